Context: an optimization exercise on an open-source flow, tuned for small area, a short achievable clock period and few clock cycles. The choices shown serve that exercise and are no tape-out recipe.
Where RTL was checked, it was by simulation tests only, not by an equivalence proof against the original.
Order is by start time. A run may have started before the one above it ended, and the first run may already hold edits.
Not every run is shown, and edits may drop behaviour that the tests do not exercise.
No functional check of the RTL was part of runs 10, 15, 17, 29, 30 and 35.

===== flow/config.mk =====
export PLATFORM = sky130hd
export DESIGN_NAME = day02_core
export DESIGN_NICKNAME = day02_core
export VERILOG_FILES = /design/flow/design.v
export SDC_FILE = /design/flow/constraint.sdc
export NUM_CORES = 8
export LEC_CHECK = 0
export CAP_MARGIN = 20
export CORE_MARGIN = 2
export CORE_UTILIZATION = 40
export SLEW_MARGIN = 20

===== flow/constraint.sdc =====
create_clock -name core_clock -period 60.0 [get_ports {clk}]
set_input_delay 12.0000 -clock core_clock [delete_from_list [all_inputs] [get_ports {clk}]]
set_output_delay 12.0000 -clock core_clock [all_outputs]
set_load 0.01 [all_outputs]

===== flow/design.v =====
module period_summer (
    input wire clk,
    input wire rst,
    input wire start,
    input wire [63:0] limit_lower,
    input wire [63:0] limit_upper,
    input wire [71:0] parsed_lower_bcd,
    input wire [71:0] parsed_upper_bcd,
    input wire [4:0] D,
    input wire [4:0] L,
    output reg done,
    output reg [63:0] sum
);
    parameter S_IDLE = 0;
    parameter S_CALC_M = 1;
    parameter S_CALC_MIN = 2;
    parameter S_CALC_MAX = 3;
    parameter S_CALC_SUM = 4;
    reg [2:0] state;
    reg [63:0] M;
    reg [63:0] s_min;
    reg [63:0] s_max;
    reg [63:0] count;
    reg [63:0] sum_ab;
    reg [63:0] temp_M;
    reg [63:0] seed;
    integer k;
    function [63:0] extract_seed;  
        input [71:0] bcd;
        input [4:0] D_in;
        input [4:0] L_in;
        integer i;
        begin
            extract_seed = 0;
            for (i = 0; i < 9; i = i+1) begin
                if (i < L_in) begin
                    extract_seed = extract_seed * 10 + bcd[(D_in - 1 - i)*4 +: 4];
                end
            end
        end
    endfunction
    function [63:0] pow10;  
        input [5:0] p;
        begin
            case (p)
                0: pow10 = 64'd1;
                1: pow10 = 64'd10;
                2: pow10 = 64'd100;
                3: pow10 = 64'd1000;
                4: pow10 = 64'd10000;
                5: pow10 = 64'd100000;
                6: pow10 = 64'd1000000;
                7: pow10 = 64'd10000000;
                8: pow10 = 64'd100000000;
                9: pow10 = 64'd1000000000;
                10: pow10 = 64'd10000000000;
                11: pow10 = 64'd100000000000;
                12: pow10 = 64'd1000000000000;
                13: pow10 = 64'd10000000000000;
                14: pow10 = 64'd100000000000000;
                15: pow10 = 64'd1000000000000000;
                16: pow10 = 64'd10000000000000000;
                17: pow10 = 64'd100000000000000000;
                18: pow10 = 64'd1000000000000000000;
                default: pow10 = 0;
            endcase
        end
    endfunction
    always @(posedge clk) begin
        if (rst) begin
            state <= S_IDLE;
            done <= 0;
        end 
        else begin
            case (state)
                S_IDLE: begin
                    done <= 0;
                    if (start) begin
                        M <= 0;
                        state <= S_CALC_M;
                    end
                end
                S_CALC_M: begin
                    temp_M = 0;
                    for (k = 0; k < 18; k = k + 1) begin
                        if ((k+1)*L <= D) begin
                            temp_M = temp_M + pow10(k*L);
                        end
                    end
                    M <= temp_M;
                    state <= S_CALC_MIN;
                end
                S_CALC_MIN: begin
                    if (limit_lower == 0) begin
                        s_min <= pow10(L-1);
                    end else begin
                        seed = extract_seed(parsed_lower_bcd, D, L);
                        if (seed < pow10(L-1)) begin
                            seed = pow10(L-1);
                        end
                        if (seed * M < limit_lower) begin
                            s_min <= seed+1;
                        end else begin
                            s_min <= seed;
                        end
                    end
                    state <= S_CALC_MAX;
                end
                S_CALC_MAX: begin
                    if (limit_upper > 64'hF000000000000000) begin
                        s_max <= pow10(L)-1;
                    end else begin
                        seed = extract_seed(parsed_upper_bcd, D, L);
                        if (seed * M > limit_upper) begin
                            s_max <= seed-1;
                        end else begin
                            s_max <= seed;
                        end
                    end
                    state <= S_CALC_SUM;
                end
                S_CALC_SUM: begin
                    if (s_max < s_min) begin
                        sum <= 0;
                    end else begin
                        count = s_max - s_min + 1;
                        sum_ab = s_max + s_min;
                        if (count[0] == 0) begin
                            count = count >> 1;
                        end else begin
                            sum_ab = sum_ab >> 1;
                        end
                        sum <= M * sum_ab * count;
                    end
                    state <= S_IDLE;
                    done <= 1;
                end
            endcase
        end
    end
endmodule
module range_summer (
    input wire clk,
    input wire rst,
    input wire start,
    input wire [4:0] D,
    input wire [63:0] range_start,
    input wire [63:0] range_end,
    input wire [71:0] parsed_lower_bcd,
    input wire [71:0] parsed_upper_bcd,
    output reg [63:0] sum_out,
    output reg [63:0] part1_sum_out,
    output reg done
);
    reg [3:0] state;
    localparam S_IDLE = 0;
    localparam S_PROCESS_PERIODS = 1;
    localparam S_WAIT_SUMMER_START = 2;
    localparam S_WAIT_RESULT = 3;
    reg [4:0] period_L;
    reg [1:0] period_idx;
    reg [4:0] p1, p2, p3;
    reg [1:0] op1, op2, op3;  
    reg [63:0] term_sum;
    wire [63:0] period_result;
    reg [4:0] next_L;
    reg [1:0] next_op;
    reg [1:0] cur_op;
    reg period_go;
    wire period_done;
    period_summer u_summer_0 (
        .clk(clk),
        .rst(rst),
        .start(period_go),
        .limit_lower(range_start),
        .limit_upper(range_end),
        .parsed_lower_bcd(parsed_lower_bcd),
        .parsed_upper_bcd(parsed_upper_bcd),
        .D(D),
        .L(period_L),
        .done(period_done),
        .sum(period_result)
    );
    always @(posedge clk) begin
        if (rst) begin
            state <= S_IDLE;
            done <= 0;
            period_go <= 0;
            part1_sum_out <= 0;
            sum_out <= 0;
        end else begin
            case (state)
                S_IDLE: begin
                    done <= 0;
                    if (start) begin
                        part1_sum_out <= 0;
                        sum_out <= 0;
                        p1 = 0;
                        p2 = 0;
                        p3 = 0;
                        op1 = 2;
                        op2 = 2;
                        op3 = 2;
                        case (D)
                            4: begin
                                p1 = 2;
                                p2 = 1;
                                op1 = 0;
                                op2 = 2;
                            end
                            6: begin
                                p1 = 3;
                                p2 = 2;
                                p3 = 1;
                                op1 = 0;
                                op2 = 0;
                                op3 = 1;
                            end
                            8: begin
                                p1 = 4;
                                p2 = 0;
                                op1 = 0;
                                op2 = 2;
                            end
                            9: begin
                                p1 = 3;
                                p2 = 0;
                                op1 = 0;
                                op2 = 2;
                            end
                            10: begin
                                p1 = 5;
                                p2 = 2;
                                p3 = 1;
                                op1 = 0;
                                op2 = 0;
                                op3 = 1;
                            end
                            12: begin
                                p1 = 6;
                                p2 = 4;
                                p3 = 2;
                                op1 = 0;
                                op2 = 0;
                                op3 = 1;
                            end
                            14: begin
                                p1 = 7;
                                p2 = 2;
                                p3 = 1;
                                op1 = 0;
                                op2 = 0;
                                op3 = 1;
                            end
                            15: begin
                                p1 = 5;
                                p2 = 3;
                                p3 = 1;
                                op1 = 0;
                                op2 = 0;
                                op3 = 1;
                            end
                            16: begin
                                p1 = 8;
                                p2 = 0;
                                op1 = 0;
                                op2 = 2;
                            end
                            18: begin
                                p1 = 9;
                                p2 = 6;
                                p3 = 3;
                                op1 = 0;
                                op2 = 0;
                                op3 = 1;
                            end
                            default: begin
                                if (D > 1) begin
                                    p1 = 1;
                                    p2 = 0;
                                    op1 = 0;
                                    op2 = 2;
                                end else begin
                                    p1 = 0;
                                    op1 = 2;
                                end
                            end
                        endcase
                        period_idx <= 0;
                        state <= S_PROCESS_PERIODS;
                    end
                end
                S_PROCESS_PERIODS: begin
                    if (period_idx == 0) begin
                        next_L = p1;
                        next_op = op1;
                    end else if (period_idx == 1) begin
                        next_L = p2;
                        next_op = op2;
                    end else if (period_idx == 2) begin
                        next_L = p3;
                        next_op = op3;
                    end else begin
                        next_L = 0;
                        next_op = 2;
                    end
                    if (next_op == 2 || next_L == 0) begin
                        done <= 1;
                        state <= S_IDLE;
                    end 
                    else begin
                        period_L <= next_L;
                        period_go <= 1;
                        state <= S_WAIT_SUMMER_START;
                    end
                end
                S_WAIT_SUMMER_START: begin
                    period_go <= 0;
                    if (!period_done) begin
                        state <= S_WAIT_RESULT;
                    end
                end
                S_WAIT_RESULT: begin
                    if (period_done) begin
                        if (period_idx == 0) begin
                            cur_op = op1;
                        end else if (period_idx == 1) begin
                            cur_op = op2;
                        end else begin
                            cur_op = op3;
                        end
                        if (period_idx == 0 && D[0] == 0) begin
                            part1_sum_out <= period_result;
                        end
                        if (cur_op == 0) begin
                            sum_out <= sum_out + period_result;
                        end else begin
                            sum_out <= sum_out - period_result;
                        end
                        period_idx <= period_idx + 2'd1;
                        state <= S_PROCESS_PERIODS;
                    end
                end
            endcase
        end
    end
endmodule
module day02_core # (
    parameter N_ADDR_BITS = 16
) (
    input wire clk,
    input wire rst,
    input wire [7:0] rom_data,
    input wire rom_valid,
    output reg [N_ADDR_BITS:0] rom_addr,
    output reg [63:0] part1_result,
    output reg [63:0] part2_result,
    output reg done
);
    reg [2:0] state;
    localparam S_WAIT_ROM = 0;
    localparam S_PARSE_LOWER = 1;
    localparam S_PARSE_UPPER = 2;
    localparam S_SETUP_CALC = 3;
    localparam S_CALC_LOOP = 4;
    localparam S_WAIT_SUMMERS = 5;
    localparam S_DONE = 6;
    wire [3:0] digit_val;
    assign digit_val = rom_data - "0";
    wire is_digit;
    assign is_digit = (rom_data >= "0" && rom_data <= "9");
    reg [2:0] next_state_after_wait;  
    reg [63:0] parsed_lower_bin, parsed_upper_bin;
    reg [71:0] parsed_lower_bcd, parsed_upper_bcd;
    reg [5:0] lower_digits, upper_digits; 
    reg [63:0] current_range_start, current_range_end;
    reg [5:0] current_D;
    reg calc_start;  
    wire done_summer;
    wire [63:0] chunk_sum_part1, chunk_sum_part2;
    reg [4:0] calc_D;
    reg [63:0] calc_range_start, calc_range_end;
    reg [71:0] calc_lower_bcd, calc_upper_bcd;
    range_summer u_range_summer_0 (
        .clk(clk),
        .rst(rst),
        .start(calc_start),
        .D(calc_D),
        .range_start(calc_range_start),
        .range_end(calc_range_end),
        .parsed_lower_bcd(calc_lower_bcd),
        .parsed_upper_bcd(calc_upper_bcd),
        .done(done_summer),
        .part1_sum_out(chunk_sum_part1),
        .sum_out(chunk_sum_part2)
    );
    function [63:0] pow10;  
        input [5:0] p;
        begin
            case (p)
                0: pow10 = 64'd1;
                1: pow10 = 64'd10;
                2: pow10 = 64'd100;
                3: pow10 = 64'd1000;
                4: pow10 = 64'd10000;
                5: pow10 = 64'd100000;
                6: pow10 = 64'd1000000;
                7: pow10 = 64'd10000000;
                8: pow10 = 64'd100000000;
                9: pow10 = 64'd1000000000;
                10: pow10 = 64'd10000000000;
                11: pow10 = 64'd100000000000;
                12: pow10 = 64'd1000000000000;
                13: pow10 = 64'd10000000000000;
                14: pow10 = 64'd100000000000000;
                15: pow10 = 64'd1000000000000000;
                16: pow10 = 64'd10000000000000000;
                17: pow10 = 64'd100000000000000000;
                18: pow10 = 64'd1000000000000000000;
                default: pow10 = 0;
            endcase
        end
    endfunction
    reg done_r;
    always @(posedge clk) begin
        if (rst) begin
            state <= S_WAIT_ROM;
            next_state_after_wait <= S_PARSE_LOWER;
            rom_addr <= 0;
            part1_result <= 0;
            part2_result <= 0;
            parsed_lower_bin <= 0;
            parsed_lower_bcd <= 0;
            parsed_upper_bin <= 0;
            parsed_upper_bcd <= 0;
            lower_digits <= 0;
            upper_digits <= 0;
            done <= 0;
            calc_start <= 0;
            done_r <= 0;
        end else begin
            case (state)
                S_WAIT_ROM: begin
                    state <= next_state_after_wait;
                end
                S_PARSE_LOWER: begin
                    if (is_digit) begin
                        if (parsed_lower_bin == 0 && digit_val == 0 && lower_digits == 0) begin
                        end else begin
                            parsed_lower_bin <= (parsed_lower_bin<<3) + (parsed_lower_bin<<1) + digit_val;
                            parsed_lower_bcd <= {parsed_lower_bcd[67:0], digit_val};
                            lower_digits <= lower_digits + 6'd1;
                        end
                        next_state_after_wait <= S_PARSE_LOWER;
                    end else if (rom_data == "-") begin
                        parsed_upper_bcd <= 0;
                        parsed_upper_bin <= 0;
                        upper_digits <= 0;
                        next_state_after_wait <= S_PARSE_UPPER;
                    end
                    state <= S_WAIT_ROM;
                    rom_addr <= rom_addr + 1'b1;
                end
                S_PARSE_UPPER: begin
                    if (is_digit) begin
                        parsed_upper_bin <= (parsed_upper_bin<<3) + (parsed_upper_bin<<1) + digit_val;
                        parsed_upper_bcd <= {parsed_upper_bcd[67:0], digit_val};
                        upper_digits <= upper_digits + 6'd1;
                        rom_addr <= rom_addr + 1'b1;
                        state <= S_WAIT_ROM;
                        next_state_after_wait <= S_PARSE_UPPER;
                    end else begin
                        state <= S_SETUP_CALC;
                        current_range_start <= parsed_lower_bin;
                        current_range_end <= parsed_upper_bin;
                        current_D <= lower_digits;
                        if (rom_data == ",") begin
                            rom_addr <= rom_addr + 1'b1;
                            next_state_after_wait <= S_PARSE_LOWER;
                        end 
                        else begin
                            next_state_after_wait <= S_DONE;
                        end
                    end
                end
                S_SETUP_CALC: begin
                    if (current_range_start > current_range_end) begin
                        parsed_lower_bin <= 0; 
                        parsed_lower_bcd <= 0; 
                        parsed_upper_bin <= 0; 
                        parsed_upper_bcd <= 0; 
                        lower_digits <= 0;
                        upper_digits <= 0;
                        if (next_state_after_wait == S_DONE) begin
                            state <= S_DONE;
                        end else begin
                            state <= S_WAIT_ROM;
                        end
                    end else begin
                        calc_D <= current_D;
                        calc_range_start <= current_range_start;
                        if (upper_digits > current_D) begin
                            calc_range_end <= 64'hFFFFFFFFFFFFFFFF;
                        end else begin
                            calc_range_end <= current_range_end;
                        end
                        if (current_D > lower_digits) begin
                            calc_lower_bcd <= 0;
                        end else begin
                            calc_lower_bcd <= parsed_lower_bcd;
                        end
                        calc_upper_bcd <= parsed_upper_bcd;
                        calc_start <= 1;
                        done_r <= 0;
                        state <= S_WAIT_SUMMERS;
                    end
                end
                S_CALC_LOOP: begin
                    current_D <= current_D + 6'd1;
                    state <= S_SETUP_CALC;
                    if (current_D < 19) begin
                        current_range_start <= pow10(current_D);
                    end else begin
                        current_range_start <= 64'hFFFFFFFFFFFFFFFF;  
                    end
                end
                S_WAIT_SUMMERS: begin
                    calc_start <= 0;
                    if (done_summer) begin
                        part1_result <= part1_result + chunk_sum_part1;
                        part2_result <= part2_result + chunk_sum_part2;
                        state <= S_CALC_LOOP;
                    end
                end
                S_DONE: begin
                    done <= 1;
                end
            endcase
        end
    end
endmodule

===== flow/run.sh =====
#!/bin/bash
# synth_recipe.tcl (not shown) runs the flow's synth.tcl, then flattens the netlist and writes it again
# the make line also repeats each setting of config.mk as NAME=value (left out here)
make -C /OpenROAD-flow-scripts/flow DESIGN_CONFIG=/design/flow/config.mk WORK_HOME=/design/flow/orfs CLKGATE_MAP_FILE= SYNTH_SCRIPT=/design/flow/synth_recipe.tcl finish

==> flow_summary_export.csv, run 1 <==
group,metric,value,unit
worst_setup_path,critPathMaxFanout,30,
placement,dp_hpwl,1260000,µm
min_path,holdPathStages,2,
synth,yosys.area_share.simple,19.1,%
sta,maxSlewViolCount,0,
synth,syn_avg_cell_area,8.32,µm²
routing,drtIter0Drc,33000,
synth,netlist_top_cells_area,"fa_1 34%, ha_1 11%, inv_1 7.5%",
synth,syn-cell-area,423000,µm²
worst_setup_path,worstSetupEndpointType,"flip-flop",
run,drv_cap,0,
synth,synth.top_cell.area_share,34.1,%
floorplanning,coreArea,1050000,µm²
synth,syn_inst,50800,
synth,yosysUniqueCellTypes,136,
synth,synth_mux_area_share,1.45,%
sta,rsz0062_at_grt,"no",
sta,setup_viol,0,
routing,routed_wirelength,1560000,µm
clock_tree,clkTransAtPathRegs,0.06,ns
routing,avgRoutedWirePerCell,24.4,µm
sta,setup_ws,17.83,ns
routing,first_pass_iters,6,
worst_setup_path,path_class,"reg -> reg",
worst_setup_path,max_stage_delay,0.98,ns
clock_tree,htreeDepth,4,
clock_tree,postCtsSetupBuffers,0,
layout,fillerInstances,106000,
synth,synth_top_family_by_area,"adder cells",
clock_tree,clock_sinks,1393,
synth,ys_seq_area_share,8.20,%
worst_setup_path,slowest_stage,"nor3b_1",
grt,grt_pass1_wl,2330000,µm
placement,place_congestion,1.03,
min_path,hp-class,"reg -> reg",
sta,max_freq,23.7,MHz
grt,grt_pass1_vias,354000,
grt,overflow,0,
synth,yosysWarnings,3,
clock_tree,clock_latency,1.00,ns
floorplanning,num_rows,377,
layout,fin_nets,60600,
sta,finClkSkew,0.117,ns
clock_tree,tritoncts,"done",
worst_setup_path,cp_data_arrival_time,43.01,ns
synth,synth-xor-area-share,5.42,%
floorplanning,initial_core_util,40.1,%
clock_tree,ctsResizeCount,0,
worst_setup_path,ff2ff_path_depth,149,
clock_tree,holdBufCountCts,0,
floorplanning,ios,157,
synth,ys_ff_latch,1393,
worst_setup_path,startpoint,"calc_D[1]",
sta,period_share,70.3,%
routing,vias,355000,
sta,tightestPinTransition,1.33,ns
worst_setup_path,r2r_slack,17.83,ns
layout,post-route-util,42.6,%
synth,yosys-top-cells-count,"8,403 x inv_1, 7,192 x fa_1, 7,022 x nand2_1",
synth,synthArstFlopShare,0,%
synth,yosys.area_share.adder,45.3,%
worst_setup_path,timing.rr.start,"calc_D[1]",
layout,drive_gt1_share,4.56,%
sta,period_needed,42.17,ns
layout,syn_to_final_growth,6.30,%
grt,globalRouteTotalUtil,29.0,%
worst_setup_path,endpoint,"u_range_summer_0.u_summer_0.s_max[49]",
floorplanning,die-width,1030,µm
sta,hold_viol,0,
sta,relSlewSlack,11.1,%
worst_setup_path,critPathLaunchType,"flip-flop",
worst_setup_path,required,60.84,ns
synth,synth_edf_count,675,
grt,antenna_found_initial,134,
clock_tree,clockBufferDepth,4,
worst_setup_path,crit_top_cell,"xnor2_1",
floorplanning,die_h,1030,µm
synth,synth_top_area_cell,"fa_1",
floorplanning,die_area,1060000,µm²
run_status,status,"no timing/DRC/antenna violations",
clock_tree,cts-root-buf,"clkbuf_16",
clock_tree,numCtsBuffers,172,
synth,synth_compound_area_share,10.8,%
sta,setup_tns,0,ns
routing,drcViolationCount,0,
synth,ys.flop_type,"dfxtp_1",
worst_setup_path,r2r_end,"u_range_summer_0.u_summer_0.s_max[49]",
placement,io_buffers,155,
grt,grt_max_degree,148,
placement,preCtsSetupSlack,18.51,ns
routing,ant_nets,0,
routing,via_per_inst,5.56,
synth,post-synth-top-count-cell,"inv_1",
layout by cell type (no fill, tap or decap), types with 431 or more instances in the layout:
master    instances
edfxtp_1        675
and2_1         3420
a21oi_1        2430
buf_4          1005
nand3_1         729
nor3_1          608
a21o_1          561
nand2_1        7015
nor2b_1         431
xor2_1          767
nor2_1         3040
dfxtp_1         718
inv_1          8399
xnor2_1        1692
o21ai_0        1474
fa_1           7190
ha_1           3771
kinds of logic after synthesis:
group | Yosys count
other | 2
XOR/XNOR | 2567
AND/OR/NAND/NOR | 17100
flip-flops | 1393
adder cells (fa/ha/maj) | 11000
multiplexers | 526
buffers and inverters | 11000
AO/OA/AOI/OAI | 7240
worst max-delay path: cells and delay by family (launching register included):
kind / cells / cell delay, ns
adders and majority gates: 30 / 11.08
AOI/OAI and AO/OA: 33 / 9.15
and+or+nand+nor: 37 / 10.38
xor gates and xnor gates: 38 / 8.22
DFF: 1 / 0.53
buffers and inverters: 11 / 2.53
through the flow:
stage | instance area (µm²) | hold WS, ns | cells
2_1_floorplan | 423000 | 0.408 | 50800
4_1_cts | 449000 | 0.404 | 63800
5_1_grt | 449000 | 0.424 | 63800
3_5_place_dp | 443000 | 0.418 | 63400
3_3_place_gp | 443000 | 0.416 | 63400
6_report | 449000 | 0.415 | 63900
how the worst min path moves through the flow:
stage,startpoint,end,slack [ns]
detailed placement,parsed_upper_bcd[69],calc_upper_bcd[69],0.42
global placement,parsed_upper_bcd[71],calc_upper_bcd[71],0.42
finish,parsed_lower_bcd[25],parsed_lower_bcd[29],0.41
global route,parsed_lower_bcd[25],parsed_lower_bcd[29],0.42
floorplan,parsed_upper_bcd[68],calc_upper_bcd[68],0.41
CTS,parsed_lower_bcd[25],parsed_lower_bcd[29],0.40
area by class of cell:
class	count	area (µm²)	area share [%]
Clock buffer	211	4600	1.02
Antenna cell	99	248	0.0551
Timing Repair Buffer	1188	9620	2.14
Inverter	8419	31600	7.04
Multi-Input combinational cell	38400	349000	77.8
Sequential cell	1393	34600	7.71
Tap cell	14000	17500	3.91
Clock inverter	107	1470	0.326
per-layer routing:
metal | share of wire, % | up-vias | GRT usage (%)
li1 | - | 158000 | -
met3 | 10 | 3647 | 7.42
met2 | 43 | 15900 | 44.5
met4 | 6.7 | 74 | 15.6
met1 | 40 | 178000 | 37.6
met5 | 0.037 | - | 0
Testbench counts, summed over its fixed seeds: cycles 150,387.
Power of run 1 is not shown: default switching activity piles up to over one toggle a cycle in this logic, so the estimate is an artifact.
==> run 2: changes to the inputs <==
==> flow/design.v (replaced) <==
module period_summer (
    input  wire [4:0]  d,
    input  wire [1:0]  t,
    output reg  [64:0] k1,
    output reg  [64:0] k21,
    output reg  [56:0] m
);
    always @(*) begin
        case (d)
            5'd1: begin k1 = 65'h0; k21 = 65'h0; end
            5'd2: begin k1 = 65'h0; k21 = 65'h0; end
            5'd3: begin k1 = 65'h3de; k21 = 65'h0; end
            5'd4: begin k1 = 65'h1ffffffffffffe05c; k21 = 65'h2706; end
            5'd5: begin k1 = 65'hf2238; k21 = 65'h2706; end
            5'd6: begin k1 = 65'h1ffffffffff77ebac; k21 = 65'h18a1a; end
            5'd7: begin k1 = 65'h3b12b1c4; k21 = 65'h55ed440; end
            5'd8: begin k1 = 65'h1fffffffde79025ec; k21 = 65'hb54b536; end
            5'd9: begin k1 = 65'he6bc350edc; k21 = 65'h1fffffffdbca77baa; end
            5'd10: begin k1 = 65'h1fffff7cea3677eec; k21 = 65'he473704420; end
            5'd11: begin k1 = 65'h3854d482c784c; k21 = 65'h1b5ff9e6bc6; end
            5'd12: begin k1 = 65'h1ffdffe6fccd802ec; k21 = 65'h1ffffa89462c80386; end
            5'd13: begin k1 = 65'hdc0b523742cc0ac; k21 = 65'h22d493c20e9cda; end
            5'd14: begin k1 = 65'h182f99a4e642192ec; k21 = 65'h22dcd86676d12e; end
            5'd15: begin k1 = 65'h1b8c348144228fc6c; k21 = 65'h1f23f3c70cdca4f58; end
            5'd16: begin k1 = 65'h19ee5b0e524cdd2ec; k21 = 65'h16bc3ca5f687bc4da; end
            5'd17: begin k1 = 65'h1bab47dd2bfd7f1ec; k21 = 65'h16bc3ca5f687bc4da; end
            5'd18: begin k1 = 65'ha5e03b106996d2ec; k21 = 65'h1ea8a8882202300fc; end
            default: begin k1 = 65'd0; k21 = 65'd0; end
        endcase
        case ({d, t})
            {5'd2, 2'd0}: m = 57'd11;
            {5'd3, 2'd0}: m = 57'd111;
            {5'd4, 2'd0}: m = 57'd101;
            {5'd5, 2'd0}: m = 57'd11111;
            {5'd6, 2'd0}: m = 57'd1001;
            {5'd6, 2'd1}: m = 57'd10101;
            {5'd6, 2'd2}: m = 57'd111111;
            {5'd7, 2'd0}: m = 57'd1111111;
            {5'd8, 2'd0}: m = 57'd10001;
            {5'd9, 2'd0}: m = 57'd1001001;
            {5'd10, 2'd0}: m = 57'd100001;
            {5'd10, 2'd1}: m = 57'd101010101;
            {5'd10, 2'd2}: m = 57'd1111111111;
            {5'd11, 2'd0}: m = 57'd11111111111;
            {5'd12, 2'd0}: m = 57'd1000001;
            {5'd12, 2'd1}: m = 57'd100010001;
            {5'd12, 2'd2}: m = 57'd10101010101;
            {5'd13, 2'd0}: m = 57'd1111111111111;
            {5'd14, 2'd0}: m = 57'd10000001;
            {5'd14, 2'd1}: m = 57'd1010101010101;
            {5'd14, 2'd2}: m = 57'd11111111111111;
            {5'd15, 2'd0}: m = 57'd10000100001;
            {5'd15, 2'd1}: m = 57'd1001001001001;
            {5'd15, 2'd2}: m = 57'd111111111111111;
            {5'd16, 2'd0}: m = 57'd100000001;
            {5'd17, 2'd0}: m = 57'd11111111111111111;
            {5'd18, 2'd0}: m = 57'd1000000001;
            {5'd18, 2'd1}: m = 57'd1000001000001;
            {5'd18, 2'd2}: m = 57'd1001001001001001;
            default: m = 57'd0;
        endcase
    end
endmodule
module day02_core #(
    parameter N_ADDR_BITS = 16
) (
    input  wire                 clk,
    input  wire                 rst,
    input  wire [7:0]           rom_data,
    input  wire                 rom_valid,
    output reg  [N_ADDR_BITS:0] rom_addr,
    output wire [63:0]          part1_result,
    output wire [63:0]          part2_result,
    output reg                  done
);
    reg rst_q;
    reg  [5:0]  rq;         
    reg         vq;         
    reg         hold;       
    reg         in_b;       
    reg         eot;        
    reg  [4:0]  dc;         
    reg  [35:0] pdig;       
    reg  [35:0] hist;       
    reg  [9:1]  dec;        
    reg  [9:1]  gt;         
    wire        is_dig = rq[4];
    wire [3:0]  dig    = rq[3:0];
    wire        more   = rq[5];    
    reg         busy;
    reg  [4:0]  cd;         
    reg  [35:0] cp;         
    reg  [9:1]  cf;         
    reg         cb;         
    reg  [1:0]  t;          
    reg         ps;         
    reg  [3:0]  j;          
    reg         kx;         
    reg  [64:0] r;
    reg  [64:0] acc1;       
    reg  [64:0] accx;       
    assign part1_result = acc1[64:1];
    assign part2_result = accx[64:1];
    reg [3:0] tl;
    reg [1:0] nt;
    always @(*) begin
        nt = 2'd1;
        tl = 4'd1;
        case (cd)
            5'd1:  nt = 2'd0;
            5'd4:  tl = 4'd2;
            5'd6:  begin nt = 2'd3; tl = (t == 2'd0) ? 4'd3 : (t == 2'd1) ? 4'd2 : 4'd1; end
            5'd8:  tl = 4'd4;
            5'd9:  tl = 4'd3;
            5'd10: begin nt = 2'd3; tl = (t == 2'd0) ? 4'd5 : (t == 2'd1) ? 4'd2 : 4'd1; end
            5'd12: begin nt = 2'd3; tl = (t == 2'd0) ? 4'd6 : (t == 2'd1) ? 4'd4 : 4'd2; end
            5'd14: begin nt = 2'd3; tl = (t == 2'd0) ? 4'd7 : (t == 2'd1) ? 4'd2 : 4'd1; end
            5'd15: begin nt = 2'd3; tl = (t == 2'd0) ? 4'd5 : (t == 2'd1) ? 4'd3 : 4'd1; end
            5'd16: tl = 4'd8;
            5'd18: begin nt = 2'd3; tl = (t == 2'd0) ? 4'd9 : (t == 2'd1) ? 4'd6 : 4'd3; end
            default: ;
        endcase
    end
    wire [64:0] k1, k21;
    wire [56:0] mval;
    period_summer u_tab (.d(cd), .t(t), .k1(k1), .k21(k21), .m(mval));
    wire last_t  = (t == nt - 2'd1);
    wire half_t  = (t == 2'd0) && !cd[0];
    wire neg_t   = (t == 2'd2);
    wire f_t     = cf[tl];
    wire jl      = (j == tl - 4'd1);
    wire need_kx = (cd == 5'd5) || (cd == 5'd7) || (cd == 5'd11) || (cd == 5'd13) || (cd == 5'd17);
    wire last_cyc   = busy && !kx && ps && jl && last_t;
    wire second_cyc = busy && !kx && last_t &&
                      ((ps && (j == tl - 4'd2) && (tl != 4'd1)) || (!ps && jl && (tl == 4'd1)));
    wire cready      = !busy || last_cyc;
    wire cready_next = !busy || last_cyc || second_cyc;
    wire sep  = vq && !is_dig && !eot;
    wire take = !hold && sep && cready;
    wire stall = !hold && sep && !cready;
    wire [3:0] pidx = ps ? (tl - 4'd1 - j) : j;
    reg  [3:0] pd;
    always @(*) begin
        case (pidx)
            4'd0: pd = cp[3:0];
            4'd1: pd = cp[7:4];
            4'd2: pd = cp[11:8];
            4'd3: pd = cp[15:12];
            4'd4: pd = cp[19:16];
            4'd5: pd = cp[23:20];
            4'd6: pd = cp[27:24];
            4'd7: pd = cp[31:28];
            default: pd = cp[35:32];
        endcase
    end
    wire [4:0] e = {1'b0, pd} + ((ps && j == 4'd0) ? (f_t ? 5'd1 : 5'd31) : 5'd0);
    reg       a_on, a_neg, b_on, b_neg;
    reg [1:0] a_sh;
    reg       b_sh;
    always @(*) begin
        a_on = 1'b1; a_neg = 1'b0; a_sh = 2'd0;
        b_on = 1'b0; b_neg = 1'b0; b_sh = 1'b0;
        case (e)
            5'd31:  a_neg = 1'b1;
            5'd0:  a_on = 1'b0;
            5'd1:  ;
            5'd2:  a_sh = 2'd1;
            5'd3:  begin a_sh = 2'd2; b_on = 1'b1; b_neg = 1'b1; end
            5'd4:  a_sh = 2'd2;
            5'd5:  begin a_sh = 2'd2; b_on = 1'b1; end
            5'd6:  begin a_sh = 2'd2; b_on = 1'b1; b_sh = 1'b1; end
            5'd7:  begin a_sh = 2'd3; b_on = 1'b1; b_neg = 1'b1; end
            5'd8:  a_sh = 2'd3;
            5'd9:  begin a_sh = 2'd3; b_on = 1'b1; end
            5'd10: begin a_sh = 2'd3; b_on = 1'b1; b_sh = 1'b1; end
            default: a_on = 1'b0;
        endcase
    end
    wire [64:0] mx   = {8'd0, mval};
    wire [64:0] ma   = a_on ? (mx << a_sh) : 65'd0;
    wire [64:0] mb   = b_on ? (mx << b_sh) : 65'd0;
    wire        mbn  = b_on && b_neg;
    wire        r0   = !ps && (j == 4'd0);
    wire [64:0] r10  = r0 ? 65'd0 : ((r << 3) + (r << 1));
    wire [64:0] rnext = ps ? r10 : (r10 + ma + (mbn ? ~mb : mb) + {64'd0, mbn});
    wire cyc_p2   = busy && !kx && ps;
    wire cyc_k1   = busy && !kx && !ps && (t == 2'd0) && (j == 4'd0);
    wire cyc_k21  = busy && ((kx) || (!need_kx && !ps && (t == 2'd0) && (j == 4'd1)));
    wire cyc_mrg  = eot && !busy && !done;
    wire sg       = cb ^ neg_t;      
    wire to1      = cyc_k1 || (cyc_p2 && half_t);
    wire [64:0] ra  = a_on ? (r << a_sh) : 65'd0;
    wire [64:0] rb  = b_on ? (r << b_sh) : 65'd0;
    wire        ran = a_on && (a_neg ^ !sg);
    wire        rbn = b_on && (b_neg ^ !sg);
    wire [64:0] kv  = cyc_k1 ? k1 : k21;
    wire        kn  = !cb;
    reg  [64:0] op1, op2;
    reg         c1, c2;
    always @(*) begin
        op1 = 65'd0; op2 = 65'd0; c1 = 1'b0; c2 = 1'b0;
        if (cyc_p2) begin
            op1 = ran ? ~ra : ra; c1 = ran;
            op2 = rbn ? ~rb : rb; c2 = rbn;
        end else if (cyc_mrg) begin
            op1 = acc1;
        end else begin
            op1 = kn ? ~kv : kv; c1 = kn;
        end
    end
    wire [64:0] ain  = to1 ? acc1 : accx;
    wire [64:0] asum = ain + op1 + op2 + {64'd0, c1} + {64'd0, c2};
    wire        acc_we = cyc_p2 || cyc_k1 || cyc_k21 || cyc_mrg;
    integer li;
    always @(posedge clk) begin
        rst_q <= rst;
        if (rst) begin
            rom_addr <= 0;
        end else if (rst_q) begin
            rom_addr <= 1;
        end else if (hold) begin
            if (cready_next) rom_addr <= rom_addr + 1'b1;
        end else if (stall) begin
            rom_addr <= rom_addr - 1'b1;
        end else if (!eot) begin
            rom_addr <= rom_addr + 1'b1;
        end
        if (rst_q) begin
            vq   <= 1'b0;
            hold <= 1'b0;
            in_b <= 1'b0;
            eot  <= 1'b0;
            dc   <= 5'd0;
            dec  <= 9'd0;
        end else begin
            if (hold) begin
                if (cready_next) hold <= 1'b0;
            end else if (stall) begin
                hold <= 1'b1;
            end else begin
                if (!vq || (!eot && (is_dig || take))) begin
                    rq <= rom_data[5:0];
                    vq <= 1'b1;
                end
                if (vq && !eot && is_dig) begin
                    dc   <= dc + 5'd1;
                    hist <= {hist[31:0], dig};
                    if (dc < 5'd9) pdig[dc*4 +: 4] <= dig;
                    for (li = 1; li <= 9; li = li + 1) begin
                        if (!dec[li] && dc >= li && dig != hist[(li-1)*4 +: 4]) begin
                            dec[li] <= 1'b1;
                            gt[li]  <= dig > hist[(li-1)*4 +: 4];
                        end
                    end
                end
                if (take) begin
                    dc   <= 5'd0;
                    dec  <= 9'd0;
                    in_b <= !in_b;
                    if (in_b && !more) eot <= 1'b1;
                end
            end
        end
        if (rst_q) begin
            busy <= 1'b0;
            acc1 <= 65'd0;
            accx <= 65'd0;
        end else begin
            if (acc_we) begin
                if (to1) acc1 <= asum;
                else     accx <= asum;
            end
            if (busy && !kx && !(ps && jl && last_t)) r <= rnext;
            if (busy) begin
                if (kx) begin
                    kx <= 1'b0;
                end else if (!ps) begin
                    if (jl) begin ps <= 1'b1; j <= 4'd0; end
                    else j <= j + 4'd1;
                end else begin
                    if (jl) begin
                        ps <= 1'b0;
                        j  <= 4'd0;
                        t  <= t + 2'd1;
                        if (last_t) busy <= 1'b0;
                    end else begin
                        j <= j + 4'd1;
                    end
                end
            end
            if (take) begin
                busy <= (dc != 5'd1);
                cd   <= dc;
                cp   <= pdig;
                for (li = 1; li <= 9; li = li + 1)
                    cf[li] <= dec[li] ? gt[li] : in_b;
                cb   <= in_b;
                t    <= 2'd0;
                ps   <= 1'b0;
                j    <= 4'd0;
                kx   <= (dc == 5'd5) || (dc == 5'd7) || (dc == 5'd11) || (dc == 5'd13) || (dc == 5'd17);
            end
        end
        if (rst || rst_q) done <= 1'b0;
        else if (cyc_mrg) done <= 1'b1;
    end
endmodule
==> run 2 against run 1 <==
  * The run now fails in synthesis
==> flow_summary_export.csv, run 2 <==
group,metric,value,unit
run_status,tool.error,"ERROR: TCL interpreter returned an error: Source files actually used in the design:",
synth,yosysWarnings,2,
run_status,status,"aborted with a tool error",
run_status,stop_stage,"synthesis",
Testbench counts for the RTL of run 2, summed over its fixed seeds: cycles 44,913.
==> run 3: changes to the inputs <==
--- a/flow/design.v
+++ b/flow/design.v
@@ -2,63 +2,71 @@
     input  wire [4:0]  d,
     input  wire [1:0]  t,
-    output reg  [64:0] k1,
-    output reg  [64:0] k21,
-    output reg  [56:0] m
+    output wire [64:0] k1,
+    output wire [64:0] k21,
+    output wire [56:0] m
 );
-    always @(*) begin
-        case (d)
-            5'd1: begin k1 = 65'h0; k21 = 65'h0; end
-            5'd2: begin k1 = 65'h0; k21 = 65'h0; end
-            5'd3: begin k1 = 65'h3de; k21 = 65'h0; end
-            5'd4: begin k1 = 65'h1ffffffffffffe05c; k21 = 65'h2706; end
-            5'd5: begin k1 = 65'hf2238; k21 = 65'h2706; end
-            5'd6: begin k1 = 65'h1ffffffffff77ebac; k21 = 65'h18a1a; end
-            5'd7: begin k1 = 65'h3b12b1c4; k21 = 65'h55ed440; end
-            5'd8: begin k1 = 65'h1fffffffde79025ec; k21 = 65'hb54b536; end
-            5'd9: begin k1 = 65'he6bc350edc; k21 = 65'h1fffffffdbca77baa; end
-            5'd10: begin k1 = 65'h1fffff7cea3677eec; k21 = 65'he473704420; end
-            5'd11: begin k1 = 65'h3854d482c784c; k21 = 65'h1b5ff9e6bc6; end
-            5'd12: begin k1 = 65'h1ffdffe6fccd802ec; k21 = 65'h1ffffa89462c80386; end
-            5'd13: begin k1 = 65'hdc0b523742cc0ac; k21 = 65'h22d493c20e9cda; end
-            5'd14: begin k1 = 65'h182f99a4e642192ec; k21 = 65'h22dcd86676d12e; end
-            5'd15: begin k1 = 65'h1b8c348144228fc6c; k21 = 65'h1f23f3c70cdca4f58; end
-            5'd16: begin k1 = 65'h19ee5b0e524cdd2ec; k21 = 65'h16bc3ca5f687bc4da; end
-            5'd17: begin k1 = 65'h1bab47dd2bfd7f1ec; k21 = 65'h16bc3ca5f687bc4da; end
-            5'd18: begin k1 = 65'ha5e03b106996d2ec; k21 = 65'h1ea8a8882202300fc; end
-            default: begin k1 = 65'd0; k21 = 65'd0; end
-        endcase
-        case ({d, t})
-            {5'd2, 2'd0}: m = 57'd11;
-            {5'd3, 2'd0}: m = 57'd111;
-            {5'd4, 2'd0}: m = 57'd101;
-            {5'd5, 2'd0}: m = 57'd11111;
-            {5'd6, 2'd0}: m = 57'd1001;
-            {5'd6, 2'd1}: m = 57'd10101;
-            {5'd6, 2'd2}: m = 57'd111111;
-            {5'd7, 2'd0}: m = 57'd1111111;
-            {5'd8, 2'd0}: m = 57'd10001;
-            {5'd9, 2'd0}: m = 57'd1001001;
-            {5'd10, 2'd0}: m = 57'd100001;
-            {5'd10, 2'd1}: m = 57'd101010101;
-            {5'd10, 2'd2}: m = 57'd1111111111;
-            {5'd11, 2'd0}: m = 57'd11111111111;
-            {5'd12, 2'd0}: m = 57'd1000001;
-            {5'd12, 2'd1}: m = 57'd100010001;
-            {5'd12, 2'd2}: m = 57'd10101010101;
-            {5'd13, 2'd0}: m = 57'd1111111111111;
-            {5'd14, 2'd0}: m = 57'd10000001;
-            {5'd14, 2'd1}: m = 57'd1010101010101;
-            {5'd14, 2'd2}: m = 57'd11111111111111;
-            {5'd15, 2'd0}: m = 57'd10000100001;
-            {5'd15, 2'd1}: m = 57'd1001001001001;
-            {5'd15, 2'd2}: m = 57'd111111111111111;
-            {5'd16, 2'd0}: m = 57'd100000001;
-            {5'd17, 2'd0}: m = 57'd11111111111111111;
-            {5'd18, 2'd0}: m = 57'd1000000001;
-            {5'd18, 2'd1}: m = 57'd1000001000001;
-            {5'd18, 2'd2}: m = 57'd1001001001001001;
-            default: m = 57'd0;
-        endcase
-    end
+    assign k1 =
+        ({65{d == 5'd3}} & 65'h3de) |
+        ({65{d == 5'd4}} & 65'h1ffffffffffffe05c) |
+        ({65{d == 5'd5}} & 65'hf2238) |
+        ({65{d == 5'd6}} & 65'h1ffffffffff77ebac) |
+        ({65{d == 5'd7}} & 65'h3b12b1c4) |
+        ({65{d == 5'd8}} & 65'h1fffffffde79025ec) |
+        ({65{d == 5'd9}} & 65'he6bc350edc) |
+        ({65{d == 5'd10}} & 65'h1fffff7cea3677eec) |
+        ({65{d == 5'd11}} & 65'h3854d482c784c) |
+        ({65{d == 5'd12}} & 65'h1ffdffe6fccd802ec) |
+        ({65{d == 5'd13}} & 65'hdc0b523742cc0ac) |
+        ({65{d == 5'd14}} & 65'h182f99a4e642192ec) |
+        ({65{d == 5'd15}} & 65'h1b8c348144228fc6c) |
+        ({65{d == 5'd16}} & 65'h19ee5b0e524cdd2ec) |
+        ({65{d == 5'd17}} & 65'h1bab47dd2bfd7f1ec) |
+        ({65{d == 5'd18}} & 65'ha5e03b106996d2ec);
+    assign k21 =
+        ({65{d == 5'd4}} & 65'h2706) |
+        ({65{d == 5'd5}} & 65'h2706) |
+        ({65{d == 5'd6}} & 65'h18a1a) |
+        ({65{d == 5'd7}} & 65'h55ed440) |
+        ({65{d == 5'd8}} & 65'hb54b536) |
+        ({65{d == 5'd9}} & 65'h1fffffffdbca77baa) |
+        ({65{d == 5'd10}} & 65'he473704420) |
+        ({65{d == 5'd11}} & 65'h1b5ff9e6bc6) |
+        ({65{d == 5'd12}} & 65'h1ffffa89462c80386) |
+        ({65{d == 5'd13}} & 65'h22d493c20e9cda) |
+        ({65{d == 5'd14}} & 65'h22dcd86676d12e) |
+        ({65{d == 5'd15}} & 65'h1f23f3c70cdca4f58) |
+        ({65{d == 5'd16}} & 65'h16bc3ca5f687bc4da) |
+        ({65{d == 5'd17}} & 65'h16bc3ca5f687bc4da) |
+        ({65{d == 5'd18}} & 65'h1ea8a8882202300fc);
+    assign m =
+        ({57{d == 5'd2 && t == 2'd0}} & 57'hb) |
+        ({57{d == 5'd3 && t == 2'd0}} & 57'h6f) |
+        ({57{d == 5'd4 && t == 2'd0}} & 57'h65) |
+        ({57{d == 5'd5 && t == 2'd0}} & 57'h2b67) |
+        ({57{d == 5'd6 && t == 2'd0}} & 57'h3e9) |
+        ({57{d == 5'd6 && t == 2'd1}} & 57'h2775) |
+        ({57{d == 5'd6 && t == 2'd2}} & 57'h1b207) |
+        ({57{d == 5'd7 && t == 2'd0}} & 57'h10f447) |
+        ({57{d == 5'd8 && t == 2'd0}} & 57'h2711) |
+        ({57{d == 5'd9 && t == 2'd0}} & 57'hf4629) |
+        ({57{d == 5'd10 && t == 2'd0}} & 57'h186a1) |
+        ({57{d == 5'd10 && t == 2'd1}} & 57'h6054ab5) |
+        ({57{d == 5'd10 && t == 2'd2}} & 57'h423a35c7) |
+        ({57{d == 5'd11 && t == 2'd0}} & 57'h2964619c7) |
+        ({57{d == 5'd12 && t == 2'd0}} & 57'hf4241) |
+        ({57{d == 5'd12 && t == 2'd1}} & 57'h5f60811) |
+        ({57{d == 5'd12 && t == 2'd2}} & 57'h25a112eb5) |
+        ({57{d == 5'd13 && t == 2'd0}} & 57'h102b36211c7) |
+        ({57{d == 5'd14 && t == 2'd0}} & 57'h989681) |
+        ({57{d == 5'd14 && t == 2'd1}} & 57'heb2eb63eb5) |
+        ({57{d == 5'd14 && t == 2'd2}} & 57'ha1b01d4b1c7) |
+        ({57{d == 5'd15 && t == 2'd0}} & 57'h2540d6aa1) |
+        ({57{d == 5'd15 && t == 2'd1}} & 57'he9104f2029) |
+        ({57{d == 5'd15 && t == 2'd2}} & 57'h650e124ef1c7) |
+        ({57{d == 5'd16 && t == 2'd0}} & 57'h5f5e101) |
+        ({57{d == 5'd17 && t == 2'd0}} & 57'h27797f26d671c7) |
+        ({57{d == 5'd18 && t == 2'd0}} & 57'h3b9aca01) |
+        ({57{d == 5'd18 && t == 2'd1}} & 57'he8d4b45241) |
+        ({57{d == 5'd18 && t == 2'd2}} & 57'h38e67b515a029);
 endmodule
 module day02_core #(
@@ -102,23 +110,17 @@
     assign part1_result = acc1[64:1];
     assign part2_result = accx[64:1];
-    reg [3:0] tl;
-    reg [1:0] nt;
+    wire three = (cd == 5'd6) || (cd == 5'd10) || (cd == 5'd12) || (cd == 5'd14) ||
+                 (cd == 5'd15) || (cd == 5'd18);
+    wire [1:0] nt = (cd == 5'd1) ? 2'd0 : three ? 2'd3 : 2'd1;
+    reg  [3:0] tl;
     always @(*) begin
-        nt = 2'd1;
-        tl = 4'd1;
-        case (cd)
-            5'd1:  nt = 2'd0;
-            5'd4:  tl = 4'd2;
-            5'd6:  begin nt = 2'd3; tl = (t == 2'd0) ? 4'd3 : (t == 2'd1) ? 4'd2 : 4'd1; end
-            5'd8:  tl = 4'd4;
-            5'd9:  tl = 4'd3;
-            5'd10: begin nt = 2'd3; tl = (t == 2'd0) ? 4'd5 : (t == 2'd1) ? 4'd2 : 4'd1; end
-            5'd12: begin nt = 2'd3; tl = (t == 2'd0) ? 4'd6 : (t == 2'd1) ? 4'd4 : 4'd2; end
-            5'd14: begin nt = 2'd3; tl = (t == 2'd0) ? 4'd7 : (t == 2'd1) ? 4'd2 : 4'd1; end
-            5'd15: begin nt = 2'd3; tl = (t == 2'd0) ? 4'd5 : (t == 2'd1) ? 4'd3 : 4'd1; end
-            5'd16: tl = 4'd8;
-            5'd18: begin nt = 2'd3; tl = (t == 2'd0) ? 4'd9 : (t == 2'd1) ? 4'd6 : 4'd3; end
-            default: ;
-        endcase
+        if (t == 2'd0)
+            tl = (cd == 5'd4) ? 4'd2 : (cd == 5'd6 || cd == 5'd9) ? 4'd3 : (cd == 5'd8) ? 4'd4 :
+                 (cd == 5'd10 || cd == 5'd15) ? 4'd5 : (cd == 5'd12) ? 4'd6 : (cd == 5'd14) ? 4'd7 :
+                 (cd == 5'd16) ? 4'd8 : (cd == 5'd18) ? 4'd9 : 4'd1;
+        else if (t == 2'd1)
+            tl = (cd == 5'd15) ? 4'd3 : (cd == 5'd12) ? 4'd4 : (cd == 5'd18) ? 4'd6 : 4'd2;
+        else
+            tl = (cd == 5'd12) ? 4'd2 : (cd == 5'd18) ? 4'd3 : 4'd1;
     end
     wire [64:0] k1, k21;
==> run 3 against run 2 <==
  * The run now finishes clean
==> flow_summary_export.csv, run 3 <==
group,metric,value,unit
worst_setup_path,crit_top_cell,"buf_4",
worst_setup_path,timing.rr.start,"cd[2]",
run,drv_cap,0,
synth,synth_top_area_cell,"edfxtp_1",
run_status,status,"no timing/DRC/antenna violations",
synth,syn-cell-area,43700,µm²
synth,synth_compound_area_share,24.2,%
clock_tree,clock_latency,0.67,ns
grt,grt_busiest_layer,"met2",
sta,setup_viol,0,
synth,post-synth-top-count-cell,"nand2_1",
sta,period_share,25.0,%
clock_tree,postCtsSetupBuffers,0,
min_path,min_to,"cp[23]",
clock_tree,holdBufCountCts,0,
synth,synth_mux_area_share,5.11,%
clock_tree,htreeDepth,2,
clock_tree,clkTransAtPathRegs,0.06,ns
worst_setup_path,startpoint,"cd[2]",
grt,grtUsageMet2,44.0,%
placement,place_congestion,1.02,
floorplanning,ios,157,
routing,via_per_inst,5.93,
clock_tree,cts-root-buf,"clkbuf_16",
worst_setup_path,cp_top_family,"compound AO/OA/AOI/OAI gates",
sta,max_freq,66.7,MHz
synth,ys_seq_area_share,22.2,%
grt,antenna_found_initial,0,
synth,netlist_top_cells_area,"edfxtp_1 14%, dfxtp_1 7.7%, ha_1 7.5%",
layout,mostFrequentLayoutCell,"nand2_1",
worst_setup_path,slowest_stage,"a311oi_1",
synth,yosys-top-cells-count,"657 x nand2_1, 625 x a21oi_1, 551 x nor2_1",
worst_setup_path,ff2ff_path_depth,46,
synth,syn_avg_cell_area,7.65,µm²
floorplanning,num_rows,121,
floorplanning,die-width,335,µm
worst_setup_path,cp_data_arrival_time,15.60,ns
grt,grt_use_met3,4.27,%
routing,vias,41100,
sta,tightestPinTransition,1.06,ns
min_path,holdPathStages,0,
placement,dp_hpwl,116000,µm
synth,yosys.area_share.simple,18.1,%
sta,relSlewSlack,28.3,%
layout,drive_gt1_share,5.01,%
floorplanning,coreArea,109000,µm²
synth,synth.top_cell.area_share,14.5,%
worst_setup_path,worstSetupEndpointType,"flip-flop",
sta,rsz0062_at_grt,"no",
worst_setup_path,required,60.61,ns
worst_setup_path,max_stage_delay,0.87,ns
worst_setup_path,critPathBufInv,8,
routing,first_pass_iters,6,
synth,yosys.area_share.adder,13.3,%
layout,final_cell_mix,"655 x nand2_1, 624 x a21oi_1, 548 x nor2_1",
synth,synth-xor-area-share,8.65,%
grt,globalRouteTotalUtil,27.3,%
routing,avgRoutedWirePerCell,22.6,µm
grt,grt_pass1_wl,240000,µm
routing,routed_wirelength,157000,µm
floorplanning,initial_core_util,40.2,%
floorplanning,die_h,335,µm
min_path,hp-class,"reg -> reg",
clock_tree,clockBufferDepth,3,
routing,drtIter0Drc,3922,
sta,maxSlewViolCount,0,
synth,ys_ff_latch,379,
sta,setup_tns,0,ns
clock_tree,clock_sinks,379,
worst_setup_path,r2r_end,"acc1[59]",
sta,hold_viol,0,
worst_setup_path,critPathMaxFanout,72,
grt,use_met1,36.8,%
clock_tree,numCtsBuffers,50,
worst_setup_path,r2r_slack,45.01,ns
synth,syn_inst,5716,
sta,period_needed,14.99,ns
grt,overflow,0,
sta,finClkSkew,0.0452,ns
floorplanning,die_area,112000,µm²
layout,fin_nets,5884,
worst_setup_path,critPathLaunchType,"flip-flop",
worst_setup_path,path_class,"reg -> reg",
grt,grt_pass1_vias,39200,
placement,io_buffers,153,
synth,synth_top_family_by_area,"compound AO/OA/AOI/OAI gates",
routing,drcViolationCount,0,
synth,synthArstFlopShare,0,%
layout,top_regs,"acc1 (65), accx (65), r (65)",
synth,yosysWarnings,1,
synth,yosysUniqueCellTypes,97,
routing,ant_nets,0,
min_path,min_from,"pdig[23]",
grt,grt_max_degree,73,
synth,ys.flop_type,"edfxtp_1",
synth,synth_edf_count,211,
clock_tree,tritoncts,"done",
layout,syn_to_final_growth,7.55,%
clock_tree,ctsResizeCount,0,
layout,antenna-diode-count,0,
==> run 3: worst max-delay path by stage <==
stage | cells past startpoint | slack, ns | endpoint
floorplan | 4 | 47.21 | rom_addr[10]
global placement | 46 | 45.49 | acc1[59]
detailed placement | 46 | 45.45 | acc1[59]
CTS | 46 | 45.36 | acc1[59]
global route | 46 | 44.41 | acc1[59]
finish | 46 | 45.01 | acc1[59]
==> run 3: worst reg2reg max path: cells and delay by family, from the launching register on <==
family / cells / cell delay, ns
muxes: 4 / 1.11
adders and majority gates: 5 / 1.97
DFF: 1 / 0.32
and+or+nand+nor: 8 / 2.22
buffers and inverters: 8 / 3.17
AOI/OAI and AO/OA: 20 / 6.02
xor gates and xnor gates: 1 / 0.16
==> run 3: logic make-up (layout without fill, tap and decap cells) <==
| group | after synthesis | in the layout |
|---|---|---|
| AO/OA/AOI/OAI | 1695 | 1695 |
| XOR/XNOR | 430 | 430 |
| adder cells (fa/ha/maj) | 388 | 388 |
| buffers and inverters | 853 | 665 |
| flip-flops | 379 | 379 |
| multiplexers | 205 | 205 |
| AND/OR/NAND/NOR | 1766 | 1766 |
==> run 3: final cells by class <==
class                      instances  area (µm²)
clock inverter                    30         300
fill                           11000       61700
tap                             1414        1770
timing repair buffer             232        2120
sequential                       379        9700
multi-input combinational       4484       30400
clock buffer                      64        1430
inverter                         339        1270
==> run 3: per-layer routing <==
metal | vias to the layer above | share of wire, %
met5 | - | 0
met4 | 0 | 4.1
met3 | 309 | 7.8
met2 | 1692 | 45
met1 | 19500 | 43
li1 | 19600 | -
==> run 3: through the flow <==
stage	instances	util (%)	hold slack (ns)	area (µm²)	setup slack (ns)
global placement	6848	41.7	0.428	45300	45.49
detailed placement	6848	41.7	0.433	45300	45.45
CTS	6942	43.3	0.448	47000	45.36
global route	6942	43.3	0.453	47000	44.41
finish	6942	43.3	0.445	47000	45.01
floorplan	5716	-	0.406	43700	47.21
Testbench counts for the RTL of run 3, summed over its fixed seeds: cycles 44,913.
Power of run 3 is not shown: the default activity estimate is doubtful for this run.
==> run 4: changes to the inputs <==
==> flow/design.v (replaced) <==
module period_summer (
    input  wire [4:0]  d,
    input  wire [1:0]  t,
    output wire [64:0] k1,
    output wire [64:0] k21,
    output wire [56:0] m
);
    assign k1 =
        ({65{d == 5'd3}} & 65'h3de) |
        ({65{d == 5'd4}} & 65'h1ffffffffffffe05c) |
        ({65{d == 5'd5}} & 65'hf2238) |
        ({65{d == 5'd6}} & 65'h1ffffffffff77ebac) |
        ({65{d == 5'd7}} & 65'h3b12b1c4) |
        ({65{d == 5'd8}} & 65'h1fffffffde79025ec) |
        ({65{d == 5'd9}} & 65'he6bc350edc) |
        ({65{d == 5'd10}} & 65'h1fffff7cea3677eec) |
        ({65{d == 5'd11}} & 65'h3854d482c784c) |
        ({65{d == 5'd12}} & 65'h1ffdffe6fccd802ec) |
        ({65{d == 5'd13}} & 65'hdc0b523742cc0ac) |
        ({65{d == 5'd14}} & 65'h182f99a4e642192ec) |
        ({65{d == 5'd15}} & 65'h1b8c348144228fc6c) |
        ({65{d == 5'd16}} & 65'h19ee5b0e524cdd2ec) |
        ({65{d == 5'd17}} & 65'h1bab47dd2bfd7f1ec) |
        ({65{d == 5'd18}} & 65'ha5e03b106996d2ec);
    assign k21 =
        ({65{d == 5'd4}} & 65'h2706) |
        ({65{d == 5'd5}} & 65'h2706) |
        ({65{d == 5'd6}} & 65'h18a1a) |
        ({65{d == 5'd7}} & 65'h55ed440) |
        ({65{d == 5'd8}} & 65'hb54b536) |
        ({65{d == 5'd9}} & 65'h1fffffffdbca77baa) |
        ({65{d == 5'd10}} & 65'he473704420) |
        ({65{d == 5'd11}} & 65'h1b5ff9e6bc6) |
        ({65{d == 5'd12}} & 65'h1ffffa89462c80386) |
        ({65{d == 5'd13}} & 65'h22d493c20e9cda) |
        ({65{d == 5'd14}} & 65'h22dcd86676d12e) |
        ({65{d == 5'd15}} & 65'h1f23f3c70cdca4f58) |
        ({65{d == 5'd16}} & 65'h16bc3ca5f687bc4da) |
        ({65{d == 5'd17}} & 65'h16bc3ca5f687bc4da) |
        ({65{d == 5'd18}} & 65'h1ea8a8882202300fc);
    assign m =
        ({57{d == 5'd2 && t == 2'd0}} & 57'hb) |
        ({57{d == 5'd3 && t == 2'd0}} & 57'h6f) |
        ({57{d == 5'd4 && t == 2'd0}} & 57'h65) |
        ({57{d == 5'd5 && t == 2'd0}} & 57'h2b67) |
        ({57{d == 5'd6 && t == 2'd0}} & 57'h3e9) |
        ({57{d == 5'd6 && t == 2'd1}} & 57'h2775) |
        ({57{d == 5'd6 && t == 2'd2}} & 57'h1b207) |
        ({57{d == 5'd7 && t == 2'd0}} & 57'h10f447) |
        ({57{d == 5'd8 && t == 2'd0}} & 57'h2711) |
        ({57{d == 5'd9 && t == 2'd0}} & 57'hf4629) |
        ({57{d == 5'd10 && t == 2'd0}} & 57'h186a1) |
        ({57{d == 5'd10 && t == 2'd1}} & 57'h6054ab5) |
        ({57{d == 5'd10 && t == 2'd2}} & 57'h423a35c7) |
        ({57{d == 5'd11 && t == 2'd0}} & 57'h2964619c7) |
        ({57{d == 5'd12 && t == 2'd0}} & 57'hf4241) |
        ({57{d == 5'd12 && t == 2'd1}} & 57'h5f60811) |
        ({57{d == 5'd12 && t == 2'd2}} & 57'h25a112eb5) |
        ({57{d == 5'd13 && t == 2'd0}} & 57'h102b36211c7) |
        ({57{d == 5'd14 && t == 2'd0}} & 57'h989681) |
        ({57{d == 5'd14 && t == 2'd1}} & 57'heb2eb63eb5) |
        ({57{d == 5'd14 && t == 2'd2}} & 57'ha1b01d4b1c7) |
        ({57{d == 5'd15 && t == 2'd0}} & 57'h2540d6aa1) |
        ({57{d == 5'd15 && t == 2'd1}} & 57'he9104f2029) |
        ({57{d == 5'd15 && t == 2'd2}} & 57'h650e124ef1c7) |
        ({57{d == 5'd16 && t == 2'd0}} & 57'h5f5e101) |
        ({57{d == 5'd17 && t == 2'd0}} & 57'h27797f26d671c7) |
        ({57{d == 5'd18 && t == 2'd0}} & 57'h3b9aca01) |
        ({57{d == 5'd18 && t == 2'd1}} & 57'he8d4b45241) |
        ({57{d == 5'd18 && t == 2'd2}} & 57'h38e67b515a029);
endmodule
module range_summer #(
    parameter W = 65
) (
    input  wire [W-1:0] a,
    input  wire [W-1:0] b,
    input  wire [W-1:0] c,
    input  wire [W-1:0] d,
    input  wire         ci0,
    input  wire         ci1,
    input  wire         ci2,
    output wire [W-1:0] s
);
    wire [W-1:0] s1 = a ^ b ^ c;
    wire [W-1:0] c1 = {(a[W-2:0] & b[W-2:0]) | (a[W-2:0] & c[W-2:0]) | (b[W-2:0] & c[W-2:0]), ci0};
    wire [W-1:0] s2 = s1 ^ c1 ^ d;
    wire [W-1:0] c2 = {(s1[W-2:0] & c1[W-2:0]) | (s1[W-2:0] & d[W-2:0]) | (c1[W-2:0] & d[W-2:0]), ci1};
    bk_add #(.W(W)) u_cpa (.a(s2), .b(c2), .ci(ci2), .s(s));
endmodule
module bk_add #(
    parameter W = 65
) (
    input  wire [W-1:0] a,
    input  wire [W-1:0] b,
    input  wire         ci,
    output wire [W-1:0] s
);
    reg [W-1:0] p, g;
    integer i, j;
    always @(*) begin
        p = a ^ b;
        g = a & b;
        g[0] = g[0] | (p[0] & ci);
        for (i = 1; (1 << i) <= W; i = i + 1)
            for (j = (1 << i) - 1; j < W; j = j + (1 << i)) begin
                g[j] = g[j] | (p[j] & g[j - (1 << (i - 1))]);
                p[j] = p[j] & p[j - (1 << (i - 1))];
            end
        for (i = 6; i > 0; i = i - 1)
            for (j = (1 << i) + (1 << (i - 1)) - 1; j < W; j = j + (1 << i)) begin
                g[j] = g[j] | (p[j] & g[j - (1 << (i - 1))]);
                p[j] = p[j] & p[j - (1 << (i - 1))];
            end
    end
    assign s = a ^ b ^ {g[W-2:0], ci};
endmodule
module day02_core #(
    parameter N_ADDR_BITS = 16
) (
    input  wire                 clk,
    input  wire                 rst,
    input  wire [7:0]           rom_data,
    input  wire                 rom_valid,
    output reg  [N_ADDR_BITS:0] rom_addr,
    output wire [63:0]          part1_result,
    output wire [63:0]          part2_result,
    output reg                  done
);
    reg rst_q;
    reg  [5:0]  rq;         
    reg         vq;         
    reg         hold;       
    reg  [5:0]  skid;
    reg         in_b;       
    reg         eot;        
    reg  [4:0]  dc;         
    reg  [35:0] pdig;       
    reg  [35:0] hist;       
    reg  [9:1]  dec;        
    reg  [9:1]  gt;         
    wire        is_dig = rq[4];
    wire [3:0]  dig    = rq[3:0];
    wire        more   = rq[5];    
    reg         busy;
    reg  [4:0]  cd;         
    reg  [35:0] cp;         
    reg  [2:0]  cf;         
    reg         cb;         
    reg  [1:0]  t;          
    reg         ph;         
    reg  [3:0]  i;          
    reg  [3:0]  jr;         
    reg  [3:0]  pdq;        
    reg         kp1;        
    reg         kp21;       
    reg  [64:0] r;
    reg  [30:0] pb;         
    reg         bprev;      
    reg  [64:0] acc1;       
    reg  [64:0] accx;       
    assign part1_result = acc1[64:1];
    assign part2_result = accx[64:1];
    function [3:0] tlf;
        input [4:0] d;
        input [1:0] tt;
        begin
            if (tt == 2'd0)
                tlf = (d == 5'd4) ? 4'd2 : (d == 5'd6 || d == 5'd9) ? 4'd3 : (d == 5'd8) ? 4'd4 :
                      (d == 5'd10 || d == 5'd15) ? 4'd5 : (d == 5'd12) ? 4'd6 : (d == 5'd14) ? 4'd7 :
                      (d == 5'd16) ? 4'd8 : (d == 5'd18) ? 4'd9 : 4'd1;
            else if (tt == 2'd1)
                tlf = (d == 5'd15) ? 4'd3 : (d == 5'd12) ? 4'd4 : (d == 5'd18) ? 4'd6 : 4'd2;
            else
                tlf = (d == 5'd12) ? 4'd2 : (d == 5'd18) ? 4'd3 : 4'd1;
        end
    endfunction
    function [3:0] nib;
        input [35:0] v;
        input [3:0]  k;
        begin
            case (k)
                4'd0: nib = v[3:0];
                4'd1: nib = v[7:4];
                4'd2: nib = v[11:8];
                4'd3: nib = v[15:12];
                4'd4: nib = v[19:16];
                4'd5: nib = v[23:20];
                4'd6: nib = v[27:24];
                4'd7: nib = v[31:28];
                default: nib = v[35:32];
            endcase
        end
    endfunction
    wire three  = (cd == 5'd6) || (cd == 5'd10) || (cd == 5'd12) || (cd == 5'd14) ||
                  (cd == 5'd15) || (cd == 5'd18);
    wire last_t = three ? (t == 2'd2) : (t == 2'd0);
    wire half_t = (t == 2'd0) && !cd[0];
    wire f_t    = (t == 2'd0) ? cf[0] : (t == 2'd1) ? cf[1] : cf[2];
    wire jl     = (jr == 4'd0);
    wire sg     = cb ^ (t == 2'd2);           
    wire [64:0] k1, k21;
    wire [56:0] mval;
    period_summer u_tab (.d(cd), .t(t), .k1(k1), .k21(k21), .m(mval));
    reg       c_on, c_sh, d_on, d_sh, d_neg;
    always @(*) begin
        c_on = 1'b0; c_sh = 1'b0; d_on = 1'b1; d_sh = 1'b0; d_neg = 1'b0;
        if (jl && !f_t) begin                  
            case (pdq)
                4'd0: d_neg = 1'b1;
                4'd1: d_on = 1'b0;
                4'd2: ;
                4'd3: d_sh = 1'b1;
                4'd4: begin c_on = 1'b1; d_neg = 1'b1; end
                4'd5: begin c_on = 1'b1; d_on = 1'b0; end
                4'd6: c_on = 1'b1;
                4'd7: begin c_on = 1'b1; d_sh = 1'b1; end
                4'd8: begin c_on = 1'b1; c_sh = 1'b1; d_neg = 1'b1; end
                default: begin c_on = 1'b1; c_sh = 1'b1; d_on = 1'b0; end
            endcase
        end else if (jl) begin                 
            case (pdq)
                4'd0: ;
                4'd1: d_sh = 1'b1;
                4'd2: begin c_on = 1'b1; d_neg = 1'b1; end
                4'd3: begin c_on = 1'b1; d_on = 1'b0; end
                4'd4: c_on = 1'b1;
                4'd5: begin c_on = 1'b1; d_sh = 1'b1; end
                4'd6: begin c_on = 1'b1; c_sh = 1'b1; d_neg = 1'b1; end
                4'd7: begin c_on = 1'b1; c_sh = 1'b1; d_on = 1'b0; end
                4'd8: begin c_on = 1'b1; c_sh = 1'b1; end
                default: begin c_on = 1'b1; c_sh = 1'b1; d_sh = 1'b1; end
            endcase
        end else begin                         
            case (pdq)
                4'd0: d_on = 1'b0;
                4'd1: ;
                4'd2: d_sh = 1'b1;
                4'd3: begin c_on = 1'b1; d_neg = 1'b1; end
                4'd4: begin c_on = 1'b1; d_on = 1'b0; end
                4'd5: c_on = 1'b1;
                4'd6: begin c_on = 1'b1; d_sh = 1'b1; end
                4'd7: begin c_on = 1'b1; c_sh = 1'b1; d_neg = 1'b1; end
                4'd8: begin c_on = 1'b1; c_sh = 1'b1; d_on = 1'b0; end
                default: begin c_on = 1'b1; c_sh = 1'b1; end
            endcase
        end
    end
    wire [2:0] bw0 = {pb[1:0], bprev};
    wire [2:0] bw1 = pb[3:1];
    wire b0_on  = (bw0 != 3'b000) && (bw0 != 3'b111);
    wire b0_two = (bw0 == 3'b011) || (bw0 == 3'b100);
    wire b0_neg = bw0[2];
    wire b1_on  = (bw1 != 3'b000) && (bw1 != 3'b111);
    wire b1_two = (bw1 == 3'b011) || (bw1 == 3'b100);
    wire b1_neg = bw1[2];
    wire blast  = (pb[30:3] == 28'd0);         
    wire p0     = busy && !ph && (t != 2'd3);
    wire p1     = busy && ph;
    wire kc     = busy && !ph && (t == 2'd3);  
    wire mrg    = eot && !busy && !done;
    wire fold1  = p1 && half_t && kp1;
    wire fold21 = p1 && !half_t && kp21;
    wire kc1    = kc && kp1;
    wire kc21   = kc && !kp1;
    wire kp1_n  = kp1 && !fold1 && !kc1;
    wire kp21_n = kp21 && !fold21 && !kc21;
    wire to1    = (p1 && half_t) || kc1;
    wire last_cyc = (p1 && blast && last_t && !kp1_n && !kp21_n) || (kc && !(kp1_n || kp21_n));
    wire cready   = !busy || last_cyc;
    wire sep   = vq && !is_dig && !eot;
    wire take  = sep && cready;
    wire stall = !hold && sep && !cready;
    wire [64:0] xv   = ph ? r : {8'd0, mval};
    wire        first = (i == 4'd0);
    wire        kon  = fold1 || fold21 || kc;
    wire        uc   = p0 ? c_on  : (p1 && b1_on);
    wire        ucs  = p0 ? c_sh  : b1_two;
    wire        ucn  = p1 && (b1_neg ^ !sg);
    wire        ud   = p0 ? d_on  : (p1 && b0_on);
    wire        uds  = p0 ? d_sh  : b0_two;
    wire        udn  = p0 ? d_neg : (b0_neg ^ !sg);
    wire [64:0] oa   = p0 ? (first ? 65'd0 : r << 3) : (to1 ? acc1 : accx);
    wire [64:0] kv   = (fold1 || kc1) ? k1 : k21;
    wire        ubn  = kon && !cb;
    wire [64:0] ob   = p0 ? (first ? 65'd0 : r << 1) : kon ? kv : mrg ? acc1 : 65'd0;
    wire [64:0] oc   = uc ? (ucs ? xv << 3 : xv << 2) : 65'd0;
    wire [64:0] od   = ud ? (uds ? xv << 1 : xv) : 65'd0;
    wire        ncn  = uc && ucn;
    wire        ndn  = ud && udn;
    wire [64:0] sum;
    range_summer #(.W(65)) u_add (
        .a(oa), .b(ubn ? ~ob : ob), .c(ncn ? ~oc : oc), .d(ndn ? ~od : od),
        .ci0(ubn), .ci1(ncn), .ci2(ndn), .s(sum));
    wire [30:0] pbm = first ? 31'd0 : pb;
    wire [30:0] pbn;
    range_summer #(.W(31)) u_pb (
        .a(pbm << 3), .b(pbm << 1), .c({27'd0, pdq}), .d(31'd0),
        .ci0(1'b0), .ci1(1'b0), .ci2(1'b0), .s(pbn));
    integer li;
    always @(posedge clk) begin
        rst_q <= rst;
        if (rst) begin
            rom_addr <= 0;
        end else if (rst_q) begin
            rom_addr <= 1;
        end else if (!vq || (!eot && (is_dig || take) && !(sep && !cready))) begin
            rom_addr <= rom_addr + 1'b1;
        end
        if (rst_q) begin
            vq   <= 1'b0;
            hold <= 1'b0;
            in_b <= 1'b0;
            eot  <= 1'b0;
            dc   <= 5'd0;
            dec  <= 9'd0;
        end else begin
            if (stall) begin
                hold <= 1'b1;
                skid <= rom_data[5:0];
            end
            if (!vq || (!eot && (is_dig || take))) begin
                rq   <= hold ? skid : rom_data[5:0];
                vq   <= 1'b1;
                hold <= 1'b0;
            end
            if (vq && !eot && is_dig) begin
                dc   <= dc + 5'd1;
                hist <= {hist[31:0], dig};
                if (dc < 5'd9) pdig[dc*4 +: 4] <= dig;
                for (li = 1; li <= 9; li = li + 1) begin
                    if (!dec[li] && dc >= li && dig != hist[(li-1)*4 +: 4]) begin
                        dec[li] <= 1'b1;
                        gt[li]  <= dig > hist[(li-1)*4 +: 4];
                    end
                end
            end
            if (take) begin
                dc   <= 5'd0;
                dec  <= 9'd0;
                in_b <= !in_b;
                if (in_b && !more) eot <= 1'b1;
            end
        end
        if (rst_q) begin
            busy <= 1'b0;
            acc1 <= 65'd0;
            accx <= 65'd0;
        end else begin
            if (p1 || kc || mrg) begin
                if (to1) acc1 <= sum;
                else     accx <= sum;
            end
            kp1  <= kp1_n;
            kp21 <= kp21_n;
            if (p0) begin
                r   <= sum;
                pb  <= pbn;
                i   <= i + 4'd1;
                jr  <= jr - 4'd1;
                pdq <= nib(cp, i + 4'd1);
                if (jl) begin
                    ph    <= 1'b1;
                    bprev <= 1'b0;
                end
            end
            if (p1) begin
                r     <= r << 4;
                pb    <= pb >> 4;
                bprev <= pb[3];
                if (blast) begin
                    ph  <= 1'b0;
                    i   <= 4'd0;
                    jr  <= tlf(cd, t + 2'd1) - 4'd1;
                    pdq <= cp[3:0];
                    t   <= last_t ? 2'd3 : t + 2'd1;
                end
            end
            if (last_cyc) busy <= 1'b0;
            if (take) begin
                busy <= (dc != 5'd1);
                cd   <= dc;
                cp   <= pdig;
                for (li = 0; li < 3; li = li + 1)
                    cf[li] <= dec[tlf(dc, li)] ? gt[tlf(dc, li)] : in_b;
                cb   <= in_b;
                t    <= 2'd0;
                ph   <= 1'b0;
                i    <= 4'd0;
                jr   <= tlf(dc, 2'd0) - 4'd1;
                pdq  <= pdig[3:0];
                kp1  <= (dc >= 5'd3);
                kp21 <= (dc >= 5'd4);
            end
        end
        if (rst || rst_q) done <= 1'b0;
        else if (mrg) done <= 1'b1;
    end
endmodule
==> run 4 against run 3 <==
  * Still clean
  * Clock-buffer cell count is 2 lower
  * Cell area decreased by 13%
  * Global-route usage shrank 1.1 points
  * Core utilization up 0.88 points
  * Synthesized cell count decreased by 20%
  * Critical path depth decreased by 45
  * Via count fell by 20%
  * Critical path type is now reg -> out
==> flow_summary_export.csv, run 4 <==
group,metric,value,unit
placement,place_congestion,1.00,
routing,vias,32800,
run,drv_cap,0,
synth,syn_avg_cell_area,8.21,µm²
floorplanning,die_area,96300,µm²
sta,setup_tns,0,ns
worst_setup_path,max_stage_delay,0.62,ns
synth,yosys.area_share.simple,16.7,%
run_status,status,"no timing/DRC/antenna violations",
synth,synthArstFlopShare,0,%
routing,drtIter0Drc,3347,
grt,globalRouteTotalUtil,26.2,%
layout,multi_input_area,23000,µm²
synth,yosysWarnings,3,
synth,syn-cell-area,37500,µm²
synth,netlist_top_cells_area,"edfxtp_1 20%, dfxtp_1 9.7%, fa_1 9.3%",
worst_setup_path,worstSetupEndpointType,"primary output",
placement,io_buffers,153,
synth,ys_ff_latch,433,
worst_setup_path,critPathLaunchType,"flip-flop",
clock_tree,clockBufferDepth,3,
floorplanning,die_h,310,µm
placement,dp_hpwl,91200,µm
sta,finClkSkew,0.0361,ns
worst_setup_path,crit_cells,1,
sta,maxSlewViolCount,0,
grt,antenna_found_initial,3,
synth,synth_mux_area_share,2.27,%
grt,grtUsageMet2,43.6,%
grt,grt_pass1_vias,32300,
floorplanning,num_rows,112,
placement,post_dp_cell_area,39300,µm²
grt,grt_use_met3,4.22,%
grt,grt_busiest_layer,"met2",
layout,fillerInstances,9236,
routing,drcViolationCount,0,
routing,ant_nets,0,
layout,final_cell_mix,"689 x nand2_1, 455 x a21oi_1, 421 x nor2_1",
worst_setup_path,cp_top_family,"buffers and inverters",
sta,rsz0062_at_grt,"no",
sta,setup_ws,46.23,ns
clock_tree,cts-root-buf,"clkbuf_16",
sta,relSlewSlack,30.7,%
sta,hold_viol,0,
grt,grt_pass1_wl,195000,µm
clock_tree,numCtsBuffers,51,
synth,yosys.area_share.adder,16.1,%
floorplanning,die-width,310,µm
worst_setup_path,worstPathCellList,"clkdlybuf4s50_1",
layout,antenna-diode-count,0,
clock_tree,clock_sinks,433,
worst_setup_path,cp_data_arrival_time,1.77,ns
placement,preCtsSetupSlack,46.81,ns
sta,whs,0.444,ns
synth,post-synth-top-count-cell,"nand2_1",
sta,period_share,22.9,%
clock_tree,tritoncts,"done",
routing,routed_wirelength,127000,µm
grt,use_met1,33.4,%
routing,avgRoutedWirePerCell,22.1,µm
min_path,hp-class,"reg -> reg",
synth,ys_seq_area_share,29.8,%
worst_setup_path,critPathMaxFanout,3,
clock_tree,postCtsSetupBuffers,0,
clock_tree,holdBufCountCts,0,
sta,setup_viol,0,
synth,ys.flop_type,"edfxtp_1",
synth,synth_top_area_cell,"edfxtp_1",
floorplanning,ios,157,
layout,syn_to_final_growth,9.64,%
worst_setup_path,path_class,"reg -> out",
grt,overflow,0,
synth,synth.top_cell.area_share,20.2,%
clock_tree,clock_latency,0.66,ns
worst_setup_path,required,48.00,ns
clock_tree,htreeDepth,2,
synth,synth_top_family_by_area,"compound AO/OA/AOI/OAI gates",
synth,syn_inst,4572,
layout,drive_gt1_share,5.63,%
synth,synth_edf_count,252,
routing,first_pass_iters,6,
layout,top_regs,"acc1 (65), accx (65), r (65)",
worst_setup_path,slowest_stage,"clkdlybuf4s50_1",
sta,period_needed,13.77,ns
grt,grt_max_degree,93,
synth,synth_compound_area_share,19.4,%
routing,via_per_inst,5.72,
clock_tree,clkTransAtPathRegs,0.06,ns
synth,yosys-top-cells-count,"693 x nand2_1, 457 x a21oi_1, 425 x nor2_1",
layout,fin_nets,4828,
synth,synth-xor-area-share,6.44,%
sta,max_freq,72.6,MHz
worst_setup_path,critPathBufInv,1,
synth,yosysUniqueCellTypes,95,
floorplanning,initial_core_util,40.3,%
clock_tree,ctsResizeCount,0,
floorplanning,coreArea,93200,µm²
layout,fin_area,41100,µm²
min_path,holdPathStages,0,
worst_setup_path,ff2ff_path_depth,29,
layout,regArea,11200,µm²
sta,tightestPinTransition,1.03,ns
layout,mostFrequentLayoutCell,"nand2_1",
==> run 4: changes by cell type after synthesis, moves of 62 or more <==
cell,delta
a21oi_1,-168
nor2_1,-126
a21o_1,-117
mux2i_1,-109
xor2_1,-101
o21ai_0,-82
o22ai_1,-82
clkbuf_1,-73
nand3_1,-64
xnor2_1,-62
==> run 4: kinds of logic (layout without fill, tap and decap cells) <==
group / after synthesis / count (layout)
AND/OR/NAND/NOR: 1455 / 1455
AO/OA/AOI/OAI: 1169 / 1169
buffers and inverters: 789 / 697
flip-flops: 433 / 433
adder cells (fa/ha/maj): 379 / 379
XOR/XNOR: 270 / 270
multiplexers: 77 / 77
==> run 4: per-layer routing <==
layer	vias to the layer above	share of wire, %
li1	15300	-
met1	15800	41
met2	1326	47
met3	306	7.4
met4	4	4.9
met5	-	0.021
==> run 4: final timing paths <==
check,from,slack [ns],end
hold / removal,pdig[18],0.44,cp[18]
setup reg to reg,t[0],50.21,r[59]
hold reg to reg,pdig[18],0.44,cp[18]
setup / recovery,accx[4],46.23,part2_result[3]
==> run 4: worst register-to-register path, delay by kind of cell (launching register included) <==
family / cells / cell delay [ns]
AOI/OAI and AO/OA: 12 / 3.38
adders and majority gates: 5 / 2.48
and+or+nand+nor: 5 / 1.56
buffers and inverters: 5 / 1.18
xor gates and xnor gates: 2 / 0.51
DFF: 1 / 0.42
==> run 4: layout make-up <==
| type | instances | area share (%) |
|---|---|---|
| inverter | 367 | 3.35 |
| multi-input combinational | 3350 | 56.0 |
| timing repair buffer | 235 | 5.22 |
| clock inverter | 33 | 1.10 |
| tap | 1254 | 3.81 |
| clock buffer | 62 | 3.35 |
| sequential | 433 | 27.2 |
==> run 4: stage by stage <==
| stage | util (%) | instances |
|---|---|---|
| after floorplan | - | 4572 |
| after global placement | 42.2 | 5638 |
| after detailed placement | 42.2 | 5638 |
| after CTS | 44.1 | 5733 |
| after global routing | 44.2 | 5734 |
| final | 44.2 | 5734 |
Testbench counts for the RTL of run 4, summed over its fixed seeds: cycles 44,660.
Power of run 4 is not shown: the default activity estimate is doubtful for this run.
==> run 5: changes to the inputs <==
--- a/flow/design.v
+++ b/flow/design.v
@@ -142,4 +142,9 @@
     wire [3:0]  dig    = rq[3:0];
     wire        more   = rq[5];    
+    reg         qv;         
+    reg  [4:0]  qd;
+    reg  [35:0] qp;
+    reg  [2:0]  qf;
+    reg         qb;
     reg         busy;
     reg  [4:0]  cd;         
@@ -258,5 +263,5 @@
     wire p1     = busy && ph;
     wire kc     = busy && !ph && (t == 2'd3);  
-    wire mrg    = eot && !busy && !done;
+    wire mrg    = eot && !busy && !qv && !done;
     wire fold1  = p1 && half_t && kp1;
     wire fold21 = p1 && !half_t && kp21;
@@ -269,6 +274,8 @@
     wire cready   = !busy || last_cyc;
     wire sep   = vq && !is_dig && !eot;
-    wire take  = sep && cready;
-    wire stall = !hold && sep && !cready;
+    wire cload = qv && cready;                
+    wire qfree = !qv || cload;
+    wire take  = sep && qfree;
+    wire stall = !hold && sep && !qfree;
     wire [64:0] xv   = ph ? r : {8'd0, mval};
     wire        first = (i == 4'd0);
@@ -300,9 +307,13 @@
     always @(posedge clk) begin
         rst_q <= rst;
+        hist  <= {hist[31:0], dig};
+        r     <= p1 ? (r << 4) : sum;
+        pb    <= p1 ? (pb >> 4) : pbn;
+        bprev <= p1 && pb[3];
         if (rst) begin
             rom_addr <= 0;
         end else if (rst_q) begin
             rom_addr <= 1;
-        end else if (!vq || (!eot && (is_dig || take) && !(sep && !cready))) begin
+        end else if (!vq || (!eot && (is_dig || take))) begin
             rom_addr <= rom_addr + 1'b1;
         end
@@ -326,5 +337,4 @@
             if (vq && !eot && is_dig) begin
                 dc   <= dc + 5'd1;
-                hist <= {hist[31:0], dig};
                 if (dc < 5'd9) pdig[dc*4 +: 4] <= dig;
                 for (li = 1; li <= 9; li = li + 1) begin
@@ -343,4 +353,17 @@
         end
         if (rst_q) begin
+            qv <= 1'b0;
+        end else begin
+            if (cload) qv <= 1'b0;
+            if (take && dc != 5'd1) begin
+                qv <= 1'b1;
+                qd <= dc;
+                qp <= pdig;
+                for (li = 0; li < 3; li = li + 1)
+                    qf[li] <= dec[tlf(dc, li)] ? gt[tlf(dc, li)] : in_b;
+                qb <= in_b;
+            end
+        end
+        if (rst_q) begin
             busy <= 1'b0;
             acc1 <= 65'd0;
@@ -354,18 +377,10 @@
             kp21 <= kp21_n;
             if (p0) begin
-                r   <= sum;
-                pb  <= pbn;
                 i   <= i + 4'd1;
                 jr  <= jr - 4'd1;
                 pdq <= nib(cp, i + 4'd1);
-                if (jl) begin
-                    ph    <= 1'b1;
-                    bprev <= 1'b0;
-                end
+                if (jl) ph <= 1'b1;
             end
             if (p1) begin
-                r     <= r << 4;
-                pb    <= pb >> 4;
-                bprev <= pb[3];
                 if (blast) begin
                     ph  <= 1'b0;
@@ -377,18 +392,17 @@
             end
             if (last_cyc) busy <= 1'b0;
-            if (take) begin
-                busy <= (dc != 5'd1);
-                cd   <= dc;
-                cp   <= pdig;
-                for (li = 0; li < 3; li = li + 1)
-                    cf[li] <= dec[tlf(dc, li)] ? gt[tlf(dc, li)] : in_b;
-                cb   <= in_b;
+            if (cload) begin
+                busy <= 1'b1;
+                cd   <= qd;
+                cp   <= qp;
+                cf   <= qf;
+                cb   <= qb;
                 t    <= 2'd0;
                 ph   <= 1'b0;
                 i    <= 4'd0;
-                jr   <= tlf(dc, 2'd0) - 4'd1;
-                pdq  <= pdig[3:0];
-                kp1  <= (dc >= 5'd3);
-                kp21 <= (dc >= 5'd4);
+                jr   <= tlf(qd, 2'd0) - 4'd1;
+                pdq  <= qp[3:0];
+                kp1  <= (qd >= 5'd3);
+                kp21 <= (qd >= 5'd4);
             end
         end
==> run 5 against run 4 <==
  * Via count down 0.18%
  * Clock-buffer cell count up 5
  * Core utilization up 0.15 points
  * Area after synthesis up 0.43%
  * Critical path depth unchanged
  * Fmax down 0.39%
  * Non-clock buffer count down 6
  * Die area up 0.43%
  * Synthesized cell count up 0.87%
  * Worst hold slack worse by 0.099 ns
  * Register-to-register slack better by 0.03 ns
  * Largest cell class unchanged
==> flow_summary_export.csv, run 5 <==
group,metric,value,unit
run_status,status,"no timing/DRC/antenna violations",
placement,io_buffers,153,
routing,ant_nets,0,
layout,fin_nets,4873,
synth,synth_top_area_cell,"dfxtp_1",
routing,vias,32700,
sta,setup_tns,0,ns
sta,tightestPinTransition,1.14,ns
synth,ys_seq_area_share,29.8,%
layout,final_cell_mix,"642 x nand2_1, 426 x nor2_1, 425 x a21oi_1",
sta,whs,0.345,ns
clock_tree,ctsResizeCount,0,
floorplanning,num_rows,112,
layout,syn_to_final_growth,9.70,%
synth,yosys.area_share.adder,16.1,%
routing,via_per_inst,5.66,
worst_setup_path,worstPathCellList,"clkdlybuf4s50_1",
synth,yosysUniqueCellTypes,85,
worst_setup_path,critPathLaunchType,"flip-flop",
synth,yosys.area_share.simple,16.4,%
synth,synth.top_cell.area_share,16.7,%
synth,synth_edf_count,164,
routing,first_pass_iters,7,
worst_setup_path,slowest_stage,"clkdlybuf4s50_1",
synth,ys.flop_type,"dfxtp_1",
floorplanning,die_h,311,µm
synth,synth_top_family_by_area,"compound AO/OA/AOI/OAI gates",
clock_tree,htreeDepth,2,
worst_setup_path,path_class,"reg -> out",
floorplanning,die_area,96700,µm²
floorplanning,die-width,311,µm
clock_tree,clock_latency,0.66,ns
placement,post_dp_cell_area,39500,µm²
routing,avgRoutedWirePerCell,21.8,µm
worst_setup_path,critPathBufInv,1,
floorplanning,coreArea,93300,µm²
clock_tree,tritoncts,"done",
clock_tree,holdBufCountCts,0,
layout,drive_gt1_share,5.79,%
synth,syn_avg_cell_area,8.17,µm²
layout,top_regs,"acc1 (65), accx (65), r (65)",
grt,overflow,0,
placement,place_congestion,1.02,
synth,synth_compound_area_share,18.5,%
synth,post-synth-top-count-cell,"nand2_1",
sta,relSlewSlack,22.9,%
routing,routed_wirelength,126000,µm
worst_setup_path,worstSetupEndpointType,"primary output",
min_path,hp-class,"reg -> reg",
synth,synthArstFlopShare,0,%
sta,maxSlewViolCount,0,
layout,antenna-diode-count,0,
layout,mostFrequentLayoutCell,"nand2_1",
synth,syn-cell-area,37700,µm²
grt,antenna_found_initial,0,
routing,drtIter0Drc,3033,
synth,syn_inst,4612,
worst_setup_path,required,48.00,ns
layout,fin_area,41300,µm²
worst_setup_path,cp_top_family,"buffers and inverters",
sta,period_share,23.0,%
grt,grt_pass1_wl,194000,µm
worst_setup_path,cp_data_arrival_time,1.82,ns
routing,drcViolationCount,0,
clock_tree,cts-root-buf,"clkbuf_16",
synth,yosys-top-cells-count,"646 x nand2_1, 430 x nor2_1, 427 x a21oi_1",
placement,dp_hpwl,89700,µm
clock_tree,clock_sinks,479,
sta,rsz0062_at_grt,"no",
sta,hold_viol,0,
synth,yosysWarnings,3,
clock_tree,clkTransAtPathRegs,0.06,ns
clock_tree,clockBufferDepth,3,
worst_setup_path,critPathMaxFanout,4,
grt,grt_pass1_vias,31900,
sta,period_needed,13.82,ns
clock_tree,postCtsSetupBuffers,0,
synth,netlist_top_cells_area,"dfxtp_1 17%, edfxtp_1 13%, fa_1 9.3%",
run,drv_cap,0,
sta,max_freq,72.3,MHz
floorplanning,ios,157,
grt,grt_max_degree,84,
synth,synth_mux_area_share,4.18,%
grt,globalRouteTotalUtil,25.5,%
floorplanning,initial_core_util,40.4,%
clock_tree,numCtsBuffers,55,
sta,setup_viol,0,
synth,synth-xor-area-share,5.83,%
worst_setup_path,max_stage_delay,0.62,ns
synth,ys_ff_latch,479,
sta,finClkSkew,0.0255,ns
-- run 5: cell count changes after synthesis, moves of 29 or more --
| cell | before | now |
|---|---|---|
| xnor2_1 | 215 | 178 |
| mux2i_1 | 52 | 103 |
| nand2_1 | 693 | 646 |
| edfxtp_1 | 252 | 164 |
| and2_1 | 47 | 18 |
| a21oi_1 | 457 | 427 |
| dfxtp_1 | 181 | 315 |
-- run 5: per-layer routing --
layer / global-route usage [%] / part of all wire (%) / up-vias
li1: - / - / 15400
met1: 33.2 / 42 / 15700
met2: 41.9 / 46 / 1323
met3: 4.09 / 7.4 / 307
met4: 11.3 / 4.8 / 0
met5: 0 / 0 / -
-- run 5: final cells by class --
cell class / instances / area (µm²)
clock buffers: 67 / 1450
clock inverters: 35 / 415
fillers: 9417 / 52000
inverters: 378 / 1420
multi-input cells: 3339 / 23200
flip-flops and latches: 479 / 11200
well taps: 1254 / 1570
repair buffers: 229 / 2100
-- run 5: final timing paths --
check        slack [ns]          endpoint      from  cells past startpoint
max               46.18  part1_result[59]  acc1[60]                      1
min                0.35          hist[35]  hist[31]                      0
max reg2reg       50.24          acc1[63]     cd[4]                     29
min reg2reg        0.35          hist[35]  hist[31]                      0
-- run 5: logic make-up after synthesis --
group / after synthesis
xor+xnor: 249
compound gates: 1136
flops: 479
buf+inv: 794
mux: 147
simple gates: 1427
fa+ha+maj: 380
-- run 5: per-stage QoR --
stage / instances / setup slack (ns) / utilization (%)
after global placement: 5679 / 46.79 / 42.3
after global routing: 5781 / 46.13 / 44.3
after detailed placement: 5679 / 46.78 / 42.3
after CTS: 5781 / 46.15 / 44.3
final: 5781 / 46.18 / 44.3
after floorplan: 4612 / 47.21 / -
Testbench counts for the RTL of run 5, summed over its fixed seeds: cycles 40,788.
Power of run 5 is not shown: the default activity estimate is doubtful for this run.
==> run 6: changes to the inputs <==
--- a/flow/config.mk
+++ b/flow/config.mk
@@ -6,6 +6,8 @@
 export NUM_CORES = 8
 export LEC_CHECK = 0
+export ABC_AREA = 1
 export CAP_MARGIN = 20
 export CORE_MARGIN = 2
 export CORE_UTILIZATION = 40
+export GPL_TIMING_DRIVEN = 1
 export SLEW_MARGIN = 20
==> run 6 against run 5 <==
  * Die area shrank 3.9%
  * Via count shrank 3.7%
  * Still clean
  * Critical path type unchanged
  * Wire length shrank 7.1%
  * Core utilization shrank 0.23 points
  * Highest routed layer unchanged
==> flow_summary_export.csv, run 6 <==
group,metric,value,unit
placement,preCtsSetupSlack,46.60,ns
synth,synthArstFlopShare,0,%
floorplanning,die_area,92900,µm²
grt,grt_max_degree,155,
worst_setup_path,critPathLaunchType,"flip-flop",
routing,via_per_inst,5.37,
synth,syn_avg_cell_area,7.65,µm²
synth,post-synth-top-count-cell,"nand2_1",
sta,whs,0.344,ns
clock_tree,clockBufferDepth,3,
clock_tree,numCtsBuffers,54,
sta,max_freq,72.7,MHz
sta,period_share,22.9,%
min_path,hp-class,"reg -> reg",
synth,yosysUniqueCellTypes,58,
routing,wl_met2,54500,µm
run,drv_cap,0,
clock_tree,clock_sinks,479,
synth,synth_top_area_cell,"dfxtp_1",
run_status,status,"no timing/DRC/antenna violations",
synth,synth_edf_count,164,
worst_setup_path,path_class,"reg -> out",
clock_tree,cts-root-buf,"clkbuf_16",
clock_tree,clock_latency,0.64,ns
floorplanning,die_h,305,µm
worst_setup_path,slowest_stage,"clkdlybuf4s50_1",
layout,antenna-diode-count,0,
layout,drive_gt1_share,4.37,%
clock_tree,holdBufCountCts,0,
worst_setup_path,cp_data_arrival_time,1.76,ns
layout,syn_to_final_growth,9.40,%
worst_setup_path,max_stage_delay,0.61,ns
routing,drtIter0Drc,2547,
sta,maxSlewViolCount,0,
synth,synth.top_cell.area_share,17.4,%
layout,fin_nets,5039,
routing,ant_nets,0,
sta,hold_viol,0,
worst_setup_path,critPathBufInv,1,
clock_tree,ctsResizeCount,0,
routing,wl_met3,7280,µm
sta,rsz0062_at_grt,"no",
sta,relSlewSlack,23.0,%
grt,overflow,0,
sta,setup_ws,46.24,ns
clock_tree,clkTransAtPathRegs,0.06,ns
synth,yosys-top-cells-count,"830 x nand2_1, 643 x inv_1, 453 x nor2_1",
placement,dp_hpwl,88200,µm
worst_setup_path,cp_top_family,"buffers and inverters",
synth,ys.flop_type,"dfxtp_1",
synth,ys_ff_latch,479,
synth,netlist_top_cells_area,"dfxtp_1 17%, edfxtp_1 14%, fa_1 9.7%",
floorplanning,initial_core_util,40.3,%
grt,grt_pass1_wl,182000,µm
grt,globalRouteTotalUtil,24.8,%
synth,syn_inst,4732,
layout,top_regs,"acc1 (65), accx (65), r (65)",
worst_setup_path,worstSetupEndpointType,"primary output",
routing,routed_wirelength,117000,µm
worst_setup_path,critPathMaxFanout,4,
sta,finClkSkew,0.0327,ns
synth,yosysWarnings,3,
routing,maxUsedRoutingLayer,"met4",
worst_setup_path,required,48.00,ns
layout,final_cell_mix,"825 x nand2_1, 641 x inv_1, 450 x nor2_1",
floorplanning,die-width,305,µm
sta,setup_tns,0,ns
clock_tree,tritoncts,"done",
routing,drcViolationCount,0,
sta,period_needed,13.76,ns
placement,place_congestion,0.984,
routing,vias,31500,
layout,fillerInstances,9160,
grt,antenna_found_initial,1,
clock_tree,postCtsSetupBuffers,0,
synth,syn-cell-area,36200,µm²
floorplanning,ios,157,
routing,avgRoutedWirePerCell,19.9,µm
routing,first_pass_iters,6,
floorplanning,num_rows,110,
worst_setup_path,r2r_slack,50.21,ns
layout,mostFrequentLayoutCell,"nand2_1",
sta,setup_viol,0,
clock_tree,htreeDepth,2,
routing,drt-met1-wl,51500,µm
floorplanning,coreArea,89900,µm²
grt,grt_pass1_vias,30600,
placement,io_buffers,153,
worst_setup_path,worstPathCellList,"clkdlybuf4s50_1",
sta,tightestPinTransition,1.14,ns
synth,ys_seq_area_share,31.0,%
-- run 6: changes by cell type after synthesis, sizes merged, moves of 87 or more --
| cell | change |
|---|---|
| a21oi | -168 |
| o21ai | +135 |
| nand3 | +105 |
| inv | +293 |
| xor2 | +177 |
| clkbuf | -87 |
| o22ai | +104 |
| xnor2 | -165 |
| nand2 | +193 |
| mux2i | -102 |
-- run 6: path summary, 6_finish.rpt --
kind	cells after the start	endpoint	from
worst max register to register	35	acc1[55]	busy
worst min-delay path	0	hist[30]	hist[26]
worst max-delay path	1	part1_result[59]	acc1[60]
worst min register to register	0	hist[30]	hist[26]
-- run 6: metal layers --
layer / track usage, % / up-vias
met3: 3.09 / 200
met2: 41.2 / 1013
li1: - / 15300
met5: 0 / -
met4: 7.54 / 0
met1: 33.7 / 15000
-- run 6: cells by family (layout without fill, tap and decap cells) --
logic type / Yosys count / in the layout / share of synthesized area [%]
compound gates: 985 / 985 / 15.4
xor+xnor: 260 / 260 / 6.29
fa+ha+maj: 380 / 380 / 16.8
buf+inv: 1005 / 967 / 11.9
flops: 479 / 479 / 31.0
mux: 1 / 1 / 0.0276
simple gates: 1622 / 1622 / 18.6
-- run 6: area by class of cell --
cell class / count / area, µm² / share of cell area, %
multi-input combinational: 3248 / 20700 / 52.4
timing repair buffer: 193 / 1840 / 4.66
clock inverter: 31 / 325 / 0.821
inverter: 672 / 2530 / 6.39
clock buffer: 71 / 1460 / 3.67
sequential: 479 / 11200 / 28.4
tap: 1176 / 1470 / 3.71
-- run 6: stage by stage --
step                cells  instance area (µm²)  util (%)
detailed placement   5768                37800      42.1
global route         5870                39600      44.1
global placement     5768                37800      42.1
floorplan            4732                36200         -
CTS                  5870                39600      44.1
finish               5870                39600      44.1
Power of run 6 is not shown: the default activity estimate is doubtful for this run.
==> run 7: changes to the inputs <==
--- a/flow/config.mk
+++ b/flow/config.mk
@@ -10,4 +10,3 @@
 export CORE_MARGIN = 2
 export CORE_UTILIZATION = 40
-export GPL_TIMING_DRIVEN = 1
 export SLEW_MARGIN = 20
==> run 7 against run 6 <==
  * Worst hold slack unchanged
  * Critical path depth unchanged
  * Global-route usage unchanged
  * Wire length unchanged
  * Synthesized cell count unchanged
  * Sequential cell count unchanged
  * Sequential share of layout area unchanged
  * Clock-buffer cell count unchanged
  * Area after synthesis unchanged
  * Die area unchanged
==> flow_summary_export.csv, run 7 <==
group,metric,value,unit
run_status,status,"no timing/DRC/antenna violations",
clock_tree,tritoncts,"done",
clock_tree,cts-root-buf,"clkbuf_16",
routing,avgRoutedWirePerCell,19.9,µm
sta,setup_viol,0,
synth,post-synth-top-count-cell,"nand2_1",
run,drv_cap,0,
clock_tree,postCtsSetupBuffers,0,
clock_tree,holdBufCountCts,0,
routing,vias,31500,
synth,syn_inst,4732,
clock_tree,clkTransAtPathRegs,0.06,ns
floorplanning,die_area,92900,µm²
synth,netlist_top_cells_area,"dfxtp_1 17%, edfxtp_1 14%, fa_1 9.7%",
layout,final_cell_mix,"825 x nand2_1, 641 x inv_1, 450 x nor2_1",
worst_setup_path,critPathBufInv,1,
worst_setup_path,worstPathCellList,"clkdlybuf4s50_1",
worst_setup_path,timing.rr.start,"busy",
synth,ys_ff_latch,479,
sta,rsz0062_at_grt,"no",
routing,drcViolationCount,0,
min_path,hp-class,"reg -> reg",
worst_setup_path,worstSetupEndpointType,"primary output",
layout,antenna-diode-count,0,
clock_tree,numCtsBuffers,54,
sta,maxSlewViolCount,0,
floorplanning,num_rows,110,
floorplanning,ios,157,
worst_setup_path,slowest_stage,"clkdlybuf4s50_1",
clock_tree,clock_sinks,479,
floorplanning,die_h,305,µm
sta,relSlewSlack,23.0,%
synth,synth_top_area_cell,"dfxtp_1",
min_path,min_to,"hist[30]",
layout,mostFrequentLayoutCell,"nand2_1",
grt,grt_pass1_vias,30600,
synth,ys.flop_type,"dfxtp_1",
routing,ant_nets,0,
placement,place_congestion,0.984,
synth,syn_avg_cell_area,7.65,µm²
synth,syn-cell-area,36200,µm²
min_path,min_from,"hist[26]",
placement,io_buffers,153,
worst_setup_path,ff2ff_path_depth,35,
clock_tree,clockBufferDepth,3,
routing,routed_wirelength,117000,µm
synth,synthArstFlopShare,0,%
grt,globalRouteTotalUtil,24.8,%
synth,ys_seq_area_share,31.0,%
min_path,holdPathStages,0,
grt,antenna_found_initial,1,
synth,synth.top_cell.area_share,17.4,%
sta,finClkSkew,0.0327,ns
worst_setup_path,required,48.00,ns
grt,grt_pass1_wl,182000,µm
layout,fin_nets,5039,
sta,max_freq,72.7,MHz
placement,placed_cells,5768,
clock_tree,clock_latency,0.64,ns
routing,via_per_inst,5.37,
routing,drtIter0Drc,2547,
sta,period_share,22.9,%
worst_setup_path,critPathMaxFanout,4,
sta,period_needed,13.76,ns
grt,overflow,0,
worst_setup_path,critPathLaunchType,"flip-flop",
floorplanning,coreArea,89900,µm²
worst_setup_path,cp_data_arrival_time,1.76,ns
worst_setup_path,r2r_slack,50.21,ns
clock_tree,htreeDepth,2,
worst_setup_path,r2r_end,"acc1[55]",
placement,dp_hpwl,88200,µm
worst_setup_path,max_stage_delay,0.61,ns
layout,final_cells,5870,
clock_tree,ctsResizeCount,0,
worst_setup_path,startpoint,"acc1[60]",
worst_setup_path,path_class,"reg -> out",
synth,yosysUniqueCellTypes,58,
grt,grt_max_degree,155,
sta,setup_tns,0,ns
sta,hold_viol,0,
worst_setup_path,cp_top_family,"buffers and inverters",
synth,synth_edf_count,164,
floorplanning,die-width,305,µm
sta,tightestPinTransition,1.14,ns
layout,syn_to_final_growth,9.40,%
floorplanning,initial_core_util,40.3,%
synth,yosys-top-cells-count,"830 x nand2_1, 643 x inv_1, 453 x nor2_1",
layout,drive_gt1_share,4.37,%
routing,first_pass_iters,6,
layout,top_regs,"acc1 (65), accx (65), r (65)",
synth,yosysWarnings,3,
-- run 7: cell counts after synthesis --
Identical to the previous run, type by type.
-- run 7: logic make-up after synthesis --
group           Yosys count  share of synthesized area, %
mux                       1                        0.0276
fa+ha+maj               380                          16.8
compound gates          985                          15.4
buf+inv                1005                          11.9
simple gates           1622                          18.6
xor+xnor                260                          6.29
flops                   479                          31.0
-- run 7: worst max-delay path by stage --
| stage | to | slack [ns] | cells past startpoint |
|---|---|---|---|
| 2_1_floorplan | rom_addr[11] | 47.35 | 4 |
| 3_3_place_gp | rom_addr[6] | 46.61 | 4 |
| 3_5_place_dp | rom_addr[6] | 46.60 | 4 |
| 4_1_cts | part1_result[48] | 46.19 | 1 |
| 5_1_grt | done | 46.16 | 1 |
| 6_report | part1_result[59] | 46.24 | 1 |
-- run 7: cell type report --
class | instances | area (µm²)
inverters | 672 | 2530
flip-flops and latches | 479 | 11200
clock buffers | 71 | 1460
repair buffers | 193 | 1840
fillers | 9160 | 50300
clock inverters | 31 | 325
well taps | 1176 | 1470
multi-input cells | 3248 | 20700
-- run 7: layer usage --
metal	GRT usage, %	vias up	share of wire, %
li1	-	15300	-
met1	33.7	15000	44
met2	41.2	1013	47
met3	3.09	200	6.2
met4	7.54	0	3.1
met5	0	-	0
-- run 7: per-stage QoR --
stage | hold slack (ns) | util [%] | cell area, µm² | setup WS, ns
global route | 0.353 | 44.1 | 39600 | 46.16
finish | 0.344 | 44.1 | 39600 | 46.24
global placement | 0.338 | 42.1 | 37800 | 46.61
detailed placement | 0.338 | 42.1 | 37800 | 46.60
floorplan | 0.331 | - | 36200 | 47.35
CTS | 0.345 | 44.1 | 39600 | 46.19
Power of run 7 is not shown: the default activity estimate is doubtful for this run.
==> run 8: changes to the inputs <==
==> flow/flow/run.sh (new file) <==
#!/bin/bash
# The standard layout, with buf_2 cells as the port buffers.
set -o pipefail
export BUFFER_PORTS_ARGS="-buffer_cell sky130_fd_sc_hd__buf_2"
bash standard.sh > standard.log 2>&1
==> flow/standard.sh (new file) <==
#!/bin/bash
# synth_recipe.tcl (not shown) runs the flow's synth.tcl, then flattens the netlist and writes it again
# the make line also repeats each setting of config.mk as NAME=value (left out here)
make -C /OpenROAD-flow-scripts/flow DESIGN_CONFIG=/design/flow/config.mk WORK_HOME=/design/flow/orfs CLKGATE_MAP_FILE= SYNTH_SCRIPT=/design/flow/synth_recipe.tcl "${@:-finish}"
--- a/flow/config.mk
+++ b/flow/config.mk
@@ -10,3 +10,4 @@
 export CORE_MARGIN = 2
 export CORE_UTILIZATION = 40
+export GPL_TIMING_DRIVEN = 1
 export SLEW_MARGIN = 20
removed: flow/run.sh
==> run 8 against run 7 <==
  * Still clean on timing, DRC and antenna
  * Cell area shrank 1.5%
  * Final cell count is essentially flat
  * Fmax grew 2.9%
  * Synthesized cell count is the same
  * Worst setup slack gained 0.39 ns
  * Die area is the same
  * Clock-buffer cell count shrank 3
  * Critical path depth is the same
  * Sequential cell count is the same
  * Area after synthesis is the same
  * Core utilization shrank 0.68 points
  * Clock skew shrank 0.011 ns
  * Critical endpoint is now part1_result[48]
==> flow_summary_export.csv, run 8 <==
group,metric,value,unit
clock_tree,ctsResizeCount,0,
routing,first_pass_iters,5,
sta,max_freq,74.8,MHz
layout,mostFrequentLayoutCell,"nand2_1",
routing,drtIter0Drc,2557,
layout,regArea,11200,µm²
worst_setup_path,worstSetupEndpointType,"primary output",
layout,fillerInstances,9277,
sta,relSlewSlack,23.2,%
synth,syn-cell-area,36200,µm²
clock_tree,clock_latency,0.66,ns
floorplanning,coreArea,89900,µm²
worst_setup_path,path_class,"reg -> out",
synth,synth_edf_count,164,
floorplanning,ios,157,
worst_setup_path,max_stage_delay,0.52,ns
worst_setup_path,critPathBufInv,1,
sta,setup_ws,46.63,ns
sta,finClkSkew,0.0213,ns
clock_tree,postCtsSetupBuffers,0,
grt,grt_pass1_wl,181000,µm
clock_tree,holdBufCountCts,0,
worst_setup_path,required,48.00,ns
min_path,hp-class,"reg -> reg",
clock_tree,clockBufferDepth,3,
placement,preCtsSetupSlack,47.00,ns
synth,yosysUniqueCellTypes,58,
worst_setup_path,cp_top_family,"flip-flops",
floorplanning,num_rows,110,
sta,setup_viol,0,
routing,ant_nets,0,
clock_tree,clock_sinks,479,
synth,ys_ff_latch,479,
grt,globalRouteTotalUtil,24.6,%
layout,syn_to_final_growth,7.72,%
layout,antenna-diode-count,0,
sta,maxSlewViolCount,0,
worst_setup_path,slowest_stage,"dfxtp_1",
placement,io_buffers,153,
sta,period_share,22.3,%
worst_setup_path,critPathLaunchType,"flip-flop",
clock_tree,clkTransAtPathRegs,0.06,ns
placement,dp_hpwl,87200,µm
layout,final_cell_mix,"825 x nand2_1, 641 x inv_1, 450 x nor2_1",
sta,hold_viol,0,
layout,multi_input_area,20700,µm²
clock_tree,tritoncts,"done",
synth,syn_avg_cell_area,7.65,µm²
layout,fin_nets,5038,
synth,syn_inst,4732,
worst_setup_path,critPathMaxFanout,4,
synth,synthArstFlopShare,0,%
clock_tree,numCtsBuffers,57,
run_status,status,"no timing/DRC/antenna violations",
grt,grt_pass1_vias,31000,
routing,drcViolationCount,0,
sta,tightestPinTransition,1.14,ns
synth,synth.top_cell.area_share,17.4,%
floorplanning,die_h,305,µm
synth,yosysWarnings,3,
grt,overflow,0,
synth,synth_top_area_cell,"dfxtp_1",
routing,avgRoutedWirePerCell,19.8,µm
placement,place_congestion,1.03,
floorplanning,die_area,92900,µm²
routing,routed_wirelength,116000,µm
synth,ys.flop_type,"dfxtp_1",
grt,antenna_found_initial,0,
floorplanning,die-width,305,µm
sta,rsz0062_at_grt,"no",
synth,post-synth-top-count-cell,"nand2_1",
sta,period_needed,13.37,ns
routing,via_per_inst,5.40,
grt,grt_max_degree,92,
synth,yosys-top-cells-count,"830 x nand2_1, 643 x inv_1, 453 x nor2_1",
routing,vias,31700,
sta,setup_tns,0,ns
worst_setup_path,worstPathCellList,"buf_2",
synth,ys_seq_area_share,31.0,%
run,drv_cap,0,
floorplanning,initial_core_util,40.3,%
worst_setup_path,cp_data_arrival_time,1.37,ns
layout,top_regs,"acc1 (65), accx (65), r (65)",
clock_tree,cts-root-buf,"clkbuf_16",
synth,netlist_top_cells_area,"dfxtp_1 17%, edfxtp_1 14%, fa_1 9.7%",
layout,drive_gt1_share,7.84,%
clock_tree,htreeDepth,2,
[run 8: cells by family after synthesis]
| kind of cell | Yosys count | synth area share (%) |
|---|---|---|
| AND/OR/NAND/NOR | 1622 | 18.6 |
| buffers and inverters | 1005 | 11.9 |
| AO/OA/AOI/OAI | 985 | 15.4 |
| flip-flops | 479 | 31.0 |
| XOR/XNOR | 260 | 6.29 |
| adder cells (fa/ha/maj) | 380 | 16.8 |
| multiplexers | 1 | 0.0276 |
[run 8: worst paths after layout]
path                            startpoint               end  slack, ns  cells past startpoint
worst max register to register          ph             r[55]      50.77                     33
worst min-delay path              hist[18]          hist[22]       0.35                      0
worst min register to register    hist[18]          hist[22]       0.35                      0
worst max-delay path              acc1[49]  part1_result[48]      46.63                      1
[run 8: metal layers]
layer	wire [µm]	vias to the layer above	global-route usage, %
met5	0	-	0
met4	3680	0	8.24
met3	8190	199	4.28
met2	53600	1053	40.4
met1	50700	15100	32.8
li1	-	15300	-
[run 8: cell type report]
cell class	count	share of cell area, %
Inverter	672	6.49
Tap cell	1176	3.77
Sequential cell	479	28.8
Multi-Input combinational cell	3248	53.2
Timing Repair Buffer	189	2.66
Clock inverter	37	1.23
Clock buffer	68	3.87
[run 8: metrics by stage]
step / hold slack, ns / cell area [µm²] / std cells / util, %
after floorplan: 0.331 / 36200 / 4732 / -
after global placement: 0.338 / 37000 / 5764 / 41.2
after detailed placement: 0.338 / 37000 / 5764 / 41.2
after CTS: 0.348 / 39000 / 5869 / 43.4
after global routing: 0.354 / 39000 / 5869 / 43.4
final: 0.347 / 39000 / 5869 / 43.4
Power of run 8 is not shown: the default activity estimate is doubtful for this run.
==> run 9: changes to the inputs <==
==> flow/flow/run.sh (replaced) <==
#!/bin/bash
set -o pipefail
export BUFFER_PORTS_ARGS="-buffer_cell sky130_fd_sc_hd__buf_2"
bash standard.sh > standard.log 2>&1
--- a/flow/config.mk
+++ b/flow/config.mk
@@ -10,4 +10,3 @@
 export CORE_MARGIN = 2
 export CORE_UTILIZATION = 40
-export GPL_TIMING_DRIVEN = 1
 export SLEW_MARGIN = 20
==> run 9 against run 8 <==
  * Area after synthesis unchanged
  * Non-clock buffer count unchanged
  * First-iteration DRC count unchanged
  * Synthesized cell count unchanged
  * Fmax unchanged
  * Clock-buffer cell count unchanged
  * Global-route usage unchanged
  * Critical path depth unchanged
  * Die area unchanged
  * Clock skew unchanged
  * Sequential share of layout area unchanged
  * Largest cell class unchanged
==> flow_summary_export.csv, run 9 <==
group,metric,value,unit
run_status,status,"no timing/DRC/antenna violations",
routing,maxUsedRoutingLayer,"met4",
routing,vias,31700,
layout,syn_to_final_growth,7.72,%
layout,antenna-diode-count,0,
sta,period_needed,13.37,ns
layout,final_cells,5869,
run,drv_cap,0,
clock_tree,clock_sinks,479,
worst_setup_path,critPathMaxFanout,4,
sta,setup_ws,46.63,ns
sta,relSlewSlack,23.2,%
clock_tree,holdBufCountCts,0,
routing,first_pass_iters,5,
grt,grt_pass1_wl,181000,µm
layout,final_cell_mix,"825 x nand2_1, 641 x inv_1, 450 x nor2_1",
layout,fillerInstances,9277,
synth,post-synth-top-count-cell,"nand2_1",
clock_tree,postCtsSetupBuffers,0,
routing,drcViolationCount,0,
synth,synth_top_area_cell,"dfxtp_1",
clock_tree,cts-root-buf,"clkbuf_16",
sta,setup_viol,0,
routing,wl_met2,53600,µm
worst_setup_path,path_class,"reg -> out",
worst_setup_path,cp_top_family,"flip-flops",
sta,period_share,22.3,%
floorplanning,num_rows,110,
routing,wl_met3,8190,µm
worst_setup_path,critPathLaunchType,"flip-flop",
sta,tightestPinTransition,1.14,ns
grt,antenna_found_initial,0,
layout,mostFrequentLayoutCell,"nand2_1",
routing,routed_wirelength,116000,µm
grt,grt_pass1_vias,31000,
placement,io_buffers,153,
placement,place_congestion,1.03,
floorplanning,ios,157,
synth,synthArstFlopShare,0,%
worst_setup_path,worstSetupEndpointType,"primary output",
sta,rsz0062_at_grt,"no",
clock_tree,tritoncts,"done",
floorplanning,die_h,305,µm
clock_tree,clock_latency,0.66,ns
synth,synth.top_cell.area_share,17.4,%
synth,syn_inst,4732,
worst_setup_path,required,48.00,ns
routing,avgRoutedWirePerCell,19.8,µm
synth,syn-cell-area,36200,µm²
sta,maxSlewViolCount,0,
worst_setup_path,cp_data_arrival_time,1.37,ns
min_path,hp-class,"reg -> reg",
grt,overflow,0,
layout,top_regs,"acc1 (65), accx (65), r (65)",
worst_setup_path,critPathBufInv,1,
worst_setup_path,max_stage_delay,0.52,ns
clock_tree,ctsResizeCount,0,
clock_tree,clockBufferDepth,3,
placement,dp_hpwl,87200,µm
synth,yosysUniqueCellTypes,58,
synth,synth_edf_count,164,
clock_tree,numCtsBuffers,57,
synth,syn_avg_cell_area,7.65,µm²
worst_setup_path,worstPathCellList,"buf_2",
layout,drive_gt1_share,7.84,%
sta,max_freq,74.8,MHz
synth,ys.flop_type,"dfxtp_1",
synth,ys_seq_area_share,31.0,%
floorplanning,coreArea,89900,µm²
sta,whs,0.347,ns
grt,globalRouteTotalUtil,24.6,%
placement,preCtsSetupSlack,47.00,ns
floorplanning,die_area,92900,µm²
synth,yosys-top-cells-count,"830 x nand2_1, 643 x inv_1, 453 x nor2_1",
layout,fin_nets,5038,
worst_setup_path,slowest_stage,"dfxtp_1",
grt,grt_max_degree,92,
routing,drtIter0Drc,2557,
floorplanning,die-width,305,µm
sta,finClkSkew,0.0213,ns
synth,ys_ff_latch,479,
synth,yosysWarnings,3,
clock_tree,clkTransAtPathRegs,0.06,ns
routing,via_per_inst,5.40,
clock_tree,htreeDepth,2,
routing,ant_nets,0,
synth,netlist_top_cells_area,"dfxtp_1 17%, edfxtp_1 14%, fa_1 9.7%",
floorplanning,initial_core_util,40.3,%
routing,drt-met1-wl,50700,µm
placement,placed_cells,5764,
sta,hold_viol,0,
sta,setup_tns,0,ns
## run 9: cell counts after synthesis
No cell type changed its count.
## run 9: path summary, 6_finish.rpt
kind | startpoint | to | slack (ns) | depth (start not counted)
hold reg to reg | hist[18] | hist[22] | 0.35 | 0
setup reg to reg | ph | r[55] | 50.77 | 33
setup / recovery | acc1[49] | part1_result[48] | 46.63 | 1
hold / removal | hist[18] | hist[22] | 0.35 | 0
## run 9: cell families after synthesis
| family | synth area share [%] |
|---|---|
| AO/OA/AOI/OAI | 15.4 |
| XOR/XNOR | 6.29 |
| adder cells (fa/ha/maj) | 16.8 |
| buffers and inverters | 11.9 |
| flip-flops | 31.0 |
| multiplexers | 0.0276 |
| AND/OR/NAND/NOR | 18.6 |
## run 9: layout make-up
class	instances	area, µm²	share of cell area, %
timing repair buffer	189	1040	2.66
inverter	672	2530	6.49
clock inverter	37	479	1.23
multi-input combinational	3248	20700	53.2
clock buffer	68	1510	3.87
sequential	479	11200	28.8
tap	1176	1470	3.77
## run 9: per-stage QoR
step | utilization [%] | cell area [µm²]
after global routing | 43.4 | 39000
after CTS | 43.4 | 39000
final | 43.4 | 39000
after floorplan | - | 36200
after global placement | 41.2 | 37000
after detailed placement | 41.2 | 37000
## run 9: routing by layer
metal  GRT usage (%)  vias to the layer above
li1                -                    15300
met1            32.8                    15100
met2            40.4                     1053
met3            4.28                      199
met4            8.24                        0
met5               0                        -
Power of run 9 is not shown: the default activity estimate is doubtful for this run.
==> run 10: changes to the inputs <==
--- a/flow/design.v
+++ b/flow/design.v
@@ -259,11 +259,15 @@
     wire b1_two = (bw1 == 3'b011) || (bw1 == 3'b100);
     wire b1_neg = bw1[2];
-    wire blast  = (pb[30:3] == 28'd0);         
+    wire [2:0] bw2 = pb[5:3];
+    wire b2_on  = (bw2 != 3'b000) && (bw2 != 3'b111);
+    wire b2_two = (bw2 == 3'b011) || (bw2 == 3'b100);
+    wire b2_neg = bw2[2];
+    wire blast  = (pb[30:5] == 26'd0);         
     wire p0     = busy && !ph && (t != 2'd3);
     wire p1     = busy && ph;
     wire kc     = busy && !ph && (t == 2'd3);  
     wire mrg    = eot && !busy && !qv && !done;
-    wire fold1  = p1 && half_t && kp1;
-    wire fold21 = p1 && !half_t && kp21;
+    wire fold1  = p1 && !b2_on && half_t && kp1;
+    wire fold21 = p1 && !b2_on && !half_t && kp21;
     wire kc1    = kc && kp1;
     wire kc21   = kc && !kp1;
@@ -289,6 +293,8 @@
     wire [64:0] oa   = p0 ? (first ? 65'd0 : r << 3) : (to1 ? acc1 : accx);
     wire [64:0] kv   = (fold1 || kc1) ? k1 : k21;
-    wire        ubn  = kon && !cb;
-    wire [64:0] ob   = p0 ? (first ? 65'd0 : r << 1) : kon ? kv : mrg ? acc1 : 65'd0;
+    wire        ub2  = p1 && b2_on;
+    wire        ubn  = kon ? !cb : (ub2 && (b2_neg ^ !sg));
+    wire [64:0] ob   = p0 ? (first ? 65'd0 : r << 1) : ub2 ? (b2_two ? r << 5 : r << 4) :
+                       kon ? kv : mrg ? acc1 : 65'd0;
     wire [64:0] oc   = uc ? (ucs ? xv << 3 : xv << 2) : 65'd0;
     wire [64:0] od   = ud ? (uds ? xv << 1 : xv) : 65'd0;
@@ -308,7 +314,7 @@
         rst_q <= rst;
         hist  <= {hist[31:0], dig};
-        r     <= p1 ? (r << 4) : sum;
-        pb    <= p1 ? (pb >> 4) : pbn;
-        bprev <= p1 && pb[3];
+        r     <= p1 ? (r << 6) : sum;
+        pb    <= p1 ? (pb >> 6) : pbn;
+        bprev <= p1 && pb[5];
         if (rst) begin
             rom_addr <= 0;
==> run 10 against run 9 <==
  * First-iteration DRC count is 14% higher
  * Clock-buffer cell count is 6 lower
  * Die area is 3.6% higher
  * Worst setup slack worse by 0.10 ns
  * Area after synthesis is 3.6% higher
  * Clock skew is 0.012 ns higher
  * Register-to-register slack worse by 0.62 ns
  * Non-clock buffer count is 8 higher
  * Critical endpoint is now part1_result[3]
==> flow_summary_export.csv, run 10 <==
group,metric,value,unit
synth,synthArstFlopShare,0,%
sta,finClkSkew,0.0329,ns
placement,io_buffers,153,
clock_tree,clock_sinks,479,
run,drv_cap,0,
routing,drcViolationCount,0,
layout,antenna-diode-count,0,
synth,syn_inst,4977,
clock_tree,postCtsSetupBuffers,0,
routing,avgRoutedWirePerCell,20.4,µm
sta,whs,0.347,ns
sta,period_share,22.5,%
floorplanning,ios,157,
worst_setup_path,required,48.00,ns
clock_tree,ctsResizeCount,0,
clock_tree,clock_latency,0.68,ns
run_status,status,"no timing/DRC/antenna violations",
grt,grt_pass1_vias,33100,
routing,routed_wirelength,126000,µm
floorplanning,initial_core_util,40.3,%
synth,synth_edf_count,164,
sta,maxSlewViolCount,0,
routing,first_pass_iters,6,
layout,final_cells,6181,
layout,fin_nets,5268,
sta,period_needed,13.47,ns
placement,post_dp_cell_area,38400,µm²
grt,grt_max_degree,94,
floorplanning,die_area,96200,µm²
clock_tree,clockBufferDepth,3,
synth,ys_seq_area_share,29.9,%
routing,vias,33700,
synth,yosysUniqueCellTypes,62,
grt,antenna_found_initial,1,
min_path,hp-class,"reg -> reg",
floorplanning,num_rows,112,
synth,yosysWarnings,3,
clock_tree,holdBufCountCts,0,
synth,synth.top_cell.area_share,16.8,%
sta,tightestPinTransition,1.16,ns
worst_setup_path,critPathMaxFanout,4,
grt,overflow,0,
worst_setup_path,slowest_stage,"dfxtp_1",
placement,placed_cells,6071,
grt,globalRouteTotalUtil,25.9,%
worst_setup_path,r2r_slack,50.15,ns
worst_setup_path,max_stage_delay,0.52,ns
routing,via_per_inst,5.45,
layout,syn_to_final_growth,7.91,%
clock_tree,clkTransAtPathRegs,0.06,ns
clock_tree,cts-root-buf,"clkbuf_16",
sta,setup_viol,0,
synth,synth_top_area_cell,"dfxtp_1",
synth,ys_ff_latch,479,
floorplanning,die_h,310,µm
floorplanning,die-width,310,µm
sta,rsz0062_at_grt,"no",
worst_setup_path,worstPathCellList,"buf_2",
placement,place_congestion,0.999,
worst_setup_path,critPathBufInv,1,
sta,max_freq,74.2,MHz
worst_setup_path,critPathLaunchType,"flip-flop",
synth,syn-cell-area,37500,µm²
layout,fin_area,40500,µm²
synth,post-synth-top-count-cell,"nand2_1",
worst_setup_path,worstSetupEndpointType,"primary output",
floorplanning,coreArea,93200,µm²
sta,setup_tns,0,ns
layout,top_regs,"acc1 (65), accx (65), r (65)",
layout,final_cell_mix,"789 x nand2_1, 684 x inv_1, 437 x o21ai_0",
synth,syn_avg_cell_area,7.54,µm²
worst_setup_path,cp_top_family,"flip-flops",
worst_setup_path,path_class,"reg -> out",
synth,ys.flop_type,"dfxtp_1",
synth,yosys-top-cells-count,"796 x nand2_1, 689 x inv_1, 437 x o21ai_0",
layout,mostFrequentLayoutCell,"nand2_1",
routing,ant_nets,0,
synth,netlist_top_cells_area,"dfxtp_1 17%, edfxtp_1 13%, fa_1 9.3%",
grt,grt_pass1_wl,194000,µm
layout,drive_gt1_share,7.83,%
worst_setup_path,cp_data_arrival_time,1.47,ns
clock_tree,numCtsBuffers,58,
clock_tree,tritoncts,"done",
routing,drtIter0Drc,2917,
sta,relSlewSlack,21.8,%
sta,hold_viol,0,
placement,dp_hpwl,93300,µm
clock_tree,htreeDepth,2,
==> run 10: cell count changes in the layout (fill, tap and decap cells not counted), moves of 24 or more <==
cell / delta
a21oi_1: +178
nor2_1: -24
inv_1: +43
a31oi_1: -87
o21ai_0: +79
nand2_1: -36
==> run 10: kinds of logic (layout without fill, tap and decap cells) <==
group	after synthesis	after routing	synth area share, %
buffers and inverters	1065	1015	12.1
muxes	1	1	0.0267
DFF	479	479	29.9
and+or+nand+nor	1613	1613	18.3
adders and majority gates	380	380	16.2
xor gates and xnor gates	255	255	5.95
AOI/OAI and AO/OA	1184	1184	17.5
==> run 10: path summary, 6_finish.rpt <==
kind,start,endpoint,cells past startpoint
max,acc1[4],part1_result[3],1
min reg2reg,hist[5],hist[9],0
max reg2reg,busy,acc1[63],34
min,hist[5],hist[9],0
==> run 10: layout make-up <==
cell class | count | area [µm²]
clock buffer | 62 | 1510
clock inverter | 48 | 598
fill | 9528 | 52700
inverter | 708 | 2670
multi-input combinational | 3433 | 21800
sequential | 479 | 11200
tap | 1254 | 1570
timing repair buffer | 197 | 1100
==> run 10: routing by layer <==
layer / up-vias / routed length [µm] / share of wire, % / track usage (%)
li1: 16200 / - / - / -
met1: 16000 / 52300 / 42 / 32.8
met2: 1295 / 60700 / 48 / 44.6
met3: 293 / 7480 / 5.9 / 3.24
met4: 2 / 5260 / 4.2 / 10.4
met5: - / 20 / 0.016 / 0
==> run 10: metrics by stage <==
step                      setup WS (ns)  util [%]
final                             46.53      43.4
after global routing              46.52      43.4
after CTS                         46.51      43.4
after detailed placement          47.09      41.2
after global placement            47.09      41.2
after floorplan                   47.37         -
Power of run 10 is not shown: the default activity estimate is doubtful for this run.
==> run 11: changes to the inputs <==
--- a/flow/design.v
+++ b/flow/design.v
@@ -139,4 +139,6 @@
     reg  [9:1]  dec;        
     reg  [9:1]  gt;         
+    reg         qa;         
+    reg         pm;         
     wire        is_dig = rq[4];
     wire [3:0]  dig    = rq[3:0];
@@ -147,4 +149,6 @@
     reg  [2:0]  qf;
     reg         qb;
+    reg         qpair;      
+    reg  [2:0]  qskip;
     reg         busy;
     reg  [4:0]  cd;         
@@ -152,4 +156,6 @@
     reg  [2:0]  cf;         
     reg         cb;         
+    reg         cpair;      
+    reg  [2:0]  cskip;      
     reg  [1:0]  t;          
     reg         ph;         
@@ -197,11 +203,31 @@
         end
     endfunction
-    wire three  = (cd == 5'd6) || (cd == 5'd10) || (cd == 5'd12) || (cd == 5'd14) ||
-                  (cd == 5'd15) || (cd == 5'd18);
-    wire last_t = three ? (t == 2'd2) : (t == 2'd0);
-    wire half_t = (t == 2'd0) && !cd[0];
-    wire f_t    = (t == 2'd0) ? cf[0] : (t == 2'd1) ? cf[1] : cf[2];
-    wire jl     = (jr == 4'd0);
-    wire sg     = cb ^ (t == 2'd2);           
+    function three;
+        input [4:0] d;
+        three = (d == 5'd6) || (d == 5'd10) || (d == 5'd12) || (d == 5'd14) ||
+                (d == 5'd15) || (d == 5'd18);
+    endfunction
+    function [1:0] nxt;
+        input [2:0] sk;
+        input [1:0] fr;
+        input       th;
+        begin
+            if (fr == 2'd0 && !sk[0])
+                nxt = 2'd0;
+            else if (fr <= 2'd1 && th && !sk[1])
+                nxt = 2'd1;
+            else if (fr <= 2'd2 && th && !sk[2])
+                nxt = 2'd2;
+            else
+                nxt = 2'd3;
+        end
+    endfunction
+    wire [1:0] tn     = nxt(cskip, t + 2'd1, three(cd));
+    wire       last_t = (tn == 2'd3);
+    wire       half_t = (t == 2'd0) && !cd[0];
+    wire       f_t    = (t == 2'd0) ? cf[0] : (t == 2'd1) ? cf[1] : cf[2];
+    wire       jl     = (jr == 4'd0);
+    wire       adj    = jl && !cpair;         
+    wire       sg     = (cpair ? f_t : cb) ^ (t == 2'd2);    
     wire [64:0] k1, k21;
     wire [56:0] mval;
@@ -210,5 +236,5 @@
     always @(*) begin
         c_on = 1'b0; c_sh = 1'b0; d_on = 1'b1; d_sh = 1'b0; d_neg = 1'b0;
-        if (jl && !f_t) begin                  
+        if (adj && !f_t) begin                 
             case (pdq)
                 4'd0: d_neg = 1'b1;
@@ -223,5 +249,5 @@
                 default: begin c_on = 1'b1; c_sh = 1'b1; d_on = 1'b0; end
             endcase
-        end else if (jl) begin                 
+        end else if (adj) begin                
             case (pdq)
                 4'd0: ;
@@ -277,9 +303,12 @@
     wire last_cyc = (p1 && blast && last_t && !kp1_n && !kp21_n) || (kc && !(kp1_n || kp21_n));
     wire cready   = !busy || last_cyc;
-    wire sep   = vq && !is_dig && !eot;
-    wire cload = qv && cready;                
-    wire qfree = !qv || cload;
-    wire take  = sep && qfree;
-    wire stall = !hold && sep && !qfree;
+    wire sep     = vq && !is_dig && !eot;
+    wire pairok  = qa && in_b && pm && (dc == qd);
+    wire hold_a  = qa && in_b && pm && (!sep || dc == qd);
+    wire cload   = qv && cready && !hold_a;   
+    wire qfree   = !qv || cload;
+    wire pair_tk = sep && pairok;
+    wire take    = sep && (pairok || qfree);
+    wire stall   = !hold && sep && !(pairok || qfree);
     wire [64:0] xv   = ph ? r : {8'd0, mval};
     wire        first = (i == 4'd0);
@@ -315,5 +344,5 @@
         hist  <= {hist[31:0], dig};
         r     <= p1 ? (r << 6) : sum;
-        pb    <= p1 ? (pb >> 6) : pbn;
+        pb    <= p1 ? (pb >> 6) : (p0 && jl && cpair) ? 31'd2 : pbn;
         bprev <= p1 && pb[5];
         if (rst) begin
@@ -325,4 +354,5 @@
         end
         if (rst_q) begin
+            qa   <= 1'b0;
             vq   <= 1'b0;
             hold <= 1'b0;
@@ -341,6 +371,9 @@
                 hold <= 1'b0;
             end
+            if (cload) qa <= 1'b0;
             if (vq && !eot && is_dig) begin
                 dc   <= dc + 5'd1;
+                if ((dc < {1'b0, tlf(qd, 2'd0)} && dig != nib(qp, dc[3:0])) || dc == qd)
+                    pm <= 1'b0;
                 if (dc < 5'd9) pdig[dc*4 +: 4] <= dig;
                 for (li = 1; li <= 9; li = li + 1) begin
@@ -356,4 +389,6 @@
                 in_b <= !in_b;
                 if (in_b && !more) eot <= 1'b1;
+                qa   <= !in_b && (dc != 5'd1);
+                pm   <= 1'b1;
             end
         end
@@ -362,11 +397,19 @@
         end else begin
             if (cload) qv <= 1'b0;
-            if (take && dc != 5'd1) begin
-                qv <= 1'b1;
-                qd <= dc;
-                qp <= pdig;
+            if (pair_tk) begin
+                qpair <= 1'b1;
+                for (li = 0; li < 3; li = li + 1) begin
+                    qf[li]    <= dec[tlf(dc, li)] ? gt[tlf(dc, li)] : 1'b1;
+                    qskip[li] <= (dec[tlf(dc, li)] ? gt[tlf(dc, li)] : 1'b1) == qf[li];
+                end
+            end else if (take && dc != 5'd1) begin
+                qv    <= 1'b1;
+                qd    <= dc;
+                qp    <= pdig;
                 for (li = 0; li < 3; li = li + 1)
                     qf[li] <= dec[tlf(dc, li)] ? gt[tlf(dc, li)] : in_b;
-                qb <= in_b;
+                qb    <= in_b;
+                qpair <= 1'b0;
+                qskip <= 3'd0;
             end
         end
@@ -392,23 +435,25 @@
                     ph  <= 1'b0;
                     i   <= 4'd0;
-                    jr  <= tlf(cd, t + 2'd1) - 4'd1;
+                    jr  <= tlf(cd, tn) - 4'd1;
                     pdq <= cp[3:0];
-                    t   <= last_t ? 2'd3 : t + 2'd1;
+                    t   <= tn;
                 end
             end
             if (last_cyc) busy <= 1'b0;
             if (cload) begin
-                busy <= 1'b1;
-                cd   <= qd;
-                cp   <= qp;
-                cf   <= qf;
-                cb   <= qb;
-                t    <= 2'd0;
-                ph   <= 1'b0;
-                i    <= 4'd0;
-                jr   <= tlf(qd, 2'd0) - 4'd1;
-                pdq  <= qp[3:0];
-                kp1  <= (qd >= 5'd3);
-                kp21 <= (qd >= 5'd4);
+                busy  <= (nxt(qskip, 2'd0, three(qd)) != 2'd3);
+                cd    <= qd;
+                cp    <= qp;
+                cf    <= qf;
+                cb    <= qb;
+                cpair <= qpair;
+                cskip <= qskip;
+                t     <= nxt(qskip, 2'd0, three(qd));
+                ph    <= 1'b0;
+                i     <= 4'd0;
+                jr    <= tlf(qd, nxt(qskip, 2'd0, three(qd))) - 4'd1;
+                pdq   <= qp[3:0];
+                kp1   <= !qpair && (qd >= 5'd3);
+                kp21  <= !qpair && (qd >= 5'd4);
             end
         end
==> run 11 against run 10 <==
  * Still clean
  * Area after synthesis up 1.7%
  * Fmax increased by 0.75%
  * Via count up 2.8%
  * Cell area rose by 1.3%
  * First-iteration DRC count up 15%
  * Clock-buffer cell count rose by 11
  * Worst setup slack gained 0.10 ns
  * Highest routed layer unchanged
==> flow_summary_export.csv, run 11 <==
group,metric,value,unit
min_path,holdPathStages,0,
floorplanning,die-width,313,µm
grt,use_met1,32.5,%
worst_setup_path,max_stage_delay,0.52,ns
sta,tightestPinTransition,1.08,ns
floorplanning,coreArea,94700,µm²
worst_setup_path,critPathMaxFanout,4,
synth,post-synth-top-count-cell,"nand2_1",
layout,final_cell_mix,"825 x nand2_1, 674 x inv_1, 454 x nor2_1",
layout,drive_gt1_share,7.46,%
synth,syn-cell-area,38100,µm²
run,drv_cap,0,
run_status,status,"no timing/DRC/antenna violations",
clock_tree,clockBufferDepth,3,
synth,ys_ff_latch,489,
routing,drtIter0Drc,3356,
worst_setup_path,slowest_stage,"dfxtp_1",
placement,io_buffers,153,
min_path,hp-class,"reg -> reg",
clock_tree,postCtsSetupBuffers,0,
placement,dp_hpwl,96100,µm
synth,yosysUniqueCellTypes,63,
floorplanning,num_rows,113,
floorplanning,die_area,97800,µm²
worst_setup_path,r2r_end,"acc1[55]",
routing,via_per_inst,5.53,
sta,period_share,22.3,%
grt,grt_use_met3,4.09,%
clock_tree,holdBufCountCts,0,
worst_setup_path,critPathBufInv,1,
layout,top_regs,"acc1 (65), accx (65), r (65)",
sta,period_needed,13.37,ns
worst_setup_path,timing.rr.start,"busy",
routing,ant_nets,0,
routing,vias,34600,
worst_setup_path,cp_data_arrival_time,1.37,ns
synth,yosysWarnings,3,
grt,overflow,0,
clock_tree,cts-root-buf,"clkbuf_16",
synth,ys.flop_type,"dfxtp_1",
sta,max_freq,74.8,MHz
routing,routed_wirelength,128000,µm
layout,mostFrequentLayoutCell,"nand2_1",
sta,relSlewSlack,27.3,%
worst_setup_path,crit_cells,1,
grt,antenna_found_initial,1,
worst_setup_path,worstSetupEndpointType,"primary output",
layout,antenna-diode-count,0,
synth,synth_edf_count,173,
clock_tree,clkTransAtPathRegs,0.06,ns
grt,grt_pass1_wl,199000,µm
clock_tree,numCtsBuffers,56,
clock_tree,tritoncts,"done",
layout,fillerInstances,9767,
clock_tree,ctsResizeCount,0,
routing,drcViolationCount,0,
min_path,min_from,"hist[27]",
grt,grtUsageMet2,43.5,%
clock_tree,clock_sinks,489,
worst_setup_path,ff2ff_path_depth,37,
layout,fin_nets,5345,
routing,avgRoutedWirePerCell,20.4,µm
worst_setup_path,critPathLaunchType,"flip-flop",
sta,finClkSkew,0.0230,ns
sta,hold_viol,0,
worst_setup_path,required,48.00,ns
synth,netlist_top_cells_area,"dfxtp_1 17%, edfxtp_1 14%, fa_1 9.2%",
sta,rsz0062_at_grt,"no",
sta,maxSlewViolCount,0,
clock_tree,htreeDepth,2,
synth,syn_inst,5047,
min_path,min_to,"hist[31]",
clock_tree,clock_latency,0.66,ns
routing,first_pass_iters,6,
synth,synth_top_area_cell,"dfxtp_1",
worst_setup_path,cp_top_family,"flip-flops",
sta,setup_viol,0,
grt,globalRouteTotalUtil,25.7,%
sta,setup_tns,0,ns
synth,ys_seq_area_share,30.2,%
placement,place_congestion,1.08,
grt,grt_busiest_layer,"met2",
synth,synth.top_cell.area_share,16.6,%
floorplanning,die_h,313,µm
worst_setup_path,worstPathCellList,"buf_2",
worst_setup_path,path_class,"reg -> out",
grt,grt_pass1_vias,33500,
floorplanning,initial_core_util,40.3,%
worst_setup_path,startpoint,"acc1[56]",
synth,yosys-top-cells-count,"834 x nand2_1, 675 x inv_1, 457 x nor2_1",
synth,synthArstFlopShare,0,%
worst_setup_path,r2r_slack,49.74,ns
grt,grt_max_degree,87,
synth,syn_avg_cell_area,7.56,µm²
floorplanning,ios,157,
layout,syn_to_final_growth,7.58,%
-- run 11: cell count changes after synthesis, moves of 27 or more --
| cell | previous run | this run |
|---|---|---|
| nand2_1 | 796 | 834 |
| nor2_1 | 430 | 457 |
| a21oi_1 | 436 | 344 |
| a31oi_1 | 13 | 61 |
-- run 11: cell type report --
type                    count  area, µm²  area share (%)
clock buffers              73       1550            3.77
clock inverters            33        440            1.07
inverters                 708       2660            6.49
multi-input cells        3499      22200            54.1
flip-flops and latches    489      11500            28.1
well taps                1265       1580            3.86
repair buffers            196       1090            2.65
-- run 11: logic make-up (layout without fill, tap and decap cells) --
family | count (synthesis) | after routing | synth area share (%)
AOI/OAI and AO/OA | 1163 | 1163 | 17.4
and+or+nand+nor | 1690 | 1690 | 18.5
adders and majority gates | 384 | 384 | 16.0
xor gates and xnor gates | 262 | 262 | 6.02
DFF | 489 | 489 | 30.2
buffers and inverters | 1059 | 1010 | 11.9
-- run 11: per-layer routing --
| layer | up-vias | share of wire (%) | wire [µm] |
|---|---|---|---|
| li1 | 16500 | - | - |
| met1 | 16500 | 42 | 53100 |
| met2 | 1288 | 47 | 60700 |
| met3 | 309 | 6.6 | 8400 |
| met4 | 2 | 4.5 | 5740 |
| met5 | - | 0.010 | 13 |
-- run 11: through the flow --
stage | cell area (µm²) | hold slack [ns] | utilization, % | setup WS (ns) | cells
after floorplan | 38100 | 0.331 | - | 47.22 | 5047
after global placement | 39000 | 0.338 | 41.2 | 46.66 | 6157
after detailed placement | 39000 | 0.337 | 41.2 | 46.58 | 6157
after CTS | 41000 | 0.347 | 43.3 | 46.58 | 6263
after global routing | 41000 | 0.355 | 43.3 | 46.59 | 6263
final | 41000 | 0.347 | 43.3 | 46.63 | 6263
-- run 11: worst max-delay path by stage --
stage	to	slack, ns
5_1_grt	part1_result[55]	46.59
3_3_place_gp	rom_addr[15]	46.66
6_report	part1_result[55]	46.63
3_5_place_dp	rom_addr[16]	46.58
4_1_cts	part1_result[55]	46.58
2_1_floorplan	rom_addr[11]	47.22
-- run 11: worst register-to-register path: cells and delay by family (launching register included) --
kind	cells	cell delay (ns)
xor+xnor	2	0.53
buf+inv	5	1.93
simple gates	22	4.07
flops	1	0.65
compound gates	4	1.54
fa+ha+maj	4	1.49
Testbench counts for the RTL of run 11, summed over its fixed seeds: cycles 35,727.
Power of run 11 is not shown: the default activity estimate is doubtful for this run.
==> run 12: changes to the inputs <==
==> flow/flow/run.sh (replaced) <==
#!/bin/bash
set -o pipefail
export BUFFER_PORTS_ARGS="-buffer_cell sky130_fd_sc_hd__buf_2"
export SETUP_SLACK_MARGIN=46.9
bash standard.sh > standard.log 2>&1
==> run 12 against run 11 <==
  * Sequential cell count unchanged
  * Worst hold slack is essentially flat
  * Fmax is 1.5% higher
  * Core utilization up 2.4 points
  * Clock-buffer cell count is the same
  * Clock skew is 0.00080 ns higher
  * Area after synthesis unchanged
  * Worst setup slack gained 0.20 ns
  * Highest routed layer unchanged
  * Critical path type unchanged
==> flow_summary_export.csv, run 12 <==
group,metric,value,unit
run_status,status,"no timing/DRC/antenna violations",
layout,syn_to_final_growth,13.7,%
sta,maxSlewViolCount,0,
grt,grt_max_degree,87,
worst_setup_path,cp_top_family,"flip-flops",
layout,multi_input_area,22200,µm²
sta,setup_viol,0,
worst_setup_path,timing.rr.start,"busy",
min_path,min_from,"hist[27]",
clock_tree,clock_latency,0.66,ns
clock_tree,clockBufferDepth,3,
synth,ys_ff_latch,489,
layout,fin_nets,5491,
routing,avgRoutedWirePerCell,20.3,µm
routing,drcViolationCount,0,
synth,ys.flop_type,"dfxtp_1",
clock_tree,tritoncts,"done",
worst_setup_path,worstSetupEndpointType,"primary output",
run,drv_cap,0,
routing,drtIter0Drc,3520,
synth,syn_avg_cell_area,7.56,µm²
synth,synth.top_cell.area_share,16.6,%
floorplanning,num_rows,113,
grt,antenna_found_initial,1,
floorplanning,ios,157,
worst_setup_path,slowest_stage,"dfxtp_4",
synth,yosysWarnings,3,
sta,rsz0062_at_grt,"yes",
sta,relSlewSlack,30.0,%
synth,synth_edf_count,173,
sta,setup_tns,0,ns
synth,netlist_top_cells_area,"dfxtp_1 17%, edfxtp_1 14%, fa_1 9.2%",
sta,tightestPinTransition,1.04,ns
routing,first_pass_iters,6,
floorplanning,coreArea,94700,µm²
worst_setup_path,worstPathCellList,"buf_6",
sta,setup_ws,46.82,ns
floorplanning,die_area,97800,µm²
placement,dp_hpwl,96100,µm
placement,place_congestion,1.08,
routing,via_per_inst,5.50,
sta,period_needed,13.18,ns
sta,period_share,22.0,%
routing,vias,35200,
grt,grt_pass1_wl,202000,µm
worst_setup_path,max_stage_delay,0.40,ns
floorplanning,initial_core_util,40.3,%
synth,synth_top_area_cell,"dfxtp_1",
worst_setup_path,ff2ff_path_depth,37,
layout,final_cell_mix,"825 x nand2_1, 674 x inv_1, 454 x nor2_1",
worst_setup_path,path_class,"reg -> out",
layout,drive_gt1_share,12.9,%
min_path,holdPathStages,0,
worst_setup_path,cp_data_arrival_time,1.18,ns
layout,antenna-diode-count,0,
synth,ys_seq_area_share,30.2,%
sta,finClkSkew,0.0238,ns
clock_tree,numCtsBuffers,56,
grt,globalRouteTotalUtil,26.1,%
worst_setup_path,required,48.00,ns
placement,io_buffers,153,
synth,synthArstFlopShare,0,%
layout,regArea,11800,µm²
clock_tree,clkTransAtPathRegs,0.07,ns
sta,hold_viol,0,
clock_tree,holdBufCountCts,0,
routing,routed_wirelength,130000,µm
synth,syn-cell-area,38100,µm²
floorplanning,die-width,313,µm
layout,fillerInstances,9526,
routing,ant_nets,0,
layout,top_regs,"acc1 (65), accx (65), r (65)",
synth,yosys-top-cells-count,"834 x nand2_1, 675 x inv_1, 457 x nor2_1",
grt,grt_pass1_vias,34500,
worst_setup_path,critPathLaunchType,"flip-flop",
synth,yosysUniqueCellTypes,63,
min_path,hp-class,"reg -> reg",
worst_setup_path,startpoint,"acc1[64]",
floorplanning,die_h,313,µm
worst_setup_path,crit_cells,1,
clock_tree,cts-root-buf,"clkbuf_16",
synth,syn_inst,5047,
clock_tree,htreeDepth,2,
grt,overflow,0,
synth,post-synth-top-count-cell,"nand2_1",
worst_setup_path,r2r_slack,49.79,ns
layout,mostFrequentLayoutCell,"nand2_1",
worst_setup_path,critPathBufInv,1,
placement,preCtsSetupSlack,46.58,ns
sta,max_freq,75.9,MHz
clock_tree,clock_sinks,489,
worst_setup_path,critPathMaxFanout,2,
[run 12: changes by cell type in the layout (fill, tap and decap cells not counted), sizes merged]
cell	change
buf	+146
[run 12: final cells by class]
cell class	instances	share of cell area [%]
clock buffer	73	3.57
clock inverter	33	1.02
inverter	708	6.15
multi-input combinational	3499	51.2
sequential	489	27.3
tap	1265	3.65
timing repair buffer	342	7.15
[run 12: cell families after synthesis]
kind of cell / Yosys count / synth area share, %
DFF: 489 / 30.2
adders and majority gates: 384 / 16.0
AOI/OAI and AO/OA: 1163 / 17.4
and+or+nand+nor: 1690 / 18.5
xor gates and xnor gates: 262 / 6.02
buffers and inverters: 1059 / 11.9
[run 12: path summary, 6_finish.rpt]
path	endpoint
setup / recovery	part1_result[63]
hold / removal	hist[31]
setup reg to reg	acc1[55]
hold reg to reg	hist[31]
[run 12: routing by layer]
metal  part of all wire, %  vias to the layer above  global-route usage (%)
li1                      -                    16800                       -
met1                    41                    16800                    33.0
met2                    48                     1336                    44.3
met3                   6.6                      314                    3.96
met4                   4.4                        2                    10.9
met5                 0.010                        -                       0
[run 12: per-stage QoR]
step	instance area [µm²]	util [%]	std cells	hold slack (ns)
final	43300	45.7	6409	0.346
after global routing	43300	45.7	6409	0.355
after CTS	43300	45.7	6404	0.347
after detailed placement	39000	41.2	6157	0.337
after global placement	39000	41.2	6157	0.338
after floorplan	38100	-	5047	0.331
[run 12: timing repair]
action	CTS	global route
setup endpoints to repair	146	144
buffers inserted	141	5
gates resized for setup	386	1
hold endpoints to repair	0	0
Power of run 12 is not shown: the default activity estimate is doubtful for this run.
==> run 13: changes to the inputs <==
==> flow/flow/run.sh (replaced) <==
#!/bin/bash
# The standard layout (standard.sh), with two changes:
#  - after the standard synthesis, OpenROAD's restructure re-maps the logic
#    between the registers for area (flow/restructure.tcl), with a copy of the
#    platform library that leaves out its don't-use cells (flow/filter_lib.py);
#  - buf_2 cells as the port buffers.
# Each tool's output goes to its own log in this folder.
set -eo pipefail
export BUFFER_PORTS_ARGS="-buffer_cell sky130_fd_sc_hd__buf_2"
bash standard.sh synth > standard_synth.log 2>&1
export RESULTS=$PWD/orfs/results/sky130hd/day02_core/base
export LIB=$FLOW_HOME/platforms/sky130hd/lib/sky130_fd_sc_hd__tt_025C_1v80.lib
export LIB_RS=$PWD/restructure_lib.lib
python3 flow/filter_lib.py "$LIB" "$LIB_RS" '*__lpflow_*' '*__probe*' '*__fill_*' \
    '*__dlygate*' '*__dlymetal*' '*__clkdly*' > filter_lib.log 2>&1
mkdir -p restructure_work
export WORK=$PWD/restructure_work
openroad -no_init -exit flow/restructure.tcl > restructure.log 2>&1
bash standard.sh > standard.log 2>&1
==> flow/flow/filter_lib.py (new file) <==
#!/usr/bin/env python3
# Writes a copy of a liberty file without the cells whose names match the given
# glob patterns (the platform's don't-use cells), for restructure/ABC.
import sys, fnmatch
src, dst, pats = sys.argv[1], sys.argv[2], sys.argv[3:]
text = open(src).read()
out = []
pos = 0
while True:
    i = text.find('cell (', pos)
    if i < 0:
        out.append(text[pos:])
        break
    # start of the line holding the cell group
    ls = text.rfind('\n', 0, i) + 1
    name = text[i + 6:text.find(')', i)].strip().strip('"')
    j = text.find('{', i)
    depth, k = 1, j + 1
    while depth:
        c = text[k]
        if c == '{':
            depth += 1
        elif c == '}':
            depth -= 1
        k += 1
    out.append(text[pos:ls])
    if not any(fnmatch.fnmatch(name, p) for p in pats):
        out.append(text[ls:k])
    pos = k
open(dst, 'w').write(''.join(out))
==> flow/flow/restructure.tcl (new file) <==
# Area recovery on the synthesized netlist: OpenROAD's restructure re-maps the
# combinational logic between registers with ABC (the registers are untouched).
# ABC maps to $::env(LIB_RS), the platform library less its don't-use cells.
set results $::env(RESULTS)
read_db $results/1_synth.odb
read_liberty $::env(LIB)
read_sdc $results/1_synth.sdc
report_design_area
restructure -liberty_file $::env(LIB_RS) -target area \
    -tielo_port sky130_fd_sc_hd__conb_1/LO -tiehi_port sky130_fd_sc_hd__conb_1/HI \
    -work_dir $::env(WORK)
report_design_area
write_db $results/1_synth.odb
==> run 13 against run 12 <==
  * Global-route usage rose by 3.4 points
  * Area after synthesis fell by 11%
  * Core utilization fell by 0.11 points
  * Cell area fell by 12%
  * Worst hold slack improved by 0.017 ns
  * Die area fell by 11%
  * Sequential cell count did not move
  * Fmax fell by 1.4%
  * Via count fell by 0.28%
==> flow_summary_export.csv, run 13 <==
group,metric,value,unit
worst_setup_path,path_class,"reg -> out",
grt,grt_max_degree,85,
sta,tightestPinTransition,1.19,ns
run,drv_cap,0,
routing,avgRoutedWirePerCell,23.7,µm
routing,drcViolationCount,0,
grt,overflow,0,
layout,top_regs,"acc1 (65), accx (65), r (65)",
routing,ant_nets,0,
floorplanning,die_h,295,µm
sta,whs,0.363,ns
sta,relSlewSlack,20.0,%
run_status,status,"no timing/DRC/antenna violations",
grt,antenna_found_initial,2,
min_path,holdPathStages,0,
worst_setup_path,critPathLaunchType,"flip-flop",
layout,antenna-diode-count,0,
layout,fin_nets,4428,
sta,setup_ws,46.64,ns
placement,preCtsSetupSlack,47.14,ns
sta,period_needed,13.36,ns
layout,syn_to_final_growth,12.8,%
placement,io_buffers,153,
clock_tree,clockBufferDepth,3,
worst_setup_path,critPathMaxFanout,3,
synth,yosysWarnings,3,
routing,vias,35100,
min_path,min_to,"hist[8]",
synth,syn_inst,4269,
worst_setup_path,max_stage_delay,0.46,ns
worst_setup_path,ff2ff_path_depth,33,
clock_tree,clock_sinks,489,
worst_setup_path,timing.rr.start,"cd[4]",
grt,grt_pass1_vias,32800,
floorplanning,initial_core_util,40.5,%
layout,mostFrequentLayoutCell,"nor2_1",
sta,max_freq,74.8,MHz
sta,period_share,22.3,%
sta,maxSlewViolCount,0,
routing,first_pass_iters,6,
worst_setup_path,critPathBufInv,1,
worst_setup_path,worstSetupEndpointType,"primary output",
clock_tree,holdBufCountCts,0,
sta,setup_viol,0,
clock_tree,tritoncts,"done",
sta,rsz0062_at_grt,"no",
synth,syn-cell-area,33900,µm²
floorplanning,num_rows,106,
clock_tree,numCtsBuffers,56,
synth,syn_avg_cell_area,7.95,µm²
routing,via_per_inst,6.28,
sta,setup_tns,0,ns
floorplanning,die-width,295,µm
min_path,min_from,"hist[4]",
clock_tree,ctsResizeCount,0,
worst_setup_path,required,48.00,ns
clock_tree,cts-root-buf,"clkbuf_16",
clock_tree,htreeDepth,2,
worst_setup_path,worstPathCellList,"buf_2",
clock_tree,clock_latency,0.67,ns
worst_setup_path,cp_data_arrival_time,1.36,ns
worst_setup_path,cp_top_family,"flip-flops",
floorplanning,coreArea,83800,µm²
min_path,hp-class,"reg -> reg",
placement,dp_hpwl,96100,µm
floorplanning,ios,157,
floorplanning,die_area,87100,µm²
layout,drive_gt1_share,7.51,%
worst_setup_path,r2r_end,"r[64]",
layout,final_cell_mix,"583 x nor2_1, 509 x o21ai_0, 343 x nand2_1",
sta,hold_viol,0,
grt,globalRouteTotalUtil,29.5,%
routing,routed_wirelength,132000,µm
worst_setup_path,r2r_slack,48.80,ns
clock_tree,clkTransAtPathRegs,0.07,ns
placement,place_congestion,1.03,
worst_setup_path,slowest_stage,"dfxtp_1",
grt,grt_pass1_wl,200000,µm
sta,finClkSkew,0.0474,ns
clock_tree,postCtsSetupBuffers,0,
routing,drtIter0Drc,3590,
[run 13: layout make-up]
type,count,area [µm²]
Sequential cell,489,11500
Clock buffer,72,1500
Inverter,302,1140
Tap cell,1134,1420
Timing Repair Buffer,219,1260
Clock inverter,31,479
Fill cell,8484,45600
Multi-Input combinational cell,3349,20900
[run 13: how the worst max path moves through the flow]
stage,slack (ns),cells past startpoint,startpoint,end
2_1_floorplan,38.44,31,ph,acc1[64]
3_3_place_gp,47.12,4,rst,rom_addr[16]
3_5_place_dp,47.14,4,rst,rom_addr[16]
4_1_cts,46.61,1,accx[25],part2_result[24]
5_1_grt,46.62,1,acc1[39],part1_result[38]
6_report,46.64,1,accx[25],part2_result[24]
[run 13: worst reg2reg max path, delay by kind of cell (launching register included)]
kind / cells / cell delay, ns
buffers and inverters: 6 / 1.68
AND/OR/NAND/NOR: 11 / 4.54
AO/OA/AOI/OAI: 16 / 4.37
flip-flops: 1 / 0.44
[run 13: routing by layer]
| layer | wire length [µm] | part of all wire, % | track usage, % | up-vias |
|---|---|---|---|---|
| li1 | - | - | - | 16700 |
| met1 | 55600 | 42 | 37.4 | 16500 |
| met2 | 60700 | 46 | 48.9 | 1458 |
| met3 | 9130 | 6.9 | 4.59 | 387 |
| met4 | 6940 | 5.2 | 14.2 | 2 |
| met5 | 13 | 0.0098 | 0 | - |
[run 13: through the flow]
stage | utilization (%) | area (µm²) | cells
after floorplan | - | 33900 | 4269
after global placement | 43.3 | 36300 | 5493
after detailed placement | 43.3 | 36300 | 5493
after CTS | 45.6 | 38200 | 5596
after global routing | 45.6 | 38300 | 5596
final | 45.6 | 38300 | 5596
Power of run 13 is not shown: the default activity estimate is doubtful for this run.
==> run 14: changes to the inputs <==
==> flow/flow/run.sh (replaced) <==
#!/bin/bash
# The standard layout (standard.sh), with two changes:
#  - after the standard synthesis, the logic between the registers is mapped
#    again for area with Yosys/ABC (flow/remap.tcl, flow/remap.abc), to a copy
#    of the platform library without its don't-use cells (flow/filter_lib.py);
#    the registers are left as the standard synthesis made them;
#  - buf_2 cells as the port buffers.
# Each tool's output goes to its own log in this folder.
set -eo pipefail
export BUFFER_PORTS_ARGS="-buffer_cell sky130_fd_sc_hd__buf_2"
R=$PWD/orfs/results/sky130hd/day02_core/base
bash standard.sh synth > standard_synth.log 2>&1
LIB=$FLOW_HOME/platforms/sky130hd/lib/sky130_fd_sc_hd__tt_025C_1v80.lib
export LIB_RS=$PWD/remap_lib.lib
python3 flow/filter_lib.py "$LIB" "$LIB_RS" '*__lpflow_*' '*__probe*' '*__fill_*' \
    '*__dlygate*' '*__dlymetal*' '*__clkdly*' > filter_lib.log 2>&1
export SEQ_CELLS="$(python3 flow/seq_cells.py "$LIB_RS")"
cp "$R/1_2_yosys.v" "$PWD/standard_netlist.v"
export NETLIST_IN=$PWD/standard_netlist.v
export NETLIST_OUT=$R/1_2_yosys.v
export FLOW_TOP
yosys -c flow/remap.tcl > remap.log 2>&1
rm -f "$R/1_synth.odb" "$R/1_synth.sdc"
bash standard.sh synth > standard_synth2.log 2>&1
bash standard.sh > standard.log 2>&1
==> flow/flow/remap.abc (new file) <==
strash
&get -n
&deepsyn -T 150
&put
dch -f
amap
topo
==> flow/flow/remap.tcl (new file) <==
# Re-maps the combinational logic of the standard synthesis netlist with ABC for
# area.  The cells' functions come from the library; the registers (sequential
# cells) stay black boxes, so they keep their instances, names and cell types.
set lib $::env(LIB_RS)
yosys read_liberty -ignore_miss_func $lib
yosys blackbox {*}$::env(SEQ_CELLS)
yosys read_verilog $::env(NETLIST_IN)
yosys hierarchy -check -top $::env(FLOW_TOP)
yosys flatten
yosys opt_clean -purge
yosys tee -o remap_before.txt stat -liberty $lib
yosys abc -liberty $lib -script flow/remap.abc
yosys opt_clean -purge
yosys hilomap -singleton -hicell sky130_fd_sc_hd__conb_1 HI -locell sky130_fd_sc_hd__conb_1 LO
yosys splitnets
yosys opt_clean -purge
yosys insbuf -buf sky130_fd_sc_hd__buf_4 A X
yosys tee -o remap_after.txt stat -liberty $lib
yosys write_verilog -noattr -noexpr -nohex -nodec $::env(NETLIST_OUT)
==> flow/flow/seq_cells.py (new file) <==
#!/usr/bin/env python3
# Prints the names of the sequential cells (flip-flops, latches) of a liberty file.
import re, sys
lib = open(sys.argv[1]).read()
names = []
for m in re.finditer(r'cell \("?(\w+)"?\)', lib):
    body = lib[m.end():m.end() + 6000]
    nxt = body.find('cell (')
    if nxt >= 0:
        body = body[:nxt]
    if re.search(r'\b(ff|latch|statetable)\s*\(', body):
        names.append(m.group(1))
print(' '.join(names))
removed: flow/flow/restructure.tcl
==> run 14 against run 13 <==
  * Area after synthesis down 5.6%
  * Non-clock buffer count is 30 higher
  * Worst setup slack worse by 10 ns
  * Die area decreased by 5.6%
==> flow_summary_export.csv, run 14 <==
group,metric,value,unit
run_status,status,"no timing/DRC/antenna violations",
sta,finClkSkew,0.0508,ns
clock_tree,holdBufCountCts,0,
routing,drtIter0Drc,4053,
floorplanning,initial_core_util,40.5,%
placement,io_buffers,153,
layout,drive_gt1_share,7.95,%
worst_setup_path,timing.rr.start,"ph",
placement,preCtsSetupSlack,37.22,ns
routing,vias,35500,
clock_tree,clock_latency,0.68,ns
worst_setup_path,r2r_end,"accx[64]",
clock_tree,htreeDepth,2,
worst_setup_path,cp_data_arrival_time,23.89,ns
sta,max_freq,42.8,MHz
grt,globalRouteTotalUtil,35.3,%
floorplanning,num_rows,103,
run,drv_cap,0,
layout,post-route-util,45.3,%
layout,fillerInstances,8155,
grt,grt_max_degree,72,
worst_setup_path,crit_top_cell,"nor2_1",
sta,tightestPinTransition,1.24,ns
placement,place_congestion,1.07,
sta,relSlewSlack,16.9,%
min_path,min_from,"hist[3]",
floorplanning,die_h,287,µm
worst_setup_path,endpoint,"accx[64]",
worst_setup_path,slowest_stage,"edfxtp_1",
worst_setup_path,required,60.53,ns
clock_tree,postCtsSetupBuffers,0,
sta,period_share,38.9,%
worst_setup_path,ff2ff_path_depth,141,
min_path,hp-class,"reg -> reg",
clock_tree,clkTransAtPathRegs,0.06,ns
clock_tree,cts-root-buf,"clkbuf_16",
floorplanning,ios,157,
floorplanning,coreArea,79100,µm²
sta,rsz0062_at_grt,"no",
worst_setup_path,critPathMaxFanout,47,
layout,mostFrequentLayoutCell,"nor2_1",
floorplanning,die_area,82300,µm²
layout,syn_to_final_growth,12.0,%
sta,setup_viol,0,
clock_tree,clock_sinks,489,
grt,grt_pass1_vias,33500,
clock_tree,clockBufferDepth,3,
worst_setup_path,r2r_slack,36.63,ns
synth,syn_inst,4468,
routing,ant_nets,0,
grt,antenna_found_initial,2,
clock_tree,numCtsBuffers,58,
routing,drcViolationCount,0,
layout,fin_area,35900,µm²
grt,grt_pass1_wl,218000,µm
synth,syn_avg_cell_area,7.16,µm²
clock_tree,ctsResizeCount,0,
worst_setup_path,critPathLaunchType,"flip-flop",
routing,first_pass_iters,7,
grt,overflow,0,
sta,maxSlewViolCount,0,
sta,setup_tns,0,ns
routing,avgRoutedWirePerCell,26.0,µm
floorplanning,die-width,287,µm
layout,top_regs,"acc1 (65), accx (65), r (65)",
placement,dp_hpwl,108000,µm
routing,via_per_inst,6.19,
sta,hold_viol,0,
sta,setup_ws,36.63,ns
synth,syn-cell-area,32000,µm²
layout,fin_nets,4642,
worst_setup_path,worstSetupEndpointType,"flip-flop",
worst_setup_path,path_class,"reg -> reg",
sta,period_needed,23.37,ns
routing,routed_wirelength,149000,µm
clock_tree,tritoncts,"done",
placement,post_dp_cell_area,33900,µm²
worst_setup_path,max_stage_delay,0.89,ns
synth,yosysWarnings,3,
layout,final_cell_mix,"912 x nor2_1, 457 x o21ai_0, 457 x a21oi_1",
worst_setup_path,startpoint,"ph",
## run 14: per-layer routing
layer	global-route usage, %	wire [µm]	up-vias
li1	-	-	16800
met1	43.8	58700	16200
met2	56.3	65900	1876
met3	6.90	13400	533
met4	22.5	10900	2
met5	0	13	-
## run 14: how the worst min path moves through the flow
| stage | to | depth (start not counted) |
|---|---|---|
| global placement | hist[35] | 0 |
| floorplan | hist[11] | 0 |
| detailed placement | hist[23] | 0 |
| finish | hist[7] | 0 |
| CTS | hist[23] | 0 |
| global route | hist[23] | 0 |
## run 14: critical path, delay by kind of cell (launching register included)
family | cells | cell delay (ns)
compound gates | 38 | 7.49
simple gates | 89 | 10.31
flops | 1 | 0.89
buf+inv | 14 | 4.31
## run 14: area by class of cell
class	count	area, µm²	share of cell area (%)
diodes	2	5.00	0.0140
clock buffers	81	1660	4.63
clock inverters	27	299	0.834
inverters	387	1450	4.05
multi-input cells	3446	18100	50.5
flip-flops and latches	489	11500	32.1
well taps	1050	1310	3.66
repair buffers	249	1490	4.15
## run 14: metrics by stage
step           std cells  hold WS, ns
2_1_floorplan       4468        0.338
5_1_grt             5729        0.362
3_5_place_dp        5621        0.348
4_1_cts             5729        0.357
3_3_place_gp        5621        0.344
6_report            5731        0.355
Power of run 14 is not shown: the default activity estimate is doubtful for this run.
==> run 15: changes to the inputs <==
--- a/flow/design.v
+++ b/flow/design.v
@@ -86,5 +86,5 @@
     wire [W-1:0] s2 = s1 ^ c1 ^ d;
     wire [W-1:0] c2 = {(s1[W-2:0] & c1[W-2:0]) | (s1[W-2:0] & d[W-2:0]) | (c1[W-2:0] & d[W-2:0]), ci1};
-    bk_add #(.W(W)) u_cpa (.a(s2), .b(c2), .ci(ci2), .s(s));
+    assign s = s2 + c2 + {{(W-1){1'b0}}, ci2};
 endmodule
 module bk_add #(
==> flow/flow/run.sh (replaced) <==
#!/bin/bash
# The standard layout (standard.sh), with two changes:
#  - after the standard synthesis, OpenROAD's restructure re-maps the logic
#    between the registers for area (flow/restructure.tcl), with a copy of the
#    platform library that leaves out its don't-use cells (flow/filter_lib.py);
#  - buf_2 cells as the port buffers.
# Each tool's output goes to its own log in this folder.
set -eo pipefail
export BUFFER_PORTS_ARGS="-buffer_cell sky130_fd_sc_hd__buf_2"
bash standard.sh synth > standard_synth.log 2>&1
export RESULTS=$PWD/orfs/results/sky130hd/day02_core/base
export LIB=$FLOW_HOME/platforms/sky130hd/lib/sky130_fd_sc_hd__tt_025C_1v80.lib
export LIB_RS=$PWD/restructure_lib.lib
python3 flow/filter_lib.py "$LIB" "$LIB_RS" '*__lpflow_*' '*__probe*' '*__fill_*' \
    '*__dlygate*' '*__dlymetal*' '*__clkdly*' > filter_lib.log 2>&1
mkdir -p restructure_work
export WORK=$PWD/restructure_work
openroad -no_init -exit flow/restructure.tcl > restructure.log 2>&1
bash standard.sh > standard.log 2>&1
==> flow/flow/restructure.tcl (new file) <==
# Area recovery on the synthesized netlist: OpenROAD's restructure re-maps the
# combinational logic between registers with ABC (the registers are untouched).
# ABC maps to $::env(LIB_RS), the platform library less its don't-use cells.
set results $::env(RESULTS)
read_db $results/1_synth.odb
read_liberty $::env(LIB)
read_sdc $results/1_synth.sdc
report_design_area
restructure -liberty_file $::env(LIB_RS) -target area \
    -tielo_port sky130_fd_sc_hd__conb_1/LO -tiehi_port sky130_fd_sc_hd__conb_1/HI \
    -work_dir $::env(WORK)
report_design_area
write_db $results/1_synth.odb
removed: flow/flow/remap.abc
removed: flow/flow/remap.tcl
removed: flow/flow/seq_cells.py
==> run 15 against run 14 <==
  * Die area is 8.7% higher
  * Clock skew is 0.0023 ns higher
  * Critical endpoint is now part1_result[51]
  * Register-to-register slack better by 10 ns
  * Worst setup slack better by 10 ns
  * Fmax is 75% higher
  * Clock-buffer cell count is 6 lower
  * Sequential cell count stayed put
  * Critical path depth is 140 lower
  * First-iteration DRC count is 6.3% higher
  * Cell area is 8.9% higher
  * Final cell count is 2.9% higher
  * Core utilization is 0.16 points lower
  * Critical path type is now reg -> out
==> flow_summary_export.csv, run 15 <==
group,metric,value,unit
grt,antenna_found_initial,2,
clock_tree,postCtsSetupBuffers,0,
sta,period_needed,13.39,ns
floorplanning,die-width,299,µm
floorplanning,num_rows,108,
routing,drcViolationCount,0,
placement,post_dp_cell_area,37200,µm²
sta,max_freq,74.7,MHz
worst_setup_path,path_class,"reg -> out",
clock_tree,tritoncts,"done",
sta,setup_tns,0,ns
placement,place_congestion,0.992,
floorplanning,initial_core_util,40.3,%
layout,top_regs,"acc1 (65), accx (65), r (65)",
placement,placed_cells,5790,
sta,whs,0.367,ns
layout,syn_to_final_growth,12.2,%
clock_tree,ctsResizeCount,0,
synth,syn_avg_cell_area,7.65,µm²
layout,final_cell_mix,"624 x nor2_1, 404 x o21ai_0, 377 x clkinv_1",
worst_setup_path,r2r_slack,46.97,ns
layout,fin_nets,4704,
clock_tree,clkTransAtPathRegs,0.06,ns
sta,tightestPinTransition,1.23,ns
placement,dp_hpwl,102000,µm
worst_setup_path,worstPathCellList,"buf_2",
worst_setup_path,critPathLaunchType,"flip-flop",
placement,io_buffers,153,
floorplanning,ios,157,
sta,period_share,22.3,%
worst_setup_path,critPathBufInv,1,
floorplanning,die_h,299,µm
layout,fin_area,39100,µm²
clock_tree,cts-root-buf,"clkbuf_16",
clock_tree,htreeDepth,2,
grt,grt_pass1_vias,34100,
routing,first_pass_iters,8,
min_path,hp-class,"reg -> reg",
worst_setup_path,slowest_stage,"dfxtp_1",
grt,grt_max_degree,127,
routing,ant_nets,0,
layout,fillerInstances,8882,
grt,grt_pass1_wl,208000,µm
routing,drtIter0Drc,4309,
routing,avgRoutedWirePerCell,23.4,µm
clock_tree,clockBufferDepth,3,
clock_tree,numCtsBuffers,56,
clock_tree,clock_sinks,489,
run_status,status,"no timing/DRC/antenna violations",
floorplanning,coreArea,86500,µm²
grt,overflow,0,
layout,final_cells,5897,
worst_setup_path,required,48.00,ns
sta,hold_viol,0,
worst_setup_path,cp_data_arrival_time,1.39,ns
sta,rsz0062_at_grt,"no",
layout,drive_gt1_share,7.00,%
layout,mostFrequentLayoutCell,"nor2_1",
clock_tree,clock_latency,0.69,ns
worst_setup_path,worstSetupEndpointType,"primary output",
synth,syn_inst,4551,
routing,routed_wirelength,138000,µm
sta,relSlewSlack,16.8,%
sta,setup_viol,0,
run,drv_cap,0,
sta,finClkSkew,0.0531,ns
sta,maxSlewViolCount,0,
grt,globalRouteTotalUtil,29.7,%
synth,yosysWarnings,1,
synth,syn-cell-area,34800,µm²
routing,via_per_inst,6.36,
worst_setup_path,max_stage_delay,0.53,ns
clock_tree,holdBufCountCts,0,
routing,vias,37500,
worst_setup_path,cp_top_family,"flip-flops",
worst_setup_path,critPathMaxFanout,4,
floorplanning,die_area,89400,µm²
==> run 15: final timing paths <==
path | from | endpoint | depth (start not counted)
worst max register to register | t[0] | r[61] | 48
worst max-delay path | acc1[52] | part1_result[51] | 1
worst min-delay path | hist[5] | hist[9] | 0
worst min register to register | hist[5] | hist[9] | 0
==> run 15: area by class of cell <==
class,instances,area [µm²],area share (%)
sequential,489,11500,29.5
clock inverter,31,314,0.804
antenna,1,2.50,0.00641
multi-input combinational,3556,21500,55.2
tap,1155,1450,3.70
clock buffer,75,1570,4.01
inverter,377,1420,3.64
timing repair buffer,213,1230,3.16
==> run 15: routing by layer <==
layer  track usage, %  part of all wire (%)  vias up
li1                 -                     -    17900
met1             43.0                    45    17400
met2             43.6                    41     1835
met3             5.60                   9.5      283
met4             10.9                   3.6        4
met5             1.06                  0.11        -
==> run 15: metrics by stage <==
step,utilization (%),worst slack [ns]
global route,45.2,46.22
detailed placement,43.0,47.29
global placement,43.0,47.29
floorplan,-,38.67
CTS,45.2,46.60
finish,45.2,46.61
Power of run 15 is not shown: the default activity estimate is doubtful for this run.
==> run 16: changes to the inputs <==
--- a/flow/design.v
+++ b/flow/design.v
@@ -86,5 +86,5 @@
     wire [W-1:0] s2 = s1 ^ c1 ^ d;
     wire [W-1:0] c2 = {(s1[W-2:0] & c1[W-2:0]) | (s1[W-2:0] & d[W-2:0]) | (c1[W-2:0] & d[W-2:0]), ci1};
-    assign s = s2 + c2 + {{(W-1){1'b0}}, ci2};
+    bk_add #(.W(W)) u_cpa (.a(s2), .b(c2), .ci(ci2), .s(s));
 endmodule
 module bk_add #(
--- a/flow/config.mk
+++ b/flow/config.mk
@@ -6,5 +6,4 @@
 export NUM_CORES = 8
 export LEC_CHECK = 0
-export ABC_AREA = 1
 export CAP_MARGIN = 20
 export CORE_MARGIN = 2
==> run 16 against run 15 <==
  * Still clean
  * Non-clock buffer count increased by 31
  * Clock skew decreased by 0.0016 ns
  * Sequential share of layout area hardly changed
  * Sequential cell count stayed put
  * Synthesized cell count decreased by 2.8%
  * Final cell count down 1.7%
  * Die area shrank 1.1%
  * Register-to-register slack improved by 0.06 ns
  * Critical path type unchanged
  * Critical endpoint is now part1_result[2]
==> flow_summary_export.csv, run 16 <==
group,metric,value,unit
synth,syn_inst,4425,
worst_setup_path,cp_data_arrival_time,1.42,ns
clock_tree,clockBufferDepth,3,
placement,dp_hpwl,104000,µm
placement,io_buffers,153,
min_path,hp-class,"reg -> reg",
min_path,min_from,"hist[24]",
clock_tree,postCtsSetupBuffers,0,
worst_setup_path,max_stage_delay,0.52,ns
synth,syn-cell-area,34400,µm²
grt,overflow,0,
routing,vias,37500,
synth,syn_avg_cell_area,7.78,µm²
worst_setup_path,critPathMaxFanout,4,
sta,rsz0062_at_grt,"no",
routing,drtIter0Drc,3982,
sta,setup_viol,0,
clock_tree,htreeDepth,2,
routing,ant_nets,0,
routing,first_pass_iters,9,
routing,routed_wirelength,147000,µm
placement,place_congestion,1.03,
grt,antenna_found_initial,3,
layout,mostFrequentLayoutCell,"nor2_1",
routing,via_per_inst,6.47,
floorplanning,initial_core_util,40.4,%
clock_tree,clkTransAtPathRegs,0.07,ns
grt,globalRouteTotalUtil,31.7,%
sta,max_freq,74.5,MHz
floorplanning,die-width,297,µm
worst_setup_path,path_class,"reg -> out",
grt,grt_max_degree,95,
worst_setup_path,required,48.00,ns
floorplanning,coreArea,85300,µm²
sta,period_needed,13.42,ns
sta,tightestPinTransition,1.10,ns
sta,relSlewSlack,26.5,%
sta,maxSlewViolCount,0,
layout,syn_to_final_growth,13.3,%
grt,grt_pass1_wl,217000,µm
layout,final_cell_mix,"695 x nor2_1, 546 x o21ai_0, 368 x nand2_1",
clock_tree,cts-root-buf,"clkbuf_16",
worst_setup_path,worstPathCellList,"buf_2",
layout,fillerInstances,8599,
layout,regArea,11500,µm²
clock_tree,holdBufCountCts,0,
worst_setup_path,worstSetupEndpointType,"primary output",
run_status,status,"no timing/DRC/antenna violations",
sta,setup_tns,0,ns
worst_setup_path,timing.rr.start,"ph",
layout,fin_nets,4611,
floorplanning,die_h,297,µm
worst_setup_path,cp_top_family,"flip-flops",
floorplanning,num_rows,107,
clock_tree,tritoncts,"done",
clock_tree,numCtsBuffers,58,
clock_tree,clock_sinks,489,
sta,hold_viol,0,
routing,drcViolationCount,0,
run,drv_cap,0,
layout,drive_gt1_share,7.83,%
sta,finClkSkew,0.0516,ns
worst_setup_path,startpoint,"acc1[3]",
worst_setup_path,critPathLaunchType,"flip-flop",
clock_tree,clock_latency,0.70,ns
floorplanning,die_area,88400,µm²
worst_setup_path,critPathBufInv,1,
sta,period_share,22.4,%
floorplanning,ios,157,
grt,grt_pass1_vias,34400,
layout,antenna-diode-count,0,
clock_tree,ctsResizeCount,0,
layout,top_regs,"acc1 (65), accx (65), r (65)",
routing,avgRoutedWirePerCell,25.3,µm
worst_setup_path,slowest_stage,"dfxtp_1",
synth,yosysWarnings,3,
layout,multi_input_area,21400,µm²
==> run 16: layout make-up <==
class	count	area share [%]
clock buffers	72	3.96
clock inverters	38	1.15
inverters	325	3.16
multi-input cells	3482	54.8
flip-flops and latches	489	29.5
well taps	1144	3.67
repair buffers	244	3.71
==> run 16: per-stage QoR <==
stage / setup slack (ns) / util [%] / hold slack, ns / area, µm² / cells
2_1_floorplan: 38.08 / - / 0.345 / 34400 / 4425
3_3_place_gp: 46.92 / 43.4 / 0.355 / 37000 / 5684
3_5_place_dp: 46.92 / 43.4 / 0.357 / 37000 / 5684
4_1_cts: 46.55 / 45.7 / 0.364 / 39000 / 5794
5_1_grt: 46.49 / 45.7 / 0.378 / 39000 / 5794
6_report: 46.58 / 45.7 / 0.364 / 39000 / 5794
==> run 16: routing by layer <==
layer | share of wire (%) | GRT usage [%] | up-vias | routed length [µm]
li1 | - | - | 17500 | -
met1 | 41 | 40.0 | 17800 | 60500
met2 | 45 | 51.4 | 1794 | 66000
met3 | 8.2 | 6.19 | 435 | 12000
met4 | 5.5 | 16.0 | 6 | 8070
met5 | 0.029 | 0 | - | 42
==> run 16: path summary, 6_finish.rpt <==
| check | end | slack [ns] | depth (start not counted) |
|---|---|---|---|
| worst max-delay path | part1_result[2] | 46.58 | 1 |
| worst min-delay path | hist[28] | 0.36 | 0 |
| worst max register to register | r[62] | 47.03 | 43 |
| worst min register to register | hist[28] | 0.36 | 0 |
Testbench counts for the RTL of run 16, summed over its fixed seeds: cycles 35,727.
Power of run 16 is not shown: the default activity estimate is doubtful for this run.
==> run 17: changes to the inputs <==
--- a/flow/design.v
+++ b/flow/design.v
@@ -289,11 +289,11 @@
     wire b2_two = (bw2 == 3'b011) || (bw2 == 3'b100);
     wire b2_neg = bw2[2];
-    wire blast  = (pb[30:5] == 26'd0);         
+    wire blast  = (pb[30:3] == 28'd0);         
     wire p0     = busy && !ph && (t != 2'd3);
     wire p1     = busy && ph;
     wire kc     = busy && !ph && (t == 2'd3);  
     wire mrg    = eot && !busy && !qv && !done;
-    wire fold1  = p1 && !b2_on && half_t && kp1;
-    wire fold21 = p1 && !b2_on && !half_t && kp21;
+    wire fold1  = p1 && half_t && kp1;
+    wire fold21 = p1 && !half_t && kp21;
     wire kc1    = kc && kp1;
     wire kc21   = kc && !kp1;
@@ -322,5 +322,5 @@
     wire [64:0] oa   = p0 ? (first ? 65'd0 : r << 3) : (to1 ? acc1 : accx);
     wire [64:0] kv   = (fold1 || kc1) ? k1 : k21;
-    wire        ub2  = p1 && b2_on;
+    wire        ub2  = 1'b0;
     wire        ubn  = kon ? !cb : (ub2 && (b2_neg ^ !sg));
     wire [64:0] ob   = p0 ? (first ? 65'd0 : r << 1) : ub2 ? (b2_two ? r << 5 : r << 4) :
@@ -343,7 +343,7 @@
         rst_q <= rst;
         hist  <= {hist[31:0], dig};
-        r     <= p1 ? (r << 6) : sum;
-        pb    <= p1 ? (pb >> 6) : (p0 && jl && cpair) ? 31'd2 : pbn;
-        bprev <= p1 && pb[5];
+        r     <= p1 ? (r << 4) : sum;
+        pb    <= p1 ? (pb >> 4) : (p0 && jl && cpair) ? 31'd2 : pbn;
+        bprev <= p1 && pb[3];
         if (rst) begin
             rom_addr <= 0;
--- a/flow/config.mk
+++ b/flow/config.mk
@@ -6,4 +6,5 @@
 export NUM_CORES = 8
 export LEC_CHECK = 0
+export ABC_AREA = 1
 export CAP_MARGIN = 20
 export CORE_MARGIN = 2
==> run 17 against run 16 <==
  * First-iteration DRC count shrank 23%
  * Clock-buffer cell count down 3
  * Worst setup slack better by 0.13 ns
  * Die area is 3.8% lower
  * Wire length shrank 12%
  * Clock skew shrank 0.020 ns
  * Via count fell by 9.0%
  * Area after synthesis is 3.8% lower
  * Highest routed layer is now met4
==> flow_summary_export.csv, run 17 <==
group,metric,value,unit
clock_tree,tritoncts,"done",
worst_setup_path,path_class,"reg -> out",
worst_setup_path,critPathLaunchType,"flip-flop",
sta,relSlewSlack,19.7,%
synth,syn-cell-area,33100,µm²
layout,drive_gt1_share,7.47,%
worst_setup_path,r2r_slack,47.23,ns
placement,io_buffers,153,
synth,yosysWarnings,3,
clock_tree,holdBufCountCts,0,
grt,overflow,0,
clock_tree,clockBufferDepth,3,
worst_setup_path,r2r_end,"accx[64]",
layout,syn_to_final_growth,12.7,%
grt,grt_max_degree,118,
worst_setup_path,timing.rr.start,"t[1]",
clock_tree,postCtsSetupBuffers,0,
floorplanning,die-width,292,µm
clock_tree,clkTransAtPathRegs,0.06,ns
sta,finClkSkew,0.0318,ns
layout,fin_nets,4351,
floorplanning,die_h,292,µm
synth,syn_inst,4200,
sta,maxSlewViolCount,0,
clock_tree,clock_sinks,489,
min_path,min_to,"hist[31]",
sta,setup_tns,0,ns
routing,routed_wirelength,129000,µm
routing,first_pass_iters,9,
worst_setup_path,cp_data_arrival_time,1.29,ns
sta,setup_viol,0,
min_path,holdPathStages,0,
sta,rsz0062_at_grt,"no",
worst_setup_path,worstPathCellList,"buf_2",
floorplanning,ios,157,
worst_setup_path,startpoint,"acc1[30]",
worst_setup_path,max_stage_delay,0.46,ns
placement,place_congestion,1.05,
routing,avgRoutedWirePerCell,23.6,µm
worst_setup_path,required,48.00,ns
grt,grt_pass1_wl,193000,µm
sta,max_freq,75.2,MHz
clock_tree,numCtsBuffers,57,
worst_setup_path,ff2ff_path_depth,41,
clock_tree,cts-root-buf,"clkbuf_16",
worst_setup_path,worstSetupEndpointType,"primary output",
layout,fillerInstances,8289,
worst_setup_path,critPathMaxFanout,4,
routing,drcViolationCount,0,
layout,mostFrequentLayoutCell,"nor2_1",
floorplanning,initial_core_util,40.4,%
floorplanning,die_area,85100,µm²
routing,drtIter0Drc,3076,
floorplanning,coreArea,82000,µm²
synth,syn_avg_cell_area,7.89,µm²
sta,period_needed,13.29,ns
routing,vias,34100,
floorplanning,num_rows,105,
run_status,status,"no timing/DRC/antenna violations",
clock_tree,ctsResizeCount,0,
sta,tightestPinTransition,1.20,ns
worst_setup_path,slowest_stage,"dfxtp_1",
placement,post_dp_cell_area,35300,µm²
min_path,hp-class,"reg -> reg",
routing,ant_nets,0,
sta,period_share,22.2,%
routing,via_per_inst,6.25,
grt,globalRouteTotalUtil,29.0,%
sta,hold_viol,0,
worst_setup_path,critPathBufInv,1,
layout,top_regs,"acc1 (65), accx (65), r (65)",
run,drv_cap,0,
min_path,min_from,"hist[27]",
worst_setup_path,cp_top_family,"flip-flops",
placement,dp_hpwl,92200,µm
layout,antenna-diode-count,0,
grt,antenna_found_initial,0,
grt,grt_pass1_vias,31500,
layout,final_cell_mix,"666 x nor2_1, 454 x o22ai_1, 327 x clkinv_1",
clock_tree,clock_latency,0.67,ns
layout,fin_area,37300,µm²
clock_tree,htreeDepth,2,
-- run 17: layout make-up --
cell class	count	area (µm²)	area share [%]
tap	1070	1340	3.59
clock inverter	39	492	1.32
timing repair buffer	210	1240	3.32
sequential	489	11500	30.9
clock buffer	69	1500	4.02
multi-input combinational	3252	20000	53.5
inverter	330	1250	3.35
-- run 17: layer usage --
layer / global-route usage [%] / wire length (µm) / share of wire (%)
met5: 0 / 0 / 0
met4: 12.1 / 5580 / 4.3
met3: 5.17 / 9290 / 7.2
met2: 47.4 / 58600 / 46
met1: 37.7 / 55100 / 43
-- run 17: worst max-delay path by stage --
stage,to,slack (ns),cells past startpoint
after floorplan,accx[64],38.15,35
after global placement,rom_addr[16],47.20,4
after detailed placement,rom_addr[16],47.20,4
after CTS,part1_result[29],46.66,1
after global routing,part1_result[29],46.68,1
final,part1_result[29],46.71,1
-- run 17: stage by stage --
stage / utilization (%) / setup WS, ns / instances / hold WS [ns]
6_report: 45.5 / 46.71 / 5459 / 0.355
4_1_cts: 45.5 / 46.66 / 5458 / 0.352
3_3_place_gp: 43.0 / 47.20 / 5350 / 0.358
5_1_grt: 45.5 / 46.68 / 5459 / 0.366
3_5_place_dp: 43.0 / 47.20 / 5350 / 0.360
2_1_floorplan: - / 38.15 / 4200 / 0.351
Power of run 17 is not shown: the default activity estimate is doubtful for this run.
==> run 18: changes to the inputs <==
--- a/flow/design.v
+++ b/flow/design.v
@@ -289,11 +289,11 @@
     wire b2_two = (bw2 == 3'b011) || (bw2 == 3'b100);
     wire b2_neg = bw2[2];
-    wire blast  = (pb[30:3] == 28'd0);         
+    wire blast  = (pb[30:5] == 26'd0);         
     wire p0     = busy && !ph && (t != 2'd3);
     wire p1     = busy && ph;
     wire kc     = busy && !ph && (t == 2'd3);  
     wire mrg    = eot && !busy && !qv && !done;
-    wire fold1  = p1 && half_t && kp1;
-    wire fold21 = p1 && !half_t && kp21;
+    wire fold1  = p1 && !b2_on && half_t && kp1;
+    wire fold21 = p1 && !b2_on && !half_t && kp21;
     wire kc1    = kc && kp1;
     wire kc21   = kc && !kp1;
@@ -322,5 +322,5 @@
     wire [64:0] oa   = p0 ? (first ? 65'd0 : r << 3) : (to1 ? acc1 : accx);
     wire [64:0] kv   = (fold1 || kc1) ? k1 : k21;
-    wire        ub2  = 1'b0;
+    wire        ub2  = p1 && b2_on;
     wire        ubn  = kon ? !cb : (ub2 && (b2_neg ^ !sg));
     wire [64:0] ob   = p0 ? (first ? 65'd0 : r << 1) : ub2 ? (b2_two ? r << 5 : r << 4) :
@@ -343,7 +343,7 @@
         rst_q <= rst;
         hist  <= {hist[31:0], dig};
-        r     <= p1 ? (r << 4) : sum;
-        pb    <= p1 ? (pb >> 4) : (p0 && jl && cpair) ? 31'd2 : pbn;
-        bprev <= p1 && pb[3];
+        r     <= p1 ? (r << 6) : sum;
+        pb    <= p1 ? (pb >> 6) : (p0 && jl && cpair) ? 31'd2 : pbn;
+        bprev <= p1 && pb[5];
         if (rst) begin
             rom_addr <= 0;
--- a/flow/config.mk
+++ b/flow/config.mk
@@ -9,4 +9,5 @@
 export CAP_MARGIN = 20
 export CORE_MARGIN = 2
-export CORE_UTILIZATION = 40
+export CORE_UTILIZATION = 65
+export PLACE_DENSITY = 0.75
 export SLEW_MARGIN = 20
==> run 18 against run 17 <==
  * Sequential cell count unchanged
  * Register-to-register slack improved by 0.73 ns
  * Non-clock buffer count increased by 7
  * Synthesized cell count increased by 1.6%
  * Sequential share of layout area decreased by 0.19 points
  * Still clean
  * Area after synthesis increased by 2.4%
  * Fmax decreased by 0.32%
  * Die area decreased by 37%
  * Clock-buffer cell count decreased by 5
  * Critical endpoint is now done
  * Highest routed layer is now met5
  * Core utilization increased by 27 points
  * Critical path depth unchanged
==> flow_summary_export.csv, run 18 <==
group,metric,value,unit
run_status,status,"no timing/DRC/antenna violations",
clock_tree,clockBufferDepth,3,
floorplanning,coreArea,51400,µm²
routing,drcViolationCount,0,
worst_setup_path,worstSetupEndpointType,"primary output",
routing,routed_wirelength,126000,µm
routing,via_per_inst,7.27,
worst_setup_path,critPathMaxFanout,3,
sta,rsz0062_at_grt,"no",
grt,globalRouteTotalUtil,44.8,%
run,drv_cap,0,
sta,period_share,22.2,%
placement,preCtsSetupSlack,47.17,ns
sta,maxSlewViolCount,0,
clock_tree,htreeDepth,2,
floorplanning,die_h,232,µm
worst_setup_path,slowest_stage,"dfxtp_1",
floorplanning,num_rows,83,
layout,final_cell_mix,"583 x nor2_1, 510 x o21ai_0, 343 x nand2_1",
worst_setup_path,crit_cells,1,
sta,setup_tns,0,ns
worst_setup_path,max_stage_delay,0.53,ns
grt,grt_pass1_vias,33700,
worst_setup_path,cp_data_arrival_time,1.33,ns
worst_setup_path,r2r_end,"r[64]",
clock_tree,tritoncts,"done",
worst_setup_path,endpoint,"done",
floorplanning,initial_core_util,66.0,%
synth,syn_avg_cell_area,7.95,µm²
sta,setup_viol,0,
worst_setup_path,ff2ff_path_depth,36,
placement,dp_hpwl,87200,µm
worst_setup_path,required,48.00,ns
min_path,hp-class,"reg -> reg",
layout,syn_to_final_growth,10.6,%
layout,fin_area,37500,µm²
routing,ant_nets,0,
routing,avgRoutedWirePerCell,24.6,µm
routing,first_pass_iters,7,
grt,grt_max_degree,111,
routing,vias,37300,
worst_setup_path,cp_top_family,"flip-flops",
sta,relSlewSlack,16.6,%
layout,drive_gt1_share,7.39,%
synth,syn-cell-area,33900,µm²
clock_tree,cts-root-buf,"clkbuf_16",
clock_tree,holdBufCountCts,0,
worst_setup_path,startpoint,"done",
clock_tree,ctsResizeCount,0,
worst_setup_path,path_class,"reg -> out",
sta,finClkSkew,0.0528,ns
grt,overflow,0,
layout,top_regs,"acc1 (65), accx (65), r (65)",
layout,final_cells,5132,
clock_tree,numCtsBuffers,52,
worst_setup_path,timing.rr.start,"t[0]",
worst_setup_path,r2r_slack,47.96,ns
sta,period_needed,13.33,ns
placement,post_dp_cell_area,35700,µm²
layout,mostFrequentLayoutCell,"nor2_1",
layout,antenna-diode-count,0,
floorplanning,ios,157,
grt,antenna_found_initial,1,
layout,fin_nets,4422,
synth,syn_inst,4269,
placement,io_buffers,153,
clock_tree,clock_sinks,489,
sta,tightestPinTransition,1.24,ns
placement,placed_cells,5036,
layout,fillerInstances,4011,
sta,setup_ws,46.67,ns
placement,place_congestion,1.10,
worst_setup_path,critPathBufInv,1,
worst_setup_path,worstPathCellList,"buf_2",
grt,grt_pass1_wl,190000,µm
clock_tree,clkTransAtPathRegs,0.06,ns
sta,max_freq,75.0,MHz
synth,yosysWarnings,3,
routing,drtIter0Drc,5278,
floorplanning,die-width,232,µm
worst_setup_path,critPathLaunchType,"flip-flop",
floorplanning,die_area,54000,µm²
clock_tree,clock_latency,0.65,ns
sta,hold_viol,0,
clock_tree,postCtsSetupBuffers,0,
run 18: metal layers:
metal  vias up  wire, µm  GRT usage, %
met5         -        18             0
met4         2      6580          21.2
met3       596     16500          11.3
met2      2807     53800          67.9
met1     17200     49200          59.7
li1      16700         -             -
run 18: final cells by class:
cell class / instances / area [µm²] / share of cell area [%]
Clock inverter: 31 / 450 / 1.20
Tap cell: 680 / 851 / 2.27
Sequential cell: 489 / 11500 / 30.7
Timing Repair Buffer: 217 / 1260 / 3.36
Inverter: 302 / 1140 / 3.04
Clock buffer: 64 / 1380 / 3.67
Multi-Input combinational cell: 3349 / 20900 / 55.8
run 18: worst reg2reg max path: cells and delay by family (launching register included):
kind | cells | cell delay (ns)
AND/OR/NAND/NOR | 10 | 2.77
buffers and inverters | 8 | 3.05
AO/OA/AOI/OAI | 18 | 5.68
flip-flops | 1 | 0.38
run 18: how the worst min path moves through the flow:
stage	startpoint	endpoint	slack (ns)	cells past startpoint
floorplan	hist[12]	hist[16]	0.35	0
global placement	hist[28]	hist[32]	0.36	0
detailed placement	hist[28]	hist[32]	0.36	0
CTS	hist[28]	hist[32]	0.37	0
global route	hist[28]	hist[32]	0.37	0
finish	hist[28]	hist[32]	0.37	0
run 18: through the flow:
stage | utilization, % | hold WS [ns]
2_1_floorplan | - | 0.347
3_3_place_gp | 69.4 | 0.357
3_5_place_dp | 69.4 | 0.357
4_1_cts | 72.9 | 0.365
5_1_grt | 73.0 | 0.373
6_report | 73.0 | 0.367
Testbench counts for the RTL of run 18, summed over its fixed seeds: cycles 35,727.
Power of run 18 is not shown: the default activity estimate is doubtful for this run.
==> run 19: changes to the inputs <==
--- a/flow/config.mk
+++ b/flow/config.mk
@@ -9,5 +9,5 @@
 export CAP_MARGIN = 20
 export CORE_MARGIN = 2
-export CORE_UTILIZATION = 65
-export PLACE_DENSITY = 0.75
+export CORE_UTILIZATION = 40
+export CTS_BUF_LIST = sky130_fd_sc_hd__clkbuf_16
 export SLEW_MARGIN = 20
==> run 19 against run 18 <==
  * Clock-buffer cell count decreased by 8
  * Global-route usage decreased by 15 points
  * Core utilization decreased by 27 points
  * Die area increased by 61%
  * Still clean on timing, DRC and antenna
  * Worst setup slack got worse by 0.023 ns
  * Clock skew decreased by 0.0088 ns
  * Register-to-register slack improved by 0.90 ns
==> flow_summary_export.csv, run 19 <==
group,metric,value,unit
run_status,status,"no timing/DRC/antenna violations",
placement,place_congestion,1.03,
sta,max_freq,74.9,MHz
grt,grt_pass1_vias,32800,
worst_setup_path,max_stage_delay,0.45,ns
sta,finClkSkew,0.0439,ns
routing,routed_wirelength,133000,µm
run,drv_cap,0,
worst_setup_path,worstPathCellList,"buf_2",
floorplanning,coreArea,83800,µm²
worst_setup_path,worstSetupEndpointType,"primary output",
layout,syn_to_final_growth,12.7,%
worst_setup_path,required,48.00,ns
sta,relSlewSlack,20.4,%
floorplanning,initial_core_util,40.5,%
synth,syn_avg_cell_area,7.95,µm²
sta,rsz0062_at_grt,"no",
routing,maxUsedRoutingLayer,"met5",
worst_setup_path,r2r_end,"accx[55]",
sta,hold_viol,0,
floorplanning,die_h,295,µm
clock_tree,cts-root-buf,"clkbuf_16",
clock_tree,clock_latency,0.67,ns
sta,setup_tns,0,ns
clock_tree,postCtsSetupBuffers,0,
grt,grt_pass1_wl,200000,µm
worst_setup_path,ff2ff_path_depth,34,
worst_setup_path,cp_top_family,"flip-flops",
floorplanning,die_area,87100,µm²
worst_setup_path,startpoint,"accx[25]",
routing,drtIter0Drc,3664,
sta,period_needed,13.36,ns
sta,period_share,22.3,%
grt,antenna_found_initial,2,
worst_setup_path,endpoint,"part2_result[24]",
synth,syn-cell-area,33900,µm²
worst_setup_path,critPathLaunchType,"flip-flop",
synth,yosysWarnings,3,
worst_setup_path,r2r_slack,48.86,ns
routing,via_per_inst,6.27,
sta,tightestPinTransition,1.19,ns
placement,placed_cells,5493,
clock_tree,htreeDepth,2,
worst_setup_path,critPathBufInv,1,
layout,drive_gt1_share,7.42,%
layout,mostFrequentLayoutCell,"nor2_1",
worst_setup_path,critPathMaxFanout,3,
sta,setup_viol,0,
routing,wl_met3,9170,µm
sta,whs,0.363,ns
grt,grt_max_degree,85,
min_path,min_from,"hist[4]",
layout,fin_area,38200,µm²
routing,wl_met2,61000,µm
floorplanning,die-width,295,µm
worst_setup_path,cp_data_arrival_time,1.36,ns
clock_tree,holdBufCountCts,0,
routing,first_pass_iters,6,
routing,drt-met1-wl,55600,µm
sta,maxSlewViolCount,0,
layout,fin_nets,4428,
placement,post_dp_cell_area,36300,µm²
worst_setup_path,path_class,"reg -> out",
clock_tree,tritoncts,"done",
routing,avgRoutedWirePerCell,23.7,µm
clock_tree,clock_sinks,489,
floorplanning,ios,157,
clock_tree,clkTransAtPathRegs,0.07,ns
layout,final_cell_mix,"583 x nor2_1, 509 x o21ai_0, 343 x nand2_1",
routing,vias,35100,
routing,drcViolationCount,0,
routing,ant_nets,0,
placement,io_buffers,153,
grt,globalRouteTotalUtil,29.5,%
layout,top_regs,"acc1 (65), accx (65), r (65)",
clock_tree,clockBufferDepth,3,
worst_setup_path,timing.rr.start,"t[0]",
layout,fillerInstances,8491,
clock_tree,ctsResizeCount,0,
worst_setup_path,slowest_stage,"dfxtp_1",
min_path,hp-class,"reg -> reg",
floorplanning,num_rows,106,
synth,syn_inst,4269,
layout,final_cells,5596,
placement,dp_hpwl,96100,µm
clock_tree,numCtsBuffers,56,
layout,antenna-diode-count,0,
grt,overflow,0,
worst_setup_path,crit_cells,1,
[run 19: layout make-up]
type,instances,area [µm²],area share (%)
multi-input combinational,3349,20900,54.8
sequential,489,11500,30.2
tap,1134,1420,3.71
clock buffer,56,1400,3.67
timing repair buffer,219,1260,3.30
inverter,302,1140,3.00
clock inverter,47,539,1.41
[run 19: worst min-delay path by stage]
stage,slack (ns),depth (start not counted),end
6_report,0.36,0,hist[8]
5_1_grt,0.38,0,hist[15]
4_1_cts,0.36,0,hist[8]
3_5_place_dp,0.36,0,hist[12]
3_3_place_gp,0.36,0,hist[11]
2_1_floorplan,0.35,0,hist[16]
[run 19: per-layer routing]
metal	vias to the layer above	track usage [%]
met1	16500	37.4
met2	1430	48.9
met5	-	0
li1	16800	-
met3	346	4.59
met4	2	14.2
[run 19: stage by stage]
step / setup WS (ns) / utilization (%)
3_3_place_gp: 47.12 / 43.3
2_1_floorplan: 38.44 / -
5_1_grt: 46.62 / 45.6
6_report: 46.64 / 45.6
4_1_cts: 46.61 / 45.6
3_5_place_dp: 47.14 / 43.3
Power of run 19 is not shown: the default activity estimate is doubtful for this run.
==> run 20: changes to the inputs <==
--- a/flow/config.mk
+++ b/flow/config.mk
@@ -10,4 +10,5 @@
 export CORE_MARGIN = 2
 export CORE_UTILIZATION = 40
-export CTS_BUF_LIST = sky130_fd_sc_hd__clkbuf_16
+export CTS_CLUSTER_DIAMETER = 80
+export CTS_CLUSTER_SIZE = 30
 export SLEW_MARGIN = 20
==> run 20 against run 19 <==
  * Still clean
  * Worst hold slack is essentially flat
  * Worst setup slack gained 0.056 ns
  * Area after synthesis is the same
  * Non-clock buffer count is the same
  * Wire length shrank 0.46%
  * Sequential cell count is the same
  * Sequential share of layout area grew 0.58 points
  * Synthesized cell count is the same
  * Cell area shrank 1.9%
  * Fmax grew 0.42%
  * Highest routed layer is now met4
==> flow_summary_export.csv, run 20 <==
group,metric,value,unit
routing,drtIter0Drc,3756,
worst_setup_path,worstSetupEndpointType,"primary output",
clock_tree,cts-root-buf,"clkbuf_16",
layout,multi_input_area,20900,µm²
floorplanning,die_h,295,µm
clock_tree,postCtsSetupBuffers,0,
grt,grt_pass1_wl,199000,µm
clock_tree,ctsResizeCount,0,
sta,setup_viol,0,
layout,regArea,11500,µm²
clock_tree,numCtsBuffers,34,
worst_setup_path,critPathLaunchType,"flip-flop",
worst_setup_path,worstPathCellList,"buf_2",
grt,antenna_found_initial,1,
layout,antenna-diode-count,0,
layout,final_cell_mix,"583 x nor2_1, 509 x o21ai_0, 343 x nand2_1",
layout,drive_gt1_share,6.97,%
routing,via_per_inst,6.28,
synth,syn_avg_cell_area,7.95,µm²
worst_setup_path,path_class,"reg -> out",
floorplanning,initial_core_util,40.5,%
synth,syn_inst,4269,
sta,max_freq,75.2,MHz
layout,mostFrequentLayoutCell,"nor2_1",
layout,post-route-util,44.7,%
sta,rsz0062_at_grt,"no",
placement,preCtsSetupSlack,47.14,ns
sta,relSlewSlack,22.3,%
worst_setup_path,cp_top_family,"flip-flops",
worst_setup_path,cp_data_arrival_time,1.30,ns
worst_setup_path,critPathMaxFanout,3,
run_status,status,"no timing/DRC/antenna violations",
floorplanning,ios,157,
sta,period_needed,13.30,ns
routing,vias,34900,
clock_tree,tritoncts,"done",
placement,place_congestion,1.03,
floorplanning,die_area,87100,µm²
floorplanning,die-width,295,µm
clock_tree,clockBufferDepth,3,
routing,ant_nets,0,
worst_setup_path,required,48.00,ns
routing,avgRoutedWirePerCell,23.8,µm
worst_setup_path,slowest_stage,"dfxtp_1",
placement,dp_hpwl,96100,µm
routing,drcViolationCount,0,
floorplanning,coreArea,83800,µm²
min_path,hp-class,"reg -> reg",
clock_tree,htreeDepth,2,
grt,grt_pass1_vias,32500,
placement,io_buffers,153,
worst_setup_path,max_stage_delay,0.48,ns
routing,first_pass_iters,6,
sta,tightestPinTransition,1.16,ns
sta,setup_ws,46.70,ns
run,drv_cap,0,
clock_tree,holdBufCountCts,0,
layout,fillerInstances,8553,
layout,syn_to_final_growth,10.5,%
clock_tree,clkTransAtPathRegs,0.11,ns
sta,period_share,22.2,%
sta,finClkSkew,0.0474,ns
clock_tree,clock_latency,0.61,ns
worst_setup_path,critPathBufInv,1,
grt,grt_max_degree,85,
clock_tree,clock_sinks,489,
layout,fin_nets,4406,
grt,globalRouteTotalUtil,29.3,%
sta,hold_viol,0,
sta,setup_tns,0,ns
layout,top_regs,"acc1 (65), accx (65), r (65)",
sta,maxSlewViolCount,0,
floorplanning,num_rows,106,
synth,syn-cell-area,33900,µm²
synth,yosysWarnings,3,
routing,routed_wirelength,132000,µm
grt,overflow,0,
-- run 20: worst paths after layout --
path	start	to	slack, ns	cells after the start
min reg2reg	hist[2]	hist[6]	0.36	0
max reg2reg	cd[2]	r[64]	48.85	32
min	hist[2]	hist[6]	0.36	0
max	accx[25]	part2_result[24]	46.70	1
-- run 20: worst register-to-register path, delay by kind of cell, from the launching register on --
| kind | cells | cell delay (ns) |
|---|---|---|
| buf+inv | 6 | 1.78 |
| compound gates | 16 | 4.40 |
| simple gates | 10 | 4.34 |
| flops | 1 | 0.47 |
-- run 20: area by class of cell --
type | instances | share of cell area [%]
tap | 1134 | 3.78
multi-input combinational | 3349 | 55.8
sequential | 489 | 30.7
inverter | 302 | 3.05
clock buffer | 36 | 2.35
clock inverter | 24 | 0.904
timing repair buffer | 219 | 3.36
-- run 20: per-stage QoR --
stage	hold WS (ns)	cell area, µm²	cells
after detailed placement	0.360	36300	5493
after global routing	0.362	37500	5553
final	0.363	37500	5553
after floorplan	0.347	33900	4269
after CTS	0.367	37500	5553
after global placement	0.360	36300	5493
-- run 20: layer usage --
layer | track usage (%) | vias up | wire, µm
li1 | - | 16700 | -
met3 | 4.04 | 313 | 9050
met5 | 0 | - | 0
met1 | 37.6 | 16500 | 55600
met2 | 48.7 | 1382 | 60900
met4 | 13.7 | 0 | 6360
Power of run 20 is not shown: the default activity estimate is doubtful for this run.
==> run 21: changes to the inputs <==
--- a/flow/config.mk
+++ b/flow/config.mk
@@ -10,5 +10,4 @@
 export CORE_MARGIN = 2
 export CORE_UTILIZATION = 40
-export CTS_CLUSTER_DIAMETER = 80
-export CTS_CLUSTER_SIZE = 30
+export CTS_BUF_LIST = sky130_fd_sc_hd__clkbuf_4 sky130_fd_sc_hd__clkbuf_8
 export SLEW_MARGIN = 20
==> run 21 against run 20 <==
  * Wire length rose by 0.90%
  * Cell area increased by 2.0%
  * Worst setup slack worse by 0.11 ns
  * Area after synthesis is the same
  * Core utilization increased by 0.90 points
  * Global-route usage up 0.38 points
  * Worst hold slack got worse by 0.0013 ns
  * Register-to-register slack better by 0.11 ns
  * Critical path type unchanged
==> flow_summary_export.csv, run 21 <==
group,metric,value,unit
layout,fillerInstances,8528,
worst_setup_path,worstSetupEndpointType,"primary output",
sta,rsz0062_at_grt,"no",
routing,drtIter0Drc,3600,
placement,placed_cells,5493,
worst_setup_path,cp_top_family,"flip-flops",
clock_tree,clockBufferDepth,3,
synth,syn_avg_cell_area,7.95,µm²
synth,syn-cell-area,33900,µm²
worst_setup_path,critPathLaunchType,"flip-flop",
run,drv_cap,0,
clock_tree,tritoncts,"done",
placement,io_buffers,153,
sta,period_share,22.4,%
sta,setup_viol,0,
worst_setup_path,ff2ff_path_depth,31,
worst_setup_path,slowest_stage,"dfxtp_1",
layout,fin_nets,4462,
sta,setup_tns,0,ns
routing,vias,35400,
worst_setup_path,worstPathCellList,"buf_2",
grt,antenna_found_initial,2,
floorplanning,num_rows,106,
clock_tree,numCtsBuffers,90,
layout,mostFrequentLayoutCell,"nor2_1",
routing,first_pass_iters,9,
layout,final_cell_mix,"583 x nor2_1, 509 x o21ai_0, 343 x nand2_1",
floorplanning,coreArea,83800,µm²
routing,avgRoutedWirePerCell,23.5,µm
floorplanning,die_area,87100,µm²
clock_tree,cts-root-buf,"clkbuf_8",
min_path,hp-class,"reg -> reg",
sta,tightestPinTransition,1.13,ns
grt,overflow,0,
clock_tree,clock_sinks,489,
placement,dp_hpwl,96100,µm
sta,max_freq,74.5,MHz
layout,drive_gt1_share,8.91,%
routing,drcViolationCount,0,
sta,maxSlewViolCount,0,
clock_tree,holdBufCountCts,0,
grt,grt_max_degree,85,
layout,syn_to_final_growth,12.7,%
grt,grt_pass1_vias,33100,
worst_setup_path,crit_cells,1,
worst_setup_path,path_class,"reg -> out",
clock_tree,htreeDepth,3,
worst_setup_path,required,48.00,ns
clock_tree,clkTransAtPathRegs,0.05,ns
min_path,holdPathStages,0,
sta,period_needed,13.41,ns
routing,routed_wirelength,133000,µm
clock_tree,ctsResizeCount,0,
synth,yosysWarnings,3,
floorplanning,die_h,295,µm
worst_setup_path,max_stage_delay,0.46,ns
synth,syn_inst,4269,
sta,whs,0.362,ns
run_status,status,"no timing/DRC/antenna violations",
sta,finClkSkew,0.0519,ns
routing,via_per_inst,6.26,
worst_setup_path,cp_data_arrival_time,1.41,ns
floorplanning,initial_core_util,40.5,%
worst_setup_path,critPathMaxFanout,3,
placement,place_congestion,1.03,
layout,final_cells,5657,
clock_tree,postCtsSetupBuffers,0,
worst_setup_path,critPathBufInv,1,
floorplanning,ios,157,
sta,hold_viol,0,
grt,grt_pass1_wl,201000,µm
floorplanning,die-width,295,µm
layout,antenna-diode-count,0,
routing,ant_nets,0,
grt,globalRouteTotalUtil,29.7,%
clock_tree,clock_latency,0.76,ns
layout,top_regs,"acc1 (65), accx (65), r (65)",
sta,relSlewSlack,24.0,%
run 21: cell type report:
cell class / instances / area [µm²] / area share [%]
multi-input cells: 3349 / 20900 / 54.7
flip-flops and latches: 489 / 11500 / 30.1
clock buffers: 131 / 1620 / 4.24
well taps: 1134 / 1420 / 3.71
repair buffers: 219 / 1260 / 3.30
inverters: 302 / 1140 / 2.99
clock inverters: 33 / 350 / 0.916
run 21: metal layers:
layer | vias up | GRT usage, % | part of all wire (%)
met5 | - | 0 | 0.0098
met4 | 2 | 14.9 | 5.0
met3 | 367 | 4.89 | 7.0
met2 | 1520 | 49.1 | 46
met1 | 16700 | 37.4 | 42
li1 | 16800 | - | -
run 21: path summary, 6_finish.rpt:
kind | start | end | slack, ns
worst min register to register | hist[28] | hist[32] | 0.36
worst max-delay path | accx[25] | part2_result[24] | 46.59
worst max register to register | cd[2] | accx[55] | 48.96
worst min-delay path | hist[28] | hist[32] | 0.36
run 21: metrics by stage:
| stage | utilization (%) | setup WS [ns] | cell area (µm²) |
|---|---|---|---|
| final | 45.6 | 46.59 | 38200 |
| after global routing | 45.6 | 46.56 | 38200 |
| after CTS | 45.6 | 46.55 | 38200 |
| after detailed placement | 43.3 | 47.14 | 36300 |
| after global placement | 43.3 | 47.12 | 36300 |
| after floorplan | - | 38.44 | 33900 |
Power of run 21 is not shown: the default activity estimate is doubtful for this run.
==> run 22: changes to the inputs <==
--- a/flow/config.mk
+++ b/flow/config.mk
@@ -10,4 +10,4 @@
 export CORE_MARGIN = 2
 export CORE_UTILIZATION = 40
-export CTS_BUF_LIST = sky130_fd_sc_hd__clkbuf_4 sky130_fd_sc_hd__clkbuf_8
+export CTS_BUF_LIST = sky130_fd_sc_hd__clkbuf_8
 export SLEW_MARGIN = 20
==> run 22 against run 21 <==
  * Sequential share of layout area increased by 0.084 points
  * Worst setup slack got worse by 0.0053 ns
  * Non-clock buffer count unchanged
  * Critical endpoint is now part1_result[18]
==> flow_summary_export.csv, run 22 <==
group,metric,value,unit
clock_tree,clkTransAtPathRegs,0.06,ns
sta,maxSlewViolCount,0,
layout,drive_gt1_share,8.27,%
grt,grt_pass1_wl,201000,µm
clock_tree,ctsResizeCount,0,
floorplanning,die_area,87100,µm²
min_path,min_to,"hist[32]",
worst_setup_path,critPathMaxFanout,4,
layout,final_cell_mix,"583 x nor2_1, 509 x o21ai_0, 343 x nand2_1",
layout,mostFrequentLayoutCell,"nor2_1",
synth,yosysWarnings,3,
sta,max_freq,74.5,MHz
clock_tree,cts-root-buf,"clkbuf_8",
clock_tree,postCtsSetupBuffers,0,
sta,hold_viol,0,
floorplanning,die_h,295,µm
worst_setup_path,worstSetupEndpointType,"primary output",
sta,tightestPinTransition,1.16,ns
grt,globalRouteTotalUtil,29.7,%
grt,grt_max_degree,85,
synth,syn-cell-area,33900,µm²
sta,finClkSkew,0.0486,ns
floorplanning,die-width,295,µm
routing,drtIter0Drc,3660,
clock_tree,clock_sinks,489,
layout,fillerInstances,8551,
worst_setup_path,worstPathCellList,"buf_2",
worst_setup_path,cp_data_arrival_time,1.42,ns
worst_setup_path,r2r_end,"r[64]",
worst_setup_path,slowest_stage,"dfxtp_1",
clock_tree,htreeDepth,3,
layout,regArea,11500,µm²
routing,routed_wirelength,133000,µm
grt,antenna_found_initial,3,
layout,multi_input_area,20900,µm²
worst_setup_path,critPathBufInv,1,
placement,io_buffers,153,
layout,syn_to_final_growth,12.4,%
clock_tree,numCtsBuffers,90,
worst_setup_path,required,48.00,ns
placement,place_congestion,1.03,
floorplanning,coreArea,83800,µm²
placement,dp_hpwl,96100,µm
floorplanning,num_rows,106,
worst_setup_path,timing.rr.start,"cd[2]",
run_status,status,"no timing/DRC/antenna violations",
sta,setup_tns,0,ns
synth,syn_avg_cell_area,7.95,µm²
routing,via_per_inst,6.26,
routing,vias,35400,
clock_tree,clockBufferDepth,3,
routing,avgRoutedWirePerCell,23.6,µm
routing,ant_nets,0,
worst_setup_path,ff2ff_path_depth,37,
floorplanning,initial_core_util,40.5,%
layout,top_regs,"acc1 (65), accx (65), r (65)",
routing,drcViolationCount,0,
worst_setup_path,r2r_slack,48.80,ns
min_path,holdPathStages,0,
worst_setup_path,cp_top_family,"flip-flops",
sta,period_needed,13.42,ns
clock_tree,holdBufCountCts,0,
floorplanning,ios,157,
clock_tree,tritoncts,"done",
sta,relSlewSlack,22.0,%
worst_setup_path,critPathLaunchType,"flip-flop",
worst_setup_path,max_stage_delay,0.47,ns
min_path,hp-class,"reg -> reg",
layout,fin_nets,4462,
min_path,min_from,"hist[28]",
sta,period_share,22.4,%
run,drv_cap,0,
clock_tree,clock_latency,0.76,ns
sta,setup_viol,0,
grt,grt_pass1_vias,33100,
sta,rsz0062_at_grt,"no",
routing,first_pass_iters,8,
grt,overflow,0,
synth,syn_inst,4269,
worst_setup_path,path_class,"reg -> out",
[run 22: cell count changes in the layout (fill, tap and decap cells not counted)]
cell / delta
diode_2: +1
inv_1: +29
clkbuf_4: -29
[run 22: worst register-to-register path: cells and delay by family (launching register included)]
family                 cells  cell delay (ns)
AO/OA/AOI/OAI             17             4.53
buffers and inverters      5             1.43
flip-flops                 1             0.45
AND/OR/NAND/NOR           15             4.67
[run 22: routing by layer]
layer	vias up	part of all wire [%]	track usage, %
met5	-	0.012	0
li1	16800	-	-
met4	2	4.9	14.7
met3	359	7.3	4.90
met1	16700	42	37.5
met2	1521	46	49.2
[run 22: worst max-delay path by stage]
stage / to / cells after the start / startpoint
floorplan: acc1[64] / 31 / ph
global placement: rom_addr[16] / 4 / rst
detailed placement: rom_addr[16] / 4 / rst
CTS: part2_result[24] / 1 / accx[25]
global route: part2_result[24] / 1 / accx[25]
finish: part1_result[18] / 1 / acc1[19]
[run 22: per-stage QoR]
stage / setup WS [ns] / cells / util [%] / instance area, µm² / hold WS (ns)
floorplan: 38.44 / 4269 / - / 33900 / 0.347
global placement: 47.12 / 5493 / 43.3 / 36300 / 0.360
detailed placement: 47.14 / 5493 / 43.3 / 36300 / 0.360
CTS: 46.54 / 5657 / 45.5 / 38100 / 0.369
global route: 46.56 / 5657 / 45.5 / 38100 / 0.371
finish: 46.58 / 5658 / 45.5 / 38100 / 0.361
[run 22: cell type report]
cell class	instances	share of cell area [%]
clock buffers	102	3.68
well taps	1134	3.72
flip-flops and latches	489	30.2
clock inverters	62	1.20
diodes	1	0.00656
repair buffers	219	3.31
multi-input cells	3349	54.9
inverters	302	3.00
Power of run 22 is not shown: the default activity estimate is doubtful for this run.
==> run 23: changes to the inputs <==
--- a/flow/config.mk
+++ b/flow/config.mk
@@ -10,4 +10,5 @@
 export CORE_MARGIN = 2
 export CORE_UTILIZATION = 40
-export CTS_BUF_LIST = sky130_fd_sc_hd__clkbuf_8
+export CTS_CLUSTER_DIAMETER = 100
+export CTS_CLUSTER_SIZE = 20
 export SLEW_MARGIN = 20
==> run 23 against run 22 <==
  * Still clean
  * Via count is 1.4% lower
  * Final cell count is 1.8% lower
  * Core utilization is 0.88 points lower
  * Register-to-register slack hardly changed
  * Sequential cell count stayed put
  * Clock-buffer cell count is 54 lower
  * Critical endpoint is now part2_result[24]
  * Largest cell class unchanged
==> flow_summary_export.csv, run 23 <==
group,metric,value,unit
clock_tree,clock_sinks,489,
routing,via_per_inst,6.29,
worst_setup_path,required,48.00,ns
routing,avgRoutedWirePerCell,23.7,µm
placement,dp_hpwl,96100,µm
synth,syn_avg_cell_area,7.95,µm²
grt,antenna_found_initial,2,
layout,final_cell_mix,"583 x nor2_1, 509 x o21ai_0, 343 x nand2_1",
routing,drtIter0Drc,3579,
layout,fin_nets,4407,
synth,syn-cell-area,33900,µm²
sta,finClkSkew,0.0365,ns
clock_tree,cts-root-buf,"clkbuf_16",
layout,fillerInstances,8567,
sta,relSlewSlack,19.1,%
routing,drcViolationCount,0,
worst_setup_path,worstSetupEndpointType,"primary output",
run_status,status,"no timing/DRC/antenna violations",
layout,syn_to_final_growth,10.3,%
layout,regArea,11500,µm²
clock_tree,ctsResizeCount,0,
layout,multi_input_area,20900,µm²
floorplanning,ios,157,
clock_tree,clockBufferDepth,3,
placement,io_buffers,153,
clock_tree,clkTransAtPathRegs,0.08,ns
worst_setup_path,r2r_slack,48.80,ns
layout,mostFrequentLayoutCell,"nor2_1",
sta,rsz0062_at_grt,"no",
floorplanning,initial_core_util,40.5,%
worst_setup_path,cp_data_arrival_time,1.28,ns
floorplanning,coreArea,83800,µm²
worst_setup_path,slowest_stage,"dfxtp_1",
sta,setup_viol,0,
clock_tree,clock_latency,0.61,ns
synth,syn_inst,4269,
layout,drive_gt1_share,6.76,%
grt,overflow,0,
layout,top_regs,"acc1 (65), accx (65), r (65)",
routing,first_pass_iters,7,
clock_tree,holdBufCountCts,0,
worst_setup_path,critPathLaunchType,"flip-flop",
sta,period_needed,13.28,ns
sta,tightestPinTransition,1.21,ns
grt,grt_pass1_wl,198000,µm
sta,hold_viol,0,
floorplanning,num_rows,106,
sta,setup_tns,0,ns
floorplanning,die_area,87100,µm²
min_path,hp-class,"reg -> reg",
worst_setup_path,cp_top_family,"flip-flops",
clock_tree,htreeDepth,2,
clock_tree,tritoncts,"done",
sta,period_share,22.1,%
grt,globalRouteTotalUtil,29.3,%
placement,place_congestion,1.03,
floorplanning,die_h,295,µm
layout,antenna-diode-count,0,
grt,grt_pass1_vias,32500,
routing,ant_nets,0,
worst_setup_path,critPathMaxFanout,3,
worst_setup_path,path_class,"reg -> out",
routing,routed_wirelength,132000,µm
floorplanning,die-width,295,µm
synth,yosysWarnings,3,
sta,maxSlewViolCount,0,
grt,grt_max_degree,85,
run,drv_cap,0,
clock_tree,numCtsBuffers,35,
routing,vias,34900,
clock_tree,postCtsSetupBuffers,0,
sta,max_freq,75.3,MHz
worst_setup_path,worstPathCellList,"buf_2",
worst_setup_path,critPathBufInv,1,
worst_setup_path,max_stage_delay,0.46,ns
[run 23: layout make-up]
cell class | instances | share of cell area [%]
multi-input combinational | 3349 | 56.0
inverter | 302 | 3.06
tap | 1134 | 3.79
clock inverter | 14 | 0.512
sequential | 489 | 30.8
clock buffer | 48 | 2.50
timing repair buffer | 219 | 3.37
[run 23: worst paths after layout]
check,from,to,depth (start not counted)
min reg2reg,hist[8],hist[12],0
max,accx[25],part2_result[24],1
max reg2reg,cd[2],r[64],32
min,hist[8],hist[12],0
[run 23: metrics by stage]
step | setup slack [ns] | hold slack (ns) | instances | area, µm² | utilization (%)
after floorplan | 38.44 | 0.347 | 4269 | 33900 | -
after global placement | 47.12 | 0.360 | 5493 | 36300 | 43.3
after detailed placement | 47.14 | 0.360 | 5493 | 36300 | 43.3
after CTS | 46.70 | 0.374 | 5555 | 37400 | 44.6
after global routing | 46.69 | 0.384 | 5555 | 37400 | 44.6
final | 46.72 | 0.373 | 5555 | 37400 | 44.6
[run 23: metal layers]
layer,track usage [%],part of all wire [%],vias to the layer above
met5,0,0,-
li1,-,-,16700
met1,37.3,42,16400
met2,48.9,46,1474
met3,4.12,7.1,329
met4,13.7,4.9,0
Power of run 23 is not shown: the default activity estimate is doubtful for this run.
==> run 24: changes to the inputs <==
--- a/flow/config.mk
+++ b/flow/config.mk
@@ -11,4 +11,4 @@
 export CORE_UTILIZATION = 40
 export CTS_CLUSTER_DIAMETER = 100
-export CTS_CLUSTER_SIZE = 20
+export CTS_CLUSTER_SIZE = 25
 export SLEW_MARGIN = 20
==> run 24 against run 23 <==
  * Highest routed layer unchanged
  * Critical path type unchanged
  * Via count is 0.37% lower
  * Sequential share of layout area is 0.099 points higher
  * Largest cell class unchanged
  * Worst hold slack better by 0.0028 ns
  * Worst setup slack got worse by 0.054 ns
  * Clock skew fell by 0.0077 ns
==> flow_summary_export.csv, run 24 <==
group,metric,value,unit
grt,globalRouteTotalUtil,29.2,%
layout,final_cell_mix,"583 x nor2_1, 509 x o21ai_0, 343 x nand2_1",
worst_setup_path,cp_top_family,"flip-flops",
floorplanning,die_h,295,µm
routing,ant_nets,0,
floorplanning,coreArea,83800,µm²
routing,routed_wirelength,132000,µm
floorplanning,die-width,295,µm
sta,period_share,22.2,%
clock_tree,clock_latency,0.66,ns
min_path,hp-class,"reg -> reg",
worst_setup_path,critPathLaunchType,"flip-flop",
worst_setup_path,max_stage_delay,0.46,ns
floorplanning,num_rows,106,
synth,syn_inst,4269,
sta,tightestPinTransition,1.15,ns
routing,drcViolationCount,0,
worst_setup_path,cp_data_arrival_time,1.33,ns
synth,syn-cell-area,33900,µm²
layout,fin_nets,4402,
sta,rsz0062_at_grt,"no",
grt,grt_pass1_wl,198000,µm
routing,via_per_inst,6.27,
placement,io_buffers,153,
worst_setup_path,critPathBufInv,1,
sta,relSlewSlack,23.0,%
floorplanning,ios,157,
worst_setup_path,required,48.00,ns
clock_tree,htreeDepth,1,
layout,mostFrequentLayoutCell,"nor2_1",
layout,syn_to_final_growth,9.90,%
floorplanning,die_area,87100,µm²
sta,setup_viol,0,
floorplanning,initial_core_util,40.5,%
grt,grt_pass1_vias,32400,
worst_setup_path,critPathMaxFanout,3,
clock_tree,postCtsSetupBuffers,0,
layout,antenna-diode-count,0,
routing,drtIter0Drc,3783,
grt,overflow,0,
worst_setup_path,worstSetupEndpointType,"primary output",
grt,antenna_found_initial,2,
clock_tree,clkTransAtPathRegs,0.09,ns
synth,syn_avg_cell_area,7.95,µm²
placement,place_congestion,1.03,
layout,top_regs,"acc1 (65), accx (65), r (65)",
run,drv_cap,0,
synth,yosysWarnings,3,
clock_tree,cts-root-buf,"clkbuf_16",
clock_tree,holdBufCountCts,0,
sta,finClkSkew,0.0287,ns
routing,avgRoutedWirePerCell,23.7,µm
run_status,status,"no timing/DRC/antenna violations",
worst_setup_path,path_class,"reg -> out",
clock_tree,numCtsBuffers,30,
worst_setup_path,slowest_stage,"dfxtp_1",
sta,hold_viol,0,
clock_tree,tritoncts,"done",
sta,setup_tns,0,ns
worst_setup_path,worstPathCellList,"buf_2",
clock_tree,ctsResizeCount,0,
layout,drive_gt1_share,6.66,%
sta,maxSlewViolCount,0,
sta,max_freq,75.0,MHz
sta,period_needed,13.33,ns
grt,grt_max_degree,85,
placement,dp_hpwl,96100,µm
clock_tree,clock_sinks,489,
clock_tree,clockBufferDepth,3,
routing,vias,34800,
routing,first_pass_iters,6,
-- run 24: stage by stage --
| stage | util (%) | setup WS, ns | cell area [µm²] | hold slack (ns) | cells |
|---|---|---|---|---|---|
| 2_1_floorplan | - | 38.44 | 33900 | 0.347 | 4269 |
| 3_3_place_gp | 43.3 | 47.12 | 36300 | 0.360 | 5493 |
| 3_5_place_dp | 43.3 | 47.14 | 36300 | 0.360 | 5493 |
| 4_1_cts | 44.5 | 46.63 | 37300 | 0.377 | 5549 |
| 5_1_grt | 44.5 | 46.63 | 37300 | 0.386 | 5549 |
| 6_report | 44.5 | 46.67 | 37300 | 0.375 | 5549 |
-- run 24: path summary, 6_finish.rpt --
check        depth (start not counted)     start  slack (ns)          endpoint
max reg2reg                         32     cd[2]       48.88             r[64]
min                                  0   hist[8]        0.38          hist[12]
min reg2reg                          0   hist[8]        0.38          hist[12]
max                                  1  accx[25]       46.67  part2_result[24]
-- run 24: cell type report --
cell class / count / area (µm²)
Timing Repair Buffer: 219 / 1260
Clock buffer: 41 / 792
Fill cell: 8585 / 46500
Tap cell: 1134 / 1420
Clock inverter: 15 / 214
Inverter: 302 / 1140
Multi-Input combinational cell: 3349 / 20900
Sequential cell: 489 / 11500
-- run 24: layer usage --
metal / GRT usage, % / vias to the layer above / part of all wire [%]
met1: 37.5 / 16400 / 42
met3: 3.64 / 316 / 6.6
met4: 13.0 / 0 / 5.0
li1: - / 16700 / -
met5: 0 / - / 0
met2: 48.9 / 1374 / 46
Power of run 24 is not shown: the default activity estimate is doubtful for this run.
==> run 25: changes to the inputs <==
--- a/flow/config.mk
+++ b/flow/config.mk
@@ -9,6 +9,7 @@
 export CAP_MARGIN = 20
 export CORE_MARGIN = 2
-export CORE_UTILIZATION = 40
+export CORE_UTILIZATION = 65
 export CTS_CLUSTER_DIAMETER = 100
-export CTS_CLUSTER_SIZE = 25
+export CTS_CLUSTER_SIZE = 20
+export PLACE_DENSITY = 0.75
 export SLEW_MARGIN = 20
==> run 25 against run 24 <==
  * Still clean on timing, DRC and antenna
  * Clock-buffer cell count unchanged
  * First-iteration DRC count up 37%
  * Via count up 5.4%
  * Cell area down 2.0%
  * Worst hold slack worse by 0.019 ns
  * Critical endpoint is now done
  * Largest cell class unchanged
==> flow_summary_export.csv, run 25 <==
group,metric,value,unit
routing,vias,36700,
worst_setup_path,cp_data_arrival_time,1.40,ns
sta,hold_viol,0,
worst_setup_path,r2r_end,"r[64]",
floorplanning,die_h,232,µm
sta,setup_tns,0,ns
worst_setup_path,path_class,"reg -> out",
routing,drcViolationCount,0,
layout,mostFrequentLayoutCell,"nor2_1",
worst_setup_path,critPathBufInv,1,
layout,regArea,11500,µm²
synth,syn-cell-area,33900,µm²
grt,grt_pass1_vias,33100,
placement,place_congestion,1.10,
sta,finClkSkew,0.0288,ns
worst_setup_path,required,48.00,ns
worst_setup_path,critPathLaunchType,"flip-flop",
min_path,hp-class,"reg -> reg",
clock_tree,clockBufferDepth,3,
grt,antenna_found_initial,4,
layout,post-route-util,71.1,%
min_path,holdPathStages,0,
placement,post_dp_cell_area,35700,µm²
min_path,min_to,"hist[24]",
sta,setup_viol,0,
clock_tree,cts-root-buf,"clkbuf_16",
floorplanning,initial_core_util,66.0,%
placement,io_buffers,153,
clock_tree,htreeDepth,1,
layout,drive_gt1_share,6.38,%
routing,via_per_inst,7.21,
floorplanning,die-width,232,µm
min_path,min_from,"hist[20]",
sta,tightestPinTransition,1.12,ns
grt,grt_max_degree,111,
routing,ant_nets,0,
routing,drtIter0Drc,5197,
layout,top_regs,"acc1 (65), accx (65), r (65)",
worst_setup_path,ff2ff_path_depth,36,
sta,period_needed,13.40,ns
worst_setup_path,slowest_stage,"dfxtp_1",
routing,first_pass_iters,10,
grt,overflow,0,
floorplanning,die_area,54000,µm²
floorplanning,num_rows,83,
layout,fin_area,36500,µm²
floorplanning,ios,157,
layout,final_cells,5085,
grt,globalRouteTotalUtil,43.6,%
clock_tree,postCtsSetupBuffers,0,
clock_tree,clock_sinks,489,
routing,avgRoutedWirePerCell,24.2,µm
layout,fin_nets,4399,
layout,syn_to_final_growth,7.72,%
synth,syn_inst,4269,
placement,placed_cells,5036,
worst_setup_path,critPathMaxFanout,3,
clock_tree,tritoncts,"done",
sta,period_share,22.3,%
layout,multi_input_area,20900,µm²
clock_tree,holdBufCountCts,0,
sta,relSlewSlack,24.3,%
layout,fillerInstances,4179,
run_status,status,"no timing/DRC/antenna violations",
synth,yosysWarnings,3,
synth,syn_avg_cell_area,7.95,µm²
run,drv_cap,0,
floorplanning,coreArea,51400,µm²
placement,dp_hpwl,87200,µm
clock_tree,clkTransAtPathRegs,0.09,ns
worst_setup_path,timing.rr.start,"t[0]",
sta,rsz0062_at_grt,"no",
routing,routed_wirelength,123000,µm
grt,grt_pass1_wl,186000,µm
clock_tree,clock_latency,0.65,ns
layout,final_cell_mix,"583 x nor2_1, 510 x o21ai_0, 343 x nand2_1",
worst_setup_path,cp_top_family,"flip-flops",
sta,max_freq,74.6,MHz
worst_setup_path,worstSetupEndpointType,"primary output",
clock_tree,numCtsBuffers,29,
sta,maxSlewViolCount,0,
worst_setup_path,r2r_slack,48.13,ns
clock_tree,ctsResizeCount,0,
worst_setup_path,worstPathCellList,"buf_2",
worst_setup_path,max_stage_delay,0.54,ns
==> run 25: per-layer routing <==
metal	global-route usage, %	vias to the layer above	wire length, µm
met3	10.9	548	15800
met2	66.5	2648	52300
li1	-	16600	-
met1	58.4	16800	48600
met5	0	-	29
met4	19.4	4	6480
==> run 25: layout make-up <==
| class | count | share of cell area, % |
|---|---|---|
| well taps | 680 | 2.33 |
| flip-flops and latches | 489 | 31.5 |
| diodes | 1 | 0.00685 |
| repair buffers | 217 | 3.46 |
| clock inverters | 6 | 0.175 |
| clock buffers | 41 | 2.11 |
| inverters | 302 | 3.13 |
| multi-input cells | 3349 | 57.3 |
==> run 25: worst max path at each step <==
stage	end	startpoint	cells after the start
after floorplan	acc1[64]	ph	31
after global placement	rom_addr[16]	rst	4
after detailed placement	rom_addr[16]	rst	4
after CTS	done	done	1
after global routing	done	done	1
final	done	done	1
==> run 25: stage by stage <==
| stage | hold slack, ns | worst slack (ns) |
|---|---|---|
| finish | 0.356 | 46.60 |
| global route | 0.369 | 46.62 |
| CTS | 0.359 | 46.60 |
| detailed placement | 0.357 | 47.17 |
| global placement | 0.357 | 47.21 |
| floorplan | 0.347 | 38.44 |
Power of run 25 is not shown: the default activity estimate is doubtful for this run.
==> run 26: changes to the inputs <==
--- a/flow/design.v
+++ b/flow/design.v
@@ -166,5 +166,5 @@
     reg         kp21;       
     reg  [64:0] r;
-    reg  [30:0] pb;         
+    reg  [29:0] pb;         
     reg         bprev;      
     reg  [64:0] acc1;       
@@ -289,5 +289,5 @@
     wire b2_two = (bw2 == 3'b011) || (bw2 == 3'b100);
     wire b2_neg = bw2[2];
-    wire blast  = (pb[30:5] == 26'd0);         
+    wire blast  = (pb[29:5] == 25'd0);         
     wire p0     = busy && !ph && (t != 2'd3);
     wire p1     = busy && ph;
@@ -312,5 +312,4 @@
     wire stall   = !hold && sep && !(pairok || qfree);
     wire [64:0] xv   = ph ? r : {8'd0, mval};
-    wire        first = (i == 4'd0);
     wire        kon  = fold1 || fold21 || kc;
     wire        uc   = p0 ? c_on  : (p1 && b1_on);
@@ -320,9 +319,9 @@
     wire        uds  = p0 ? d_sh  : b0_two;
     wire        udn  = p0 ? d_neg : (b0_neg ^ !sg);
-    wire [64:0] oa   = p0 ? (first ? 65'd0 : r << 3) : (to1 ? acc1 : accx);
+    wire [64:0] oa   = p0 ? r << 3 : (to1 ? acc1 : accx);
     wire [64:0] kv   = (fold1 || kc1) ? k1 : k21;
     wire        ub2  = p1 && b2_on;
     wire        ubn  = kon ? !cb : (ub2 && (b2_neg ^ !sg));
-    wire [64:0] ob   = p0 ? (first ? 65'd0 : r << 1) : ub2 ? (b2_two ? r << 5 : r << 4) :
+    wire [64:0] ob   = p0 ? r << 1 : ub2 ? (b2_two ? r << 5 : r << 4) :
                        kon ? kv : mrg ? acc1 : 65'd0;
     wire [64:0] oc   = uc ? (ucs ? xv << 3 : xv << 2) : 65'd0;
@@ -334,8 +333,7 @@
         .a(oa), .b(ubn ? ~ob : ob), .c(ncn ? ~oc : oc), .d(ndn ? ~od : od),
         .ci0(ubn), .ci1(ncn), .ci2(ndn), .s(sum));
-    wire [30:0] pbm = first ? 31'd0 : pb;
-    wire [30:0] pbn;
-    range_summer #(.W(31)) u_pb (
-        .a(pbm << 3), .b(pbm << 1), .c({27'd0, pdq}), .d(31'd0),
+    wire [29:0] pbn;
+    range_summer #(.W(30)) u_pb (
+        .a(pb << 3), .b(pb << 1), .c({26'd0, pdq}), .d(30'd0),
         .ci0(1'b0), .ci1(1'b0), .ci2(1'b0), .s(pbn));
     integer li;
@@ -343,6 +341,6 @@
         rst_q <= rst;
         hist  <= {hist[31:0], dig};
-        r     <= p1 ? (r << 6) : sum;
-        pb    <= p1 ? (pb >> 6) : (p0 && jl && cpair) ? 31'd2 : pbn;
+        r     <= p0 ? sum : (p1 && !blast) ? (r << 6) : 65'd0;
+        pb    <= p0 ? ((jl && cpair) ? 30'd2 : pbn) : (p1 && !blast) ? (pb >> 6) : 30'd0;
         bprev <= p1 && pb[5];
         if (rst) begin
==> run 26 against run 25 <==
  * Still clean
  * Global-route usage decreased by 1.4 points
  * Wire length decreased by 5.2%
  * Worst setup slack improved by 0.023 ns
  * Critical path depth unchanged
  * First-iteration DRC count increased by 0.48%
  * Via count decreased by 2.1%
  * Final cell count decreased by 2.3%
  * Area after synthesis decreased by 1.7%
  * Sequential cell count decreased by 1
  * Die area decreased by 1.6%
  * Largest cell class unchanged
==> flow_summary_export.csv, run 26 <==
group,metric,value,unit
placement,post_dp_cell_area,35000,µm²
clock_tree,htreeDepth,1,
layout,top_regs,"acc1 (65), accx (65), r (65)",
layout,fin_nets,4281,
worst_setup_path,critPathMaxFanout,3,
routing,ant_nets,0,
worst_setup_path,worstSetupEndpointType,"primary output",
clock_tree,holdBufCountCts,0,
grt,grt_pass1_vias,32300,
worst_setup_path,cp_data_arrival_time,1.37,ns
floorplanning,die_h,231,µm
sta,rsz0062_at_grt,"no",
sta,max_freq,74.8,MHz
worst_setup_path,startpoint,"done",
sta,period_needed,13.37,ns
worst_setup_path,worstPathCellList,"buf_2",
floorplanning,coreArea,51000,µm²
min_path,holdPathStages,0,
sta,maxSlewViolCount,0,
layout,fin_area,35900,µm²
clock_tree,tritoncts,"done",
routing,avgRoutedWirePerCell,23.5,µm
synth,syn_avg_cell_area,8.02,µm²
clock_tree,clock_sinks,488,
run,drv_cap,0,
grt,grt_max_degree,80,
run_status,status,"no timing/DRC/antenna violations",
clock_tree,clock_latency,0.65,ns
sta,hold_viol,0,
worst_setup_path,ff2ff_path_depth,42,
floorplanning,initial_core_util,65.4,%
clock_tree,clockBufferDepth,3,
clock_tree,clkTransAtPathRegs,0.09,ns
placement,io_buffers,153,
sta,setup_tns,0,ns
routing,first_pass_iters,8,
layout,regArea,11500,µm²
grt,grt_pass1_wl,181000,µm
layout,fillerInstances,4248,
routing,drcViolationCount,0,
routing,drtIter0Drc,5222,
worst_setup_path,crit_cells,1,
worst_setup_path,critPathLaunchType,"flip-flop",
worst_setup_path,cp_top_family,"flip-flops",
placement,place_congestion,1.04,
clock_tree,cts-root-buf,"clkbuf_16",
worst_setup_path,path_class,"reg -> out",
layout,mostFrequentLayoutCell,"nor2_1",
routing,routed_wirelength,117000,µm
layout,drive_gt1_share,6.27,%
worst_setup_path,slowest_stage,"dfxtp_1",
placement,placed_cells,4919,
layout,syn_to_final_growth,7.69,%
grt,globalRouteTotalUtil,42.3,%
sta,period_share,22.3,%
routing,via_per_inst,7.22,
synth,syn_inst,4160,
layout,post-route-util,70.4,%
min_path,hp-class,"reg -> reg",
layout,final_cells,4970,
floorplanning,die-width,231,µm
clock_tree,ctsResizeCount,0,
layout,multi_input_area,20300,µm²
routing,vias,35900,
worst_setup_path,required,48.00,ns
floorplanning,ios,157,
synth,syn-cell-area,33400,µm²
min_path,min_from,"hist[28]",
worst_setup_path,timing.rr.start,"t[1]",
layout,final_cell_mix,"587 x nor2_1, 413 x o22ai_1, 314 x dfxtp_1",
sta,tightestPinTransition,1.20,ns
grt,antenna_found_initial,2,
grt,overflow,0,
clock_tree,postCtsSetupBuffers,0,
placement,dp_hpwl,82200,µm
floorplanning,num_rows,83,
synth,yosysWarnings,3,
clock_tree,numCtsBuffers,29,
worst_setup_path,critPathBufInv,1,
sta,relSlewSlack,18.9,%
worst_setup_path,max_stage_delay,0.53,ns
sta,setup_viol,0,
floorplanning,die_area,53100,µm²
sta,finClkSkew,0.0257,ns
-- run 26: cell type report --
cell class | count | area share [%]
Multi-Input combinational cell | 3225 | 56.5
Sequential cell | 488 | 32.0
Inverter | 318 | 3.35
Timing Repair Buffer | 208 | 3.28
Tap cell | 680 | 2.37
Clock buffer | 44 | 2.18
Clock inverter | 5 | 0.240
Antenna cell | 2 | 0.0139
-- run 26: worst paths after layout --
path | to | slack [ns]
worst max-delay path | done | 46.63
worst min register to register | hist[32] | 0.37
worst min-delay path | hist[32] | 0.37
worst max register to register | r[63] | 47.28
-- run 26: through the flow --
step	hold WS (ns)	worst slack, ns
floorplan	0.351	36.37
global placement	0.356	47.26
detailed placement	0.363	47.24
CTS	0.374	46.61
global route	0.381	46.63
finish	0.370	46.63
-- run 26: metal layers --
metal	vias to the layer above	wire [µm]	track usage, %	part of all wire, %
met4	2	4860	17.5	4.2
met2	2450	49800	63.8	43
li1	16600	-	-	-
met3	429	14800	10.1	13
met1	16500	47300	58.1	41
met5	-	11	0	0.0094
Testbench counts for the RTL of run 26, summed over its fixed seeds: cycles 35,727.
Power of run 26 is not shown: the default activity estimate is doubtful for this run.
==> run 27: changes to the inputs <==
--- a/flow/config.mk
+++ b/flow/config.mk
@@ -7,5 +7,5 @@
 export LEC_CHECK = 0
 export ABC_AREA = 1
-export CAP_MARGIN = 20
+export CAP_MARGIN = 0
 export CORE_MARGIN = 2
 export CORE_UTILIZATION = 65
@@ -13,3 +13,3 @@
 export CTS_CLUSTER_SIZE = 20
 export PLACE_DENSITY = 0.75
-export SLEW_MARGIN = 20
+export SLEW_MARGIN = 0
==> run 27 against run 26 <==
  * Wire length about the same
  * Area after synthesis unchanged
  * Critical path depth unchanged
  * First-iteration DRC count about the same
  * Die area unchanged
  * Cell area about the same
  * Critical endpoint unchanged
==> flow_summary_export.csv, run 27 <==
group,metric,value,unit
run_status,status,"no timing/DRC/antenna violations",
sta,hold_viol,0,
clock_tree,holdBufCountCts,0,
grt,grt_pass1_wl,181000,µm
grt,grt_pass1_vias,32300,
sta,max_freq,74.8,MHz
floorplanning,initial_core_util,65.4,%
worst_setup_path,worstSetupEndpointType,"primary output",
layout,syn_to_final_growth,7.68,%
worst_setup_path,critPathLaunchType,"flip-flop",
synth,yosysWarnings,3,
routing,ant_nets,0,
sta,tightestPinTransition,1.19,ns
clock_tree,cts-root-buf,"clkbuf_16",
sta,rsz0062_at_grt,"no",
grt,globalRouteTotalUtil,42.3,%
clock_tree,postCtsSetupBuffers,0,
min_path,hp-class,"reg -> reg",
floorplanning,die_h,231,µm
routing,avgRoutedWirePerCell,23.5,µm
routing,via_per_inst,7.22,
sta,setup_ws,46.63,ns
synth,syn_inst,4160,
placement,dp_hpwl,82200,µm
worst_setup_path,critPathMaxFanout,3,
worst_setup_path,startpoint,"done",
grt,overflow,0,
layout,top_regs,"acc1 (65), accx (65), r (65)",
grt,grt_max_degree,80,
routing,routed_wirelength,117000,µm
routing,drtIter0Drc,5223,
sta,period_share,22.3,%
floorplanning,num_rows,83,
worst_setup_path,cp_data_arrival_time,1.37,ns
layout,fin_nets,4281,
worst_setup_path,path_class,"reg -> out",
worst_setup_path,r2r_slack,47.26,ns
worst_setup_path,cp_top_family,"flip-flops",
clock_tree,clockBufferDepth,3,
placement,preCtsSetupSlack,47.24,ns
worst_setup_path,r2r_end,"r[63]",
placement,io_buffers,153,
floorplanning,die_area,53100,µm²
clock_tree,clock_latency,0.64,ns
min_path,min_to,"hist[32]",
sta,finClkSkew,0.0249,ns
run,drv_cap,0,
floorplanning,coreArea,51000,µm²
synth,syn-cell-area,33400,µm²
floorplanning,ios,157,
routing,vias,35900,
worst_setup_path,required,48.00,ns
layout,post-route-util,70.4,%
routing,first_pass_iters,8,
worst_setup_path,max_stage_delay,0.53,ns
min_path,min_from,"hist[28]",
grt,antenna_found_initial,2,
placement,place_congestion,1.04,
clock_tree,clock_sinks,488,
sta,maxSlewViolCount,0,
clock_tree,numCtsBuffers,29,
worst_setup_path,ff2ff_path_depth,42,
synth,syn_avg_cell_area,8.02,µm²
min_path,holdPathStages,0,
worst_setup_path,timing.rr.start,"t[1]",
sta,setup_viol,0,
clock_tree,tritoncts,"done",
routing,drcViolationCount,0,
layout,mostFrequentLayoutCell,"nor2_1",
worst_setup_path,critPathBufInv,1,
sta,relSlewSlack,18.4,%
clock_tree,clkTransAtPathRegs,0.09,ns
sta,setup_tns,0,ns
layout,drive_gt1_share,6.27,%
clock_tree,htreeDepth,1,
worst_setup_path,slowest_stage,"dfxtp_1",
worst_setup_path,worstPathCellList,"buf_2",
floorplanning,die-width,231,µm
sta,period_needed,13.37,ns
clock_tree,ctsResizeCount,0,
layout,final_cell_mix,"587 x nor2_1, 413 x o22ai_1, 314 x dfxtp_1",
-- run 27: final cells by class --
class / instances / area (µm²)
clock inverter: 5 / 86.3
sequential: 488 / 11500
tap: 680 / 851
inverter: 318 / 1200
fill: 4249 / 15100
multi-input combinational: 3225 / 20300
antenna: 2 / 5.00
timing repair buffer: 208 / 1180
clock buffer: 44 / 782
-- run 27: through the flow --
step,instances,hold slack [ns],area (µm²)
CTS,4968,0.374,35900
global route,4968,0.381,35900
finish,4970,0.370,35900
floorplan,4160,0.351,33400
global placement,4919,0.356,35000
detailed placement,4919,0.363,35000
-- run 27: worst reg2reg max path, delay by kind of cell, from the launching register on --
family | cells | cell delay, ns
AO/OA/AOI/OAI | 20 | 6.29
buffers and inverters | 11 | 3.31
AND/OR/NAND/NOR | 9 | 2.03
flip-flops | 1 | 0.50
XOR/XNOR | 2 | 0.47
-- run 27: per-layer routing --
metal,up-vias,routed length [µm],global-route usage [%]
met5,-,11,0
met4,2,4910,17.5
met3,437,14700,10.1
met2,2450,49800,63.8
met1,16500,47400,58.1
li1,16500,-,-
-- run 27: worst max-delay path by stage --
stage	slack (ns)	to	cells past startpoint
4_1_cts	46.61	done	1
3_5_place_dp	47.24	rom_addr[16]	4
3_3_place_gp	47.26	rom_addr[16]	4
6_report	46.63	done	1
2_1_floorplan	36.37	acc1[63]	29
5_1_grt	46.63	done	1
Power of run 27 is not shown: the default activity estimate is doubtful for this run.
==> run 28: changes to the inputs <==
--- a/flow/config.mk
+++ b/flow/config.mk
@@ -7,9 +7,9 @@
 export LEC_CHECK = 0
 export ABC_AREA = 1
-export CAP_MARGIN = 0
+export CAP_MARGIN = 20
 export CORE_MARGIN = 2
-export CORE_UTILIZATION = 65
+export CORE_UTILIZATION = 75
 export CTS_CLUSTER_DIAMETER = 100
 export CTS_CLUSTER_SIZE = 20
-export PLACE_DENSITY = 0.75
-export SLEW_MARGIN = 0
+export PLACE_DENSITY = 0.85
+export SLEW_MARGIN = 20
==> run 28 against run 27 <==
  * Still clean on timing, DRC and antenna
  * Clock-buffer cell count stayed put
  * Worst setup slack hardly changed
  * Core utilization is 11 points higher
  * Wire length is 9.2% higher
  * Sequential share of layout area is 0.13 points higher
  * Highest routed layer unchanged
==> flow_summary_export.csv, run 28 <==
group,metric,value,unit
run_status,status,"no timing/DRC/antenna violations",
placement,post_dp_cell_area,34900,µm²
layout,drive_gt1_share,6.14,%
layout,regArea,11500,µm²
sta,relSlewSlack,15.3,%
min_path,hp-class,"reg -> reg",
routing,ant_nets,0,
sta,hold_viol,0,
worst_setup_path,worstSetupEndpointType,"primary output",
sta,maxSlewViolCount,0,
layout,syn_to_final_growth,7.24,%
layout,fin_nets,4278,
clock_tree,clkTransAtPathRegs,0.10,ns
layout,final_cell_mix,"587 x nor2_1, 413 x o22ai_1, 314 x dfxtp_1",
floorplanning,die-width,215,µm
worst_setup_path,critPathBufInv,1,
routing,drtIter0Drc,8261,
worst_setup_path,path_class,"reg -> out",
sta,max_freq,74.8,MHz
clock_tree,numCtsBuffers,28,
sta,rsz0062_at_grt,"no",
placement,place_congestion,1.06,
worst_setup_path,required,48.00,ns
floorplanning,ios,157,
layout,post-route-util,81.2,%
synth,yosysWarnings,3,
clock_tree,htreeDepth,1,
grt,antenna_found_initial,2,
clock_tree,ctsResizeCount,0,
routing,first_pass_iters,13,
grt,grt_pass1_vias,35700,
floorplanning,die_area,46200,µm²
clock_tree,holdBufCountCts,0,
routing,via_per_inst,8.04,
run,drv_cap,0,
clock_tree,clock_latency,0.66,ns
clock_tree,clock_sinks,488,
sta,period_needed,13.37,ns
worst_setup_path,cp_data_arrival_time,1.37,ns
floorplanning,coreArea,44000,µm²
layout,fin_area,35800,µm²
placement,dp_hpwl,83800,µm
placement,io_buffers,153,
clock_tree,postCtsSetupBuffers,0,
sta,setup_viol,0,
layout,fillerInstances,2739,
synth,syn-cell-area,33400,µm²
grt,grt_pass1_wl,195000,µm
sta,finClkSkew,0.0687,ns
worst_setup_path,cp_top_family,"flip-flops",
layout,top_regs,"acc1 (65), accx (65), r (65)",
clock_tree,tritoncts,"done",
floorplanning,initial_core_util,75.8,%
routing,avgRoutedWirePerCell,26.1,µm
floorplanning,num_rows,77,
sta,tightestPinTransition,1.24,ns
worst_setup_path,critPathMaxFanout,3,
routing,drcViolationCount,0,
worst_setup_path,max_stage_delay,0.55,ns
clock_tree,cts-root-buf,"clkbuf_16",
grt,globalRouteTotalUtil,52.2,%
grt,overflow,0,
worst_setup_path,worstPathCellList,"buf_2",
grt,grt_max_degree,125,
sta,setup_tns,0,ns
worst_setup_path,slowest_stage,"dfxtp_1",
clock_tree,clockBufferDepth,3,
floorplanning,die_h,215,µm
routing,routed_wirelength,127000,µm
synth,syn_inst,4160,
sta,period_share,22.3,%
routing,vias,39200,
worst_setup_path,critPathLaunchType,"flip-flop",
synth,syn_avg_cell_area,8.02,µm²
layout,mostFrequentLayoutCell,"nor2_1",
layout,multi_input_area,20300,µm²
run 28: metal layers:
metal / track usage [%] / share of wire, %
met5: 1.25 / 0.081
met3: 16.6 / 16
met4: 31.5 / 8.0
met2: 78.5 / 41
met1: 65.7 / 34
run 28: layout make-up:
cell class / count / share of cell area (%)
Tap cell: 592 / 2.07
Clock inverter: 3 / 0.122
Timing Repair Buffer: 206 / 3.34
Antenna cell: 2 / 0.0140
Inverter: 318 / 3.36
Sequential cell: 488 / 32.2
Multi-Input combinational cell: 3225 / 56.8
Clock buffer: 44 / 2.15
run 28: final timing paths:
kind | startpoint | end | slack, ns | depth (start not counted)
worst min register to register | hist[8] | hist[12] | 0.36 | 0
worst min-delay path | hist[8] | hist[12] | 0.36 | 0
worst max register to register | t[0] | r[63] | 47.35 | 39
worst max-delay path | done | done | 46.63 | 1
run 28: metrics by stage:
step / std cells / hold WS, ns / setup WS, ns
after floorplan: 4160 / 0.351 / 36.37
after global placement: 4828 / 0.359 / 47.26
after detailed placement: 4828 / 0.363 / 47.26
after CTS: 4875 / 0.361 / 46.65
after global routing: 4876 / 0.366 / 46.64
final: 4878 / 0.359 / 46.63
Power of run 28 is not shown: the default activity estimate is doubtful for this run.
==> run 29: changes to the inputs <==
--- a/flow/design.v
+++ b/flow/design.v
@@ -289,11 +289,11 @@
     wire b2_two = (bw2 == 3'b011) || (bw2 == 3'b100);
     wire b2_neg = bw2[2];
-    wire blast  = (pb[29:5] == 25'd0);         
+    wire blast  = (pb[29:3] == 27'd0);         
     wire p0     = busy && !ph && (t != 2'd3);
     wire p1     = busy && ph;
     wire kc     = busy && !ph && (t == 2'd3);  
     wire mrg    = eot && !busy && !qv && !done;
-    wire fold1  = p1 && !b2_on && half_t && kp1;
-    wire fold21 = p1 && !b2_on && !half_t && kp21;
+    wire fold1  = p1 && half_t && kp1;
+    wire fold21 = p1 && !half_t && kp21;
     wire kc1    = kc && kp1;
     wire kc21   = kc && !kp1;
@@ -321,5 +321,5 @@
     wire [64:0] oa   = p0 ? r << 3 : (to1 ? acc1 : accx);
     wire [64:0] kv   = (fold1 || kc1) ? k1 : k21;
-    wire        ub2  = p1 && b2_on;
+    wire        ub2  = 1'b0;
     wire        ubn  = kon ? !cb : (ub2 && (b2_neg ^ !sg));
     wire [64:0] ob   = p0 ? r << 1 : ub2 ? (b2_two ? r << 5 : r << 4) :
@@ -341,7 +341,7 @@
         rst_q <= rst;
         hist  <= {hist[31:0], dig};
-        r     <= p0 ? sum : (p1 && !blast) ? (r << 6) : 65'd0;
-        pb    <= p0 ? ((jl && cpair) ? 30'd2 : pbn) : (p1 && !blast) ? (pb >> 6) : 30'd0;
-        bprev <= p1 && pb[5];
+        r     <= p0 ? sum : (p1 && !blast) ? (r << 4) : 65'd0;
+        pb    <= p0 ? ((jl && cpair) ? 30'd2 : pbn) : (p1 && !blast) ? (pb >> 4) : 30'd0;
+        bprev <= p1 && pb[3];
         if (rst) begin
             rom_addr <= 0;
--- a/flow/config.mk
+++ b/flow/config.mk
@@ -9,7 +9,7 @@
 export CAP_MARGIN = 20
 export CORE_MARGIN = 2
-export CORE_UTILIZATION = 75
+export CORE_UTILIZATION = 65
 export CTS_CLUSTER_DIAMETER = 100
 export CTS_CLUSTER_SIZE = 20
-export PLACE_DENSITY = 0.85
+export PLACE_DENSITY = 0.75
 export SLEW_MARGIN = 20
==> run 29 against run 28 <==
  * Critical endpoint unchanged
  * Fmax decreased by 0.16%
  * Synthesized cell count decreased by 2.6%
  * Worst setup slack got worse by 0.022 ns
  * Non-clock buffer count increased by 1
  * Area after synthesis decreased by 1.1%
  * Die area increased by 14%
  * Worst hold slack got worse by 0.0031 ns
  * Critical path depth unchanged
  * Clock-buffer cell count decreased by 2
  * Register-to-register slack improved by 1.7 ns
==> flow_summary_export.csv, run 29 <==
group,metric,value,unit
run_status,status,"no timing/DRC/antenna violations",
min_path,hp-class,"reg -> reg",
sta,tightestPinTransition,1.21,ns
layout,mostFrequentLayoutCell,"nor2_1",
layout,drive_gt1_share,6.25,%
placement,io_buffers,153,
grt,grt_max_degree,145,
clock_tree,numCtsBuffers,29,
synth,yosysWarnings,3,
run,drv_cap,0,
floorplanning,die_h,229,µm
worst_setup_path,worstPathCellList,"buf_2",
clock_tree,htreeDepth,1,
synth,syn-cell-area,33000,µm²
clock_tree,clock_latency,0.64,ns
floorplanning,initial_core_util,65.7,%
worst_setup_path,max_stage_delay,0.55,ns
worst_setup_path,critPathBufInv,1,
sta,setup_tns,0,ns
grt,antenna_found_initial,1,
sta,maxSlewViolCount,0,
layout,antenna-diode-count,0,
routing,vias,34800,
routing,avgRoutedWirePerCell,23.5,µm
routing,routed_wirelength,114000,µm
worst_setup_path,critPathLaunchType,"flip-flop",
clock_tree,clockBufferDepth,3,
floorplanning,ios,157,
floorplanning,die-width,229,µm
clock_tree,ctsResizeCount,0,
clock_tree,cts-root-buf,"clkbuf_16",
worst_setup_path,worstSetupEndpointType,"primary output",
routing,ant_nets,0,
grt,overflow,0,
placement,place_congestion,1.10,
placement,placed_cells,4800,
worst_setup_path,critPathMaxFanout,3,
layout,fillerInstances,4106,
clock_tree,clkTransAtPathRegs,0.09,ns
sta,period_needed,13.39,ns
clock_tree,holdBufCountCts,0,
routing,drcViolationCount,0,
clock_tree,postCtsSetupBuffers,0,
grt,globalRouteTotalUtil,41.6,%
layout,regArea,11500,µm²
routing,via_per_inst,7.17,
routing,drtIter0Drc,4440,
layout,top_regs,"acc1 (65), accx (65), r (65)",
sta,finClkSkew,0.0229,ns
worst_setup_path,cp_data_arrival_time,1.39,ns
grt,grt_pass1_wl,176000,µm
layout,final_cells,4849,
sta,period_share,22.3,%
worst_setup_path,required,48.00,ns
sta,rsz0062_at_grt,"no",
worst_setup_path,path_class,"reg -> out",
layout,multi_input_area,20100,µm²
worst_setup_path,slowest_stage,"dfxtp_1",
clock_tree,clock_sinks,488,
floorplanning,coreArea,50200,µm²
layout,final_cell_mix,"477 x nor2_1, 460 x o21ai_0, 314 x dfxtp_1",
layout,syn_to_final_growth,7.64,%
sta,max_freq,74.7,MHz
synth,syn_inst,4051,
grt,grt_pass1_vias,31300,
clock_tree,tritoncts,"done",
worst_setup_path,cp_top_family,"flip-flops",
sta,setup_viol,0,
sta,hold_viol,0,
synth,syn_avg_cell_area,8.14,µm²
floorplanning,num_rows,82,
placement,dp_hpwl,80200,µm
sta,relSlewSlack,19.3,%
floorplanning,die_area,52600,µm²
routing,first_pass_iters,9,
layout,fin_nets,4171,
run 29: area by class of cell:
type,instances,share of cell area (%)
Tap cell,672,2.37
Clock inverter,6,0.236
Timing Repair Buffer,207,3.32
Inverter,284,3.03
Multi-Input combinational cell,3150,56.5
Clock buffer,42,2.18
Sequential cell,488,32.4
run 29: per-stage QoR:
stage	hold slack (ns)	instance area, µm²	worst slack, ns	util [%]
final	0.356	35500	46.61	70.8
after global routing	0.370	35500	46.61	70.8
after CTS	0.360	35500	46.61	70.8
after detailed placement	0.361	34600	47.21	69.0
after global placement	0.360	34600	47.24	69.0
after floorplan	0.347	33000	36.47	-
run 29: path summary, 6_finish.rpt:
kind / from / to / slack, ns / cells past startpoint
worst max-delay path: done / done / 46.61 / 1
worst min-delay path: hist[24] / hist[28] / 0.36 / 0
worst max register to register: t[0] / r[64] / 49.03 / 35
worst min register to register: hist[24] / hist[28] / 0.36 / 0
run 29: routing by layer:
metal	GRT usage, %	wire (µm)
met5	0	13
met4	15.8	4410
met1	58.2	46500
met2	62.8	48600
met3	9.31	14400
Power of run 29 is not shown: the default activity estimate is doubtful for this run.
==> run 30: changes to the inputs <==
--- a/flow/design.v
+++ b/flow/design.v
@@ -161,5 +161,4 @@
     reg         ph;         
     reg  [3:0]  i;          
-    reg  [3:0]  jr;         
     reg  [3:0]  pdq;        
     reg         kp1;        
@@ -227,5 +226,5 @@
     wire       half_t = (t == 2'd0) && !cd[0];
     wire       f_t    = (t == 2'd0) ? cf[0] : (t == 2'd1) ? cf[1] : cf[2];
-    wire       jl     = (jr == 4'd0);
+    wire       jl     = (i == tlf(cd, t) - 4'd1);    
     wire       adj    = jl && !cpair;         
     wire       sg     = (cpair ? f_t : cb) ^ (t == 2'd2);    
@@ -289,11 +288,11 @@
     wire b2_two = (bw2 == 3'b011) || (bw2 == 3'b100);
     wire b2_neg = bw2[2];
-    wire blast  = (pb[29:3] == 27'd0);         
+    wire blast  = (pb[29:5] == 25'd0);         
     wire p0     = busy && !ph && (t != 2'd3);
     wire p1     = busy && ph;
     wire kc     = busy && !ph && (t == 2'd3);  
     wire mrg    = eot && !busy && !qv && !done;
-    wire fold1  = p1 && half_t && kp1;
-    wire fold21 = p1 && !half_t && kp21;
+    wire fold1  = p1 && !b2_on && half_t && kp1;
+    wire fold21 = p1 && !b2_on && !half_t && kp21;
     wire kc1    = kc && kp1;
     wire kc21   = kc && !kp1;
@@ -321,5 +320,5 @@
     wire [64:0] oa   = p0 ? r << 3 : (to1 ? acc1 : accx);
     wire [64:0] kv   = (fold1 || kc1) ? k1 : k21;
-    wire        ub2  = 1'b0;
+    wire        ub2  = p1 && b2_on;
     wire        ubn  = kon ? !cb : (ub2 && (b2_neg ^ !sg));
     wire [64:0] ob   = p0 ? r << 1 : ub2 ? (b2_two ? r << 5 : r << 4) :
@@ -341,7 +340,7 @@
         rst_q <= rst;
         hist  <= {hist[31:0], dig};
-        r     <= p0 ? sum : (p1 && !blast) ? (r << 4) : 65'd0;
-        pb    <= p0 ? ((jl && cpair) ? 30'd2 : pbn) : (p1 && !blast) ? (pb >> 4) : 30'd0;
-        bprev <= p1 && pb[3];
+        r     <= p0 ? sum : (p1 && !blast) ? (r << 6) : 65'd0;
+        pb    <= p0 ? ((jl && cpair) ? 30'd2 : pbn) : (p1 && !blast) ? (pb >> 6) : 30'd0;
+        bprev <= p1 && pb[5];
         if (rst) begin
             rom_addr <= 0;
@@ -425,5 +424,4 @@
             if (p0) begin
                 i   <= i + 4'd1;
-                jr  <= jr - 4'd1;
                 pdq <= nib(cp, i + 4'd1);
                 if (jl) ph <= 1'b1;
@@ -433,5 +431,4 @@
                     ph  <= 1'b0;
                     i   <= 4'd0;
-                    jr  <= tlf(cd, tn) - 4'd1;
                     pdq <= cp[3:0];
                     t   <= tn;
@@ -450,5 +447,4 @@
                 ph    <= 1'b0;
                 i     <= 4'd0;
-                jr    <= tlf(qd, nxt(qskip, 2'd0, three(qd))) - 4'd1;
                 pdq   <= qp[3:0];
                 kp1   <= !qpair && (qd >= 5'd3);
==> run 30 against run 29 <==
  * Critical path depth grew 49
  * First-iteration DRC count grew 41%
  * Worst hold slack gained 0.0096 ns
  * Fmax shrank 9.9%
  * Die area grew 1.0%
  * Register-to-register slack lost 3.9 ns
  * Clock-buffer cell count grew 2
  * Non-clock buffer count grew 5
  * Worst setup slack lost 1.5 ns
  * Critical path type is now reg -> reg
  * Highest routed layer unchanged
==> flow_summary_export.csv, run 30 <==
group,metric,value,unit
routing,avgRoutedWirePerCell,24.7,µm
synth,syn_avg_cell_area,8.07,µm²
worst_setup_path,slowest_stage,"a221oi_1",
sta,max_freq,67.3,MHz
grt,antenna_found_initial,2,
routing,routed_wirelength,122000,µm
sta,rsz0062_at_grt,"no",
clock_tree,clkTransAtPathRegs,0.09,ns
min_path,min_to,"hist[29]",
clock_tree,clock_sinks,484,
placement,post_dp_cell_area,35100,µm²
clock_tree,clockBufferDepth,3,
layout,fin_area,36000,µm²
placement,io_buffers,153,
floorplanning,ios,157,
layout,fin_nets,4252,
worst_setup_path,crit_top_cell,"nor2_1",
sta,period_share,24.8,%
routing,via_per_inst,7.47,
worst_setup_path,startpoint,"cd[2]",
clock_tree,holdBufCountCts,0,
worst_setup_path,critPathMaxFanout,62,
clock_tree,ctsResizeCount,0,
synth,syn-cell-area,33300,µm²
clock_tree,numCtsBuffers,29,
floorplanning,die_area,53100,µm²
run,drv_cap,0,
floorplanning,initial_core_util,66.1,%
layout,post-route-util,71.4,%
sta,relSlewSlack,19.2,%
min_path,hp-class,"reg -> reg",
worst_setup_path,timing.rr.start,"cd[2]",
layout,antenna-diode-count,0,
floorplanning,coreArea,50400,µm²
grt,grt_use_met3,10.8,%
clock_tree,cts-root-buf,"clkbuf_16",
floorplanning,num_rows,82,
worst_setup_path,critPathLaunchType,"flip-flop",
routing,drtIter0Drc,6249,
sta,tightestPinTransition,1.20,ns
grt,grtUsageMet2,65.7,%
sta,setup_tns,0,ns
layout,fillerInstances,4047,
routing,first_pass_iters,7,
grt,grt_max_degree,159,
sta,maxSlewViolCount,0,
floorplanning,die-width,230,µm
routing,drcViolationCount,0,
grt,use_met1,60.6,%
worst_setup_path,max_stage_delay,0.79,ns
sta,finClkSkew,0.0389,ns
grt,grt_busiest_layer,"met2",
worst_setup_path,path_class,"reg -> reg",
clock_tree,clock_latency,0.66,ns
layout,drive_gt1_share,6.48,%
clock_tree,htreeDepth,1,
placement,preCtsSetupSlack,45.52,ns
run_status,status,"no timing/DRC/antenna violations",
floorplanning,die_h,230,µm
layout,mostFrequentLayoutCell,"nor2_1",
layout,syn_to_final_growth,7.92,%
layout,final_cell_mix,"548 x nor2_1, 419 x o22ai_1, 322 x clkinv_1",
clock_tree,postCtsSetupBuffers,0,
worst_setup_path,worstSetupEndpointType,"flip-flop",
clock_tree,tritoncts,"done",
placement,dp_hpwl,85000,µm
sta,period_needed,14.86,ns
layout,top_regs,"acc1 (65), accx (65), r (65)",
placement,place_congestion,1.08,
grt,overflow,0,
worst_setup_path,r2r_end,"r[64]",
sta,setup_viol,0,
worst_setup_path,cp_data_arrival_time,15.34,ns
min_path,min_from,"hist[25]",
worst_setup_path,ff2ff_path_depth,50,
sta,hold_viol,0,
worst_setup_path,r2r_slack,45.14,ns
grt,grt_pass1_vias,33200,
sta,setup_ws,45.14,ns
routing,ant_nets,0,
routing,vias,36900,
grt,grt_pass1_wl,187000,µm
min_path,holdPathStages,0,
synth,syn_inst,4127,
synth,yosysWarnings,3,
worst_setup_path,required,60.48,ns
grt,globalRouteTotalUtil,43.8,%
## run 30: layer usage
layer  vias up  part of all wire [%]
met3       478                    14
met2      2889                    42
met1     17000                    39
li1      16500                     -
met5         -                 0.014
met4         2                   4.6
## run 30: layout make-up
class | count | area [µm²] | share of cell area (%)
Timing Repair Buffer | 212 | 1230 | 3.42
Sequential cell | 484 | 11400 | 31.7
Clock buffer | 44 | 803 | 2.23
Tap cell | 672 | 841 | 2.34
Multi-Input combinational cell | 3181 | 20400 | 56.6
Inverter | 333 | 1260 | 3.50
Clock inverter | 5 | 83.8 | 0.233
## run 30: worst max-delay path by stage
stage                to  slack, ns  cells after the start
2_1_floorplan  acc1[64]      33.65                     34
3_3_place_gp      r[64]      45.78                     46
3_5_place_dp      r[64]      45.52                     44
4_1_cts           r[64]      45.47                     44
5_1_grt        acc1[64]      44.24                     50
6_report          r[64]      45.14                     50
## run 30: per-stage QoR
| stage | hold slack [ns] | cells |
|---|---|---|
| floorplan | 0.351 | 4127 |
| global placement | 0.358 | 4881 |
| detailed placement | 0.361 | 4881 |
| CTS | 0.365 | 4930 |
| global route | 0.377 | 4931 |
| finish | 0.366 | 4931 |
## run 30: critical path: cells and delay by family (launching register included)
family                 cells  cell delay, ns
flip-flops                 1            0.50
AND/OR/NAND/NOR           18            3.97
buffers and inverters     12            3.88
AO/OA/AOI/OAI             20            6.31
Power of run 30 is not shown: the default activity estimate is doubtful for this run.
==> run 31: changes to the inputs <==
--- a/flow/design.v
+++ b/flow/design.v
@@ -161,4 +161,5 @@
     reg         ph;         
     reg  [3:0]  i;          
+    reg  [3:0]  jr;         
     reg  [3:0]  pdq;        
     reg         kp1;        
@@ -226,5 +227,5 @@
     wire       half_t = (t == 2'd0) && !cd[0];
     wire       f_t    = (t == 2'd0) ? cf[0] : (t == 2'd1) ? cf[1] : cf[2];
-    wire       jl     = (i == tlf(cd, t) - 4'd1);    
+    wire       jl     = (jr == 4'd0);
     wire       adj    = jl && !cpair;         
     wire       sg     = (cpair ? f_t : cb) ^ (t == 2'd2);    
@@ -424,4 +425,5 @@
             if (p0) begin
                 i   <= i + 4'd1;
+                jr  <= jr - 4'd1;
                 pdq <= nib(cp, i + 4'd1);
                 if (jl) ph <= 1'b1;
@@ -431,4 +433,5 @@
                     ph  <= 1'b0;
                     i   <= 4'd0;
+                    jr  <= tlf(cd, tn) - 4'd1;
                     pdq <= cp[3:0];
                     t   <= tn;
@@ -447,4 +450,5 @@
                 ph    <= 1'b0;
                 i     <= 4'd0;
+                jr    <= tlf(qd, nxt(qskip, 2'd0, three(qd))) - 4'd1;
                 pdq   <= qp[3:0];
                 kp1   <= !qpair && (qd >= 5'd3);
==> flow/flow/run.sh (replaced) <==
#!/bin/bash
# The standard layout (standard.sh), with two changes:
#  - after the standard synthesis, the logic between the registers is mapped
#    again for area with Yosys/ABC (flow/remap.tcl, flow/remap.abc), to a copy
#    of the platform library without its don't-use cells (flow/filter_lib.py);
#    the registers are left as the standard synthesis made them;
#  - buf_2 cells as the port buffers.
# Each tool's output goes to its own log in this folder.
set -eo pipefail
export BUFFER_PORTS_ARGS="-buffer_cell sky130_fd_sc_hd__buf_2"
R=$PWD/orfs/results/sky130hd/day02_core/base
bash standard.sh synth > standard_synth.log 2>&1
LIB=$FLOW_HOME/platforms/sky130hd/lib/sky130_fd_sc_hd__tt_025C_1v80.lib
export LIB_RS=$PWD/remap_lib.lib
python3 flow/filter_lib.py "$LIB" "$LIB_RS" '*__lpflow_*' '*__probe*' '*__fill_*' \
    '*__dlygate*' '*__dlymetal*' '*__clkdly*' > filter_lib.log 2>&1
export SEQ_CELLS="$(python3 flow/seq_cells.py "$LIB_RS")"
cp "$R/1_2_yosys.v" "$PWD/standard_netlist.v"
export NETLIST_IN=$PWD/standard_netlist.v
export NETLIST_OUT=$R/1_2_yosys.v
export FLOW_TOP
yosys -c flow/remap.tcl > remap.log 2>&1
rm -f "$R/1_synth.odb" "$R/1_synth.sdc"
bash standard.sh synth > standard_synth2.log 2>&1
bash standard.sh > standard.log 2>&1
==> flow/flow/remap.abc (new file) <==
strash
dch -f
amap
topo
==> flow/flow/remap.tcl (new file) <==
# Re-maps the combinational logic of the standard synthesis netlist with ABC for
# area.  The cells' functions come from the library; the registers (sequential
# cells) stay black boxes, so they keep their instances, names and cell types.
set lib $::env(LIB_RS)
yosys read_liberty -ignore_miss_func $lib
yosys blackbox {*}$::env(SEQ_CELLS)
yosys read_verilog $::env(NETLIST_IN)
yosys hierarchy -check -top $::env(FLOW_TOP)
yosys flatten
yosys opt_clean -purge
yosys tee -o remap_before.txt stat -liberty $lib
yosys abc -liberty $lib -script flow/remap.abc
yosys opt_clean -purge
yosys hilomap -singleton -hicell sky130_fd_sc_hd__conb_1 HI -locell sky130_fd_sc_hd__conb_1 LO
yosys splitnets
yosys opt_clean -purge
yosys insbuf -buf sky130_fd_sc_hd__buf_4 A X
yosys tee -o remap_after.txt stat -liberty $lib
yosys write_verilog -noattr -noexpr -nohex -nodec $::env(NETLIST_OUT)
==> flow/flow/seq_cells.py (new file) <==
#!/usr/bin/env python3
# Prints the names of the sequential cells (flip-flops, latches) of a liberty file.
import re, sys
lib = open(sys.argv[1]).read()
names = []
for m in re.finditer(r'cell \("?(\w+)"?\)', lib):
    body = lib[m.end():m.end() + 6000]
    nxt = body.find('cell (')
    if nxt >= 0:
        body = body[:nxt]
    if re.search(r'\b(ff|latch|statetable)\s*\(', body):
        names.append(m.group(1))
print(' '.join(names))
removed: flow/flow/restructure.tcl
==> run 31 against run 30 <==
  * Sequential share of layout area increased by 0.42 points
  * Non-clock buffer count is 4 lower
  * Worst setup slack improved by 1.5 ns
  * Register-to-register slack better by 2.5 ns
  * Critical path type is now reg -> out
==> flow_summary_export.csv, run 31 <==
group,metric,value,unit
run_status,status,"no timing/DRC/antenna violations",
routing,vias,38100,
sta,setup_tns,0,ns
placement,dp_hpwl,87300,µm
placement,io_buffers,153,
floorplanning,initial_core_util,65.9,%
sta,period_needed,13.33,ns
layout,final_cell_mix,"1,145 x nor2_1, 552 x a21oi_1, 433 x o21ai_0",
floorplanning,num_rows,83,
worst_setup_path,timing.rr.start,"cd[4]",
worst_setup_path,critPathMaxFanout,3,
clock_tree,htreeDepth,1,
worst_setup_path,max_stage_delay,0.51,ns
worst_setup_path,startpoint,"done",
routing,avgRoutedWirePerCell,21.4,µm
sta,max_freq,75.0,MHz
synth,syn_avg_cell_area,7.00,µm²
placement,place_congestion,1.06,
floorplanning,ios,157,
sta,setup_viol,0,
routing,drcViolationCount,0,
routing,first_pass_iters,7,
clock_tree,clockBufferDepth,3,
grt,grt_pass1_wl,184000,µm
worst_setup_path,cp_data_arrival_time,1.33,ns
floorplanning,die-width,232,µm
synth,yosysWarnings,3,
sta,hold_viol,0,
worst_setup_path,critPathLaunchType,"flip-flop",
routing,ant_nets,0,
grt,globalRouteTotalUtil,42.8,%
placement,placed_cells,5586,
clock_tree,ctsResizeCount,0,
floorplanning,coreArea,51500,µm²
worst_setup_path,r2r_end,"r[63]",
sta,period_share,22.2,%
layout,drive_gt1_share,5.33,%
clock_tree,clkTransAtPathRegs,0.09,ns
clock_tree,postCtsSetupBuffers,0,
clock_tree,cts-root-buf,"clkbuf_16",
sta,tightestPinTransition,1.19,ns
layout,fin_nets,4948,
worst_setup_path,cp_top_family,"flip-flops",
grt,grt_pass1_vias,33500,
layout,mostFrequentLayoutCell,"nor2_1",
sta,finClkSkew,0.0309,ns
worst_setup_path,worstPathCellList,"buf_2",
routing,drtIter0Drc,5399,
min_path,min_from,"hist[15]",
floorplanning,die_h,232,µm
layout,syn_to_final_growth,5.68,%
clock_tree,clock_sinks,488,
floorplanning,die_area,54000,µm²
worst_setup_path,path_class,"reg -> out",
min_path,holdPathStages,0,
worst_setup_path,required,48.00,ns
synth,syn-cell-area,33900,µm²
grt,antenna_found_initial,1,
layout,top_regs,"acc1 (65), accx (65), r (65)",
clock_tree,holdBufCountCts,0,
synth,syn_inst,4844,
routing,via_per_inst,6.77,
clock_tree,clock_latency,0.65,ns
routing,routed_wirelength,120000,µm
worst_setup_path,ff2ff_path_depth,46,
worst_setup_path,slowest_stage,"dfxtp_1",
grt,overflow,0,
min_path,hp-class,"reg -> reg",
min_path,min_to,"hist[19]",
run,drv_cap,0,
worst_setup_path,worstSetupEndpointType,"primary output",
worst_setup_path,r2r_slack,47.63,ns
worst_setup_path,critPathBufInv,1,
layout,final_cells,5635,
sta,maxSlewViolCount,0,
sta,rsz0062_at_grt,"no",
grt,grt_max_degree,104,
clock_tree,tritoncts,"done",
clock_tree,numCtsBuffers,29,
sta,relSlewSlack,19.6,%
-- run 31: cell count changes in the layout (fill, tap and decap cells not counted), moves of 107 or more --
cell and change:
a21oi_1 +407, nor2_1 +597, nand2_1 +192, a2bb2oi_1 -217
o221ai_1 -107, o21ai_0 +146
-- run 31: layout make-up --
class | count | area (µm²)
flip-flops and latches | 488 | 11500
clock inverters | 5 | 61.3
well taps | 680 | 851
inverters | 346 | 1310
repair buffers | 208 | 1180
clock buffers | 43 | 778
multi-input cells | 3864 | 20200
fillers | 4431 | 15700
diodes | 1 | 2.50
-- run 31: metrics by stage --
step	hold slack [ns]	worst slack [ns]	cell area (µm²)	util, %
finish	0.350	46.67	35900	69.6
global route	0.362	46.64	35900	69.6
CTS	0.354	46.66	35800	69.6
detailed placement	0.356	46.88	35000	68.0
global placement	0.352	46.89	35000	68.0
floorplan	0.345	41.74	33900	-
-- run 31: how the worst max path moves through the flow --
stage	slack, ns	endpoint	depth (start not counted)
3_3_place_gp	46.89	rom_addr[6]	3
2_1_floorplan	41.74	accx[63]	41
4_1_cts	46.66	done	1
3_5_place_dp	46.88	rom_addr[4]	3
5_1_grt	46.64	r[63]	47
6_report	46.67	done	1
-- run 31: per-layer routing --
layer	up-vias	global-route usage, %	routed length [µm]
met4	0	18.4	5660
li1	18000	-	-
met2	2620	65.2	51500
met5	-	0	0
met1	17100	58.2	47600
met3	458	9.72	15700
Testbench counts for the RTL of run 31, summed over its fixed seeds: cycles 35,727.
Power of run 31 is not shown: the default activity estimate is doubtful for this run.
==> run 32: changes to the inputs <==
==> flow/flow/remap.abc (replaced) <==
strash
&get -n
&deepsyn -T 20
&put
dch -f
amap
topo
==> run 32 against run 31 <==
  * Still clean
  * Via count decreased by 5.7%
  * Cell area fell by 4.3%
  * Clock skew grew 0.042 ns
  * Worst setup slack worse by 6.8 ns
  * Register-to-register slack worse by 7.8 ns
  * Core utilization increased by 0.36 points
  * Area after synthesis is 4.6% lower
  * First-iteration DRC count shrank 19%
  * Critical path depth grew 126
  * Critical endpoint is now accx[64]
==> flow_summary_export.csv, run 32 <==
group,metric,value,unit
clock_tree,clock_latency,0.68,ns
layout,top_regs,"acc1 (65), accx (65), r (65)",
layout,syn_to_final_growth,6.01,%
clock_tree,holdBufCountCts,0,
floorplanning,num_rows,81,
clock_tree,tritoncts,"done",
grt,overflow,0,
synth,yosysWarnings,3,
routing,wl_met3,13800,µm
sta,relSlewSlack,19.8,%
routing,routed_wirelength,120000,µm
worst_setup_path,worstSetupEndpointType,"flip-flop",
worst_setup_path,critPathMaxFanout,32,
clock_tree,clock_sinks,488,
sta,period_share,33.6,%
clock_tree,htreeDepth,1,
routing,first_pass_iters,8,
placement,dp_hpwl,85000,µm
synth,syn-cell-area,32400,µm²
floorplanning,die-width,227,µm
run_status,status,"no timing/DRC/antenna violations",
grt,grt_pass1_wl,179000,µm
worst_setup_path,critPathLaunchType,"flip-flop",
sta,rsz0062_at_grt,"no",
routing,avgRoutedWirePerCell,22.5,µm
routing,via_per_inst,6.76,
sta,hold_viol,0,
routing,vias,36000,
sta,tightestPinTransition,1.19,ns
layout,fillerInstances,4220,
sta,period_needed,20.18,ns
clock_tree,postCtsSetupBuffers,0,
floorplanning,die_h,227,µm
clock_tree,numCtsBuffers,29,
run,drv_cap,0,
worst_setup_path,slowest_stage,"clkinv_1",
min_path,hp-class,"reg -> reg",
clock_tree,clkTransAtPathRegs,0.09,ns
worst_setup_path,cp_data_arrival_time,20.63,ns
clock_tree,clockBufferDepth,3,
routing,wl_met2,52500,µm
worst_setup_path,max_stage_delay,0.74,ns
layout,fin_nets,4645,
grt,grt_pass1_vias,32200,
grt,grt_max_degree,120,
floorplanning,die_area,51600,µm²
synth,syn_inst,4545,
routing,maxUsedRoutingLayer,"met5",
floorplanning,ios,157,
synth,syn_avg_cell_area,7.12,µm²
layout,final_cells,5323,
placement,place_congestion,1.12,
grt,globalRouteTotalUtil,44.9,%
routing,drcViolationCount,0,
floorplanning,initial_core_util,66.0,%
placement,io_buffers,153,
worst_setup_path,required,60.46,ns
floorplanning,coreArea,49100,µm²
routing,drt-met1-wl,43500,µm
sta,setup_tns,0,ns
worst_setup_path,path_class,"reg -> reg",
routing,ant_nets,0,
sta,max_freq,49.6,MHz
clock_tree,cts-root-buf,"clkbuf_16",
routing,drtIter0Drc,4382,
layout,mostFrequentLayoutCell,"nor2_1",
layout,final_cell_mix,"980 x nor2_1, 518 x a21oi_1, 455 x nand2_1",
sta,setup_viol,0,
clock_tree,ctsResizeCount,0,
layout,drive_gt1_share,5.65,%
worst_setup_path,crit_top_cell,"nor2_1",
grt,antenna_found_initial,4,
sta,finClkSkew,0.0730,ns
placement,placed_cells,5266,
layout,multi_input_area,18700,µm²
layout,regArea,11500,µm²
sta,maxSlewViolCount,0,
-- run 32: stage by stage --
stage               utilization (%)  hold slack, ns  setup WS (ns)  area (µm²)
finish                         70.0           0.365          39.82       34300
CTS                            69.9           0.363          40.56       34300
global route                   69.9           0.365          37.98       34300
global placement               68.1           0.352          41.15       33400
detailed placement             68.1           0.351          40.75       33400
floorplan                         -           0.345          35.19       32400
-- run 32: worst max-delay path: cells and delay by family (launching register included) --
kind / cells / cell delay (ns)
and+or+nand+nor: 89 / 10.50
AOI/OAI and AO/OA: 30 / 5.80
DFF: 1 / 0.50
buffers and inverters: 8 / 3.16
-- run 32: cell type report --
type / instances / area share [%]
antenna: 5 / 0.0365
clock buffer: 46 / 2.30
clock inverter: 5 / 0.171
inverter: 319 / 3.51
multi-input combinational: 3592 / 54.5
sequential: 488 / 33.5
tap: 664 / 2.42
timing repair buffer: 204 / 3.51
-- run 32: final timing paths --
check / from / to / slack (ns) / depth (start not counted)
min reg2reg: hist[29] / hist[33] / 0.36 / 0
max reg2reg: t[1] / accx[64] / 39.82 / 127
max: t[1] / accx[64] / 39.82 / 127
min: hist[29] / hist[33] / 0.36 / 0
-- run 32: metal layers --
layer	global-route usage, %	vias to the layer above
met5	0	-
met2	70.5	2421
met1	53.4	16100
met4	32.6	2
li1	-	16800
met3	11.5	638
Power of run 32 is not shown: the default activity estimate is doubtful for this run.
==> run 33: changes to the inputs <==
==> flow/flow/remap.abc (replaced) <==
strash
dc2
dc2
dch -f
amap
topo
==> run 33 against run 32 <==
  * Still clean
  * Via count increased by 4.9%
  * Sequential cell count unchanged
  * Fmax increased by 7.0%
==> flow_summary_export.csv, run 33 <==
group,metric,value,unit
run_status,status,"no timing/DRC/antenna violations",
clock_tree,tritoncts,"done",
clock_tree,clock_latency,0.65,ns
synth,yosysWarnings,3,
layout,syn_to_final_growth,5.93,%
worst_setup_path,required,60.48,ns
floorplanning,num_rows,83,
clock_tree,htreeDepth,1,
sta,setup_viol,0,
layout,drive_gt1_share,5.48,%
worst_setup_path,slowest_stage,"nor2_1",
floorplanning,ios,157,
grt,grt_pass1_wl,184000,µm
clock_tree,clockBufferDepth,3,
layout,mostFrequentLayoutCell,"nor2_1",
grt,antenna_found_initial,3,
min_path,hp-class,"reg -> reg",
placement,dp_hpwl,86800,µm
layout,top_regs,"acc1 (65), accx (65), r (65)",
routing,drcViolationCount,0,
sta,hold_viol,0,
sta,rsz0062_at_grt,"no",
floorplanning,die_h,232,µm
sta,period_share,31.4,%
sta,finClkSkew,0.0196,ns
floorplanning,die-width,232,µm
grt,grt_max_degree,133,
worst_setup_path,worstSetupEndpointType,"flip-flop",
worst_setup_path,critPathMaxFanout,10,
worst_setup_path,cp_data_arrival_time,19.33,ns
clock_tree,clock_sinks,488,
routing,ant_nets,0,
grt,overflow,0,
clock_tree,cts-root-buf,"clkbuf_16",
sta,relSlewSlack,28.5,%
layout,final_cell_mix,"1,195 x nor2_1, 519 x a21oi_1, 406 x nand2_1",
synth,syn-cell-area,33600,µm²
grt,grt_pass1_vias,33200,
worst_setup_path,critPathLaunchType,"flip-flop",
routing,via_per_inst,6.76,
layout,fillerInstances,4368,
grt,globalRouteTotalUtil,43.2,%
routing,vias,37700,
sta,tightestPinTransition,1.07,ns
floorplanning,die_area,53600,µm²
placement,place_congestion,1.06,
layout,fin_nets,4899,
worst_setup_path,max_stage_delay,0.74,ns
routing,drtIter0Drc,5331,
worst_setup_path,path_class,"reg -> reg",
floorplanning,coreArea,51200,µm²
floorplanning,initial_core_util,65.7,%
worst_setup_path,r2r_slack,41.14,ns
clock_tree,ctsResizeCount,0,
placement,io_buffers,153,
synth,syn_avg_cell_area,7.03,µm²
sta,period_needed,18.86,ns
clock_tree,holdBufCountCts,0,
routing,first_pass_iters,7,
sta,maxSlewViolCount,0,
routing,routed_wirelength,120000,µm
synth,syn_inst,4790,
sta,setup_tns,0,ns
run,drv_cap,0,
worst_setup_path,crit_top_cell,"nor2_1",
routing,avgRoutedWirePerCell,21.5,µm
clock_tree,postCtsSetupBuffers,0,
clock_tree,numCtsBuffers,29,
sta,max_freq,53.0,MHz
clock_tree,clkTransAtPathRegs,0.09,ns
==> run 33: per-layer routing <==
metal,global-route usage (%),routed length [µm]
met3,10.5,16300
met1,59.2,47600
met4,18.1,6200
met2,65.1,50200
met5,0,32
==> run 33: cell type report <==
type                       count  area [µm²]  share of cell area (%)
clock inverter                 4        53.8                   0.151
sequential                   488       11500                    32.3
timing repair buffer         213        1250                    3.50
inverter                     314        1180                    3.32
tap                          680         851                    2.39
multi-input combinational   3842       20000                    56.1
antenna                        1        2.50                 0.00702
clock buffer                  44         792                    2.22
==> run 33: metrics by stage <==
| stage | area (µm²) | util (%) | hold WS [ns] | cells | setup WS, ns |
|---|---|---|---|---|---|
| floorplan | 33600 | - | 0.345 | 4790 | 34.99 |
| global placement | 34800 | 67.9 | 0.350 | 5536 | 42.39 |
| detailed placement | 34800 | 68.0 | 0.355 | 5537 | 41.90 |
| CTS | 35600 | 69.6 | 0.359 | 5585 | 41.83 |
| global route | 35600 | 69.6 | 0.369 | 5585 | 39.47 |
| finish | 35600 | 69.6 | 0.361 | 5586 | 41.14 |
==> run 33: critical path: cells and delay by family, from the launching register on <==
family	cells	cell delay, ns
buffers and inverters	10	2.42
flip-flops	1	0.50
AND/OR/NAND/NOR	40	7.05
AO/OA/AOI/OAI	37	8.71
==> run 33: worst paths after layout <==
check,startpoint,endpoint,cells after the start
worst max-delay path,cd[4],r[64],87
worst min-delay path,hist[20],hist[24],0
worst max register to register,cd[4],r[64],87
worst min register to register,hist[20],hist[24],0
Power of run 33 is not shown: the default activity estimate is doubtful for this run.
==> run 34: changes to the inputs <==
--- a/flow/flow/run.sh
+++ b/flow/flow/run.sh
@@ -23,3 +23,7 @@
 rm -f "$R/1_synth.odb" "$R/1_synth.sdc"
 bash standard.sh synth > standard_synth2.log 2>&1
+export RESULTS=$R LIB RT_SLACK=47
+mkdir -p restructure_work
+export WORK=$PWD/restructure_work
+openroad -no_init -exit flow/retime.tcl > retime.log 2>&1
 bash standard.sh > standard.log 2>&1
==> flow/flow/remap.abc (replaced) <==
strash
&get -n
&deepsyn -T 20
&put
dch -f
amap
topo
==> flow/flow/retime.tcl (new file) <==
# Re-synthesizes the slowest logic cones for delay (OpenROAD restructure).
set results $::env(RESULTS)
read_db $results/1_synth.odb
read_liberty $::env(LIB)
read_sdc $results/1_synth.sdc
report_design_area
report_checks -path_delay max -format end
restructure -liberty_file $::env(LIB_RS) -target timing -slack_threshold $::env(RT_SLACK) \
    -tielo_port sky130_fd_sc_hd__conb_1/LO -tiehi_port sky130_fd_sc_hd__conb_1/HI \
    -work_dir $::env(WORK)
report_design_area
report_checks -path_delay max -format end
write_db $results/1_synth.odb
==> run 34 against run 33 <==
  * Still clean
  * Worst setup slack lost 1.3 ns
  * Sequential share of layout area is 1.2 points higher
  * First-iteration DRC count shrank 18%
  * Global-route usage up 1.6 points
  * Via count decreased by 4.7%
  * Worst hold slack better by 0.0041 ns
  * Clock skew grew 0.053 ns
  * Fmax fell by 6.6%
  * Cell area down 3.7%
  * Critical endpoint is now accx[64]
==> flow_summary_export.csv, run 34 <==
group,metric,value,unit
min_path,hp-class,"reg -> reg",
run_status,status,"no timing/DRC/antenna violations",
synth,syn_inst,4545,
sta,whs,0.365,ns
clock_tree,ctsResizeCount,0,
floorplanning,ios,157,
worst_setup_path,path_class,"reg -> reg",
floorplanning,die-width,227,µm
clock_tree,clock_latency,0.68,ns
layout,syn_to_final_growth,6.01,%
worst_setup_path,critPathBufInv,8,
worst_setup_path,critPathLaunchType,"flip-flop",
routing,via_per_inst,6.76,
clock_tree,tritoncts,"done",
clock_tree,cts-root-buf,"clkbuf_16",
clock_tree,numCtsBuffers,29,
grt,grt_pass1_wl,179000,µm
sta,period_share,33.6,%
grt,grt_max_degree,120,
clock_tree,postCtsSetupBuffers,0,
worst_setup_path,cp_data_arrival_time,20.63,ns
worst_setup_path,critPathMaxFanout,32,
placement,place_congestion,1.12,
routing,routed_wirelength,120000,µm
sta,relSlewSlack,19.8,%
clock_tree,holdBufCountCts,0,
clock_tree,htreeDepth,1,
routing,ant_nets,0,
routing,drtIter0Drc,4382,
sta,period_needed,20.18,ns
placement,dp_hpwl,85000,µm
clock_tree,clockBufferDepth,3,
sta,finClkSkew,0.0730,ns
layout,mostFrequentLayoutCell,"nor2_1",
grt,overflow,0,
worst_setup_path,cp_top_family,"simple AND/OR/NAND/NOR gates",
clock_tree,clock_sinks,488,
worst_setup_path,crit_top_cell,"nor2_1",
sta,max_freq,49.6,MHz
floorplanning,coreArea,49100,µm²
grt,antenna_found_initial,4,
placement,io_buffers,153,
synth,syn-cell-area,32400,µm²
worst_setup_path,worstSetupEndpointType,"flip-flop",
routing,avgRoutedWirePerCell,22.5,µm
run,drv_cap,0,
floorplanning,die_h,227,µm
floorplanning,initial_core_util,66.0,%
grt,globalRouteTotalUtil,44.9,%
sta,hold_viol,0,
synth,syn_avg_cell_area,7.12,µm²
sta,tightestPinTransition,1.19,ns
layout,drive_gt1_share,5.65,%
worst_setup_path,slowest_stage,"clkinv_1",
layout,post-route-util,70.0,%
floorplanning,num_rows,81,
grt,grt_pass1_vias,32200,
sta,setup_tns,0,ns
worst_setup_path,max_stage_delay,0.74,ns
layout,fin_nets,4645,
routing,vias,36000,
sta,setup_viol,0,
synth,yosysWarnings,3,
clock_tree,clkTransAtPathRegs,0.09,ns
floorplanning,die_area,51600,µm²
routing,drcViolationCount,0,
layout,final_cell_mix,"980 x nor2_1, 518 x a21oi_1, 455 x nand2_1",
sta,rsz0062_at_grt,"no",
layout,top_regs,"acc1 (65), accx (65), r (65)",
routing,first_pass_iters,8,
sta,maxSlewViolCount,0,
worst_setup_path,required,60.46,ns
## run 34: layer usage
layer / routed length [µm] / GRT usage, % / vias to the layer above
li1: - / - / 16800
met1: 43500 / 53.4 / 16100
met2: 52500 / 70.5 / 2421
met3: 13800 / 11.5 / 638
met4: 9770 / 32.6 / 2
met5: 19 / 0 / -
## run 34: cell type report
class,instances,area (µm²)
clock inverter,5,58.8
multi-input combinational,3592,18700
fill,4220,14700
tap,664,831
clock buffer,46,790
antenna,5,12.5
sequential,488,11500
timing repair buffer,204,1210
inverter,319,1200
## run 34: per-stage QoR
stage | area, µm² | setup slack [ns] | std cells
finish | 34300 | 39.82 | 5323
global route | 34300 | 37.98 | 5318
CTS | 34300 | 40.56 | 5317
detailed placement | 33400 | 40.75 | 5266
global placement | 33400 | 41.15 | 5265
floorplan | 32400 | 35.19 | 4545
## run 34: path summary, 6_finish.rpt
check / cells after the start / endpoint / from / slack [ns]
hold / removal: 0 / hist[33] / hist[29] / 0.36
setup / recovery: 127 / accx[64] / t[1] / 39.82
hold reg to reg: 0 / hist[33] / hist[29] / 0.36
setup reg to reg: 127 / accx[64] / t[1] / 39.82
Power of run 34 is not shown: the default activity estimate is doubtful for this run.
==> run 35: changes to the inputs <==
--- a/flow/design.v
+++ b/flow/design.v
@@ -2,71 +2,68 @@
     input  wire [4:0]  d,
     input  wire [1:0]  t,
-    output wire [64:0] k1,
-    output wire [64:0] k21,
-    output wire [56:0] m
+    input  wire        ks,
+    output wire [64:0] v
 );
-    assign k1 =
-        ({65{d == 5'd3}} & 65'h3de) |
-        ({65{d == 5'd4}} & 65'h1ffffffffffffe05c) |
-        ({65{d == 5'd5}} & 65'hf2238) |
-        ({65{d == 5'd6}} & 65'h1ffffffffff77ebac) |
-        ({65{d == 5'd7}} & 65'h3b12b1c4) |
-        ({65{d == 5'd8}} & 65'h1fffffffde79025ec) |
-        ({65{d == 5'd9}} & 65'he6bc350edc) |
-        ({65{d == 5'd10}} & 65'h1fffff7cea3677eec) |
-        ({65{d == 5'd11}} & 65'h3854d482c784c) |
-        ({65{d == 5'd12}} & 65'h1ffdffe6fccd802ec) |
-        ({65{d == 5'd13}} & 65'hdc0b523742cc0ac) |
-        ({65{d == 5'd14}} & 65'h182f99a4e642192ec) |
-        ({65{d == 5'd15}} & 65'h1b8c348144228fc6c) |
-        ({65{d == 5'd16}} & 65'h19ee5b0e524cdd2ec) |
-        ({65{d == 5'd17}} & 65'h1bab47dd2bfd7f1ec) |
-        ({65{d == 5'd18}} & 65'ha5e03b106996d2ec);
-    assign k21 =
-        ({65{d == 5'd4}} & 65'h2706) |
-        ({65{d == 5'd5}} & 65'h2706) |
-        ({65{d == 5'd6}} & 65'h18a1a) |
-        ({65{d == 5'd7}} & 65'h55ed440) |
-        ({65{d == 5'd8}} & 65'hb54b536) |
-        ({65{d == 5'd9}} & 65'h1fffffffdbca77baa) |
-        ({65{d == 5'd10}} & 65'he473704420) |
-        ({65{d == 5'd11}} & 65'h1b5ff9e6bc6) |
-        ({65{d == 5'd12}} & 65'h1ffffa89462c80386) |
-        ({65{d == 5'd13}} & 65'h22d493c20e9cda) |
-        ({65{d == 5'd14}} & 65'h22dcd86676d12e) |
-        ({65{d == 5'd15}} & 65'h1f23f3c70cdca4f58) |
-        ({65{d == 5'd16}} & 65'h16bc3ca5f687bc4da) |
-        ({65{d == 5'd17}} & 65'h16bc3ca5f687bc4da) |
-        ({65{d == 5'd18}} & 65'h1ea8a8882202300fc);
-    assign m =
-        ({57{d == 5'd2 && t == 2'd0}} & 57'hb) |
-        ({57{d == 5'd3 && t == 2'd0}} & 57'h6f) |
-        ({57{d == 5'd4 && t == 2'd0}} & 57'h65) |
-        ({57{d == 5'd5 && t == 2'd0}} & 57'h2b67) |
-        ({57{d == 5'd6 && t == 2'd0}} & 57'h3e9) |
-        ({57{d == 5'd6 && t == 2'd1}} & 57'h2775) |
-        ({57{d == 5'd6 && t == 2'd2}} & 57'h1b207) |
-        ({57{d == 5'd7 && t == 2'd0}} & 57'h10f447) |
-        ({57{d == 5'd8 && t == 2'd0}} & 57'h2711) |
-        ({57{d == 5'd9 && t == 2'd0}} & 57'hf4629) |
-        ({57{d == 5'd10 && t == 2'd0}} & 57'h186a1) |
-        ({57{d == 5'd10 && t == 2'd1}} & 57'h6054ab5) |
-        ({57{d == 5'd10 && t == 2'd2}} & 57'h423a35c7) |
-        ({57{d == 5'd11 && t == 2'd0}} & 57'h2964619c7) |
-        ({57{d == 5'd12 && t == 2'd0}} & 57'hf4241) |
-        ({57{d == 5'd12 && t == 2'd1}} & 57'h5f60811) |
-        ({57{d == 5'd12 && t == 2'd2}} & 57'h25a112eb5) |
-        ({57{d == 5'd13 && t == 2'd0}} & 57'h102b36211c7) |
-        ({57{d == 5'd14 && t == 2'd0}} & 57'h989681) |
-        ({57{d == 5'd14 && t == 2'd1}} & 57'heb2eb63eb5) |
-        ({57{d == 5'd14 && t == 2'd2}} & 57'ha1b01d4b1c7) |
-        ({57{d == 5'd15 && t == 2'd0}} & 57'h2540d6aa1) |
-        ({57{d == 5'd15 && t == 2'd1}} & 57'he9104f2029) |
-        ({57{d == 5'd15 && t == 2'd2}} & 57'h650e124ef1c7) |
-        ({57{d == 5'd16 && t == 2'd0}} & 57'h5f5e101) |
-        ({57{d == 5'd17 && t == 2'd0}} & 57'h27797f26d671c7) |
-        ({57{d == 5'd18 && t == 2'd0}} & 57'h3b9aca01) |
-        ({57{d == 5'd18 && t == 2'd1}} & 57'he8d4b45241) |
-        ({57{d == 5'd18 && t == 2'd2}} & 57'h38e67b515a029);
+    assign v =
+        ({65{d == 5'd2 && t == 2'd0}} & 65'hb) |
+        ({65{d == 5'd3 && t == 2'd0}} & 65'h6f) |
+        ({65{d == 5'd4 && t == 2'd0}} & 65'h65) |
+        ({65{d == 5'd5 && t == 2'd0}} & 65'h2b67) |
+        ({65{d == 5'd6 && t == 2'd0}} & 65'h3e9) |
+        ({65{d == 5'd6 && t == 2'd1}} & 65'h2775) |
+        ({65{d == 5'd6 && t == 2'd2}} & 65'h1b207) |
+        ({65{d == 5'd7 && t == 2'd0}} & 65'h10f447) |
+        ({65{d == 5'd8 && t == 2'd0}} & 65'h2711) |
+        ({65{d == 5'd9 && t == 2'd0}} & 65'hf4629) |
+        ({65{d == 5'd10 && t == 2'd0}} & 65'h186a1) |
+        ({65{d == 5'd10 && t == 2'd1}} & 65'h6054ab5) |
+        ({65{d == 5'd10 && t == 2'd2}} & 65'h423a35c7) |
+        ({65{d == 5'd11 && t == 2'd0}} & 65'h2964619c7) |
+        ({65{d == 5'd12 && t == 2'd0}} & 65'hf4241) |
+        ({65{d == 5'd12 && t == 2'd1}} & 65'h5f60811) |
+        ({65{d == 5'd12 && t == 2'd2}} & 65'h25a112eb5) |
+        ({65{d == 5'd13 && t == 2'd0}} & 65'h102b36211c7) |
+        ({65{d == 5'd14 && t == 2'd0}} & 65'h989681) |
+        ({65{d == 5'd14 && t == 2'd1}} & 65'heb2eb63eb5) |
+        ({65{d == 5'd14 && t == 2'd2}} & 65'ha1b01d4b1c7) |
+        ({65{d == 5'd15 && t == 2'd0}} & 65'h2540d6aa1) |
+        ({65{d == 5'd15 && t == 2'd1}} & 65'he9104f2029) |
+        ({65{d == 5'd15 && t == 2'd2}} & 65'h650e124ef1c7) |
+        ({65{d == 5'd16 && t == 2'd0}} & 65'h5f5e101) |
+        ({65{d == 5'd17 && t == 2'd0}} & 65'h27797f26d671c7) |
+        ({65{d == 5'd18 && t == 2'd0}} & 65'h3b9aca01) |
+        ({65{d == 5'd18 && t == 2'd1}} & 65'he8d4b45241) |
+        ({65{d == 5'd18 && t == 2'd2}} & 65'h38e67b515a029) |
+        ({65{d == 5'd3 && t == 2'd3 && ks}} & 65'h3de) |
+        ({65{d == 5'd4 && t == 2'd3 && ks}} & 65'h1ffffffffffffe05c) |
+        ({65{d == 5'd4 && t == 2'd3 && !ks}} & 65'h2706) |
+        ({65{d == 5'd5 && t == 2'd3 && ks}} & 65'hf2238) |
+        ({65{d == 5'd5 && t == 2'd3 && !ks}} & 65'h2706) |
+        ({65{d == 5'd6 && t == 2'd3 && ks}} & 65'h1ffffffffff77ebac) |
+        ({65{d == 5'd6 && t == 2'd3 && !ks}} & 65'h18a1a) |
+        ({65{d == 5'd7 && t == 2'd3 && ks}} & 65'h3b12b1c4) |
+        ({65{d == 5'd7 && t == 2'd3 && !ks}} & 65'h55ed440) |
+        ({65{d == 5'd8 && t == 2'd3 && ks}} & 65'h1fffffffde79025ec) |
+        ({65{d == 5'd8 && t == 2'd3 && !ks}} & 65'hb54b536) |
+        ({65{d == 5'd9 && t == 2'd3 && ks}} & 65'he6bc350edc) |
+        ({65{d == 5'd9 && t == 2'd3 && !ks}} & 65'h1fffffffdbca77baa) |
+        ({65{d == 5'd10 && t == 2'd3 && ks}} & 65'h1fffff7cea3677eec) |
+        ({65{d == 5'd10 && t == 2'd3 && !ks}} & 65'he473704420) |
+        ({65{d == 5'd11 && t == 2'd3 && ks}} & 65'h3854d482c784c) |
+        ({65{d == 5'd11 && t == 2'd3 && !ks}} & 65'h1b5ff9e6bc6) |
+        ({65{d == 5'd12 && t == 2'd3 && ks}} & 65'h1ffdffe6fccd802ec) |
+        ({65{d == 5'd12 && t == 2'd3 && !ks}} & 65'h1ffffa89462c80386) |
+        ({65{d == 5'd13 && t == 2'd3 && ks}} & 65'hdc0b523742cc0ac) |
+        ({65{d == 5'd13 && t == 2'd3 && !ks}} & 65'h22d493c20e9cda) |
+        ({65{d == 5'd14 && t == 2'd3 && ks}} & 65'h182f99a4e642192ec) |
+        ({65{d == 5'd14 && t == 2'd3 && !ks}} & 65'h22dcd86676d12e) |
+        ({65{d == 5'd15 && t == 2'd3 && ks}} & 65'h1b8c348144228fc6c) |
+        ({65{d == 5'd15 && t == 2'd3 && !ks}} & 65'h1f23f3c70cdca4f58) |
+        ({65{d == 5'd16 && t == 2'd3 && ks}} & 65'h19ee5b0e524cdd2ec) |
+        ({65{d == 5'd16 && t == 2'd3 && !ks}} & 65'h16bc3ca5f687bc4da) |
+        ({65{d == 5'd17 && t == 2'd3 && ks}} & 65'h1bab47dd2bfd7f1ec) |
+        ({65{d == 5'd17 && t == 2'd3 && !ks}} & 65'h16bc3ca5f687bc4da) |
+        ({65{d == 5'd18 && t == 2'd3 && ks}} & 65'ha5e03b106996d2ec) |
+        ({65{d == 5'd18 && t == 2'd3 && !ks}} & 65'h1ea8a8882202300fc);
 endmodule
 module range_summer #(
@@ -230,7 +227,6 @@
     wire       adj    = jl && !cpair;         
     wire       sg     = (cpair ? f_t : cb) ^ (t == 2'd2);    
-    wire [64:0] k1, k21;
-    wire [56:0] mval;
-    period_summer u_tab (.d(cd), .t(t), .k1(k1), .k21(k21), .m(mval));
+    wire [64:0] tv;
+    period_summer u_tab (.d(cd), .t(t), .ks(kp1), .v(tv));
     reg       c_on, c_sh, d_on, d_sh, d_neg;
     always @(*) begin
@@ -294,10 +290,8 @@
     wire kc     = busy && !ph && (t == 2'd3);  
     wire mrg    = eot && !busy && !qv && !done;
-    wire fold1  = p1 && !b2_on && half_t && kp1;
-    wire fold21 = p1 && !b2_on && !half_t && kp21;
     wire kc1    = kc && kp1;
     wire kc21   = kc && !kp1;
-    wire kp1_n  = kp1 && !fold1 && !kc1;
-    wire kp21_n = kp21 && !fold21 && !kc21;
+    wire kp1_n  = kp1 && !kc1;
+    wire kp21_n = kp21 && !kc21;
     wire to1    = (p1 && half_t) || kc1;
     wire last_cyc = (p1 && blast && last_t && !kp1_n && !kp21_n) || (kc && !(kp1_n || kp21_n));
@@ -311,18 +305,16 @@
     wire take    = sep && (pairok || qfree);
     wire stall   = !hold && sep && !(pairok || qfree);
-    wire [64:0] xv   = ph ? r : {8'd0, mval};
-    wire        kon  = fold1 || fold21 || kc;
+    wire [64:0] xv   = ph ? r : tv;
     wire        uc   = p0 ? c_on  : (p1 && b1_on);
     wire        ucs  = p0 ? c_sh  : b1_two;
     wire        ucn  = p1 && (b1_neg ^ !sg);
-    wire        ud   = p0 ? d_on  : (p1 && b0_on);
-    wire        uds  = p0 ? d_sh  : b0_two;
-    wire        udn  = p0 ? d_neg : (b0_neg ^ !sg);
+    wire        ud   = p0 ? d_on  : ((p1 && b0_on) || kc);
+    wire        uds  = p0 ? d_sh  : (p1 && b0_two);
+    wire        udn  = p0 ? d_neg : p1 ? (b0_neg ^ !sg) : !cb;
     wire [64:0] oa   = p0 ? r << 3 : (to1 ? acc1 : accx);
-    wire [64:0] kv   = (fold1 || kc1) ? k1 : k21;
     wire        ub2  = p1 && b2_on;
-    wire        ubn  = kon ? !cb : (ub2 && (b2_neg ^ !sg));
+    wire        ubn  = ub2 && (b2_neg ^ !sg);
     wire [64:0] ob   = p0 ? r << 1 : ub2 ? (b2_two ? r << 5 : r << 4) :
-                       kon ? kv : mrg ? acc1 : 65'd0;
+                       mrg ? acc1 : 65'd0;
     wire [64:0] oc   = uc ? (ucs ? xv << 3 : xv << 2) : 65'd0;
     wire [64:0] od   = ud ? (uds ? xv << 1 : xv) : 65'd0;
==> flow/flow/run.sh (replaced) <==
#!/bin/bash
# The standard layout (standard.sh), with two changes:
#  - after the standard synthesis, OpenROAD's restructure re-maps the logic
#    between the registers for area (flow/restructure.tcl), with a copy of the
#    platform library that leaves out its don't-use cells (flow/filter_lib.py);
#  - buf_2 cells as the port buffers.
# Each tool's output goes to its own log in this folder.
set -eo pipefail
export BUFFER_PORTS_ARGS="-buffer_cell sky130_fd_sc_hd__buf_2"
bash standard.sh synth > standard_synth.log 2>&1
export RESULTS=$PWD/orfs/results/sky130hd/day02_core/base
export LIB=$FLOW_HOME/platforms/sky130hd/lib/sky130_fd_sc_hd__tt_025C_1v80.lib
export LIB_RS=$PWD/restructure_lib.lib
python3 flow/filter_lib.py "$LIB" "$LIB_RS" '*__lpflow_*' '*__probe*' '*__fill_*' \
    '*__dlygate*' '*__dlymetal*' '*__clkdly*' > filter_lib.log 2>&1
mkdir -p restructure_work
export WORK=$PWD/restructure_work
openroad -no_init -exit flow/restructure.tcl > restructure.log 2>&1
bash standard.sh > standard.log 2>&1
==> flow/flow/restructure.tcl (new file) <==
# Area recovery on the synthesized netlist: OpenROAD's restructure re-maps the
# combinational logic between registers with ABC (the registers are untouched).
# ABC maps to $::env(LIB_RS), the platform library less its don't-use cells.
set results $::env(RESULTS)
read_db $results/1_synth.odb
read_liberty $::env(LIB)
read_sdc $results/1_synth.sdc
report_design_area
restructure -liberty_file $::env(LIB_RS) -target area \
    -tielo_port sky130_fd_sc_hd__conb_1/LO -tiehi_port sky130_fd_sc_hd__conb_1/HI \
    -work_dir $::env(WORK)
report_design_area
write_db $results/1_synth.odb
removed: flow/flow/remap.abc
removed: flow/flow/remap.tcl
removed: flow/flow/retime.tcl
removed: flow/flow/seq_cells.py
==> run 35 against run 34 <==
  * Still clean on timing, DRC and antenna
  * Final cell count fell by 6.9%
  * Register-to-register slack improved by 7.6 ns
  * Non-clock buffer count rose by 7
  * Highest routed layer unchanged
==> flow_summary_export.csv, run 35 <==
group,metric,value,unit
floorplanning,coreArea,50300,µm²
sta,tightestPinTransition,1.22,ns
worst_setup_path,critPathLaunchType,"flip-flop",
layout,top_regs,"acc1 (65), accx (65), r (65)",
grt,antenna_found_initial,2,
worst_setup_path,worstSetupEndpointType,"primary output",
sta,relSlewSlack,17.8,%
grt,grt_max_degree,178,
synth,syn_avg_cell_area,7.99,µm²
grt,grt_pass1_wl,179000,µm
worst_setup_path,slowest_stage,"dfxtp_1",
clock_tree,postCtsSetupBuffers,0,
grt,globalRouteTotalUtil,42.0,%
layout,drive_gt1_share,6.35,%
layout,fillerInstances,3985,
worst_setup_path,critPathBufInv,1,
layout,mostFrequentLayoutCell,"nor2_1",
sta,setup_tns,0,ns
worst_setup_path,path_class,"reg -> out",
min_path,hp-class,"reg -> reg",
layout,final_cell_mix,"619 x nor2_1, 486 x o22ai_1, 314 x dfxtp_1",
synth,syn_inst,4151,
run,drv_cap,0,
sta,setup_ws,46.76,ns
worst_setup_path,required,48.00,ns
synth,syn-cell-area,33200,µm²
floorplanning,num_rows,82,
synth,yosysWarnings,3,
placement,preCtsSetupSlack,47.24,ns
routing,vias,36200,
routing,avgRoutedWirePerCell,23.6,µm
placement,io_buffers,153,
floorplanning,die_area,52800,µm²
floorplanning,ios,157,
worst_setup_path,cp_top_family,"flip-flops",
sta,period_needed,13.24,ns
placement,dp_hpwl,81500,µm
routing,via_per_inst,7.31,
clock_tree,tritoncts,"done",
worst_setup_path,worstPathCellList,"buf_2",
placement,placed_cells,4905,
worst_setup_path,max_stage_delay,0.45,ns
clock_tree,ctsResizeCount,0,
layout,final_cells,4958,
sta,period_share,22.1,%
layout,regArea,11500,µm²
grt,overflow,0,
sta,max_freq,75.5,MHz
worst_setup_path,critPathMaxFanout,4,
clock_tree,numCtsBuffers,30,
clock_tree,clock_sinks,488,
routing,routed_wirelength,117000,µm
worst_setup_path,r2r_slack,47.40,ns
sta,finClkSkew,0.0260,ns
routing,drcViolationCount,0,
worst_setup_path,cp_data_arrival_time,1.24,ns
floorplanning,die-width,230,µm
clock_tree,clockBufferDepth,3,
layout,syn_to_final_growth,7.94,%
clock_tree,clkTransAtPathRegs,0.08,ns
layout,fin_nets,4276,
layout,multi_input_area,20300,µm²
sta,maxSlewViolCount,0,
floorplanning,initial_core_util,65.9,%
clock_tree,holdBufCountCts,0,
clock_tree,clock_latency,0.64,ns
sta,rsz0062_at_grt,"no",
routing,drtIter0Drc,4929,
clock_tree,htreeDepth,1,
sta,hold_viol,0,
floorplanning,die_h,230,µm
clock_tree,cts-root-buf,"clkbuf_16",
placement,place_congestion,1.16,
grt,grt_pass1_vias,32100,
routing,ant_nets,0,
sta,setup_viol,0,
run_status,status,"no timing/DRC/antenna violations",
routing,first_pass_iters,9,
run 35: changes by cell type in the layout (fill, tap and decap cells not counted), sizes merged, moves of 52 or more:
cell,change
and2,+76
o2bb2ai,+101
a21oi,-356
or4,+53
o22a,+174
o22ai,+198
o21ai,-174
xor2,+72
a31oi,-57
a2bb2oi,+227
o21bai,+52
nor2,-366
nand2,-252
run 35: worst paths after layout:
path,start,end,cells after the start
worst max register to register,t[0],accx[63],41
worst min register to register,hist[25],hist[29],0
worst max-delay path,acc1[22],part1_result[21],1
worst min-delay path,hist[25],hist[29],0
run 35: cell type report:
type | instances | area share (%)
clock buffers | 43 | 2.23
diodes | 3 | 0.0210
clock inverters | 7 | 0.217
inverters | 274 | 2.89
flip-flops and latches | 488 | 32.1
well taps | 672 | 2.35
repair buffers | 211 | 3.43
multi-input cells | 3260 | 56.7
run 35: per-layer routing:
layer	routed length (µm)	global-route usage (%)	share of wire, %
met5	22	0	0.019
met3	16400	10.9	14
met4	5170	15.6	4.4
met2	49000	63.3	42
met1	46300	57.9	40
run 35: stage by stage:
stage                     instance area [µm²]  hold WS, ns  utilization [%]
after floorplan                         33200        0.351                -
after global placement                  34900        0.356             69.4
after detailed placement                34900        0.359             69.4
after CTS                               35800        0.363             71.2
after global routing                    35800        0.370             71.2
final                                   35800        0.364             71.2
Power of run 35 is not shown: the default activity estimate is doubtful for this run.
==> run 36: changes to the inputs <==
==> flow/design.v: back to that of run 26 <==
--- a/flow/flow/run.sh
+++ b/flow/flow/run.sh
@@ -8,4 +8,5 @@
 set -eo pipefail
 export BUFFER_PORTS_ARGS="-buffer_cell sky130_fd_sc_hd__buf_2"
+export SETUP_SLACK_MARGIN=46.75
 bash standard.sh synth > standard_synth.log 2>&1
 export RESULTS=$PWD/orfs/results/sky130hd/day02_core/base
==> run 36 against run 35 <==
  * Clock skew grew 0.019 ns
  * Register-to-register slack gained 1.4 ns
  * Core utilization shrank 0.20 points
  * Via count grew 1.5%
  * Final cell count grew 0.16%
  * Global-route usage grew 3.0 points
  * Highest routed layer unchanged
==> flow_summary_export.csv, run 36 <==
group,metric,value,unit
sta,tightestPinTransition,1.16,ns
layout,fin_nets,4278,
worst_setup_path,path_class,"reg -> out",
floorplanning,die_area,53100,µm²
clock_tree,htreeDepth,1,
sta,max_freq,75.4,MHz
clock_tree,postCtsSetupBuffers,0,
synth,syn-cell-area,33400,µm²
layout,final_cell_mix,"586 x nor2_1, 413 x o22ai_1, 308 x clkinv_1",
clock_tree,tritoncts,"done",
floorplanning,die-width,231,µm
routing,first_pass_iters,10,
floorplanning,num_rows,83,
min_path,holdPathStages,0,
worst_setup_path,worstSetupEndpointType,"primary output",
clock_tree,clock_latency,0.66,ns
layout,post-route-util,71.0,%
worst_setup_path,critPathBufInv,1,
sta,period_needed,13.27,ns
worst_setup_path,crit_cells,1,
grt,grt_pass1_vias,33300,
routing,via_per_inst,7.41,
layout,final_cells,4966,
worst_setup_path,required,48.00,ns
worst_setup_path,cp_data_arrival_time,1.27,ns
sta,hold_viol,0,
run,drv_cap,0,
worst_setup_path,cp_top_family,"flip-flops",
grt,grt_pass1_wl,189000,µm
sta,setup_viol,0,
grt,globalRouteTotalUtil,45.0,%
layout,mostFrequentLayoutCell,"nor2_1",
worst_setup_path,critPathMaxFanout,3,
routing,drtIter0Drc,5725,
clock_tree,holdBufCountCts,0,
layout,drive_gt1_share,7.44,%
sta,period_share,22.1,%
worst_setup_path,worstPathCellList,"buf_2",
synth,syn_inst,4160,
grt,grt_max_degree,150,
layout,syn_to_final_growth,8.50,%
placement,io_buffers,153,
placement,place_congestion,1.06,
placement,dp_hpwl,85900,µm
synth,yosysWarnings,3,
clock_tree,cts-root-buf,"clkbuf_16",
routing,routed_wirelength,125000,µm
layout,top_regs,"acc1 (65), accx (65), r (65)",
clock_tree,clkTransAtPathRegs,0.09,ns
placement,placed_cells,4916,
grt,overflow,0,
sta,setup_tns,0,ns
floorplanning,initial_core_util,65.4,%
sta,rsz0062_at_grt,"no",
synth,syn_avg_cell_area,8.02,µm²
clock_tree,clock_sinks,488,
worst_setup_path,critPathLaunchType,"flip-flop",
worst_setup_path,ff2ff_path_depth,39,
floorplanning,die_h,231,µm
routing,ant_nets,0,
min_path,hp-class,"reg -> reg",
routing,drcViolationCount,0,
sta,finClkSkew,0.0455,ns
floorplanning,coreArea,51000,µm²
grt,antenna_found_initial,2,
worst_setup_path,max_stage_delay,0.46,ns
run_status,status,"no timing/DRC/antenna violations",
routing,vias,36800,
sta,relSlewSlack,22.6,%
clock_tree,numCtsBuffers,29,
sta,maxSlewViolCount,0,
routing,avgRoutedWirePerCell,25.2,µm
floorplanning,ios,157,
clock_tree,clockBufferDepth,3,
worst_setup_path,slowest_stage,"dfxtp_1",
-- run 36: final timing paths --
check | from | end | slack [ns]
setup / recovery | accx[22] | part2_result[21] | 46.73
hold / removal | hist[17] | hist[21] | 0.35
setup reg to reg | t[1] | r[63] | 48.81
hold reg to reg | hist[17] | hist[21] | 0.35
-- run 36: cell type report --
class                   instances  area (µm²)
diodes                          1        2.50
clock buffers                  45         786
clock inverters                 4        82.6
fillers                      4109       14800
inverters                     318        1210
multi-input cells            3225       20500
flip-flops and latches        488       11500
well taps                     680         851
repair buffers                205        1210
-- run 36: repair_timing --
item / 4_1_cts / 5_1_grt
setup endpoints to repair: 16 / 11
gates cloned: 0 / 0
gates resized for setup: 16 / 11
-- run 36: routing by layer --
metal / up-vias / routed length [µm] / global-route usage (%) / part of all wire (%)
li1: 16500 / - / - / -
met2: 2823 / 52300 / 66.6 / 42
met5: - / 13 / 0 / 0.010
met4: 2 / 5660 / 20.5 / 4.5
met3: 499 / 18400 / 13.4 / 15
met1: 16900 / 48900 / 60.7 / 39
-- run 36: per-stage QoR --
| stage | instance area (µm²) | setup slack [ns] | hold slack (ns) |
|---|---|---|---|
| 6_report | 36200 | 46.73 | 0.349 |
| 5_1_grt | 36200 | 46.75 | 0.351 |
| 4_1_cts | 36200 | 46.70 | 0.349 |
| 3_5_place_dp | 35300 | 47.25 | 0.357 |
| 3_3_place_gp | 35300 | 47.27 | 0.356 |
| 2_1_floorplan | 33600 | 45.74 | 0.351 |
Testbench counts for the RTL of run 36, summed over its fixed seeds: cycles 35,727.
Power of run 36 is not shown: the default activity estimate is doubtful for this run.

==> afterwards: timing with drivers on the ports <==
How much do the figures lean on ideal ports? The routed layouts below were timed once more, with nothing changed but the port constraints. Step 1: set_driving_cell puts a clkbuf_16 on clk and a buf_2 on each other input, an assumption about the parent block. Step 2 times the ports against the registers' clock, not the clock port: input delays grow and output delays shrink by t, the midpoint of the rising clock arrivals with the driver on. Slacks: ideal ports / drivers / drivers and shift; pairs: ideal ports / drivers.
run	t (ns)	setup slack, ns	latest minus earliest clock arrival (ns)	slew at the worst register clock pin (ns)	pins driven straight from the clock port
run 1	1.095	17.829 / 17.829 / 17.829	0.121 / 0.121	0.08 / 0.08	1
run 3	0.725	45.009 / 45.009 / 45.009	0.046 / 0.046	0.07 / 0.07	1
run 4	0.705	46.232 / 46.165 / 46.789	0.036 / 0.036	0.07 / 0.07	1
run 5	0.722	46.177 / 46.108 / 46.763	0.026 / 0.025	0.07 / 0.07	1
run 6	0.690	46.237 / 46.169 / 46.594	0.035 / 0.035	0.07 / 0.07	1
run 7	0.690	46.237 / 46.169 / 46.594	0.035 / 0.035	0.07 / 0.07	1
run 8	0.718	46.631 / 46.562 / 47.012	0.023 / 0.023	0.07 / 0.07	1
run 9	0.718	46.631 / 46.562 / 47.012	0.023 / 0.023	0.07 / 0.07	1
run 10	0.732	46.528 / 46.464 / 47.068	0.033 / 0.033	0.07 / 0.07	1
run 11	0.716	46.628 / 46.562 / 46.616	0.023 / 0.023	0.07 / 0.07	1
run 12	0.720	46.824 / 46.754 / 46.578	0.024 / 0.024	0.07 / 0.07	1
run 13	0.715	46.636 / 46.571 / 47.144	0.048 / 0.048	0.07 / 0.07	1
run 14	0.728	36.631 / 36.631 / 36.631	0.051 / 0.051	0.07 / 0.07	1
run 15	0.737	46.612 / 46.543 / 46.972	0.054 / 0.054	0.07 / 0.07	1
run 16	0.747	46.580 / 46.513 / 46.947	0.057 / 0.056	0.07 / 0.07	1
run 17	0.720	46.708 / 46.641 / 47.172	0.032 / 0.032	0.07 / 0.07	1
run 18	0.691	46.665 / 46.600 / 47.062	0.055 / 0.054	0.07 / 0.07	1
run 19	0.714	46.643 / 46.578 / 47.138	0.044 / 0.044	0.07 / 0.07	1
run 20	0.647	46.698 / 46.634 / 47.145	0.048 / 0.047	0.11 / 0.11	1
run 21	0.792	46.585 / 46.525 / 47.122	0.052 / 0.052	0.07 / 0.07	1
run 22	0.799	46.580 / 46.518 / 47.122	0.048 / 0.049	0.07 / 0.07	1
run 23	0.657	46.721 / 46.654 / 47.136	0.037 / 0.036	0.09 / 0.09	1
run 24	0.710	46.667 / 46.602 / 47.156	0.031 / 0.032	0.10 / 0.10	1
run 25	0.697	46.604 / 46.541 / 47.172	0.029 / 0.029	0.09 / 0.09	1
run 26	0.696	46.627 / 46.565 / 47.182	0.025 / 0.026	0.10 / 0.10	1
run 27	0.696	46.628 / 46.565 / 47.182	0.025 / 0.025	0.09 / 0.09	1
run 28	0.692	46.628 / 46.567 / 47.190	0.069 / 0.069	0.10 / 0.10	1
run 29	0.699	46.606 / 46.541 / 47.144	0.027 / 0.027	0.10 / 0.10	1
run 30	0.703	45.140 / 45.140 / 45.140	0.040 / 0.040	0.10 / 0.10	1
run 31	0.697	46.665 / 46.601 / 46.872	0.036 / 0.037	0.10 / 0.10	1
run 32	0.698	39.823 / 39.823 / 39.823	0.085 / 0.086	0.10 / 0.10	1
run 33	0.707	41.145 / 41.145 / 41.145	0.020 / 0.020	0.10 / 0.10	1
run 34	0.698	39.823 / 39.823 / 39.823	0.085 / 0.086	0.10 / 0.10	1
run 35	0.686	46.760 / 46.696 / 47.227	0.028 / 0.029	0.09 / 0.09	1
run 36	0.703	46.734 / 46.668 / 47.251	0.055 / 0.055	0.10 / 0.10	1
After both steps setup and hold are still met in every run listed. The setup slack of run 12, which loses most, moves by -0.070 ns with the drivers and by -0.246 ns with both steps.
